This design comes from an exercise in tuning for small area and a short achievable clock period on the open sky130 flow, not from production work.
RTL that was checked went through simulation tests only; none was proved equivalent to the original.
The runs stand in the order in which they began. Some may have run side by side, so a run need not build on the results above it, and the first need not be the original design.
The series may have gaps, and a smaller design here may also do less where the tests do not look.
Only the layout flow was run in runs 2, 4 to 7 and 12 to 14; the RTL was not checked for function there.
Power figures rest on the tool's default switching activity, not on a simulated workload.

==> flow/design.v <==
`timescale 1ns / 1ps
module KalmanFilter(
    input clk,
    input reset,
    input valid_in,
    input [7:0] z_k,
    output reg [7:0] x_k
);
    reg signed [7:0] x_pred; 
    reg [15:0] K_k1,K_k2, P_pred, P_k, test;
    reg [1:0] state;
    parameter Q = 16'd32;     
    parameter R = 16'd64;   
    parameter A = 2'b00, B = 2'b01, C = 2'b10, D = 2'b11;
    always @(posedge clk) begin
        if (reset) begin
            x_k <= 8'd70;  
            x_pred <= 8'd0;
            P_k <= 16'd70;    
            state <= A;
        end else begin
            case (state) 
                A: begin 
                    if (valid_in)
                        state <= B;
                end 
                B: begin
                        x_pred <= x_k;
                        P_pred <= P_k + Q;
                        state <= C;
                end
                C: begin
                    K_k1 <= (P_pred);
                    K_k2 <= (P_pred + R); 
                    state <= D; 
                end 
                D: begin 
                    x_k <= x_pred + ((K_k1*z_k)/K_k2)-((K_k1*x_pred)/K_k2);
                    test <= ((K_k1*P_pred)/K_k2);
                    P_k <= K_k1 - ((K_k1*P_pred)/K_k2);
                    state <= A;
                end 
            endcase
        end
    end
endmodule
==> flow/run.sh <==
#!/bin/bash
# synth_recipe.tcl (not shown) runs the flow's synth.tcl, then flattens the netlist and writes it again
# the make line also repeats each setting of config.mk as NAME=value (left out here)
make -C /OpenROAD-flow-scripts/flow DESIGN_CONFIG=/design/flow/config.mk WORK_HOME=/design/flow/orfs CLKGATE_MAP_FILE= SYNTH_SCRIPT=/design/flow/synth_recipe.tcl finish
==> flow/config.mk <==
export PLATFORM = sky130hd
export DESIGN_NAME = KalmanFilter
export DESIGN_NICKNAME = KalmanFilter
export VERILOG_FILES = /design/flow/design.v
export SDC_FILE = /design/flow/constraint.sdc
export NUM_CORES = 4
export LEC_CHECK = 0
export CAP_MARGIN = 20
export CORE_MARGIN = 2
export CORE_UTILIZATION = 40
export SLEW_MARGIN = 20
==> flow/constraint.sdc <==
create_clock -name core_clock -period 40.0 [get_ports {clk}]
set_input_delay 8.0000 -clock core_clock [delete_from_list [all_inputs] [get_ports {clk}]]
set_output_delay 8.0000 -clock core_clock [all_outputs]
set_load 0.01 [all_outputs]
==> impl_metrics.yaml, run 1 <==
floorplanning:
  die_w_um: 289
  die_area_um2: 83500
  rows: 104
  die_h_um: 289
  start_util_pct: 40.4
  design.core.area_um2: 80400
  io_pins: 19
critical_path:
  cpPeakStageDelay_ps: 550
  cp_max_fo: 9
  cp.required_ps: 40220
  criticalPathCategory: "in -> reg"
  path_common_cell: "ha_1"
  start_kind: "input port"
  cp_slowest_cell: "fa_1"
  r2r_slack_ps: 2730
  critPathArrivalTime_ps: 38910
  cp-end-kind: "flip-flop"
synth:
  synth_cells: 4208
  synth_seq_cells: 76
  synthFlopType: "edfxtp_1"
  synth_edf_count: 42
  synth_nets: 4964
  ys_seq_area_share_pct: 5.98
  syn-mean-instance-area_um2: 7.72
  ys_async_sr_fraction_pct: 0
  syn_area_um2: 32500
  ys_types: 94
  ys_warn_count: 1
timing:
  rsz0062_at_grt: "true"
  fin_setup_tns_ps: 0
  fmax_mhz: 25.8
  hold_viol_final: 0
  fin_crit_ps: 38690
  fin_ws_ps: 1310
  setup_viol: 0
  relSlewSlack_pct: 42.9
  skew_ps: 15.0
  maxSlewViolCount: 0
  period_share_pct: 96.7
  tightestPinTransition_ps: 850
detailed_routing:
  totalWireLength_um: 99800
  post_drt_wl_per_cell_um: 18.5
  drtAntennaViolNets: 0
  vias: 30400
  avgViaCountPerCell: 5.62
  detail_route.iter0.violations: 1975
  drc: 0
  dr.pass1.iters: 6
global_routing:
  grt_remaining_overflow: 0
  grtUsageTotal_pct: 23.6
  grt_pass1_wl_um: 159000
  grt.busiest_layer: "met2"
  grt_pass1_vias: 29700
  met3_usage_pct: 1.94
  use_met1_pct: 32.1
  met2_usage_pct: 40.4
  antenna_found_initial: 1
  grt_max_degree: 37
clocking:
  clkTransAtPathRegs_ps: 70
  hold_buffers: 0
  cts.path.max_buffers: 2
  cts_tree: "done"
  cts_made_buffers: 9
  insertion_delay_ps: 360
  numClockSinks: 76
  cts_root_buffer: "clkbuf_16"
  cts_max_level: 3
cells_and_area:
  fillers: 8161
  post-route-util_pct: 45.2
  drive_above_1_share_pct: 11.9
  nets: 5096
  syn_to_final_growth_pct: 11.8
placement:
  dp_slack_ps: -221
  globalplace.congestion: 0.939
  port_buffers: 18
  dpl.hpwl_um: 78200
job:
  cap_violations: 0
status:
  status: "timing/DRC/antenna clean"
worst_hold_path:
  min_path_type: "reg -> reg"
## flip-flops by register name (all words and copies together) (netlist names)
name / flops
K_k2: 16
x_pred: 8
P_pred: 16
K_k1: 10
x_k: 8
state: 2
P_k: 16
## metal layers
layer,wire length (um),share of wire [%]
met4,2410,2.4
met3,4610,4.6
met1,46400,46
met2,46400,46
met5,0,0
## synthesized netlist by cell type, types with 42 or more instances
master | n | area, um^2
a21o_1 | 113 | 848
a21oi_1 | 263 | 1320
and2_1 | 171 | 1070
clkbuf_1 | 104 | 390
edfxtp_1 | 42 | 1260
fa_1 | 207 | 4140
ha_1 | 538 | 6730
inv_1 | 434 | 1630
mux2_2 | 102 | 1150
mux2i_1 | 45 | 450
nand2_1 | 399 | 1500
nand3_1 | 68 | 340
nor2_1 | 328 | 1230
nor2b_1 | 52 | 325
nor3_1 | 116 | 581
o21a_1 | 119 | 893
o21ai_0 | 206 | 1030
xnor2_1 | 210 | 1840
xor2_1 | 109 | 955
## final cells by class
class                   instances  area (um^2)  share of cell area (%)
diodes                          1         2.50                 0.00689
clock buffers                   9          225                   0.620
clock inverters                 7         87.6                   0.241
inverters                     444         1670                    4.61
multi-input cells            3573        29200                    80.4
flip-flops and latches         76         1940                    5.35
well taps                    1060         1330                    3.65
repair buffers                236         1880                    5.16
## final timing paths
path	start	to	depth (start not counted)
setup / recovery	z_k[7]	x_k[7]	157
setup reg to reg	P_pred[6]	P_k[14]	158
hold / removal	P_k[2]	P_pred[2]	0
hold reg to reg	P_k[2]	P_pred[2]	0
## placed cells by master, fill, tap and decap left out, types with 169 or more instances in the layout
master,synthesis,layout
ha_1,538,517
inv_1,434,425
nand2_1,399,396
nor2_1,328,319
a21oi_1,263,242
xnor2_1,210,210
fa_1,207,205
buf_4,0,205
o21ai_0,206,177
and2_1,171,169
## worst max-delay path: cells and delay by family
kind | cells | cell delay, ps
muxes | 8 | 2270
xor gates and xnor gates | 3 | 380
adders and majority gates | 23 | 7110
AOI/OAI and AO/OA | 76 | 13590
buffers and inverters | 17 | 2490
and+or+nand+nor | 30 | 5040
## cell families (layout without fill, tap and decap cells)
kind of cell | Yosys count | after routing | share of synthesized area (%)
muxes | 149 | 149 | 5.04
other | 0 | 1 | 0
and+or+nand+nor | 1344 | 1344 | 19.9
buffers and inverters | 559 | 696 | 6.50
xor gates and xnor gates | 322 | 322 | 8.81
DFF | 76 | 76 | 5.98
AOI/OAI and AO/OA | 1013 | 1013 | 20.3
adders and majority gates | 745 | 745 | 33.5
## stage by stage
| stage | instances | instance area (um^2) | hold WS (ps) |
|---|---|---|---|
| 2_1_floorplan | 4208 | 32500 | 403 |
| 3_3_place_gp | 5352 | 34900 | 404 |
| 3_5_place_dp | 5352 | 35000 | 419 |
| 4_1_cts | 5368 | 35300 | 430 |
| 5_1_grt | 5405 | 36300 | 447 |
| 6_report | 5406 | 36300 | 427 |
## repair_timing
item                                    4_1_cts  5_1_grt
resized for setup                             1      177
cloned                                        0        2
pin swaps                                     0       68
setup buffers                                 0       33
endpoints found under the setup margin        1       22
Power of run 1 is left out: the tool's default activity adds up to more than one toggle a clock period on the data nets, which glitch-free logic cannot reach.
==> run 2, diff against run 1 <==
==> flow/design.v (replaced) <==
module KalmanFilter(
    input clk,
    input reset,
    input valid_in,
    input [7:0] z_k,
    output reg [7:0] x_k
);
    reg [1:0] state;   
    reg [1:0] pidx;    
    wire [7:0] fz_in = z_k;
    wire [7:0] cx_in = x_k;
    reg  [7:0] fz, cx;
    always @* begin
      case ({pidx, fz_in})
        10'd0: fz = 8'd0;
        10'd1: fz = 8'd0;
        10'd2: fz = 8'd1;
        10'd3: fz = 8'd1;
        10'd4: fz = 8'd2;
        10'd5: fz = 8'd3;
        10'd6: fz = 8'd3;
        10'd7: fz = 8'd4;
        10'd8: fz = 8'd4;
        10'd9: fz = 8'd5;
        10'd10: fz = 8'd6;
        10'd11: fz = 8'd6;
        10'd12: fz = 8'd7;
        10'd13: fz = 8'd7;
        10'd14: fz = 8'd8;
        10'd15: fz = 8'd9;
        10'd16: fz = 8'd9;
        10'd17: fz = 8'd10;
        10'd18: fz = 8'd11;
        10'd19: fz = 8'd11;
        10'd20: fz = 8'd12;
        10'd21: fz = 8'd12;
        10'd22: fz = 8'd13;
        10'd23: fz = 8'd14;
        10'd24: fz = 8'd14;
        10'd25: fz = 8'd15;
        10'd26: fz = 8'd15;
        10'd27: fz = 8'd16;
        10'd28: fz = 8'd17;
        10'd29: fz = 8'd17;
        10'd30: fz = 8'd18;
        10'd31: fz = 8'd19;
        10'd32: fz = 8'd19;
        10'd33: fz = 8'd20;
        10'd34: fz = 8'd20;
        10'd35: fz = 8'd21;
        10'd36: fz = 8'd22;
        10'd37: fz = 8'd22;
        10'd38: fz = 8'd23;
        10'd39: fz = 8'd23;
        10'd40: fz = 8'd24;
        10'd41: fz = 8'd25;
        10'd42: fz = 8'd25;
        10'd43: fz = 8'd26;
        10'd44: fz = 8'd27;
        10'd45: fz = 8'd27;
        10'd46: fz = 8'd28;
        10'd47: fz = 8'd28;
        10'd48: fz = 8'd29;
        10'd49: fz = 8'd30;
        10'd50: fz = 8'd30;
        10'd51: fz = 8'd31;
        10'd52: fz = 8'd31;
        10'd53: fz = 8'd32;
        10'd54: fz = 8'd33;
        10'd55: fz = 8'd33;
        10'd56: fz = 8'd34;
        10'd57: fz = 8'd35;
        10'd58: fz = 8'd35;
        10'd59: fz = 8'd36;
        10'd60: fz = 8'd36;
        10'd61: fz = 8'd37;
        10'd62: fz = 8'd38;
        10'd63: fz = 8'd38;
        10'd64: fz = 8'd39;
        10'd65: fz = 8'd39;
        10'd66: fz = 8'd40;
        10'd67: fz = 8'd41;
        10'd68: fz = 8'd41;
        10'd69: fz = 8'd42;
        10'd70: fz = 8'd43;
        10'd71: fz = 8'd43;
        10'd72: fz = 8'd44;
        10'd73: fz = 8'd44;
        10'd74: fz = 8'd45;
        10'd75: fz = 8'd46;
        10'd76: fz = 8'd46;
        10'd77: fz = 8'd47;
        10'd78: fz = 8'd47;
        10'd79: fz = 8'd48;
        10'd80: fz = 8'd49;
        10'd81: fz = 8'd49;
        10'd82: fz = 8'd50;
        10'd83: fz = 8'd51;
        10'd84: fz = 8'd51;
        10'd85: fz = 8'd52;
        10'd86: fz = 8'd52;
        10'd87: fz = 8'd53;
        10'd88: fz = 8'd54;
        10'd89: fz = 8'd54;
        10'd90: fz = 8'd55;
        10'd91: fz = 8'd55;
        10'd92: fz = 8'd56;
        10'd93: fz = 8'd57;
        10'd94: fz = 8'd57;
        10'd95: fz = 8'd58;
        10'd96: fz = 8'd58;
        10'd97: fz = 8'd59;
        10'd98: fz = 8'd60;
        10'd99: fz = 8'd60;
        10'd100: fz = 8'd61;
        10'd101: fz = 8'd62;
        10'd102: fz = 8'd62;
        10'd103: fz = 8'd63;
        10'd104: fz = 8'd63;
        10'd105: fz = 8'd64;
        10'd106: fz = 8'd65;
        10'd107: fz = 8'd65;
        10'd108: fz = 8'd66;
        10'd109: fz = 8'd66;
        10'd110: fz = 8'd67;
        10'd111: fz = 8'd68;
        10'd112: fz = 8'd68;
        10'd113: fz = 8'd69;
        10'd114: fz = 8'd70;
        10'd115: fz = 8'd70;
        10'd116: fz = 8'd71;
        10'd117: fz = 8'd71;
        10'd118: fz = 8'd72;
        10'd119: fz = 8'd73;
        10'd120: fz = 8'd73;
        10'd121: fz = 8'd74;
        10'd122: fz = 8'd74;
        10'd123: fz = 8'd75;
        10'd124: fz = 8'd76;
        10'd125: fz = 8'd76;
        10'd126: fz = 8'd77;
        10'd127: fz = 8'd78;
        10'd128: fz = 8'd78;
        10'd129: fz = 8'd79;
        10'd130: fz = 8'd79;
        10'd131: fz = 8'd80;
        10'd132: fz = 8'd81;
        10'd133: fz = 8'd81;
        10'd134: fz = 8'd82;
        10'd135: fz = 8'd82;
        10'd136: fz = 8'd83;
        10'd137: fz = 8'd84;
        10'd138: fz = 8'd84;
        10'd139: fz = 8'd85;
        10'd140: fz = 8'd86;
        10'd141: fz = 8'd86;
        10'd142: fz = 8'd87;
        10'd143: fz = 8'd87;
        10'd144: fz = 8'd88;
        10'd145: fz = 8'd89;
        10'd146: fz = 8'd89;
        10'd147: fz = 8'd90;
        10'd148: fz = 8'd90;
        10'd149: fz = 8'd91;
        10'd150: fz = 8'd92;
        10'd151: fz = 8'd92;
        10'd152: fz = 8'd93;
        10'd153: fz = 8'd94;
        10'd154: fz = 8'd94;
        10'd155: fz = 8'd95;
        10'd156: fz = 8'd95;
        10'd157: fz = 8'd96;
        10'd158: fz = 8'd97;
        10'd159: fz = 8'd97;
        10'd160: fz = 8'd98;
        10'd161: fz = 8'd98;
        10'd162: fz = 8'd99;
        10'd163: fz = 8'd100;
        10'd164: fz = 8'd100;
        10'd165: fz = 8'd101;
        10'd166: fz = 8'd102;
        10'd167: fz = 8'd102;
        10'd168: fz = 8'd103;
        10'd169: fz = 8'd103;
        10'd170: fz = 8'd104;
        10'd171: fz = 8'd105;
        10'd172: fz = 8'd105;
        10'd173: fz = 8'd106;
        10'd174: fz = 8'd106;
        10'd175: fz = 8'd107;
        10'd176: fz = 8'd108;
        10'd177: fz = 8'd108;
        10'd178: fz = 8'd109;
        10'd179: fz = 8'd109;
        10'd180: fz = 8'd110;
        10'd181: fz = 8'd111;
        10'd182: fz = 8'd111;
        10'd183: fz = 8'd112;
        10'd184: fz = 8'd113;
        10'd185: fz = 8'd113;
        10'd186: fz = 8'd114;
        10'd187: fz = 8'd114;
        10'd188: fz = 8'd115;
        10'd189: fz = 8'd116;
        10'd190: fz = 8'd116;
        10'd191: fz = 8'd117;
        10'd192: fz = 8'd117;
        10'd193: fz = 8'd118;
        10'd194: fz = 8'd119;
        10'd195: fz = 8'd119;
        10'd196: fz = 8'd120;
        10'd197: fz = 8'd121;
        10'd198: fz = 8'd121;
        10'd199: fz = 8'd122;
        10'd200: fz = 8'd122;
        10'd201: fz = 8'd123;
        10'd202: fz = 8'd124;
        10'd203: fz = 8'd124;
        10'd204: fz = 8'd125;
        10'd205: fz = 8'd125;
        10'd206: fz = 8'd126;
        10'd207: fz = 8'd127;
        10'd208: fz = 8'd127;
        10'd209: fz = 8'd128;
        10'd210: fz = 8'd129;
        10'd211: fz = 8'd129;
        10'd212: fz = 8'd130;
        10'd213: fz = 8'd130;
        10'd214: fz = 8'd131;
        10'd215: fz = 8'd132;
        10'd216: fz = 8'd132;
        10'd217: fz = 8'd133;
        10'd218: fz = 8'd133;
        10'd219: fz = 8'd134;
        10'd220: fz = 8'd135;
        10'd221: fz = 8'd135;
        10'd222: fz = 8'd136;
        10'd223: fz = 8'd137;
        10'd224: fz = 8'd137;
        10'd225: fz = 8'd138;
        10'd226: fz = 8'd138;
        10'd227: fz = 8'd139;
        10'd228: fz = 8'd140;
        10'd229: fz = 8'd140;
        10'd230: fz = 8'd141;
        10'd231: fz = 8'd141;
        10'd232: fz = 8'd142;
        10'd233: fz = 8'd143;
        10'd234: fz = 8'd143;
        10'd235: fz = 8'd144;
        10'd236: fz = 8'd145;
        10'd237: fz = 8'd145;
        10'd238: fz = 8'd146;
        10'd239: fz = 8'd146;
        10'd240: fz = 8'd147;
        10'd241: fz = 8'd148;
        10'd242: fz = 8'd148;
        10'd243: fz = 8'd149;
        10'd244: fz = 8'd149;
        10'd245: fz = 8'd150;
        10'd246: fz = 8'd151;
        10'd247: fz = 8'd151;
        10'd248: fz = 8'd152;
        10'd249: fz = 8'd153;
        10'd250: fz = 8'd153;
        10'd251: fz = 8'd154;
        10'd252: fz = 8'd154;
        10'd253: fz = 8'd155;
        10'd254: fz = 8'd156;
        10'd255: fz = 8'd156;
        10'd256: fz = 8'd0;
        10'd257: fz = 8'd0;
        10'd258: fz = 8'd1;
        10'd259: fz = 8'd1;
        10'd260: fz = 8'd2;
        10'd261: fz = 8'd2;
        10'd262: fz = 8'd3;
        10'd263: fz = 8'd3;
        10'd264: fz = 8'd4;
        10'd265: fz = 8'd4;
        10'd266: fz = 8'd5;
        10'd267: fz = 8'd5;
        10'd268: fz = 8'd6;
        10'd269: fz = 8'd6;
        10'd270: fz = 8'd7;
        10'd271: fz = 8'd7;
        10'd272: fz = 8'd8;
        10'd273: fz = 8'd9;
        10'd274: fz = 8'd9;
        10'd275: fz = 8'd10;
        10'd276: fz = 8'd10;
        10'd277: fz = 8'd11;
        10'd278: fz = 8'd11;
        10'd279: fz = 8'd12;
        10'd280: fz = 8'd12;
        10'd281: fz = 8'd13;
        10'd282: fz = 8'd13;
        10'd283: fz = 8'd14;
        10'd284: fz = 8'd14;
        10'd285: fz = 8'd15;
        10'd286: fz = 8'd15;
        10'd287: fz = 8'd16;
        10'd288: fz = 8'd16;
        10'd289: fz = 8'd17;
        10'd290: fz = 8'd18;
        10'd291: fz = 8'd18;
        10'd292: fz = 8'd19;
        10'd293: fz = 8'd19;
        10'd294: fz = 8'd20;
        10'd295: fz = 8'd20;
        10'd296: fz = 8'd21;
        10'd297: fz = 8'd21;
        10'd298: fz = 8'd22;
        10'd299: fz = 8'd22;
        10'd300: fz = 8'd23;
        10'd301: fz = 8'd23;
        10'd302: fz = 8'd24;
        10'd303: fz = 8'd24;
        10'd304: fz = 8'd25;
        10'd305: fz = 8'd25;
        10'd306: fz = 8'd26;
        10'd307: fz = 8'd27;
        10'd308: fz = 8'd27;
        10'd309: fz = 8'd28;
        10'd310: fz = 8'd28;
        10'd311: fz = 8'd29;
        10'd312: fz = 8'd29;
        10'd313: fz = 8'd30;
        10'd314: fz = 8'd30;
        10'd315: fz = 8'd31;
        10'd316: fz = 8'd31;
        10'd317: fz = 8'd32;
        10'd318: fz = 8'd32;
        10'd319: fz = 8'd33;
        10'd320: fz = 8'd33;
        10'd321: fz = 8'd34;
        10'd322: fz = 8'd34;
        10'd323: fz = 8'd35;
        10'd324: fz = 8'd36;
        10'd325: fz = 8'd36;
        10'd326: fz = 8'd37;
        10'd327: fz = 8'd37;
        10'd328: fz = 8'd38;
        10'd329: fz = 8'd38;
        10'd330: fz = 8'd39;
        10'd331: fz = 8'd39;
        10'd332: fz = 8'd40;
        10'd333: fz = 8'd40;
        10'd334: fz = 8'd41;
        10'd335: fz = 8'd41;
        10'd336: fz = 8'd42;
        10'd337: fz = 8'd42;
        10'd338: fz = 8'd43;
        10'd339: fz = 8'd43;
        10'd340: fz = 8'd44;
        10'd341: fz = 8'd45;
        10'd342: fz = 8'd45;
        10'd343: fz = 8'd46;
        10'd344: fz = 8'd46;
        10'd345: fz = 8'd47;
        10'd346: fz = 8'd47;
        10'd347: fz = 8'd48;
        10'd348: fz = 8'd48;
        10'd349: fz = 8'd49;
        10'd350: fz = 8'd49;
        10'd351: fz = 8'd50;
        10'd352: fz = 8'd50;
        10'd353: fz = 8'd51;
        10'd354: fz = 8'd51;
        10'd355: fz = 8'd52;
        10'd356: fz = 8'd52;
        10'd357: fz = 8'd53;
        10'd358: fz = 8'd54;
        10'd359: fz = 8'd54;
        10'd360: fz = 8'd55;
        10'd361: fz = 8'd55;
        10'd362: fz = 8'd56;
        10'd363: fz = 8'd56;
        10'd364: fz = 8'd57;
        10'd365: fz = 8'd57;
        10'd366: fz = 8'd58;
        10'd367: fz = 8'd58;
        10'd368: fz = 8'd59;
        10'd369: fz = 8'd59;
        10'd370: fz = 8'd60;
        10'd371: fz = 8'd60;
        10'd372: fz = 8'd61;
        10'd373: fz = 8'd61;
        10'd374: fz = 8'd62;
        10'd375: fz = 8'd63;
        10'd376: fz = 8'd63;
        10'd377: fz = 8'd64;
        10'd378: fz = 8'd64;
        10'd379: fz = 8'd65;
        10'd380: fz = 8'd65;
        10'd381: fz = 8'd66;
        10'd382: fz = 8'd66;
        10'd383: fz = 8'd67;
        10'd384: fz = 8'd67;
        10'd385: fz = 8'd68;
        10'd386: fz = 8'd68;
        10'd387: fz = 8'd69;
        10'd388: fz = 8'd69;
        10'd389: fz = 8'd70;
        10'd390: fz = 8'd70;
        10'd391: fz = 8'd71;
        10'd392: fz = 8'd72;
        10'd393: fz = 8'd72;
        10'd394: fz = 8'd73;
        10'd395: fz = 8'd73;
        10'd396: fz = 8'd74;
        10'd397: fz = 8'd74;
        10'd398: fz = 8'd75;
        10'd399: fz = 8'd75;
        10'd400: fz = 8'd76;
        10'd401: fz = 8'd76;
        10'd402: fz = 8'd77;
        10'd403: fz = 8'd77;
        10'd404: fz = 8'd78;
        10'd405: fz = 8'd78;
        10'd406: fz = 8'd79;
        10'd407: fz = 8'd79;
        10'd408: fz = 8'd80;
        10'd409: fz = 8'd81;
        10'd410: fz = 8'd81;
        10'd411: fz = 8'd82;
        10'd412: fz = 8'd82;
        10'd413: fz = 8'd83;
        10'd414: fz = 8'd83;
        10'd415: fz = 8'd84;
        10'd416: fz = 8'd84;
        10'd417: fz = 8'd85;
        10'd418: fz = 8'd85;
        10'd419: fz = 8'd86;
        10'd420: fz = 8'd86;
        10'd421: fz = 8'd87;
        10'd422: fz = 8'd87;
        10'd423: fz = 8'd88;
        10'd424: fz = 8'd88;
        10'd425: fz = 8'd89;
        10'd426: fz = 8'd90;
        10'd427: fz = 8'd90;
        10'd428: fz = 8'd91;
        10'd429: fz = 8'd91;
        10'd430: fz = 8'd92;
        10'd431: fz = 8'd92;
        10'd432: fz = 8'd93;
        10'd433: fz = 8'd93;
        10'd434: fz = 8'd94;
        10'd435: fz = 8'd94;
        10'd436: fz = 8'd95;
        10'd437: fz = 8'd95;
        10'd438: fz = 8'd96;
        10'd439: fz = 8'd96;
        10'd440: fz = 8'd97;
        10'd441: fz = 8'd97;
        10'd442: fz = 8'd98;
        10'd443: fz = 8'd99;
        10'd444: fz = 8'd99;
        10'd445: fz = 8'd100;
        10'd446: fz = 8'd100;
        10'd447: fz = 8'd101;
        10'd448: fz = 8'd101;
        10'd449: fz = 8'd102;
        10'd450: fz = 8'd102;
        10'd451: fz = 8'd103;
        10'd452: fz = 8'd103;
        10'd453: fz = 8'd104;
        10'd454: fz = 8'd104;
        10'd455: fz = 8'd105;
        10'd456: fz = 8'd105;
        10'd457: fz = 8'd106;
        10'd458: fz = 8'd106;
        10'd459: fz = 8'd107;
        10'd460: fz = 8'd108;
        10'd461: fz = 8'd108;
        10'd462: fz = 8'd109;
        10'd463: fz = 8'd109;
        10'd464: fz = 8'd110;
        10'd465: fz = 8'd110;
        10'd466: fz = 8'd111;
        10'd467: fz = 8'd111;
        10'd468: fz = 8'd112;
        10'd469: fz = 8'd112;
        10'd470: fz = 8'd113;
        10'd471: fz = 8'd113;
        10'd472: fz = 8'd114;
        10'd473: fz = 8'd114;
        10'd474: fz = 8'd115;
        10'd475: fz = 8'd115;
        10'd476: fz = 8'd116;
        10'd477: fz = 8'd117;
        10'd478: fz = 8'd117;
        10'd479: fz = 8'd118;
        10'd480: fz = 8'd118;
        10'd481: fz = 8'd119;
        10'd482: fz = 8'd119;
        10'd483: fz = 8'd120;
        10'd484: fz = 8'd120;
        10'd485: fz = 8'd121;
        10'd486: fz = 8'd121;
        10'd487: fz = 8'd122;
        10'd488: fz = 8'd122;
        10'd489: fz = 8'd123;
        10'd490: fz = 8'd123;
        10'd491: fz = 8'd124;
        10'd492: fz = 8'd124;
        10'd493: fz = 8'd125;
        10'd494: fz = 8'd126;
        10'd495: fz = 8'd126;
        10'd496: fz = 8'd127;
        10'd497: fz = 8'd127;
        10'd498: fz = 8'd128;
        10'd499: fz = 8'd128;
        10'd500: fz = 8'd129;
        10'd501: fz = 8'd129;
        10'd502: fz = 8'd130;
        10'd503: fz = 8'd130;
        10'd504: fz = 8'd131;
        10'd505: fz = 8'd131;
        10'd506: fz = 8'd132;
        10'd507: fz = 8'd132;
        10'd508: fz = 8'd133;
        10'd509: fz = 8'd133;
        10'd510: fz = 8'd134;
        10'd511: fz = 8'd135;
        10'd512: fz = 8'd0;
        10'd513: fz = 8'd0;
        10'd514: fz = 8'd1;
        10'd515: fz = 8'd1;
        10'd516: fz = 8'd2;
        10'd517: fz = 8'd2;
        10'd518: fz = 8'd3;
        10'd519: fz = 8'd3;
        10'd520: fz = 8'd4;
        10'd521: fz = 8'd4;
        10'd522: fz = 8'd5;
        10'd523: fz = 8'd5;
        10'd524: fz = 8'd6;
        10'd525: fz = 8'd6;
        10'd526: fz = 8'd7;
        10'd527: fz = 8'd7;
        10'd528: fz = 8'd8;
        10'd529: fz = 8'd8;
        10'd530: fz = 8'd9;
        10'd531: fz = 8'd9;
        10'd532: fz = 8'd10;
        10'd533: fz = 8'd10;
        10'd534: fz = 8'd11;
        10'd535: fz = 8'd11;
        10'd536: fz = 8'd12;
        10'd537: fz = 8'd12;
        10'd538: fz = 8'd13;
        10'd539: fz = 8'd13;
        10'd540: fz = 8'd14;
        10'd541: fz = 8'd14;
        10'd542: fz = 8'd15;
        10'd543: fz = 8'd15;
        10'd544: fz = 8'd16;
        10'd545: fz = 8'd16;
        10'd546: fz = 8'd17;
        10'd547: fz = 8'd17;
        10'd548: fz = 8'd18;
        10'd549: fz = 8'd18;
        10'd550: fz = 8'd19;
        10'd551: fz = 8'd19;
        10'd552: fz = 8'd20;
        10'd553: fz = 8'd20;
        10'd554: fz = 8'd21;
        10'd555: fz = 8'd21;
        10'd556: fz = 8'd22;
        10'd557: fz = 8'd22;
        10'd558: fz = 8'd23;
        10'd559: fz = 8'd23;
        10'd560: fz = 8'd24;
        10'd561: fz = 8'd24;
        10'd562: fz = 8'd25;
        10'd563: fz = 8'd25;
        10'd564: fz = 8'd26;
        10'd565: fz = 8'd26;
        10'd566: fz = 8'd27;
        10'd567: fz = 8'd27;
        10'd568: fz = 8'd28;
        10'd569: fz = 8'd28;
        10'd570: fz = 8'd29;
        10'd571: fz = 8'd29;
        10'd572: fz = 8'd30;
        10'd573: fz = 8'd30;
        10'd574: fz = 8'd31;
        10'd575: fz = 8'd31;
        10'd576: fz = 8'd32;
        10'd577: fz = 8'd33;
        10'd578: fz = 8'd33;
        10'd579: fz = 8'd34;
        10'd580: fz = 8'd34;
        10'd581: fz = 8'd35;
        10'd582: fz = 8'd35;
        10'd583: fz = 8'd36;
        10'd584: fz = 8'd36;
        10'd585: fz = 8'd37;
        10'd586: fz = 8'd37;
        10'd587: fz = 8'd38;
        10'd588: fz = 8'd38;
        10'd589: fz = 8'd39;
        10'd590: fz = 8'd39;
        10'd591: fz = 8'd40;
        10'd592: fz = 8'd40;
        10'd593: fz = 8'd41;
        10'd594: fz = 8'd41;
        10'd595: fz = 8'd42;
        10'd596: fz = 8'd42;
        10'd597: fz = 8'd43;
        10'd598: fz = 8'd43;
        10'd599: fz = 8'd44;
        10'd600: fz = 8'd44;
        10'd601: fz = 8'd45;
        10'd602: fz = 8'd45;
        10'd603: fz = 8'd46;
        10'd604: fz = 8'd46;
        10'd605: fz = 8'd47;
        10'd606: fz = 8'd47;
        10'd607: fz = 8'd48;
        10'd608: fz = 8'd48;
        10'd609: fz = 8'd49;
        10'd610: fz = 8'd49;
        10'd611: fz = 8'd50;
        10'd612: fz = 8'd50;
        10'd613: fz = 8'd51;
        10'd614: fz = 8'd51;
        10'd615: fz = 8'd52;
        10'd616: fz = 8'd52;
        10'd617: fz = 8'd53;
        10'd618: fz = 8'd53;
        10'd619: fz = 8'd54;
        10'd620: fz = 8'd54;
        10'd621: fz = 8'd55;
        10'd622: fz = 8'd55;
        10'd623: fz = 8'd56;
        10'd624: fz = 8'd56;
        10'd625: fz = 8'd57;
        10'd626: fz = 8'd57;
        10'd627: fz = 8'd58;
        10'd628: fz = 8'd58;
        10'd629: fz = 8'd59;
        10'd630: fz = 8'd59;
        10'd631: fz = 8'd60;
        10'd632: fz = 8'd60;
        10'd633: fz = 8'd61;
        10'd634: fz = 8'd61;
        10'd635: fz = 8'd62;
        10'd636: fz = 8'd62;
        10'd637: fz = 8'd63;
        10'd638: fz = 8'd63;
        10'd639: fz = 8'd64;
        10'd640: fz = 8'd64;
        10'd641: fz = 8'd65;
        10'd642: fz = 8'd66;
        10'd643: fz = 8'd66;
        10'd644: fz = 8'd67;
        10'd645: fz = 8'd67;
        10'd646: fz = 8'd68;
        10'd647: fz = 8'd68;
        10'd648: fz = 8'd69;
        10'd649: fz = 8'd69;
        10'd650: fz = 8'd70;
        10'd651: fz = 8'd70;
        10'd652: fz = 8'd71;
        10'd653: fz = 8'd71;
        10'd654: fz = 8'd72;
        10'd655: fz = 8'd72;
        10'd656: fz = 8'd73;
        10'd657: fz = 8'd73;
        10'd658: fz = 8'd74;
        10'd659: fz = 8'd74;
        10'd660: fz = 8'd75;
        10'd661: fz = 8'd75;
        10'd662: fz = 8'd76;
        10'd663: fz = 8'd76;
        10'd664: fz = 8'd77;
        10'd665: fz = 8'd77;
        10'd666: fz = 8'd78;
        10'd667: fz = 8'd78;
        10'd668: fz = 8'd79;
        10'd669: fz = 8'd79;
        10'd670: fz = 8'd80;
        10'd671: fz = 8'd80;
        10'd672: fz = 8'd81;
        10'd673: fz = 8'd81;
        10'd674: fz = 8'd82;
        10'd675: fz = 8'd82;
        10'd676: fz = 8'd83;
        10'd677: fz = 8'd83;
        10'd678: fz = 8'd84;
        10'd679: fz = 8'd84;
        10'd680: fz = 8'd85;
        10'd681: fz = 8'd85;
        10'd682: fz = 8'd86;
        10'd683: fz = 8'd86;
        10'd684: fz = 8'd87;
        10'd685: fz = 8'd87;
        10'd686: fz = 8'd88;
        10'd687: fz = 8'd88;
        10'd688: fz = 8'd89;
        10'd689: fz = 8'd89;
        10'd690: fz = 8'd90;
        10'd691: fz = 8'd90;
        10'd692: fz = 8'd91;
        10'd693: fz = 8'd91;
        10'd694: fz = 8'd92;
        10'd695: fz = 8'd92;
        10'd696: fz = 8'd93;
        10'd697: fz = 8'd93;
        10'd698: fz = 8'd94;
        10'd699: fz = 8'd94;
        10'd700: fz = 8'd95;
        10'd701: fz = 8'd95;
        10'd702: fz = 8'd96;
        10'd703: fz = 8'd96;
        10'd704: fz = 8'd97;
        10'd705: fz = 8'd97;
        10'd706: fz = 8'd98;
        10'd707: fz = 8'd99;
        10'd708: fz = 8'd99;
        10'd709: fz = 8'd100;
        10'd710: fz = 8'd100;
        10'd711: fz = 8'd101;
        10'd712: fz = 8'd101;
        10'd713: fz = 8'd102;
        10'd714: fz = 8'd102;
        10'd715: fz = 8'd103;
        10'd716: fz = 8'd103;
        10'd717: fz = 8'd104;
        10'd718: fz = 8'd104;
        10'd719: fz = 8'd105;
        10'd720: fz = 8'd105;
        10'd721: fz = 8'd106;
        10'd722: fz = 8'd106;
        10'd723: fz = 8'd107;
        10'd724: fz = 8'd107;
        10'd725: fz = 8'd108;
        10'd726: fz = 8'd108;
        10'd727: fz = 8'd109;
        10'd728: fz = 8'd109;
        10'd729: fz = 8'd110;
        10'd730: fz = 8'd110;
        10'd731: fz = 8'd111;
        10'd732: fz = 8'd111;
        10'd733: fz = 8'd112;
        10'd734: fz = 8'd112;
        10'd735: fz = 8'd113;
        10'd736: fz = 8'd113;
        10'd737: fz = 8'd114;
        10'd738: fz = 8'd114;
        10'd739: fz = 8'd115;
        10'd740: fz = 8'd115;
        10'd741: fz = 8'd116;
        10'd742: fz = 8'd116;
        10'd743: fz = 8'd117;
        10'd744: fz = 8'd117;
        10'd745: fz = 8'd118;
        10'd746: fz = 8'd118;
        10'd747: fz = 8'd119;
        10'd748: fz = 8'd119;
        10'd749: fz = 8'd120;
        10'd750: fz = 8'd120;
        10'd751: fz = 8'd121;
        10'd752: fz = 8'd121;
        10'd753: fz = 8'd122;
        10'd754: fz = 8'd122;
        10'd755: fz = 8'd123;
        10'd756: fz = 8'd123;
        10'd757: fz = 8'd124;
        10'd758: fz = 8'd124;
        10'd759: fz = 8'd125;
        10'd760: fz = 8'd125;
        10'd761: fz = 8'd126;
        10'd762: fz = 8'd126;
        10'd763: fz = 8'd127;
        10'd764: fz = 8'd127;
        10'd765: fz = 8'd128;
        10'd766: fz = 8'd128;
        10'd767: fz = 8'd129;
        10'd768: fz = 8'd0;
        10'd769: fz = 8'd0;
        10'd770: fz = 8'd1;
        10'd771: fz = 8'd1;
        10'd772: fz = 8'd2;
        10'd773: fz = 8'd2;
        10'd774: fz = 8'd3;
        10'd775: fz = 8'd3;
        10'd776: fz = 8'd4;
        10'd777: fz = 8'd4;
        10'd778: fz = 8'd5;
        10'd779: fz = 8'd5;
        10'd780: fz = 8'd6;
        10'd781: fz = 8'd6;
        10'd782: fz = 8'd7;
        10'd783: fz = 8'd7;
        10'd784: fz = 8'd8;
        10'd785: fz = 8'd8;
        10'd786: fz = 8'd9;
        10'd787: fz = 8'd9;
        10'd788: fz = 8'd10;
        10'd789: fz = 8'd10;
        10'd790: fz = 8'd11;
        10'd791: fz = 8'd11;
        10'd792: fz = 8'd12;
        10'd793: fz = 8'd12;
        10'd794: fz = 8'd13;
        10'd795: fz = 8'd13;
        10'd796: fz = 8'd14;
        10'd797: fz = 8'd14;
        10'd798: fz = 8'd15;
        10'd799: fz = 8'd15;
        10'd800: fz = 8'd16;
        10'd801: fz = 8'd16;
        10'd802: fz = 8'd17;
        10'd803: fz = 8'd17;
        10'd804: fz = 8'd18;
        10'd805: fz = 8'd18;
        10'd806: fz = 8'd19;
        10'd807: fz = 8'd19;
        10'd808: fz = 8'd20;
        10'd809: fz = 8'd20;
        10'd810: fz = 8'd21;
        10'd811: fz = 8'd21;
        10'd812: fz = 8'd22;
        10'd813: fz = 8'd22;
        10'd814: fz = 8'd23;
        10'd815: fz = 8'd23;
        10'd816: fz = 8'd24;
        10'd817: fz = 8'd24;
        10'd818: fz = 8'd25;
        10'd819: fz = 8'd25;
        10'd820: fz = 8'd26;
        10'd821: fz = 8'd26;
        10'd822: fz = 8'd27;
        10'd823: fz = 8'd27;
        10'd824: fz = 8'd28;
        10'd825: fz = 8'd28;
        10'd826: fz = 8'd29;
        10'd827: fz = 8'd29;
        10'd828: fz = 8'd30;
        10'd829: fz = 8'd30;
        10'd830: fz = 8'd31;
        10'd831: fz = 8'd31;
        10'd832: fz = 8'd32;
        10'd833: fz = 8'd32;
        10'd834: fz = 8'd33;
        10'd835: fz = 8'd33;
        10'd836: fz = 8'd34;
        10'd837: fz = 8'd34;
        10'd838: fz = 8'd35;
        10'd839: fz = 8'd35;
        10'd840: fz = 8'd36;
        10'd841: fz = 8'd36;
        10'd842: fz = 8'd37;
        10'd843: fz = 8'd37;
        10'd844: fz = 8'd38;
        10'd845: fz = 8'd38;
        10'd846: fz = 8'd39;
        10'd847: fz = 8'd39;
        10'd848: fz = 8'd40;
        10'd849: fz = 8'd40;
        10'd850: fz = 8'd41;
        10'd851: fz = 8'd41;
        10'd852: fz = 8'd42;
        10'd853: fz = 8'd42;
        10'd854: fz = 8'd43;
        10'd855: fz = 8'd43;
        10'd856: fz = 8'd44;
        10'd857: fz = 8'd44;
        10'd858: fz = 8'd45;
        10'd859: fz = 8'd45;
        10'd860: fz = 8'd46;
        10'd861: fz = 8'd46;
        10'd862: fz = 8'd47;
        10'd863: fz = 8'd47;
        10'd864: fz = 8'd48;
        10'd865: fz = 8'd48;
        10'd866: fz = 8'd49;
        10'd867: fz = 8'd49;
        10'd868: fz = 8'd50;
        10'd869: fz = 8'd50;
        10'd870: fz = 8'd51;
        10'd871: fz = 8'd51;
        10'd872: fz = 8'd52;
        10'd873: fz = 8'd52;
        10'd874: fz = 8'd53;
        10'd875: fz = 8'd53;
        10'd876: fz = 8'd54;
        10'd877: fz = 8'd54;
        10'd878: fz = 8'd55;
        10'd879: fz = 8'd55;
        10'd880: fz = 8'd56;
        10'd881: fz = 8'd56;
        10'd882: fz = 8'd57;
        10'd883: fz = 8'd57;
        10'd884: fz = 8'd58;
        10'd885: fz = 8'd58;
        10'd886: fz = 8'd59;
        10'd887: fz = 8'd59;
        10'd888: fz = 8'd60;
        10'd889: fz = 8'd60;
        10'd890: fz = 8'd61;
        10'd891: fz = 8'd61;
        10'd892: fz = 8'd62;
        10'd893: fz = 8'd62;
        10'd894: fz = 8'd63;
        10'd895: fz = 8'd63;
        10'd896: fz = 8'd64;
        10'd897: fz = 8'd65;
        10'd898: fz = 8'd65;
        10'd899: fz = 8'd66;
        10'd900: fz = 8'd66;
        10'd901: fz = 8'd67;
        10'd902: fz = 8'd67;
        10'd903: fz = 8'd68;
        10'd904: fz = 8'd68;
        10'd905: fz = 8'd69;
        10'd906: fz = 8'd69;
        10'd907: fz = 8'd70;
        10'd908: fz = 8'd70;
        10'd909: fz = 8'd71;
        10'd910: fz = 8'd71;
        10'd911: fz = 8'd72;
        10'd912: fz = 8'd72;
        10'd913: fz = 8'd73;
        10'd914: fz = 8'd73;
        10'd915: fz = 8'd74;
        10'd916: fz = 8'd74;
        10'd917: fz = 8'd75;
        10'd918: fz = 8'd75;
        10'd919: fz = 8'd76;
        10'd920: fz = 8'd76;
        10'd921: fz = 8'd77;
        10'd922: fz = 8'd77;
        10'd923: fz = 8'd78;
        10'd924: fz = 8'd78;
        10'd925: fz = 8'd79;
        10'd926: fz = 8'd79;
        10'd927: fz = 8'd80;
        10'd928: fz = 8'd80;
        10'd929: fz = 8'd81;
        10'd930: fz = 8'd81;
        10'd931: fz = 8'd82;
        10'd932: fz = 8'd82;
        10'd933: fz = 8'd83;
        10'd934: fz = 8'd83;
        10'd935: fz = 8'd84;
        10'd936: fz = 8'd84;
        10'd937: fz = 8'd85;
        10'd938: fz = 8'd85;
        10'd939: fz = 8'd86;
        10'd940: fz = 8'd86;
        10'd941: fz = 8'd87;
        10'd942: fz = 8'd87;
        10'd943: fz = 8'd88;
        10'd944: fz = 8'd88;
        10'd945: fz = 8'd89;
        10'd946: fz = 8'd89;
        10'd947: fz = 8'd90;
        10'd948: fz = 8'd90;
        10'd949: fz = 8'd91;
        10'd950: fz = 8'd91;
        10'd951: fz = 8'd92;
        10'd952: fz = 8'd92;
        10'd953: fz = 8'd93;
        10'd954: fz = 8'd93;
        10'd955: fz = 8'd94;
        10'd956: fz = 8'd94;
        10'd957: fz = 8'd95;
        10'd958: fz = 8'd95;
        10'd959: fz = 8'd96;
        10'd960: fz = 8'd96;
        10'd961: fz = 8'd97;
        10'd962: fz = 8'd97;
        10'd963: fz = 8'd98;
        10'd964: fz = 8'd98;
        10'd965: fz = 8'd99;
        10'd966: fz = 8'd99;
        10'd967: fz = 8'd100;
        10'd968: fz = 8'd100;
        10'd969: fz = 8'd101;
        10'd970: fz = 8'd101;
        10'd971: fz = 8'd102;
        10'd972: fz = 8'd102;
        10'd973: fz = 8'd103;
        10'd974: fz = 8'd103;
        10'd975: fz = 8'd104;
        10'd976: fz = 8'd104;
        10'd977: fz = 8'd105;
        10'd978: fz = 8'd105;
        10'd979: fz = 8'd106;
        10'd980: fz = 8'd106;
        10'd981: fz = 8'd107;
        10'd982: fz = 8'd107;
        10'd983: fz = 8'd108;
        10'd984: fz = 8'd108;
        10'd985: fz = 8'd109;
        10'd986: fz = 8'd109;
        10'd987: fz = 8'd110;
        10'd988: fz = 8'd110;
        10'd989: fz = 8'd111;
        10'd990: fz = 8'd111;
        10'd991: fz = 8'd112;
        10'd992: fz = 8'd112;
        10'd993: fz = 8'd113;
        10'd994: fz = 8'd113;
        10'd995: fz = 8'd114;
        10'd996: fz = 8'd114;
        10'd997: fz = 8'd115;
        10'd998: fz = 8'd115;
        10'd999: fz = 8'd116;
        10'd1000: fz = 8'd116;
        10'd1001: fz = 8'd117;
        10'd1002: fz = 8'd117;
        10'd1003: fz = 8'd118;
        10'd1004: fz = 8'd118;
        10'd1005: fz = 8'd119;
        10'd1006: fz = 8'd119;
        10'd1007: fz = 8'd120;
        10'd1008: fz = 8'd120;
        10'd1009: fz = 8'd121;
        10'd1010: fz = 8'd121;
        10'd1011: fz = 8'd122;
        10'd1012: fz = 8'd122;
        10'd1013: fz = 8'd123;
        10'd1014: fz = 8'd123;
        10'd1015: fz = 8'd124;
        10'd1016: fz = 8'd124;
        10'd1017: fz = 8'd125;
        10'd1018: fz = 8'd125;
        10'd1019: fz = 8'd126;
        10'd1020: fz = 8'd126;
        10'd1021: fz = 8'd127;
        10'd1022: fz = 8'd127;
        10'd1023: fz = 8'd128;
        default: fz = 8'd0;
      endcase
    end
    always @* begin
      case ({pidx, cx_in})
        10'd0: cx = 8'd0;
        10'd1: cx = 8'd1;
        10'd2: cx = 8'd1;
        10'd3: cx = 8'd2;
        10'd4: cx = 8'd2;
        10'd5: cx = 8'd2;
        10'd6: cx = 8'd3;
        10'd7: cx = 8'd3;
        10'd8: cx = 8'd4;
        10'd9: cx = 8'd4;
        10'd10: cx = 8'd4;
        10'd11: cx = 8'd5;
        10'd12: cx = 8'd5;
        10'd13: cx = 8'd6;
        10'd14: cx = 8'd6;
        10'd15: cx = 8'd6;
        10'd16: cx = 8'd7;
        10'd17: cx = 8'd7;
        10'd18: cx = 8'd7;
        10'd19: cx = 8'd8;
        10'd20: cx = 8'd8;
        10'd21: cx = 8'd9;
        10'd22: cx = 8'd9;
        10'd23: cx = 8'd9;
        10'd24: cx = 8'd10;
        10'd25: cx = 8'd10;
        10'd26: cx = 8'd11;
        10'd27: cx = 8'd11;
        10'd28: cx = 8'd11;
        10'd29: cx = 8'd12;
        10'd30: cx = 8'd12;
        10'd31: cx = 8'd12;
        10'd32: cx = 8'd13;
        10'd33: cx = 8'd13;
        10'd34: cx = 8'd14;
        10'd35: cx = 8'd14;
        10'd36: cx = 8'd14;
        10'd37: cx = 8'd15;
        10'd38: cx = 8'd15;
        10'd39: cx = 8'd16;
        10'd40: cx = 8'd16;
        10'd41: cx = 8'd16;
        10'd42: cx = 8'd17;
        10'd43: cx = 8'd17;
        10'd44: cx = 8'd17;
        10'd45: cx = 8'd18;
        10'd46: cx = 8'd18;
        10'd47: cx = 8'd19;
        10'd48: cx = 8'd19;
        10'd49: cx = 8'd19;
        10'd50: cx = 8'd20;
        10'd51: cx = 8'd20;
        10'd52: cx = 8'd21;
        10'd53: cx = 8'd21;
        10'd54: cx = 8'd21;
        10'd55: cx = 8'd22;
        10'd56: cx = 8'd22;
        10'd57: cx = 8'd22;
        10'd58: cx = 8'd23;
        10'd59: cx = 8'd23;
        10'd60: cx = 8'd24;
        10'd61: cx = 8'd24;
        10'd62: cx = 8'd24;
        10'd63: cx = 8'd25;
        10'd64: cx = 8'd25;
        10'd65: cx = 8'd26;
        10'd66: cx = 8'd26;
        10'd67: cx = 8'd26;
        10'd68: cx = 8'd27;
        10'd69: cx = 8'd27;
        10'd70: cx = 8'd27;
        10'd71: cx = 8'd28;
        10'd72: cx = 8'd28;
        10'd73: cx = 8'd29;
        10'd74: cx = 8'd29;
        10'd75: cx = 8'd29;
        10'd76: cx = 8'd30;
        10'd77: cx = 8'd30;
        10'd78: cx = 8'd31;
        10'd79: cx = 8'd31;
        10'd80: cx = 8'd31;
        10'd81: cx = 8'd32;
        10'd82: cx = 8'd32;
        10'd83: cx = 8'd32;
        10'd84: cx = 8'd33;
        10'd85: cx = 8'd33;
        10'd86: cx = 8'd34;
        10'd87: cx = 8'd34;
        10'd88: cx = 8'd34;
        10'd89: cx = 8'd35;
        10'd90: cx = 8'd35;
        10'd91: cx = 8'd36;
        10'd92: cx = 8'd36;
        10'd93: cx = 8'd36;
        10'd94: cx = 8'd37;
        10'd95: cx = 8'd37;
        10'd96: cx = 8'd38;
        10'd97: cx = 8'd38;
        10'd98: cx = 8'd38;
        10'd99: cx = 8'd39;
        10'd100: cx = 8'd39;
        10'd101: cx = 8'd39;
        10'd102: cx = 8'd40;
        10'd103: cx = 8'd40;
        10'd104: cx = 8'd41;
        10'd105: cx = 8'd41;
        10'd106: cx = 8'd41;
        10'd107: cx = 8'd42;
        10'd108: cx = 8'd42;
        10'd109: cx = 8'd43;
        10'd110: cx = 8'd43;
        10'd111: cx = 8'd43;
        10'd112: cx = 8'd44;
        10'd113: cx = 8'd44;
        10'd114: cx = 8'd44;
        10'd115: cx = 8'd45;
        10'd116: cx = 8'd45;
        10'd117: cx = 8'd46;
        10'd118: cx = 8'd46;
        10'd119: cx = 8'd46;
        10'd120: cx = 8'd47;
        10'd121: cx = 8'd47;
        10'd122: cx = 8'd48;
        10'd123: cx = 8'd48;
        10'd124: cx = 8'd48;
        10'd125: cx = 8'd49;
        10'd126: cx = 8'd49;
        10'd127: cx = 8'd49;
        10'd128: cx = 8'd50;
        10'd129: cx = 8'd50;
        10'd130: cx = 8'd51;
        10'd131: cx = 8'd51;
        10'd132: cx = 8'd51;
        10'd133: cx = 8'd52;
        10'd134: cx = 8'd52;
        10'd135: cx = 8'd53;
        10'd136: cx = 8'd53;
        10'd137: cx = 8'd53;
        10'd138: cx = 8'd54;
        10'd139: cx = 8'd54;
        10'd140: cx = 8'd54;
        10'd141: cx = 8'd55;
        10'd142: cx = 8'd55;
        10'd143: cx = 8'd56;
        10'd144: cx = 8'd56;
        10'd145: cx = 8'd56;
        10'd146: cx = 8'd57;
        10'd147: cx = 8'd57;
        10'd148: cx = 8'd58;
        10'd149: cx = 8'd58;
        10'd150: cx = 8'd58;
        10'd151: cx = 8'd59;
        10'd152: cx = 8'd59;
        10'd153: cx = 8'd59;
        10'd154: cx = 8'd60;
        10'd155: cx = 8'd60;
        10'd156: cx = 8'd61;
        10'd157: cx = 8'd61;
        10'd158: cx = 8'd61;
        10'd159: cx = 8'd62;
        10'd160: cx = 8'd62;
        10'd161: cx = 8'd63;
        10'd162: cx = 8'd63;
        10'd163: cx = 8'd63;
        10'd164: cx = 8'd64;
        10'd165: cx = 8'd64;
        10'd166: cx = 8'd64;
        10'd167: cx = 8'd65;
        10'd168: cx = 8'd65;
        10'd169: cx = 8'd66;
        10'd170: cx = 8'd66;
        10'd171: cx = 8'd66;
        10'd172: cx = 8'd67;
        10'd173: cx = 8'd67;
        10'd174: cx = 8'd68;
        10'd175: cx = 8'd68;
        10'd176: cx = 8'd68;
        10'd177: cx = 8'd69;
        10'd178: cx = 8'd69;
        10'd179: cx = 8'd70;
        10'd180: cx = 8'd70;
        10'd181: cx = 8'd70;
        10'd182: cx = 8'd71;
        10'd183: cx = 8'd71;
        10'd184: cx = 8'd71;
        10'd185: cx = 8'd72;
        10'd186: cx = 8'd72;
        10'd187: cx = 8'd73;
        10'd188: cx = 8'd73;
        10'd189: cx = 8'd73;
        10'd190: cx = 8'd74;
        10'd191: cx = 8'd74;
        10'd192: cx = 8'd75;
        10'd193: cx = 8'd75;
        10'd194: cx = 8'd75;
        10'd195: cx = 8'd76;
        10'd196: cx = 8'd76;
        10'd197: cx = 8'd76;
        10'd198: cx = 8'd77;
        10'd199: cx = 8'd77;
        10'd200: cx = 8'd78;
        10'd201: cx = 8'd78;
        10'd202: cx = 8'd78;
        10'd203: cx = 8'd79;
        10'd204: cx = 8'd79;
        10'd205: cx = 8'd80;
        10'd206: cx = 8'd80;
        10'd207: cx = 8'd80;
        10'd208: cx = 8'd81;
        10'd209: cx = 8'd81;
        10'd210: cx = 8'd81;
        10'd211: cx = 8'd82;
        10'd212: cx = 8'd82;
        10'd213: cx = 8'd83;
        10'd214: cx = 8'd83;
        10'd215: cx = 8'd83;
        10'd216: cx = 8'd84;
        10'd217: cx = 8'd84;
        10'd218: cx = 8'd85;
        10'd219: cx = 8'd85;
        10'd220: cx = 8'd85;
        10'd221: cx = 8'd86;
        10'd222: cx = 8'd86;
        10'd223: cx = 8'd86;
        10'd224: cx = 8'd87;
        10'd225: cx = 8'd87;
        10'd226: cx = 8'd88;
        10'd227: cx = 8'd88;
        10'd228: cx = 8'd88;
        10'd229: cx = 8'd89;
        10'd230: cx = 8'd89;
        10'd231: cx = 8'd90;
        10'd232: cx = 8'd90;
        10'd233: cx = 8'd90;
        10'd234: cx = 8'd91;
        10'd235: cx = 8'd91;
        10'd236: cx = 8'd91;
        10'd237: cx = 8'd92;
        10'd238: cx = 8'd92;
        10'd239: cx = 8'd93;
        10'd240: cx = 8'd93;
        10'd241: cx = 8'd93;
        10'd242: cx = 8'd94;
        10'd243: cx = 8'd94;
        10'd244: cx = 8'd95;
        10'd245: cx = 8'd95;
        10'd246: cx = 8'd95;
        10'd247: cx = 8'd96;
        10'd248: cx = 8'd96;
        10'd249: cx = 8'd96;
        10'd250: cx = 8'd97;
        10'd251: cx = 8'd97;
        10'd252: cx = 8'd98;
        10'd253: cx = 8'd98;
        10'd254: cx = 8'd98;
        10'd255: cx = 8'd99;
        10'd256: cx = 8'd0;
        10'd257: cx = 8'd1;
        10'd258: cx = 8'd1;
        10'd259: cx = 8'd2;
        10'd260: cx = 8'd2;
        10'd261: cx = 8'd3;
        10'd262: cx = 8'd3;
        10'd263: cx = 8'd4;
        10'd264: cx = 8'd4;
        10'd265: cx = 8'd5;
        10'd266: cx = 8'd5;
        10'd267: cx = 8'd6;
        10'd268: cx = 8'd6;
        10'd269: cx = 8'd7;
        10'd270: cx = 8'd7;
        10'd271: cx = 8'd8;
        10'd272: cx = 8'd8;
        10'd273: cx = 8'd8;
        10'd274: cx = 8'd9;
        10'd275: cx = 8'd9;
        10'd276: cx = 8'd10;
        10'd277: cx = 8'd10;
        10'd278: cx = 8'd11;
        10'd279: cx = 8'd11;
        10'd280: cx = 8'd12;
        10'd281: cx = 8'd12;
        10'd282: cx = 8'd13;
        10'd283: cx = 8'd13;
        10'd284: cx = 8'd14;
        10'd285: cx = 8'd14;
        10'd286: cx = 8'd15;
        10'd287: cx = 8'd15;
        10'd288: cx = 8'd16;
        10'd289: cx = 8'd16;
        10'd290: cx = 8'd16;
        10'd291: cx = 8'd17;
        10'd292: cx = 8'd17;
        10'd293: cx = 8'd18;
        10'd294: cx = 8'd18;
        10'd295: cx = 8'd19;
        10'd296: cx = 8'd19;
        10'd297: cx = 8'd20;
        10'd298: cx = 8'd20;
        10'd299: cx = 8'd21;
        10'd300: cx = 8'd21;
        10'd301: cx = 8'd22;
        10'd302: cx = 8'd22;
        10'd303: cx = 8'd23;
        10'd304: cx = 8'd23;
        10'd305: cx = 8'd24;
        10'd306: cx = 8'd24;
        10'd307: cx = 8'd24;
        10'd308: cx = 8'd25;
        10'd309: cx = 8'd25;
        10'd310: cx = 8'd26;
        10'd311: cx = 8'd26;
        10'd312: cx = 8'd27;
        10'd313: cx = 8'd27;
        10'd314: cx = 8'd28;
        10'd315: cx = 8'd28;
        10'd316: cx = 8'd29;
        10'd317: cx = 8'd29;
        10'd318: cx = 8'd30;
        10'd319: cx = 8'd30;
        10'd320: cx = 8'd31;
        10'd321: cx = 8'd31;
        10'd322: cx = 8'd32;
        10'd323: cx = 8'd32;
        10'd324: cx = 8'd32;
        10'd325: cx = 8'd33;
        10'd326: cx = 8'd33;
        10'd327: cx = 8'd34;
        10'd328: cx = 8'd34;
        10'd329: cx = 8'd35;
        10'd330: cx = 8'd35;
        10'd331: cx = 8'd36;
        10'd332: cx = 8'd36;
        10'd333: cx = 8'd37;
        10'd334: cx = 8'd37;
        10'd335: cx = 8'd38;
        10'd336: cx = 8'd38;
        10'd337: cx = 8'd39;
        10'd338: cx = 8'd39;
        10'd339: cx = 8'd40;
        10'd340: cx = 8'd40;
        10'd341: cx = 8'd40;
        10'd342: cx = 8'd41;
        10'd343: cx = 8'd41;
        10'd344: cx = 8'd42;
        10'd345: cx = 8'd42;
        10'd346: cx = 8'd43;
        10'd347: cx = 8'd43;
        10'd348: cx = 8'd44;
        10'd349: cx = 8'd44;
        10'd350: cx = 8'd45;
        10'd351: cx = 8'd45;
        10'd352: cx = 8'd46;
        10'd353: cx = 8'd46;
        10'd354: cx = 8'd47;
        10'd355: cx = 8'd47;
        10'd356: cx = 8'd48;
        10'd357: cx = 8'd48;
        10'd358: cx = 8'd48;
        10'd359: cx = 8'd49;
        10'd360: cx = 8'd49;
        10'd361: cx = 8'd50;
        10'd362: cx = 8'd50;
        10'd363: cx = 8'd51;
        10'd364: cx = 8'd51;
        10'd365: cx = 8'd52;
        10'd366: cx = 8'd52;
        10'd367: cx = 8'd53;
        10'd368: cx = 8'd53;
        10'd369: cx = 8'd54;
        10'd370: cx = 8'd54;
        10'd371: cx = 8'd55;
        10'd372: cx = 8'd55;
        10'd373: cx = 8'd56;
        10'd374: cx = 8'd56;
        10'd375: cx = 8'd56;
        10'd376: cx = 8'd57;
        10'd377: cx = 8'd57;
        10'd378: cx = 8'd58;
        10'd379: cx = 8'd58;
        10'd380: cx = 8'd59;
        10'd381: cx = 8'd59;
        10'd382: cx = 8'd60;
        10'd383: cx = 8'd60;
        10'd384: cx = 8'd61;
        10'd385: cx = 8'd61;
        10'd386: cx = 8'd62;
        10'd387: cx = 8'd62;
        10'd388: cx = 8'd63;
        10'd389: cx = 8'd63;
        10'd390: cx = 8'd64;
        10'd391: cx = 8'd64;
        10'd392: cx = 8'd64;
        10'd393: cx = 8'd65;
        10'd394: cx = 8'd65;
        10'd395: cx = 8'd66;
        10'd396: cx = 8'd66;
        10'd397: cx = 8'd67;
        10'd398: cx = 8'd67;
        10'd399: cx = 8'd68;
        10'd400: cx = 8'd68;
        10'd401: cx = 8'd69;
        10'd402: cx = 8'd69;
        10'd403: cx = 8'd70;
        10'd404: cx = 8'd70;
        10'd405: cx = 8'd71;
        10'd406: cx = 8'd71;
        10'd407: cx = 8'd72;
        10'd408: cx = 8'd72;
        10'd409: cx = 8'd72;
        10'd410: cx = 8'd73;
        10'd411: cx = 8'd73;
        10'd412: cx = 8'd74;
        10'd413: cx = 8'd74;
        10'd414: cx = 8'd75;
        10'd415: cx = 8'd75;
        10'd416: cx = 8'd76;
        10'd417: cx = 8'd76;
        10'd418: cx = 8'd77;
        10'd419: cx = 8'd77;
        10'd420: cx = 8'd78;
        10'd421: cx = 8'd78;
        10'd422: cx = 8'd79;
        10'd423: cx = 8'd79;
        10'd424: cx = 8'd80;
        10'd425: cx = 8'd80;
        10'd426: cx = 8'd80;
        10'd427: cx = 8'd81;
        10'd428: cx = 8'd81;
        10'd429: cx = 8'd82;
        10'd430: cx = 8'd82;
        10'd431: cx = 8'd83;
        10'd432: cx = 8'd83;
        10'd433: cx = 8'd84;
        10'd434: cx = 8'd84;
        10'd435: cx = 8'd85;
        10'd436: cx = 8'd85;
        10'd437: cx = 8'd86;
        10'd438: cx = 8'd86;
        10'd439: cx = 8'd87;
        10'd440: cx = 8'd87;
        10'd441: cx = 8'd88;
        10'd442: cx = 8'd88;
        10'd443: cx = 8'd88;
        10'd444: cx = 8'd89;
        10'd445: cx = 8'd89;
        10'd446: cx = 8'd90;
        10'd447: cx = 8'd90;
        10'd448: cx = 8'd91;
        10'd449: cx = 8'd91;
        10'd450: cx = 8'd92;
        10'd451: cx = 8'd92;
        10'd452: cx = 8'd93;
        10'd453: cx = 8'd93;
        10'd454: cx = 8'd94;
        10'd455: cx = 8'd94;
        10'd456: cx = 8'd95;
        10'd457: cx = 8'd95;
        10'd458: cx = 8'd96;
        10'd459: cx = 8'd96;
        10'd460: cx = 8'd96;
        10'd461: cx = 8'd97;
        10'd462: cx = 8'd97;
        10'd463: cx = 8'd98;
        10'd464: cx = 8'd98;
        10'd465: cx = 8'd99;
        10'd466: cx = 8'd99;
        10'd467: cx = 8'd100;
        10'd468: cx = 8'd100;
        10'd469: cx = 8'd101;
        10'd470: cx = 8'd101;
        10'd471: cx = 8'd102;
        10'd472: cx = 8'd102;
        10'd473: cx = 8'd103;
        10'd474: cx = 8'd103;
        10'd475: cx = 8'd104;
        10'd476: cx = 8'd104;
        10'd477: cx = 8'd104;
        10'd478: cx = 8'd105;
        10'd479: cx = 8'd105;
        10'd480: cx = 8'd106;
        10'd481: cx = 8'd106;
        10'd482: cx = 8'd107;
        10'd483: cx = 8'd107;
        10'd484: cx = 8'd108;
        10'd485: cx = 8'd108;
        10'd486: cx = 8'd109;
        10'd487: cx = 8'd109;
        10'd488: cx = 8'd110;
        10'd489: cx = 8'd110;
        10'd490: cx = 8'd111;
        10'd491: cx = 8'd111;
        10'd492: cx = 8'd112;
        10'd493: cx = 8'd112;
        10'd494: cx = 8'd112;
        10'd495: cx = 8'd113;
        10'd496: cx = 8'd113;
        10'd497: cx = 8'd114;
        10'd498: cx = 8'd114;
        10'd499: cx = 8'd115;
        10'd500: cx = 8'd115;
        10'd501: cx = 8'd116;
        10'd502: cx = 8'd116;
        10'd503: cx = 8'd117;
        10'd504: cx = 8'd117;
        10'd505: cx = 8'd118;
        10'd506: cx = 8'd118;
        10'd507: cx = 8'd119;
        10'd508: cx = 8'd119;
        10'd509: cx = 8'd120;
        10'd510: cx = 8'd120;
        10'd511: cx = 8'd120;
        10'd512: cx = 8'd0;
        10'd513: cx = 8'd1;
        10'd514: cx = 8'd1;
        10'd515: cx = 8'd2;
        10'd516: cx = 8'd2;
        10'd517: cx = 8'd3;
        10'd518: cx = 8'd3;
        10'd519: cx = 8'd4;
        10'd520: cx = 8'd4;
        10'd521: cx = 8'd5;
        10'd522: cx = 8'd5;
        10'd523: cx = 8'd6;
        10'd524: cx = 8'd6;
        10'd525: cx = 8'd7;
        10'd526: cx = 8'd7;
        10'd527: cx = 8'd8;
        10'd528: cx = 8'd8;
        10'd529: cx = 8'd9;
        10'd530: cx = 8'd9;
        10'd531: cx = 8'd10;
        10'd532: cx = 8'd10;
        10'd533: cx = 8'd11;
        10'd534: cx = 8'd11;
        10'd535: cx = 8'd12;
        10'd536: cx = 8'd12;
        10'd537: cx = 8'd13;
        10'd538: cx = 8'd13;
        10'd539: cx = 8'd14;
        10'd540: cx = 8'd14;
        10'd541: cx = 8'd15;
        10'd542: cx = 8'd15;
        10'd543: cx = 8'd16;
        10'd544: cx = 8'd16;
        10'd545: cx = 8'd17;
        10'd546: cx = 8'd17;
        10'd547: cx = 8'd18;
        10'd548: cx = 8'd18;
        10'd549: cx = 8'd19;
        10'd550: cx = 8'd19;
        10'd551: cx = 8'd20;
        10'd552: cx = 8'd20;
        10'd553: cx = 8'd21;
        10'd554: cx = 8'd21;
        10'd555: cx = 8'd22;
        10'd556: cx = 8'd22;
        10'd557: cx = 8'd23;
        10'd558: cx = 8'd23;
        10'd559: cx = 8'd24;
        10'd560: cx = 8'd24;
        10'd561: cx = 8'd25;
        10'd562: cx = 8'd25;
        10'd563: cx = 8'd26;
        10'd564: cx = 8'd26;
        10'd565: cx = 8'd27;
        10'd566: cx = 8'd27;
        10'd567: cx = 8'd28;
        10'd568: cx = 8'd28;
        10'd569: cx = 8'd29;
        10'd570: cx = 8'd29;
        10'd571: cx = 8'd30;
        10'd572: cx = 8'd30;
        10'd573: cx = 8'd31;
        10'd574: cx = 8'd31;
        10'd575: cx = 8'd32;
        10'd576: cx = 8'd32;
        10'd577: cx = 8'd32;
        10'd578: cx = 8'd33;
        10'd579: cx = 8'd33;
        10'd580: cx = 8'd34;
        10'd581: cx = 8'd34;
        10'd582: cx = 8'd35;
        10'd583: cx = 8'd35;
        10'd584: cx = 8'd36;
        10'd585: cx = 8'd36;
        10'd586: cx = 8'd37;
        10'd587: cx = 8'd37;
        10'd588: cx = 8'd38;
        10'd589: cx = 8'd38;
        10'd590: cx = 8'd39;
        10'd591: cx = 8'd39;
        10'd592: cx = 8'd40;
        10'd593: cx = 8'd40;
        10'd594: cx = 8'd41;
        10'd595: cx = 8'd41;
        10'd596: cx = 8'd42;
        10'd597: cx = 8'd42;
        10'd598: cx = 8'd43;
        10'd599: cx = 8'd43;
        10'd600: cx = 8'd44;
        10'd601: cx = 8'd44;
        10'd602: cx = 8'd45;
        10'd603: cx = 8'd45;
        10'd604: cx = 8'd46;
        10'd605: cx = 8'd46;
        10'd606: cx = 8'd47;
        10'd607: cx = 8'd47;
        10'd608: cx = 8'd48;
        10'd609: cx = 8'd48;
        10'd610: cx = 8'd49;
        10'd611: cx = 8'd49;
        10'd612: cx = 8'd50;
        10'd613: cx = 8'd50;
        10'd614: cx = 8'd51;
        10'd615: cx = 8'd51;
        10'd616: cx = 8'd52;
        10'd617: cx = 8'd52;
        10'd618: cx = 8'd53;
        10'd619: cx = 8'd53;
        10'd620: cx = 8'd54;
        10'd621: cx = 8'd54;
        10'd622: cx = 8'd55;
        10'd623: cx = 8'd55;
        10'd624: cx = 8'd56;
        10'd625: cx = 8'd56;
        10'd626: cx = 8'd57;
        10'd627: cx = 8'd57;
        10'd628: cx = 8'd58;
        10'd629: cx = 8'd58;
        10'd630: cx = 8'd59;
        10'd631: cx = 8'd59;
        10'd632: cx = 8'd60;
        10'd633: cx = 8'd60;
        10'd634: cx = 8'd61;
        10'd635: cx = 8'd61;
        10'd636: cx = 8'd62;
        10'd637: cx = 8'd62;
        10'd638: cx = 8'd63;
        10'd639: cx = 8'd63;
        10'd640: cx = 8'd64;
        10'd641: cx = 8'd64;
        10'd642: cx = 8'd64;
        10'd643: cx = 8'd65;
        10'd644: cx = 8'd65;
        10'd645: cx = 8'd66;
        10'd646: cx = 8'd66;
        10'd647: cx = 8'd67;
        10'd648: cx = 8'd67;
        10'd649: cx = 8'd68;
        10'd650: cx = 8'd68;
        10'd651: cx = 8'd69;
        10'd652: cx = 8'd69;
        10'd653: cx = 8'd70;
        10'd654: cx = 8'd70;
        10'd655: cx = 8'd71;
        10'd656: cx = 8'd71;
        10'd657: cx = 8'd72;
        10'd658: cx = 8'd72;
        10'd659: cx = 8'd73;
        10'd660: cx = 8'd73;
        10'd661: cx = 8'd74;
        10'd662: cx = 8'd74;
        10'd663: cx = 8'd75;
        10'd664: cx = 8'd75;
        10'd665: cx = 8'd76;
        10'd666: cx = 8'd76;
        10'd667: cx = 8'd77;
        10'd668: cx = 8'd77;
        10'd669: cx = 8'd78;
        10'd670: cx = 8'd78;
        10'd671: cx = 8'd79;
        10'd672: cx = 8'd79;
        10'd673: cx = 8'd80;
        10'd674: cx = 8'd80;
        10'd675: cx = 8'd81;
        10'd676: cx = 8'd81;
        10'd677: cx = 8'd82;
        10'd678: cx = 8'd82;
        10'd679: cx = 8'd83;
        10'd680: cx = 8'd83;
        10'd681: cx = 8'd84;
        10'd682: cx = 8'd84;
        10'd683: cx = 8'd85;
        10'd684: cx = 8'd85;
        10'd685: cx = 8'd86;
        10'd686: cx = 8'd86;
        10'd687: cx = 8'd87;
        10'd688: cx = 8'd87;
        10'd689: cx = 8'd88;
        10'd690: cx = 8'd88;
        10'd691: cx = 8'd89;
        10'd692: cx = 8'd89;
        10'd693: cx = 8'd90;
        10'd694: cx = 8'd90;
        10'd695: cx = 8'd91;
        10'd696: cx = 8'd91;
        10'd697: cx = 8'd92;
        10'd698: cx = 8'd92;
        10'd699: cx = 8'd93;
        10'd700: cx = 8'd93;
        10'd701: cx = 8'd94;
        10'd702: cx = 8'd94;
        10'd703: cx = 8'd95;
        10'd704: cx = 8'd95;
        10'd705: cx = 8'd96;
        10'd706: cx = 8'd96;
        10'd707: cx = 8'd96;
        10'd708: cx = 8'd97;
        10'd709: cx = 8'd97;
        10'd710: cx = 8'd98;
        10'd711: cx = 8'd98;
        10'd712: cx = 8'd99;
        10'd713: cx = 8'd99;
        10'd714: cx = 8'd100;
        10'd715: cx = 8'd100;
        10'd716: cx = 8'd101;
        10'd717: cx = 8'd101;
        10'd718: cx = 8'd102;
        10'd719: cx = 8'd102;
        10'd720: cx = 8'd103;
        10'd721: cx = 8'd103;
        10'd722: cx = 8'd104;
        10'd723: cx = 8'd104;
        10'd724: cx = 8'd105;
        10'd725: cx = 8'd105;
        10'd726: cx = 8'd106;
        10'd727: cx = 8'd106;
        10'd728: cx = 8'd107;
        10'd729: cx = 8'd107;
        10'd730: cx = 8'd108;
        10'd731: cx = 8'd108;
        10'd732: cx = 8'd109;
        10'd733: cx = 8'd109;
        10'd734: cx = 8'd110;
        10'd735: cx = 8'd110;
        10'd736: cx = 8'd111;
        10'd737: cx = 8'd111;
        10'd738: cx = 8'd112;
        10'd739: cx = 8'd112;
        10'd740: cx = 8'd113;
        10'd741: cx = 8'd113;
        10'd742: cx = 8'd114;
        10'd743: cx = 8'd114;
        10'd744: cx = 8'd115;
        10'd745: cx = 8'd115;
        10'd746: cx = 8'd116;
        10'd747: cx = 8'd116;
        10'd748: cx = 8'd117;
        10'd749: cx = 8'd117;
        10'd750: cx = 8'd118;
        10'd751: cx = 8'd118;
        10'd752: cx = 8'd119;
        10'd753: cx = 8'd119;
        10'd754: cx = 8'd120;
        10'd755: cx = 8'd120;
        10'd756: cx = 8'd121;
        10'd757: cx = 8'd121;
        10'd758: cx = 8'd122;
        10'd759: cx = 8'd122;
        10'd760: cx = 8'd123;
        10'd761: cx = 8'd123;
        10'd762: cx = 8'd124;
        10'd763: cx = 8'd124;
        10'd764: cx = 8'd125;
        10'd765: cx = 8'd125;
        10'd766: cx = 8'd126;
        10'd767: cx = 8'd126;
        10'd768: cx = 8'd0;
        10'd769: cx = 8'd1;
        10'd770: cx = 8'd1;
        10'd771: cx = 8'd2;
        10'd772: cx = 8'd2;
        10'd773: cx = 8'd3;
        10'd774: cx = 8'd3;
        10'd775: cx = 8'd4;
        10'd776: cx = 8'd4;
        10'd777: cx = 8'd5;
        10'd778: cx = 8'd5;
        10'd779: cx = 8'd6;
        10'd780: cx = 8'd6;
        10'd781: cx = 8'd7;
        10'd782: cx = 8'd7;
        10'd783: cx = 8'd8;
        10'd784: cx = 8'd8;
        10'd785: cx = 8'd9;
        10'd786: cx = 8'd9;
        10'd787: cx = 8'd10;
        10'd788: cx = 8'd10;
        10'd789: cx = 8'd11;
        10'd790: cx = 8'd11;
        10'd791: cx = 8'd12;
        10'd792: cx = 8'd12;
        10'd793: cx = 8'd13;
        10'd794: cx = 8'd13;
        10'd795: cx = 8'd14;
        10'd796: cx = 8'd14;
        10'd797: cx = 8'd15;
        10'd798: cx = 8'd15;
        10'd799: cx = 8'd16;
        10'd800: cx = 8'd16;
        10'd801: cx = 8'd17;
        10'd802: cx = 8'd17;
        10'd803: cx = 8'd18;
        10'd804: cx = 8'd18;
        10'd805: cx = 8'd19;
        10'd806: cx = 8'd19;
        10'd807: cx = 8'd20;
        10'd808: cx = 8'd20;
        10'd809: cx = 8'd21;
        10'd810: cx = 8'd21;
        10'd811: cx = 8'd22;
        10'd812: cx = 8'd22;
        10'd813: cx = 8'd23;
        10'd814: cx = 8'd23;
        10'd815: cx = 8'd24;
        10'd816: cx = 8'd24;
        10'd817: cx = 8'd25;
        10'd818: cx = 8'd25;
        10'd819: cx = 8'd26;
        10'd820: cx = 8'd26;
        10'd821: cx = 8'd27;
        10'd822: cx = 8'd27;
        10'd823: cx = 8'd28;
        10'd824: cx = 8'd28;
        10'd825: cx = 8'd29;
        10'd826: cx = 8'd29;
        10'd827: cx = 8'd30;
        10'd828: cx = 8'd30;
        10'd829: cx = 8'd31;
        10'd830: cx = 8'd31;
        10'd831: cx = 8'd32;
        10'd832: cx = 8'd32;
        10'd833: cx = 8'd33;
        10'd834: cx = 8'd33;
        10'd835: cx = 8'd34;
        10'd836: cx = 8'd34;
        10'd837: cx = 8'd35;
        10'd838: cx = 8'd35;
        10'd839: cx = 8'd36;
        10'd840: cx = 8'd36;
        10'd841: cx = 8'd37;
        10'd842: cx = 8'd37;
        10'd843: cx = 8'd38;
        10'd844: cx = 8'd38;
        10'd845: cx = 8'd39;
        10'd846: cx = 8'd39;
        10'd847: cx = 8'd40;
        10'd848: cx = 8'd40;
        10'd849: cx = 8'd41;
        10'd850: cx = 8'd41;
        10'd851: cx = 8'd42;
        10'd852: cx = 8'd42;
        10'd853: cx = 8'd43;
        10'd854: cx = 8'd43;
        10'd855: cx = 8'd44;
        10'd856: cx = 8'd44;
        10'd857: cx = 8'd45;
        10'd858: cx = 8'd45;
        10'd859: cx = 8'd46;
        10'd860: cx = 8'd46;
        10'd861: cx = 8'd47;
        10'd862: cx = 8'd47;
        10'd863: cx = 8'd48;
        10'd864: cx = 8'd48;
        10'd865: cx = 8'd49;
        10'd866: cx = 8'd49;
        10'd867: cx = 8'd50;
        10'd868: cx = 8'd50;
        10'd869: cx = 8'd51;
        10'd870: cx = 8'd51;
        10'd871: cx = 8'd52;
        10'd872: cx = 8'd52;
        10'd873: cx = 8'd53;
        10'd874: cx = 8'd53;
        10'd875: cx = 8'd54;
        10'd876: cx = 8'd54;
        10'd877: cx = 8'd55;
        10'd878: cx = 8'd55;
        10'd879: cx = 8'd56;
        10'd880: cx = 8'd56;
        10'd881: cx = 8'd57;
        10'd882: cx = 8'd57;
        10'd883: cx = 8'd58;
        10'd884: cx = 8'd58;
        10'd885: cx = 8'd59;
        10'd886: cx = 8'd59;
        10'd887: cx = 8'd60;
        10'd888: cx = 8'd60;
        10'd889: cx = 8'd61;
        10'd890: cx = 8'd61;
        10'd891: cx = 8'd62;
        10'd892: cx = 8'd62;
        10'd893: cx = 8'd63;
        10'd894: cx = 8'd63;
        10'd895: cx = 8'd64;
        10'd896: cx = 8'd64;
        10'd897: cx = 8'd64;
        10'd898: cx = 8'd65;
        10'd899: cx = 8'd65;
        10'd900: cx = 8'd66;
        10'd901: cx = 8'd66;
        10'd902: cx = 8'd67;
        10'd903: cx = 8'd67;
        10'd904: cx = 8'd68;
        10'd905: cx = 8'd68;
        10'd906: cx = 8'd69;
        10'd907: cx = 8'd69;
        10'd908: cx = 8'd70;
        10'd909: cx = 8'd70;
        10'd910: cx = 8'd71;
        10'd911: cx = 8'd71;
        10'd912: cx = 8'd72;
        10'd913: cx = 8'd72;
        10'd914: cx = 8'd73;
        10'd915: cx = 8'd73;
        10'd916: cx = 8'd74;
        10'd917: cx = 8'd74;
        10'd918: cx = 8'd75;
        10'd919: cx = 8'd75;
        10'd920: cx = 8'd76;
        10'd921: cx = 8'd76;
        10'd922: cx = 8'd77;
        10'd923: cx = 8'd77;
        10'd924: cx = 8'd78;
        10'd925: cx = 8'd78;
        10'd926: cx = 8'd79;
        10'd927: cx = 8'd79;
        10'd928: cx = 8'd80;
        10'd929: cx = 8'd80;
        10'd930: cx = 8'd81;
        10'd931: cx = 8'd81;
        10'd932: cx = 8'd82;
        10'd933: cx = 8'd82;
        10'd934: cx = 8'd83;
        10'd935: cx = 8'd83;
        10'd936: cx = 8'd84;
        10'd937: cx = 8'd84;
        10'd938: cx = 8'd85;
        10'd939: cx = 8'd85;
        10'd940: cx = 8'd86;
        10'd941: cx = 8'd86;
        10'd942: cx = 8'd87;
        10'd943: cx = 8'd87;
        10'd944: cx = 8'd88;
        10'd945: cx = 8'd88;
        10'd946: cx = 8'd89;
        10'd947: cx = 8'd89;
        10'd948: cx = 8'd90;
        10'd949: cx = 8'd90;
        10'd950: cx = 8'd91;
        10'd951: cx = 8'd91;
        10'd952: cx = 8'd92;
        10'd953: cx = 8'd92;
        10'd954: cx = 8'd93;
        10'd955: cx = 8'd93;
        10'd956: cx = 8'd94;
        10'd957: cx = 8'd94;
        10'd958: cx = 8'd95;
        10'd959: cx = 8'd95;
        10'd960: cx = 8'd96;
        10'd961: cx = 8'd96;
        10'd962: cx = 8'd97;
        10'd963: cx = 8'd97;
        10'd964: cx = 8'd98;
        10'd965: cx = 8'd98;
        10'd966: cx = 8'd99;
        10'd967: cx = 8'd99;
        10'd968: cx = 8'd100;
        10'd969: cx = 8'd100;
        10'd970: cx = 8'd101;
        10'd971: cx = 8'd101;
        10'd972: cx = 8'd102;
        10'd973: cx = 8'd102;
        10'd974: cx = 8'd103;
        10'd975: cx = 8'd103;
        10'd976: cx = 8'd104;
        10'd977: cx = 8'd104;
        10'd978: cx = 8'd105;
        10'd979: cx = 8'd105;
        10'd980: cx = 8'd106;
        10'd981: cx = 8'd106;
        10'd982: cx = 8'd107;
        10'd983: cx = 8'd107;
        10'd984: cx = 8'd108;
        10'd985: cx = 8'd108;
        10'd986: cx = 8'd109;
        10'd987: cx = 8'd109;
        10'd988: cx = 8'd110;
        10'd989: cx = 8'd110;
        10'd990: cx = 8'd111;
        10'd991: cx = 8'd111;
        10'd992: cx = 8'd112;
        10'd993: cx = 8'd112;
        10'd994: cx = 8'd113;
        10'd995: cx = 8'd113;
        10'd996: cx = 8'd114;
        10'd997: cx = 8'd114;
        10'd998: cx = 8'd115;
        10'd999: cx = 8'd115;
        10'd1000: cx = 8'd116;
        10'd1001: cx = 8'd116;
        10'd1002: cx = 8'd117;
        10'd1003: cx = 8'd117;
        10'd1004: cx = 8'd118;
        10'd1005: cx = 8'd118;
        10'd1006: cx = 8'd119;
        10'd1007: cx = 8'd119;
        10'd1008: cx = 8'd120;
        10'd1009: cx = 8'd120;
        10'd1010: cx = 8'd121;
        10'd1011: cx = 8'd121;
        10'd1012: cx = 8'd122;
        10'd1013: cx = 8'd122;
        10'd1014: cx = 8'd123;
        10'd1015: cx = 8'd123;
        10'd1016: cx = 8'd124;
        10'd1017: cx = 8'd124;
        10'd1018: cx = 8'd125;
        10'd1019: cx = 8'd125;
        10'd1020: cx = 8'd126;
        10'd1021: cx = 8'd126;
        10'd1022: cx = 8'd127;
        10'd1023: cx = 8'd127;
        default: cx = 8'd0;
      endcase
    end
    always @(posedge clk) begin
        if (reset) begin
            x_k   <= 8'd70;
            pidx  <= 2'd0;
            state <= 2'd0;
        end else begin
            if (state != 2'd0 || valid_in)
                state <= state + 2'd1;
            if (state == 2'd3) begin
                x_k <= cx + fz;
                if (pidx != 2'd3)
                    pidx <= pidx + 2'd1;
            end
        end
    end
endmodule
==> run 2 against run 1 <==
The flow now stops in synthesis (1_2_yosys).
==> impl_metrics.yaml, run 2 <==
status:
  status: "aborted with a tool error"
  lastStage: "synthesis (1_2_yosys)"
  stop_error: "ERROR: TCL interpreter returned an error: Source files actually used in the design:"
synth:
  ys_warn_count: 1
==> run 3, diff against run 2 <==
==> flow/design.v (replaced) <==
module KalmanFilter(
    input clk,
    input reset,
    input valid_in,
    input [7:0] z_k,
    output reg [7:0] x_k
);
    reg [1:0] state;   
    reg [1:0] pidx;    
    wire [2:0] rz0, rz1, rz2, rz3, rx1, rx2, rx3;
    kf_r0 uz0(.v(z_k), .r(rz0));
    kf_r1 uz1(.v(z_k), .r(rz1));
    kf_r2 uz2(.v(z_k), .r(rz2));
    kf_r3 uz3(.v(z_k), .r(rz3));
    kf_r1 ux1(.v(x_k), .r(rx1));
    kf_r2 ux2(.v(x_k), .r(rx2));
    kf_r3 ux3(.v(x_k), .r(rx3));
    reg [2:0] rz, rx;
    reg [7:0] gz, gx;
    always @* begin
        case (pidx)
            2'd0: begin rz = rz0; rx = 3'd0; gz = z_k >> 3; gx = 8'd0; end
            2'd1: begin rz = rz1; rx = rx1;  gz = z_k >> 5; gx = x_k >> 5; end
            2'd2: begin rz = rz2; rx = rx2;  gz = 8'd0;     gx = 8'd0; end
            default: begin rz = rz3; rx = rx3; gz = 8'd0;   gx = 8'd0; end
        endcase
    end
    wire [7:0] c = (pidx == 2'd0) ? 8'd24 : x_k - (x_k >> 1) - gx - rx;
    wire [7:0] x_next = c + (z_k >> 1) + gz + rz;
    always @(posedge clk) begin
        if (reset) begin
            x_k   <= 8'd70;
            pidx  <= 2'd0;
            state <= 2'd0;
        end else begin
            if (state != 2'd0 || valid_in)
                state <= state + 2'd1;
            if (state == 2'd3) begin
                x_k <= x_next;
                if (pidx != 2'd3)
                    pidx <= pidx + 2'd1;
            end
        end
    end
endmodule
module kf_r0(input [7:0] v, output [2:0] r);
  wire new_n12, new_n13, new_n14, new_n15, new_n16, new_n17, new_n19,
    new_n20, new_n21, new_n22, new_n23, new_n24, new_n25, new_n26, new_n27,
    new_n28, new_n29, new_n30, new_n31, new_n32, new_n33, new_n34, new_n35,
    new_n36, new_n37, new_n38, new_n39, new_n40, new_n42, new_n43, new_n44,
    new_n45, new_n46, new_n47, new_n48, new_n49, new_n50, new_n51, new_n52,
    new_n53, new_n54, new_n55, new_n56, new_n57, new_n58, new_n59, new_n60,
    new_n61, new_n62, new_n63, new_n64, new_n65, new_n66, new_n67, new_n68,
    new_n69, new_n70, new_n71, new_n72, new_n73, new_n74, new_n75, new_n76,
    new_n77, new_n78;
  assign new_n12 = ~v[4] & ~v[3];
  assign new_n13 = ~v[1] & ~new_n12;
  assign new_n14 = v[0] & ~new_n13;
  assign new_n15 = ~v[5] & v[2];
  assign new_n16 = ~v[7] & ~v[6];
  assign new_n17 = new_n15 & new_n16;
  assign r[2] = new_n14 & new_n17;
  assign new_n19 = ~v[4] & v[1];
  assign new_n20 = v[5] & ~new_n19;
  assign new_n21 = v[0] & ~new_n20;
  assign new_n22 = v[4] & ~v[1];
  assign new_n23 = ~v[5] & ~new_n22;
  assign new_n24 = v[1] & new_n12;
  assign new_n25 = ~v[0] & ~new_n23;
  assign new_n26 = ~new_n24 & new_n25;
  assign new_n27 = v[2] & ~new_n26;
  assign new_n28 = ~new_n21 & ~new_n27;
  assign new_n29 = v[2] & new_n14;
  assign new_n30 = v[6] & ~new_n29;
  assign new_n31 = v[6] & v[5];
  assign new_n32 = ~new_n30 & ~new_n31;
  assign new_n33 = ~new_n28 & new_n32;
  assign new_n34 = v[4] & v[3];
  assign new_n35 = v[1] & ~new_n34;
  assign new_n36 = ~v[2] & ~v[0];
  assign new_n37 = new_n31 & new_n36;
  assign new_n38 = ~new_n35 & new_n37;
  assign new_n39 = ~v[7] & ~new_n38;
  assign new_n40 = ~new_n33 & ~new_n39;
  assign r[1] = ~r[2] & ~new_n40;
  assign new_n42 = v[7] & ~new_n36;
  assign new_n43 = ~v[0] & ~new_n12;
  assign new_n44 = new_n15 & ~new_n43;
  assign new_n45 = ~v[7] & ~v[0];
  assign new_n46 = ~v[5] & ~new_n45;
  assign new_n47 = new_n35 & new_n46;
  assign new_n48 = v[2] & ~v[1];
  assign new_n49 = ~v[5] & ~v[1];
  assign new_n50 = ~v[7] & ~new_n49;
  assign new_n51 = ~new_n48 & ~new_n50;
  assign new_n52 = ~v[0] & ~new_n35;
  assign new_n53 = ~new_n51 & new_n52;
  assign new_n54 = ~new_n42 & ~new_n44;
  assign new_n55 = ~new_n47 & new_n54;
  assign new_n56 = ~new_n53 & new_n55;
  assign new_n57 = new_n30 & new_n56;
  assign new_n58 = ~v[5] & ~new_n34;
  assign new_n59 = ~new_n13 & new_n58;
  assign new_n60 = ~v[6] & new_n21;
  assign new_n61 = v[7] & ~new_n60;
  assign new_n62 = ~new_n31 & new_n36;
  assign new_n63 = ~new_n59 & new_n62;
  assign new_n64 = ~new_n61 & new_n63;
  assign new_n65 = ~v[7] & v[6];
  assign new_n66 = ~new_n19 & new_n65;
  assign new_n67 = v[7] & ~v[6];
  assign new_n68 = v[5] & new_n22;
  assign new_n69 = ~new_n67 & new_n68;
  assign new_n70 = ~new_n66 & ~new_n69;
  assign new_n71 = ~v[0] & ~new_n70;
  assign new_n72 = ~v[5] & ~new_n65;
  assign new_n73 = new_n14 & new_n72;
  assign new_n74 = ~new_n71 & ~new_n73;
  assign new_n75 = v[2] & ~new_n74;
  assign new_n76 = ~new_n28 & new_n67;
  assign new_n77 = ~new_n57 & ~new_n64;
  assign new_n78 = ~new_n75 & ~new_n76;
  assign r[0] = new_n77 & new_n78;
endmodule
module kf_r1(input [7:0] v, output [2:0] r);
  wire new_n13, new_n14, new_n15, new_n16, new_n17, new_n18, new_n19,
    new_n20, new_n21, new_n22, new_n24, new_n25;
  assign new_n13 = v[7] & ~v[3];
  assign new_n14 = v[6] & ~v[2];
  assign new_n15 = v[5] & ~v[1];
  assign new_n16 = ~new_n14 & ~new_n15;
  assign new_n17 = ~v[7] & v[3];
  assign new_n18 = ~v[6] & v[2];
  assign new_n19 = ~new_n17 & ~new_n18;
  assign new_n20 = ~new_n16 & new_n19;
  assign new_n21 = ~new_n13 & ~new_n20;
  assign new_n22 = v[4] & v[0];
  assign r[1] = new_n21 & new_n22;
  assign new_n24 = ~v[4] & ~v[0];
  assign new_n25 = ~new_n21 & new_n24;
  assign r[0] = ~r[1] & ~new_n25;
  assign r[2] = 1'b0;
endmodule
module kf_r2(input [7:0] v, output [2:0] r);
  wire new_n13, new_n14, new_n15, new_n16, new_n17, new_n18, new_n20,
    new_n21, new_n22, new_n23;
  assign new_n13 = v[6] & v[0];
  assign new_n14 = ~v[5] & ~v[4];
  assign new_n15 = ~v[3] & ~v[2];
  assign new_n16 = ~v[1] & new_n15;
  assign new_n17 = new_n14 & new_n16;
  assign new_n18 = v[7] & new_n13;
  assign r[1] = ~new_n17 & new_n18;
  assign new_n20 = ~v[7] & ~new_n13;
  assign new_n21 = ~v[6] & ~v[0];
  assign new_n22 = new_n17 & new_n21;
  assign new_n23 = ~r[1] & ~new_n20;
  assign r[0] = ~new_n22 & new_n23;
  assign r[2] = 1'b0;
endmodule
module kf_r3(input [7:0] v, output [2:0] r);
  assign r[0] = v[7] & v[0];
  assign r[2] = 1'b0;
  assign r[1] = 1'b0;
endmodule
==> run 3 against run 2 <==
Now clean on timing, DRC and antenna.
==> impl_metrics.yaml, run 3 <==
clocking:
  numClockSinks: 12
  post_cts_buffers: 0
  cts_tree: "done"
  cts_made_buffers: 3
  cts_root_buffer: "clkbuf_8"
  insertion_delay_ps: 250
  cts-resized-gates: 0
  cts_max_level: 1
  cts.path.max_buffers: 2
  clkTransAtPathRegs_ps: 50
  hold_buffers: 0
synth:
  synth_cells: 273
  synth_area_leader_cell: "ha_1"
  synth_top_area_share_pct: 18.8
  syn_area_um2: 2130
  ys_async_sr_fraction_pct: 0
  ys_top_cells_by_count: "39 x inv_1, 32 x ha_1, 23 x nor2_1"
  synth_edf_count: 0
  synth_nets: 329
  yosysMostFrequentCell: "inv_1"
  syn-mean-instance-area_um2: 7.81
  synthFlopType: "dfxtp_1"
  synthTopCellsByArea: "ha_1 19%, fa_1 12%, dfxtp_1 11%"
  ys_warn_count: 1
  ys_seq_area_share_pct: 11.3
  ys_types: 52
  synth_seq_cells: 12
critical_path:
  start_kind: "input port"
  cp_slowest_cell: "clkdlybuf4s50_1"
  path_common_cell: "fa_1"
  cpPeakStageDelay_ps: 780
  critPathArrivalTime_ps: 12700
  criticalPathCategory: "in -> reg"
  path_cells: "clkdlybuf4s50_1, nand2b_1, o21ai_0, maj3_1, and3_1, o221ai_1, o21ai_0, fa_1, inv_1, fa_1, ha_1, fa_1, a211oi_1, o21bai_1, a21oi_1, xnor2_1, or3_1, nand4b_1"
  cp-end-kind: "flip-flop"
  cp_max_fo: 15
  cp.required_ps: 40180
status:
  status: "timing/DRC/antenna clean"
global_routing:
  grt_pass1_wl_um: 8580
  grt_pass1_vias: 1876
  grtUsageTotal_pct: 17.4
  grt_max_degree: 18
  antenna_found_initial: 0
  grt_remaining_overflow: 0
detailed_routing:
  avgViaCountPerCell: 5.38
  vias: 1920
  drc: 0
  post_drt_wl_per_cell_um: 13.8
  drtAntennaViolNets: 0
  dr.pass1.iters: 4
  totalWireLength_um: 4940
  detail_route.iter0.violations: 152
placement:
  dp_slack_ps: 27270
  port_buffers: 18
  globalplace.congestion: 0.869
  dpl.hpwl_um: 3910
timing:
  fin_crit_ps: 12520
  hold_viol_final: 0
  relSlewSlack_pct: 61.5
  maxSlewViolCount: 0
  skew_ps: 7.01
  hold_ws_ps: 531
  period_share_pct: 31.3
  fmax_mhz: 79.9
  tightestPinTransition_ps: 578
  setup_viol: 0
  fin_setup_tns_ps: 0
  rsz0062_at_grt: "false"
  fin_ws_ps: 27480
cells_and_area:
  biggestRegsByFlops: "x_k x8, pidx x2, state x2"
  fillers: 549
  syn_to_final_growth_pct: 13.7
  final_cell_mix: "39 x inv_1, 32 x ha_1, 23 x nor2_1"
  nets: 344
  largest_reg_flops: 8
  n_antenna_cell: 0
  top_register: "x_k"
  mostFrequentLayoutCell: "inv_1"
  drive_above_1_share_pct: 3.83
  post-route-util_pct: 47.2
floorplanning:
  start_util_pct: 41.5
  design.core.area_um2: 5140
  io_pins: 19
  die_w_um: 77.0
  die_h_um: 77.0
  die_area_um2: 5930
  rows: 26
power_and_ir_drop:
  vdd_drop_max_mv: 0.0275
  power_leakage_uw: 0.00105
  powerDensity_nw_per_um2: 49.7
job:
  cap_violations: 0
worst_hold_path:
  min_path_type: "reg -> reg"
==> run 3: report_power, final <==
| part | internal (uW) | switching [uW] |
|---|---|---|
| logic | 40.1 | 48.0 |
| clock network | 8.71 | 4.98 |
| registers | 14.7 | 4.21 |
==> run 3: area by class of cell <==
cell class | count | area (um^2) | share of cell area [%]
Tap cell | 70 | 87.6 | 3.61
Timing Repair Buffer | 18 | 180 | 7.43
Clock buffer | 4 | 55.1 | 2.27
Sequential cell | 12 | 240 | 9.91
Multi-Input combinational cell | 214 | 1720 | 70.7
Inverter | 39 | 146 | 6.04
==> run 3: per-stage QoR <==
| step | instances | instance area [um^2] | total power (uW) |
|---|---|---|---|
| 2_1_floorplan | 273 | 2130 | 85.7 |
| 3_3_place_gp | 353 | 2370 | 107 |
| 3_5_place_dp | 353 | 2370 | 108 |
| 4_1_cts | 357 | 2420 | 122 |
| 5_1_grt | 357 | 2420 | 136 |
| 6_report | 357 | 2420 | 121 |
==> run 3: per-layer routing <==
| metal | global-route usage (%) | vias up | share of wire, % |
|---|---|---|---|
| met5 | 0 | - | 0 |
| met4 | 4.64 | 0 | 1.4 |
| met3 | 2.47 | 9 | 3.7 |
| met2 | 28.3 | 56 | 45 |
| met1 | 24.2 | 884 | 50 |
| li1 | - | 971 | - |
==> run 3: critical path, delay by kind of cell <==
kind,cells,cell delay (ps)
AOI/OAI and AO/OA,6,1020
xor gates and xnor gates,1,110
adders and majority gates,5,1860
buffers and inverters,2,860
and+or+nand+nor,4,850
==> run 3: cell families after synthesis <==
kind of cell	share of synthesized area, %
AO/OA/AOI/OAI	20.8
XOR/XNOR	4.52
adder cells (fa/ha/maj)	32.4
buffers and inverters	8.33
flip-flops	11.3
multiplexers	1.88
AND/OR/NAND/NOR	20.8
==> run 3: final timing paths <==
check | to | cells after the start | slack [ps] | from
setup / recovery | x_k[7] | 18 | 27480 | z_k[6]
hold / removal | state[1] | 2 | 530 | state[1]
setup reg to reg | x_k[7] | 22 | 34030 | x_k[4]
hold reg to reg | state[1] | 2 | 530 | state[1]
==> run 4, diff against run 3 <==
--- a/flow/design.v
+++ b/flow/design.v
@@ -8,24 +8,32 @@
     reg [1:0] state;   
     reg [1:0] pidx;    
-    wire [2:0] rz0, rz1, rz2, rz3, rx1, rx2, rx3;
-    kf_r0 uz0(.v(z_k), .r(rz0));
-    kf_r1 uz1(.v(z_k), .r(rz1));
-    kf_r2 uz2(.v(z_k), .r(rz2));
-    kf_r3 uz3(.v(z_k), .r(rz3));
-    kf_r1 ux1(.v(x_k), .r(rx1));
-    kf_r2 ux2(.v(x_k), .r(rx2));
-    kf_r3 ux3(.v(x_k), .r(rx3));
-    reg [2:0] rz, rx;
-    reg [7:0] gz, gx;
+    wire [2:0] rz0, rz1, rz2, rz3;
+    wire [4:0] dx1, dx2, dx3;
+    kf_r0 uz0(.v(z_k), .o(rz0));
+    kf_r1 uz1(.v(z_k), .o(rz1));
+    kf_r2 uz2(.v(z_k), .o(rz2));
+    kf_r3 uz3(.v(z_k), .o(rz3));
+    kf_d1 ux1(.v(x_k), .o(dx1));
+    kf_d2 ux2(.v(x_k), .o(dx2));
+    kf_d3 ux3(.v(x_k), .o(dx3));
+    reg [2:0] rz;
+    reg [4:0] dx;
+    reg [7:0] gz;
     always @* begin
         case (pidx)
-            2'd0: begin rz = rz0; rx = 3'd0; gz = z_k >> 3; gx = 8'd0; end
-            2'd1: begin rz = rz1; rx = rx1;  gz = z_k >> 5; gx = x_k >> 5; end
-            2'd2: begin rz = rz2; rx = rx2;  gz = 8'd0;     gx = 8'd0; end
-            default: begin rz = rz3; rx = rx3; gz = 8'd0;   gx = 8'd0; end
+            2'd0: begin rz = rz0; dx = 5'b10101; gz = z_k >> 3; end
+            2'd1: begin rz = rz1; dx = dx1;      gz = z_k >> 5; end
+            2'd2: begin rz = rz2; dx = dx2;      gz = 8'd0;     end
+            default: begin rz = rz3; dx = dx3;   gz = 8'd0;     end
         endcase
     end
-    wire [7:0] c = (pidx == 2'd0) ? 8'd24 : x_k - (x_k >> 1) - gx - rx;
-    wire [7:0] x_next = c + (z_k >> 1) + gz + rz;
+    wire [7:0] c = (x_k >> 1) + {{3{dx[4]}}, dx};
+    wire [7:0] zh = z_k >> 1;
+    wire [7:0] s1 = c ^ zh ^ gz;
+    wire [7:0] c1 = ((c & zh) | (c & gz) | (zh & gz)) << 1;
+    wire [7:0] r8 = {5'd0, rz};
+    wire [7:0] s2 = s1 ^ c1 ^ r8;
+    wire [7:0] c2 = ((s1 & c1) | (s1 & r8) | (c1 & r8)) << 1;
+    wire [7:0] x_next = s2 + c2;
     always @(posedge clk) begin
         if (reset) begin
@@ -44,14 +52,6 @@
     end
 endmodule
-module kf_r0(input [7:0] v, output [2:0] r);
-  wire new_n12, new_n13, new_n14, new_n15, new_n16, new_n17, new_n19,
-    new_n20, new_n21, new_n22, new_n23, new_n24, new_n25, new_n26, new_n27,
-    new_n28, new_n29, new_n30, new_n31, new_n32, new_n33, new_n34, new_n35,
-    new_n36, new_n37, new_n38, new_n39, new_n40, new_n42, new_n43, new_n44,
-    new_n45, new_n46, new_n47, new_n48, new_n49, new_n50, new_n51, new_n52,
-    new_n53, new_n54, new_n55, new_n56, new_n57, new_n58, new_n59, new_n60,
-    new_n61, new_n62, new_n63, new_n64, new_n65, new_n66, new_n67, new_n68,
-    new_n69, new_n70, new_n71, new_n72, new_n73, new_n74, new_n75, new_n76,
-    new_n77, new_n78;
+module kf_r0(input [7:0] v, output [2:0] o);
+  wire new_n12, new_n13, new_n14, new_n15, new_n16, new_n17, new_n19, new_n20, new_n21, new_n22, new_n23, new_n24, new_n25, new_n26, new_n27, new_n28, new_n29, new_n30, new_n31, new_n32, new_n33, new_n34, new_n35, new_n36, new_n37, new_n38, new_n39, new_n40, new_n42, new_n43, new_n44, new_n45, new_n46, new_n47, new_n48, new_n49, new_n50, new_n51, new_n52, new_n53, new_n54, new_n55, new_n56, new_n57, new_n58, new_n59, new_n60, new_n61, new_n62, new_n63, new_n64, new_n65, new_n66, new_n67, new_n68, new_n69, new_n70, new_n71, new_n72, new_n73, new_n74, new_n75, new_n76, new_n77, new_n78;
   assign new_n12 = ~v[4] & ~v[3];
   assign new_n13 = ~v[1] & ~new_n12;
@@ -60,5 +60,5 @@
   assign new_n16 = ~v[7] & ~v[6];
   assign new_n17 = new_n15 & new_n16;
-  assign r[2] = new_n14 & new_n17;
+  assign o[2] = new_n14 & new_n17;
   assign new_n19 = ~v[4] & v[1];
   assign new_n20 = v[5] & ~new_n19;
@@ -83,5 +83,5 @@
   assign new_n39 = ~v[7] & ~new_n38;
   assign new_n40 = ~new_n33 & ~new_n39;
-  assign r[1] = ~r[2] & ~new_n40;
+  assign o[1] = ~o[2] & ~new_n40;
   assign new_n42 = v[7] & ~new_n36;
   assign new_n43 = ~v[0] & ~new_n12;
@@ -121,9 +121,8 @@
   assign new_n77 = ~new_n57 & ~new_n64;
   assign new_n78 = ~new_n75 & ~new_n76;
-  assign r[0] = new_n77 & new_n78;
-endmodule
-module kf_r1(input [7:0] v, output [2:0] r);
-  wire new_n13, new_n14, new_n15, new_n16, new_n17, new_n18, new_n19,
-    new_n20, new_n21, new_n22, new_n24, new_n25;
+  assign o[0] = new_n77 & new_n78;
+endmodule
+module kf_r1(input [7:0] v, output [2:0] o);
+  wire new_n13, new_n14, new_n15, new_n16, new_n17, new_n18, new_n19, new_n20, new_n21, new_n22, new_n24, new_n25;
   assign new_n13 = v[7] & ~v[3];
   assign new_n14 = v[6] & ~v[2];
@@ -136,13 +135,12 @@
   assign new_n21 = ~new_n13 & ~new_n20;
   assign new_n22 = v[4] & v[0];
-  assign r[1] = new_n21 & new_n22;
+  assign o[1] = new_n21 & new_n22;
   assign new_n24 = ~v[4] & ~v[0];
   assign new_n25 = ~new_n21 & new_n24;
-  assign r[0] = ~r[1] & ~new_n25;
-  assign r[2] = 1'b0;
-endmodule
-module kf_r2(input [7:0] v, output [2:0] r);
-  wire new_n13, new_n14, new_n15, new_n16, new_n17, new_n18, new_n20,
-    new_n21, new_n22, new_n23;
+  assign o[0] = ~o[1] & ~new_n25;
+  assign o[2] = 1'b0;
+endmodule
+module kf_r2(input [7:0] v, output [2:0] o);
+  wire new_n13, new_n14, new_n15, new_n16, new_n17, new_n18, new_n20, new_n21, new_n22, new_n23;
   assign new_n13 = v[6] & v[0];
   assign new_n14 = ~v[5] & ~v[4];
@@ -151,15 +149,72 @@
   assign new_n17 = new_n14 & new_n16;
   assign new_n18 = v[7] & new_n13;
-  assign r[1] = ~new_n17 & new_n18;
+  assign o[1] = ~new_n17 & new_n18;
   assign new_n20 = ~v[7] & ~new_n13;
   assign new_n21 = ~v[6] & ~v[0];
   assign new_n22 = new_n17 & new_n21;
-  assign new_n23 = ~r[1] & ~new_n20;
-  assign r[0] = ~new_n22 & new_n23;
-  assign r[2] = 1'b0;
-endmodule
-module kf_r3(input [7:0] v, output [2:0] r);
-  assign r[0] = v[7] & v[0];
-  assign r[2] = 1'b0;
-  assign r[1] = 1'b0;
-endmodule
+  assign new_n23 = ~o[1] & ~new_n20;
+  assign o[0] = ~new_n22 & new_n23;
+  assign o[2] = 1'b0;
+endmodule
+module kf_r3(input [7:0] v, output [2:0] o);
+  assign o[0] = v[7] & v[0];
+  assign o[2] = 1'b0;
+  assign o[1] = 1'b0;
+endmodule
+module kf_d1(input [7:0] v, output [4:0] o);
+  wire new_n14, new_n15, new_n16, new_n18, new_n19, new_n20, new_n21, new_n22, new_n24, new_n25, new_n26, new_n27, new_n28, new_n29, new_n30, new_n31, new_n32, new_n34, new_n35, new_n36, new_n37, new_n38, new_n39, new_n40, new_n41;
+  assign new_n14 = ~v[4] & v[0];
+  assign new_n15 = ~v[6] & ~v[5];
+  assign new_n16 = ~v[7] & new_n14;
+  assign o[4] = ~new_n15 | ~new_n16;
+  assign new_n18 = v[3] & ~new_n14;
+  assign new_n19 = v[4] & ~v[0];
+  assign new_n20 = new_n15 & ~new_n19;
+  assign new_n21 = ~new_n18 & new_n20;
+  assign new_n22 = v[7] & ~new_n21;
+  assign o[2] = o[4] & ~new_n22;
+  assign new_n24 = ~v[7] & ~new_n14;
+  assign new_n25 = ~new_n18 & ~new_n24;
+  assign new_n26 = v[2] & ~new_n25;
+  assign new_n27 = v[3] & new_n24;
+  assign new_n28 = ~new_n19 & ~new_n27;
+  assign new_n29 = ~new_n26 & new_n28;
+  assign new_n30 = ~v[5] & new_n29;
+  assign new_n31 = v[6] & ~new_n30;
+  assign new_n32 = new_n20 & new_n25;
+  assign o[1] = ~new_n31 & ~new_n32;
+  assign new_n34 = ~v[6] & ~new_n25;
+  assign new_n35 = new_n29 & ~new_n34;
+  assign new_n36 = ~v[6] & v[2];
+  assign new_n37 = ~v[1] & ~new_n36;
+  assign new_n38 = new_n28 & new_n37;
+  assign new_n39 = v[5] & ~new_n38;
+  assign new_n40 = ~new_n35 & new_n39;
+  assign new_n41 = new_n30 & ~new_n34;
+  assign o[0] = ~new_n40 & ~new_n41;
+  assign o[3] = o[4];
+endmodule
+module kf_d2(input [7:0] v, output [4:0] o);
+  wire new_n14, new_n15, new_n16, new_n17, new_n18, new_n19, new_n20, new_n21, new_n23;
+  assign new_n14 = v[6] & ~v[0];
+  assign new_n15 = ~v[5] & ~v[4];
+  assign new_n16 = ~v[3] & ~v[2];
+  assign new_n17 = ~v[1] & new_n16;
+  assign new_n18 = ~new_n14 & new_n15;
+  assign new_n19 = new_n17 & new_n18;
+  assign new_n20 = ~v[6] & v[0];
+  assign new_n21 = v[7] & ~new_n20;
+  assign o[4] = ~new_n19 & new_n21;
+  assign new_n23 = ~v[7] & new_n20;
+  assign o[0] = o[4] | new_n23;
+  assign o[3] = o[4];
+  assign o[2] = o[4];
+  assign o[1] = o[4];
+endmodule
+module kf_d3(input [7:0] v, output [4:0] o);
+  assign o[0] = ~v[7] & v[0];
+  assign o[4] = 1'b0;
+  assign o[3] = 1'b0;
+  assign o[2] = 1'b0;
+  assign o[1] = 1'b0;
+endmodule
==> flow/flow/run.sh (new file) <==
#!/bin/bash
# Standard layout, but with small plain buffers on the ports.
cat standard.sh > standard_sh_copy.log
export BUFFER_PORTS_ARGS="-buffer_cell sky130_fd_sc_hd__buf_2"
bash standard.sh > standard.log 2>&1
==> flow/standard.sh (new file) <==
#!/bin/bash
# synth_recipe.tcl (not shown) runs the flow's synth.tcl, then flattens the netlist and writes it again
# the make line also repeats each setting of config.mk as NAME=value (left out here)
make -C /OpenROAD-flow-scripts/flow DESIGN_CONFIG=/design/flow/config.mk WORK_HOME=/design/flow/orfs CLKGATE_MAP_FILE= SYNTH_SCRIPT=/design/flow/synth_recipe.tcl "${@:-finish}"
removed: flow/run.sh
==> run 4 against run 3 <==
Area after synthesis decreased by 5.7%; synthesized cell count is 4.8% lower; via count decreased by 2.4%; global-route usage rose by 1.9 points; die area down 5.5%; non-clock buffer count unchanged; fmax is 8.7% higher; count of clock-buffer cells in the layout shrank 1; flip-flop and latch count did not move; sequential share of layout area up 1.1 points.
==> impl_metrics.yaml, run 4 <==
placement:
  dp_slack_ps: 28240
  place_area_um2: 2140
  globalplace.congestion: 0.851
  port_buffers: 18
  dpl.hpwl_um: 3910
detailed_routing:
  drtAntennaViolNets: 0
  drc: 0
  wl_met1_um: 2280
  post_drt_wl_per_cell_um: 14.5
  dr.pass1.iters: 4
  totalWireLength_um: 4890
  top_layer_used: "met4"
  routed-wl-met3_um: 259
  avgViaCountPerCell: 5.58
  detail_route.iter0.violations: 141
  wl_met2_um: 2260
  vias: 1874
global_routing:
  grtUsageTotal_pct: 19.3
  grt_remaining_overflow: 0
  grt_pass1_wl_um: 8270
  grt_pass1_vias: 1712
  grt_max_degree: 19
  antenna_found_initial: 0
synth:
  ys_top_cells_by_count: "27 x a21oi_1, 26 x ha_1, 26 x inv_1"
  synth_area_leader_cell: "ha_1"
  synthFlopType: "dfxtp_1"
  yosysMostFrequentCell: "a21oi_1"
  ys_async_sr_fraction_pct: 0
  ys_seq_area_share_pct: 11.9
  synth_nets: 306
  ys_types: 48
  syn-mean-instance-area_um2: 7.73
  synth_seq_cells: 12
  syn_area_um2: 2010
  synth_edf_count: 0
  ys_warn_count: 1
  synthTopCellsByArea: "ha_1 16%, dfxtp_1 12%, fa_1 9.0%"
  synth_top_area_share_pct: 16.2
  synth_cells: 260
worst_hold_path:
  min_path_type: "reg -> reg"
  min_from: "state[1]"
  whs_path_depth: 2
floorplanning:
  start_util_pct: 42.0
  rows: 25
  die_h_um: 74.9
  io_pins: 19
  die_area_um2: 5610
  design.core.area_um2: 4790
  die_w_um: 74.9
timing:
  hold_ws_ps: 528
  fin_ws_ps: 28490
  maxSlewViolCount: 0
  fin_crit_ps: 11510
  setup_viol: 0
  fmax_mhz: 86.9
  fin_setup_tns_ps: 0
  rsz0062_at_grt: "false"
  skew_ps: 4.50
  hold_viol_final: 0
  period_share_pct: 28.8
  relSlewSlack_pct: 52.0
  tightestPinTransition_ps: 710
cells_and_area:
  biggestRegsByFlops: "x_k x8, pidx x2, state x2"
  top_register: "x_k"
  syn_to_final_growth_pct: 8.28
  design_area_um2: 2180
  nets: 317
  largest_reg_flops: 8
  mostFrequentLayoutCell: "a21oi_1"
  n_antenna_cell: 0
  drive_above_1_share_pct: 10.8
  final_cell_mix: "27 x a21oi_1, 26 x inv_1, 26 x ha_1"
critical_path:
  critPathArrivalTime_ps: 11620
  start_kind: "input port"
  r2r_cells: 20
  criticalPathCategory: "in -> reg"
  cp.required_ps: 40110
  crit-reg2reg-launch: "x_k[2]"
  cp-end-kind: "flip-flop"
  cp_max_fo: 11
  critPathLaunch: "z_k[6]"
clocking:
  cts-resized-gates: 0
  cts_root_buffer: "clkbuf_8"
  clkTransAtPathRegs_ps: 50
  post_cts_buffers: 0
  cts_made_buffers: 3
  numClockSinks: 12
  cts_tree: "done"
  hold_buffers: 0
  cts_max_level: 1
  insertion_delay_ps: 240
  cts.path.max_buffers: 2
status:
  status: "timing/DRC/antenna clean"
job:
  cap_violations: 0
-- run 4: cell types whose count changed in the layout (fill, tap and decap cells not counted), sizes merged, moves of 3 or more --
| cell | delta |
|---|---|
| o21ai | -5 |
| and2 | -3 |
| maj3 | +7 |
| nor2b | -3 |
| buf | +18 |
| ha | -6 |
| nand3 | -3 |
| clkdlybuf4s50 | -18 |
| fa | -4 |
| a21oi | +13 |
| inv | -12 |
-- run 4: critical path: stages --
cell and delay [ps]:
buf_2 190, inv_1 130, maj3_2 330, maj3_2 330, and4_1 210, a21oi_1 110, o32ai_1 120, fa_1 470
ha_1 240, fa_1 440, a211oi_1 250, o21bai_1 110, a211oi_1 310, nor3_1 90, o21ai_0 160, o311ai_0 130
-- run 4: kinds of logic (layout without fill, tap and decap cells) --
group / Yosys count / in the layout / share of synthesized area (%)
XOR/XNOR: 12 / 12 / 5.23
AND/OR/NAND/NOR: 66 / 66 / 15.9
multiplexers: 4 / 4 / 1.99
AO/OA/AOI/OAI: 82 / 82 / 27.1
buffers and inverters: 39 / 48 / 7.47
flip-flops: 12 / 12 / 11.9
adder cells (fa/ha/maj): 45 / 45 / 30.4
-- run 4: final cells by class --
class | count | area [um^2]
fillers | 521 | 2610
multi-input cells | 209 | 1620
well taps | 67 | 83.8
repair buffers | 18 | 90.1
flip-flops and latches | 12 | 240
clock buffers | 3 | 41.3
inverters | 27 | 101
-- run 4: through the flow --
| stage | utilization [%] | cells |
|---|---|---|
| 2_1_floorplan | - | 260 |
| 6_report | 45.5 | 336 |
| 3_3_place_gp | 44.6 | 333 |
| 3_5_place_dp | 44.6 | 333 |
| 4_1_cts | 45.5 | 336 |
| 5_1_grt | 45.5 | 336 |
-- run 4: path summary, 6_finish.rpt --
kind,endpoint,slack (ps)
worst max-delay path,x_k[7],28490
worst min-delay path,state[1],530
worst max register to register,x_k[7],34550
worst min register to register,state[1],530
-- run 4: per-layer routing --
metal  global-route usage [%]  vias up
li1                         -      951
met1                     27.6      857
met2                     29.9       58
met3                     2.95        8
met4                     5.75        0
met5                        0        -
Power of run 4 is not shown: the default activity estimate is doubtful for this run.
==> run 5, diff against run 4 <==
--- a/flow/config.mk
+++ b/flow/config.mk
@@ -6,4 +6,5 @@
 export NUM_CORES = 4
 export LEC_CHECK = 0
+export ABC_AREA = 1
 export CAP_MARGIN = 20
 export CORE_MARGIN = 2
==> run 5 against run 4 <==
Still clean; clock skew is essentially flat; worst setup slack gained 780 ps; worst hold slack lost 47 ps; design area shrank 0.98%; first-iteration DRC count grew 38%; register-to-register slack gained 940 ps; critical path depth grew 1; die area shrank 2.1%; wire length shrank 0.47%.
==> impl_metrics.yaml, run 5 <==
synth:
  ys_types: 34
  synth_edf_count: 0
  synth_top_area_share_pct: 16.5
  synth_seq_cells: 12
  synthFlopType: "dfxtp_1"
  syn_area_um2: 1970
  yosysMostFrequentCell: "nand2_1"
  ys_top_cells_by_count: "59 x nand2_1, 48 x inv_1, 33 x a21oi_1"
  synthTopCellsByArea: "ha_1 17%, dfxtp_1 12%, nand2_1 11%"
  ys_async_sr_fraction_pct: 0
  synth_nets: 349
  synth_cells: 303
  ys_seq_area_share_pct: 12.2
  ys_warn_count: 1
  syn-mean-instance-area_um2: 6.49
  synth_area_leader_cell: "ha_1"
placement:
  globalplace.congestion: 0.865
  port_buffers: 18
  dpl.hpwl_um: 4000
worst_hold_path:
  min_path_type: "reg -> reg"
cells_and_area:
  largest_reg_flops: 8
  mostFrequentLayoutCell: "nand2_1"
  n_antenna_cell: 0
  top_register: "x_k"
  nets: 366
  biggestRegsByFlops: "x_k x8, pidx x2, state x2"
  drive_above_1_share_pct: 11.3
  final_cell_mix: "59 x nand2_1, 48 x inv_1, 33 x a21oi_1"
  syn_to_final_growth_pct: 9.61
timing:
  fin_crit_ps: 10730
  hold_viol_final: 0
  relSlewSlack_pct: 74.5
  period_share_pct: 26.8
  rsz0062_at_grt: "false"
  setup_viol: 0
  maxSlewViolCount: 0
  fin_setup_tns_ps: 0
  tightestPinTransition_ps: 382
  fmax_mhz: 93.2
  skew_ps: 4.86
critical_path:
  path_common_cell: "inv_1"
  cpPeakStageDelay_ps: 480
  path_cells: "buf_2, inv_1, o22ai_1, inv_1, fa_1, inv_1, fa_1, ha_1, fa_1, inv_1, nor3_1, nor2_1, nand3_1, nand3_1, nand3_1, nand2_1, inv_1"
  cp_slowest_cell: "fa_1"
  start_kind: "input port"
  criticalPathCategory: "in -> reg"
  cp-end-kind: "flip-flop"
  cp_max_fo: 7
  critPathArrivalTime_ps: 10880
  cp.required_ps: 40140
detailed_routing:
  avgViaCountPerCell: 5.08
  post_drt_wl_per_cell_um: 12.6
  detail_route.iter0.violations: 194
  vias: 1962
  drtAntennaViolNets: 0
  totalWireLength_um: 4860
  drc: 0
  dr.pass1.iters: 4
floorplanning:
  die_area_um2: 5490
  die_w_um: 74.1
  io_pins: 19
  rows: 25
  design.core.area_um2: 4720
  die_h_um: 74.1
  start_util_pct: 41.6
clocking:
  cts_max_level: 1
  insertion_delay_ps: 240
  numClockSinks: 12
  clkTransAtPathRegs_ps: 60
  hold_buffers: 0
  cts.path.max_buffers: 2
  cts-resized-gates: 0
  cts_made_buffers: 3
  cts_tree: "done"
  post_cts_buffers: 0
  cts_root_buffer: "clkbuf_8"
global_routing:
  grt_pass1_vias: 1771
  grt_max_degree: 13
  grtUsageTotal_pct: 19.0
  grt_pass1_wl_um: 8190
  grt_remaining_overflow: 0
  antenna_found_initial: 0
job:
  cap_violations: 0
status:
  status: "timing/DRC/antenna clean"
## run 5: worst paths after layout
| check | startpoint | endpoint | slack [ps] | cells after the start |
|---|---|---|---|---|
| hold / removal | state[1] | state[1] | 480 | 2 |
| hold reg to reg | state[1] | state[1] | 480 | 2 |
| setup / recovery | z_k[6] | x_k[7] | 29270 | 17 |
| setup reg to reg | x_k[3] | x_k[7] | 35490 | 24 |
## run 5: area by class of cell
type                       instances  area [um^2]
multi-input combinational        231         1480
sequential                        12          240
inverter                          54          203
tap                               67         83.8
clock buffer                       4         55.1
timing repair buffer              18         90.1
fill                             509         2570
## run 5: kinds of logic after synthesis
| group | synth area share [%] |
|---|---|
| simple gates | 25.8 |
| compound gates | 19.5 |
| buf+inv | 12.3 |
| fa+ha+maj | 25.7 |
| flops | 12.2 |
| xor+xnor | 4.45 |
## run 5: critical path, delay by kind of cell
family / cells / cell delay (ps)
adders and majority gates: 4 / 1590
buffers and inverters: 6 / 550
and+or+nand+nor: 6 / 550
AOI/OAI and AO/OA: 1 / 180
## run 5: layer usage
metal	vias up	track usage, %	wire (um)
met2	46	30.1	2190
met4	0	4.85	63
met5	-	0	0
met3	7	1.90	205
met1	883	27.7	2400
li1	1026	-	-
## run 5: per-stage QoR
stage | hold WS (ps) | cells | worst slack, ps | utilization, % | instance area, um^2
2_1_floorplan | 451 | 303 | 29490 | - | 1970
3_3_place_gp | 467 | 382 | 29060 | 44.5 | 2100
3_5_place_dp | 474 | 382 | 29030 | 44.5 | 2100
4_1_cts | 482 | 386 | 29270 | 45.6 | 2160
5_1_grt | 531 | 386 | 28980 | 45.6 | 2160
6_report | 482 | 386 | 29270 | 45.6 | 2160
Power of run 5 is not shown: the default activity estimate is doubtful for this run.
==> run 6, diff against run 5 <==
--- a/flow/config.mk
+++ b/flow/config.mk
@@ -9,4 +9,4 @@
 export CAP_MARGIN = 20
 export CORE_MARGIN = 2
-export CORE_UTILIZATION = 40
+export CORE_UTILIZATION = 70
 export SLEW_MARGIN = 20
==> run 6 against run 5 <==
Critical path depth grew 2; global-route usage grew 13 points; flip-flop and latch count is the same; cell count shrank 9.3%; count of clock-buffer cells in the layout is the same; worst hold slack gained 3.9 ps; fmax is essentially flat; worst setup slack lost 7.3 ps; non-clock buffer count is the same; area after synthesis is the same; critical path type unchanged.
==> impl_metrics.yaml, run 6 <==
synth:
  synth_top_family_by_area: "simple AND/OR/NAND/NOR gates"
  muxShareOfSynthArea_pct: 0
  syn-mean-instance-area_um2: 6.49
  yosys.area_share.simple_pct: 25.8
  synth-compound-area-share_pct: 19.5
  ys_warn_count: 1
  synth_nets: 349
  synth_seq_cells: 12
  synth_xor_area_share_pct: 4.45
  syn_area_um2: 1970
  synth_area_leader_cell: "ha_1"
  ys_async_sr_fraction_pct: 0
  ys_seq_area_share_pct: 12.2
  synth_edf_count: 0
  synth_cells: 303
  synthTopCellsByArea: "ha_1 17%, dfxtp_1 12%, nand2_1 11%"
  ys_types: 34
  yosysMostFrequentCell: "nand2_1"
  synthFlopType: "dfxtp_1"
  synth-adder-area-share_pct: 25.7
  synth_top_area_share_pct: 16.5
  ys_top_cells_by_count: "59 x nand2_1, 48 x inv_1, 33 x a21oi_1"
cells_and_area:
  nets: 366
  syn_to_final_growth_pct: 6.36
  n_antenna_cell: 0
  final_cell_mix: "59 x nand2_1, 48 x inv_1, 33 x a21oi_1"
  biggestRegsByFlops: "x_k x8, pidx x2, state x2"
  drive_above_1_share_pct: 11.3
  mostFrequentLayoutCell: "nand2_1"
  largest_reg_flops: 8
  multiInputGateArea_um2: 1480
  fin_cells: 350
  top_register: "x_k"
  register_area_um2: 240
  fillers: 205
placement:
  globalplace.congestion: 1.08
  dp_cells: 346
  dpl.hpwl_um: 4050
  port_buffers: 18
global_routing:
  grt_remaining_overflow: 0
  grt_max_degree: 13
  grtUsageTotal_pct: 32.0
  grt_pass1_vias: 1810
  grt_pass1_wl_um: 8160
  antenna_found_initial: 0
clocking:
  cts_max_level: 1
  hold_buffers: 0
  clkTransAtPathRegs_ps: 80
  insertion_delay_ps: 280
  cts_made_buffers: 3
  numClockSinks: 12
  cts_root_buffer: "clkbuf_4"
  cts-resized-gates: 0
  cts.path.max_buffers: 2
  post_cts_buffers: 0
  cts_tree: "done"
timing:
  setup_viol: 0
  relSlewSlack_pct: 74.9
  rsz0062_at_grt: "false"
  fmax_mhz: 93.1
  tightestPinTransition_ps: 377
  hold_viol_final: 0
  maxSlewViolCount: 0
  hold_ws_ps: 486
  skew_ps: 7.28
  fin_crit_ps: 10740
  period_share_pct: 26.8
  fin_setup_tns_ps: 0
detailed_routing:
  post_drt_wl_per_cell_um: 14.4
  drtAntennaViolNets: 0
  avgViaCountPerCell: 6.01
  detail_route.iter0.violations: 225
  totalWireLength_um: 5050
  dr.pass1.iters: 5
  vias: 2104
  drc: 0
critical_path:
  critPathArrivalTime_ps: 10920
  r2r_cells: 23
  criticalPathCategory: "in -> reg"
  start_kind: "input port"
  cp.required_ps: 40180
  cp_max_fo: 6
  cp-end-kind: "flip-flop"
floorplanning:
  rows: 19
  die_h_um: 57.0
  die_w_um: 57.0
  io_pins: 19
  start_util_pct: 72.6
  design.core.area_um2: 2710
  die_area_um2: 3250
job:
  cap_violations: 0
worst_hold_path:
  whs_path_depth: 2
  min_path_type: "reg -> reg"
status:
  status: "timing/DRC/antenna clean"
-- run 6: path summary, 6_finish.rpt --
| check | from | to | slack, ps |
|---|---|---|---|
| max | z_k[4] | x_k[7] | 29260 |
| min reg2reg | state[1] | state[1] | 490 |
| min | state[1] | state[1] | 490 |
| max reg2reg | pidx[0] | x_k[7] | 35430 |
-- run 6: kinds of logic after synthesis --
kind of cell    after synthesis
flops                        12
compound gates               70
fa+ha+maj                    35
xor+xnor                     10
buf+inv                      60
simple gates                116
-- run 6: critical path, cell delays in order --
cell	delay (ps)
buf_2	140
inv_2	120
nand2_1	100
a21oi_1	250
a21oi_1	120
o21ai_1	150
nand3_1	100
a21oi_1	220
fa_1	450
ha_1	230
fa_1	400
inv_1	80
nor3_1	60
nor2_1	140
nand3_1	100
nand3_1	100
nand3_1	70
nand2_1	60
inv_1	40
-- run 6: final cells by class --
cell class	count	share of cell area, %
tap	31	1.85
timing repair buffer	18	4.31
inverter	54	9.69
clock buffer	4	1.73
multi-input combinational	231	70.9
sequential	12	11.5
-- run 6: routing by layer --
| metal | vias to the layer above | GRT usage [%] | wire length [um] |
|---|---|---|---|
| li1 | 1028 | - | - |
| met1 | 940 | 45.3 | 2110 |
| met2 | 122 | 49.4 | 2240 |
| met3 | 14 | 10.4 | 625 |
| met4 | 0 | 4.32 | 79 |
| met5 | - | 0 | 0 |
-- run 6: through the flow --
| stage | worst slack, ps | instance area [um^2] | utilization (%) |
|---|---|---|---|
| floorplan | 29490 | 1970 | - |
| global placement | 29140 | 2060 | 75.9 |
| detailed placement | 29050 | 2060 | 75.9 |
| CTS | 29340 | 2090 | 77.2 |
| global route | 29030 | 2090 | 77.2 |
| finish | 29260 | 2090 | 77.2 |
Power of run 6 is not shown: the default activity estimate is doubtful for this run.
==> run 7, diff against run 6 <==
--- a/flow/config.mk
+++ b/flow/config.mk
@@ -9,4 +9,5 @@
 export CAP_MARGIN = 20
 export CORE_MARGIN = 2
-export CORE_UTILIZATION = 70
+export CORE_UTILIZATION = 40
+export CTS_BUF_LIST = sky130_fd_sc_hd__clkbuf_4
 export SLEW_MARGIN = 20
==> run 7 against run 6 <==
Cell count grew 10%; flip-flop and latch count is the same; count of clock-buffer cells in the layout shrank 1; clock skew grew 3.9 ps; synthesized cell count is the same; non-clock buffer count is the same; worst hold slack lost 4.7 ps; critical path type unchanged.
==> impl_metrics.yaml, run 7 <==
status:
  status: "timing/DRC/antenna clean"
cells_and_area:
  drive_above_1_share_pct: 11.0
  mostFrequentLayoutCell: "nand2_1"
  largest_reg_flops: 8
  top_register: "x_k"
  fin_cells: 386
  final_cell_mix: "59 x nand2_1, 48 x inv_1, 33 x a21oi_1"
  biggestRegsByFlops: "x_k x8, pidx x2, state x2"
  nets: 366
  n_antenna_cell: 0
  syn_to_final_growth_pct: 8.14
clocking:
  cts_max_level: 1
  cts_made_buffers: 3
  hold_buffers: 0
  cts.path.max_buffers: 2
  cts_tree: "done"
  numClockSinks: 12
  post_cts_buffers: 0
  clkTransAtPathRegs_ps: 80
  cts_root_buffer: "clkbuf_4"
  insertion_delay_ps: 280
  cts-resized-gates: 0
placement:
  globalplace.congestion: 0.865
  dpl.hpwl_um: 4000
  dp_cells: 382
  port_buffers: 18
critical_path:
  path_cells: "buf_2, inv_1, o22ai_1, inv_1, fa_1, inv_1, fa_1, ha_1, fa_1, inv_1, nor3_1, nor2_1, nand3_1, nand3_1, nand3_1, nand2_1, inv_1"
  cp_max_fo: 7
  path_common_cell: "inv_1"
  critPathArrivalTime_ps: 10890
  cp_top_family: "adder cells"
  crit_buf_inv: 6
  start_kind: "input port"
  criticalPathCategory: "in -> reg"
  cp-end-kind: "flip-flop"
  cp_slowest_cell: "fa_1"
  cpPeakStageDelay_ps: 480
  cp.required_ps: 40190
synth:
  synth_area_leader_cell: "ha_1"
  syn_area_um2: 1970
  synth_nets: 349
  synth_top_area_share_pct: 16.5
  synth_edf_count: 0
  ys_seq_area_share_pct: 12.2
  ys_top_cells_by_count: "59 x nand2_1, 48 x inv_1, 33 x a21oi_1"
  ys_warn_count: 1
  synth_seq_cells: 12
  ys_types: 34
  syn-mean-instance-area_um2: 6.49
  ys_async_sr_fraction_pct: 0
  synth_cells: 303
  yosysMostFrequentCell: "nand2_1"
  synthTopCellsByArea: "ha_1 17%, dfxtp_1 12%, nand2_1 11%"
  synthFlopType: "dfxtp_1"
detailed_routing:
  drtAntennaViolNets: 0
  drc: 0
  detail_route.iter0.violations: 186
  vias: 1984
  avgViaCountPerCell: 5.14
  post_drt_wl_per_cell_um: 12.5
  dr.pass1.iters: 4
  totalWireLength_um: 4840
global_routing:
  grt_remaining_overflow: 0
  grtUsageTotal_pct: 19.0
  grt_pass1_wl_um: 8180
  grt_pass1_vias: 1778
  grt_max_degree: 13
  antenna_found_initial: 0
timing:
  skew_ps: 11.2
  fmax_mhz: 93.4
  hold_viol_final: 0
  fin_crit_ps: 10700
  setup_viol: 0
  rsz0062_at_grt: "false"
  maxSlewViolCount: 0
  relSlewSlack_pct: 74.0
  fin_setup_tns_ps: 0
  period_share_pct: 26.8
  tightestPinTransition_ps: 390
  hold_ws_ps: 481
floorplanning:
  rows: 25
  io_pins: 19
  start_util_pct: 41.6
  die_h_um: 74.1
  die_area_um2: 5490
  die_w_um: 74.1
  design.core.area_um2: 4720
job:
  cap_violations: 0
worst_hold_path:
  min_path_type: "reg -> reg"
run 7: cell counts after synthesis:
Identical to the previous run, type by type.
run 7: final cells by class:
cell class	instances	area (um^2)
Fill cell	514	2600
Multi-Input combinational cell	231	1480
Sequential cell	12	240
Inverter	54	203
Timing Repair Buffer	18	90.1
Tap cell	67	83.8
Clock buffer	3	22.5
Clock inverter	1	3.75
run 7: per-layer routing:
metal	wire (um)	global-route usage, %	vias to the layer above
li1	-	-	1029
met1	2350	27.6	887
met2	2170	30.0	61
met3	258	1.90	7
met4	63	4.85	0
met5	0	0	-
run 7: cells by family (layout without fill, tap and decap cells):
family	count (synthesis)	after routing	synth area share (%)
AND/OR/NAND/NOR	116	116	25.8
AO/OA/AOI/OAI	70	70	19.5
buffers and inverters	60	76	12.3
adder cells (fa/ha/maj)	35	35	25.7
flip-flops	12	12	12.2
XOR/XNOR	10	10	4.45
run 7: path summary, 6_finish.rpt:
check | start | end | slack (ps) | cells after the start
hold / removal | state[1] | state[1] | 480 | 2
setup reg to reg | x_k[3] | x_k[7] | 35470 | 24
setup / recovery | z_k[6] | x_k[7] | 29300 | 17
hold reg to reg | state[1] | state[1] | 480 | 2
run 7: worst min-delay path: cells and delay by family (launching register included):
family	cells	cell delay, ps
DFF	1	310
buffers and inverters	1	70
AOI/OAI and AO/OA	1	60
run 7: stage by stage:
| step | area (um^2) | setup slack [ps] | util [%] |
|---|---|---|---|
| 3_3_place_gp | 2100 | 29060 | 44.5 |
| 5_1_grt | 2130 | 29030 | 45.0 |
| 2_1_floorplan | 1970 | 29490 | - |
| 4_1_cts | 2130 | 29310 | 45.0 |
| 6_report | 2130 | 29300 | 45.0 |
| 3_5_place_dp | 2100 | 29030 | 44.5 |
Power of run 7 is not shown: the default activity estimate is doubtful for this run.
==> run 8, diff against run 7 <==
==> flow/design.v (replaced) <==
module KalmanFilter(
    input clk,
    input reset,
    input valid_in,
    input [7:0] z_k,
    output reg [7:0] x_k
);
    reg [1:0] state;   
    reg [1:0] pidx;    
    wire [7:0] x_next;
    kf_next u_next(.p(pidx), .x(x_k), .z(z_k), .y(x_next));
    always @(posedge clk) begin
        if (reset) begin
            x_k   <= 8'd70;
            pidx  <= 2'd0;
            state <= 2'd0;
        end else begin
            if (state != 2'd0 || valid_in)
                state <= state + 2'd1;
            if (state == 2'd3) begin
                x_k <= x_next;
                if (pidx != 2'd3)
                    pidx <= pidx + 2'd1;
            end
        end
    end
endmodule
module kf_next(input [1:0] p, input [7:0] x, input [7:0] z, output [7:0] y);
    wire new_n27, new_n28, new_n29, new_n30, new_n31, new_n32, new_n33, new_n34, new_n35, new_n36;
    wire new_n37, new_n38, new_n39, new_n40, new_n41, new_n42, new_n43, new_n44, new_n45, new_n46;
    wire new_n47, new_n48, new_n49, new_n50, new_n51, new_n52, new_n53, new_n54, new_n55, new_n56;
    wire new_n57, new_n58, new_n59, new_n60, new_n61, new_n62, new_n63, new_n64, new_n65, new_n66;
    wire new_n67, new_n68, new_n69, new_n70, new_n71, new_n72, new_n73, new_n74, new_n75, new_n76;
    wire new_n77, new_n78, new_n79, new_n80, new_n81, new_n82, new_n83, new_n84, new_n85, new_n86;
    wire new_n87, new_n88, new_n89, new_n90, new_n91, new_n92, new_n93, new_n94, new_n95, new_n96;
    wire new_n97, new_n98, new_n99, new_n100, new_n101, new_n102, new_n103, new_n104, new_n105, new_n106;
    wire new_n107, new_n108, new_n109, new_n110, new_n111, new_n112, new_n113, new_n114, new_n115, new_n116;
    wire new_n117, new_n118, new_n119, new_n120, new_n121, new_n122, new_n123, new_n124, new_n125, new_n126;
    wire new_n127, new_n128, new_n129, new_n130, new_n131, new_n132, new_n133, new_n134, new_n135, new_n136;
    wire new_n137, new_n138, new_n139, new_n140, new_n141, new_n142, new_n143, new_n144, new_n145, new_n146;
    wire new_n147, new_n148, new_n150, new_n151, new_n152, new_n153, new_n154, new_n155, new_n156, new_n157;
    wire new_n158, new_n159, new_n160, new_n161, new_n162, new_n163, new_n164, new_n165, new_n166, new_n167;
    wire new_n168, new_n169, new_n170, new_n171, new_n172, new_n173, new_n174, new_n175, new_n176, new_n177;
    wire new_n178, new_n179, new_n180, new_n181, new_n182, new_n183, new_n184, new_n186, new_n187, new_n188;
    wire new_n189, new_n190, new_n191, new_n192, new_n193, new_n194, new_n195, new_n196, new_n197, new_n198;
    wire new_n199, new_n200, new_n201, new_n202, new_n203, new_n204, new_n205, new_n206, new_n207, new_n208;
    wire new_n209, new_n210, new_n211, new_n212, new_n213, new_n214, new_n215, new_n216, new_n217, new_n218;
    wire new_n219, new_n221, new_n222, new_n223, new_n224, new_n225, new_n226, new_n227, new_n228, new_n229;
    wire new_n230, new_n231, new_n232, new_n233, new_n234, new_n235, new_n236, new_n237, new_n238, new_n239;
    wire new_n240, new_n241, new_n242, new_n243, new_n244, new_n245, new_n246, new_n247, new_n249, new_n250;
    wire new_n251, new_n252, new_n253, new_n254, new_n255, new_n256, new_n257, new_n258, new_n259, new_n260;
    wire new_n261, new_n262, new_n263, new_n264, new_n265, new_n266, new_n267, new_n268, new_n270, new_n271;
    wire new_n272, new_n273, new_n274, new_n275, new_n276, new_n277, new_n278, new_n279, new_n280, new_n281;
    wire new_n282, new_n283, new_n285, new_n286, new_n287, new_n288, new_n289, new_n290, new_n291, new_n292;
    wire new_n293, new_n294, new_n295, new_n296, new_n297, new_n298, new_n299, new_n301, new_n302, new_n303;
    wire new_n304, new_n305, new_n306;
    assign new_n27 = p[0] & ~p[1];
    assign new_n28 = z[5] & new_n27;
    assign new_n29 = ~p[0] & ~p[1];
    assign new_n30 = z[3] & new_n29;
    assign new_n31 = ~new_n28 & ~new_n30;
    assign new_n32 = ~z[1] & new_n31;
    assign new_n33 = z[1] & ~new_n31;
    assign new_n34 = ~new_n32 & ~new_n33;
    assign new_n35 = ~x[2] & x[6];
    assign new_n36 = ~x[3] & x[7];
    assign new_n37 = ~new_n35 & ~new_n36;
    assign new_n38 = x[3] & ~x[7];
    assign new_n39 = ~x[0] & x[4];
    assign new_n40 = ~new_n38 & ~new_n39;
    assign new_n41 = ~new_n37 & new_n40;
    assign new_n42 = x[0] & ~x[4];
    assign new_n43 = ~new_n41 & ~new_n42;
    assign new_n44 = ~x[5] & ~new_n43;
    assign new_n45 = x[2] & ~x[6];
    assign new_n46 = ~x[1] & ~new_n45;
    assign new_n47 = new_n40 & new_n46;
    assign new_n48 = x[5] & ~new_n47;
    assign new_n49 = new_n43 & new_n48;
    assign new_n50 = ~new_n44 & ~new_n49;
    assign new_n51 = new_n27 & ~new_n50;
    assign new_n52 = ~x[3] & ~x[4];
    assign new_n53 = ~x[5] & new_n52;
    assign new_n54 = ~x[0] & x[6];
    assign new_n55 = ~x[1] & ~x[2];
    assign new_n56 = ~new_n54 & new_n55;
    assign new_n57 = new_n53 & new_n56;
    assign new_n58 = x[0] & ~x[6];
    assign new_n59 = ~p[0] & p[1];
    assign new_n60 = x[7] & new_n59;
    assign new_n61 = ~new_n58 & new_n60;
    assign new_n62 = ~new_n57 & new_n61;
    assign new_n63 = p[1] & ~new_n62;
    assign new_n64 = ~p[0] & x[6];
    assign new_n65 = x[0] & ~x[7];
    assign new_n66 = ~new_n64 & new_n65;
    assign new_n67 = new_n63 & ~new_n66;
    assign new_n68 = ~new_n51 & ~new_n67;
    assign new_n69 = x[1] & new_n68;
    assign new_n70 = ~x[1] & ~new_n68;
    assign new_n71 = ~new_n69 & ~new_n70;
    assign new_n72 = ~new_n34 & new_n71;
    assign new_n73 = new_n34 & ~new_n71;
    assign new_n74 = ~new_n72 & ~new_n73;
    assign new_n75 = ~z[3] & ~z[4];
    assign new_n76 = ~z[1] & z[5];
    assign new_n77 = z[4] & new_n76;
    assign new_n78 = z[2] & ~new_n77;
    assign new_n79 = z[3] & z[4];
    assign new_n80 = z[1] & ~new_n79;
    assign new_n81 = ~z[5] & new_n80;
    assign new_n82 = ~new_n78 & ~new_n81;
    assign new_n83 = z[6] & ~z[7];
    assign new_n84 = ~z[0] & new_n83;
    assign new_n85 = ~new_n82 & ~new_n84;
    assign new_n86 = ~z[0] & ~z[5];
    assign new_n87 = ~new_n85 & new_n86;
    assign new_n88 = new_n75 & new_n87;
    assign new_n89 = z[0] & z[6];
    assign new_n90 = ~new_n88 & ~new_n89;
    assign new_n91 = z[2] & ~z[6];
    assign new_n92 = ~z[2] & z[6];
    assign new_n93 = ~new_n76 & ~new_n92;
    assign new_n94 = ~new_n91 & ~new_n93;
    assign new_n95 = ~new_n90 & ~new_n94;
    assign new_n96 = z[3] & z[5];
    assign new_n97 = new_n83 & new_n96;
    assign new_n98 = new_n85 & ~new_n97;
    assign new_n99 = ~new_n80 & new_n84;
    assign new_n100 = z[5] & new_n99;
    assign new_n101 = ~z[6] & z[7];
    assign new_n102 = z[0] & ~new_n83;
    assign new_n103 = ~new_n101 & ~new_n102;
    assign new_n104 = new_n29 & new_n103;
    assign new_n105 = ~new_n100 & new_n104;
    assign new_n106 = ~new_n98 & new_n105;
    assign new_n107 = ~new_n95 & new_n106;
    assign new_n108 = ~z[1] & ~new_n75;
    assign new_n109 = ~z[5] & ~new_n108;
    assign new_n110 = ~z[1] & new_n92;
    assign new_n111 = new_n109 & new_n110;
    assign new_n112 = z[7] & new_n59;
    assign new_n113 = ~new_n111 & new_n112;
    assign new_n114 = ~new_n90 & new_n113;
    assign new_n115 = ~z[4] & ~new_n76;
    assign new_n116 = ~new_n96 & new_n115;
    assign new_n117 = ~z[0] & ~new_n116;
    assign new_n118 = new_n101 & ~new_n117;
    assign new_n119 = ~new_n103 & new_n109;
    assign new_n120 = ~new_n99 & ~new_n119;
    assign new_n121 = ~new_n118 & new_n120;
    assign new_n122 = z[5] & ~new_n115;
    assign new_n123 = z[0] & new_n101;
    assign new_n124 = ~new_n122 & new_n123;
    assign new_n125 = ~z[2] & ~new_n124;
    assign new_n126 = new_n29 & ~new_n125;
    assign new_n127 = ~new_n121 & new_n126;
    assign new_n128 = z[3] & ~z[7];
    assign new_n129 = ~z[3] & z[7];
    assign new_n130 = ~new_n94 & ~new_n129;
    assign new_n131 = ~new_n128 & ~new_n130;
    assign new_n132 = z[0] & z[4];
    assign new_n133 = new_n27 & new_n132;
    assign new_n134 = ~new_n131 & new_n133;
    assign new_n135 = ~new_n127 & ~new_n134;
    assign new_n136 = ~new_n114 & new_n135;
    assign new_n137 = ~z[4] & new_n131;
    assign new_n138 = ~p[1] & ~new_n137;
    assign new_n139 = p[0] & ~z[0];
    assign new_n140 = ~p[0] & new_n89;
    assign new_n141 = p[1] & ~z[7];
    assign new_n142 = ~new_n140 & new_n141;
    assign new_n143 = ~new_n139 & ~new_n142;
    assign new_n144 = ~new_n138 & ~new_n143;
    assign new_n145 = new_n136 & ~new_n144;
    assign new_n146 = ~new_n107 & new_n145;
    assign new_n147 = ~new_n74 & new_n146;
    assign new_n148 = new_n74 & ~new_n146;
    assign y[0] = ~new_n147 & ~new_n148;
    assign new_n150 = x[6] & ~new_n44;
    assign new_n151 = ~x[6] & new_n44;
    assign new_n152 = new_n27 & ~new_n151;
    assign new_n153 = ~new_n150 & new_n152;
    assign new_n154 = ~new_n62 & ~new_n153;
    assign new_n155 = ~x[2] & new_n154;
    assign new_n156 = x[2] & ~new_n154;
    assign new_n157 = ~new_n155 & ~new_n156;
    assign new_n158 = ~new_n69 & ~new_n157;
    assign new_n159 = new_n69 & new_n157;
    assign new_n160 = ~new_n158 & ~new_n159;
    assign new_n161 = z[4] & new_n29;
    assign new_n162 = z[6] & new_n27;
    assign new_n163 = ~new_n161 & ~new_n162;
    assign new_n164 = ~z[2] & new_n163;
    assign new_n165 = z[2] & ~new_n163;
    assign new_n166 = ~new_n164 & ~new_n165;
    assign new_n167 = ~new_n160 & new_n166;
    assign new_n168 = new_n160 & ~new_n166;
    assign new_n169 = ~new_n167 & ~new_n168;
    assign new_n170 = ~new_n32 & ~new_n73;
    assign new_n171 = ~new_n169 & new_n170;
    assign new_n172 = new_n169 & ~new_n170;
    assign new_n173 = ~new_n171 & ~new_n172;
    assign new_n174 = ~z[7] & new_n29;
    assign new_n175 = ~new_n100 & new_n174;
    assign new_n176 = new_n147 & new_n175;
    assign new_n177 = ~new_n87 & ~new_n136;
    assign new_n178 = ~new_n175 & ~new_n177;
    assign new_n179 = ~new_n147 & new_n178;
    assign new_n180 = new_n175 & new_n177;
    assign new_n181 = ~new_n179 & ~new_n180;
    assign new_n182 = ~new_n176 & new_n181;
    assign new_n183 = new_n173 & new_n182;
    assign new_n184 = ~new_n173 & ~new_n182;
    assign y[1] = ~new_n183 & ~new_n184;
    assign new_n186 = ~x[7] & new_n151;
    assign new_n187 = x[7] & ~new_n151;
    assign new_n188 = ~new_n186 & ~new_n187;
    assign new_n189 = p[0] & ~new_n188;
    assign new_n190 = ~new_n63 & ~new_n189;
    assign new_n191 = x[3] & new_n190;
    assign new_n192 = ~x[3] & ~new_n190;
    assign new_n193 = ~new_n191 & ~new_n192;
    assign new_n194 = ~new_n156 & ~new_n159;
    assign new_n195 = new_n193 & ~new_n194;
    assign new_n196 = ~new_n193 & new_n194;
    assign new_n197 = ~new_n195 & ~new_n196;
    assign new_n198 = z[7] & new_n27;
    assign new_n199 = z[5] & new_n29;
    assign new_n200 = ~new_n198 & ~new_n199;
    assign new_n201 = ~z[3] & new_n200;
    assign new_n202 = z[3] & ~new_n200;
    assign new_n203 = ~new_n201 & ~new_n202;
    assign new_n204 = ~new_n197 & new_n203;
    assign new_n205 = new_n197 & ~new_n203;
    assign new_n206 = ~new_n204 & ~new_n205;
    assign new_n207 = ~new_n167 & new_n180;
    assign new_n208 = ~new_n164 & ~new_n167;
    assign new_n209 = ~new_n180 & ~new_n208;
    assign new_n210 = ~new_n207 & ~new_n209;
    assign new_n211 = ~new_n206 & new_n210;
    assign new_n212 = new_n206 & ~new_n210;
    assign new_n213 = ~new_n211 & ~new_n212;
    assign new_n214 = ~new_n176 & ~new_n183;
    assign new_n215 = new_n213 & ~new_n214;
    assign new_n216 = ~new_n213 & new_n214;
    assign new_n217 = ~new_n215 & ~new_n216;
    assign new_n218 = ~new_n171 & new_n217;
    assign new_n219 = new_n171 & ~new_n217;
    assign y[2] = new_n218 | new_n219;
    assign new_n221 = ~new_n191 & ~new_n195;
    assign new_n222 = ~new_n29 & ~new_n63;
    assign new_n223 = ~new_n186 & new_n222;
    assign new_n224 = ~x[4] & new_n223;
    assign new_n225 = x[4] & ~new_n223;
    assign new_n226 = ~new_n224 & ~new_n225;
    assign new_n227 = ~new_n221 & ~new_n226;
    assign new_n228 = new_n221 & new_n226;
    assign new_n229 = ~new_n227 & ~new_n228;
    assign new_n230 = z[6] & new_n29;
    assign new_n231 = ~z[4] & ~new_n230;
    assign new_n232 = z[4] & new_n230;
    assign new_n233 = ~new_n231 & ~new_n232;
    assign new_n234 = new_n229 & ~new_n233;
    assign new_n235 = ~new_n229 & new_n233;
    assign new_n236 = ~new_n234 & ~new_n235;
    assign new_n237 = ~new_n201 & ~new_n204;
    assign new_n238 = ~new_n236 & new_n237;
    assign new_n239 = new_n236 & ~new_n237;
    assign new_n240 = ~new_n238 & ~new_n239;
    assign new_n241 = ~new_n207 & ~new_n211;
    assign new_n242 = ~new_n216 & ~new_n218;
    assign new_n243 = ~new_n241 & new_n242;
    assign new_n244 = new_n241 & ~new_n242;
    assign new_n245 = ~new_n243 & ~new_n244;
    assign new_n246 = new_n240 & new_n245;
    assign new_n247 = ~new_n240 & ~new_n245;
    assign y[3] = ~new_n246 & ~new_n247;
    assign new_n249 = new_n238 & new_n243;
    assign new_n250 = ~new_n238 & ~new_n243;
    assign new_n251 = ~new_n249 & ~new_n250;
    assign new_n252 = ~new_n246 & ~new_n251;
    assign new_n253 = x[5] & z[5];
    assign new_n254 = ~x[5] & ~z[5];
    assign new_n255 = ~new_n253 & ~new_n254;
    assign new_n256 = ~new_n174 & ~new_n224;
    assign new_n257 = ~new_n227 & ~new_n256;
    assign new_n258 = new_n227 & new_n256;
    assign new_n259 = ~new_n257 & ~new_n258;
    assign new_n260 = new_n255 & new_n259;
    assign new_n261 = ~new_n255 & ~new_n259;
    assign new_n262 = ~new_n260 & ~new_n261;
    assign new_n263 = ~new_n231 & ~new_n235;
    assign new_n264 = new_n262 & ~new_n263;
    assign new_n265 = ~new_n262 & new_n263;
    assign new_n266 = ~new_n264 & ~new_n265;
    assign new_n267 = ~new_n252 & ~new_n266;
    assign new_n268 = new_n252 & new_n266;
    assign y[4] = new_n267 | new_n268;
    assign new_n270 = x[6] & z[6];
    assign new_n271 = ~x[6] & ~z[6];
    assign new_n272 = ~new_n270 & ~new_n271;
    assign new_n273 = new_n254 & new_n257;
    assign new_n274 = ~new_n254 & ~new_n257;
    assign new_n275 = ~new_n273 & ~new_n274;
    assign new_n276 = ~new_n260 & ~new_n275;
    assign new_n277 = ~new_n249 & ~new_n276;
    assign new_n278 = ~new_n264 & ~new_n268;
    assign new_n279 = new_n277 & ~new_n278;
    assign new_n280 = ~new_n277 & new_n278;
    assign new_n281 = ~new_n279 & ~new_n280;
    assign new_n282 = ~new_n272 & new_n281;
    assign new_n283 = new_n272 & ~new_n281;
    assign y[5] = new_n282 | new_n283;
    assign new_n285 = new_n272 & new_n276;
    assign new_n286 = ~new_n270 & ~new_n285;
    assign new_n287 = ~new_n273 & ~new_n286;
    assign new_n288 = new_n271 & new_n273;
    assign new_n289 = ~new_n287 & ~new_n288;
    assign new_n290 = x[7] & z[7];
    assign new_n291 = ~x[7] & ~z[7];
    assign new_n292 = ~new_n290 & ~new_n291;
    assign new_n293 = new_n289 & ~new_n292;
    assign new_n294 = ~new_n289 & new_n292;
    assign new_n295 = ~new_n293 & ~new_n294;
    assign new_n296 = ~new_n279 & ~new_n285;
    assign new_n297 = ~new_n282 & new_n296;
    assign new_n298 = new_n295 & ~new_n297;
    assign new_n299 = ~new_n295 & new_n297;
    assign y[6] = new_n298 | new_n299;
    assign new_n301 = ~new_n287 & new_n290;
    assign new_n302 = ~new_n288 & ~new_n290;
    assign new_n303 = ~new_n293 & new_n302;
    assign new_n304 = ~new_n301 & ~new_n303;
    assign new_n305 = new_n298 & ~new_n304;
    assign new_n306 = ~new_n298 & new_n304;
    assign y[7] = ~new_n305 & ~new_n306;
endmodule
==> flow/flow/run.sh (replaced) <==
#!/bin/bash
# Layout flow: the standard flow (standard.sh) with three changes:
#  - synthesis maps the logic with flow/light.abc (strash; dch -f; amap), an
#    area mapping that keeps the structure of the pre-optimised RTL, instead
#    of ORFS's ABC script;
#  - full/half-adder extraction is skipped (ADDER_MAP_FILE left empty);
#  - ports are buffered with buf_2 cells.
# Registers, their names and cell types are those of the standard synthesis.
set -euo pipefail
here=$(pwd)
cat > my_synth.tcl <<EOT
proc abc {args} {
  set i [lsearch -exact \$args -script]
  if {\$i >= 0} { lset args [expr {\$i + 1}] $here/flow/light.abc }
  yosys abc {*}\$args
}
source $here/synth_recipe.tcl
EOT
sed -e "s#SYNTH_SCRIPT=[^ ]*#SYNTH_SCRIPT=$here/my_synth.tcl ADDER_MAP_FILE=#" standard.sh > my_standard.sh
grep -q "my_synth.tcl ADDER_MAP_FILE=" my_standard.sh
export BUFFER_PORTS_ARGS="-buffer_cell sky130_fd_sc_hd__buf_2"
bash my_standard.sh > flow.log 2>&1
==> flow/flow/light.abc (new file) <==
strash
dch -f
amap
topo
stime -p
--- a/flow/config.mk
+++ b/flow/config.mk
@@ -6,5 +6,4 @@
 export NUM_CORES = 4
 export LEC_CHECK = 0
-export ABC_AREA = 1
 export CAP_MARGIN = 20
 export CORE_MARGIN = 2
==> run 8 against run 7 <==
Area after synthesis fell by 34%; still clean on timing, DRC and antenna; cell count fell by 25%; fmax down 15%; highest routed layer unchanged; critical path type unchanged; design area decreased by 31%; global-route usage rose by 3.3 points; critical path depth rose by 17.
==> impl_metrics.yaml, run 8 <==
detailed_routing:
  dr.pass1.iters: 4
  drc: 0
  avgViaCountPerCell: 5.59
  detail_route.iter0.violations: 124
  vias: 1621
  drtAntennaViolNets: 0
  totalWireLength_um: 3620
  post_drt_wl_per_cell_um: 12.5
timing:
  fin_crit_ps: 12550
  hold_viol_final: 0
  tightestPinTransition_ps: 535
  period_share_pct: 31.4
  skew_ps: 9.20
  rsz0062_at_grt: "false"
  setup_viol: 0
  fin_setup_tns_ps: 0
  maxSlewViolCount: 0
  fmax_mhz: 79.7
  hold_ws_ps: 476
  relSlewSlack_pct: 63.4
clocking:
  cts-resized-gates: 0
  cts.path.max_buffers: 2
  cts_made_buffers: 3
  cts_root_buffer: "clkbuf_4"
  cts_tree: "done"
  hold_buffers: 0
  cts_max_level: 1
  clkTransAtPathRegs_ps: 70
  numClockSinks: 12
  insertion_delay_ps: 270
  post_cts_buffers: 0
placement:
  dpl.hpwl_um: 2950
  port_buffers: 18
  globalplace.congestion: 0.832
  place_area_um2: 1440
power_and_ir_drop:
  powerDensity_nw_per_um2: 30.3
  vdd_drop_max_mv: 0.0179
  finalPower_uw: 44.3
  power_leakage_uw: 0.000561
floorplanning:
  rows: 20
  start_util_pct: 42.4
  io_pins: 19
  die_h_um: 60.9
  die_area_um2: 3710
  design.core.area_um2: 3050
  die_w_um: 60.9
critical_path:
  cpPeakStageDelay_ps: 370
  criticalPathCategory: "in -> reg"
  critPathArrivalTime_ps: 12760
  path_common_cell: "nand2_1"
  cp-end-kind: "flip-flop"
  crit_buf_inv: 2
  cp_top_family: "compound AO/OA/AOI/OAI gates"
  cp_slowest_cell: "nor3_1"
  start_kind: "input port"
  cp_max_fo: 6
  cp.required_ps: 40210
  r2r_slack_ps: 34810
global_routing:
  grt_remaining_overflow: 0
  grt_pass1_wl_um: 6330
  antenna_found_initial: 0
  grt_max_degree: 10
  grt_pass1_vias: 1447
  grtUsageTotal_pct: 22.2
synth:
  ys_warn_count: 1
  ys_seq_area_share_pct: 18.6
  synth_edf_count: 0
  synth-adder-area-share_pct: 0
  ys_top_cells_by_count: "41 x nor2_1, 34 x nand2_1, 28 x o21ai_0"
  yosys.area_share.simple_pct: 27.9
  syn_area_um2: 1290
  syn-mean-instance-area_um2: 5.75
  synthTopCellsByArea: "dfxtp_1 19%, nor2_1 12%, o21ai_0 11%"
  synth_seq_cells: 12
  synth_cells: 225
  muxShareOfSynthArea_pct: 0
  synth_area_leader_cell: "dfxtp_1"
  synth_xor_area_share_pct: 0
  ys_types: 26
  ys_async_sr_fraction_pct: 0
  synthFlopType: "dfxtp_1"
  synth-compound-area-share_pct: 46.3
  synth_nets: 236
  synth_top_family_by_area: "compound AO/OA/AOI/OAI gates"
  synth_top_area_share_pct: 18.6
  yosysMostFrequentCell: "nor2_1"
cells_and_area:
  final_cell_mix: "41 x nor2_1, 34 x nand2_1, 28 x o21ai_0"
  nets: 259
  design_area_um2: 1460
  syn_to_final_growth_pct: 13.0
  n_antenna_cell: 0
  largest_reg_flops: 8
  top_register: "x_k"
  mostFrequentLayoutCell: "nor2_1"
  biggestRegsByFlops: "x_k x8, pidx x2, state x2"
  drive_above_1_share_pct: 8.54
job:
  cap_violations: 0
status:
  status: "timing/DRC/antenna clean"
worst_hold_path:
  min_path_type: "reg -> reg"
==> run 8: cell count changes after synthesis, moves of 7 or more <==
| cell | delta |
|---|---|
| a21oi_1 | -7 |
| ha_1 | -26 |
| nand3_1 | -19 |
| fa_1 | -9 |
| clkinv_1 | +25 |
| o22ai_1 | +9 |
| nand2_1 | -25 |
| o21a_1 | +11 |
| o21ai_0 | +13 |
| nor2_1 | +21 |
| inv_1 | -48 |
==> run 8: cell type report <==
cell class | instances | area [um^2]
Sequential cell | 12 | 240
Tap cell | 44 | 55.1
Clock buffer | 3 | 22.5
Timing Repair Buffer | 18 | 90.1
Fill cell | 346 | 1590
Multi-Input combinational cell | 188 | 960
Inverter | 25 | 93.8
==> run 8: path summary, 6_finish.rpt <==
path | start | endpoint | cells after the start
worst max register to register | x_k[6] | x_k[6] | 29
worst min register to register | state[0] | state[0] | 1
worst min-delay path | state[0] | state[0] | 1
worst max-delay path | z_k[5] | x_k[6] | 34
==> run 8: worst reg2reg max path: cells and delay by family, from the launching register on <==
kind	cells	cell delay [ps]
flip-flops	1	470
AND/OR/NAND/NOR	11	1050
buffers and inverters	2	330
AO/OA/AOI/OAI	16	3240
==> run 8: per-layer routing <==
layer	wire length (um)	GRT usage (%)
met1	1720	32.0
met2	1620	36.4
met3	271	3.41
met4	10	2.17
met5	0	0
==> run 8: per-stage QoR <==
stage          setup WS, ps  utilization [%]  cells
6_report              27450             47.9    290
5_1_grt               26610             47.9    290
4_1_cts               27560             47.9    290
3_5_place_dp          27300             47.1    287
3_3_place_gp          27330             47.1    287
2_1_floorplan         28180                -    225
==> run 8: cell families (layout without fill, tap and decap cells) <==
kind of cell / after synthesis / after routing
DFF: 12 / 12
AOI/OAI and AO/OA: 99 / 99
buffers and inverters: 25 / 46
and+or+nand+nor: 89 / 89
==> run 8: report_power, final <==
group	internal [uW]	switching, uW	total (uW)
Combinational	8.79	15.0	23.8
Sequential	12.5	0.745	13.3
Clock	3.48	3.77	7.25
==> run 9, diff against run 8 <==
--- a/flow/flow/run.sh
+++ b/flow/flow/run.sh
@@ -19,4 +19,5 @@
 sed -e "s#SYNTH_SCRIPT=[^ ]*#SYNTH_SCRIPT=$here/my_synth.tcl ADDER_MAP_FILE=#" standard.sh > my_standard.sh
 grep -q "my_synth.tcl ADDER_MAP_FILE=" my_standard.sh
+export SETUP_SLACK_MARGIN=29
 export BUFFER_PORTS_ARGS="-buffer_cell sky130_fd_sc_hd__buf_2"
 bash my_standard.sh > flow.log 2>&1
==> run 9 against run 8 <==
Fmax increased by 6.4%; count of clock-buffer cells in the layout unchanged; combinational power increased to 2.6 times the previous value; utilization increased by 20 points; clock skew decreased by 2.7 ps; synthesized cell count unchanged; die area unchanged; wire length increased by 36%; non-clock buffer count increased by 45; cell count increased by 16%; worst hold slack improved by 5.1 ps; critical path type unchanged.
==> impl_metrics.yaml, run 9 <==
detailed_routing:
  drc: 0
  dr.pass1.iters: 4
  totalWireLength_um: 4930
  avgViaCountPerCell: 5.54
  post_drt_wl_per_cell_um: 14.7
  drtAntennaViolNets: 0
  vias: 1860
  detail_route.iter0.violations: 111
critical_path:
  cpPeakStageDelay_ps: 310
  cp.required_ps: 40160
  critPathArrivalTime_ps: 11950
  cp_slowest_cell: "a2111oi_4"
  start_kind: "input port"
  path_common_cell: "buf_4"
  criticalPathCategory: "in -> reg"
  cp-end-kind: "flip-flop"
  cp_max_fo: 4
clocking:
  hold_buffers: 0
  numClockSinks: 12
  clkTransAtPathRegs_ps: 80
  cts_root_buffer: "clkbuf_4"
  insertion_delay_ps: 280
  cts_tree: "done"
  cts_made_buffers: 3
  cts.path.max_buffers: 2
  cts_max_level: 1
global_routing:
  grt_max_degree: 10
  grt_pass1_vias: 1691
  grt_remaining_overflow: 0
  antenna_found_initial: 0
  grtUsageTotal_pct: 27.8
  grt_pass1_wl_um: 7690
synth:
  synth_cells: 225
  ys_types: 26
  synthFlopType: "dfxtp_1"
  synth_nets: 236
  synth_edf_count: 0
  syn-mean-instance-area_um2: 5.75
  synth_area_leader_cell: "dfxtp_1"
  ys_async_sr_fraction_pct: 0
  synth_top_area_share_pct: 18.6
  ys_warn_count: 1
  synthTopCellsByArea: "dfxtp_1 19%, nor2_1 12%, o21ai_0 11%"
  ys_seq_area_share_pct: 18.6
  yosysMostFrequentCell: "nor2_1"
  syn_area_um2: 1290
  ys_top_cells_by_count: "41 x nor2_1, 34 x nand2_1, 28 x o21ai_0"
  synth_seq_cells: 12
timing:
  skew_ps: 6.53
  fin_ws_ps: 28210
  period_share_pct: 29.5
  maxSlewViolCount: 0
  fmax_mhz: 84.8
  tightestPinTransition_ps: 611
  fin_setup_tns_ps: 0
  fin_crit_ps: 11790
  relSlewSlack_pct: 58.2
  setup_viol: 0
  rsz0062_at_grt: "true"
  hold_viol_final: 0
placement:
  port_buffers: 18
  dpl.hpwl_um: 3100
  dp_slack_ps: 27540
  globalplace.congestion: 0.848
power_and_ir_drop:
  vdd_drop_max_mv: 0.0242
  power_leakage_uw: 0.000859
  powerDensity_nw_per_um2: 40.0
cells_and_area:
  syn_to_final_growth_pct: 60.4
  drive_above_1_share_pct: 35.3
  largest_reg_flops: 8
  biggestRegsByFlops: "x_k x8, pidx x2, state x2"
  mostFrequentLayoutCell: "buf_4"
  nets: 304
  top_register: "x_k"
  final_cell_mix: "41 x buf_4, 37 x nor2_1, 27 x nand2_1"
  n_antenna_cell: 0
floorplanning:
  die_h_um: 60.9
  design.core.area_um2: 3050
  io_pins: 19
  die_w_um: 60.9
  rows: 20
  start_util_pct: 42.4
  die_area_um2: 3710
job:
  cap_violations: 0
status:
  status: "timing/DRC/antenna clean"
worst_hold_path:
  min_path_type: "reg -> reg"
-- run 9: kinds of logic after synthesis --
kind of cell	count (synthesis)	share of synthesized area, %
AOI/OAI and AO/OA	99	46.3
buffers and inverters	25	7.25
DFF	12	18.6
and+or+nand+nor	89	27.9
-- run 9: timing repair --
action                     in CTS  in global routing
setup endpoints to repair       5                  6
gates resized for setup        40                 16
pin swaps                      20                  3
buffers inserted               39                  6
-- run 9: per-layer routing --
layer	global-route usage (%)	routed length [um]	vias to the layer above
met1	36.2	2190	842
met4	8.39	110	0
met2	48.7	2470	49
met5	0	0	-
met3	2.35	164	15
li1	-	-	954
-- run 9: critical path, delay by kind of cell --
family | cells | cell delay, ps
simple gates | 7 | 460
compound gates | 12 | 1940
buf+inv | 13 | 1550
-- run 9: worst paths after layout --
kind	from	end	slack, ps	cells after the start
setup / recovery	z_k[5]	x_k[2]	28210	32
hold / removal	state[0]	state[0]	480	1
setup reg to reg	x_k[6]	x_k[2]	34700	28
hold reg to reg	state[0]	state[0]	480	1
-- run 9: power breakdown --
group	internal, uW	switching [uW]	leakage, uW	total, uW
Sequential	12.5	0.748	0.0000976	13.3
Combinational	33.9	28.0	0.000747	61.9
Clock	3.62	4.31	0.0000154	7.93
-- run 9: stage by stage --
step	power (uW)	instance area, um^2	util (%)	cells	hold slack (ps)
3_5_place_dp	39.0	1510	49.3	287	470
3_3_place_gp	39.0	1510	49.3	287	467
5_1_grt	88.5	2080	68.0	336	501
6_report	83.1	2080	68.0	336	481
2_1_floorplan	33.1	1360	-	225	443
4_1_cts	73.0	1970	64.5	330	482
-- run 9: area by class of cell --
cell class / count / area [um^2]
Clock buffer: 3 / 22.5
Clock inverter: 1 / 3.75
Fill cell: 278 / 977
Inverter: 25 / 141
Multi-Input combinational cell: 188 / 1120
Sequential cell: 12 / 240
Tap cell: 44 / 55.1
Timing Repair Buffer: 63 / 489
==> run 10, diff against run 9 <==
--- a/flow/flow/run.sh
+++ b/flow/flow/run.sh
@@ -19,5 +19,5 @@
 sed -e "s#SYNTH_SCRIPT=[^ ]*#SYNTH_SCRIPT=$here/my_synth.tcl ADDER_MAP_FILE=#" standard.sh > my_standard.sh
 grep -q "my_synth.tcl ADDER_MAP_FILE=" my_standard.sh
-export SETUP_SLACK_MARGIN=29
+export SETUP_SLACK_MARGIN=28
 export BUFFER_PORTS_ARGS="-buffer_cell sky130_fd_sc_hd__buf_2"
 bash my_standard.sh > flow.log 2>&1
==> run 10 against run 9 <==
Synthesized cell count did not move; first-iteration DRC count is 35% higher; wire length is 13% lower; fmax fell by 1.3%; sequential share of layout area is 1.9 points higher; cell count is 8.9% lower; utilization decreased by 9.8 points; worst setup slack worse by 150 ps; critical path depth shrank 1; critical endpoint is now x_k[7].
==> impl_metrics.yaml, run 10 <==
floorplanning:
  die_w_um: 60.9
  rows: 20
  io_pins: 19
  start_util_pct: 42.4
  die_area_um2: 3710
  die_h_um: 60.9
  design.core.area_um2: 3050
detailed_routing:
  drc: 0
  drtAntennaViolNets: 0
  totalWireLength_um: 4310
  top_layer_used: "met4"
  post_drt_wl_per_cell_um: 14.1
  routed-wl-met3_um: 295
  wl_met1_um: 1850
  detail_route.iter0.violations: 150
  wl_met2_um: 2110
  avgViaCountPerCell: 5.78
  vias: 1769
  dr.pass1.iters: 5
worst_hold_path:
  whs_path_depth: 1
  min_path_type: "reg -> reg"
cells_and_area:
  final_cell_mix: "38 x nor2_1, 27 x nand2_1, 22 x a21oi_1"
  nets: 275
  largest_reg_flops: 8
  mostFrequentLayoutCell: "nor2_1"
  drive_above_1_share_pct: 27.9
  n_antenna_cell: 0
  syn_to_final_growth_pct: 37.3
  biggestRegsByFlops: "x_k x8, pidx x2, state x2"
  top_register: "x_k"
critical_path:
  criticalPathCategory: "in -> reg"
  critPathLaunch: "z_k[6]"
  cp_max_fo: 7
  r2r_cells: 30
  endpoint: "x_k[7]"
  cp.required_ps: 40130
  path_common_cell: "nand2_2"
  crit-reg2reg-launch: "x_k[6]"
  critPathArrivalTime_ps: 12070
  r2r_slack_ps: 34940
  cp_slowest_cell: "nor4_1"
  reg2reg_to: "x_k[7]"
  start_kind: "input port"
  cpPeakStageDelay_ps: 430
  cp-end-kind: "flip-flop"
clocking:
  cts_max_level: 1
  hold_buffers: 0
  clkTransAtPathRegs_ps: 70
  cts.path.max_buffers: 2
  numClockSinks: 12
  cts_tree: "done"
  cts_root_buffer: "clkbuf_4"
  cts_made_buffers: 3
  insertion_delay_ps: 270
synth:
  synth_seq_cells: 12
  ys_warn_count: 1
  synth_nets: 236
  synth_cells: 225
  synth_edf_count: 0
  ys_async_sr_fraction_pct: 0
  ys_types: 26
  synth_top_area_share_pct: 18.6
  yosysMostFrequentCell: "nor2_1"
  synthTopCellsByArea: "dfxtp_1 19%, nor2_1 12%, o21ai_0 11%"
  synthFlopType: "dfxtp_1"
  syn_area_um2: 1290
  synth_area_leader_cell: "dfxtp_1"
  ys_top_cells_by_count: "41 x nor2_1, 34 x nand2_1, 28 x o21ai_0"
  syn-mean-instance-area_um2: 5.75
  ys_seq_area_share_pct: 18.6
global_routing:
  grt_pass1_vias: 1485
  antenna_found_initial: 0
  grt_max_degree: 10
  grtUsageTotal_pct: 23.3
  grt_pass1_wl_um: 6600
  grt_remaining_overflow: 0
timing:
  skew_ps: 7.87
  relSlewSlack_pct: 59.8
  tightestPinTransition_ps: 596
  rsz0062_at_grt: "false"
  fin_setup_tns_ps: 0
  fin_ws_ps: 28060
  maxSlewViolCount: 0
  fmax_mhz: 83.7
  setup_viol: 0
  period_share_pct: 29.9
  fin_crit_ps: 11940
  hold_viol_final: 0
power_and_ir_drop:
  vdd_drop_max_mv: 0.0186
  power_leakage_uw: 0.000689
  powerDensity_nw_per_um2: 33.5
placement:
  dp_slack_ps: 27300
  port_buffers: 18
  globalplace.congestion: 0.832
  dpl.hpwl_um: 2950
status:
  status: "timing/DRC/antenna clean"
job:
  cap_violations: 0
[run 10: cell counts after synthesis]
No cell type changed its count.
[run 10: what timing repair did]
action,CTS,global route
resized for setup,13,57
endpoints found under the hold margin,0,0
endpoints found under the setup margin,3,4
pin swaps,5,17
buffers inserted,1,15
[run 10: routing by layer]
layer / GRT usage, % / vias up
met4: 3.73 / 0
met5: 0 / -
met2: 38.2 / 86
met1: 32.9 / 772
met3: 3.41 / 10
li1: - / 901
[run 10: logic make-up after synthesis]
logic type             synth area share (%)
AO/OA/AOI/OAI                          46.3
AND/OR/NAND/NOR                        27.9
buffers and inverters                  7.25
flip-flops                             18.6
[run 10: area by class of cell]
cell class	count	area [um^2]
Sequential cell	12	240
Fill cell	303	1280
Timing Repair Buffer	34	235
Tap cell	44	55.1
Multi-Input combinational cell	188	1120
Inverter	25	108
Clock buffer	3	22.5
[run 10: worst min path at each step]
| stage | from | to |
|---|---|---|
| floorplan | state[0] | state[0] |
| global placement | state[0] | state[0] |
| detailed placement | state[0] | state[0] |
| CTS | state[0] | state[0] |
| global route | state[0] | state[0] |
| finish | state[0] | state[0] |
[run 10: critical path, delay by kind of cell]
| kind | cells | cell delay [ps] |
|---|---|---|
| AOI/OAI and AO/OA | 15 | 1940 |
| buffers and inverters | 3 | 570 |
| and+or+nand+nor | 13 | 1530 |
[run 10: power by group]
| part | leakage [uW] | total, uW | internal (uW) | switching [uW] |
|---|---|---|---|---|
| Clock | 0.0000138 | 7.18 | 3.48 | 3.70 |
| Combinational | 0.000577 | 39.1 | 16.8 | 22.3 |
| Sequential | 0.0000976 | 13.3 | 12.5 | 0.745 |
| Total | 0.000689 | 59.5 | 32.8 | 26.8 |
[run 10: metrics by stage]
step	cells	hold WS, ps	total power [uW]	utilization, %	cell area [um^2]
floorplan	225	443	31.5	-	1290
global placement	287	468	37.0	47.1	1440
detailed placement	287	469	37.0	47.1	1440
CTS	291	477	45.5	48.9	1490
global route	306	496	64.3	58.2	1780
finish	306	476	59.5	58.2	1780
==> run 11, diff against run 10 <==
==> flow/design.v (replaced) <==
module KalmanFilter(
    input clk,
    input reset,
    input valid_in,
    input [7:0] z_k,
    output reg [7:0] x_k
);
    reg [1:0] state;   
    reg [1:0] pidx;    
    wire [7:0] c, x_next;
    kf_x u_x(.p(pidx), .x(x_k), .c(c));
    kf_z u_z(.p(pidx), .c(c), .z(z_k), .y(x_next));
    always @(posedge clk) begin
        if (reset) begin
            x_k   <= 8'd70;
            pidx  <= 2'd0;
            state <= 2'd0;
        end else begin
            if (state != 2'd0 || valid_in)
                state <= state + 2'd1;
            if (state == 2'd3) begin
                x_k <= x_next;
                if (pidx != 2'd3)
                    pidx <= pidx + 2'd1;
            end
        end
    end
endmodule
module kf_x(input [1:0] p, input [7:0] x, output [7:0] c);
    wire new_n19, new_n20, new_n21, new_n22, new_n23, new_n24, new_n25, new_n26, new_n27, new_n28;
    wire new_n29, new_n30, new_n31, new_n32, new_n33, new_n34, new_n35, new_n36, new_n37, new_n38;
    wire new_n39, new_n40, new_n41, new_n42, new_n43, new_n44, new_n45, new_n46, new_n47, new_n48;
    wire new_n49, new_n50, new_n51, new_n52, new_n53, new_n54, new_n56, new_n57, new_n58, new_n59;
    wire new_n60, new_n61, new_n62, new_n63, new_n64, new_n65, new_n66, new_n67, new_n68, new_n70;
    wire new_n71, new_n72, new_n73, new_n74, new_n75, new_n76, new_n77, new_n78, new_n79, new_n80;
    wire new_n81, new_n83, new_n84, new_n85, new_n86, new_n87, new_n88, new_n89, new_n91, new_n92;
    wire new_n93, new_n94, new_n95, new_n96, new_n98, new_n99, new_n100, new_n101, new_n102, new_n104;
    wire new_n105, new_n106, new_n107, new_n108;
    assign new_n19 = x[0] & ~x[4];
    assign new_n20 = ~x[3] & x[7];
    assign new_n21 = ~x[2] & x[6];
    assign new_n22 = ~new_n20 & ~new_n21;
    assign new_n23 = x[3] & ~x[7];
    assign new_n24 = ~x[0] & x[4];
    assign new_n25 = ~new_n23 & ~new_n24;
    assign new_n26 = ~new_n22 & new_n25;
    assign new_n27 = ~new_n19 & ~new_n26;
    assign new_n28 = x[2] & ~x[6];
    assign new_n29 = ~x[1] & ~new_n28;
    assign new_n30 = new_n25 & new_n29;
    assign new_n31 = x[5] & ~new_n30;
    assign new_n32 = new_n27 & new_n31;
    assign new_n33 = ~x[5] & ~new_n27;
    assign new_n34 = ~p[1] & ~new_n33;
    assign new_n35 = ~new_n32 & new_n34;
    assign new_n36 = ~x[3] & ~x[4];
    assign new_n37 = ~x[5] & new_n36;
    assign new_n38 = ~x[0] & x[6];
    assign new_n39 = ~x[1] & ~x[2];
    assign new_n40 = ~new_n38 & new_n39;
    assign new_n41 = new_n37 & new_n40;
    assign new_n42 = x[0] & ~x[6];
    assign new_n43 = x[7] & ~new_n42;
    assign new_n44 = ~new_n41 & new_n43;
    assign new_n45 = p[1] & ~new_n44;
    assign new_n46 = ~p[0] & ~new_n45;
    assign new_n47 = ~p[0] & x[6];
    assign new_n48 = p[1] & x[0];
    assign new_n49 = ~x[7] & new_n48;
    assign new_n50 = ~new_n47 & new_n49;
    assign new_n51 = ~new_n46 & ~new_n50;
    assign new_n52 = ~new_n35 & new_n51;
    assign new_n53 = x[1] & ~new_n52;
    assign new_n54 = ~x[1] & new_n52;
    assign c[0] = ~new_n53 & ~new_n54;
    assign new_n56 = p[1] & new_n46;
    assign new_n57 = x[6] & ~new_n33;
    assign new_n58 = p[0] & ~p[1];
    assign new_n59 = ~x[5] & ~x[6];
    assign new_n60 = ~new_n27 & new_n59;
    assign new_n61 = new_n58 & ~new_n60;
    assign new_n62 = ~new_n57 & new_n61;
    assign new_n63 = ~new_n56 & ~new_n62;
    assign new_n64 = ~x[2] & new_n63;
    assign new_n65 = x[2] & ~new_n63;
    assign new_n66 = ~new_n64 & ~new_n65;
    assign new_n67 = new_n53 & new_n66;
    assign new_n68 = ~new_n53 & ~new_n66;
    assign c[1] = ~new_n67 & ~new_n68;
    assign new_n70 = ~new_n65 & ~new_n67;
    assign new_n71 = ~x[7] & new_n59;
    assign new_n72 = new_n19 & new_n71;
    assign new_n73 = new_n58 & ~new_n72;
    assign new_n74 = ~new_n46 & ~new_n73;
    assign new_n75 = x[7] & new_n61;
    assign new_n76 = ~new_n74 & ~new_n75;
    assign new_n77 = ~x[3] & ~new_n76;
    assign new_n78 = x[3] & new_n76;
    assign new_n79 = ~new_n77 & ~new_n78;
    assign new_n80 = ~new_n70 & new_n79;
    assign new_n81 = new_n70 & ~new_n79;
    assign c[2] = ~new_n80 & ~new_n81;
    assign new_n83 = ~new_n78 & ~new_n80;
    assign new_n84 = ~new_n56 & ~new_n73;
    assign new_n85 = ~x[4] & new_n84;
    assign new_n86 = x[4] & ~new_n84;
    assign new_n87 = ~new_n85 & ~new_n86;
    assign new_n88 = new_n83 & new_n87;
    assign new_n89 = ~new_n83 & ~new_n87;
    assign c[3] = new_n88 | new_n89;
    assign new_n91 = ~new_n85 & ~new_n88;
    assign new_n92 = ~x[5] & ~new_n74;
    assign new_n93 = x[5] & new_n74;
    assign new_n94 = ~new_n92 & ~new_n93;
    assign new_n95 = new_n91 & ~new_n94;
    assign new_n96 = ~new_n91 & new_n94;
    assign c[4] = ~new_n95 & ~new_n96;
    assign new_n98 = ~new_n91 & ~new_n92;
    assign new_n99 = new_n91 & ~new_n93;
    assign new_n100 = ~new_n98 & ~new_n99;
    assign new_n101 = x[6] & new_n100;
    assign new_n102 = ~x[6] & ~new_n100;
    assign c[5] = ~new_n101 & ~new_n102;
    assign new_n104 = x[5] & x[6];
    assign new_n105 = ~new_n59 & ~new_n104;
    assign new_n106 = new_n100 & ~new_n105;
    assign new_n107 = ~x[7] & new_n106;
    assign new_n108 = x[7] & ~new_n106;
    assign c[6] = new_n107 | new_n108;
    assign c[7] = new_n71 & new_n100;
endmodule
module kf_z(input [7:0] c, input [1:0] p, input [7:0] z, output [7:0] y);
    wire new_n27, new_n28, new_n29, new_n30, new_n31, new_n32, new_n33, new_n34, new_n35, new_n36;
    wire new_n37, new_n38, new_n39, new_n40, new_n41, new_n42, new_n43, new_n44, new_n45, new_n46;
    wire new_n47, new_n48, new_n49, new_n50, new_n51, new_n52, new_n53, new_n54, new_n55, new_n56;
    wire new_n57, new_n58, new_n59, new_n60, new_n61, new_n62, new_n63, new_n64, new_n65, new_n66;
    wire new_n67, new_n68, new_n69, new_n70, new_n71, new_n72, new_n73, new_n74, new_n75, new_n76;
    wire new_n77, new_n78, new_n79, new_n80, new_n81, new_n82, new_n83, new_n84, new_n85, new_n86;
    wire new_n87, new_n88, new_n89, new_n90, new_n91, new_n92, new_n93, new_n94, new_n95, new_n96;
    wire new_n97, new_n98, new_n99, new_n100, new_n101, new_n102, new_n103, new_n104, new_n105, new_n106;
    wire new_n107, new_n108, new_n109, new_n110, new_n111, new_n112, new_n113, new_n115, new_n116, new_n117;
    wire new_n118, new_n119, new_n120, new_n121, new_n122, new_n123, new_n124, new_n125, new_n126, new_n127;
    wire new_n128, new_n129, new_n130, new_n131, new_n132, new_n133, new_n134, new_n135, new_n136, new_n137;
    wire new_n139, new_n140, new_n141, new_n142, new_n143, new_n144, new_n145, new_n146, new_n147, new_n148;
    wire new_n149, new_n150, new_n151, new_n152, new_n153, new_n154, new_n155, new_n156, new_n158, new_n159;
    wire new_n160, new_n161, new_n162, new_n163, new_n164, new_n165, new_n166, new_n167, new_n168, new_n169;
    wire new_n170, new_n171, new_n172, new_n173, new_n174, new_n175, new_n176, new_n178, new_n179, new_n180;
    wire new_n181, new_n182, new_n183, new_n184, new_n185, new_n186, new_n187, new_n188, new_n189, new_n190;
    wire new_n191, new_n192, new_n193, new_n195, new_n196, new_n197, new_n198, new_n199, new_n200, new_n201;
    wire new_n202, new_n203, new_n204, new_n206, new_n207, new_n208, new_n209, new_n210, new_n211, new_n212;
    wire new_n213, new_n214, new_n216, new_n217, new_n218, new_n219, new_n220, new_n221;
    assign new_n27 = p[0] & ~p[1];
    assign new_n28 = z[5] & new_n27;
    assign new_n29 = ~p[0] & ~p[1];
    assign new_n30 = z[3] & new_n29;
    assign new_n31 = ~new_n28 & ~new_n30;
    assign new_n32 = c[0] & z[1];
    assign new_n33 = ~c[0] & ~z[1];
    assign new_n34 = ~new_n32 & ~new_n33;
    assign new_n35 = new_n31 & new_n34;
    assign new_n36 = ~new_n31 & ~new_n34;
    assign new_n37 = ~new_n35 & ~new_n36;
    assign new_n38 = ~z[3] & z[7];
    assign new_n39 = z[3] & ~z[7];
    assign new_n40 = z[2] & ~z[6];
    assign new_n41 = ~z[1] & z[5];
    assign new_n42 = ~new_n40 & new_n41;
    assign new_n43 = ~z[2] & z[6];
    assign new_n44 = ~new_n42 & ~new_n43;
    assign new_n45 = ~new_n39 & ~new_n44;
    assign new_n46 = ~new_n38 & ~new_n45;
    assign new_n47 = ~z[0] & new_n46;
    assign new_n48 = z[4] & ~new_n46;
    assign new_n49 = z[0] & ~z[4];
    assign new_n50 = ~new_n48 & ~new_n49;
    assign new_n51 = ~new_n47 & new_n50;
    assign new_n52 = new_n27 & ~new_n51;
    assign new_n53 = ~z[6] & z[7];
    assign new_n54 = ~z[3] & ~z[4];
    assign new_n55 = z[2] & new_n54;
    assign new_n56 = ~new_n49 & ~new_n55;
    assign new_n57 = z[1] & ~new_n56;
    assign new_n58 = z[0] & z[2];
    assign new_n59 = ~new_n57 & ~new_n58;
    assign new_n60 = new_n53 & ~new_n59;
    assign new_n61 = z[6] & ~z[7];
    assign new_n62 = ~z[0] & new_n61;
    assign new_n63 = ~new_n57 & new_n62;
    assign new_n64 = new_n29 & ~new_n63;
    assign new_n65 = ~new_n60 & new_n64;
    assign new_n66 = z[3] & z[4];
    assign new_n67 = z[1] & ~new_n66;
    assign new_n68 = ~z[2] & ~new_n67;
    assign new_n69 = ~z[6] & new_n54;
    assign new_n70 = new_n68 & ~new_n69;
    assign new_n71 = ~z[5] & ~new_n70;
    assign new_n72 = ~z[1] & ~new_n54;
    assign new_n73 = new_n58 & ~new_n72;
    assign new_n74 = ~new_n53 & ~new_n73;
    assign new_n75 = ~z[1] & z[4];
    assign new_n76 = z[2] & ~new_n75;
    assign new_n77 = ~z[0] & ~new_n76;
    assign new_n78 = ~new_n61 & ~new_n77;
    assign new_n79 = new_n74 & ~new_n78;
    assign new_n80 = ~new_n71 & new_n79;
    assign new_n81 = ~z[5] & ~new_n74;
    assign new_n82 = new_n78 & new_n81;
    assign new_n83 = ~new_n80 & ~new_n82;
    assign new_n84 = new_n65 & new_n83;
    assign new_n85 = z[7] & new_n27;
    assign new_n86 = z[5] & new_n29;
    assign new_n87 = ~new_n85 & ~new_n86;
    assign new_n88 = new_n62 & ~new_n87;
    assign new_n89 = new_n68 & new_n88;
    assign new_n90 = z[6] & z[7];
    assign new_n91 = ~z[0] & ~new_n90;
    assign new_n92 = ~z[5] & new_n54;
    assign new_n93 = new_n68 & new_n92;
    assign new_n94 = z[7] & ~new_n93;
    assign new_n95 = new_n91 & ~new_n94;
    assign new_n96 = ~p[0] & z[6];
    assign new_n97 = ~new_n27 & ~new_n96;
    assign new_n98 = z[0] & ~new_n97;
    assign new_n99 = ~new_n53 & ~new_n91;
    assign new_n100 = new_n29 & ~new_n99;
    assign new_n101 = ~new_n98 & ~new_n100;
    assign new_n102 = new_n94 & ~new_n101;
    assign new_n103 = p[0] & ~z[0];
    assign new_n104 = z[7] & ~new_n103;
    assign new_n105 = ~new_n96 & ~new_n104;
    assign new_n106 = p[1] & ~new_n105;
    assign new_n107 = ~new_n102 & new_n106;
    assign new_n108 = ~new_n95 & new_n107;
    assign new_n109 = ~new_n89 & ~new_n108;
    assign new_n110 = ~new_n84 & new_n109;
    assign new_n111 = ~new_n52 & new_n110;
    assign new_n112 = new_n37 & ~new_n111;
    assign new_n113 = ~new_n37 & new_n111;
    assign y[0] = new_n112 | new_n113;
    assign new_n115 = z[6] & new_n27;
    assign new_n116 = z[4] & new_n29;
    assign new_n117 = ~new_n115 & ~new_n116;
    assign new_n118 = ~c[1] & ~z[2];
    assign new_n119 = c[1] & z[2];
    assign new_n120 = ~new_n118 & ~new_n119;
    assign new_n121 = ~new_n117 & ~new_n120;
    assign new_n122 = new_n117 & new_n120;
    assign new_n123 = ~new_n121 & ~new_n122;
    assign new_n124 = ~new_n33 & ~new_n35;
    assign new_n125 = ~new_n123 & new_n124;
    assign new_n126 = new_n123 & ~new_n124;
    assign new_n127 = ~new_n125 & ~new_n126;
    assign new_n128 = ~new_n101 & new_n111;
    assign new_n129 = ~z[7] & new_n29;
    assign new_n130 = ~new_n88 & new_n129;
    assign new_n131 = new_n37 & ~new_n130;
    assign new_n132 = ~new_n37 & new_n130;
    assign new_n133 = ~new_n131 & ~new_n132;
    assign new_n134 = ~new_n111 & new_n133;
    assign new_n135 = ~new_n128 & ~new_n134;
    assign new_n136 = new_n127 & ~new_n135;
    assign new_n137 = ~new_n127 & new_n135;
    assign y[1] = ~new_n136 & ~new_n137;
    assign new_n139 = ~c[2] & ~z[3];
    assign new_n140 = c[2] & z[3];
    assign new_n141 = ~new_n139 & ~new_n140;
    assign new_n142 = new_n87 & ~new_n141;
    assign new_n143 = ~new_n87 & new_n141;
    assign new_n144 = ~new_n142 & ~new_n143;
    assign new_n145 = ~new_n118 & ~new_n122;
    assign new_n146 = new_n144 & new_n145;
    assign new_n147 = ~new_n144 & ~new_n145;
    assign new_n148 = ~new_n146 & ~new_n147;
    assign new_n149 = new_n126 & ~new_n135;
    assign new_n150 = new_n125 & ~new_n130;
    assign new_n151 = ~new_n125 & new_n130;
    assign new_n152 = ~new_n150 & ~new_n151;
    assign new_n153 = new_n135 & new_n152;
    assign new_n154 = ~new_n149 & ~new_n153;
    assign new_n155 = new_n148 & new_n154;
    assign new_n156 = ~new_n148 & ~new_n154;
    assign y[2] = ~new_n155 & ~new_n156;
    assign new_n158 = ~c[3] & ~z[4];
    assign new_n159 = c[3] & z[4];
    assign new_n160 = ~new_n158 & ~new_n159;
    assign new_n161 = z[6] & new_n29;
    assign new_n162 = ~new_n160 & ~new_n161;
    assign new_n163 = new_n160 & new_n161;
    assign new_n164 = ~new_n162 & ~new_n163;
    assign new_n165 = ~new_n140 & ~new_n143;
    assign new_n166 = ~new_n164 & new_n165;
    assign new_n167 = new_n164 & ~new_n165;
    assign new_n168 = ~new_n166 & ~new_n167;
    assign new_n169 = ~new_n147 & new_n154;
    assign new_n170 = new_n125 & new_n146;
    assign new_n171 = ~new_n125 & ~new_n146;
    assign new_n172 = ~new_n170 & ~new_n171;
    assign new_n173 = ~new_n154 & new_n172;
    assign new_n174 = ~new_n169 & ~new_n173;
    assign new_n175 = ~new_n168 & ~new_n174;
    assign new_n176 = new_n168 & new_n174;
    assign y[3] = new_n175 | new_n176;
    assign new_n178 = new_n135 & new_n170;
    assign new_n179 = ~z[7] & ~new_n178;
    assign new_n180 = new_n29 & ~new_n179;
    assign new_n181 = c[4] & z[5];
    assign new_n182 = ~c[4] & ~z[5];
    assign new_n183 = ~new_n181 & ~new_n182;
    assign new_n184 = ~new_n159 & ~new_n163;
    assign new_n185 = ~new_n183 & ~new_n184;
    assign new_n186 = new_n183 & new_n184;
    assign new_n187 = ~new_n185 & ~new_n186;
    assign new_n188 = ~new_n180 & new_n187;
    assign new_n189 = new_n180 & ~new_n187;
    assign new_n190 = ~new_n188 & ~new_n189;
    assign new_n191 = ~new_n166 & ~new_n176;
    assign new_n192 = ~new_n190 & ~new_n191;
    assign new_n193 = new_n190 & new_n191;
    assign y[4] = ~new_n192 & ~new_n193;
    assign new_n195 = c[5] & z[6];
    assign new_n196 = ~c[5] & ~z[6];
    assign new_n197 = ~new_n195 & ~new_n196;
    assign new_n198 = ~new_n189 & ~new_n193;
    assign new_n199 = ~new_n182 & ~new_n186;
    assign new_n200 = new_n198 & ~new_n199;
    assign new_n201 = ~new_n198 & new_n199;
    assign new_n202 = ~new_n200 & ~new_n201;
    assign new_n203 = new_n197 & ~new_n202;
    assign new_n204 = ~new_n197 & new_n202;
    assign y[5] = new_n203 | new_n204;
    assign new_n206 = ~c[6] & ~z[7];
    assign new_n207 = c[6] & z[7];
    assign new_n208 = ~new_n206 & ~new_n207;
    assign new_n209 = new_n195 & new_n201;
    assign new_n210 = ~new_n196 & ~new_n203;
    assign new_n211 = ~new_n201 & ~new_n210;
    assign new_n212 = ~new_n209 & ~new_n211;
    assign new_n213 = ~new_n208 & new_n212;
    assign new_n214 = new_n208 & ~new_n212;
    assign y[6] = new_n213 | new_n214;
    assign new_n216 = ~new_n211 & ~new_n213;
    assign new_n217 = c[7] & ~new_n207;
    assign new_n218 = ~c[7] & new_n207;
    assign new_n219 = ~new_n217 & ~new_n218;
    assign new_n220 = new_n216 & new_n219;
    assign new_n221 = ~new_n216 & ~new_n219;
    assign y[7] = new_n220 | new_n221;
endmodule
==> flow/flow/run.sh (replaced) <==
#!/bin/bash
# Layout flow: the standard flow (standard.sh) with these changes:
#  - synthesis keeps module kf_x (the logic that only depends on registers)
#    separate until technology mapping, maps it for area (flow/area.abc) and
#    the rest of the design for delay with area recovery (flow/delay.abc),
#    instead of ORFS's single ABC script; the design is flattened afterwards
#    exactly as in the standard synthesis;
#  - full/half-adder extraction is skipped (ADDER_MAP_FILE left empty);
#  - ports are buffered with buf_2 cells.
# Registers, their names and cell types are those of the standard synthesis.
set -euo pipefail
here=$(pwd)
cat > my_synth.tcl <<EOT
proc abc {args} {
  set i [lsearch -exact \$args -script]
  set ax \$args; lset ax [expr {\$i + 1}] $here/flow/area.abc
  set at \$args; lset at [expr {\$i + 1}] $here/flow/delay.abc
  yosys abc {*}\$ax kf_x
  yosys abc {*}\$at KalmanFilter
}
source $here/synth_recipe.tcl
EOT
sed -e "s#SYNTH_SCRIPT=[^ ]*#SYNTH_SCRIPT=$here/my_synth.tcl ADDER_MAP_FILE=#" standard.sh > my_standard.sh
grep -q "my_synth.tcl ADDER_MAP_FILE=" my_standard.sh
export SYNTH_KEEP_MODULES=kf_x
export BUFFER_PORTS_ARGS="-buffer_cell sky130_fd_sc_hd__buf_2"
bash my_standard.sh > flow.log 2>&1
==> flow/flow/area.abc (new file) <==
strash
dch -f
amap
topo
stime -p
==> flow/flow/delay.abc (new file) <==
strash
dch -f
map -D 2500
topo
stime -p
removed: flow/flow/light.abc
==> run 11 against run 10 <==
Still clean; critical path depth is 10 lower; register-to-register slack better by 470 ps; fmax is 7.7% higher; clock skew is 6.0 ps lower; sequential share of layout area is 1.4 points higher; flip-flop and latch count stayed put; design area is 9.1% lower; total power is 15% lower; synthesized cell count is 13% higher; area after synthesis is 11% higher; via count is 6.8% lower; combinational power is 24% lower.
==> impl_metrics.yaml, run 11 <==
timing:
  fmax_mhz: 90.2
  tightestPinTransition_ps: 429
  fin_setup_tns_ps: 0
  setup_viol: 0
  period_share_pct: 27.7
  relSlewSlack_pct: 71.1
  fin_crit_ps: 11090
  rsz0062_at_grt: "false"
  skew_ps: 1.90
  maxSlewViolCount: 0
  hold_ws_ps: 443
  hold_viol_final: 0
synth:
  synth_cells: 254
  synth_top_area_share_pct: 16.7
  muxShareOfSynthArea_pct: 0
  synth-compound-area-share_pct: 30.2
  yosys.area_share.simple_pct: 31.9
  ys_async_sr_fraction_pct: 0
  syn-mean-instance-area_um2: 5.67
  synth_edf_count: 0
  synthFlopType: "dfxtp_1"
  synth_area_leader_cell: "dfxtp_1"
  synth_nets: 265
  synth_xor_area_share_pct: 10.3
  ys_warn_count: 1
  synth_top_family_by_area: "simple AND/OR/NAND/NOR gates"
  yosysMostFrequentCell: "nor2_1"
  synth-adder-area-share_pct: 0
  ys_types: 30
  ys_seq_area_share_pct: 16.7
  synthTopCellsByArea: "dfxtp_1 17%, nor2_1 15%, clkinv_1 11%"
  synth_seq_cells: 12
  syn_area_um2: 1440
  ys_top_cells_by_count: "56 x nor2_1, 42 x clkinv_1, 37 x nand2_1"
critical_path:
  cpPeakStageDelay_ps: 350
  criticalPathCategory: "in -> reg"
  crit_buf_inv: 2
  critPathArrivalTime_ps: 11260
  cp_max_fo: 7
  cp-end-kind: "flip-flop"
  cp.required_ps: 40170
  cp_slowest_cell: "o21ai_0"
  path_common_cell: "nand2_1"
  cp_top_family: "compound AO/OA/AOI/OAI gates"
  start_kind: "input port"
  path_cells: "buf_2, clkinv_1, o21ai_0, nand2_1, o21ai_0, nand3_1, nand2_1, o221ai_1, o21ai_0, nand2_1, o21ai_0, a21oi_1, nand2_1, o21ai_0, o21a_1, or2_2, a31oi_1, nand2_1, nand3_1, nand2_1, o22a_2"
global_routing:
  grtUsageTotal_pct: 18.8
  grt_max_degree: 11
  grt_pass1_vias: 1517
  grt_remaining_overflow: 0
  grt_pass1_wl_um: 6310
  antenna_found_initial: 0
cells_and_area:
  nets: 288
  top_register: "x_k"
  largest_reg_flops: 8
  biggestRegsByFlops: "x_k x8, pidx x2, state x2"
  n_antenna_cell: 0
  design_area_um2: 1620
  final_cell_mix: "56 x nor2_1, 43 x clkinv_1, 37 x nand2_1"
  mostFrequentLayoutCell: "nor2_1"
  syn_to_final_growth_pct: 12.1
  drive_above_1_share_pct: 9.78
  fin_cells: 322
clocking:
  post_cts_buffers: 0
  cts.path.max_buffers: 2
  cts_root_buffer: "clkbuf_4"
  cts-resized-gates: 0
  cts_made_buffers: 3
  hold_buffers: 0
  clkTransAtPathRegs_ps: 70
  numClockSinks: 12
  cts_max_level: 1
  cts_tree: "done"
  insertion_delay_ps: 270
detailed_routing:
  avgViaCountPerCell: 5.12
  top_layer_used: "met4"
  drtAntennaViolNets: 0
  detail_route.iter0.violations: 151
  routed-wl-met3_um: 131
  dr.pass1.iters: 5
  wl_met1_um: 1710
  wl_met2_um: 1760
  vias: 1648
  post_drt_wl_per_cell_um: 11.3
  drc: 0
  totalWireLength_um: 3630
floorplanning:
  die_h_um: 64.0
  start_util_pct: 42.5
  die_area_um2: 4100
  rows: 21
  design.core.area_um2: 3390
  io_pins: 19
  die_w_um: 64.0
placement:
  globalplace.congestion: 0.886
  place_area_um2: 1590
  dpl.hpwl_um: 3100
  dp_cells: 318
  port_buffers: 18
power_and_ir_drop:
  power_leakage_uw: 0.000638
  powerDensity_nw_per_um2: 31.4
  finalPower_uw: 50.8
  vdd_drop_max_mv: 0.00934
status:
  status: "timing/DRC/antenna clean"
job:
  cap_violations: 0
worst_hold_path:
  min_path_type: "reg -> reg"
## run 11: cell types whose count changed after synthesis, moves of 3 or more
cell | before | now
xnor2_1 | 0 | 6
o21ai_0 | 28 | 22
o22ai_1 | 14 | 10
nand2_1 | 34 | 37
or2_2 | 0 | 3
a21oi_1 | 26 | 17
nand3_1 | 2 | 6
o21a_1 | 12 | 3
clkinv_1 | 25 | 42
xor2_1 | 0 | 11
nor2_1 | 41 | 56
## run 11: Yosys stat by module, one instance, submodules excluded
| module | flip-flops and latches | cells inside | cell area [um^2] | times used |
|---|---|---|---|---|
| KalmanFilter | 12 | 186 | 1110 | 1 |
| kf_x | 0 | 68 | 328 | 1 |
## run 11: power by group
group	switching [uW]	leakage, uW	internal [uW]	total, uW
Combinational	18.3	0.000525	11.4	29.7
Clock	3.89	0.0000154	3.60	7.49
Sequential	0.928	0.0000976	12.6	13.5
Total	23.1	0.000638	27.6	50.8
## run 11: path summary, 6_finish.rpt
kind	start	to	slack [ps]	cells past startpoint
min	state[0]	state[0]	440	1
max reg2reg	x_k[7]	x_k[6]	35410	27
max	z_k[4]	x_k[6]	28910	21
min reg2reg	state[0]	state[0]	440	1
## run 11: metrics by stage
| stage | util [%] | setup WS (ps) |
|---|---|---|
| final | 47.7 | 28910 |
| after CTS | 47.7 | 28920 |
| after global placement | 46.9 | 28710 |
| after detailed placement | 46.9 | 28640 |
| after global routing | 47.7 | 28360 |
| after floorplan | - | 29270 |
## run 11: routing by layer
layer	global-route usage, %	up-vias
met5	0	-
met3	0.704	2
li1	-	902
met2	34.4	40
met1	23.9	704
met4	5.16	0
## run 11: kinds of logic after synthesis
group                     Yosys count
DFF                                12
and+or+nand+nor                   112
AOI/OAI and AO/OA                  71
xor gates and xnor gates           17
buffers and inverters              42
## run 11: area by class of cell
| cell class | instances | area (um^2) |
|---|---|---|
| well taps | 46 | 57.6 |
| inverters | 42 | 158 |
| fillers | 380 | 1770 |
| multi-input cells | 200 | 1040 |
| clock inverters | 1 | 3.75 |
| flip-flops and latches | 12 | 240 |
| clock buffers | 3 | 22.5 |
| repair buffers | 18 | 90.1 |
## run 11: worst register-to-register path: stages, from the launching register on
cell	delay, ps
dfxtp_1	530
o22ai_1	160
o22ai_1	230
clkinv_1	110
o211ai_1	210
nor2_1	80
nor2_1	150
nor2_1	60
a21oi_1	150
nand2_1	90
o21ai_0	100
and2_0	180
nor2_1	70
o21ai_0	370
clkinv_1	130
nor2_1	140
nor2_1	80
xor2_1	230
xnor2_1	140
nand2_1	80
o21ai_0	130
o21a_1	220
or2_2	280
a31oi_1	180
nand2_1	90
nand3_1	80
nand2_1	50
o22a_2	170
==> run 12, diff against run 11 <==
--- a/flow/design.v
+++ b/flow/design.v
@@ -17,7 +17,6 @@
             state <= 2'd0;
         end else begin
-            if (state != 2'd0 || valid_in)
-                state <= state + 2'd1;
-            if (state == 2'd3) begin
+            state <= {state[0], ~state[1] & (state[0] | valid_in)};
+            if (state == 2'b10) begin
                 x_k <= x_next;
                 if (pidx != 2'd3)
--- a/flow/config.mk
+++ b/flow/config.mk
@@ -8,5 +8,5 @@
 export CAP_MARGIN = 20
 export CORE_MARGIN = 2
-export CORE_UTILIZATION = 40
+export CORE_UTILIZATION = 60
 export CTS_BUF_LIST = sky130_fd_sc_hd__clkbuf_4
 export SLEW_MARGIN = 20
==> run 12 against run 11 <==
First-iteration DRC count shrank 62%; die area fell by 32%; synthesized cell count down 1.6%; non-clock buffer count unchanged; clock power is 3% higher; global-route usage is 9.9 points higher; combinational power increased by 18%; critical endpoint is now x_k[7]; largest cell class unchanged; largest power group unchanged; highest routed layer unchanged.
==> impl_metrics.yaml, run 12 <==
clocking:
  cts.path.max_buffers: 2
  numClockSinks: 12
  insertion_delay_ps: 280
  post_cts_buffers: 0
  clkTransAtPathRegs_ps: 80
  cts-resized-gates: 0
  cts_tree: "done"
  cts_root_buffer: "clkbuf_4"
  hold_buffers: 0
  cts_made_buffers: 3
  cts_max_level: 1
critical_path:
  cp_max_fo: 8
  start_kind: "input port"
  cp.required_ps: 40210
  cp-end-kind: "flip-flop"
  crit-reg2reg-launch: "x_k[0]"
  reg2reg_to: "x_k[7]"
  critPathArrivalTime_ps: 11440
  criticalPathCategory: "in -> reg"
  r2r_cells: 25
  r2r_slack_ps: 35350
placement:
  globalplace.congestion: 0.970
  dpl.hpwl_um: 2930
  dp_cells: 296
  dp_slack_ps: 28570
  port_buffers: 18
worst_hold_path:
  min_path_type: "reg -> reg"
  hold_end: "state[1]"
  min_from: "state[0]"
  whs_path_depth: 2
cells_and_area:
  fin_cells: 300
  nets: 284
  mostFrequentLayoutCell: "nor2_1"
  register_area_um2: 240
  biggestRegsByFlops: "x_k x8, pidx x2, state x2"
  n_antenna_cell: 0
  syn_to_final_growth_pct: 10.5
  fillers: 222
  top_register: "x_k"
  largest_reg_flops: 8
  drive_above_1_share_pct: 9.56
  final_cell_mix: "50 x nor2_1, 40 x clkinv_1, 37 x nand2_1"
  multiInputGateArea_um2: 1050
detailed_routing:
  dr.pass1.iters: 4
  avgViaCountPerCell: 5.71
  drc: 0
  detail_route.iter0.violations: 57
  totalWireLength_um: 3600
  drtAntennaViolNets: 0
  vias: 1714
  post_drt_wl_per_cell_um: 12.0
global_routing:
  use_met1_pct: 33.7
  grt.busiest_layer: "met2"
  met3_usage_pct: 5.37
  grt_max_degree: 12
  grt_pass1_vias: 1523
  grt_remaining_overflow: 0
  grtUsageTotal_pct: 28.7
  grt_pass1_wl_um: 6020
  antenna_found_initial: 0
  met2_usage_pct: 50.6
timing:
  skew_ps: 4.91
  hold_ws_ps: 442
  rsz0062_at_grt: "false"
  fin_ws_ps: 28770
  tightestPinTransition_ps: 482
  period_share_pct: 28.1
  fmax_mhz: 89.0
  fin_setup_tns_ps: 0
  hold_viol_final: 0
  setup_viol: 0
  relSlewSlack_pct: 67.5
  fin_crit_ps: 11230
  maxSlewViolCount: 0
synth:
  synth_top_area_share_pct: 16.7
  ys_async_sr_fraction_pct: 0
  syn-mean-instance-area_um2: 5.75
  ys_top_cells_by_count: "50 x nor2_1, 39 x clkinv_1, 37 x nand2_1"
  yosysMostFrequentCell: "nor2_1"
  synth_area_leader_cell: "dfxtp_1"
  synth_cells: 250
  ys_types: 32
  synth_edf_count: 0
  synthTopCellsByArea: "dfxtp_1 17%, nor2_1 13%, clkinv_1 10%"
  synthFlopType: "dfxtp_1"
  syn_area_um2: 1440
  ys_seq_area_share_pct: 16.7
  synth_seq_cells: 12
  synth_nets: 261
  ys_warn_count: 1
floorplanning:
  io_pins: 19
  start_util_pct: 64.3
  design.core.area_um2: 2230
  rows: 17
  die_h_um: 52.9
  die_w_um: 52.9
  die_area_um2: 2800
power_and_ir_drop:
  finalPower_uw: 56.7
  powerDensity_nw_per_um2: 35.7
  power_leakage_uw: 0.000639
  vdd_drop_max_mv: 0.0304
job:
  cap_violations: 0
status:
  status: "timing/DRC/antenna clean"
-- run 12: changes by cell type after synthesis, sizes merged, moves of 2 or more --
cell | before | now
nor2 | 56 | 50
a21oi | 17 | 25
nand3 | 6 | 4
clkinv | 42 | 39
o22ai | 10 | 7
-- run 12: final cells by class --
type	count	share of cell area [%]
inverters	39	9.22
clock buffers	3	1.42
clock inverters	1	0.236
multi-input cells	199	66.1
well taps	28	2.21
flip-flops and latches	12	15.1
repair buffers	18	5.67
-- run 12: cells by family (layout without fill, tap and decap cells) --
| family | after synthesis | after routing | share of synthesized area (%) |
|---|---|---|---|
| adder cells (fa/ha/maj) | 1 | 1 | 0.697 |
| XOR/XNOR | 18 | 18 | 11.0 |
| AO/OA/AOI/OAI | 77 | 77 | 32.1 |
| flip-flops | 12 | 12 | 16.7 |
| AND/OR/NAND/NOR | 103 | 103 | 29.3 |
| buffers and inverters | 39 | 61 | 10.2 |
-- run 12: through the flow --
step	instance area (um^2)	util (%)
after CTS	1590	71.1
after detailed placement	1560	69.9
final	1590	71.1
after global routing	1590	71.1
after global placement	1560	69.9
after floorplan	1440	-
-- run 12: report_power, final --
part           switching [uW]  internal (uW)  total [uW]
Sequential               1.18           12.7        13.9
Combinational            21.5           13.6        35.1
Clock                    4.08           3.62        7.69
Total                    26.8           29.9        56.7
-- run 12: worst max-delay path: stages --
cell,delay [ps]
buf_2,180
clkinv_1,210
nor2_1,170
a21oi_1,80
o221ai_1,80
o41ai_1,100
o31ai_1,290
nor2_1,120
o21ai_0,430
nor2_1,70
a21oi_1,250
a21oi_1,150
a21boi_0,300
nand2_1,120
nand2_1,100
nand2_1,60
a31oi_1,190
nand2_1,90
a21oi_1,210
o21ai_0,110
a21oi_1,140
-- run 12: routing by layer --
layer,vias up,wire length (um)
li1,898,-
met1,740,1570
met2,63,1710
met3,13,230
met4,0,85
met5,-,0
-- run 12: worst max-delay path by stage --
| stage | slack (ps) | to | startpoint | cells past startpoint |
|---|---|---|---|---|
| final | 28770 | x_k[7] | z_k[7] | 21 |
| after detailed placement | 28570 | x_k[7] | z_k[7] | 21 |
| after CTS | 28840 | x_k[7] | z_k[7] | 21 |
| after floorplan | 29250 | x_k[7] | z_k[6] | 21 |
| after global placement | 28620 | x_k[7] | z_k[7] | 20 |
| after global routing | 28270 | x_k[6] | z_k[0] | 21 |
-- run 12: Yosys stat by module, one instance, submodules excluded --
module,cell area [um^2],times used,cells inside,flip-flops and latches
KalmanFilter,1110,1,182,12
kf_x,328,1,68,0
==> run 13, diff against run 12 <==
--- a/flow/config.mk
+++ b/flow/config.mk
@@ -8,5 +8,5 @@
 export CAP_MARGIN = 20
 export CORE_MARGIN = 2
-export CORE_UTILIZATION = 60
+export CORE_UTILIZATION = 40
 export CTS_BUF_LIST = sky130_fd_sc_hd__clkbuf_4
 export SLEW_MARGIN = 20
==> run 13 against run 12 <==
Sequential share of layout area shrank 0.21 points; largest cell class unchanged; still clean on timing, DRC and antenna; worst setup slack improved by 120 ps; wire length increased by 5.4%; clock skew grew 4.3 ps; critical endpoint is now x_k[6]; largest power group unchanged.
==> impl_metrics.yaml, run 13 <==
cells_and_area:
  nets: 284
  biggestRegsByFlops: "x_k x8, pidx x2, state x2"
  largest_reg_flops: 8
  final_cell_mix: "50 x nor2_1, 40 x clkinv_1, 37 x nand2_1"
  n_antenna_cell: 0
  fin_cells: 318
  syn_to_final_growth_pct: 12.1
  drive_above_1_share_pct: 9.56
  top_register: "x_k"
  mostFrequentLayoutCell: "nor2_1"
clocking:
  cts_tree: "done"
  cts_max_level: 1
  cts_root_buffer: "clkbuf_4"
  numClockSinks: 12
  cts_made_buffers: 3
  cts.path.max_buffers: 2
  clkTransAtPathRegs_ps: 80
  cts-resized-gates: 0
  post_cts_buffers: 0
  hold_buffers: 0
  insertion_delay_ps: 270
global_routing:
  grt_pass1_wl_um: 6800
  grt_remaining_overflow: 0
  grt_pass1_vias: 1566
  antenna_found_initial: 0
  grtUsageTotal_pct: 20.5
  grt_max_degree: 12
detailed_routing:
  totalWireLength_um: 3790
  avgViaCountPerCell: 5.34
  drc: 0
  drtAntennaViolNets: 0
  dr.pass1.iters: 15
  detail_route.iter0.violations: 84
  vias: 1697
  post_drt_wl_per_cell_um: 11.9
floorplanning:
  design.core.area_um2: 3390
  rows: 21
  die_w_um: 63.9
  die_area_um2: 4090
  start_util_pct: 42.4
  io_pins: 19
  die_h_um: 63.9
critical_path:
  r2r_slack_ps: 35420
  critPathArrivalTime_ps: 11270
  cp_slowest_cell: "a21oi_1"
  criticalPathCategory: "in -> reg"
  path_common_cell: "nor2_1"
  crit-reg2reg-launch: "x_k[0]"
  start_kind: "input port"
  cp_top_family: "compound AO/OA/AOI/OAI gates"
  cp.required_ps: 40160
  r2r_cells: 25
  cp_num_cells: 23
  critPathLaunch: "z_k[6]"
  crit_buf_inv: 2
  cp-end-kind: "flip-flop"
  cpPeakStageDelay_ps: 240
  path_cells: "buf_2, clkinv_1, o22ai_1, o221ai_1, o21ai_0, nor2_1, a211oi_1, nor2_1, nor2_1, nand2_1, o21ai_0, nor2_1, a21oi_1, nor2_1, a21oi_1, a21boi_0, nand2_1, nand3_1, a31oi_1, nand2_1, and3_2, o21ai_0, nand2_1"
  reg2reg_to: "x_k[6]"
  cp_max_fo: 6
  endpoint: "x_k[6]"
synth:
  ys_types: 32
  synth_top_area_share_pct: 16.7
  synth_area_leader_cell: "dfxtp_1"
  synth_edf_count: 0
  ys_seq_area_share_pct: 16.7
  ys_top_cells_by_count: "50 x nor2_1, 39 x clkinv_1, 37 x nand2_1"
  ys_async_sr_fraction_pct: 0
  synthFlopType: "dfxtp_1"
  synth_cells: 250
  syn_area_um2: 1440
  ys_warn_count: 1
  syn-mean-instance-area_um2: 5.75
  synthTopCellsByArea: "dfxtp_1 17%, nor2_1 13%, clkinv_1 10%"
  synth_seq_cells: 12
  yosysMostFrequentCell: "nor2_1"
  synth_nets: 261
placement:
  dpl.hpwl_um: 3100
  dp_cells: 314
  port_buffers: 18
  globalplace.congestion: 0.926
timing:
  period_share_pct: 27.8
  hold_ws_ps: 430
  fmax_mhz: 90.0
  fin_crit_ps: 11110
  rsz0062_at_grt: "false"
  hold_viol_final: 0
  maxSlewViolCount: 0
  setup_viol: 0
  tightestPinTransition_ps: 421
  skew_ps: 9.23
  relSlewSlack_pct: 71.6
  fin_setup_tns_ps: 0
job:
  cap_violations: 0
worst_hold_path:
  whs_path_depth: 1
  min_from: "state[1]"
  min_path_type: "reg -> reg"
power_and_ir_drop:
  powerDensity_nw_per_um2: 35.6
  power_leakage_uw: 0.000639
  vdd_drop_max_mv: 0.0102
status:
  status: "timing/DRC/antenna clean"
run 13: layout make-up:
| cell class | count | area, um^2 |
|---|---|---|
| fillers | 371 | 1780 |
| multi-input cells | 199 | 1050 |
| flip-flops and latches | 12 | 240 |
| inverters | 39 | 146 |
| repair buffers | 18 | 90.1 |
| well taps | 46 | 57.6 |
| clock buffers | 3 | 22.5 |
| clock inverters | 1 | 3.75 |
run 13: worst min path at each step:
stage / to / slack, ps
after CTS: state[0] / 420
after global routing: state[0] / 470
final: state[0] / 430
after floorplan: state[0] / 400
after detailed placement: state[0] / 410
after global placement: state[0] / 410
run 13: worst reg2reg max path: cells and delay by family (launching register included):
kind	cells	cell delay (ps)
simple gates	10	1240
xor+xnor	3	550
buf+inv	2	270
flops	1	420
compound gates	10	1960
run 13: logic make-up (layout without fill, tap and decap cells):
| group | count (synthesis) | count (layout) | synth area share, % |
|---|---|---|---|
| adders and majority gates | 1 | 1 | 0.697 |
| AOI/OAI and AO/OA | 77 | 77 | 32.1 |
| and+or+nand+nor | 103 | 103 | 29.3 |
| DFF | 12 | 12 | 16.7 |
| buffers and inverters | 39 | 61 | 10.2 |
| xor gates and xnor gates | 18 | 18 | 11.0 |
run 13: where the power goes:
part / internal, uW / switching [uW] / total [uW] / leakage (uW)
Sequential: 12.7 / 1.15 / 13.9 / 0.0000983
Clock: 3.61 / 3.95 / 7.56 / 0.0000154
Combinational: 13.6 / 22.2 / 35.8 / 0.000526
run 13: Yosys stat by module, one instance, submodules excluded:
module / flip-flops and latches / copies in the design / cell area, um^2 / cells
KalmanFilter: 12 / 1 / 1110 / 182
kf_x: 0 / 1 / 328 / 68
run 13: metrics by stage:
step | cell area, um^2 | util (%) | worst slack [ps] | power [uW]
2_1_floorplan | 1440 | - | 29250 | 42.1
3_3_place_gp | 1580 | 46.7 | 28570 | 49.8
3_5_place_dp | 1580 | 46.7 | 28580 | 49.8
4_1_cts | 1610 | 47.5 | 28850 | 57.6
5_1_grt | 1610 | 47.5 | 28220 | 64.1
6_report | 1610 | 47.5 | 28890 | 57.2
run 13: layer usage:
layer  share of wire (%)  GRT usage, %  wire length [um]
met5                   0             0                 0
met3                 4.8          2.29               182
met1                  49          26.0              1860
met4                 1.3          7.34                51
met2                  45          35.7              1700
==> run 14, diff against run 13 <==
--- a/flow/config.mk
+++ b/flow/config.mk
@@ -8,5 +8,5 @@
 export CAP_MARGIN = 20
 export CORE_MARGIN = 2
-export CORE_UTILIZATION = 40
+export CORE_UTILIZATION = 75
 export CTS_BUF_LIST = sky130_fd_sc_hd__clkbuf_4
 export SLEW_MARGIN = 20
==> run 14 against run 13 <==
The run now fails in global placement (3_3_place_gp); area after synthesis unchanged; synthesized cell count is the same.
==> impl_metrics.yaml, run 14 <==
status:
  lastStage: "global placement (3_3_place_gp)"
  stop_error: "[ERROR GPL-0301] Utilization 102.117 % exceeds 100%."
  status: "aborted with a tool error"
synth:
  synthTopCellsByArea: "dfxtp_1 17%, nor2_1 13%, clkinv_1 10%"
  syn-mean-instance-area_um2: 5.75
  yosysMostFrequentCell: "nor2_1"
  synth_cells: 250
  synth_area_leader_cell: "dfxtp_1"
  synthFlopType: "dfxtp_1"
  syn_area_um2: 1440
  ys_types: 32
  ys_top_cells_by_count: "50 x nor2_1, 39 x clkinv_1, 37 x nand2_1"
  ys_seq_area_share_pct: 16.7
  synth_top_area_share_pct: 16.7
  synth_edf_count: 0
  synth_seq_cells: 12
  ys_warn_count: 1
  ys_async_sr_fraction_pct: 0
  synth_nets: 261
floorplanning:
  die_h_um: 47.8
  io_pins: 19
  rows: 15
  start_util_pct: 81.4
  die_w_um: 47.8
placement:
  port_buffers: 18
run 14: logic make-up after synthesis:
logic type | synth area share [%]
AND/OR/NAND/NOR | 29.3
AO/OA/AOI/OAI | 32.1
adder cells (fa/ha/maj) | 0.697
buffers and inverters | 10.2
flip-flops | 16.7
XOR/XNOR | 11.0
run 14: Yosys stat by module, one instance, submodules excluded:
| module | times used | flip-flops and latches | cells | area (um^2) |
|---|---|---|---|---|
| kf_x | 1 | 0 | 68 | 328 |
| KalmanFilter | 1 | 12 | 182 | 1110 |
==> run 15, diff against run 14 <==
--- a/flow/design.v
+++ b/flow/design.v
@@ -17,6 +17,7 @@
             state <= 2'd0;
         end else begin
-            state <= {state[0], ~state[1] & (state[0] | valid_in)};
-            if (state == 2'b10) begin
+            if (state != 2'd0 || valid_in)
+                state <= state + 2'd1;
+            if (state == 2'd3) begin
                 x_k <= x_next;
                 if (pidx != 2'd3)
--- a/flow/flow/run.sh
+++ b/flow/flow/run.sh
@@ -24,4 +24,5 @@
 grep -q "my_synth.tcl ADDER_MAP_FILE=" my_standard.sh
 export SYNTH_KEEP_MODULES=kf_x
+export PRE_DETAIL_PLACE_TCL=$here/flow/pre_dp.tcl
 export BUFFER_PORTS_ARGS="-buffer_cell sky130_fd_sc_hd__buf_2"
 bash my_standard.sh > flow.log 2>&1
==> flow/flow/pre_dp.tcl (new file) <==
# Output ports only drive the 0.01 pF port load: use buf_1 as their buffers.
foreach inst [[ord::get_db_block] getInsts] {
  set n [$inst getName]
  if {[string match "output*" $n] && [[$inst getMaster] getName] == "sky130_fd_sc_hd__buf_2"} {
    replace_cell $n sky130_fd_sc_hd__buf_1
  }
}
--- a/flow/config.mk
+++ b/flow/config.mk
@@ -8,5 +8,5 @@
 export CAP_MARGIN = 20
 export CORE_MARGIN = 2
-export CORE_UTILIZATION = 75
+export CORE_UTILIZATION = 40
 export CTS_BUF_LIST = sky130_fd_sc_hd__clkbuf_4
 export SLEW_MARGIN = 20
==> run 15 against run 14 <==
Area after synthesis rose by 0.35%; synthesized cell count up 1.6%; now clean on timing, DRC and antenna.
==> impl_metrics.yaml, run 15 <==
detailed_routing:
  drc: 0
  dr.pass1.iters: 4
  detail_route.iter0.violations: 132
  post_drt_wl_per_cell_um: 11.4
  drtAntennaViolNets: 0
  avgViaCountPerCell: 5.13
  vias: 1651
  totalWireLength_um: 3660
critical_path:
  criticalPathCategory: "in -> reg"
  start_kind: "input port"
  critPathArrivalTime_ps: 11300
  cp.required_ps: 40190
  cp_max_fo: 7
  cp-end-kind: "flip-flop"
timing:
  relSlewSlack_pct: 70.0
  period_share_pct: 27.8
  fin_crit_ps: 11110
  hold_viol_final: 0
  fin_setup_tns_ps: 0
  tightestPinTransition_ps: 445
  maxSlewViolCount: 0
  rsz0062_at_grt: "false"
  fmax_mhz: 90.0
  setup_viol: 0
  skew_ps: 1.69
  hold_ws_ps: 443
clocking:
  cts_root_buffer: "clkbuf_4"
  cts_max_level: 1
  cts-resized-gates: 0
  post_cts_buffers: 0
  cts.path.max_buffers: 2
  clkTransAtPathRegs_ps: 80
  cts_tree: "done"
  insertion_delay_ps: 270
  numClockSinks: 12
  hold_buffers: 0
  cts_made_buffers: 3
synth:
  yosysMostFrequentCell: "nor2_1"
  syn-mean-instance-area_um2: 5.67
  synth_cells: 254
  synth_top_area_share_pct: 16.7
  synth_seq_cells: 12
  ys_warn_count: 1
  synthTopCellsByArea: "dfxtp_1 17%, nor2_1 15%, clkinv_1 11%"
  ys_top_cells_by_count: "56 x nor2_1, 42 x clkinv_1, 37 x nand2_1"
  synth_edf_count: 0
  synth_area_leader_cell: "dfxtp_1"
  synthFlopType: "dfxtp_1"
  ys_async_sr_fraction_pct: 0
  syn_area_um2: 1440
  ys_types: 30
  ys_seq_area_share_pct: 16.7
  synth_nets: 265
cells_and_area:
  nets: 288
  biggestRegsByFlops: "x_k x8, pidx x2, state x2"
  syn_to_final_growth_pct: 11.4
  n_antenna_cell: 0
  post-route-util_pct: 47.4
  design_area_um2: 1610
  mostFrequentLayoutCell: "nor2_1"
  drive_above_1_share_pct: 6.88
  top_register: "x_k"
  largest_reg_flops: 8
  final_cell_mix: "56 x nor2_1, 43 x clkinv_1, 37 x nand2_1"
placement:
  dpl.hpwl_um: 3110
  globalplace.congestion: 0.886
  place_area_um2: 1580
  port_buffers: 18
floorplanning:
  die_h_um: 64.0
  die_area_um2: 4100
  start_util_pct: 42.5
  design.core.area_um2: 3390
  die_w_um: 64.0
  rows: 21
  io_pins: 19
global_routing:
  grt_pass1_vias: 1500
  grt_pass1_wl_um: 6220
  grtUsageTotal_pct: 18.7
  grt.busiest_layer: "met2"
  met3_usage_pct: 0.880
  use_met1_pct: 23.4
  met2_usage_pct: 33.3
  grt_remaining_overflow: 0
  grt_max_degree: 11
  antenna_found_initial: 0
worst_hold_path:
  min_path_type: "reg -> reg"
power_and_ir_drop:
  vdd_drop_max_mv: 0.0101
  power_leakage_uw: 0.000612
  powerDensity_nw_per_um2: 31.7
job:
  cap_violations: 0
status:
  status: "timing/DRC/antenna clean"
[run 15: cell count changes after synthesis, moves of 2 or more]
| cell | change |
|---|---|
| nor2_1 | +6 |
| nand3_1 | +2 |
| a21oi_1 | -8 |
| o22ai_1 | +3 |
| clkinv_1 | +3 |
[run 15: cells by family (layout without fill, tap and decap cells)]
kind of cell	count (synthesis)	count (layout)	share of synthesized area (%)
buf+inv	42	64	10.9
compound gates	71	71	30.2
simple gates	112	112	31.9
xor+xnor	17	17	10.3
flops	12	12	16.7
[run 15: path summary, 6_finish.rpt]
kind | startpoint | end | slack [ps] | cells after the start
setup reg to reg | x_k[7] | x_k[7] | 35410 | 26
hold / removal | state[0] | state[0] | 440 | 1
setup / recovery | z_k[4] | x_k[7] | 28890 | 20
hold reg to reg | state[0] | state[0] | 440 | 1
[run 15: final cells by class]
type	count	area, um^2
clock buffers	3	22.5
clock inverters	1	3.75
fillers	382	1780
inverters	42	158
multi-input cells	200	1040
flip-flops and latches	12	240
well taps	46	57.6
repair buffers	18	80.1
[run 15: critical path, stage by stage]
cell,delay [ps]
buf_2,150
clkinv_1,140
o21ai_0,180
nand2_1,120
o21ai_0,270
nand3_1,110
nand2_1,70
o221ai_1,130
o21ai_0,170
nand2_1,130
o21ai_0,350
a21oi_1,160
nand2_1,70
o21ai_0,140
o21a_1,230
or2_2,280
a31oi_1,180
o22ai_1,110
xor2_1,150
o21ai_0,150
[run 15: layer usage]
layer	routed length, um	vias up
met5	0	-
met4	40	0
met3	116	4
met2	1760	39
met1	1740	709
li1	-	899
[run 15: per-module statistics from Yosys (local to each module, per instance)]
module,times used,cells inside
KalmanFilter,1,186
kf_x,1,68
[run 15: report_power, final]
| group | total [uW] | internal (uW) | switching [uW] |
|---|---|---|---|
| combinational | 29.7 | 11.3 | 18.4 |
| sequential | 13.5 | 12.6 | 0.947 |
| clock | 7.61 | 3.60 | 4.00 |
[run 15: metrics by stage]
step / total power [uW] / instances / setup slack, ps
after CTS: 51.3 / 322 / 28890
after global placement: 43.7 / 318 / 28710
after detailed placement: 43.7 / 318 / 28600
final: 50.9 / 322 / 28890
after global routing: 56.3 / 322 / 28390
after floorplan: 37.5 / 254 / 29270
==> run 16, diff against run 15 <==
--- a/flow/design.v
+++ b/flow/design.v
@@ -17,7 +17,6 @@
             state <= 2'd0;
         end else begin
-            if (state != 2'd0 || valid_in)
-                state <= state + 2'd1;
-            if (state == 2'd3) begin
+            state <= {state[0], ~state[1] & (state[0] | valid_in)};
+            if (state == 2'b10) begin
                 x_k <= x_next;
                 if (pidx != 2'd3)
@@ -31,102 +30,95 @@
     wire new_n29, new_n30, new_n31, new_n32, new_n33, new_n34, new_n35, new_n36, new_n37, new_n38;
     wire new_n39, new_n40, new_n41, new_n42, new_n43, new_n44, new_n45, new_n46, new_n47, new_n48;
-    wire new_n49, new_n50, new_n51, new_n52, new_n53, new_n54, new_n56, new_n57, new_n58, new_n59;
-    wire new_n60, new_n61, new_n62, new_n63, new_n64, new_n65, new_n66, new_n67, new_n68, new_n70;
-    wire new_n71, new_n72, new_n73, new_n74, new_n75, new_n76, new_n77, new_n78, new_n79, new_n80;
-    wire new_n81, new_n83, new_n84, new_n85, new_n86, new_n87, new_n88, new_n89, new_n91, new_n92;
-    wire new_n93, new_n94, new_n95, new_n96, new_n98, new_n99, new_n100, new_n101, new_n102, new_n104;
-    wire new_n105, new_n106, new_n107, new_n108;
-    assign new_n19 = x[0] & ~x[4];
-    assign new_n20 = ~x[3] & x[7];
-    assign new_n21 = ~x[2] & x[6];
-    assign new_n22 = ~new_n20 & ~new_n21;
-    assign new_n23 = x[3] & ~x[7];
-    assign new_n24 = ~x[0] & x[4];
-    assign new_n25 = ~new_n23 & ~new_n24;
-    assign new_n26 = ~new_n22 & new_n25;
-    assign new_n27 = ~new_n19 & ~new_n26;
-    assign new_n28 = x[2] & ~x[6];
-    assign new_n29 = ~x[1] & ~new_n28;
-    assign new_n30 = new_n25 & new_n29;
-    assign new_n31 = x[5] & ~new_n30;
-    assign new_n32 = new_n27 & new_n31;
-    assign new_n33 = ~x[5] & ~new_n27;
-    assign new_n34 = ~p[1] & ~new_n33;
-    assign new_n35 = ~new_n32 & new_n34;
-    assign new_n36 = ~x[3] & ~x[4];
-    assign new_n37 = ~x[5] & new_n36;
-    assign new_n38 = ~x[0] & x[6];
-    assign new_n39 = ~x[1] & ~x[2];
-    assign new_n40 = ~new_n38 & new_n39;
-    assign new_n41 = new_n37 & new_n40;
-    assign new_n42 = x[0] & ~x[6];
-    assign new_n43 = x[7] & ~new_n42;
-    assign new_n44 = ~new_n41 & new_n43;
-    assign new_n45 = p[1] & ~new_n44;
-    assign new_n46 = ~p[0] & ~new_n45;
-    assign new_n47 = ~p[0] & x[6];
-    assign new_n48 = p[1] & x[0];
-    assign new_n49 = ~x[7] & new_n48;
-    assign new_n50 = ~new_n47 & new_n49;
-    assign new_n51 = ~new_n46 & ~new_n50;
-    assign new_n52 = ~new_n35 & new_n51;
-    assign new_n53 = x[1] & ~new_n52;
-    assign new_n54 = ~x[1] & new_n52;
-    assign c[0] = ~new_n53 & ~new_n54;
-    assign new_n56 = p[1] & new_n46;
-    assign new_n57 = x[6] & ~new_n33;
-    assign new_n58 = p[0] & ~p[1];
-    assign new_n59 = ~x[5] & ~x[6];
-    assign new_n60 = ~new_n27 & new_n59;
-    assign new_n61 = new_n58 & ~new_n60;
-    assign new_n62 = ~new_n57 & new_n61;
-    assign new_n63 = ~new_n56 & ~new_n62;
-    assign new_n64 = ~x[2] & new_n63;
-    assign new_n65 = x[2] & ~new_n63;
-    assign new_n66 = ~new_n64 & ~new_n65;
-    assign new_n67 = new_n53 & new_n66;
-    assign new_n68 = ~new_n53 & ~new_n66;
-    assign c[1] = ~new_n67 & ~new_n68;
-    assign new_n70 = ~new_n65 & ~new_n67;
-    assign new_n71 = ~x[7] & new_n59;
-    assign new_n72 = new_n19 & new_n71;
-    assign new_n73 = new_n58 & ~new_n72;
-    assign new_n74 = ~new_n46 & ~new_n73;
-    assign new_n75 = x[7] & new_n61;
+    wire new_n49, new_n50, new_n51, new_n52, new_n53, new_n55, new_n56, new_n57, new_n58, new_n59;
+    wire new_n60, new_n61, new_n62, new_n63, new_n64, new_n65, new_n66, new_n67, new_n68, new_n69;
+    wire new_n71, new_n72, new_n73, new_n74, new_n75, new_n76, new_n77, new_n78, new_n79, new_n81;
+    wire new_n82, new_n83, new_n84, new_n85, new_n86, new_n88, new_n89, new_n90, new_n91, new_n92;
+    wire new_n93, new_n95, new_n96, new_n97, new_n98, new_n99, new_n101, new_n103;
+    assign new_n19 = ~x[3] & ~x[4];
+    assign new_n20 = ~x[5] & new_n19;
+    assign new_n21 = ~x[0] & x[6];
+    assign new_n22 = ~x[1] & ~x[2];
+    assign new_n23 = ~new_n21 & new_n22;
+    assign new_n24 = new_n20 & new_n23;
+    assign new_n25 = x[0] & ~x[6];
+    assign new_n26 = ~p[0] & ~new_n25;
+    assign new_n27 = x[7] & new_n26;
+    assign new_n28 = ~new_n24 & new_n27;
+    assign new_n29 = p[1] & ~new_n28;
+    assign new_n30 = x[0] & ~x[7];
+    assign new_n31 = ~new_n26 & new_n30;
+    assign new_n32 = new_n29 & ~new_n31;
+    assign new_n33 = ~x[3] & x[7];
+    assign new_n34 = ~x[2] & x[6];
+    assign new_n35 = ~new_n33 & ~new_n34;
+    assign new_n36 = x[3] & ~x[7];
+    assign new_n37 = ~x[0] & x[4];
+    assign new_n38 = ~new_n36 & ~new_n37;
+    assign new_n39 = ~new_n35 & new_n38;
+    assign new_n40 = x[0] & ~x[4];
+    assign new_n41 = ~new_n39 & ~new_n40;
+    assign new_n42 = ~x[5] & ~new_n41;
+    assign new_n43 = x[2] & ~x[6];
+    assign new_n44 = ~x[1] & ~new_n43;
+    assign new_n45 = new_n38 & new_n44;
+    assign new_n46 = x[5] & ~new_n45;
+    assign new_n47 = new_n41 & new_n46;
+    assign new_n48 = ~new_n42 & ~new_n47;
+    assign new_n49 = p[0] & ~p[1];
+    assign new_n50 = ~new_n48 & new_n49;
+    assign new_n51 = ~new_n32 & ~new_n50;
+    assign new_n52 = x[1] & new_n51;
+    assign new_n53 = ~x[1] & ~new_n51;
+    assign c[0] = ~new_n52 & ~new_n53;
+    assign new_n55 = ~p[0] & ~p[1];
+    assign new_n56 = ~x[6] & new_n42;
+    assign new_n57 = p[0] & ~x[7];
+    assign new_n58 = new_n56 & new_n57;
+    assign new_n59 = ~new_n29 & ~new_n58;
+    assign new_n60 = ~new_n55 & new_n59;
+    assign new_n61 = x[6] & ~new_n42;
+    assign new_n62 = ~new_n56 & ~new_n61;
+    assign new_n63 = ~p[1] & ~new_n62;
+    assign new_n64 = new_n60 & ~new_n63;
+    assign new_n65 = x[2] & new_n52;
+    assign new_n66 = ~x[2] & ~new_n52;
+    assign new_n67 = ~new_n65 & ~new_n66;
+    assign new_n68 = new_n64 & ~new_n67;
+    assign new_n69 = ~new_n64 & new_n67;
+    assign c[1] = new_n68 | new_n69;
+    assign new_n71 = p[0] & x[7];
+    assign new_n72 = ~new_n56 & new_n71;
+    assign new_n73 = new_n59 & ~new_n72;
+    assign new_n74 = x[3] & new_n73;
+    assign new_n75 = ~x[3] & ~new_n73;
     assign new_n76 = ~new_n74 & ~new_n75;
-    assign new_n77 = ~x[3] & ~new_n76;
-    assign new_n78 = x[3] & new_n76;
-    assign new_n79 = ~new_n77 & ~new_n78;
-    assign new_n80 = ~new_n70 & new_n79;
-    assign new_n81 = new_n70 & ~new_n79;
-    assign c[2] = ~new_n80 & ~new_n81;
-    assign new_n83 = ~new_n78 & ~new_n80;
-    assign new_n84 = ~new_n56 & ~new_n73;
-    assign new_n85 = ~x[4] & new_n84;
-    assign new_n86 = x[4] & ~new_n84;
-    assign new_n87 = ~new_n85 & ~new_n86;
-    assign new_n88 = new_n83 & new_n87;
-    assign new_n89 = ~new_n83 & ~new_n87;
-    assign c[3] = new_n88 | new_n89;
-    assign new_n91 = ~new_n85 & ~new_n88;
-    assign new_n92 = ~x[5] & ~new_n74;
-    assign new_n93 = x[5] & new_n74;
-    assign new_n94 = ~new_n92 & ~new_n93;
-    assign new_n95 = new_n91 & ~new_n94;
-    assign new_n96 = ~new_n91 & new_n94;
-    assign c[4] = ~new_n95 & ~new_n96;
-    assign new_n98 = ~new_n91 & ~new_n92;
-    assign new_n99 = new_n91 & ~new_n93;
-    assign new_n100 = ~new_n98 & ~new_n99;
-    assign new_n101 = x[6] & new_n100;
-    assign new_n102 = ~x[6] & ~new_n100;
-    assign c[5] = ~new_n101 & ~new_n102;
-    assign new_n104 = x[5] & x[6];
-    assign new_n105 = ~new_n59 & ~new_n104;
-    assign new_n106 = new_n100 & ~new_n105;
-    assign new_n107 = ~x[7] & new_n106;
-    assign new_n108 = x[7] & ~new_n106;
-    assign c[6] = new_n107 | new_n108;
-    assign c[7] = new_n71 & new_n100;
+    assign new_n77 = ~new_n66 & ~new_n69;
+    assign new_n78 = new_n76 & new_n77;
+    assign new_n79 = ~new_n76 & ~new_n77;
+    assign c[2] = ~new_n78 & ~new_n79;
+    assign new_n81 = ~new_n74 & ~new_n78;
+    assign new_n82 = x[4] & ~new_n81;
+    assign new_n83 = ~x[4] & new_n81;
+    assign new_n84 = ~new_n82 & ~new_n83;
+    assign new_n85 = new_n60 & new_n84;
+    assign new_n86 = ~new_n60 & ~new_n84;
+    assign c[3] = ~new_n85 & ~new_n86;
+    assign new_n88 = ~new_n59 & new_n82;
+    assign new_n89 = new_n59 & ~new_n82;
+    assign new_n90 = ~new_n85 & new_n89;
+    assign new_n91 = ~new_n88 & ~new_n90;
+    assign new_n92 = x[5] & ~new_n91;
+    assign new_n93 = ~x[5] & new_n91;
+    assign c[4] = ~new_n92 & ~new_n93;
+    assign new_n95 = x[5] & new_n88;
+    assign new_n96 = ~x[5] & new_n90;
+    assign new_n97 = ~new_n95 & ~new_n96;
+    assign new_n98 = ~x[6] & ~new_n97;
+    assign new_n99 = x[6] & new_n97;
+    assign c[5] = new_n98 | new_n99;
+    assign new_n101 = ~x[7] & ~new_n95;
+    assign c[7] = new_n98 & new_n101;
+    assign new_n103 = ~new_n98 & ~new_n101;
+    assign c[6] = c[7] | new_n103;
 endmodule
 module kf_z(input [7:0] c, input [1:0] p, input [7:0] z, output [7:0] y);
==> run 16 against run 15 <==
Wire length is 1.4% higher; critical endpoint unchanged; utilization is 0.78 points lower; worst hold slack worse by 12 ps; critical path type unchanged; clock skew is 5.2 ps higher; still clean.
==> impl_metrics.yaml, run 16 <==
status:
  status: "timing/DRC/antenna clean"
critical_path:
  crit_buf_inv: 2
  critPathArrivalTime_ps: 11410
  start_kind: "input port"
  cpPeakStageDelay_ps: 400
  path_common_cell: "a21oi_1"
  cp.required_ps: 40160
  criticalPathCategory: "in -> reg"
  cp-end-kind: "flip-flop"
  cp_top_family: "compound AO/OA/AOI/OAI gates"
  cp_slowest_cell: "o21ai_0"
  path_cells: "buf_2, clkinv_1, nor2_1, a21oi_1, o221ai_1, o41ai_1, o31ai_1, nor2_1, o21ai_0, nor2_1, a21oi_1, a21oi_1, a21boi_0, nand2_1, nand2_1, nand2_1, a31oi_1, nand2_1, a21oi_1, o31a_2, a21oi_1"
  cp_max_fo: 8
floorplanning:
  die_h_um: 63.2
  die_area_um2: 4000
  design.core.area_um2: 3360
  start_util_pct: 41.7
  rows: 21
  die_w_um: 63.2
  io_pins: 19
cells_and_area:
  biggestRegsByFlops: "x_k x8, pidx x2, state x2"
  register_area_um2: 240
  n_antenna_cell: 0
  final_cell_mix: "40 x nor2_1, 38 x clkinv_1, 38 x nand2_1"
  fillers: 404
  mostFrequentLayoutCell: "nor2_1"
  nets: 275
  multiInputGateArea_um2: 1020
  top_register: "x_k"
  largest_reg_flops: 8
  post-route-util_pct: 46.6
  design_area_um2: 1570
  syn_to_final_growth_pct: 11.7
  drive_above_1_share_pct: 6.84
timing:
  hold_viol_final: 0
  fmax_mhz: 88.9
  setup_viol: 0
  maxSlewViolCount: 0
  relSlewSlack_pct: 70.3
  period_share_pct: 28.1
  fin_ws_ps: 28760
  rsz0062_at_grt: "false"
  fin_setup_tns_ps: 0
  tightestPinTransition_ps: 441
  fin_crit_ps: 11240
  skew_ps: 6.90
synth:
  synth_seq_cells: 12
  ys_types: 31
  ys_top_cells_by_count: "40 x nor2_1, 38 x nand2_1, 37 x clkinv_1"
  synthFlopType: "dfxtp_1"
  synth_nets: 252
  synthTopCellsByArea: "dfxtp_1 17%, nor2_1 11%, nand2_1 10%"
  yosysMostFrequentCell: "nor2_1"
  synth_top_area_share_pct: 17.1
  synth_cells: 241
  syn-mean-instance-area_um2: 5.82
  synth_area_leader_cell: "dfxtp_1"
  ys_warn_count: 1
  syn_area_um2: 1400
  ys_seq_area_share_pct: 17.1
  synth_edf_count: 0
  ys_async_sr_fraction_pct: 0
global_routing:
  antenna_found_initial: 0
  grt_max_degree: 12
  grt_pass1_vias: 1531
  grtUsageTotal_pct: 19.8
  grt_pass1_wl_um: 6470
  grt_remaining_overflow: 0
clocking:
  clkTransAtPathRegs_ps: 80
  cts_tree: "done"
  hold_buffers: 0
  numClockSinks: 12
  insertion_delay_ps: 280
  cts_root_buffer: "clkbuf_4"
  cts-resized-gates: 0
  cts_max_level: 1
  post_cts_buffers: 0
  cts_made_buffers: 3
  cts.path.max_buffers: 2
power_and_ir_drop:
  switching_share_pct: 47.5
  power_leakage_uw: 0.000621
  p_switching_uw: 26.3
  powerDensity_nw_per_um2: 35.3
  internal_power_uw: 29.0
  vdd_drop_max_mv: 0.0120
  p_comb_share_pct: 60.4
  seqPwrFrac_pct: 25.4
  pwr-share-clk_pct: 14.3
worst_hold_path:
  min_path_type: "reg -> reg"
detailed_routing:
  vias: 1640
  avgViaCountPerCell: 5.31
  drc: 0
  totalWireLength_um: 3710
  drtAntennaViolNets: 0
  detail_route.iter0.violations: 100
  dr.pass1.iters: 4
  post_drt_wl_per_cell_um: 12.0
placement:
  globalplace.congestion: 0.875
  dpl.hpwl_um: 3040
  dp_slack_ps: 28540
  place_area_um2: 1540
  port_buffers: 18
job:
  cap_violations: 0
[run 16: cell families (layout without fill, tap and decap cells)]
logic type               Yosys count  after routing  synth area share (%)
AO/OA/AOI/OAI                     82             82                  34.7
flip-flops                        12             12                  17.1
AND/OR/NAND/NOR                   91             91                  26.3
buffers and inverters             37             59                  9.90
XOR/XNOR                          18             18                  11.2
adder cells (fa/ha/maj)            1              1                 0.714
[run 16: worst paths after layout]
kind / startpoint / endpoint / slack [ps] / depth (start not counted)
worst max-delay path: z_k[7] / x_k[7] / 28760 / 21
worst min-delay path: state[1] / state[0] / 430 / 1
worst max register to register: x_k[7] / x_k[7] / 34990 / 30
worst min register to register: state[1] / state[0] / 430 / 1
[run 16: metrics by stage]
step	total power [uW]	hold slack [ps]	instances
2_1_floorplan	40.2	398	241
3_3_place_gp	47.5	417	305
3_5_place_dp	47.3	418	305
4_1_cts	55.4	432	309
5_1_grt	61.3	477	309
6_report	55.3	431	309
[run 16: layer usage]
metal / vias up / GRT usage (%) / routed length [um]
met2: 35 / 35.5 / 1750
met1: 721 / 24.9 / 1820
met3: 4 / 1.25 / 95
met4: 0 / 7.07 / 45
met5: - / 0 / 0
li1: 880 / - / -
[run 16: final cells by class]
| class | instances | area share (%) |
|---|---|---|
| Multi-Input combinational cell | 192 | 65.3 |
| Sequential cell | 12 | 15.3 |
| Inverter | 37 | 8.87 |
| Timing Repair Buffer | 18 | 5.11 |
| Tap cell | 46 | 3.67 |
| Clock buffer | 3 | 1.44 |
| Clock inverter | 1 | 0.240 |
[run 16: per-module statistics from Yosys, one instance, submodules excluded]
| module | cells inside | copies in the design | flip-flops and latches | area (um^2) |
|---|---|---|---|---|
| kf_x | 59 | 1 | 0 | 294 |
| KalmanFilter | 182 | 1 | 12 | 1110 |
[run 16: power by group through the flow]
stage,combinational (uW),sequential (uW),clock [uW]
4_1_cts,33.2,14.0,8.17
6_report,33.4,14.0,7.88
2_1_floorplan,26.0,14.2,0
3_5_place_dp,33.0,14.3,0
5_1_grt,38.4,14.2,8.65
3_3_place_gp,33.2,14.3,0
[run 16: worst reg2reg max path, delay by kind of cell, from the launching register on]
| family | cells | cell delay [ps] |
|---|---|---|
| AOI/OAI and AO/OA | 14 | 2300 |
| buffers and inverters | 1 | 180 |
| xor gates and xnor gates | 3 | 660 |
| and+or+nand+nor | 12 | 1250 |
| DFF | 1 | 500 |
==> run 17, diff against run 16 <==
==> flow/flow/delay.abc (replaced) <==
strash
dch -f
map -D 2300
topo
upsize -D 2100
dnsize -D 2100
topo
stime -p
==> run 17 against run 16 <==
Worst hold slack worse by 11 ps; non-clock buffer count unchanged; flip-flop and latch count unchanged; combinational power up 7.5%; fmax up 6.3%; synthesized cell count up 2.1%; global-route usage down 0.28 points; register-to-register slack better by 190 ps; clock power down 4.3%; critical endpoint is now x_k[6].
==> impl_metrics.yaml, run 17 <==
global_routing:
  grt_remaining_overflow: 0
  met2_usage_pct: 35.7
  grtUsageTotal_pct: 19.5
  antenna_found_initial: 0
  met3_usage_pct: 0.868
  grt_max_degree: 14
  grt.busiest_layer: "met2"
  grt_pass1_vias: 1557
  grt_pass1_wl_um: 6600
  use_met1_pct: 23.5
detailed_routing:
  vias: 1669
  drc: 0
  detail_route.iter0.violations: 47
  dr.pass1.iters: 4
  drtAntennaViolNets: 0
  avgViaCountPerCell: 5.28
  post_drt_wl_per_cell_um: 11.7
  totalWireLength_um: 3700
floorplanning:
  rows: 22
  design.core.area_um2: 3610
  die_w_um: 65.0
  io_pins: 19
  die_h_um: 65.0
  die_area_um2: 4230
  start_util_pct: 41.3
critical_path:
  critPathArrivalTime_ps: 10740
  cpPeakStageDelay_ps: 240
  cp.required_ps: 40170
  path_common_cell: "nand2_1"
  path_cells: "buf_2, inv_1, nor2_1, a21oi_1, nor2_1, nor4_1, nor2_1, o2111ai_1, o221ai_2, nor2_4, nand2_1, o21ai_2, nor2_2, a21oi_2, nand2_1, o21ai_1, nand3b_4, nand4_4, a21oi_2, nand2_1, and3_1, o21ai_1, nand2_1"
  cp_max_fo: 6
  start_kind: "input port"
  criticalPathCategory: "in -> reg"
  cp-end-kind: "flip-flop"
  cp_slowest_cell: "nor4_1"
cells_and_area:
  largest_reg_flops: 8
  biggestRegsByFlops: "x_k x8, pidx x2, state x2"
  mostFrequentLayoutCell: "nand2_1"
  multiInputGateArea_um2: 1110
  syn_to_final_growth_pct: 11.2
  drive_above_1_share_pct: 12.3
  fillers: 412
  fin_cells: 316
  nets: 280
  n_antenna_cell: 0
  register_area_um2: 240
  final_cell_mix: "44 x nand2_1, 34 x nor2_1, 27 x clkinv_1"
  top_register: "x_k"
clocking:
  post_cts_buffers: 0
  cts.path.max_buffers: 2
  cts_made_buffers: 3
  cts_max_level: 1
  cts_root_buffer: "clkbuf_4"
  hold_buffers: 0
  clkTransAtPathRegs_ps: 70
  insertion_delay_ps: 270
  cts-resized-gates: 0
  cts_tree: "done"
  numClockSinks: 12
power_and_ir_drop:
  switching_share_pct: 47.5
  p_switching_uw: 27.3
  power_leakage_uw: 0.000685
  powerDensity_nw_per_um2: 34.7
  seqPwrFrac_pct: 24.2
  pwr-share-clk_pct: 13.1
  vdd_drop_max_mv: 0.0115
  p_comb_share_pct: 62.6
  internal_power_uw: 30.1
timing:
  setup_viol: 0
  fin_crit_ps: 10580
  fin_setup_tns_ps: 0
  period_share_pct: 26.4
  fmax_mhz: 94.5
  fin_ws_ps: 29420
  rsz0062_at_grt: "false"
  skew_ps: 1.22
  maxSlewViolCount: 0
  hold_ws_ps: 420
  relSlewSlack_pct: 64.4
  tightestPinTransition_ps: 529
  hold_viol_final: 0
synth:
  ys_async_sr_fraction_pct: 0
  synth_top_area_share_pct: 16.1
  ys_seq_area_share_pct: 16.1
  syn_area_um2: 1490
  yosysMostFrequentCell: "nand2_1"
  synthFlopType: "dfxtp_1"
  ys_top_cells_by_count: "44 x nand2_1, 34 x nor2_1, 26 x clkinv_1"
  synth_edf_count: 0
  ys_types: 44
  synth_area_leader_cell: "dfxtp_1"
  synthTopCellsByArea: "dfxtp_1 16%, nand2_1 11%, nor2_1 8.6%"
  ys_warn_count: 1
  syn-mean-instance-area_um2: 6.05
  synth_cells: 246
  synth_nets: 257
  synth_seq_cells: 12
placement:
  globalplace.congestion: 0.864
  dp_cells: 312
  port_buffers: 18
  dpl.hpwl_um: 3120
  dp_slack_ps: 29110
worst_hold_path:
  min_path_type: "reg -> reg"
status:
  status: "timing/DRC/antenna clean"
job:
  cap_violations: 0
## run 17: cell count changes in the layout (fill, tap and decap cells not counted), moves of 3 or more
cell,before,now
clkinv_1,38,27
a21oi_1,25,17
o21ai_1,0,7
inv_1,0,6
nand2_1,38,44
nor2_1,40,34
inv_2,0,5
o21ai_0,24,19
a21oi_2,0,3
a31oi_1,6,9
xnor2_1,6,3
## run 17: cells by family after synthesis
kind of cell              count (synthesis)  share of synthesized area [%]
AOI/OAI and AO/OA                        84                           36.0
and+or+nand+nor                          99                           30.3
buffers and inverters                    37                           9.33
xor gates and xnor gates                 14                           8.24
DFF                                      12                           16.1
## run 17: metal layers
layer / part of all wire (%) / routed length, um
met1: 48 / 1780
met2: 48 / 1770
met3: 1.9 / 72
met4: 2.1 / 79
met5: 0 / 0
## run 17: final timing paths
check,startpoint,end,slack (ps),depth (start not counted)
setup / recovery,z_k[0],x_k[6],29420,23
setup reg to reg,x_k[7],x_k[7],35180,26
hold reg to reg,state[1],state[0],420,1
hold / removal,state[1],state[0],420,1
## run 17: worst max-delay path, delay by kind of cell
family	cells	cell delay [ps]
simple gates	13	1400
buf+inv	2	280
compound gates	8	1060
## run 17: through the flow
stage / cell area (um^2) / utilization (%) / total power [uW]
finish: 1660 / 45.9 / 57.4
global route: 1660 / 45.9 / 63.7
CTS: 1660 / 45.9 / 57.7
detailed placement: 1630 / 45.2 / 50.3
global placement: 1640 / 45.5 / 50.4
floorplan: 1490 / - / 43.5
## run 17: final cells by class
cell class	instances	share of cell area, %
well taps	48	3.63
clock buffers	3	1.36
multi-input cells	197	67.0
inverters	37	8.39
flip-flops and latches	12	14.5
clock inverters	1	0.227
repair buffers	18	4.84
## run 17: Yosys stat by module, one instance, submodules excluded
module / cell area [um^2] / cells inside / times used / flops+latches
kf_x: 294 / 59 / 1 / 0
KalmanFilter: 1190 / 187 / 1 / 12
## run 17: power by group through the flow
stage	clock network, uW	logic [uW]	registers (uW)
final	7.54	35.9	13.9
after global routing	8.33	41.3	14.1
after CTS	7.58	36.2	13.9
after detailed placement	0	36.1	14.2
after global placement	0	36.2	14.2
after floorplan	0	29.3	14.1
==> run 18, diff against run 17 <==
==> flow/flow/delay.abc (replaced) <==
strash
dch -f
map -D 2500
topo
upsize -D 2300
dnsize -D 2300
topo
stime -p
==> run 18 against run 17 <==
Sequential share of layout area rose by 0.27 points; flip-flop and latch count did not move; non-clock buffer count did not move; cell count fell by 2.2%; total power rose by 0.68%; design area fell by 1.8%; clock power rose by 2%; synthesized cell count fell by 2.0%; fmax fell by 0.55%.
==> impl_metrics.yaml, run 18 <==
global_routing:
  use_met1_pct: 25.1
  grt_pass1_wl_um: 6430
  met2_usage_pct: 33.6
  grt.busiest_layer: "met2"
  grt_pass1_vias: 1527
  grt_remaining_overflow: 0
  grt_max_degree: 12
  antenna_found_initial: 0
  grtUsageTotal_pct: 19.0
  met3_usage_pct: 1.04
synth:
  synth_area_leader_cell: "dfxtp_1"
  syn_area_um2: 1460
  synthFlopType: "dfxtp_1"
  yosysMostFrequentCell: "nand2_1"
  ys_seq_area_share_pct: 16.4
  synth_seq_cells: 12
  ys_warn_count: 1
  synth_edf_count: 0
  ys_top_cells_by_count: "36 x nand2_1, 35 x nor2_1, 28 x clkinv_1"
  synthTopCellsByArea: "dfxtp_1 16%, nand2_1 9.2%, nor2_1 9.0%"
  synth_top_area_share_pct: 16.4
  synth_cells: 241
  ys_types: 42
  ys_async_sr_fraction_pct: 0
  syn-mean-instance-area_um2: 6.06
  synth_nets: 252
placement:
  globalplace.congestion: 0.849
  port_buffers: 18
  dp_slack_ps: 29080
  dpl.hpwl_um: 2940
  place_area_um2: 1600
clocking:
  cts_tree: "done"
  cts_made_buffers: 3
  cts-resized-gates: 0
  cts_max_level: 1
  insertion_delay_ps: 270
  cts_root_buffer: "clkbuf_4"
  cts.path.max_buffers: 2
  clkTransAtPathRegs_ps: 80
  numClockSinks: 12
  post_cts_buffers: 0
  hold_buffers: 0
cells_and_area:
  n_antenna_cell: 0
  top_register: "x_k"
  drive_above_1_share_pct: 14.1
  biggestRegsByFlops: "x_k x8, pidx x2, state x2"
  nets: 275
  fillers: 379
  post-route-util_pct: 47.6
  largest_reg_flops: 8
  syn_to_final_growth_pct: 11.2
  final_cell_mix: "36 x nand2_1, 35 x nor2_1, 29 x clkinv_1"
  mostFrequentLayoutCell: "nand2_1"
  design_area_um2: 1630
  register_area_um2: 240
  multiInputGateArea_um2: 1080
status:
  status: "timing/DRC/antenna clean"
worst_hold_path:
  min_path_type: "reg -> reg"
  min_from: "state[1]"
  hold_end: "state[0]"
  whs_path_depth: 1
power_and_ir_drop:
  vdd_drop_max_mv: 0.0129
  powerDensity_nw_per_um2: 35.5
  finalPower_uw: 57.8
  power_leakage_uw: 0.000658
floorplanning:
  die_area_um2: 4150
  die_w_um: 64.4
  start_util_pct: 42.8
  die_h_um: 64.4
  design.core.area_um2: 3420
  rows: 21
  io_pins: 19
critical_path:
  cp.required_ps: 40210
  criticalPathCategory: "in -> reg"
  r2r_cells: 28
  crit-reg2reg-launch: "x_k[7]"
  cpPeakStageDelay_ps: 290
  critPathLaunch: "z_k[0]"
  critPathArrivalTime_ps: 10840
  reg2reg_to: "x_k[7]"
  cp-end-kind: "flip-flop"
  cp_max_fo: 6
  path_cells: "buf_2, inv_2, nor2_1, a21oi_1, nor2_1, o21ai_0, nand2_1, o31ai_2, nor2_4, o21ai_4, nor2_2, a21oi_2, nor2_1, a21oi_2, a21boi_2, nand2_2, nand3_1, a31oi_1, nand2_1, a21oi_2, o21ai_0, a21oi_1"
  r2r_slack_ps: 35000
  start_kind: "input port"
  cp_slowest_cell: "o31ai_2"
timing:
  rsz0062_at_grt: "false"
  tightestPinTransition_ps: 451
  period_share_pct: 26.6
  setup_viol: 0
  skew_ps: 7.45
  fin_ws_ps: 29360
  fmax_mhz: 94.0
  hold_viol_final: 0
  maxSlewViolCount: 0
  fin_setup_tns_ps: 0
  fin_crit_ps: 10640
  relSlewSlack_pct: 69.6
detailed_routing:
  post_drt_wl_per_cell_um: 11.6
  detail_route.iter0.violations: 90
  avgViaCountPerCell: 5.12
  drc: 0
  drtAntennaViolNets: 0
  dr.pass1.iters: 4
  vias: 1582
  totalWireLength_um: 3570
job:
  cap_violations: 0
==> run 18: final cells by class <==
cell class / count / share of cell area, %
Multi-Input combinational cell: 192 / 66.6
Sequential cell: 12 / 14.8
Inverter: 37 / 8.55
Timing Repair Buffer: 18 / 4.93
Tap cell: 46 / 3.54
Clock buffer: 3 / 1.39
Clock inverter: 1 / 0.231
==> run 18: worst max path at each step <==
stage             end  slack (ps)  depth (start not counted)
6_report       x_k[7]       29360                         22
5_1_grt        x_k[7]       28950                         22
4_1_cts        x_k[7]       29350                         22
3_5_place_dp   x_k[7]       29080                         22
3_3_place_gp   x_k[7]       29080                         23
2_1_floorplan  x_k[6]       29620                         21
==> run 18: per-module statistics from Yosys (local to each module, per instance) <==
module,cells inside,copies in the design
kf_x,59,1
KalmanFilter,182,1
==> run 18: critical path: cells and delay by family <==
kind	cells	cell delay, ps
and+or+nand+nor	9	680
buffers and inverters	2	250
AOI/OAI and AO/OA	11	1900
==> run 18: power breakdown <==
part	internal, uW	switching (uW)	leakage, uW
sequential	12.7	1.27	0.0000983
clock	3.61	4.07	0.0000154
combinational	13.9	22.2	0.000544
total	30.3	27.5	0.000658
==> run 18: cells by family (layout without fill, tap and decap cells) <==
logic type	Yosys count	count (layout)	synth area share, %
fa+ha+maj	1	1	0.685
simple gates	91	91	26.7
buf+inv	37	59	9.50
compound gates	82	82	35.9
xor+xnor	18	18	10.8
flops	12	12	16.4
==> run 18: layer usage <==
metal | vias to the layer above | share of wire [%]
li1 | 872 | -
met1 | 676 | 51
met2 | 32 | 45
met3 | 2 | 4.1
met4 | 0 | 0.76
met5 | - | 0
==> run 18: stage by stage <==
step / hold slack [ps] / cells
final: 429 / 309
after global routing: 469 / 309
after CTS: 427 / 309
after detailed placement: 415 / 305
after global placement: 417 / 305
after floorplan: 398 / 241
==> run 19, diff against run 18 <==
==> flow/flow/delay.abc (replaced) <==
strash
dch -f
map -D 2500
topo
upsize -D 2400
dnsize -D 2400
topo
stime -p
==> run 19 against run 18 <==
Wire length did not move; global-route usage unchanged; total power unchanged; critical endpoint unchanged.
==> impl_metrics.yaml, run 19 <==
status:
  status: "timing/DRC/antenna clean"
cells_and_area:
  mostFrequentLayoutCell: "nand2_1"
  design_area_um2: 1630
  largest_reg_flops: 8
  n_antenna_cell: 0
  final_cell_mix: "36 x nand2_1, 35 x nor2_1, 29 x clkinv_1"
  drive_above_1_share_pct: 14.1
  biggestRegsByFlops: "x_k x8, pidx x2, state x2"
  top_register: "x_k"
  syn_to_final_growth_pct: 11.2
  nets: 275
  fillers: 379
synth:
  ys_warn_count: 1
  synth_nets: 252
  muxShareOfSynthArea_pct: 0
  synth_edf_count: 0
  synthTopCellsByArea: "dfxtp_1 16%, nand2_1 9.2%, nor2_1 9.0%"
  synth_top_area_share_pct: 16.4
  synth_seq_cells: 12
  ys_types: 42
  synth_area_leader_cell: "dfxtp_1"
  synth_xor_area_share_pct: 10.8
  yosys.area_share.simple_pct: 26.7
  synth-compound-area-share_pct: 35.9
  synth_cells: 241
  ys_async_sr_fraction_pct: 0
  yosysMostFrequentCell: "nand2_1"
  synth_top_family_by_area: "compound AO/OA/AOI/OAI gates"
  ys_top_cells_by_count: "36 x nand2_1, 35 x nor2_1, 28 x clkinv_1"
  synth-adder-area-share_pct: 0.685
  synthFlopType: "dfxtp_1"
  ys_seq_area_share_pct: 16.4
  syn-mean-instance-area_um2: 6.06
  syn_area_um2: 1460
detailed_routing:
  drtAntennaViolNets: 0
  post_drt_wl_per_cell_um: 11.6
  totalWireLength_um: 3570
  drc: 0
  avgViaCountPerCell: 5.12
  vias: 1582
  detail_route.iter0.violations: 90
  dr.pass1.iters: 4
power_and_ir_drop:
  finalPower_uw: 57.8
  vdd_drop_max_mv: 0.0129
  powerDensity_nw_per_um2: 35.5
  power_leakage_uw: 0.000658
floorplanning:
  rows: 21
  die_area_um2: 4150
  io_pins: 19
  design.core.area_um2: 3420
  start_util_pct: 42.8
  die_w_um: 64.4
  die_h_um: 64.4
critical_path:
  critPathLaunch: "z_k[0]"
  critPathArrivalTime_ps: 10840
  r2r_slack_ps: 35000
  cp_slowest_cell: "o31ai_2"
  cp_max_fo: 6
  crit_buf_inv: 2
  start_kind: "input port"
  r2r_cells: 28
  criticalPathCategory: "in -> reg"
  cp_num_cells: 22
  cp_top_family: "compound AO/OA/AOI/OAI gates"
  endpoint: "x_k[7]"
  reg2reg_to: "x_k[7]"
  cp-end-kind: "flip-flop"
  cpPeakStageDelay_ps: 290
  crit-reg2reg-launch: "x_k[7]"
  path_cells: "buf_2, inv_2, nor2_1, a21oi_1, nor2_1, o21ai_0, nand2_1, o31ai_2, nor2_4, o21ai_4, nor2_2, a21oi_2, nor2_1, a21oi_2, a21boi_2, nand2_2, nand3_1, a31oi_1, nand2_1, a21oi_2, o21ai_0, a21oi_1"
  cp.required_ps: 40210
clocking:
  cts_max_level: 1
  cts_made_buffers: 3
  cts.path.max_buffers: 2
  insertion_delay_ps: 270
  cts-resized-gates: 0
  clkTransAtPathRegs_ps: 80
  post_cts_buffers: 0
  numClockSinks: 12
  cts_tree: "done"
  cts_root_buffer: "clkbuf_4"
  hold_buffers: 0
job:
  cap_violations: 0
timing:
  hold_viol_final: 0
  rsz0062_at_grt: "false"
  relSlewSlack_pct: 69.6
  period_share_pct: 26.6
  tightestPinTransition_ps: 451
  setup_viol: 0
  fmax_mhz: 94.0
  fin_crit_ps: 10640
  hold_ws_ps: 429
  skew_ps: 7.45
  maxSlewViolCount: 0
  fin_setup_tns_ps: 0
placement:
  port_buffers: 18
  globalplace.congestion: 0.849
  dpl.hpwl_um: 2940
  place_area_um2: 1600
global_routing:
  grt_pass1_vias: 1527
  antenna_found_initial: 0
  grt_remaining_overflow: 0
  grt_max_degree: 12
  grtUsageTotal_pct: 19.0
  grt_pass1_wl_um: 6430
worst_hold_path:
  min_path_type: "reg -> reg"
-- run 19: kinds of logic (layout without fill, tap and decap cells) --
kind of cell             Yosys count  count (layout)
AO/OA/AOI/OAI                     82              82
AND/OR/NAND/NOR                   91              91
XOR/XNOR                          18              18
flip-flops                        12              12
buffers and inverters             37              59
adder cells (fa/ha/maj)            1               1
-- run 19: power breakdown --
group	internal [uW]	total [uW]	leakage, uW	switching (uW)
sequential	12.7	14.0	0.0000983	1.27
combinational	13.9	36.1	0.000544	22.2
clock	3.61	7.68	0.0000154	4.07
-- run 19: through the flow --
stage	util [%]	std cells	worst slack (ps)
2_1_floorplan	-	241	29620
3_3_place_gp	47.1	305	29080
3_5_place_dp	46.8	305	29080
4_1_cts	47.6	309	29350
5_1_grt	47.6	309	28950
6_report	47.6	309	29360
-- run 19: layout make-up --
| cell class | count | area [um^2] | share of cell area [%] |
|---|---|---|---|
| Clock inverter | 1 | 3.75 | 0.231 |
| Sequential cell | 12 | 240 | 14.8 |
| Clock buffer | 3 | 22.5 | 1.39 |
| Tap cell | 46 | 57.6 | 3.54 |
| Inverter | 37 | 139 | 8.55 |
| Multi-Input combinational cell | 192 | 1080 | 66.6 |
| Timing Repair Buffer | 18 | 80.1 | 4.93 |
-- run 19: per-module statistics from Yosys (local to each module, per instance) --
module,times used,cell area (um^2),flops+latches
KalmanFilter,1,1170,12
kf_x,1,294,0
-- run 19: how the worst min path moves through the flow --
stage	from	to	cells past startpoint
after CTS	state[1]	state[0]	1
after global placement	state[1]	state[0]	1
after floorplan	state[1]	state[0]	1
after detailed placement	state[1]	state[0]	1
final	state[1]	state[0]	1
after global routing	state[1]	state[0]	1
-- run 19: per-layer routing --
metal	wire length [um]	GRT usage, %	up-vias
met5	0	0	-
met4	27	5.32	0
li1	-	-	872
met1	1810	25.1	676
met3	145	1.04	2
met2	1590	33.6	32
==> run 20, diff against run 19 <==
==> flow/flow/delay.abc (replaced) <==
strash
dch -f
map -D 2500
topo
upsize -D 2200
dnsize -D 2200
topo
stime -p
==> run 20 against run 19 <==
Still clean on timing, DRC and antenna; combinational power hardly changed; total power unchanged; worst hold slack did not move; synthesized cell count did not move; non-clock buffer count unchanged; cell count is the same; register-to-register slack about the same; area after synthesis unchanged; fmax did not move; first-iteration DRC count stayed put; clock power hardly changed; critical endpoint unchanged.
==> impl_metrics.yaml, run 20 <==
status:
  status: "timing/DRC/antenna clean"
detailed_routing:
  drtAntennaViolNets: 0
  avgViaCountPerCell: 5.12
  dr.pass1.iters: 4
  drc: 0
  totalWireLength_um: 3570
  detail_route.iter0.violations: 90
  vias: 1582
  post_drt_wl_per_cell_um: 11.6
power_and_ir_drop:
  switching_share_pct: 47.6
  finalPower_uw: 57.8
  internal_power_uw: 30.3
  p_comb_share_pct: 62.5
  power_leakage_uw: 0.000658
  powerDensity_nw_per_um2: 35.5
  seqPwrFrac_pct: 24.2
  pwr-share-clk_pct: 13.3
  p_switching_uw: 27.5
  vdd_drop_max_mv: 0.0129
critical_path:
  cp.required_ps: 40210
  crit_buf_inv: 2
  cp_top_family: "compound AO/OA/AOI/OAI gates"
  cpPeakStageDelay_ps: 290
  cp-end-kind: "flip-flop"
  criticalPathCategory: "in -> reg"
  cp_slowest_cell: "o31ai_2"
  path_cells: "buf_2, inv_2, nor2_1, a21oi_1, nor2_1, o21ai_0, nand2_1, o31ai_2, nor2_4, o21ai_4, nor2_2, a21oi_2, nor2_1, a21oi_2, a21boi_2, nand2_2, nand3_1, a31oi_1, nand2_1, a21oi_2, o21ai_0, a21oi_1"
  cp_max_fo: 6
  start_kind: "input port"
  critPathArrivalTime_ps: 10840
placement:
  globalplace.congestion: 0.849
  port_buffers: 18
  dp_slack_ps: 29080
  dp_cells: 305
  dpl.hpwl_um: 2940
clocking:
  cts-resized-gates: 0
  numClockSinks: 12
  hold_buffers: 0
  insertion_delay_ps: 270
  cts_tree: "done"
  cts.path.max_buffers: 2
  cts_max_level: 1
  cts_root_buffer: "clkbuf_4"
  clkTransAtPathRegs_ps: 80
  cts_made_buffers: 3
  post_cts_buffers: 0
synth:
  synth_area_leader_cell: "dfxtp_1"
  ys_async_sr_fraction_pct: 0
  ys_seq_area_share_pct: 16.4
  synth_nets: 252
  synthFlopType: "dfxtp_1"
  ys_types: 42
  ys_warn_count: 1
  synth_cells: 241
  synth_top_area_share_pct: 16.4
  syn_area_um2: 1460
  yosysMostFrequentCell: "nand2_1"
  syn-mean-instance-area_um2: 6.06
  synthTopCellsByArea: "dfxtp_1 16%, nand2_1 9.2%, nor2_1 9.0%"
  ys_top_cells_by_count: "36 x nand2_1, 35 x nor2_1, 28 x clkinv_1"
  synth_seq_cells: 12
  synth_edf_count: 0
timing:
  rsz0062_at_grt: "false"
  tightestPinTransition_ps: 451
  period_share_pct: 26.6
  skew_ps: 7.45
  fmax_mhz: 94.0
  fin_setup_tns_ps: 0
  hold_ws_ps: 429
  relSlewSlack_pct: 69.6
  maxSlewViolCount: 0
  fin_crit_ps: 10640
  hold_viol_final: 0
  fin_ws_ps: 29360
  setup_viol: 0
global_routing:
  met3_usage_pct: 1.04
  grt.busiest_layer: "met2"
  use_met1_pct: 25.1
  grt_pass1_vias: 1527
  grt_max_degree: 12
  grt_remaining_overflow: 0
  grtUsageTotal_pct: 19.0
  met2_usage_pct: 33.6
  grt_pass1_wl_um: 6430
  antenna_found_initial: 0
floorplanning:
  design.core.area_um2: 3420
  die_h_um: 64.4
  rows: 21
  die_area_um2: 4150
  io_pins: 19
  start_util_pct: 42.8
  die_w_um: 64.4
cells_and_area:
  mostFrequentLayoutCell: "nand2_1"
  largest_reg_flops: 8
  drive_above_1_share_pct: 14.1
  syn_to_final_growth_pct: 11.2
  n_antenna_cell: 0
  final_cell_mix: "36 x nand2_1, 35 x nor2_1, 29 x clkinv_1"
  nets: 275
  fin_cells: 309
  fillers: 379
  biggestRegsByFlops: "x_k x8, pidx x2, state x2"
  top_register: "x_k"
job:
  cap_violations: 0
worst_hold_path:
  min_path_type: "reg -> reg"
-- run 20: final cells by class --
| type | instances | area [um^2] | area share, % |
|---|---|---|---|
| Clock inverter | 1 | 3.75 | 0.231 |
| Inverter | 37 | 139 | 8.55 |
| Multi-Input combinational cell | 192 | 1080 | 66.6 |
| Tap cell | 46 | 57.6 | 3.54 |
| Timing Repair Buffer | 18 | 80.1 | 4.93 |
| Sequential cell | 12 | 240 | 14.8 |
| Clock buffer | 3 | 22.5 | 1.39 |
-- run 20: path summary, 6_finish.rpt --
path / from / end / slack (ps) / depth (start not counted)
worst min-delay path: state[1] / state[0] / 430 / 1
worst max-delay path: z_k[0] / x_k[7] / 29360 / 22
worst min register to register: state[1] / state[0] / 430 / 1
worst max register to register: x_k[7] / x_k[7] / 35000 / 28
-- run 20: logic make-up after synthesis --
kind of cell | share of synthesized area [%]
compound gates | 35.9
flops | 16.4
simple gates | 26.7
xor+xnor | 10.8
buf+inv | 9.50
fa+ha+maj | 0.685
-- run 20: through the flow --
stage	instance area [um^2]	util (%)
finish	1630	47.6
detailed placement	1600	46.8
global placement	1610	47.1
global route	1630	47.6
floorplan	1460	-
CTS	1630	47.6
-- run 20: power groups by stage --
stage,sequential [uW],clock (uW),combinational (uW)
floorplan,14.2,0,29.0
global placement,14.2,0,36.2
detailed placement,14.3,0,36.0
CTS,14.0,7.94,36.1
global route,14.2,8.33,41.5
finish,14.0,7.68,36.1
-- run 20: per-module statistics from Yosys (local to each module, per instance) --
module | cell area [um^2] | flops+latches
KalmanFilter | 1170 | 12
kf_x | 294 | 0
-- run 20: metal layers --
layer	wire length [um]	up-vias
met1	1810	676
met5	0	-
met4	27	0
li1	-	872
met3	145	2
met2	1590	32
==> run 21, diff against run 20 <==
==> flow/flow/delay.abc (replaced) <==
strash
dch -f
map -D 2500
topo
upsize -D 2000
dnsize -D 2000
topo
stime -p
==> run 21 against run 20 <==
Area after synthesis did not move; highest routed layer unchanged; non-clock buffer count unchanged; synthesized cell count unchanged; total power stayed put; sequential share of layout area did not move; die area stayed put; still clean; worst setup slack is the same; register-to-register slack barely moved; worst hold slack is the same.
==> impl_metrics.yaml, run 21 <==
status:
  status: "timing/DRC/antenna clean"
timing:
  hold_ws_ps: 429
  period_share_pct: 26.6
  maxSlewViolCount: 0
  skew_ps: 7.45
  fin_crit_ps: 10640
  relSlewSlack_pct: 69.6
  rsz0062_at_grt: "false"
  fmax_mhz: 94.0
  fin_setup_tns_ps: 0
  setup_viol: 0
  hold_viol_final: 0
  tightestPinTransition_ps: 451
clocking:
  cts_root_buffer: "clkbuf_4"
  hold_buffers: 0
  numClockSinks: 12
  clkTransAtPathRegs_ps: 80
  cts_made_buffers: 3
  insertion_delay_ps: 270
  cts.path.max_buffers: 2
  cts_tree: "done"
  cts_max_level: 1
  cts-resized-gates: 0
  post_cts_buffers: 0
synth:
  synth_top_area_share_pct: 16.4
  syn-mean-instance-area_um2: 6.06
  muxShareOfSynthArea_pct: 0
  ys_async_sr_fraction_pct: 0
  ys_types: 42
  synth_nets: 252
  yosys.area_share.simple_pct: 26.7
  synthTopCellsByArea: "dfxtp_1 16%, nand2_1 9.2%, nor2_1 9.0%"
  synth_edf_count: 0
  synth-compound-area-share_pct: 35.9
  ys_top_cells_by_count: "36 x nand2_1, 35 x nor2_1, 28 x clkinv_1"
  yosysMostFrequentCell: "nand2_1"
  syn_area_um2: 1460
  synth_xor_area_share_pct: 10.8
  ys_warn_count: 1
  synth_top_family_by_area: "compound AO/OA/AOI/OAI gates"
  ys_seq_area_share_pct: 16.4
  synth_seq_cells: 12
  synth_area_leader_cell: "dfxtp_1"
  synth-adder-area-share_pct: 0.685
  synth_cells: 241
  synthFlopType: "dfxtp_1"
critical_path:
  cp-end-kind: "flip-flop"
  criticalPathCategory: "in -> reg"
  cp.required_ps: 40210
  cp_max_fo: 6
  r2r_slack_ps: 35000
  critPathArrivalTime_ps: 10840
  start_kind: "input port"
  r2r_cells: 28
global_routing:
  antenna_found_initial: 0
  grtUsageTotal_pct: 19.0
  grt_pass1_vias: 1527
  grt_pass1_wl_um: 6430
  grt_max_degree: 12
  grt_remaining_overflow: 0
detailed_routing:
  vias: 1582
  post_drt_wl_per_cell_um: 11.6
  dr.pass1.iters: 4
  drc: 0
  detail_route.iter0.violations: 90
  avgViaCountPerCell: 5.12
  totalWireLength_um: 3570
  drtAntennaViolNets: 0
cells_and_area:
  post-route-util_pct: 47.6
  largest_reg_flops: 8
  top_register: "x_k"
  drive_above_1_share_pct: 14.1
  biggestRegsByFlops: "x_k x8, pidx x2, state x2"
  mostFrequentLayoutCell: "nand2_1"
  register_area_um2: 240
  syn_to_final_growth_pct: 11.2
  n_antenna_cell: 0
  fillers: 379
  multiInputGateArea_um2: 1080
  nets: 275
  final_cell_mix: "36 x nand2_1, 35 x nor2_1, 29 x clkinv_1"
placement:
  port_buffers: 18
  dpl.hpwl_um: 2940
  globalplace.congestion: 0.849
worst_hold_path:
  whs_path_depth: 1
  min_path_type: "reg -> reg"
floorplanning:
  die_w_um: 64.4
  design.core.area_um2: 3420
  start_util_pct: 42.8
  io_pins: 19
  die_h_um: 64.4
  rows: 21
  die_area_um2: 4150
power_and_ir_drop:
  power_leakage_uw: 0.000658
  finalPower_uw: 57.8
  powerDensity_nw_per_um2: 35.5
  vdd_drop_max_mv: 0.0129
job:
  cap_violations: 0
## run 21: kinds of logic after synthesis
| group | after synthesis |
|---|---|
| buffers and inverters | 37 |
| AO/OA/AOI/OAI | 82 |
| AND/OR/NAND/NOR | 91 |
| adder cells (fa/ha/maj) | 1 |
| flip-flops | 12 |
| XOR/XNOR | 18 |
## run 21: path summary, 6_finish.rpt
kind                                from        to
worst min register to register  state[1]  state[0]
worst min-delay path            state[1]  state[0]
worst max-delay path              z_k[0]    x_k[7]
worst max register to register    x_k[7]    x_k[7]
## run 21: Yosys stat by module, one instance, submodules excluded
| module | area [um^2] | flops+latches | cells |
|---|---|---|---|
| KalmanFilter | 1170 | 12 | 182 |
| kf_x | 294 | 0 | 59 |
## run 21: per-layer routing
| metal | global-route usage (%) | wire, um | up-vias |
|---|---|---|---|
| met5 | 0 | 0 | - |
| met4 | 5.32 | 27 | 0 |
| met3 | 1.04 | 145 | 2 |
| met2 | 33.6 | 1590 | 32 |
| met1 | 25.1 | 1810 | 676 |
| li1 | - | - | 872 |
## run 21: area by class of cell
type	count	area share (%)
clock inverters	1	0.231
multi-input cells	192	66.6
flip-flops and latches	12	14.8
inverters	37	8.55
well taps	46	3.54
repair buffers	18	4.93
clock buffers	3	1.39
## run 21: power by group
part / leakage [uW] / switching, uW / internal (uW) / total, uW
Sequential: 0.0000983 / 1.27 / 12.7 / 14.0
Combinational: 0.000544 / 22.2 / 13.9 / 36.1
Clock: 0.0000154 / 4.07 / 3.61 / 7.68
## run 21: per-stage QoR
stage | cell area [um^2] | instances | worst slack [ps]
after floorplan | 1460 | 241 | 29620
after global routing | 1630 | 309 | 28950
after CTS | 1630 | 309 | 29350
after global placement | 1610 | 305 | 29080
final | 1630 | 309 | 29360
after detailed placement | 1600 | 305 | 29080
## run 21: critical path: stages
cell	delay (ps)
buf_2	140
inv_2	110
nor2_1	70
a21oi_1	130
nor2_1	70
o21ai_0	150
nand2_1	80
o31ai_2	290
nor2_4	80
o21ai_4	210
nor2_2	50
a21oi_2	180
nor2_1	70
a21oi_2	190
a21boi_2	110
nand2_2	70
nand3_1	80
a31oi_1	220
nand2_1	110
a21oi_2	170
o21ai_0	90
a21oi_1	160
==> run 22, diff against run 21 <==
==> flow/flow/delay.abc (replaced) <==
strash
dch -f
map -D 2500
topo
buffer -p
upsize -D 2300
dnsize -D 2300
topo
stime -p
==> run 22 against run 21 <==
Fmax is essentially flat; total power shrank 0.46%; design area grew 0.92%; still clean on timing, DRC and antenna; combinational power is essentially flat; critical endpoint unchanged; critical path type unchanged; global-route usage shrank 0.85 points; highest routed layer unchanged; clock power shrank 1%; worst setup slack gained 10 ps.
==> impl_metrics.yaml, run 22 <==
floorplanning:
  rows: 22
  die_w_um: 64.9
  die_area_um2: 4220
  start_util_pct: 41.2
  io_pins: 19
  die_h_um: 64.9
  design.core.area_um2: 3610
detailed_routing:
  drc: 0
  drtAntennaViolNets: 0
  dr.pass1.iters: 4
  post_drt_wl_per_cell_um: 11.5
  detail_route.iter0.violations: 82
  totalWireLength_um: 3580
  avgViaCountPerCell: 5.26
  vias: 1637
worst_hold_path:
  min_from: "state[1]"
  min_path_type: "reg -> reg"
synth:
  synth_seq_cells: 12
  syn_area_um2: 1490
  yosysMostFrequentCell: "nor2_1"
  synthTopCellsByArea: "dfxtp_1 16%, nor2_1 9.4%, nand2_1 8.8%"
  synth_nets: 254
  ys_seq_area_share_pct: 16.2
  synth_cells: 243
  synth_area_leader_cell: "dfxtp_1"
  ys_types: 45
  synth_top_area_share_pct: 16.2
  synth_edf_count: 0
  syn-mean-instance-area_um2: 6.11
  ys_top_cells_by_count: "37 x nor2_1, 35 x nand2_1, 20 x a21oi_1, 20 x inv_1, 19 x o21ai_0"
  synthFlopType: "dfxtp_1"
  ys_async_sr_fraction_pct: 0
  ys_warn_count: 1
timing:
  rsz0062_at_grt: "false"
  tightestPinTransition_ps: 428
  fmax_mhz: 94.1
  period_share_pct: 26.6
  fin_ws_ps: 29370
  fin_setup_tns_ps: 0
  hold_ws_ps: 428
  skew_ps: 1.49
  setup_viol: 0
  hold_viol_final: 0
  maxSlewViolCount: 0
  fin_crit_ps: 10630
  relSlewSlack_pct: 71.1
cells_and_area:
  final_cell_mix: "37 x nor2_1, 35 x nand2_1, 20 x inv_1, 20 x a21oi_1, 19 x o21ai_0"
  fillers: 407
  design_area_um2: 1640
  mostFrequentLayoutCell: "nor2_1"
  biggestRegsByFlops: "x_k x8, pidx x2, state x2"
  n_antenna_cell: 0
  post-route-util_pct: 45.5
  syn_to_final_growth_pct: 10.4
  drive_above_1_share_pct: 14.1
  nets: 275
  top_register: "x_k"
  largest_reg_flops: 8
global_routing:
  grt_remaining_overflow: 0
  antenna_found_initial: 0
  grt_max_degree: 12
  grt_pass1_vias: 1466
  grtUsageTotal_pct: 18.2
  grt_pass1_wl_um: 6080
placement:
  port_buffers: 18
  dp_slack_ps: 29090
  dpl.hpwl_um: 3010
  globalplace.congestion: 0.856
  place_area_um2: 1610
critical_path:
  cp_max_fo: 6
  start_kind: "input port"
  criticalPathCategory: "in -> reg"
  cp-end-kind: "flip-flop"
  critPathLaunch: "z_k[0]"
  crit-reg2reg-launch: "x_k[7]"
  critPathArrivalTime_ps: 10830
  cp.required_ps: 40210
clocking:
  numClockSinks: 12
  clkTransAtPathRegs_ps: 70
  cts_max_level: 1
  cts.path.max_buffers: 2
  hold_buffers: 0
  post_cts_buffers: 0
  cts_tree: "done"
  cts_made_buffers: 3
  insertion_delay_ps: 270
  cts-resized-gates: 0
  cts_root_buffer: "clkbuf_4"
power_and_ir_drop:
  powerDensity_nw_per_um2: 35.1
  power_leakage_uw: 0.000723
  vdd_drop_max_mv: 0.0104
status:
  status: "timing/DRC/antenna clean"
job:
  cap_violations: 0
## run 22: worst max-delay path, cell delays in order
cell and delay, ps:
buf_2 130, inv_1 170, nor2_1 90, a21oi_1 120, nor2_1 60, o21ai_1 140, nand2_1 80, o31ai_2 280
nor2_4 80, o21ai_4 210, nor2_2 50, a21oi_2 180, nor2_1 80, a21oi_2 190, a21boi_2 100, nand2_2 70
nand3_1 80, a31oi_1 210, nand2_1 100, a21oi_2 160, o21ai_0 100, a21oi_1 150
## run 22: modules after synthesis, one instance, submodules excluded
| module | times used | flip-flops and latches | cells inside | cell area (um^2) |
|---|---|---|---|---|
| KalmanFilter | 1 | 12 | 184 | 1190 |
| kf_x | 1 | 0 | 59 | 294 |
## run 22: power breakdown
group          internal [uW]  switching (uW)  leakage, uW
sequential              12.7            1.25    0.0000983
clock                   3.62            3.96    0.0000154
combinational           13.9            22.1     0.000610
total                   30.2            27.3     0.000723
## run 22: logic make-up after synthesis
logic type | share of synthesized area [%]
buffers and inverters | 10.1
AOI/OAI and AO/OA | 36.4
adders and majority gates | 0.674
xor gates and xnor gates | 10.6
DFF | 16.2
and+or+nand+nor | 26.0
## run 22: routing by layer
layer / global-route usage, % / wire (um)
met1: 22.9 / 1710
met2: 31.7 / 1640
met3: 1.04 / 155
met4: 8.24 / 79
met5: 0 / 0
## run 22: layout make-up
cell class / count / area (um^2) / area share, %
Timing Repair Buffer: 18 / 80.1 / 4.88
Sequential cell: 12 / 240 / 14.6
Multi-Input combinational cell: 192 / 1090 / 66.7
Tap cell: 48 / 60.1 / 3.66
Clock inverter: 1 / 3.75 / 0.229
Inverter: 37 / 139 / 8.47
Clock buffer: 3 / 22.5 / 1.37
## run 22: metrics by stage
step | total power [uW] | cells
after floorplan | 43.2 | 243
after global placement | 50.2 | 307
after detailed placement | 50.1 | 307
after CTS | 57.7 | 311
after global routing | 63.5 | 311
final | 57.5 | 311
## run 22: final timing paths
path              endpoint  slack, ps  cells after the start
setup / recovery    x_k[7]      29370                     22
hold / removal    state[0]        430                      1
setup reg to reg    x_k[7]      35010                     30
hold reg to reg   state[0]        430                      1
==> run 23, diff against run 22 <==
--- a/flow/flow/run.sh
+++ b/flow/flow/run.sh
@@ -3,5 +3,6 @@
 #  - synthesis keeps module kf_x (the logic that only depends on registers)
 #    separate until technology mapping, maps it for area (flow/area.abc) and
-#    the rest of the design for delay with area recovery (flow/delay.abc),
+#    the rest of the design for delay with area recovery and gate sizing
+#    (flow/delay.abc),
 #    instead of ORFS's single ABC script; the design is flattened afterwards
 #    exactly as in the standard synthesis;
==> flow/flow/delay.abc (replaced) <==
strash
dch -f
map -D 2500
topo
upsize -D 2300
dnsize -D 2300
topo
stime -p
==> run 23 against run 22 <==
Still clean on timing, DRC and antenna; total power increased by 0.47%; clock skew is 6.0 ps higher; cell count decreased by 0.64%; highest routed layer unchanged.
==> impl_metrics.yaml, run 23 <==
status:
  status: "timing/DRC/antenna clean"
synth:
  synth_seq_cells: 12
  synth_area_leader_cell: "dfxtp_1"
  syn-mean-instance-area_um2: 6.06
  synth_edf_count: 0
  synth_nets: 252
  yosysMostFrequentCell: "nand2_1"
  synth_top_area_share_pct: 16.4
  syn_area_um2: 1460
  synth_cells: 241
  yosys.area_share.simple_pct: 26.7
  synthTopCellsByArea: "dfxtp_1 16%, nand2_1 9.2%, nor2_1 9.0%"
  ys_warn_count: 1
  synthFlopType: "dfxtp_1"
  synth-compound-area-share_pct: 35.9
  muxShareOfSynthArea_pct: 0
  ys_top_cells_by_count: "36 x nand2_1, 35 x nor2_1, 28 x clkinv_1"
  ys_seq_area_share_pct: 16.4
  synth-adder-area-share_pct: 0.685
  ys_async_sr_fraction_pct: 0
  synth_xor_area_share_pct: 10.8
  ys_types: 42
  synth_top_family_by_area: "compound AO/OA/AOI/OAI gates"
detailed_routing:
  drc: 0
  vias: 1582
  totalWireLength_um: 3570
  drtAntennaViolNets: 0
  avgViaCountPerCell: 5.12
  detail_route.iter0.violations: 90
  dr.pass1.iters: 4
  post_drt_wl_per_cell_um: 11.6
clocking:
  post_cts_buffers: 0
  cts.path.max_buffers: 2
  cts_root_buffer: "clkbuf_4"
  clkTransAtPathRegs_ps: 80
  cts_tree: "done"
  cts-resized-gates: 0
  hold_buffers: 0
  insertion_delay_ps: 270
  numClockSinks: 12
  cts_max_level: 1
  cts_made_buffers: 3
global_routing:
  grt_max_degree: 12
  antenna_found_initial: 0
  met2_usage_pct: 33.6
  use_met1_pct: 25.1
  met3_usage_pct: 1.04
  grt_pass1_vias: 1527
  grt.busiest_layer: "met2"
  grtUsageTotal_pct: 19.0
  grt_remaining_overflow: 0
  grt_pass1_wl_um: 6430
timing:
  fin_setup_tns_ps: 0
  rsz0062_at_grt: "false"
  period_share_pct: 26.6
  fin_crit_ps: 10640
  tightestPinTransition_ps: 451
  setup_viol: 0
  relSlewSlack_pct: 69.6
  hold_viol_final: 0
  fmax_mhz: 94.0
  skew_ps: 7.45
  maxSlewViolCount: 0
critical_path:
  reg2reg_to: "x_k[7]"
  critPathArrivalTime_ps: 10840
  criticalPathCategory: "in -> reg"
  cp_max_fo: 6
  crit-reg2reg-launch: "x_k[7]"
  r2r_slack_ps: 35000
  r2r_cells: 28
  cp.required_ps: 40210
  cp-end-kind: "flip-flop"
  start_kind: "input port"
floorplanning:
  rows: 21
  die_h_um: 64.4
  die_area_um2: 4150
  die_w_um: 64.4
  design.core.area_um2: 3420
  start_util_pct: 42.8
  io_pins: 19
power_and_ir_drop:
  vdd_drop_max_mv: 0.0129
  power_leakage_uw: 0.000658
  powerDensity_nw_per_um2: 35.5
cells_and_area:
  biggestRegsByFlops: "x_k x8, pidx x2, state x2"
  mostFrequentLayoutCell: "nand2_1"
  fillers: 379
  nets: 275
  n_antenna_cell: 0
  top_register: "x_k"
  final_cell_mix: "36 x nand2_1, 35 x nor2_1, 29 x clkinv_1"
  drive_above_1_share_pct: 14.1
  syn_to_final_growth_pct: 11.2
  design_area_um2: 1630
  largest_reg_flops: 8
placement:
  globalplace.congestion: 0.849
  port_buffers: 18
  dpl.hpwl_um: 2940
  place_area_um2: 1600
worst_hold_path:
  hold_end: "state[0]"
  min_path_type: "reg -> reg"
  whs_path_depth: 1
  min_from: "state[1]"
job:
  cap_violations: 0
run 23: cell count changes after synthesis, sizes merged:
| cell | before | now |
|---|---|---|
| inv | 26 | 9 |
| clkbuf | 1 | 0 |
| clkinv | 11 | 28 |
| buf | 1 | 0 |
run 23: kinds of logic (layout without fill, tap and decap cells):
group                    Yosys count  after routing
AO/OA/AOI/OAI                     82             82
flip-flops                        12             12
buffers and inverters             37             59
AND/OR/NAND/NOR                   91             91
adder cells (fa/ha/maj)            1              1
XOR/XNOR                          18             18
run 23: final cells by class:
| cell class | instances | area (um^2) | share of cell area [%] |
|---|---|---|---|
| Multi-Input combinational cell | 192 | 1080 | 66.6 |
| Timing Repair Buffer | 18 | 80.1 | 4.93 |
| Tap cell | 46 | 57.6 | 3.54 |
| Clock buffer | 3 | 22.5 | 1.39 |
| Inverter | 37 | 139 | 8.55 |
| Sequential cell | 12 | 240 | 14.8 |
| Clock inverter | 1 | 3.75 | 0.231 |
run 23: routing by layer:
| layer | wire, um | share of wire, % |
|---|---|---|
| met5 | 0 | 0 |
| met4 | 27 | 0.76 |
| met3 | 145 | 4.1 |
| met2 | 1590 | 45 |
| met1 | 1810 | 51 |
run 23: critical path: stages:
cell	delay (ps)
buf_2	140
inv_2	110
nor2_1	70
a21oi_1	130
nor2_1	70
o21ai_0	150
nand2_1	80
o31ai_2	290
nor2_4	80
o21ai_4	210
nor2_2	50
a21oi_2	180
nor2_1	70
a21oi_2	190
a21boi_2	110
nand2_2	70
nand3_1	80
a31oi_1	220
nand2_1	110
a21oi_2	170
o21ai_0	90
a21oi_1	160
run 23: modules after synthesis, one instance, submodules excluded:
module	copies in the design	flip-flops and latches
KalmanFilter	1	12
kf_x	1	0
run 23: where the power goes:
part	internal, uW	leakage (uW)	switching (uW)
registers	12.7	0.0000983	1.27
clock network	3.61	0.0000154	4.07
logic	13.9	0.000544	22.2
run 23: worst max-delay path by stage:
| stage | from | cells past startpoint | endpoint |
|---|---|---|---|
| floorplan | z_k[3] | 21 | x_k[6] |
| global placement | z_k[6] | 23 | x_k[7] |
| detailed placement | z_k[0] | 22 | x_k[7] |
| CTS | z_k[0] | 22 | x_k[7] |
| global route | z_k[3] | 22 | x_k[7] |
| finish | z_k[0] | 22 | x_k[7] |
run 23: stage by stage:
stage	total power (uW)	hold slack [ps]	util, %	instances	worst slack [ps]
5_1_grt	64.0	469	47.6	309	28950
3_3_place_gp	50.4	417	47.1	305	29080
2_1_floorplan	43.2	398	-	241	29620
3_5_place_dp	50.3	415	46.8	305	29080
4_1_cts	58.0	427	47.6	309	29350
6_report	57.8	429	47.6	309	29360
==> run 24, diff against run 23 <==
==> flow/flow/delay.abc (replaced) <==
strash
dch -f
map -D 2200
topo
upsize -D 2000
dnsize -D 2000
topo
stime -p
==> run 24 against run 23 <==
Critical endpoint is now x_k[6]; non-clock buffer count did not move; fmax rose by 0.95%; cell count rose by 3.6%; count of clock-buffer cells in the layout did not move; combinational power fell by 2%.
==> impl_metrics.yaml, run 24 <==
status:
  status: "timing/DRC/antenna clean"
timing:
  setup_viol: 0
  fin_setup_tns_ps: 0
  skew_ps: 6.91
  fin_crit_ps: 10540
  fmax_mhz: 94.9
  maxSlewViolCount: 0
  period_share_pct: 26.3
  rsz0062_at_grt: "false"
  relSlewSlack_pct: 70.6
  hold_viol_final: 0
  tightestPinTransition_ps: 435
synth:
  syn-mean-instance-area_um2: 5.91
  synth_top_area_share_pct: 16.3
  yosysMostFrequentCell: "nand2_1"
  ys_types: 39
  syn_area_um2: 1480
  synthFlopType: "dfxtp_1"
  synth_cells: 250
  ys_seq_area_share_pct: 16.3
  ys_top_cells_by_count: "45 x nand2_1, 36 x nor2_1, 26 x clkinv_1"
  ys_async_sr_fraction_pct: 0
  synth_area_leader_cell: "dfxtp_1"
  synthTopCellsByArea: "dfxtp_1 16%, nand2_1 11%, nor2_1 9.1%"
  synth_nets: 261
  synth_edf_count: 0
  synth_seq_cells: 12
  ys_warn_count: 1
job:
  cap_violations: 0
floorplanning:
  start_util_pct: 41.0
  die_w_um: 64.8
  rows: 22
  io_pins: 19
  design.core.area_um2: 3610
  die_h_um: 64.8
  die_area_um2: 4200
placement:
  dpl.hpwl_um: 3070
  dp_cells: 316
  port_buffers: 18
  place_area_um2: 1620
  globalplace.congestion: 0.869
critical_path:
  cp_max_fo: 8
  cp-end-kind: "flip-flop"
  critPathArrivalTime_ps: 10710
  criticalPathCategory: "in -> reg"
  start_kind: "input port"
  cp.required_ps: 40170
detailed_routing:
  top_layer_used: "met4"
  post_drt_wl_per_cell_um: 11.5
  dr.pass1.iters: 4
  avgViaCountPerCell: 5.25
  detail_route.iter0.violations: 105
  wl_met2_um: 1750
  drtAntennaViolNets: 0
  vias: 1681
  routed-wl-met3_um: 113
  totalWireLength_um: 3680
  wl_met1_um: 1740
  drc: 0
power_and_ir_drop:
  pwr-share-clk_pct: 13.9
  vdd_drop_max_mv: 0.00960
  powerDensity_nw_per_um2: 35.0
  seqPwrFrac_pct: 24.3
  switching_share_pct: 48.6
  p_switching_uw: 27.9
  power_leakage_uw: 0.000693
  internal_power_uw: 29.6
  p_comb_share_pct: 61.8
clocking:
  cts_max_level: 1
  cts-resized-gates: 0
  hold_buffers: 0
  post_cts_buffers: 0
  clkTransAtPathRegs_ps: 90
  cts.path.max_buffers: 2
  numClockSinks: 12
  cts_root_buffer: "clkbuf_4"
  cts_tree: "done"
  cts_made_buffers: 3
  insertion_delay_ps: 270
global_routing:
  grtUsageTotal_pct: 18.9
  antenna_found_initial: 0
  grt_max_degree: 12
  grt_remaining_overflow: 0
  grt_pass1_wl_um: 6320
  grt_pass1_vias: 1463
cells_and_area:
  register_area_um2: 240
  syn_to_final_growth_pct: 11.3
  fillers: 406
  largest_reg_flops: 8
  drive_above_1_share_pct: 10.3
  top_register: "x_k"
  design_area_um2: 1640
  final_cell_mix: "45 x nand2_1, 36 x nor2_1, 27 x clkinv_1"
  mostFrequentLayoutCell: "nand2_1"
  multiInputGateArea_um2: 1100
  nets: 284
  n_antenna_cell: 0
  fin_cells: 320
  biggestRegsByFlops: "x_k x8, pidx x2, state x2"
worst_hold_path:
  min_path_type: "reg -> reg"
## run 24: changes by cell type after synthesis, sizes merged, moves of 3 or more
cell / change
nand2: +10
nand3: +3
nor2: -3
xnor2: -4
## run 24: area by class of cell
class | instances | share of cell area (%)
Multi-Input combinational cell | 201 | 66.8
Inverter | 37 | 8.45
Clock buffer | 3 | 1.37
Sequential cell | 12 | 14.6
Timing Repair Buffer | 18 | 4.87
Clock inverter | 1 | 0.228
Tap cell | 48 | 3.65
## run 24: path summary, 6_finish.rpt
kind | startpoint | to | slack, ps | cells after the start
hold reg to reg | state[1] | state[0] | 430 | 1
setup / recovery | z_k[4] | x_k[6] | 29460 | 17
hold / removal | state[1] | state[0] | 430 | 1
setup reg to reg | x_k[7] | x_k[6] | 35200 | 26
## run 24: kinds of logic (layout without fill, tap and decap cells)
group,Yosys count,count (layout),synth area share [%]
buffers and inverters,37,59,9.40
xor gates and xnor gates,15,15,8.89
DFF,12,12,16.3
and+or+nand+nor,101,101,29.0
AOI/OAI and AO/OA,85,85,36.5
## run 24: stage by stage
| stage | utilization, % | hold slack [ps] | worst slack (ps) | power (uW) |
|---|---|---|---|---|
| after floorplan | - | 398 | 29680 | 42.3 |
| after global placement | 45.1 | 416 | 29180 | 49.7 |
| after detailed placement | 44.9 | 418 | 29190 | 49.6 |
| after CTS | 45.6 | 433 | 29470 | 57.9 |
| after global routing | 45.6 | 457 | 29210 | 63.0 |
| final | 45.6 | 427 | 29460 | 57.5 |
## run 24: routing by layer
layer  GRT usage (%)  vias to the layer above
li1                -                      910
met1            23.9                      730
met2            33.5                       33
met3            1.04                        8
met4            7.18                        0
met5               0                        -
## run 24: power groups by stage
stage               clock, uW  combinational (uW)  sequential [uW]
floorplan                   0                28.2             14.2
global placement            0                35.5             14.2
detailed placement          0                35.3             14.2
CTS                      8.25                35.7             13.9
global route             8.74                40.2             14.1
finish                   8.01                35.5             13.9
## run 24: per-module statistics from Yosys (local to each module, per instance)
module        copies in the design  cell area, um^2  cells inside  flip-flops and latches
KalmanFilter                     1             1180           191                      12
kf_x                             1              294            59                       0
## run 24: critical path: stages
cell and delay (ps):
buf_2 150, o21ai_0 240, a21oi_1 130, o41ai_1 390, o31ai_2 130, nor2_1 200, a21boi_2 120, or2_4 250
nand2_2 70, nand2_2 80, a31oi_4 170, nand3_2 120, a21oi_1 230, nand2_1 100, and3_1 170, o21ai_1 110
nand2_1 60
==> run 25, diff against run 24 <==
==> flow/flow/delay.abc (replaced) <==
strash
dch -f
map -D 2800
topo
upsize -D 2500
dnsize -D 2500
topo
stime -p
==> run 25 against run 24 <==
Still clean; worst setup slack lost 380 ps; count of clock-buffer cells in the layout is the same; clock power shrank 8.4%; combinational power shrank 5.6%; total power shrank 4.7%; design area shrank 3.0%; critical endpoint is now x_k[7].
==> impl_metrics.yaml, run 25 <==
detailed_routing:
  detail_route.iter0.violations: 75
  dr.pass1.iters: 4
  post_drt_wl_per_cell_um: 11.6
  avgViaCountPerCell: 5.20
  vias: 1564
  drtAntennaViolNets: 0
  totalWireLength_um: 3490
  drc: 0
floorplanning:
  die_h_um: 63.8
  start_util_pct: 42.2
  rows: 21
  design.core.area_um2: 3390
  io_pins: 19
  die_area_um2: 4070
  die_w_um: 63.8
timing:
  maxSlewViolCount: 0
  fin_ws_ps: 29080
  rsz0062_at_grt: "false"
  period_share_pct: 27.3
  fmax_mhz: 91.6
  hold_viol_final: 0
  relSlewSlack_pct: 68.3
  setup_viol: 0
  skew_ps: 0.607
  fin_crit_ps: 10920
  tightestPinTransition_ps: 469
  fin_setup_tns_ps: 0
  hold_ws_ps: 420
synth:
  yosysMostFrequentCell: "nand2_1"
  ys_top_cells_by_count: "38 x nand2_1, 32 x nor2_1, 20 x a21oi_1"
  synth_cells: 233
  synthFlopType: "dfxtp_1"
  synth_seq_cells: 12
  synth_area_leader_cell: "dfxtp_1"
  synthTopCellsByArea: "dfxtp_1 17%, nand2_1 10%, xor2_1 8.6%"
  syn-mean-instance-area_um2: 6.14
  synth_edf_count: 0
  ys_seq_area_share_pct: 16.8
  ys_types: 41
  synth_nets: 244
  ys_warn_count: 1
  ys_async_sr_fraction_pct: 0
  syn_area_um2: 1430
  synth_top_area_share_pct: 16.8
clocking:
  cts_tree: "done"
  cts_max_level: 1
  insertion_delay_ps: 260
  hold_buffers: 0
  post_cts_buffers: 0
  cts_made_buffers: 3
  numClockSinks: 12
  cts.path.max_buffers: 2
  cts_root_buffer: "clkbuf_4"
  clkTransAtPathRegs_ps: 70
  cts-resized-gates: 0
cells_and_area:
  final_cell_mix: "38 x nand2_1, 32 x nor2_1, 20 x a21oi_1"
  n_antenna_cell: 0
  drive_above_1_share_pct: 13.3
  biggestRegsByFlops: "x_k x8, pidx x2, state x2"
  syn_to_final_growth_pct: 11.5
  largest_reg_flops: 8
  top_register: "x_k"
  post-route-util_pct: 47.0
  fillers: 377
  mostFrequentLayoutCell: "nand2_1"
  nets: 267
power_and_ir_drop:
  power_leakage_uw: 0.000674
  vdd_drop_max_mv: 0.0146
  powerDensity_nw_per_um2: 34.4
critical_path:
  criticalPathCategory: "in -> reg"
  reg2reg_to: "x_k[7]"
  cp_max_fo: 8
  critPathArrivalTime_ps: 11070
  cpPeakStageDelay_ps: 410
  start_kind: "input port"
  cp_slowest_cell: "o41ai_1"
  cp_top_family: "compound AO/OA/AOI/OAI gates"
  cp-end-kind: "flip-flop"
  r2r_slack_ps: 34950
  path_cells: "buf_2, inv_2, nor2_1, a21oi_1, o41ai_1, o31ai_2, nor2_4, nand2_1, o21ai_2, nand4_1, a21oi_1, inv_1, or2_1, and2_4, clkinv_2, o21ai_2, xnor2_1, nand2_1, o21ai_1, nand2_1, o21ai_2, o21ai_1, xor2_1, a21oi_1"
  r2r_cells: 31
  cp.required_ps: 40150
  crit-reg2reg-launch: "x_k[6]"
  crit_buf_inv: 4
global_routing:
  grt_pass1_wl_um: 6140
  grt_pass1_vias: 1453
  antenna_found_initial: 0
  grt_remaining_overflow: 0
  grt_max_degree: 12
  grtUsageTotal_pct: 18.6
worst_hold_path:
  whs_path_depth: 1
  min_from: "state[1]"
  min_path_type: "reg -> reg"
  hold_end: "state[0]"
placement:
  globalplace.congestion: 0.883
  dpl.hpwl_um: 2870
  port_buffers: 18
  dp_slack_ps: 28790
job:
  cap_violations: 0
status:
  status: "timing/DRC/antenna clean"
==> run 25: cell types whose count changed after synthesis, sizes merged, moves of 2 or more <==
cell and change:
inv +5, maj3 +3, nor2 -3, o22ai -2
nand2 -10, xnor2 +3, clkinv -9, nand3 -4
and2 +2, o21ai +3, a21oi -2
==> run 25: kinds of logic after synthesis <==
logic type,share of synthesized area (%)
xor gates and xnor gates,11.6
and+or+nand+nor,25.5
DFF,16.8
adders and majority gates,2.10
AOI/OAI and AO/OA,35.3
buffers and inverters,8.75
==> run 25: power by group <==
group	total, uW	switching [uW]	internal (uW)
Clock	7.34	3.74	3.60
Sequential	14.0	1.25	12.7
Combinational	33.5	20.0	13.5
Total	54.8	25.0	29.8
==> run 25: area by class of cell <==
| cell class | instances | area, um^2 | area share [%] |
|---|---|---|---|
| well taps | 46 | 57.6 | 3.61 |
| clock buffers | 3 | 22.5 | 1.41 |
| multi-input cells | 188 | 1060 | 66.8 |
| inverters | 33 | 125 | 7.85 |
| repair buffers | 18 | 80.1 | 5.02 |
| flip-flops and latches | 12 | 240 | 15.1 |
| clock inverters | 1 | 3.75 | 0.235 |
==> run 25: per-module statistics from Yosys, one instance, submodules excluded <==
module / cells inside / area [um^2] / flops+latches
KalmanFilter: 174 / 1140 / 12
kf_x: 59 / 294 / 0
==> run 25: worst max path at each step <==
stage / start / to / slack (ps) / cells past startpoint
global route: z_k[2] / x_k[7] / 28750 / 24
global placement: z_k[7] / x_k[7] / 28800 / 24
detailed placement: z_k[7] / x_k[7] / 28790 / 24
CTS: z_k[7] / x_k[7] / 29070 / 24
floorplan: z_k[0] / x_k[7] / 29380 / 24
finish: z_k[7] / x_k[7] / 29080 / 24
==> run 25: per-layer routing <==
metal  global-route usage (%)  routed length, um  vias up
li1                         -                  -      850
met1                     24.0               1730      680
met2                     32.4               1630       30
met3                     1.06                 85        4
met4                     6.79                 42        0
met5                        0                  0        -
==> run 25: through the flow <==
step                cell area (um^2)  power, uW  std cells
floorplan                       1430       41.5        233
global placement                1580       47.7        297
detailed placement              1570       47.8        297
CTS                             1590       55.3        301
global route                    1590       61.1        301
finish                          1590       54.8        301
==> run 26, diff against run 25 <==
==> flow/flow/delay.abc (replaced) <==
strash
dch -f
map -D 2500
topo
upsize -D 2300
topo
stime -p
==> run 26 against run 25 <==
Utilization decreased by 1.4 points; worst hold slack improved by 8.9 ps; clock skew increased by 1.5 ps; sequential share of layout area decreased by 0.48 points; combinational power increased by 9.0%; via count increased by 3.6%; sequential power about the same; register-to-register slack about the same; largest cell class unchanged; highest routed layer unchanged.
==> impl_metrics.yaml, run 26 <==
global_routing:
  grt_max_degree: 12
  grt_pass1_wl_um: 6390
  grt_remaining_overflow: 0
  grt_pass1_vias: 1474
  grtUsageTotal_pct: 19.2
  antenna_found_initial: 0
detailed_routing:
  detail_route.iter0.violations: 89
  dr.pass1.iters: 4
  drc: 0
  vias: 1620
  drtAntennaViolNets: 0
  post_drt_wl_per_cell_um: 12.0
  avgViaCountPerCell: 5.21
  totalWireLength_um: 3720
synth:
  synth_xor_area_share_pct: 10.7
  syn-mean-instance-area_um2: 6.14
  ys_top_cells_by_count: "35 x nand2_1, 35 x nor2_1, 28 x clkinv_1"
  synth_top_family_by_area: "compound AO/OA/AOI/OAI gates"
  synth_area_leader_cell: "dfxtp_1"
  syn_area_um2: 1480
  synthFlopType: "dfxtp_1"
  synth-adder-area-share_pct: 0.676
  synth-compound-area-share_pct: 36.1
  ys_seq_area_share_pct: 16.2
  ys_async_sr_fraction_pct: 0
  synth_seq_cells: 12
  ys_types: 43
  synth_edf_count: 0
  muxShareOfSynthArea_pct: 0
  ys_warn_count: 1
  yosys.area_share.simple_pct: 27.0
  synthTopCellsByArea: "dfxtp_1 16%, nand2_1 8.9%, nor2_1 8.9%"
  synth_cells: 241
  synth_top_area_share_pct: 16.2
  synth_nets: 252
power_and_ir_drop:
  powerDensity_nw_per_um2: 35.4
  vdd_drop_max_mv: 0.0108
  power_leakage_uw: 0.000663
critical_path:
  cpPeakStageDelay_ps: 210
  cp-end-kind: "flip-flop"
  cp_top_family: "compound AO/OA/AOI/OAI gates"
  cp_max_fo: 6
  cp_slowest_cell: "a31oi_1"
  critPathArrivalTime_ps: 10830
  crit_buf_inv: 2
  start_kind: "input port"
  cp.required_ps: 40210
  criticalPathCategory: "in -> reg"
  path_cells: "buf_2, inv_2, o22ai_1, o221ai_1, o21ai_2, nor2_1, a211oi_1, nor2_1, nor2_4, nand2_2, o21ai_4, nor2_2, a21oi_2, nor2_1, a21oi_2, a21boi_2, nand2_2, nand3_1, a31oi_1, nand2_1, a21oi_2, o21ai_0, a21oi_1"
job:
  cap_violations: 0
floorplanning:
  die_w_um: 64.8
  die_area_um2: 4200
  io_pins: 19
  design.core.area_um2: 3610
  start_util_pct: 41.0
  rows: 22
  die_h_um: 64.8
timing:
  hold_viol_final: 0
  fin_setup_tns_ps: 0
  relSlewSlack_pct: 72.8
  fmax_mhz: 94.1
  rsz0062_at_grt: "false"
  maxSlewViolCount: 0
  skew_ps: 2.12
  setup_viol: 0
  fin_crit_ps: 10620
  tightestPinTransition_ps: 404
  hold_ws_ps: 429
  period_share_pct: 26.6
cells_and_area:
  final_cell_mix: "35 x nor2_1, 35 x nand2_1, 29 x clkinv_1"
  nets: 275
  largest_reg_flops: 8
  post-route-util_pct: 45.7
  biggestRegsByFlops: "x_k x8, pidx x2, state x2"
  design_area_um2: 1650
  syn_to_final_growth_pct: 11.2
  top_register: "x_k"
  drive_above_1_share_pct: 15.6
  n_antenna_cell: 0
  fin_cells: 311
clocking:
  clkTransAtPathRegs_ps: 80
  cts_root_buffer: "clkbuf_4"
  insertion_delay_ps: 270
  numClockSinks: 12
  cts_max_level: 1
  hold_buffers: 0
  cts_made_buffers: 3
  cts-resized-gates: 0
  cts_tree: "done"
  cts.path.max_buffers: 2
  post_cts_buffers: 0
placement:
  dp_cells: 307
  port_buffers: 18
  dpl.hpwl_um: 3070
  globalplace.congestion: 0.849
  place_area_um2: 1620
status:
  status: "timing/DRC/antenna clean"
worst_hold_path:
  min_path_type: "reg -> reg"
run 26: cell types whose count changed in the layout (fill, tap and decap cells not counted), sizes merged, moves of 2 or more:
cell	previous run	this run
clkinv	18	29
inv	16	9
nor2	34	40
a21oi	21	25
o21ai	27	24
and2	3	1
maj3	3	1
xor2	14	12
run 26: final cells by class:
cell class	count	area (um^2)
fill	415	1960
multi-input combinational	192	1100
sequential	12	240
inverter	37	139
timing repair buffer	18	80.1
tap	48	60.1
clock buffer	3	22.5
clock inverter	1	3.75
run 26: power by group:
group / internal (uW) / switching (uW)
sequential: 12.7 / 1.26
clock: 3.61 / 4.26
combinational: 14.0 / 22.4
total: 30.4 / 27.9
run 26: through the flow:
step / setup slack, ps / power, uW
6_report: 29380 / 58.3
5_1_grt: 29000 / 63.8
4_1_cts: 29370 / 58.8
3_5_place_dp: 29070 / 50.8
3_3_place_gp: 29120 / 50.9
2_1_floorplan: 29630 / 43.4
run 26: path summary, 6_finish.rpt:
check	start	to	slack (ps)	cells after the start
worst max-delay path	z_k[6]	x_k[7]	29380	23
worst min-delay path	state[1]	state[0]	430	1
worst max register to register	x_k[7]	x_k[7]	34960	28
worst min register to register	state[1]	state[0]	430	1
run 26: kinds of logic after synthesis:
logic type | count (synthesis)
AOI/OAI and AO/OA | 82
and+or+nand+nor | 91
DFF | 12
xor gates and xnor gates | 18
adders and majority gates | 1
buffers and inverters | 37
run 26: modules after synthesis (local to each module, per instance):
module        flops+latches  copies in the design  cells inside  cell area (um^2)
KalmanFilter             12                     1           182              1190
kf_x                      0                     1            59               294
run 26: per-layer routing:
layer	wire (um)	vias up	track usage [%]	share of wire, %
met5	0	-	0	0
met3	115	4	1.74	3.1
met1	1800	705	25.1	48
li1	-	877	-	-
met4	51	0	8.24	1.4
met2	1750	34	32.0	47
==> run 27, diff against run 26 <==
==> flow/flow/delay.abc (replaced) <==
strash
dch -f
map -D 2500
topo
upsize -D 2300
dnsize -D 2300
topo
stime -p
--- a/flow/config.mk
+++ b/flow/config.mk
@@ -9,4 +9,4 @@
 export CORE_MARGIN = 2
 export CORE_UTILIZATION = 40
-export CTS_BUF_LIST = sky130_fd_sc_hd__clkbuf_4
+export CTS_BUF_LIST = sky130_fd_sc_hd__clkbuf_2
 export SLEW_MARGIN = 20
==> run 27 against run 26 <==
Sequential power about the same; non-clock buffer count stayed put; utilization is 1.7 points higher; register-to-register slack gained 30 ps; worst hold slack gained 6.4 ps; flip-flop and latch count did not move; via count shrank 2.5%; fmax shrank 0.24%; global-route usage decreased by 0.14 points.
==> impl_metrics.yaml, run 27 <==
status:
  status: "timing/DRC/antenna clean"
timing:
  hold_ws_ps: 435
  hold_viol_final: 0
  fmax_mhz: 93.9
  skew_ps: 6.81
  tightestPinTransition_ps: 444
  setup_viol: 0
  rsz0062_at_grt: "false"
  fin_crit_ps: 10650
  maxSlewViolCount: 0
  relSlewSlack_pct: 70.1
  period_share_pct: 26.6
  fin_setup_tns_ps: 0
detailed_routing:
  dr.pass1.iters: 4
  drtAntennaViolNets: 0
  routed-wl-met3_um: 123
  totalWireLength_um: 3540
  wl_met2_um: 1590
  post_drt_wl_per_cell_um: 11.5
  vias: 1580
  top_layer_used: "met4"
  drc: 0
  detail_route.iter0.violations: 103
  avgViaCountPerCell: 5.11
  wl_met1_um: 1800
global_routing:
  grt_pass1_vias: 1527
  grt_max_degree: 12
  grtUsageTotal_pct: 19.0
  grt_remaining_overflow: 0
  grt_pass1_wl_um: 6430
  antenna_found_initial: 0
clocking:
  cts.path.max_buffers: 2
  cts_tree: "done"
  insertion_delay_ps: 260
  cts_root_buffer: "clkbuf_2"
  cts-resized-gates: 0
  cts_made_buffers: 3
  post_cts_buffers: 0
  hold_buffers: 0
  numClockSinks: 12
  cts_max_level: 1
  clkTransAtPathRegs_ps: 120
power_and_ir_drop:
  finalPower_uw: 56.1
  power_leakage_uw: 0.000657
  vdd_drop_max_mv: 0.0129
  internal_power_uw: 28.8
  powerDensity_nw_per_um2: 34.7
  p_switching_uw: 27.3
  seqPwrFrac_pct: 24.9
  p_comb_share_pct: 64.2
  pwr-share-clk_pct: 10.9
  switching_share_pct: 48.6
cells_and_area:
  top_register: "x_k"
  register_area_um2: 240
  fin_cells: 309
  post-route-util_pct: 47.4
  biggestRegsByFlops: "x_k x8, pidx x2, state x2"
  largest_reg_flops: 8
  nets: 275
  drive_above_1_share_pct: 14.1
  mostFrequentLayoutCell: "nand2_1"
  n_antenna_cell: 0
  multiInputGateArea_um2: 1080
  fillers: 379
  syn_to_final_growth_pct: 10.7
  final_cell_mix: "36 x nand2_1, 35 x nor2_1, 29 x clkinv_1"
critical_path:
  crit_buf_inv: 2
  cp-end-kind: "flip-flop"
  critPathLaunch: "z_k[0]"
  cp.required_ps: 40200
  cp_top_family: "compound AO/OA/AOI/OAI gates"
  critPathArrivalTime_ps: 10850
  crit-reg2reg-launch: "x_k[7]"
  criticalPathCategory: "in -> reg"
  cp_slowest_cell: "o31ai_2"
  cp_max_fo: 6
  path_cells: "buf_2, inv_2, nor2_1, a21oi_1, nor2_1, o21ai_0, nand2_1, o31ai_2, nor2_4, o21ai_4, nor2_2, a21oi_2, nor2_1, a21oi_2, a21boi_2, nand2_2, nand3_1, a31oi_1, nand2_1, a21oi_2, o21ai_0, a21oi_1"
  cpPeakStageDelay_ps: 280
  start_kind: "input port"
  r2r_slack_ps: 34990
synth:
  ys_warn_count: 1
  ys_types: 42
  synthTopCellsByArea: "dfxtp_1 16%, nand2_1 9.2%, nor2_1 9.0%"
  syn-mean-instance-area_um2: 6.06
  yosysMostFrequentCell: "nand2_1"
  synth_seq_cells: 12
  ys_seq_area_share_pct: 16.4
  synth_nets: 252
  synth_area_leader_cell: "dfxtp_1"
  synthFlopType: "dfxtp_1"
  synth_top_area_share_pct: 16.4
  synth_cells: 241
  ys_top_cells_by_count: "36 x nand2_1, 35 x nor2_1, 28 x clkinv_1"
  ys_async_sr_fraction_pct: 0
  synth_edf_count: 0
  syn_area_um2: 1460
floorplanning:
  start_util_pct: 42.8
  design.core.area_um2: 3420
  die_area_um2: 4150
  rows: 21
  die_h_um: 64.4
  io_pins: 19
  die_w_um: 64.4
job:
  cap_violations: 0
worst_hold_path:
  min_path_type: "reg -> reg"
  min_from: "state[1]"
placement:
  port_buffers: 18
  globalplace.congestion: 0.849
  dp_cells: 305
  dpl.hpwl_um: 2940
==> run 27: cell type report <==
cell class	count	area share (%)
Clock buffer	3	0.928
Clock inverter	1	0.232
Inverter	37	8.58
Tap cell	46	3.56
Multi-Input combinational cell	192	66.9
Sequential cell	12	14.8
Timing Repair Buffer	18	4.95
==> run 27: metal layers <==
metal / vias to the layer above / global-route usage, %
met4: 0 / 5.32
met3: 2 / 1.04
met1: 674 / 25.1
met5: - / 0
met2: 33 / 33.6
li1: 871 / -
==> run 27: worst paths after layout <==
path                   end  depth (start not counted)
setup / recovery    x_k[7]                         22
setup reg to reg    x_k[7]                         28
hold reg to reg   state[0]                          1
hold / removal    state[0]                          1
==> run 27: logic make-up after synthesis <==
| family | Yosys count | synth area share (%) |
|---|---|---|
| AOI/OAI and AO/OA | 82 | 35.9 |
| DFF | 12 | 16.4 |
| adders and majority gates | 1 | 0.685 |
| buffers and inverters | 37 | 9.50 |
| xor gates and xnor gates | 18 | 10.8 |
| and+or+nand+nor | 91 | 26.7 |
==> run 27: worst register-to-register path, delay by kind of cell (launching register included) <==
family	cells	cell delay (ps)
xor+xnor	3	660
compound gates	14	2580
buf+inv	1	170
simple gates	10	1070
flops	1	490
==> run 27: stage by stage <==
stage / setup WS [ps] / instance area (um^2)
2_1_floorplan: 29620 / 1460
3_3_place_gp: 29080 / 1610
3_5_place_dp: 29080 / 1600
4_1_cts: 29360 / 1620
5_1_grt: 28950 / 1620
6_report: 29350 / 1620
==> run 27: modules after synthesis, one instance, submodules excluded <==
module	cell area, um^2	flops+latches	copies in the design
KalmanFilter	1170	12	1
kf_x	294	0	1
==> run 27: power by group through the flow <==
stage | registers (uW) | logic (uW) | clock network (uW)
after global routing | 14.2 | 41.5 | 6.86
after CTS | 14.0 | 36.1 | 6.52
after floorplan | 14.2 | 29.0 | 0
final | 14.0 | 36.0 | 6.09
after global placement | 14.2 | 36.2 | 0
after detailed placement | 14.3 | 36.0 | 0
==> run 28, diff against run 27 <==
--- a/flow/config.mk
+++ b/flow/config.mk
@@ -8,5 +8,5 @@
 export CAP_MARGIN = 20
 export CORE_MARGIN = 2
-export CORE_UTILIZATION = 40
-export CTS_BUF_LIST = sky130_fd_sc_hd__clkbuf_2
+export CORE_UTILIZATION = 55
+export CTS_BUF_LIST = sky130_fd_sc_hd__clkbuf_4
 export SLEW_MARGIN = 20
==> run 28 against run 27 <==
Worst setup slack got worse by 3.6 ps; global-route usage rose by 5.4 points; fmax about the same; count of clock-buffer cells in the layout did not move; critical path type unchanged; highest routed layer unchanged.
==> impl_metrics.yaml, run 28 <==
cells_and_area:
  final_cell_mix: "36 x nand2_1, 35 x nor2_1, 29 x clkinv_1"
  largest_reg_flops: 8
  top_register: "x_k"
  post-route-util_pct: 64.2
  biggestRegsByFlops: "x_k x8, pidx x2, state x2"
  mostFrequentLayoutCell: "nand2_1"
  n_antenna_cell: 0
  fillers: 256
  nets: 275
  syn_to_final_growth_pct: 9.85
  drive_above_1_share_pct: 14.1
synth:
  ys_async_sr_fraction_pct: 0
  synth_top_area_share_pct: 16.4
  synth_nets: 252
  syn-mean-instance-area_um2: 6.06
  synth_edf_count: 0
  syn_area_um2: 1460
  ys_types: 42
  ys_warn_count: 1
  synth_seq_cells: 12
  synthFlopType: "dfxtp_1"
  yosysMostFrequentCell: "nand2_1"
  synth_area_leader_cell: "dfxtp_1"
  synth_cells: 241
  ys_seq_area_share_pct: 16.4
  synthTopCellsByArea: "dfxtp_1 16%, nand2_1 9.2%, nor2_1 9.0%"
  ys_top_cells_by_count: "36 x nand2_1, 35 x nor2_1, 28 x clkinv_1"
clocking:
  post_cts_buffers: 0
  hold_buffers: 0
  insertion_delay_ps: 270
  cts_root_buffer: "clkbuf_4"
  cts-resized-gates: 0
  cts_max_level: 1
  cts.path.max_buffers: 2
  numClockSinks: 12
  cts_tree: "done"
  clkTransAtPathRegs_ps: 80
  cts_made_buffers: 3
floorplanning:
  die_w_um: 55.5
  design.core.area_um2: 2500
  start_util_pct: 58.5
  die_h_um: 55.5
  io_pins: 19
  rows: 18
  die_area_um2: 3090
detailed_routing:
  drtAntennaViolNets: 0
  detail_route.iter0.violations: 92
  drc: 0
  avgViaCountPerCell: 5.57
  post_drt_wl_per_cell_um: 12.3
  dr.pass1.iters: 4
  vias: 1631
  totalWireLength_um: 3590
timing:
  fmax_mhz: 93.9
  skew_ps: 8.82
  hold_ws_ps: 430
  hold_viol_final: 0
  rsz0062_at_grt: "false"
  relSlewSlack_pct: 72.8
  period_share_pct: 26.6
  tightestPinTransition_ps: 404
  maxSlewViolCount: 0
  fin_setup_tns_ps: 0
  setup_viol: 0
  fin_crit_ps: 10650
global_routing:
  grtUsageTotal_pct: 24.4
  antenna_found_initial: 0
  grt_max_degree: 12
  grt_remaining_overflow: 0
  grt_pass1_wl_um: 6150
  grt_pass1_vias: 1421
power_and_ir_drop:
  finalPower_uw: 57.5
  powerDensity_nw_per_um2: 35.8
  vdd_drop_max_mv: 0.0284
  power_leakage_uw: 0.000658
placement:
  port_buffers: 18
  dpl.hpwl_um: 2870
  globalplace.congestion: 0.864
critical_path:
  start_kind: "input port"
  criticalPathCategory: "in -> reg"
  cp.required_ps: 40160
  cp_max_fo: 6
  cp-end-kind: "flip-flop"
  critPathArrivalTime_ps: 10820
status:
  status: "timing/DRC/antenna clean"
job:
  cap_violations: 0
worst_hold_path:
  min_path_type: "reg -> reg"
run 28: cell families after synthesis:
family,synth area share (%)
and+or+nand+nor,26.7
buffers and inverters,9.50
AOI/OAI and AO/OA,35.9
xor gates and xnor gates,10.8
adders and majority gates,0.685
DFF,16.4
run 28: stage by stage:
stage	setup slack [ps]	area (um^2)	instances
after global routing	29110	1610	293
after CTS	29350	1610	293
after floorplan	29620	1460	241
after global placement	29110	1590	289
final	29350	1610	293
after detailed placement	29070	1580	289
run 28: worst paths after layout:
check | start | endpoint | slack (ps) | cells after the start
worst max-delay path | z_k[6] | x_k[6] | 29350 | 23
worst min-delay path | state[1] | state[0] | 430 | 1
worst max register to register | x_k[7] | x_k[6] | 35020 | 30
worst min register to register | state[1] | state[0] | 430 | 1
run 28: layout make-up:
class	count	area, um^2	share of cell area (%)
multi-input cells	192	1080	67.4
clock inverters	1	3.75	0.234
clock buffers	3	22.5	1.40
well taps	30	37.5	2.34
flip-flops and latches	12	240	15.0
inverters	37	139	8.65
repair buffers	18	80.1	4.99
run 28: power breakdown:
group | switching [uW] | internal (uW) | total, uW
combinational | 21.9 | 13.9 | 35.8
sequential | 1.29 | 12.7 | 14.0
clock | 4.12 | 3.61 | 7.74
run 28: layer usage:
| metal | share of wire, % | global-route usage (%) |
|---|---|---|
| met1 | 51 | 35.3 |
| met2 | 42 | 37.1 |
| met3 | 5.6 | 3.04 |
| met4 | 1.7 | 8.71 |
| met5 | 0 | 0 |
run 28: worst max-delay path, cell delays in order:
cell      delay, ps
buf_2           160
inv_2           100
o22ai_1         170
o221ai_1        150
o21ai_2          90
nor2_1           50
a211oi_1        210
nor2_1          110
nor2_4          180
nand2_2          80
o21ai_4         100
nor2_2           50
a21oi_2         180
nor2_1           70
a21oi_2         160
a21boi_2        100
nand2_2          70
nand3_1          80
a31oi_1         210
nand2_1         100
and3_2          180
o21ai_1         130
nand2_1          60
run 28: Yosys stat by module (local to each module, per instance):
module,area (um^2),cells
kf_x,294,59
KalmanFilter,1170,182
==> run 29, diff against run 28 <==
--- a/flow/config.mk
+++ b/flow/config.mk
@@ -8,5 +8,5 @@
 export CAP_MARGIN = 20
 export CORE_MARGIN = 2
-export CORE_UTILIZATION = 55
+export CORE_UTILIZATION = 30
 export CTS_BUF_LIST = sky130_fd_sc_hd__clkbuf_4
 export SLEW_MARGIN = 20
==> run 29 against run 28 <==
Still clean; count of clock-buffer cells in the layout stayed put; global-route usage is 11 points lower; critical path depth stayed put; critical path type unchanged.
==> impl_metrics.yaml, run 29 <==
status:
  status: "timing/DRC/antenna clean"
detailed_routing:
  totalWireLength_um: 3520
  routed-wl-met3_um: 69
  wl_met1_um: 1860
  drtAntennaViolNets: 0
  drc: 0
  vias: 1576
  dr.pass1.iters: 4
  top_layer_used: "met4"
  post_drt_wl_per_cell_um: 10.7
  avgViaCountPerCell: 4.78
  wl_met2_um: 1560
  detail_route.iter0.violations: 59
synth:
  syn-mean-instance-area_um2: 6.06
  synth_cells: 241
  ys_async_sr_fraction_pct: 0
  ys_top_cells_by_count: "36 x nand2_1, 35 x nor2_1, 28 x clkinv_1"
  yosys.area_share.simple_pct: 26.7
  synthFlopType: "dfxtp_1"
  muxShareOfSynthArea_pct: 0
  synth_edf_count: 0
  yosysMostFrequentCell: "nand2_1"
  synth_nets: 252
  synth_top_family_by_area: "compound AO/OA/AOI/OAI gates"
  synthTopCellsByArea: "dfxtp_1 16%, nand2_1 9.2%, nor2_1 9.0%"
  syn_area_um2: 1460
  synth_area_leader_cell: "dfxtp_1"
  synth_seq_cells: 12
  synth-adder-area-share_pct: 0.685
  ys_warn_count: 1
  ys_seq_area_share_pct: 16.4
  synth_xor_area_share_pct: 10.8
  synth-compound-area-share_pct: 35.9
  synth_top_area_share_pct: 16.4
  ys_types: 42
critical_path:
  endpoint: "x_k[7]"
  cp_max_fo: 6
  r2r_cells: 28
  crit-reg2reg-launch: "x_k[7]"
  r2r_slack_ps: 35050
  criticalPathCategory: "in -> reg"
  critPathArrivalTime_ps: 10780
  cp_top_family: "compound AO/OA/AOI/OAI gates"
  cpPeakStageDelay_ps: 210
  cp-end-kind: "flip-flop"
  crit_buf_inv: 2
  path_cells: "buf_2, inv_2, o22ai_1, o221ai_1, o21ai_2, nor2_1, a211oi_1, nor2_1, nor2_4, nand2_2, o21ai_4, nor2_2, a21oi_2, nor2_1, a21oi_2, a21boi_2, nand2_2, nand3_1, a31oi_1, nand2_1, a21oi_2, o31a_1, a21oi_1"
  critPathLaunch: "z_k[6]"
  cp.required_ps: 40150
  start_kind: "input port"
  reg2reg_to: "x_k[7]"
  cp_slowest_cell: "a211oi_1"
  cp_num_cells: 23
cells_and_area:
  final_cell_mix: "36 x nand2_1, 35 x nor2_1, 29 x clkinv_1"
  top_register: "x_k"
  mostFrequentLayoutCell: "nand2_1"
  syn_to_final_growth_pct: 13.0
  fillers: 535
  biggestRegsByFlops: "x_k x8, pidx x2, state x2"
  drive_above_1_share_pct: 14.1
  n_antenna_cell: 0
  largest_reg_flops: 8
  design_area_um2: 1650
  nets: 275
timing:
  rsz0062_at_grt: "false"
  fmax_mhz: 94.0
  tightestPinTransition_ps: 420
  fin_crit_ps: 10640
  period_share_pct: 26.6
  setup_viol: 0
  relSlewSlack_pct: 71.7
  skew_ps: 3.11
  maxSlewViolCount: 0
  hold_viol_final: 0
  fin_setup_tns_ps: 0
global_routing:
  antenna_found_initial: 0
  grt_max_degree: 12
  grt_remaining_overflow: 0
  grt_pass1_vias: 1449
  grt_pass1_wl_um: 6160
  grtUsageTotal_pct: 13.9
clocking:
  cts_root_buffer: "clkbuf_4"
  hold_buffers: 0
  insertion_delay_ps: 260
  cts_max_level: 1
  clkTransAtPathRegs_ps: 70
  cts_tree: "done"
  cts.path.max_buffers: 2
  post_cts_buffers: 0
  numClockSinks: 12
  cts-resized-gates: 0
  cts_made_buffers: 3
placement:
  port_buffers: 18
  dpl.hpwl_um: 2990
  globalplace.congestion: 0.898
  place_area_um2: 1630
floorplanning:
  rows: 25
  die_area_um2: 5450
  start_util_pct: 30.9
  die_h_um: 73.8
  io_pins: 19
  design.core.area_um2: 4720
  die_w_um: 73.8
power_and_ir_drop:
  power_leakage_uw: 0.000658
  vdd_drop_max_mv: 0.00983
  powerDensity_nw_per_um2: 34.2
worst_hold_path:
  min_path_type: "reg -> reg"
job:
  cap_violations: 0
## run 29: area by class of cell
type	instances	area (um^2)	share of cell area [%]
tap	67	83.8	5.08
multi-input combinational	192	1080	65.5
clock inverter	1	3.75	0.227
sequential	12	240	14.5
clock buffer	3	22.5	1.36
inverter	37	139	8.41
timing repair buffer	18	80.1	4.85
## run 29: through the flow
stage / setup WS [ps] / utilization, % / power, uW / std cells / hold WS [ps]
5_1_grt: 28930 / 35.0 / 62.4 / 330 / 451
4_1_cts: 29310 / 35.0 / 57.0 / 330 / 421
3_3_place_gp: 29100 / 34.6 / 49.8 / 326 / 407
3_5_place_dp: 29050 / 34.4 / 49.8 / 326 / 407
2_1_floorplan: 29620 / - / 43.2 / 241 / 398
6_report: 29360 / 35.0 / 56.5 / 330 / 417
## run 29: worst min path at each step
| stage | from | endpoint | slack (ps) | cells past startpoint |
|---|---|---|---|---|
| 2_1_floorplan | state[1] | state[0] | 400 | 1 |
| 3_3_place_gp | state[1] | state[0] | 410 | 1 |
| 3_5_place_dp | state[1] | state[0] | 410 | 1 |
| 4_1_cts | state[1] | state[0] | 420 | 1 |
| 5_1_grt | state[1] | state[0] | 450 | 1 |
| 6_report | state[1] | state[0] | 420 | 1 |
## run 29: modules after synthesis, one instance, submodules excluded
| module | cell area [um^2] | flip-flops and latches |
|---|---|---|
| kf_x | 294 | 0 |
| KalmanFilter | 1170 | 12 |
## run 29: metal layers
| layer | global-route usage, % | vias up |
|---|---|---|
| met5 | 0 | - |
| met4 | 3.43 | 0 |
| met3 | 0.549 | 2 |
| met2 | 23.1 | 26 |
| met1 | 19.7 | 677 |
| li1 | - | 871 |
## run 29: logic make-up after synthesis
| family | count (synthesis) |
|---|---|
| DFF | 12 |
| adders and majority gates | 1 |
| xor gates and xnor gates | 18 |
| and+or+nand+nor | 91 |
| AOI/OAI and AO/OA | 82 |
| buffers and inverters | 37 |
## run 29: report_power, final
group | internal (uW) | total (uW) | switching (uW)
clock network | 3.59 | 7.16 | 3.56
logic | 13.9 | 35.4 | 21.5
registers | 12.7 | 14.0 | 1.24
## run 29: worst register-to-register path: cells and delay by family (launching register included)
kind | cells | cell delay (ps)
buf+inv | 1 | 190
flops | 1 | 480
compound gates | 14 | 2430
xor+xnor | 3 | 660
simple gates | 10 | 1060
==> run 30, diff against run 29 <==
--- a/flow/config.mk
+++ b/flow/config.mk
@@ -8,5 +8,6 @@
 export CAP_MARGIN = 20
 export CORE_MARGIN = 2
-export CORE_UTILIZATION = 30
+export CORE_UTILIZATION = 40
 export CTS_BUF_LIST = sky130_fd_sc_hd__clkbuf_4
+export PLACE_DENSITY = 0.75
 export SLEW_MARGIN = 20
==> run 30 against run 29 <==
Wire length is 3.8% lower; clock skew is 1.8 ps higher; die area is 24% lower; synthesized cell count stayed put; critical path depth is 1 lower; design area is 1.6% lower; sequential share of layout area is 0.24 points higher; worst hold slack hardly changed; cell count is 6.4% lower; flip-flop and latch count stayed put; area after synthesis stayed put; critical endpoint unchanged; largest power group unchanged.
==> impl_metrics.yaml, run 30 <==
status:
  status: "timing/DRC/antenna clean"
clocking:
  hold_buffers: 0
  cts_root_buffer: "clkbuf_4"
  numClockSinks: 12
  post_cts_buffers: 0
  insertion_delay_ps: 270
  cts_max_level: 1
  cts-resized-gates: 0
  clkTransAtPathRegs_ps: 80
  cts_made_buffers: 3
  cts.path.max_buffers: 2
  cts_tree: "done"
timing:
  relSlewSlack_pct: 70.9
  fin_setup_tns_ps: 0
  tightestPinTransition_ps: 432
  rsz0062_at_grt: "false"
  hold_viol_final: 0
  setup_viol: 0
  fin_crit_ps: 10590
  maxSlewViolCount: 0
  period_share_pct: 26.5
  skew_ps: 4.87
  fmax_mhz: 94.4
critical_path:
  criticalPathCategory: "in -> reg"
  critPathLaunch: "z_k[7]"
  cpPeakStageDelay_ps: 210
  cp_slowest_cell: "a31oi_1"
  cp.required_ps: 40200
  endpoint: "x_k[7]"
  r2r_slack_ps: 35010
  r2r_cells: 28
  start_kind: "input port"
  reg2reg_to: "x_k[7]"
  path_common_cell: "a21oi_2"
  crit-reg2reg-launch: "x_k[7]"
  cp_max_fo: 8
  critPathArrivalTime_ps: 10790
  cp-end-kind: "flip-flop"
  path_cells: "buf_2, inv_2, nand2_1, a31oi_1, o21a_1, a21oi_1, o31ai_2, nor2_4, nand2_2, o21ai_4, nor2_2, a21oi_2, nor2_1, a21oi_2, a21boi_2, nand2_2, nand3_1, a31oi_1, nand2_1, a21oi_2, o21ai_0, a21oi_1"
detailed_routing:
  avgViaCountPerCell: 5.28
  drtAntennaViolNets: 0
  post_drt_wl_per_cell_um: 11.0
  vias: 1633
  totalWireLength_um: 3390
  drc: 0
  detail_route.iter0.violations: 111
  dr.pass1.iters: 4
global_routing:
  grt_max_degree: 12
  met2_usage_pct: 30.7
  grt_pass1_vias: 1451
  grtUsageTotal_pct: 17.9
  grt.busiest_layer: "met2"
  grt_remaining_overflow: 0
  antenna_found_initial: 0
  use_met1_pct: 24.0
  grt_pass1_wl_um: 6050
  met3_usage_pct: 0.521
synth:
  ys_types: 42
  ys_warn_count: 1
  synth_edf_count: 0
  yosys.area_share.simple_pct: 26.7
  synth_top_area_share_pct: 16.4
  synth_nets: 252
  synth_area_leader_cell: "dfxtp_1"
  synthFlopType: "dfxtp_1"
  synth_top_family_by_area: "compound AO/OA/AOI/OAI gates"
  syn-mean-instance-area_um2: 6.06
  muxShareOfSynthArea_pct: 0
  syn_area_um2: 1460
  synth-compound-area-share_pct: 35.9
  synth_xor_area_share_pct: 10.8
  synth_cells: 241
  ys_seq_area_share_pct: 16.4
  ys_async_sr_fraction_pct: 0
  yosysMostFrequentCell: "nand2_1"
  synth-adder-area-share_pct: 0.685
  synth_seq_cells: 12
  ys_top_cells_by_count: "36 x nand2_1, 35 x nor2_1, 28 x clkinv_1"
  synthTopCellsByArea: "dfxtp_1 16%, nand2_1 9.2%, nor2_1 9.0%"
floorplanning:
  design.core.area_um2: 3420
  die_h_um: 64.4
  rows: 21
  start_util_pct: 42.8
  io_pins: 19
  die_area_um2: 4150
  die_w_um: 64.4
cells_and_area:
  largest_reg_flops: 8
  biggestRegsByFlops: "x_k x8, pidx x2, state x2"
  design_area_um2: 1630
  fillers: 382
  n_antenna_cell: 0
  top_register: "x_k"
  syn_to_final_growth_pct: 11.2
  final_cell_mix: "36 x nand2_1, 35 x nor2_1, 29 x clkinv_1"
  nets: 275
  mostFrequentLayoutCell: "nand2_1"
  drive_above_1_share_pct: 14.1
placement:
  port_buffers: 18
  globalplace.congestion: 0.951
  place_area_um2: 1600
  dpl.hpwl_um: 2820
power_and_ir_drop:
  powerDensity_nw_per_um2: 35.1
  power_leakage_uw: 0.000658
  vdd_drop_max_mv: 0.0110
worst_hold_path:
  min_path_type: "reg -> reg"
job:
  cap_violations: 0
## run 30: metal layers
metal	wire (um)	share of wire [%]
met5	0	0
met4	49	1.4
met3	97	2.9
met2	1520	45
met1	1720	51
## run 30: layout make-up
class / count / area (um^2) / area share (%)
Clock inverter: 1 / 3.75 / 0.231
Timing Repair Buffer: 18 / 80.1 / 4.93
Clock buffer: 3 / 22.5 / 1.39
Inverter: 37 / 139 / 8.55
Multi-Input combinational cell: 192 / 1080 / 66.6
Sequential cell: 12 / 240 / 14.8
Tap cell: 46 / 57.6 / 3.54
## run 30: logic make-up after synthesis
group / after synthesis
buf+inv: 37
flops: 12
fa+ha+maj: 1
simple gates: 91
xor+xnor: 18
compound gates: 82
## run 30: worst min-delay path by stage
stage                        start       end  slack, ps  cells after the start
final                     state[1]  state[0]        420                      1
after global routing      state[1]  state[0]        450                      1
after CTS                 state[1]  state[0]        420                      1
after detailed placement  state[1]  state[0]        410                      1
after global placement    state[1]  state[0]        410                      1
after floorplan           state[1]  state[0]        400                      1
## run 30: through the flow
| step | cells | total power [uW] | util (%) | hold slack [ps] | setup slack (ps) |
|---|---|---|---|---|---|
| final | 309 | 57.1 | 47.6 | 417 | 29410 |
| after global routing | 309 | 62.9 | 47.6 | 451 | 29080 |
| after CTS | 309 | 57.3 | 47.6 | 420 | 29390 |
| after detailed placement | 305 | 49.7 | 46.8 | 409 | 29120 |
| after global placement | 305 | 49.4 | 47.1 | 407 | 29160 |
| after floorplan | 241 | 43.2 | - | 398 | 29620 |
## run 30: critical path: cells and delay by family
kind / cells / cell delay, ps
buf+inv: 2 / 310
compound gates: 12 / 1780
simple gates: 8 / 690
## run 30: per-module statistics from Yosys, one instance, submodules excluded
module | cells inside | times used
KalmanFilter | 182 | 1
kf_x | 59 | 1
## run 30: power by group
group | internal, uW | switching [uW] | leakage [uW]
Sequential | 12.7 | 1.23 | 0.0000983
Combinational | 13.9 | 21.6 | 0.000544
Clock | 3.61 | 3.93 | 0.0000154
==> run 31, diff against run 30 <==
--- a/flow/config.mk
+++ b/flow/config.mk
@@ -9,5 +9,5 @@
 export CORE_MARGIN = 2
 export CORE_UTILIZATION = 40
-export CTS_BUF_LIST = sky130_fd_sc_hd__clkbuf_4
+export CTS_BUF_LIST = sky130_fd_sc_hd__clkbuf_2
 export PLACE_DENSITY = 0.75
 export SLEW_MARGIN = 20
==> run 31 against run 30 <==
Fmax is essentially flat; count of clock-buffer cells in the layout is the same; highest routed layer unchanged; non-clock buffer count is the same; largest cell class unchanged; area after synthesis is the same; still clean on timing, DRC and antenna; die area is the same; total power shrank 2.6%.
==> impl_metrics.yaml, run 31 <==
floorplanning:
  die_h_um: 64.4
  start_util_pct: 42.8
  io_pins: 19
  die_area_um2: 4150
  design.core.area_um2: 3420
  rows: 21
  die_w_um: 64.4
detailed_routing:
  vias: 1633
  dr.pass1.iters: 4
  drtAntennaViolNets: 0
  detail_route.iter0.violations: 110
  avgViaCountPerCell: 5.28
  post_drt_wl_per_cell_um: 11.0
  drc: 0
  totalWireLength_um: 3390
placement:
  port_buffers: 18
  dp_slack_ps: 29120
  dpl.hpwl_um: 2820
  globalplace.congestion: 0.951
timing:
  fin_crit_ps: 10590
  period_share_pct: 26.5
  relSlewSlack_pct: 70.9
  fin_ws_ps: 29410
  hold_viol_final: 0
  setup_viol: 0
  skew_ps: 6.38
  fin_setup_tns_ps: 0
  fmax_mhz: 94.4
  rsz0062_at_grt: "false"
  maxSlewViolCount: 0
  tightestPinTransition_ps: 431
worst_hold_path:
  whs_path_depth: 1
  min_path_type: "reg -> reg"
  min_from: "state[1]"
  hold_end: "state[0]"
critical_path:
  cpPeakStageDelay_ps: 210
  cp.required_ps: 40200
  path_common_cell: "a21oi_2"
  reg2reg_to: "x_k[7]"
  r2r_cells: 28
  crit_buf_inv: 2
  critPathArrivalTime_ps: 10790
  cp_top_family: "compound AO/OA/AOI/OAI gates"
  cp_max_fo: 8
  start_kind: "input port"
  cp-end-kind: "flip-flop"
  crit-reg2reg-launch: "x_k[7]"
  criticalPathCategory: "in -> reg"
  path_cells: "buf_2, inv_2, nand2_1, a31oi_1, o21a_1, a21oi_1, o31ai_2, nor2_4, nand2_2, o21ai_4, nor2_2, a21oi_2, nor2_1, a21oi_2, a21boi_2, nand2_2, nand3_1, a31oi_1, nand2_1, a21oi_2, o21ai_0, a21oi_1"
  r2r_slack_ps: 35000
  cp_slowest_cell: "a31oi_1"
clocking:
  cts_made_buffers: 3
  numClockSinks: 12
  post_cts_buffers: 0
  cts_max_level: 1
  cts_tree: "done"
  insertion_delay_ps: 260
  clkTransAtPathRegs_ps: 120
  cts-resized-gates: 0
  hold_buffers: 0
  cts_root_buffer: "clkbuf_2"
  cts.path.max_buffers: 2
cells_and_area:
  biggestRegsByFlops: "x_k x8, pidx x2, state x2"
  nets: 275
  top_register: "x_k"
  register_area_um2: 240
  multiInputGateArea_um2: 1080
  largest_reg_flops: 8
  syn_to_final_growth_pct: 10.7
  drive_above_1_share_pct: 14.1
  final_cell_mix: "36 x nand2_1, 35 x nor2_1, 29 x clkinv_1"
  fillers: 385
  mostFrequentLayoutCell: "nand2_1"
  n_antenna_cell: 0
synth:
  synthTopCellsByArea: "dfxtp_1 16%, nand2_1 9.2%, nor2_1 9.0%"
  ys_types: 42
  syn-mean-instance-area_um2: 6.06
  synth_edf_count: 0
  yosysMostFrequentCell: "nand2_1"
  ys_async_sr_fraction_pct: 0
  synth_seq_cells: 12
  synth_nets: 252
  synth_area_leader_cell: "dfxtp_1"
  ys_warn_count: 1
  synth_cells: 241
  synth_top_area_share_pct: 16.4
  synthFlopType: "dfxtp_1"
  ys_seq_area_share_pct: 16.4
  ys_top_cells_by_count: "36 x nand2_1, 35 x nor2_1, 28 x clkinv_1"
  syn_area_um2: 1460
power_and_ir_drop:
  power_leakage_uw: 0.000657
  powerDensity_nw_per_um2: 34.3
  vdd_drop_max_mv: 0.0104
global_routing:
  grtUsageTotal_pct: 17.9
  grt_remaining_overflow: 0
  antenna_found_initial: 0
  grt_max_degree: 12
  grt_pass1_vias: 1451
  grt_pass1_wl_um: 6050
job:
  cap_violations: 0
status:
  status: "timing/DRC/antenna clean"
run 31: cell families after synthesis:
kind of cell,synth area share [%]
and+or+nand+nor,26.7
AOI/OAI and AO/OA,35.9
buffers and inverters,9.50
xor gates and xnor gates,10.8
DFF,16.4
adders and majority gates,0.685
run 31: worst max-delay path by stage:
stage               slack (ps)  cells past startpoint     end   start
global route             29080                     23  x_k[7]  z_k[6]
global placement         29160                     22  x_k[6]  z_k[7]
floorplan                29620                     21  x_k[6]  z_k[3]
detailed placement       29120                     23  x_k[7]  z_k[6]
finish                   29410                     22  x_k[7]  z_k[7]
CTS                      29390                     23  x_k[7]  z_k[6]
run 31: stage by stage:
| stage | total power, uW | cell area [um^2] | cells | utilization [%] | hold WS [ps] |
|---|---|---|---|---|---|
| 3_3_place_gp | 49.4 | 1610 | 305 | 47.1 | 407 |
| 2_1_floorplan | 43.2 | 1460 | 241 | - | 398 |
| 4_1_cts | 55.9 | 1620 | 309 | 47.4 | 426 |
| 5_1_grt | 61.4 | 1620 | 309 | 47.4 | 458 |
| 6_report | 55.6 | 1620 | 309 | 47.4 | 423 |
| 3_5_place_dp | 49.7 | 1600 | 305 | 46.8 | 409 |
run 31: area by class of cell:
| class | instances | area share [%] |
|---|---|---|
| Tap cell | 46 | 3.56 |
| Timing Repair Buffer | 18 | 4.95 |
| Sequential cell | 12 | 14.8 |
| Clock buffer | 3 | 0.928 |
| Inverter | 37 | 8.58 |
| Multi-Input combinational cell | 192 | 66.9 |
| Clock inverter | 1 | 0.232 |
run 31: modules after synthesis, one instance, submodules excluded:
| module | cell area (um^2) | flip-flops and latches |
|---|---|---|
| KalmanFilter | 1170 | 12 |
| kf_x | 294 | 0 |
run 31: metal layers:
layer  GRT usage [%]  vias to the layer above  wire (um)  part of all wire [%]
li1                -                      879          -                     -
met1            24.0                      710       1720                    51
met2            30.7                       39       1520                    45
met3           0.521                        5         94                   2.8
met4            6.91                        0         49                   1.4
met5               0                        -          0                     0
run 31: report_power, final:
group          internal, uW  switching, uW  total [uW]  leakage [uW]
sequential             12.7           1.23        14.0     0.0000983
clock                  2.17           3.88        6.05     0.0000140
combinational          13.9           21.6        35.6      0.000544
==> run 32, diff against run 31 <==
==> flow/flow/delay.abc (replaced) <==
strash
dch -f
map -D 2200
topo
upsize -D 2000
dnsize -D 2000
topo
stime -p
==> run 32 against run 31 <==
Worst setup slack gained 9.4 ps; total power hardly changed; register-to-register slack better by 210 ps; worst hold slack improved by 14 ps; critical path depth down 3; count of clock-buffer cells in the layout unchanged; clock power grew 2%; non-clock buffer count unchanged; wire length increased by 12%; global-route usage rose by 1.3 points; first-iteration DRC count fell by 23%; critical path type unchanged; critical endpoint is now x_k[6].
==> impl_metrics.yaml, run 32 <==
synth:
  ys_types: 39
  synth_cells: 250
  synth_nets: 261
  ys_warn_count: 1
  ys_seq_area_share_pct: 16.3
  ys_async_sr_fraction_pct: 0
  synth_top_area_share_pct: 16.3
  syn-mean-instance-area_um2: 5.91
  synthTopCellsByArea: "dfxtp_1 16%, nand2_1 11%, nor2_1 9.1%"
  synth_seq_cells: 12
  synth_edf_count: 0
  yosysMostFrequentCell: "nand2_1"
  synthFlopType: "dfxtp_1"
  synth_area_leader_cell: "dfxtp_1"
  syn_area_um2: 1480
  ys_top_cells_by_count: "45 x nand2_1, 36 x nor2_1, 26 x clkinv_1"
detailed_routing:
  detail_route.iter0.violations: 85
  vias: 1734
  avgViaCountPerCell: 5.42
  drc: 0
  post_drt_wl_per_cell_um: 11.9
  dr.pass1.iters: 4
  drtAntennaViolNets: 0
  totalWireLength_um: 3810
worst_hold_path:
  whs_path_depth: 1
  min_path_type: "reg -> reg"
  hold_end: "state[0]"
  min_from: "state[1]"
critical_path:
  cp.required_ps: 40170
  r2r_cells: 28
  critPathArrivalTime_ps: 10750
  criticalPathCategory: "in -> reg"
  cpPeakStageDelay_ps: 250
  r2r_slack_ps: 35210
  path_cells: "buf_2, inv_2, o22ai_1, o221ai_1, o21ai_1, nor2_1, a211oi_1, nor2_1, o21ai_1, a21boi_2, or2_4, nand3_1, a31oi_4, nand3_2, a21oi_1, nand2_1, and3_1, o21ai_1, nand2_1"
  crit-reg2reg-launch: "x_k[2]"
  path_common_cell: "o21ai_1"
  cp_max_fo: 7
  start_kind: "input port"
  critPathLaunch: "z_k[6]"
  cp_slowest_cell: "a21boi_2"
  cp_top_family: "compound AO/OA/AOI/OAI gates"
  reg2reg_to: "x_k[6]"
  cp-end-kind: "flip-flop"
  crit_buf_inv: 2
global_routing:
  grt_pass1_vias: 1527
  grt_pass1_wl_um: 6490
  grtUsageTotal_pct: 19.2
  antenna_found_initial: 0
  grt_remaining_overflow: 0
  grt_max_degree: 12
clocking:
  insertion_delay_ps: 260
  cts_tree: "done"
  cts.path.max_buffers: 2
  cts_max_level: 1
  numClockSinks: 12
  cts_made_buffers: 3
  hold_buffers: 0
  cts-resized-gates: 0
  post_cts_buffers: 0
  cts_root_buffer: "clkbuf_2"
  clkTransAtPathRegs_ps: 120
timing:
  tightestPinTransition_ps: 464
  period_share_pct: 26.5
  fin_setup_tns_ps: 0
  hold_viol_final: 0
  rsz0062_at_grt: "false"
  setup_viol: 0
  skew_ps: 6.10
  maxSlewViolCount: 0
  fin_crit_ps: 10590
  relSlewSlack_pct: 68.8
  fmax_mhz: 94.5
floorplanning:
  die_area_um2: 4200
  rows: 22
  die_w_um: 64.8
  start_util_pct: 41.0
  io_pins: 19
  design.core.area_um2: 3610
  die_h_um: 64.8
placement:
  globalplace.congestion: 1.00
  dpl.hpwl_um: 3040
  port_buffers: 18
status:
  status: "timing/DRC/antenna clean"
cells_and_area:
  n_antenna_cell: 0
  nets: 284
  mostFrequentLayoutCell: "nand2_1"
  syn_to_final_growth_pct: 10.8
  final_cell_mix: "45 x nand2_1, 36 x nor2_1, 27 x clkinv_1"
  biggestRegsByFlops: "x_k x8, pidx x2, state x2"
  top_register: "x_k"
  drive_above_1_share_pct: 10.3
  largest_reg_flops: 8
power_and_ir_drop:
  finalPower_uw: 55.6
  vdd_drop_max_mv: 0.0265
  power_leakage_uw: 0.000692
  powerDensity_nw_per_um2: 34.0
job:
  cap_violations: 0
-- run 32: cell families (layout without fill, tap and decap cells) --
logic type | after synthesis | in the layout | share of synthesized area (%)
compound gates | 85 | 85 | 36.5
simple gates | 101 | 101 | 29.0
flops | 12 | 12 | 16.3
xor+xnor | 15 | 15 | 8.89
buf+inv | 37 | 59 | 9.40
-- run 32: how the worst max path moves through the flow --
stage	cells past startpoint	to
after floorplan	18	x_k[6]
after global routing	19	x_k[6]
after CTS	19	x_k[6]
after global placement	19	x_k[6]
final	19	x_k[6]
after detailed placement	19	x_k[6]
-- run 32: where the power goes --
part           internal (uW)  switching (uW)  total, uW
sequential              12.7            1.29       14.0
combinational           13.2            22.2       35.5
clock                   2.17            4.00       6.17
-- run 32: modules after synthesis (local to each module, per instance) --
module	cell area, um^2	flops+latches
KalmanFilter	1180	12
kf_x	294	0
-- run 32: stage by stage --
stage / instances / area (um^2) / utilization [%] / setup WS, ps / hold slack, ps
CTS: 320 / 1640 / 45.4 / 29480 / 441
floorplan: 250 / 1480 / - / 29680 / 398
global placement: 316 / 1630 / 45.1 / 29230 / 418
detailed placement: 316 / 1620 / 44.9 / 29180 / 412
global route: 320 / 1640 / 45.4 / 29160 / 468
finish: 320 / 1640 / 45.4 / 29410 / 437
-- run 32: cell type report --
class / count / area (um^2)
clock inverter: 1 / 3.75
inverter: 37 / 139
timing repair buffer: 18 / 80.1
multi-input combinational: 201 / 1100
fill: 399 / 1970
tap: 48 / 60.1
sequential: 12 / 240
clock buffer: 3 / 15.0
-- run 32: layer usage --
| layer | GRT usage, % | up-vias | part of all wire, % |
|---|---|---|---|
| met1 | 26.0 | 768 | 47 |
| met3 | 4.51 | 8 | 6.9 |
| met4 | 2.13 | 0 | 0.74 |
| met2 | 31.8 | 53 | 46 |
| met5 | 0 | - | 0 |
| li1 | - | 905 | - |
==> run 33, diff against run 32 <==
==> flow/flow/delay.abc (replaced) <==
strash
dch -f
map -D 2500
topo
upsize -D 2300
dnsize -D 2300
topo
stime -p
--- a/flow/config.mk
+++ b/flow/config.mk
@@ -10,4 +10,4 @@
 export CORE_UTILIZATION = 40
 export CTS_BUF_LIST = sky130_fd_sc_hd__clkbuf_2
-export PLACE_DENSITY = 0.75
+export PLACE_DENSITY = 0.85
 export SLEW_MARGIN = 20
==> run 33 against run 32 <==
Die area fell by 1.0%; critical path type unchanged; global-route usage down 1.1 points; sequential power is essentially flat; largest power group unchanged; highest routed layer unchanged; still clean.
==> impl_metrics.yaml, run 33 <==
floorplanning:
  die_w_um: 64.4
  die_h_um: 64.4
  design.core.area_um2: 3420
  die_area_um2: 4150
  io_pins: 19
  rows: 21
  start_util_pct: 42.8
power_and_ir_drop:
  vdd_drop_max_mv: 0.0121
  powerDensity_nw_per_um2: 34.3
  power_leakage_uw: 0.000655
cells_and_area:
  mostFrequentLayoutCell: "nand2_1"
  final_cell_mix: "36 x nand2_1, 35 x nor2_1, 28 x clkinv_1"
  n_antenna_cell: 0
  multiInputGateArea_um2: 1080
  largest_reg_flops: 8
  biggestRegsByFlops: "x_k x8, pidx x2, state x2"
  register_area_um2: 240
  fin_cells: 308
  drive_above_1_share_pct: 14.1
  nets: 275
  top_register: "x_k"
  fillers: 376
  syn_to_final_growth_pct: 10.4
  design_area_um2: 1610
clocking:
  numClockSinks: 12
  cts.path.max_buffers: 2
  cts-resized-gates: 0
  cts_root_buffer: "clkbuf_2"
  post_cts_buffers: 0
  hold_buffers: 0
  clkTransAtPathRegs_ps: 100
  cts_tree: "done"
  insertion_delay_ps: 250
  cts_made_buffers: 3
  cts_max_level: 1
detailed_routing:
  drc: 0
  detail_route.iter0.violations: 95
  dr.pass1.iters: 4
  drtAntennaViolNets: 0
  post_drt_wl_per_cell_um: 11.5
  vias: 1652
  avgViaCountPerCell: 5.36
  totalWireLength_um: 3530
synth:
  synthTopCellsByArea: "dfxtp_1 16%, nand2_1 9.2%, nor2_1 9.0%"
  synth_top_area_share_pct: 16.4
  ys_async_sr_fraction_pct: 0
  synth_seq_cells: 12
  synth_area_leader_cell: "dfxtp_1"
  syn_area_um2: 1460
  syn-mean-instance-area_um2: 6.06
  synth_cells: 241
  ys_top_cells_by_count: "36 x nand2_1, 35 x nor2_1, 28 x clkinv_1"
  ys_warn_count: 1
  yosysMostFrequentCell: "nand2_1"
  synth_nets: 252
  synthFlopType: "dfxtp_1"
  synth_edf_count: 0
  ys_types: 42
  ys_seq_area_share_pct: 16.4
global_routing:
  grt_max_degree: 12
  antenna_found_initial: 0
  grt_pass1_vias: 1494
  grtUsageTotal_pct: 18.1
  grt_remaining_overflow: 0
  grt_pass1_wl_um: 6120
critical_path:
  critPathArrivalTime_ps: 10860
  cp_max_fo: 6
  criticalPathCategory: "in -> reg"
  cp.required_ps: 40190
  cp-end-kind: "flip-flop"
  start_kind: "input port"
timing:
  fin_setup_tns_ps: 0
  setup_viol: 0
  period_share_pct: 26.7
  skew_ps: 1.31
  tightestPinTransition_ps: 434
  fin_ws_ps: 29330
  hold_viol_final: 0
  maxSlewViolCount: 0
  relSlewSlack_pct: 70.7
  fmax_mhz: 93.7
  fin_crit_ps: 10670
  rsz0062_at_grt: "false"
placement:
  dpl.hpwl_um: 2940
  globalplace.congestion: 0.926
  dp_cells: 305
  place_area_um2: 1600
  port_buffers: 18
  dp_slack_ps: 29070
status:
  status: "timing/DRC/antenna clean"
job:
  cap_violations: 0
worst_hold_path:
  min_path_type: "reg -> reg"
==> run 33: changes by cell type after synthesis, sizes merged, moves of 2 or more <==
cell	delta
nand2	-10
xnor2	+4
nand3	-3
nor2	+3
a21oi	+2
a31oi	-2
clkinv	+2
inv	-2
==> run 33: final timing paths <==
| kind | slack [ps] | start | depth (start not counted) | end |
|---|---|---|---|---|
| setup reg to reg | 35020 | x_k[6] | 28 | x_k[7] |
| hold reg to reg | 430 | state[1] | 1 | state[0] |
| hold / removal | 430 | state[1] | 1 | state[0] |
| setup / recovery | 29330 | z_k[6] | 23 | x_k[7] |
==> run 33: cell type report <==
type / count / area share (%)
clock buffers: 3 / 0.930
inverters: 37 / 8.60
multi-input cells: 192 / 67.1
flip-flops and latches: 12 / 14.9
well taps: 46 / 3.57
repair buffers: 18 / 4.96
==> run 33: worst max-delay path, stage by stage <==
cell      delay [ps]
buf_2            170
inv_2             90
o22ai_1          180
o221ai_1         150
o21ai_2           90
nor2_1            50
a211oi_1         200
nor2_1           100
nor2_4           170
nand2_2           80
o21ai_4           90
nor2_2            50
a21oi_2          180
nor2_1            70
a21oi_2          180
a21boi_2         100
nand2_2           70
nand3_1           80
a31oi_1          210
nand2_1          100
a21oi_2          170
o21ai_0          100
a21oi_1          150
==> run 33: through the flow <==
stage	util [%]	power [uW]	hold WS [ps]
6_report	47.3	55.4	432
5_1_grt	47.3	60.9	453
4_1_cts	47.3	55.7	431
3_5_place_dp	46.8	50.2	423
3_3_place_gp	47.1	49.3	411
2_1_floorplan	-	43.2	398
==> run 33: power breakdown <==
part	switching [uW]	total [uW]	leakage (uW)	internal [uW]
Sequential	1.26	14.0	0.0000983	12.7
Combinational	22.1	36.0	0.000544	13.9
Clock	3.36	5.40	0.0000125	2.05
==> run 33: kinds of logic after synthesis <==
| group | Yosys count | share of synthesized area [%] |
|---|---|---|
| and+or+nand+nor | 91 | 26.7 |
| AOI/OAI and AO/OA | 82 | 35.9 |
| buffers and inverters | 37 | 9.50 |
| xor gates and xnor gates | 18 | 10.8 |
| DFF | 12 | 16.4 |
| adders and majority gates | 1 | 0.685 |
==> run 33: routing by layer <==
layer,track usage [%],share of wire [%],vias to the layer above
met1,24.0,48,732
met3,0.521,3.8,4
met5,0,0,-
met2,31.4,47,41
li1,-,-,875
met4,6.65,1.2,0
==> run 33: modules after synthesis (local to each module, per instance) <==
module        cells  flops+latches  area, um^2
KalmanFilter    182             12        1170
kf_x             59              0         294
==> run 34, diff against run 33 <==
--- a/flow/flow/run.sh
+++ b/flow/flow/run.sh
@@ -4,9 +4,10 @@
 #    separate until technology mapping, maps it for area (flow/area.abc) and
 #    the rest of the design for delay with area recovery and gate sizing
-#    (flow/delay.abc),
-#    instead of ORFS's single ABC script; the design is flattened afterwards
+#    (flow/delay.abc), instead of ORFS's single ABC script; the design is flattened afterwards
 #    exactly as in the standard synthesis;
 #  - full/half-adder extraction is skipped (ADDER_MAP_FILE left empty);
-#  - ports are buffered with buf_2 cells.
+#  - input ports are buffered with buf_2 cells and output ports, which only
+#    drive the 0.01 pF port load, with buf_1 cells (flow/pre_dp.tcl swaps
+#    them before detailed placement).
 # Registers, their names and cell types are those of the standard synthesis.
 set -euo pipefail
@@ -27,3 +28,3 @@
 export PRE_DETAIL_PLACE_TCL=$here/flow/pre_dp.tcl
 export BUFFER_PORTS_ARGS="-buffer_cell sky130_fd_sc_hd__buf_2"
-bash my_standard.sh > flow.log 2>&1
+bash my_standard.sh > flow.log 2>&1   # each ORFS step also logs to orfs/logs/
--- a/flow/config.mk
+++ b/flow/config.mk
@@ -10,4 +10,4 @@
 export CORE_UTILIZATION = 40
 export CTS_BUF_LIST = sky130_fd_sc_hd__clkbuf_2
-export PLACE_DENSITY = 0.85
+export PLACE_DENSITY = 0.75
 export SLEW_MARGIN = 20
==> run 34 against run 33 <==
Worst setup slack better by 75 ps; non-clock buffer count stayed put; combinational power is 1% lower; highest routed layer unchanged; first-iteration DRC count is 16% higher.
==> impl_metrics.yaml, run 34 <==
cells_and_area:
  fillers: 385
  mostFrequentLayoutCell: "nand2_1"
  final_cell_mix: "36 x nand2_1, 35 x nor2_1, 29 x clkinv_1"
  largest_reg_flops: 8
  drive_above_1_share_pct: 14.1
  nets: 275
  syn_to_final_growth_pct: 10.7
  n_antenna_cell: 0
  fin_cells: 309
  design_area_um2: 1620
  top_register: "x_k"
  biggestRegsByFlops: "x_k x8, pidx x2, state x2"
floorplanning:
  io_pins: 19
  die_area_um2: 4150
  die_h_um: 64.4
  rows: 21
  design.core.area_um2: 3420
  die_w_um: 64.4
  start_util_pct: 42.8
worst_hold_path:
  min_path_type: "reg -> reg"
critical_path:
  cp-end-kind: "flip-flop"
  criticalPathCategory: "in -> reg"
  start_kind: "input port"
  critPathArrivalTime_ps: 10790
  cp.required_ps: 40200
  cp_max_fo: 8
placement:
  dpl.hpwl_um: 2820
  dp_slack_ps: 29120
  port_buffers: 18
  dp_cells: 305
  globalplace.congestion: 0.951
  place_area_um2: 1600
detailed_routing:
  post_drt_wl_per_cell_um: 11.0
  dr.pass1.iters: 4
  avgViaCountPerCell: 5.28
  totalWireLength_um: 3390
  vias: 1633
  drc: 0
  drtAntennaViolNets: 0
  detail_route.iter0.violations: 110
timing:
  rsz0062_at_grt: "false"
  fin_crit_ps: 10590
  fmax_mhz: 94.4
  maxSlewViolCount: 0
  tightestPinTransition_ps: 431
  fin_ws_ps: 29410
  skew_ps: 6.38
  relSlewSlack_pct: 70.9
  fin_setup_tns_ps: 0
  hold_viol_final: 0
  setup_viol: 0
  period_share_pct: 26.5
global_routing:
  grtUsageTotal_pct: 17.9
  grt_max_degree: 12
  grt_pass1_wl_um: 6050
  antenna_found_initial: 0
  grt_pass1_vias: 1451
  grt_remaining_overflow: 0
clocking:
  hold_buffers: 0
  cts_max_level: 1
  cts.path.max_buffers: 2
  numClockSinks: 12
  cts_tree: "done"
  cts_made_buffers: 3
  clkTransAtPathRegs_ps: 120
  post_cts_buffers: 0
  insertion_delay_ps: 260
  cts-resized-gates: 0
  cts_root_buffer: "clkbuf_2"
status:
  status: "timing/DRC/antenna clean"
power_and_ir_drop:
  powerDensity_nw_per_um2: 34.3
  vdd_drop_max_mv: 0.0104
  finalPower_uw: 55.6
  power_leakage_uw: 0.000657
synth:
  yosysMostFrequentCell: "nand2_1"
  ys_async_sr_fraction_pct: 0
  synth_top_area_share_pct: 16.4
  synth_nets: 252
  ys_warn_count: 1
  ys_seq_area_share_pct: 16.4
  ys_types: 42
  syn_area_um2: 1460
  syn-mean-instance-area_um2: 6.06
  synth_edf_count: 0
  synth_seq_cells: 12
  synthTopCellsByArea: "dfxtp_1 16%, nand2_1 9.2%, nor2_1 9.0%"
  ys_top_cells_by_count: "36 x nand2_1, 35 x nor2_1, 28 x clkinv_1"
  synthFlopType: "dfxtp_1"
  synth_area_leader_cell: "dfxtp_1"
  synth_cells: 241
job:
  cap_violations: 0
-- run 34: cell counts after synthesis --
Identical to the previous run, type by type.
-- run 34: worst max-delay path: stages --
cell	delay (ps)
buf_2	190
inv_2	120
nand2_1	80
a31oi_1	120
o21a_1	200
a21oi_1	170
o31ai_2	120
nor2_4	160
nand2_2	80
o21ai_4	90
nor2_2	50
a21oi_2	180
nor2_1	70
a21oi_2	180
a21boi_2	100
nand2_2	70
nand3_1	80
a31oi_1	210
nand2_1	100
a21oi_2	170
o21ai_0	90
a21oi_1	150
-- run 34: through the flow --
| stage | utilization, % | hold WS (ps) |
|---|---|---|
| after global placement | 47.1 | 407 |
| after global routing | 47.4 | 458 |
| after detailed placement | 46.8 | 409 |
| after CTS | 47.4 | 426 |
| after floorplan | - | 398 |
| final | 47.4 | 423 |
-- run 34: Yosys stat by module, one instance, submodules excluded --
module        area (um^2)  flops+latches  cells  copies in the design
KalmanFilter         1170             12    182                     1
kf_x                  294              0     59                     1
-- run 34: worst paths after layout --
| check | start | endpoint | slack [ps] | cells past startpoint |
|---|---|---|---|---|
| max | z_k[7] | x_k[7] | 29410 | 22 |
| min | state[1] | state[0] | 420 | 1 |
| max reg2reg | x_k[7] | x_k[7] | 35000 | 28 |
| min reg2reg | state[1] | state[0] | 420 | 1 |
-- run 34: layer usage --
metal	up-vias	wire length [um]	global-route usage (%)
met1	710	1720	24.0
met5	-	0	0
met2	39	1520	30.7
li1	879	-	-
met3	5	94	0.521
met4	0	49	6.91
-- run 34: power by group --
| group | internal (uW) | switching, uW | total, uW |
|---|---|---|---|
| Combinational | 13.9 | 21.6 | 35.6 |
| Clock | 2.17 | 3.88 | 6.05 |
| Sequential | 12.7 | 1.23 | 14.0 |
| Total | 28.8 | 26.7 | 55.6 |
-- run 34: area by class of cell --
type	count	area (um^2)	share of cell area [%]
clock buffer	3	15.0	0.928
tap	46	57.6	3.56
inverter	37	139	8.58
sequential	12	240	14.8
timing repair buffer	18	80.1	4.95
clock inverter	1	3.75	0.232
multi-input combinational	192	1080	66.9
-- run 34: kinds of logic after synthesis --
group	Yosys count	synth area share, %
buffers and inverters	37	9.50
AOI/OAI and AO/OA	82	35.9
DFF	12	16.4
and+or+nand+nor	91	26.7
adders and majority gates	1	0.685
xor gates and xnor gates	18	10.8

==> static timing again, ports no longer ideal <==
The results above use ideal ports. As a check the final layouts listed here were re-extracted and re-timed, cells and wires unchanged. Step 1 sets driving cells, clkbuf_16 on the clock port and buf_2 on the other inputs (assumed; they add their load-dependent delay and slew). Step 2 moves the port delays by t, midway between the first and last clock arrival at a register: inputs arrive t later, outputs are due t later. That takes back most of the time a late clock gives input paths. Slacks: ideal ports / drivers / drivers and shift; pairs: ideal ports / drivers.
run | shift t [ns] | setup slack, ns | worst setup path after step 2 | slew at the worst register clock pin (ns) | worst data-port slew with drivers (ns)
run 1 | 0.397 | 1.307 / 1.332 / 0.936 | input to register | 0.08 / 0.08 | 0.04
run 3 | 0.264 | 27.484 / 27.484 / 27.220 | input to register | 0.06 / 0.06 | 0.03
run 4 | 0.267 | 28.489 / 28.494 / 28.227 | input to register | 0.05 / 0.05 | 0.03
run 5 | 0.261 | 29.268 / 29.264 / 29.004 | input to register | 0.06 / 0.06 | 0.03
run 6 | 0.292 | 29.261 / 29.260 / 28.968 | input to register | 0.08 / 0.08 | 0.03
run 7 | 0.291 | 29.296 / 29.290 / 28.998 | input to register | 0.08 / 0.08 | 0.03
run 8 | 0.285 | 27.454 / 27.448 / 27.163 | input to register | 0.07 / 0.07 | 0.03
run 9 | 0.294 | 28.213 / 28.182 / 27.888 | input to register | 0.08 / 0.08 | 0.06
run 10 | 0.284 | 28.059 / 28.053 / 27.769 | input to register | 0.07 / 0.07 | 0.05
run 11 | 0.284 | 28.909 / 28.907 / 28.623 | input to register | 0.07 / 0.07 | 0.03
run 12 | 0.294 | 28.768 / 28.768 / 28.473 | input to register | 0.08 / 0.08 | 0.03
run 13 | 0.290 | 28.885 / 28.888 / 28.597 | input to register | 0.08 / 0.08 | 0.03
run 15 | 0.285 | 28.887 / 28.885 / 28.600 | input to register | 0.08 / 0.08 | 0.03
run 16 | 0.293 | 28.757 / 28.758 / 28.465 | input to register | 0.08 / 0.08 | 0.03
run 17 | 0.289 | 29.422 / 29.421 / 29.132 | input to register | 0.07 / 0.07 | 0.03
run 18 | 0.291 | 29.364 / 29.365 / 29.074 | input to register | 0.08 / 0.08 | 0.03
run 19 | 0.291 | 29.364 / 29.365 / 29.074 | input to register | 0.08 / 0.08 | 0.03
run 20 | 0.291 | 29.364 / 29.365 / 29.074 | input to register | 0.08 / 0.08 | 0.03
run 21 | 0.291 | 29.364 / 29.365 / 29.074 | input to register | 0.08 / 0.08 | 0.03
run 22 | 0.291 | 29.374 / 29.371 / 29.079 | input to register | 0.07 / 0.07 | 0.03
run 23 | 0.291 | 29.364 / 29.365 / 29.074 | input to register | 0.08 / 0.08 | 0.03
run 24 | 0.291 | 29.464 / 29.467 / 29.176 | input to register | 0.09 / 0.09 | 0.03
run 25 | 0.282 | 29.085 / 29.084 / 28.802 | input to register | 0.07 / 0.07 | 0.03
run 26 | 0.296 | 29.376 / 29.378 / 29.082 | input to register | 0.08 / 0.08 | 0.03
run 27 | 0.278 | 29.350 / 29.352 / 29.074 | input to register | 0.12 / 0.12 | 0.03
run 28 | 0.294 | 29.347 / 29.351 / 29.056 | input to register | 0.08 / 0.08 | 0.04
run 29 | 0.277 | 29.365 / 29.363 / 29.086 | input to register | 0.07 / 0.07 | 0.03
run 30 | 0.289 | 29.412 / 29.412 / 29.123 | input to register | 0.08 / 0.08 | 0.03
run 31 | 0.278 | 29.405 / 29.405 / 29.127 | input to register | 0.12 / 0.12 | 0.03
run 32 | 0.278 | 29.414 / 29.407 / 29.129 | input to register | 0.12 / 0.12 | 0.03
run 33 | 0.268 | 29.330 / 29.330 / 29.062 | input to register | 0.10 / 0.10 | 0.03
run 34 | 0.278 | 29.405 / 29.405 / 29.127 | input to register | 0.12 / 0.12 | 0.03
After both steps every run listed still meets setup and hold. The setup slack of run 1, which loses most, moves by +0.025 ns with the drivers and by -0.371 ns with both steps.
